What follows belongs to an exercise in optimizing a design on an open flow for small area; a production flow would make more cautious choices. RTL that was checked went through simulation tests only; none was proved equivalent to the original. Runs are listed by start time; runs that overlapped did not see each other's results, and the first one shown may already differ from the original design. The series may have gaps, and a smaller design here may also do less where the tests do not look. The RTL of runs 2 to 8, 14, 15, 18, 20, 21, 23, 27, 30, 31 and 39 was laid out without a check of its function. The clock input has no modelled driver; a real chip could not lean on it and would need a root buffer or a full tree. Power and IR drop assume default switching activity.

`flow/run.sh`:
```
#!/bin/bash
# synth_recipe.tcl (not shown) runs the flow's synth.tcl, then flattens the netlist and writes it again
# the make line also repeats each setting of config.mk as NAME=value (left out here)
make -C /OpenROAD-flow-scripts/flow DESIGN_CONFIG=/design/flow/config.mk WORK_HOME=/design/flow/orfs CLKGATE_MAP_FILE= SYNTH_SCRIPT=/design/flow/synth_recipe.tcl finish
```
`flow/config.mk`:
```
export PLATFORM = sky130hd
export DESIGN_NAME = FIR
export DESIGN_NICKNAME = FIR
export VERILOG_FILES = /design/flow/design.v
export SDC_FILE = /design/flow/constraint.sdc
export NUM_CORES = 4
export LEC_CHECK = 0
export CAP_MARGIN = 20
export CORE_MARGIN = 2
export CORE_UTILIZATION = 40
export SLEW_MARGIN = 20
```
`flow/constraint.sdc`:
```
create_clock -name core_clock -period 6.0 [get_ports {clk}]
set_input_delay 1.2000 -clock core_clock [delete_from_list [all_inputs] [get_ports {clk}]]
set_output_delay 1.2000 -clock core_clock [all_outputs]
set_load 0.01 [all_outputs]
```
`flow/design.v`:
```
`timescale 1ns/1ns
module FIR(
		input				clk,			 
		input				rst_n,		 
		input				clk_en,		 
		input  [15:0]	filter_in,	 
		output [15:0]	filter_out	 
);
parameter  [7:0]	coeff0 = 8'd7;
parameter  [7:0]	coeff1 = 8'd5;
parameter  [7:0]	coeff2 = 8'd51;
parameter  [7:0]	coeff3 = 8'd135;
parameter  [7:0]	coeff4 = 8'd179;
parameter  [7:0]	coeff5 = 8'd135;
parameter  [7:0]	coeff6 = 8'd51;
parameter  [7:0]	coeff7 = 8'd5;
parameter  [7:0]	coeff8 = 8'd7;
reg [15:0]	delay_pipeline [0:8];	 
reg [23:0]	product 			[0:8];	 
reg [26:0]	sum;							 
always@(posedge clk or negedge rst_n) begin
	if(!rst_n) begin
		delay_pipeline[0] <= 0;
		delay_pipeline[1] <= 0;
		delay_pipeline[2] <= 0;
		delay_pipeline[3] <= 0;
		delay_pipeline[4] <= 0;
		delay_pipeline[5] <= 0;
		delay_pipeline[6] <= 0;
		delay_pipeline[7] <= 0;
		delay_pipeline[8] <= 0;
	end
	else if(clk_en) begin
		delay_pipeline[0] <= filter_in;
		delay_pipeline[1] <= delay_pipeline[0];
		delay_pipeline[2] <= delay_pipeline[1];
		delay_pipeline[3] <= delay_pipeline[2];
	   delay_pipeline[4] <= delay_pipeline[3];
		delay_pipeline[5] <= delay_pipeline[4];
		delay_pipeline[6] <= delay_pipeline[5];
		delay_pipeline[7] <= delay_pipeline[6];
	   delay_pipeline[8] <= delay_pipeline[7];
	end
end
always@(posedge clk or negedge rst_n) begin
	if(!rst_n) begin
		product[0] <= 0; 
		product[1] <= 0; 
		product[2] <= 0; 
		product[3] <= 0; 
	   product[4] <= 0; 
	   product[5] <= 0; 
	   product[6] <= 0; 
	   product[7] <= 0; 
	   product[8] <= 0; 
	end
	else if(clk_en) begin
		product[0] <= delay_pipeline[0]*coeff0;
		product[1] <= delay_pipeline[1]*coeff1;
		product[2] <= delay_pipeline[2]*coeff2;
		product[3] <= delay_pipeline[3]*coeff3;
		product[4] <= delay_pipeline[4]*coeff4;
		product[5] <= delay_pipeline[5]*coeff5;
		product[6] <= delay_pipeline[6]*coeff6;
		product[7] <= delay_pipeline[7]*coeff7;
		product[8] <= delay_pipeline[8]*coeff8;
	end
end
always@(posedge clk or negedge rst_n) begin
	if(!rst_n)
		sum <= 0;
	else if(clk_en)
		sum <= (product[8]+product[7]+product[6]+product[5]+product[4]+product[3]+product[2]+product[1]+product[0]);
end	
assign filter_out = sum[26:11];
endmodule
```
==> qor.csv, run 1 <==
stage,metric,value,unit
sta,fmax,198,MHz
synthesis,synth_edf_count,0,
place,hpwl,56900,microns
worst_setup_path,cp.depth,15,
clock_tree,clkLatencyLatePin,0.58,ns
clock_tree,htreeDepth,2,
synthesis,syn_nets,3549,
worst_setup_path,worstSetupPathType,flop to flop,
global_routing,met1_usage,26.4,%
synthesis,synth_area,30500,sq um
sta,worst_pin_slew,0.920,ns
drt,viasPerCell,5.27,
place,gp_congestion,0.905,
global_routing,use_met2,33.0,%
global_routing,antenna_found_initial,0,
sta,slew_viol_final,0,
synthesis,synth-main-ff-cell,dfrtp_1,
global_routing,grt_pass1_wl,119000,microns
drt,detailedRoute.firstPassIterationCount,5,
clock_tree,cts_setup_buffers,0,
clock_tree,hold_buffers,0,
clock_tree,path_clk_slew,0.06,ns
floorplan,dieArea,78600,sq um
finish,fillers,7168,
worst_setup_path,cp_common_cell,fa_1,
finish,drive_gt1_share,11.1,%
flow_run,cap_violations,0,
finish,nets,3575,
synthesis,synthArstFlopShare,100,%
drt,drtAntennaViolNets,0,
clock_tree,clk_path_buf_depth,3,
clock_tree,cts-root-buf,clkbuf_16,
finish,area_growth,9.53,%
global_routing,grt_max_degree,157,
worst_setup_path,required,6.41,ns
floorplan,die_x,280,microns
status,outcome,finished clean,
drt,drc_errors,0,
worst_setup_path,slowest_delay,0.53,ns
clock_tree,post_cts_resized,0,
sta,final.setup.tns,0,ns
worst_setup_path,slowest_stage,fa_1,
sta,min_period_over_period,84.1,%
sta,setup_viol,0,
global_routing,globalRouteOverflowTotal,0,
clock_tree,cts_buffers,41,
place,placedCellCount,3781,
clock_tree,clock_sinks,342,
worst_setup_path,cp.arrival,5.46,ns
sta,slew_headroom,38.7,%
floorplan,die_y,280,microns
synthesis,synth_warnings,3,
finish,layout_commonest_cell,inv_1,
sta,skew,0.0189,ns
worst_hold_path,min_path_cells,2,
sta,period_needed,5.05,ns
synthesis,yosysSeqAreaShare,28.0,%
worst_setup_path,crit_family,adder cells,
global_routing,gr-max-usage-layer,met2,
worst_setup_path,crit_path_end_kind,flop,
global_routing,grt_usage,19.3,%
finish,fin_cells,3852,
place,port_buffers,34,
synthesis,syn_area_per_cell,10.8,sq um
finish,final_cell_mix,"454 x inv_1, 400 x ha_1, 342 x dfrtp_1",
worst_setup_path,r2r_cells,15,
worst_setup_path,path_buf_inv,2,
global_routing,grt_use_met3,1.87,%
worst_hold_path,hold_class,flop to flop,
finish,num_antenna_cells,0,
synthesis,ys_types,74,
floorplan,rows,101,
drt,vias,20300,
drt,drt_iter0_drc,1117,
sta,rsz0062_at_grt,no,
synthesis,ys_seq_elements,342,
floorplan,start_util,40.3,%
worst_setup_path,critPathLaunchType,flop,
worst_setup_path,crit_path_max_fanout,6,
clock_tree,cts_tree,done,
floorplan,core,75800,sq um
sta,hold_viol,0,
worst_setup_path,crit_chain,inv_1 > fa_1 > inv_1 > fa_1 > fa_1 > fa_1 > ha_1 > a21o_1 > a221oi_1 > o211ai_1 > a31o_2 > a211oi_1 > o221ai_1 > a21oi_1 > a21oi_1,
global_routing,grt_pass1_vias,21500,
floorplan,io_pins,35,
synthesis,syn_inst,2820,
drt,wl_per_cell,18.8,microns
drt,wl,72500,microns
## flip-flops by register name, summed over array words and instances, names as in the netlist
register	count
sum	16
product	184
delay_pipeline	142
## layer usage
metal  share of wire [%]  routed length [microns]  vias up
met5                   0                        0        -
met4                 2.0                     1440        0
met3                 2.7                     1970       65
met2                  49                    35400      276
met1                  46                    33700    10300
li1                    -                        -     9667
## worst register-to-register path, stage by stage, from the launching register on
cell and delay, ns:
dfrtp_1 0.34, inv_1 0.06, fa_1 0.53, inv_1 0.06
fa_1 0.50, fa_1 0.51, fa_1 0.49, ha_1 0.33
a21o_1 0.19, a221oi_1 0.29, o211ai_1 0.23, a31o_2 0.40
a211oi_1 0.42, o221ai_1 0.23, a21oi_1 0.20, a21oi_1 0.08
## cell families after synthesis
family / Yosys count / share of synthesized area, %
DFF: 342 / 28.0
buffers and inverters: 514 / 6.32
AOI/OAI and AO/OA: 499 / 10.9
adders and majority gates: 710 / 36.7
and+or+nand+nor: 421 / 6.70
xor gates and xnor gates: 108 / 3.10
muxes: 226 / 8.26
## cells in the mapped netlist (10+ instances only)
cell type,n,share of area [%]
a211oi_1,18,0.44
a21boi_0,10,0.25
a21o_1,58,1.4
a21oi_1,122,2.0
a31oi_1,17,0.35
and3_1,12,0.25
clkbuf_1,56,0.69
dfrtp_1,342,28
fa_1,310,20
ha_1,400,16
inv_1,455,5.6
mux2_2,208,7.7
mux2i_1,18,0.59
nand2_1,114,1.4
nand2b_1,12,0.25
nand3_1,36,0.59
nand4_1,19,0.39
nor2_1,102,1.3
nor2b_1,18,0.37
nor3_1,40,0.66
nor4_1,11,0.23
o211ai_1,13,0.32
o21a_1,25,0.61
o21ai_0,115,1.9
o21bai_1,19,0.47
o31ai_1,20,0.49
or3_1,21,0.43
xnor2_1,74,2.1
xor2_1,34,0.97
## layout make-up
type | count | area, sq um | area share [%]
clock buffers | 60 | 1250 | 3.74
clock inverters | 11 | 209 | 0.625
inverters | 455 | 1710 | 5.11
multi-input cells | 1964 | 20100 | 60.0
flip-flops and latches | 342 | 8560 | 25.6
well taps | 978 | 1220 | 3.66
repair buffers | 42 | 448 | 1.34
## metrics by stage
step / utilization [%] / instance area [sq um] / worst slack (ns) / hold slack (ns)
2_1_floorplan: - / 30500 / 1.48 / 0.449
3_3_place_gp: 42.2 / 32000 / 1.05 / 0.483
3_5_place_dp: 42.2 / 32000 / 1.00 / 0.481
4_1_cts: 44.1 / 33500 / 0.968 / 0.496
5_1_grt: 44.1 / 33500 / 0.669 / 0.531
6_report: 44.1 / 33500 / 0.955 / 0.486
## worst paths after layout
| kind | from | endpoint | slack, ns |
|---|---|---|---|
| worst max-delay path | product[0][6] | sum[26] | 0.95 |
| worst min-delay path | sum[19] | sum[19] | 0.49 |
| min in group asynchronous | rst_n | delay_pipeline[0][15] | 0.64 |
| worst max register to register | product[0][6] | sum[26] | 0.95 |
| worst min register to register | sum[19] | sum[19] | 0.49 |
| max in group asynchronous | rst_n | delay_pipeline[6][14] | 4.02 |
Power of run 1 is not shown: default switching activity piles up to over one toggle a cycle in this logic, so the estimate is an artifact.
==> run 2: changes to the inputs <==
==> flow/design.v (replaced) <==
`timescale 1ns/1ns
module FIR(
	input				clk,
	input				rst_n,
	input				clk_en,
	input  [15:0]	filter_in,
	output [15:0]	filter_out
);
reg [15:0] d0, d1, d2, d3, d4, d5, d6, d7, d8;
reg [15:0] out;
reg [22:0] R;    
reg clr;    
always @(posedge clk or negedge rst_n) begin
	if (!rst_n) clr <= 1'b1;
	else        clr <= 1'b0;
end
always @(posedge clk or negedge rst_n) begin
	if (!rst_n) out <= 16'd0;
	else if (clk_en & ~clr) out <= S[26:11];
end
always @(posedge clk) begin
	if (clk_en) d0 <= filter_in;
	else if (clr) d0 <= 16'd0;
	if (clr) begin
		d1 <= 16'd0; d2 <= 16'd0; d3 <= 16'd0; d4 <= 16'd0; d5 <= 16'd0; d6 <= 16'd0; d7 <= 16'd0; d8 <= 16'd0; R <= {23{1'b0}};
	end else if (clk_en) begin
		d1 <= d0; d2 <= d1; d3 <= d2; d4 <= d3; d5 <= d4; d6 <= d5; d7 <= d6; d8 <= d7; R <= P;
	end
end
wire [16:0] A1 = d0 + d8;
wire [16:0] B1 = d1 + d7;
wire [16:0] C1 = d2 + d6;
wire Ps1 = ~(A1[1] ^ B1[4]);
wire Pc2 = A1[1] | B1[4];
wire Ps3 = A1[2] ^ B1[5] ^ B1[3];
wire Pc4 = (A1[2] & B1[5]) | (A1[2] & B1[3]) | (B1[5] & B1[3]);
wire Ps5 = A1[3] ^ B1[6] ^ B1[4];
wire Pc6 = (A1[3] & B1[6]) | (A1[3] & B1[4]) | (B1[6] & B1[4]);
wire Ps7 = C1[4] ^ C1[0];
wire Pc8 = C1[4] & C1[0];
wire Ps9 = A1[4] ^ B1[7] ^ B1[5];
wire Pc10 = (A1[4] & B1[7]) | (A1[4] & B1[5]) | (B1[7] & B1[5]);
wire Ps11 = C1[5] ^ C1[1] ^ ~A1[7];
wire Pc12 = (C1[5] & C1[1]) | (C1[5] & ~A1[7]) | (C1[1] & ~A1[7]);
wire Ps13 = A1[5] ^ B1[8] ^ B1[6];
wire Pc14 = (A1[5] & B1[8]) | (A1[5] & B1[6]) | (B1[8] & B1[6]);
wire Ps15 = C1[6] ^ C1[2] ^ ~A1[8];
wire Pc16 = (C1[6] & C1[2]) | (C1[6] & ~A1[8]) | (C1[2] & ~A1[8]);
wire Ps17 = A1[6] ^ B1[9] ^ B1[7];
wire Pc18 = (A1[6] & B1[9]) | (A1[6] & B1[7]) | (B1[9] & B1[7]);
wire Ps19 = C1[7] ^ C1[3] ^ ~A1[9];
wire Pc20 = (C1[7] & C1[3]) | (C1[7] & ~A1[9]) | (C1[3] & ~A1[9]);
wire Ps21 = A1[7] ^ B1[10] ^ B1[8];
wire Pc22 = (A1[7] & B1[10]) | (A1[7] & B1[8]) | (B1[10] & B1[8]);
wire Ps23 = C1[8] ^ C1[4] ^ ~A1[10];
wire Pc24 = (C1[8] & C1[4]) | (C1[8] & ~A1[10]) | (C1[4] & ~A1[10]);
wire Ps25 = A1[8] ^ B1[11] ^ B1[9];
wire Pc26 = (A1[8] & B1[11]) | (A1[8] & B1[9]) | (B1[11] & B1[9]);
wire Ps27 = C1[9] ^ C1[5] ^ ~A1[11];
wire Pc28 = (C1[9] & C1[5]) | (C1[9] & ~A1[11]) | (C1[5] & ~A1[11]);
wire Ps29 = A1[9] ^ B1[12] ^ B1[10];
wire Pc30 = (A1[9] & B1[12]) | (A1[9] & B1[10]) | (B1[12] & B1[10]);
wire Ps31 = C1[10] ^ C1[6] ^ ~A1[12];
wire Pc32 = (C1[10] & C1[6]) | (C1[10] & ~A1[12]) | (C1[6] & ~A1[12]);
wire Ps33 = A1[10] ^ B1[13] ^ B1[11];
wire Pc34 = (A1[10] & B1[13]) | (A1[10] & B1[11]) | (B1[13] & B1[11]);
wire Ps35 = C1[11] ^ C1[7] ^ ~A1[13];
wire Pc36 = (C1[11] & C1[7]) | (C1[11] & ~A1[13]) | (C1[7] & ~A1[13]);
wire Ps37 = A1[11] ^ B1[14] ^ B1[12];
wire Pc38 = (A1[11] & B1[14]) | (A1[11] & B1[12]) | (B1[14] & B1[12]);
wire Ps39 = C1[12] ^ C1[8] ^ ~A1[14];
wire Pc40 = (C1[12] & C1[8]) | (C1[12] & ~A1[14]) | (C1[8] & ~A1[14]);
wire Ps41 = A1[12] ^ B1[15] ^ B1[13];
wire Pc42 = (A1[12] & B1[15]) | (A1[12] & B1[13]) | (B1[15] & B1[13]);
wire Ps43 = C1[13] ^ C1[9] ^ ~A1[15];
wire Pc44 = (C1[13] & C1[9]) | (C1[13] & ~A1[15]) | (C1[9] & ~A1[15]);
wire Ps45 = A1[13] ^ B1[16] ^ B1[14];
wire Pc46 = (A1[13] & B1[16]) | (A1[13] & B1[14]) | (B1[16] & B1[14]);
wire Ps47 = C1[14] ^ C1[10] ^ ~A1[16];
wire Pc48 = (C1[14] & C1[10]) | (C1[14] & ~A1[16]) | (C1[10] & ~A1[16]);
wire Ps49 = A1[14] ^ B1[15];
wire Pc50 = A1[14] & B1[15];
wire Ps51 = ~A1[15];
wire Pc52 = A1[15];
wire Ps53 = B1[2] ^ B1[0];
wire Pc54 = B1[2] & B1[0];
wire Ps55 = A1[0] ^ B1[3] ^ B1[1];
wire Pc56 = (A1[0] & B1[3]) | (A1[0] & B1[1]) | (B1[3] & B1[1]);
wire Ps57 = C1[1] ^ ~A1[3];
wire Pc58 = C1[1] & ~A1[3];
wire Ps59 = B1[2] ^ C1[2] ^ ~A1[4];
wire Pc60 = (B1[2] & C1[2]) | (B1[2] & ~A1[4]) | (C1[2] & ~A1[4]);
wire Ps61 = ~C1[4] ^ ~C1[0] ^ Ps1;
wire Pc62 = (~C1[4] & ~C1[0]) | (~C1[4] & Ps1) | (~C1[0] & Ps1);
wire Ps63 = C1[3] ^ ~A1[5] ^ ~C1[5];
wire Pc64 = (C1[3] & ~A1[5]) | (C1[3] & ~C1[5]) | (~A1[5] & ~C1[5]);
wire Ps65 = ~C1[1] ^ Pc2 ^ Ps3;
wire Pc66 = (~C1[1] & Pc2) | (~C1[1] & Ps3) | (Pc2 & Ps3);
wire Ps67 = ~A1[6] ^ ~C1[6] ^ ~C1[2];
wire Pc68 = (~A1[6] & ~C1[6]) | (~A1[6] & ~C1[2]) | (~C1[6] & ~C1[2]);
wire Ps69 = Ps7 ^ Pc4 ^ Ps5;
wire Pc70 = (Ps7 & Pc4) | (Ps7 & Ps5) | (Pc4 & Ps5);
wire Ps71 = ~C1[7] ^ ~C1[3] ^ Pc8;
wire Pc72 = (~C1[7] & ~C1[3]) | (~C1[7] & Pc8) | (~C1[3] & Pc8);
wire Ps73 = Pc6 ^ Ps9 ^ Ps11;
wire Pc74 = (Pc6 & Ps9) | (Pc6 & Ps11) | (Ps9 & Ps11);
wire Ps75 = ~C1[8] ^ ~C1[4] ^ Pc10;
wire Pc76 = (~C1[8] & ~C1[4]) | (~C1[8] & Pc10) | (~C1[4] & Pc10);
wire Ps77 = Pc12 ^ Ps13 ^ Ps15;
wire Pc78 = (Pc12 & Ps13) | (Pc12 & Ps15) | (Ps13 & Ps15);
wire Ps79 = ~C1[9] ^ ~C1[5] ^ Pc14;
wire Pc80 = (~C1[9] & ~C1[5]) | (~C1[9] & Pc14) | (~C1[5] & Pc14);
wire Ps81 = Pc16 ^ Ps17 ^ Ps19;
wire Pc82 = (Pc16 & Ps17) | (Pc16 & Ps19) | (Ps17 & Ps19);
wire Ps83 = ~C1[10] ^ ~C1[6] ^ Pc18;
wire Pc84 = (~C1[10] & ~C1[6]) | (~C1[10] & Pc18) | (~C1[6] & Pc18);
wire Ps85 = Pc20 ^ Ps21 ^ Ps23;
wire Pc86 = (Pc20 & Ps21) | (Pc20 & Ps23) | (Ps21 & Ps23);
wire Ps87 = ~C1[11] ^ ~C1[7] ^ Pc22;
wire Pc88 = (~C1[11] & ~C1[7]) | (~C1[11] & Pc22) | (~C1[7] & Pc22);
wire Ps89 = Pc24 ^ Ps25 ^ Ps27;
wire Pc90 = (Pc24 & Ps25) | (Pc24 & Ps27) | (Ps25 & Ps27);
wire Ps91 = ~C1[12] ^ ~C1[8] ^ Pc26;
wire Pc92 = (~C1[12] & ~C1[8]) | (~C1[12] & Pc26) | (~C1[8] & Pc26);
wire Ps93 = Pc28 ^ Ps29 ^ Ps31;
wire Pc94 = (Pc28 & Ps29) | (Pc28 & Ps31) | (Ps29 & Ps31);
wire Ps95 = ~C1[13] ^ ~C1[9] ^ Pc30;
wire Pc96 = (~C1[13] & ~C1[9]) | (~C1[13] & Pc30) | (~C1[9] & Pc30);
wire Ps97 = Pc32 ^ Ps33 ^ Ps35;
wire Pc98 = (Pc32 & Ps33) | (Pc32 & Ps35) | (Ps33 & Ps35);
wire Ps99 = ~C1[14] ^ ~C1[10] ^ Pc34;
wire Pc100 = (~C1[14] & ~C1[10]) | (~C1[14] & Pc34) | (~C1[10] & Pc34);
wire Ps101 = Pc36 ^ Ps37 ^ Ps39;
wire Pc102 = (Pc36 & Ps37) | (Pc36 & Ps39) | (Ps37 & Ps39);
wire Ps103 = ~C1[15] ^ ~C1[11] ^ Pc38;
wire Pc104 = (~C1[15] & ~C1[11]) | (~C1[15] & Pc38) | (~C1[11] & Pc38);
wire Ps105 = Pc40 ^ Ps41 ^ Ps43;
wire Pc106 = (Pc40 & Ps41) | (Pc40 & Ps43) | (Ps41 & Ps43);
wire Ps107 = ~C1[16] ^ ~C1[12] ^ Pc42;
wire Pc108 = (~C1[16] & ~C1[12]) | (~C1[16] & Pc42) | (~C1[12] & Pc42);
wire Ps109 = Pc44 ^ Ps45 ^ Ps47;
wire Pc110 = (Pc44 & Ps45) | (Pc44 & Ps47) | (Ps45 & Ps47);
wire Ps111 = C1[15] ^ C1[11] ^ ~C1[13];
wire Pc112 = (C1[15] & C1[11]) | (C1[15] & ~C1[13]) | (C1[11] & ~C1[13]);
wire Ps113 = Ps49 ^ Pc46 ^ Pc48;
wire Pc114 = (Ps49 & Pc46) | (Ps49 & Pc48) | (Pc46 & Pc48);
wire Ps115 = B1[16] ^ C1[16] ^ C1[12];
wire Pc116 = (B1[16] & C1[16]) | (B1[16] & C1[12]) | (C1[16] & C1[12]);
wire Ps117 = ~C1[14] ^ Pc50 ^ Ps51;
wire Pc118 = (~C1[14] & Pc50) | (~C1[14] & Ps51) | (Pc50 & Ps51);
wire Ps119 = ~(A1[16] ^ C1[13]);
wire Pc120 = A1[16] | C1[13];
wire Ps121 = ~C1[15] ^ Pc52;
wire Pc122 = ~C1[15] & Pc52;
wire Ps123 = ~C1[14];
wire Pc124 = C1[14];
wire Ps125 = ~B1[1];
wire Pc126 = B1[1];
wire Ps127 = C1[0] ^ ~A1[2] ^ ~C1[2];
wire Pc128 = (C1[0] & ~A1[2]) | (C1[0] & ~C1[2]) | (~A1[2] & ~C1[2]);
wire Ps129 = ~C1[3] ^ Pc54 ^ Ps57;
wire Pc130 = (~C1[3] & Pc54) | (~C1[3] & Ps57) | (Pc54 & Ps57);
wire Ps131 = Pc58 ^ Pc56 ^ Ps59;
wire Pc132 = (Pc58 & Pc56) | (Pc58 & Ps59) | (Pc56 & Ps59);
wire Ps133 = Pc60 ^ Ps63 ^ Pc62;
wire Pc134 = (Pc60 & Ps63) | (Pc60 & Pc62) | (Ps63 & Pc62);
wire Ps135 = Pc64 ^ Ps67 ^ Pc66;
wire Pc136 = (Pc64 & Ps67) | (Pc64 & Pc66) | (Ps67 & Pc66);
wire Ps137 = Pc68 ^ Ps71 ^ Pc70;
wire Pc138 = (Pc68 & Ps71) | (Pc68 & Pc70) | (Ps71 & Pc70);
wire Ps139 = Pc72 ^ Ps75 ^ Pc74;
wire Pc140 = (Pc72 & Ps75) | (Pc72 & Pc74) | (Ps75 & Pc74);
wire Ps141 = Pc76 ^ Ps79 ^ Pc78;
wire Pc142 = (Pc76 & Ps79) | (Pc76 & Pc78) | (Ps79 & Pc78);
wire Ps143 = Pc80 ^ Ps83 ^ Pc82;
wire Pc144 = (Pc80 & Ps83) | (Pc80 & Pc82) | (Ps83 & Pc82);
wire Ps145 = Pc84 ^ Ps87 ^ Pc86;
wire Pc146 = (Pc84 & Ps87) | (Pc84 & Pc86) | (Ps87 & Pc86);
wire Ps147 = Pc88 ^ Ps91 ^ Pc90;
wire Pc148 = (Pc88 & Ps91) | (Pc88 & Pc90) | (Ps91 & Pc90);
wire Ps149 = Pc92 ^ Ps95 ^ Pc94;
wire Pc150 = (Pc92 & Ps95) | (Pc92 & Pc94) | (Ps95 & Pc94);
wire Ps151 = Pc96 ^ Ps99 ^ Pc98;
wire Pc152 = (Pc96 & Ps99) | (Pc96 & Pc98) | (Ps99 & Pc98);
wire Ps153 = Pc100 ^ Ps103 ^ Pc102;
wire Pc154 = (Pc100 & Ps103) | (Pc100 & Pc102) | (Ps103 & Pc102);
wire Ps155 = Pc104 ^ Ps107 ^ Pc106;
wire Pc156 = (Pc104 & Ps107) | (Pc104 & Pc106) | (Ps107 & Pc106);
wire Ps157 = Ps111 ^ Pc108 ^ Pc110;
wire Pc158 = (Ps111 & Pc108) | (Ps111 & Pc110) | (Pc108 & Pc110);
wire Ps159 = Pc112 ^ Ps115 ^ Ps117;
wire Pc160 = (Pc112 & Ps115) | (Pc112 & Ps117) | (Ps115 & Ps117);
wire Ps161 = Pc116 ^ Ps119 ^ Ps121;
wire Pc162 = (Pc116 & Ps119) | (Pc116 & Ps121) | (Ps119 & Ps121);
wire Ps163 = ~C1[16] ^ Ps123 ^ Pc120;
wire Pc164 = (~C1[16] & Ps123) | (~C1[16] & Pc120) | (Ps123 & Pc120);
wire Ps165 = B1[0] ^ ~A1[0];
wire Pc166 = B1[0] & ~A1[0];
wire Ps167 = ~A1[1] ^ ~C1[1] ^ Ps125;
wire Pc168 = (~A1[1] & ~C1[1]) | (~A1[1] & Ps125) | (~C1[1] & Ps125);
wire Ps169 = Pc126 ^ Ps53 ^ Ps127;
wire Pc170 = (Pc126 & Ps53) | (Pc126 & Ps127) | (Ps53 & Ps127);
wire Ps171 = Pc128 ^ Ps55 ^ Ps129;
wire Pc172 = (Pc128 & Ps55) | (Pc128 & Ps129) | (Ps55 & Ps129);
wire Ps173 = Pc130 ^ Ps61 ^ Ps131;
wire Pc174 = (Pc130 & Ps61) | (Pc130 & Ps131) | (Ps61 & Ps131);
wire Ps175 = Pc132 ^ Ps65 ^ Ps133;
wire Pc176 = (Pc132 & Ps65) | (Pc132 & Ps133) | (Ps65 & Ps133);
wire Ps177 = Ps69 ^ Pc134 ^ Ps135;
wire Pc178 = (Ps69 & Pc134) | (Ps69 & Ps135) | (Pc134 & Ps135);
wire Ps179 = Ps73 ^ Pc136 ^ Ps137;
wire Pc180 = (Ps73 & Pc136) | (Ps73 & Ps137) | (Pc136 & Ps137);
wire Ps181 = Ps77 ^ Pc138 ^ Ps139;
wire Pc182 = (Ps77 & Pc138) | (Ps77 & Ps139) | (Pc138 & Ps139);
wire Ps183 = Ps81 ^ Pc140 ^ Ps141;
wire Pc184 = (Ps81 & Pc140) | (Ps81 & Ps141) | (Pc140 & Ps141);
wire Ps185 = Ps85 ^ Pc142 ^ Ps143;
wire Pc186 = (Ps85 & Pc142) | (Ps85 & Ps143) | (Pc142 & Ps143);
wire Ps187 = Ps89 ^ Pc144 ^ Ps145;
wire Pc188 = (Ps89 & Pc144) | (Ps89 & Ps145) | (Pc144 & Ps145);
wire Ps189 = Ps93 ^ Pc146 ^ Ps147;
wire Pc190 = (Ps93 & Pc146) | (Ps93 & Ps147) | (Pc146 & Ps147);
wire Ps191 = Ps97 ^ Pc148 ^ Ps149;
wire Pc192 = (Ps97 & Pc148) | (Ps97 & Ps149) | (Pc148 & Ps149);
wire Ps193 = Ps101 ^ Pc150 ^ Ps151;
wire Pc194 = (Ps101 & Pc150) | (Ps101 & Ps151) | (Pc150 & Ps151);
wire Ps195 = Ps105 ^ Pc152 ^ Ps153;
wire Pc196 = (Ps105 & Pc152) | (Ps105 & Ps153) | (Pc152 & Ps153);
wire Ps197 = Ps109 ^ Pc154 ^ Ps155;
wire Pc198 = (Ps109 & Pc154) | (Ps109 & Ps155) | (Pc154 & Ps155);
wire Ps199 = Ps113 ^ Pc156 ^ Ps157;
wire Pc200 = (Ps113 & Pc156) | (Ps113 & Ps157) | (Pc156 & Ps157);
wire Ps201 = Pc114 ^ Ps159 ^ Pc158;
wire Pc202 = (Pc114 & Ps159) | (Pc114 & Pc158) | (Ps159 & Pc158);
wire Ps203 = Pc118 ^ Ps161 ^ Pc160;
wire Pc204 = (Pc118 & Ps161) | (Pc118 & Pc160) | (Ps161 & Pc160);
wire Ps205 = Pc122 ^ Ps163 ^ Pc162;
wire Pc206 = (Pc122 & Ps163) | (Pc122 & Pc162) | (Ps163 & Pc162);
wire Ps207 = C1[15] ^ Pc124 ^ Pc164;
wire Pc208 = (C1[15] & Pc124) | (C1[15] & Pc164) | (Pc124 & Pc164);
wire Ps209 = ~C1[16];
wire Pc210 = C1[16];
wire [22:0] P_r1 = {Pc208, Pc206, Pc204, Pc202, Pc200, Pc198, Pc196, Pc194, Pc192, Pc190, Pc188, Pc186, Pc184, Pc182, Pc180, Pc178, Pc176, Pc174, Pc172, Pc170, Pc168, Pc166, Ps165};
wire [22:0] P_r2 = {Ps209, Ps207, Ps205, Ps203, Ps201, Ps199, Ps197, Ps195, Ps193, Ps191, Ps189, Ps187, Ps185, Ps183, Ps181, Ps179, Ps177, Ps175, Ps173, Ps171, Ps169, Ps167, ~C1[0]};
wire [22:0] P = P_r1 + P_r2;
wire [16:0] D2 = d4 + d6;
wire Ss211 = ~d5[2];
wire Sc212 = d5[2];
wire Ss213 = d5[3] ^ R[5];
wire Sc214 = d5[3] & R[5];
wire Ss215 = ~(d5[4] ^ R[6]);
wire Sc216 = d5[4] | R[6];
wire Ss217 = ~d5[6] ^ ~d5[2];
wire Sc218 = ~d5[6] & ~d5[2];
wire Ss219 = d5[5] ^ R[7] ^ ~d5[7];
wire Sc220 = (d5[5] & R[7]) | (d5[5] & ~d5[7]) | (R[7] & ~d5[7]);
wire Ss221 = ~d5[3] ^ ~d5[1] ^ D2[4];
wire Sc222 = (~d5[3] & ~d5[1]) | (~d5[3] & D2[4]) | (~d5[1] & D2[4]);
wire Ss223 = d5[6] ^ d5[0] ^ R[8];
wire Sc224 = (d5[6] & d5[0]) | (d5[6] & R[8]) | (d5[0] & R[8]);
wire Ss225 = ~d5[8] ^ ~d5[4] ^ ~d5[2];
wire Sc226 = (~d5[8] & ~d5[4]) | (~d5[8] & ~d5[2]) | (~d5[4] & ~d5[2]);
wire Ss227 = D2[5] ^ D2[1];
wire Sc228 = D2[5] & D2[1];
wire Ss229 = d5[7] ^ d5[1] ^ R[9];
wire Sc230 = (d5[7] & d5[1]) | (d5[7] & R[9]) | (d5[1] & R[9]);
wire Ss231 = ~d5[9] ^ ~d5[5] ^ ~d5[3];
wire Sc232 = (~d5[9] & ~d5[5]) | (~d5[9] & ~d5[3]) | (~d5[5] & ~d5[3]);
wire Ss233 = D2[6] ^ D2[2] ^ ~D2[9];
wire Sc234 = (D2[6] & D2[2]) | (D2[6] & ~D2[9]) | (D2[2] & ~D2[9]);
wire Ss235 = d5[8] ^ d5[2] ^ R[10];
wire Sc236 = (d5[8] & d5[2]) | (d5[8] & R[10]) | (d5[2] & R[10]);
wire Ss237 = ~d5[10] ^ ~d5[6] ^ ~d5[4];
wire Sc238 = (~d5[10] & ~d5[6]) | (~d5[10] & ~d5[4]) | (~d5[6] & ~d5[4]);
wire Ss239 = D2[7] ^ D2[3] ^ ~D2[10];
wire Sc240 = (D2[7] & D2[3]) | (D2[7] & ~D2[10]) | (D2[3] & ~D2[10]);
wire Ss241 = d5[9] ^ d5[3] ^ R[11];
wire Sc242 = (d5[9] & d5[3]) | (d5[9] & R[11]) | (d5[3] & R[11]);
wire Ss243 = ~d5[11] ^ ~d5[7] ^ ~d5[5];
wire Sc244 = (~d5[11] & ~d5[7]) | (~d5[11] & ~d5[5]) | (~d5[7] & ~d5[5]);
wire Ss245 = D2[8] ^ D2[4] ^ ~D2[11];
wire Sc246 = (D2[8] & D2[4]) | (D2[8] & ~D2[11]) | (D2[4] & ~D2[11]);
wire Ss247 = d5[10] ^ d5[4] ^ R[12];
wire Sc248 = (d5[10] & d5[4]) | (d5[10] & R[12]) | (d5[4] & R[12]);
wire Ss249 = ~d5[12] ^ ~d5[8] ^ ~d5[6];
wire Sc250 = (~d5[12] & ~d5[8]) | (~d5[12] & ~d5[6]) | (~d5[8] & ~d5[6]);
wire Ss251 = D2[9] ^ D2[5] ^ ~D2[12];
wire Sc252 = (D2[9] & D2[5]) | (D2[9] & ~D2[12]) | (D2[5] & ~D2[12]);
wire Ss253 = d5[11] ^ d5[5] ^ R[13];
wire Sc254 = (d5[11] & d5[5]) | (d5[11] & R[13]) | (d5[5] & R[13]);
wire Ss255 = ~d5[13] ^ ~d5[9] ^ ~d5[7];
wire Sc256 = (~d5[13] & ~d5[9]) | (~d5[13] & ~d5[7]) | (~d5[9] & ~d5[7]);
wire Ss257 = D2[10] ^ D2[6] ^ ~D2[13];
wire Sc258 = (D2[10] & D2[6]) | (D2[10] & ~D2[13]) | (D2[6] & ~D2[13]);
wire Ss259 = d5[12] ^ d5[6] ^ R[14];
wire Sc260 = (d5[12] & d5[6]) | (d5[12] & R[14]) | (d5[6] & R[14]);
wire Ss261 = ~d5[14] ^ ~d5[10] ^ ~d5[8];
wire Sc262 = (~d5[14] & ~d5[10]) | (~d5[14] & ~d5[8]) | (~d5[10] & ~d5[8]);
wire Ss263 = D2[11] ^ D2[7] ^ ~D2[14];
wire Sc264 = (D2[11] & D2[7]) | (D2[11] & ~D2[14]) | (D2[7] & ~D2[14]);
wire Ss265 = d5[13] ^ d5[7] ^ R[15];
wire Sc266 = (d5[13] & d5[7]) | (d5[13] & R[15]) | (d5[7] & R[15]);
wire Ss267 = ~d5[15] ^ ~d5[11] ^ ~d5[9];
wire Sc268 = (~d5[15] & ~d5[11]) | (~d5[15] & ~d5[9]) | (~d5[11] & ~d5[9]);
wire Ss269 = D2[12] ^ D2[8] ^ ~D2[15];
wire Sc270 = (D2[12] & D2[8]) | (D2[12] & ~D2[15]) | (D2[8] & ~D2[15]);
wire Ss271 = ~(d5[14] ^ d5[8]);
wire Sc272 = d5[14] | d5[8];
wire Ss273 = R[16] ^ ~d5[12] ^ ~d5[10];
wire Sc274 = (R[16] & ~d5[12]) | (R[16] & ~d5[10]) | (~d5[12] & ~d5[10]);
wire Ss275 = D2[13] ^ D2[9] ^ ~D2[16];
wire Sc276 = (D2[13] & D2[9]) | (D2[13] & ~D2[16]) | (D2[9] & ~D2[16]);
wire Ss277 = d5[15] ^ d5[9] ^ R[17];
wire Sc278 = (d5[15] & d5[9]) | (d5[15] & R[17]) | (d5[9] & R[17]);
wire Ss279 = ~d5[13] ^ ~d5[11] ^ D2[14];
wire Sc280 = (~d5[13] & ~d5[11]) | (~d5[13] & D2[14]) | (~d5[11] & D2[14]);
wire Ss281 = ~(d5[10] ^ R[18]);
wire Sc282 = d5[10] | R[18];
wire Ss283 = ~d5[14] ^ ~d5[12];
wire Sc284 = ~d5[14] & ~d5[12];
wire Ss285 = ~(d5[11] ^ R[19]);
wire Sc286 = d5[11] | R[19];
wire Ss287 = ~d5[15] ^ ~d5[13];
wire Sc288 = ~d5[15] & ~d5[13];
wire Ss289 = d5[1] ^ R[3];
wire Sc290 = d5[1] & R[3];
wire Ss291 = R[4] ^ ~d5[4] ^ ~d5[0];
wire Sc292 = (R[4] & ~d5[4]) | (R[4] & ~d5[0]) | (~d5[4] & ~d5[0]);
wire Ss293 = Ss211 ^ D2[1];
wire Sc294 = Ss211 & D2[1];
wire Ss295 = ~d5[5] ^ ~d5[1] ^ Sc212;
wire Sc296 = (~d5[5] & ~d5[1]) | (~d5[5] & Sc212) | (~d5[1] & Sc212);
wire Ss297 = Ss213 ^ D2[2] ^ ~D2[5];
wire Sc298 = (Ss213 & D2[2]) | (Ss213 & ~D2[5]) | (D2[2] & ~D2[5]);
wire Ss299 = ~d5[0] ^ Sc214 ^ Ss217;
wire Sc300 = (~d5[0] & Sc214) | (~d5[0] & Ss217) | (Sc214 & Ss217);
wire Ss301 = Ss215 ^ D2[3] ^ ~D2[6];
wire Sc302 = (Ss215 & D2[3]) | (Ss215 & ~D2[6]) | (D2[3] & ~D2[6]);
wire Ss303 = Sc218 ^ Sc216 ^ Ss219;
wire Sc304 = (Sc218 & Sc216) | (Sc218 & Ss219) | (Sc216 & Ss219);
wire Ss305 = D2[0] ^ ~D2[7] ^ Ss221;
wire Sc306 = (D2[0] & ~D2[7]) | (D2[0] & Ss221) | (~D2[7] & Ss221);
wire Ss307 = Sc220 ^ Ss223 ^ Ss225;
wire Sc308 = (Sc220 & Ss223) | (Sc220 & Ss225) | (Ss223 & Ss225);
wire Ss309 = ~D2[8] ^ Ss227 ^ Sc222;
wire Sc310 = (~D2[8] & Ss227) | (~D2[8] & Sc222) | (Ss227 & Sc222);
wire Ss311 = Sc224 ^ Sc226 ^ Ss229;
wire Sc312 = (Sc224 & Sc226) | (Sc224 & Ss229) | (Sc226 & Ss229);
wire Ss313 = Ss231 ^ Sc228 ^ Ss233;
wire Sc314 = (Ss231 & Sc228) | (Ss231 & Ss233) | (Sc228 & Ss233);
wire Ss315 = Sc230 ^ Sc232 ^ Ss235;
wire Sc316 = (Sc230 & Sc232) | (Sc230 & Ss235) | (Sc232 & Ss235);
wire Ss317 = Ss237 ^ Sc234 ^ Ss239;
wire Sc318 = (Ss237 & Sc234) | (Ss237 & Ss239) | (Sc234 & Ss239);
wire Ss319 = Sc236 ^ Sc238 ^ Ss241;
wire Sc320 = (Sc236 & Sc238) | (Sc236 & Ss241) | (Sc238 & Ss241);
wire Ss321 = Ss243 ^ Sc240 ^ Ss245;
wire Sc322 = (Ss243 & Sc240) | (Ss243 & Ss245) | (Sc240 & Ss245);
wire Ss323 = Sc242 ^ Sc244 ^ Ss247;
wire Sc324 = (Sc242 & Sc244) | (Sc242 & Ss247) | (Sc244 & Ss247);
wire Ss325 = Ss249 ^ Sc246 ^ Ss251;
wire Sc326 = (Ss249 & Sc246) | (Ss249 & Ss251) | (Sc246 & Ss251);
wire Ss327 = Sc248 ^ Sc250 ^ Ss253;
wire Sc328 = (Sc248 & Sc250) | (Sc248 & Ss253) | (Sc250 & Ss253);
wire Ss329 = Ss255 ^ Sc252 ^ Ss257;
wire Sc330 = (Ss255 & Sc252) | (Ss255 & Ss257) | (Sc252 & Ss257);
wire Ss331 = Sc254 ^ Sc256 ^ Ss259;
wire Sc332 = (Sc254 & Sc256) | (Sc254 & Ss259) | (Sc256 & Ss259);
wire Ss333 = Ss261 ^ Sc258 ^ Ss263;
wire Sc334 = (Ss261 & Sc258) | (Ss261 & Ss263) | (Sc258 & Ss263);
wire Ss335 = Sc260 ^ Sc262 ^ Ss265;
wire Sc336 = (Sc260 & Sc262) | (Sc260 & Ss265) | (Sc262 & Ss265);
wire Ss337 = Ss267 ^ Sc264 ^ Ss269;
wire Sc338 = (Ss267 & Sc264) | (Ss267 & Ss269) | (Sc264 & Ss269);
wire Ss339 = Sc266 ^ Sc268 ^ Ss271;
wire Sc340 = (Sc266 & Sc268) | (Sc266 & Ss271) | (Sc268 & Ss271);
wire Ss341 = Ss273 ^ Sc270 ^ Ss275;
wire Sc342 = (Ss273 & Sc270) | (Ss273 & Ss275) | (Sc270 & Ss275);
wire Ss343 = Sc272 ^ Sc274 ^ Ss277;
wire Sc344 = (Sc272 & Sc274) | (Sc272 & Ss277) | (Sc274 & Ss277);
wire Ss345 = D2[10] ^ Sc276 ^ Ss279;
wire Sc346 = (D2[10] & Sc276) | (D2[10] & Ss279) | (Sc276 & Ss279);
wire Ss347 = Ss283 ^ Sc278 ^ Ss281;
wire Sc348 = (Ss283 & Sc278) | (Ss283 & Ss281) | (Sc278 & Ss281);
wire Ss349 = D2[15] ^ D2[11] ^ Sc280;
wire Sc350 = (D2[15] & D2[11]) | (D2[15] & Sc280) | (D2[11] & Sc280);
wire Ss351 = Sc284 ^ Ss287 ^ Sc282;
wire Sc352 = (Sc284 & Ss287) | (Sc284 & Sc282) | (Ss287 & Sc282);
wire Ss353 = Ss285 ^ D2[16] ^ D2[12];
wire Sc354 = (Ss285 & D2[16]) | (Ss285 & D2[12]) | (D2[16] & D2[12]);
wire Ss355 = d5[12] ^ R[20] ^ ~d5[14];
wire Sc356 = (d5[12] & R[20]) | (d5[12] & ~d5[14]) | (R[20] & ~d5[14]);
wire Ss357 = Sc288 ^ Sc286 ^ D2[13];
wire Sc358 = (Sc288 & Sc286) | (Sc288 & D2[13]) | (Sc286 & D2[13]);
wire Ss359 = ~(d5[13] ^ R[21]);
wire Sc360 = d5[13] | R[21];
wire Ss361 = ~d5[15] ^ D2[14];
wire Sc362 = ~d5[15] & D2[14];
wire Ss363 = d5[14] ^ R[22];
wire Sc364 = d5[14] & R[22];
wire Ss365 = ~R[1];
wire Sc366 = R[1];
wire Ss367 = d5[0] ^ R[2] ^ ~d5[2];
wire Sc368 = (d5[0] & R[2]) | (d5[0] & ~d5[2]) | (R[2] & ~d5[2]);
wire Ss369 = ~d5[3] ^ Ss289 ^ D2[0];
wire Sc370 = (~d5[3] & Ss289) | (~d5[3] & D2[0]) | (Ss289 & D2[0]);
wire Ss371 = Sc290 ^ Ss291 ^ ~D2[4];
wire Sc372 = (Sc290 & Ss291) | (Sc290 & ~D2[4]) | (Ss291 & ~D2[4]);
wire Ss373 = Sc292 ^ Ss295 ^ Sc294;
wire Sc374 = (Sc292 & Ss295) | (Sc292 & Sc294) | (Ss295 & Sc294);
wire Ss375 = Sc296 ^ Ss299 ^ Sc298;
wire Sc376 = (Sc296 & Ss299) | (Sc296 & Sc298) | (Ss299 & Sc298);
wire Ss377 = Sc300 ^ Ss303 ^ Sc302;
wire Sc378 = (Sc300 & Ss303) | (Sc300 & Sc302) | (Ss303 & Sc302);
wire Ss379 = Sc304 ^ Ss307 ^ Sc306;
wire Sc380 = (Sc304 & Ss307) | (Sc304 & Sc306) | (Ss307 & Sc306);
wire Ss381 = Sc308 ^ Ss311 ^ Sc310;
wire Sc382 = (Sc308 & Ss311) | (Sc308 & Sc310) | (Ss311 & Sc310);
wire Ss383 = Sc312 ^ Ss315 ^ Sc314;
wire Sc384 = (Sc312 & Ss315) | (Sc312 & Sc314) | (Ss315 & Sc314);
wire Ss385 = Sc316 ^ Ss319 ^ Sc318;
wire Sc386 = (Sc316 & Ss319) | (Sc316 & Sc318) | (Ss319 & Sc318);
wire Ss387 = Sc320 ^ Ss323 ^ Sc322;
wire Sc388 = (Sc320 & Ss323) | (Sc320 & Sc322) | (Ss323 & Sc322);
wire Ss389 = Sc324 ^ Ss327 ^ Sc326;
wire Sc390 = (Sc324 & Ss327) | (Sc324 & Sc326) | (Ss327 & Sc326);
wire Ss391 = Sc328 ^ Ss331 ^ Sc330;
wire Sc392 = (Sc328 & Ss331) | (Sc328 & Sc330) | (Ss331 & Sc330);
wire Ss393 = Sc332 ^ Ss335 ^ Sc334;
wire Sc394 = (Sc332 & Ss335) | (Sc332 & Sc334) | (Ss335 & Sc334);
wire Ss395 = Sc336 ^ Ss339 ^ Sc338;
wire Sc396 = (Sc336 & Ss339) | (Sc336 & Sc338) | (Ss339 & Sc338);
wire Ss397 = Sc340 ^ Ss343 ^ Sc342;
wire Sc398 = (Sc340 & Ss343) | (Sc340 & Sc342) | (Ss343 & Sc342);
wire Ss399 = Sc344 ^ Ss347 ^ Sc346;
wire Sc400 = (Sc344 & Ss347) | (Sc344 & Sc346) | (Ss347 & Sc346);
wire Ss401 = Sc348 ^ Ss351 ^ Ss353;
wire Sc402 = (Sc348 & Ss351) | (Sc348 & Ss353) | (Ss351 & Ss353);
wire Ss403 = Ss355 ^ Sc352 ^ Sc354;
wire Sc404 = (Ss355 & Sc352) | (Ss355 & Sc354) | (Sc352 & Sc354);
wire Ss405 = Sc356 ^ Ss359 ^ Ss361;
wire Sc406 = (Sc356 & Ss359) | (Sc356 & Ss361) | (Ss359 & Ss361);
wire Ss407 = Ss363 ^ Sc360 ^ D2[15];
wire Sc408 = (Ss363 & Sc360) | (Ss363 & D2[15]) | (Sc360 & D2[15]);
wire Ss409 = ~(d5[15] ^ Sc364);
wire Sc410 = d5[15] | Sc364;
wire Ss411 = R[0] ^ ~d5[0];
wire Sc412 = R[0] & ~d5[0];
wire Ss413 = ~d5[1] ^ Ss365 ^ ~D2[1];
wire Sc414 = (~d5[1] & Ss365) | (~d5[1] & ~D2[1]) | (Ss365 & ~D2[1]);
wire Ss415 = Sc366 ^ Ss367 ^ ~D2[2];
wire Sc416 = (Sc366 & Ss367) | (Sc366 & ~D2[2]) | (Ss367 & ~D2[2]);
wire Ss417 = Sc368 ^ ~D2[3] ^ Ss369;
wire Sc418 = (Sc368 & ~D2[3]) | (Sc368 & Ss369) | (~D2[3] & Ss369);
wire Ss419 = Ss293 ^ Sc370 ^ Ss371;
wire Sc420 = (Ss293 & Sc370) | (Ss293 & Ss371) | (Sc370 & Ss371);
wire Ss421 = Sc372 ^ Ss297 ^ Ss373;
wire Sc422 = (Sc372 & Ss297) | (Sc372 & Ss373) | (Ss297 & Ss373);
wire Ss423 = Ss301 ^ Sc374 ^ Ss375;
wire Sc424 = (Ss301 & Sc374) | (Ss301 & Ss375) | (Sc374 & Ss375);
wire Ss425 = Sc376 ^ Ss377 ^ Ss305;
wire Sc426 = (Sc376 & Ss377) | (Sc376 & Ss305) | (Ss377 & Ss305);
wire Ss427 = Sc378 ^ Ss309 ^ Ss379;
wire Sc428 = (Sc378 & Ss309) | (Sc378 & Ss379) | (Ss309 & Ss379);
wire Ss429 = Ss313 ^ Sc380 ^ Ss381;
wire Sc430 = (Ss313 & Sc380) | (Ss313 & Ss381) | (Sc380 & Ss381);
wire Ss431 = Ss317 ^ Sc382 ^ Ss383;
wire Sc432 = (Ss317 & Sc382) | (Ss317 & Ss383) | (Sc382 & Ss383);
wire Ss433 = Ss321 ^ Sc384 ^ Ss385;
wire Sc434 = (Ss321 & Sc384) | (Ss321 & Ss385) | (Sc384 & Ss385);
wire Ss435 = Ss325 ^ Sc386 ^ Ss387;
wire Sc436 = (Ss325 & Sc386) | (Ss325 & Ss387) | (Sc386 & Ss387);
wire Ss437 = Ss329 ^ Sc388 ^ Ss389;
wire Sc438 = (Ss329 & Sc388) | (Ss329 & Ss389) | (Sc388 & Ss389);
wire Ss439 = Ss333 ^ Sc390 ^ Ss391;
wire Sc440 = (Ss333 & Sc390) | (Ss333 & Ss391) | (Sc390 & Ss391);
wire Ss441 = Ss337 ^ Sc392 ^ Ss393;
wire Sc442 = (Ss337 & Sc392) | (Ss337 & Ss393) | (Sc392 & Ss393);
wire Ss443 = Ss341 ^ Sc394 ^ Ss395;
wire Sc444 = (Ss341 & Sc394) | (Ss341 & Ss395) | (Sc394 & Ss395);
wire Ss445 = Ss345 ^ Sc396 ^ Ss397;
wire Sc446 = (Ss345 & Sc396) | (Ss345 & Ss397) | (Sc396 & Ss397);
wire Ss447 = Ss349 ^ Sc398 ^ Ss399;
wire Sc448 = (Ss349 & Sc398) | (Ss349 & Ss399) | (Sc398 & Ss399);
wire Ss449 = Sc350 ^ Ss401 ^ Sc400;
wire Sc450 = (Sc350 & Ss401) | (Sc350 & Sc400) | (Ss401 & Sc400);
wire Ss451 = Ss357 ^ Sc402 ^ Ss403;
wire Sc452 = (Ss357 & Sc402) | (Ss357 & Ss403) | (Sc402 & Ss403);
wire Ss453 = Sc358 ^ Ss405 ^ Sc404;
wire Sc454 = (Sc358 & Ss405) | (Sc358 & Sc404) | (Ss405 & Sc404);
wire Ss455 = Sc362 ^ Ss407 ^ Sc406;
wire Sc456 = (Sc362 & Ss407) | (Sc362 & Sc406) | (Ss407 & Sc406);
wire Ss457 = Ss409 ^ D2[16] ^ Sc408;
wire Sc458 = (Ss409 & D2[16]) | (Ss409 & Sc408) | (D2[16] & Sc408);
wire Ss459 = ~Sc410;
wire Sc460 = Sc410;
wire [26:0] S_r1 = {1'b1, Sc460, Sc458, Sc456, Sc454, Sc452, Sc450, Sc448, Sc446, Sc444, Sc442, Sc440, Sc438, Sc436, Sc434, Sc432, Sc430, Sc428, Sc426, Sc424, Sc422, Sc420, Sc418, Sc416, Sc414, Sc412, Ss411};
wire [26:0] S_r2 = {1'b0, 1'b1, Ss459, Ss457, Ss455, Ss453, Ss451, Ss449, Ss447, Ss445, Ss443, Ss441, Ss439, Ss437, Ss435, Ss433, Ss431, Ss429, Ss427, Ss425, Ss423, Ss421, Ss419, Ss417, Ss415, Ss413, ~D2[0]};
wire [26:0] S = S_r1 + S_r2;
assign filter_out = out;
endmodule
==> qor.csv, run 2 <==
stage,metric,value,unit,change
finish,area_growth,21.5,%,
sta,hold_viol,0,,unchanged
clock_tree,htreeDepth,4,,+2
finish,regMostFlops,R,,
worst_setup_path,r2r_end,R[22],,
synthesis,synth.area.top_cells,"fa_1 22%, dfxtp_1 18%, ha_1 11%",,
place,port_buffers,34,,unchanged
synthesis,synth_area,16600,sq um,-46%
sta,setup_viol,0,,unchanged
power,powerDensity,351,nW/um^2,
power,p_switching,2.83,mW,
finish,final_cell_mix,"253 x inv_1, 199 x buf_4, 188 x nor2_1",,
clock_tree,hold_buffers,0,,unchanged
power,pwr-share-comb,62.7,%,
drt,wl_per_cell,16.6,microns,-12%
drt,vias,12400,,-39%
clock_tree,cts-root-buf,clkbuf_16,,
worst_hold_path,hold_class,flop to flop,,
synthesis,synth.most_common_cell,inv_1,,
sta,final.setup.tns,0,ns,unchanged
worst_setup_path,r2r-start,d6[0],,
worst_hold_path,hold_path_end,out[13],,
finish,layout_commonest_cell,inv_1,,
synthesis,ys_types,80,,+8.1%
clock_tree,cts_tree,done,,
place,hpwl,33600,microns,-41%
finish,fin_area,20100,sq um,-40%
floorplan,die_x,208,microns,-26%
worst_setup_path,critPathLaunchType,flop,,
finish,num_antenna_cells,0,,unchanged
worst_hold_path,min-delay-start,out[13],,
synthesis,yosysSeqAreaShare,23.7,%,-4.3 points
global_routing,grt_pass1_wl,66300,microns,-44%
sta,slew_headroom,39.7,%,+1.0 points
power,power,7.06,mW,
drt,drc_errors,0,,unchanged
sta,skew,0.0201,ns,+0.00116 ns
worst_setup_path,r2r_cells,26,,+11
synthesis,synth_edf_count,16,,+16
drt,drtAntennaViolNets,0,,unchanged
sta,slew_viol_final,0,,unchanged
floorplan,io_pins,35,,unchanged
power,peakVddDrop,0.279,mV,
clock_tree,clk_path_buf_depth,2,,-1
worst_setup_path,worstSetupPathType,flop to flop,,
drt,drt_iter0_drc,617,,-45%
global_routing,grt_max_degree,79,,-50%
finish,fillers,3757,,-48%
worst_setup_path,cp.arrival,6.27,ns,+0.81 ns
clock_tree,cts_buffers,17,,-59%
floorplan,dieArea,43100,sq um,-45%
synthesis,yosys-top-cells-count,"266 x inv_1, 190 x nor2_1, 180 x fa_1",,
synthesis,synth_warnings,1,,-2
global_routing,antenna_found_initial,0,,unchanged
synthesis,syn_area_per_cell,9.60,sq um,-11%
synthesis,synthArstFlopShare,9.24,%,-91 points
global_routing,globalRouteOverflowTotal,0,,unchanged
drt,detailedRoute.firstPassIterationCount,5,,unchanged
worst_setup_path,crit_path_max_fanout,3,,-3
flow_run,cap_violations,0,,unchanged
floorplan,core,40800,sq um,-46%
worst_setup_path,required,6.35,ns,-0.06 ns
sta,fmax,169,MHz,-15%
drt,wl,41300,microns,-43%
worst_setup_path,crit_path_end_kind,flop,,
power,leakage,9.44,nW,
synthesis,synth_top_area_share,21.7,%,-6.3 points
power,seqPwrFrac,20.4,%,
clock_tree,path_clk_slew,0.07,ns,about the same
place,postPlaceCellArea,18800,sq um,-41%
global_routing,grt_usage,19.3,%,+0.074 points
floorplan,start_util,40.6,%,+0.29 points
sta,worst_pin_slew,0.905,ns,-0.0153 ns
power,power.share.clock,16.9,%,
synthesis,ys_seq_elements,184,,-46%
sta,fin_hold_ws,0.483,ns,-0.00319 ns
status,outcome,finished clean,,
synthesis,syn_inst,1726,,-39%
floorplan,rows,74,,-27%
sta,rsz0062_at_grt,yes,,
worst_hold_path,min_path_cells,2,,unchanged
synthesis,synth-main-ff-cell,dfxtp_1,,
worst_setup_path,regToRegSetupSlack,0.08,ns,-0.87 ns
sta,setup_ws,0.0834,ns,-0.871 ns
place,post-place-ws,-0.336,ns,-1.34 ns
power,p_int,4.22,mW,
floorplan,die_y,208,microns,-26%
sta,period_needed,5.92,ns,+0.871 ns
synthesis,yosysTopAreaCell,fa_1,,
clock_tree,clock_sinks,184,,-46%
clock_tree,clkLatencyLatePin,0.46,ns,-0.12 ns
finish,drive_gt1_share,19.2,%,+8.1 points
global_routing,grt_pass1_vias,12900,,-40%
power,p_sw_share,40.1,%,
synthesis,syn_nets,2068,,-42%
place,gp_congestion,0.932,,+3.1%
sta,min_period_over_period,98.6,%,+15 points
drt,viasPerCell,5.01,,-5.0%
finish,largest_reg_flops,23,,-88%
finish,nets,2281,,-36%
-- run 2: critical path, cell delays in order, from the launching register on --
cell	delay (ns)
dfxtp_4	0.36
ha_2	0.18
inv_2	0.05
fa_2	0.20
nor2b_2	0.05
o31a_1	0.32
o211a_1	0.26
o21a_1	0.21
o21a_1	0.21
or3_4	0.33
and2_4	0.15
inv_1	0.10
ha_4	0.22
xor2_2	0.18
fa_2	0.38
inv_1	0.08
fa_1	0.43
fa_2	0.37
ha_2	0.19
a21o_1	0.18
a21o_1	0.18
a21oi_2	0.13
o21ai_2	0.07
o21a_1	0.21
o211a_1	0.22
or3_1	0.30
a32o_1	0.24
-- run 2: through the flow --
stage / cells / utilization (%)
after floorplan: 1726 / -
after global placement: 2428 / 46.0
after detailed placement: 2428 / 46.0
after CTS: 2467 / 47.9
after global routing: 2484 / 49.3
final: 2484 / 49.3
-- run 2: kinds of logic after synthesis --
kind of cell	count (synthesis)	synth area share, %
DFF	184	23.7
other	1	0.0226
muxes	136	8.22
adders and majority gates	337	33.4
buffers and inverters	308	6.99
xor gates and xnor gates	108	5.88
and+or+nand+nor	374	10.3
AOI/OAI and AO/OA	278	11.4
-- run 2: area by class of cell --
| class | instances | area (sq um) | share of cell area [%] |
|---|---|---|---|
| clock buffers | 22 | 454 | 2.26 |
| repair buffers | 235 | 1870 | 9.29 |
| well taps | 532 | 666 | 3.31 |
| clock inverters | 10 | 140 | 0.696 |
| inverters | 267 | 1000 | 4.99 |
| multi-input cells | 1234 | 12000 | 59.9 |
| flip-flops and latches | 184 | 3950 | 19.6 |
-- run 2: layer usage --
layer / GRT usage, % / share of wire, % / vias up
met5: 0 / 0 / -
met4: 5.86 / 2.1 / 0
met3: 2.19 / 2.5 / 43
met2: 33.1 / 48 / 166
met1: 25.7 / 47 / 6088
li1: - / - / 6137
-- run 2: timing repair --
item                       CTS  global route
buffers inserted             7            17
gates resized for setup     41            99
setup endpoints to repair   11            20
pin swaps                   26            78
-- run 2: how the worst max path moves through the flow --
stage / startpoint / end / depth (start not counted) / slack (ns)
finish: d6[0] / R[22] / 26 / 0.08
global route: d6[0] / out[11] / 27 / -0.22
CTS: d4[2] / out[11] / 24 / 0.004
detailed placement: d0[0] / R[22] / 25 / -0.34
global placement: d0[0] / R[22] / 25 / -0.30
floorplan: d1[0] / R[22] / 24 / 0.05
-- run 2: power groups by stage --
stage,logic [mW],registers [mW],clock network [mW]
6_report,4.42,1.44,1.19
5_1_grt,4.95,1.46,1.27
4_1_cts,4.09,1.44,1.21
3_5_place_dp,3.91,1.47,0
3_3_place_gp,3.85,1.47,0
2_1_floorplan,2.60,1.47,0
--- run 3: outline of the changes from run 2 ---
flow/design.v: 501 -> 511 lines; modules unchanged: 0
  FIR: edited, 500 -> 510 lines, not shown
==> qor.csv, run 3 <==
stage,metric,value,unit,change
clock_tree,cts-root-buf,clkbuf_16,,
power,peakVddDrop,0.278,mV,-0.45%
sta,final.setup.tns,-7.14,ns,-7.14 ns
sta,slew_headroom,41.8,%,+2.2 points
sta,setup_viol,16,,+16
place,gp_congestion,0.881,,-5.5%
clock_tree,htreeDepth,4,,unchanged
finish,num_antenna_cells,0,,unchanged
synthesis,synthArstFlopShare,9.60,%,+0.37 points
power,leakage,9.94,nW,+5.2%
clock_tree,clock_sinks,177,,-3.8%
worst_setup_path,cp.arrival,7.06,ns,+0.79 ns
synthesis,synth_top_area_share,28.0,%,+6.2 points
worst_setup_path,crit_path_end_kind,flop,,
synthesis,ys_types,67,,-16%
power,power.share.clock,19.8,%,+2.9 points
finish,drive_gt1_share,27.7,%,+8.5 points
finish,nets,2287,,+0.26%
sta,rsz0062_at_grt,yes,,
flow_run,cap_violations,0,,unchanged
global_routing,grt_usage,20.6,%,+1.2 points
power,powerDensity,288,nW/um^2,-18%
drt,vias,11800,,-5.1%
global_routing,grt_pass1_wl,65700,microns,-0.82%
sta,slew_viol_final,0,,unchanged
clock_tree,clk_path_buf_depth,2,,unchanged
worst_setup_path,crit_path_max_fanout,4,,+1
synthesis,yosysSeqAreaShare,24.0,%,+0.26 points
finish,final_cell_mix,"309 x buf_4, 271 x inv_1, 197 x fa_1",,
clock_tree,cts_buffers,17,,unchanged
drt,viasPerCell,4.78,,-4.4%
sta,fmax,150,MHz,-11%
place,placedCellCount,2409,,-0.78%
place,hpwl,33400,microns,-0.72%
sta,setup_ws,-0.681,ns,-0.764 ns
worst_setup_path,regToRegSetupSlack,-0.68,ns,-0.76 ns
worst_setup_path,required,6.38,ns,+0.03 ns
clock_tree,cts_tree,done,,
synthesis,syn_area_per_cell,9.85,sq um,+2.6%
synthesis,syn_nets,1956,,-5.4%
sta,hold_viol,0,,unchanged
worst_setup_path,worstSetupPathType,flop to flop,,
synthesis,yosysTopAreaCell,fa_1,,
drt,detailedRoute.firstPassIterationCount,5,,unchanged
synthesis,synth_edf_count,16,,unchanged
status,violatedChecks,setup timing,,
power,power,5.91,mW,-16%
floorplan,io_pins,35,,unchanged
power,seqPwrFrac,22.3,%,+1.9 points
power,p_switching,2.16,mW,-24%
synthesis,ys_seq_elements,177,,-3.8%
finish,fin_area,20500,sq um,+2.0%
synthesis,synth.area.top_cells,"fa_1 28%, dfxtp_1 18%, mux2i_1 9.2%",,
finish,area_growth,29.9,%,
floorplan,start_util,40.7,%,+0.13 points
global_routing,antenna_found_initial,0,,unchanged
synthesis,synth-main-ff-cell,dfxtp_1,,
drt,drtAntennaViolNets,0,,unchanged
drt,drc_errors,0,,unchanged
floorplan,rows,72,,-2.7%
synthesis,synth_warnings,1,,unchanged
floorplan,die_y,203,microns,-2.3%
status,outcome,failed layout checks,,
drt,wl,40500,microns,-1.9%
clock_tree,clkLatencyLatePin,0.46,ns,about the same
clock_tree,path_clk_slew,0.06,ns,about the same
power,p_sw_share,36.5,%,-3.6 points
synthesis,synth_area,15800,sq um,-4.6%
sta,period_needed,6.68,ns,+0.764 ns
drt,wl_per_cell,16.4,microns,-1.2%
floorplan,core,38800,sq um,-4.9%
drt,drt_iter0_drc,535,,-13%
worst_setup_path,critPathLaunchType,flop,,
finish,fin_cells,2467,,-0.68%
finish,layout_commonest_cell,buf_4,,
synthesis,synth.most_common_cell,inv_1,,
synthesis,syn_inst,1605,,-7.0%
sta,worst_pin_slew,0.873,ns,-0.0323 ns
sta,skew,0.0138,ns,-0.00623 ns
place,post-place-ws,-0.765,ns,-0.430 ns
floorplan,dieArea,41100,sq um,-4.5%
power,pwr-share-comb,57.9,%,-4.8 points
finish,utilization,52.9,%,+3.6 points
place,postPlaceCellArea,19100,sq um,+1.8%
sta,min_period_over_period,111,%,+13 points
global_routing,globalRouteOverflowTotal,0,,unchanged
global_routing,grt_pass1_vias,12600,,-2.2%
worst_hold_path,hold_class,flop to flop,,
sta,fin_hold_ws,0.480,ns,-0.00263 ns
synthesis,yosys-top-cells-count,"304 x inv_1, 221 x fa_1, 189 x nor2_1",,
power,p_int,3.75,mW,-11%
place,port_buffers,34,,unchanged
floorplan,die_x,203,microns,-2.3%
global_routing,grt_max_degree,108,,+37%
## run 3: cell count changes in the layout (fill, tap and decap cells not counted), moves of 18 or more
cell | previous run | this run
ha_1 | 127 | 92
inv_1 | 253 | 271
inv_2 | 13 | 31
buf_4 | 199 | 309
fa_1 | 166 | 197
xnor2_1 | 63 | 35
nand2_1 | 63 | 39
o21ai_0 | 44 | 18
## run 3: timing repair
item	4_1_cts	5_1_grt
hold buffers	0	0
gates resized for setup	84	82
pin swaps	78	112
buffers inserted	15	16
endpoints found under the setup margin	16	16
## run 3: worst max-delay path: stages (launching register included)
cell and delay [ns]:
dfxtp_2 0.33, ha_4 0.16, buf_6 0.11, a211o_1 0.33
a2111oi_4 0.28, buf_4 0.18, buf_4 0.11, buf_6 0.08
nor2_2 0.03, nor2_2 0.14, xnor2_2 0.17, fa_1 0.49
fa_1 0.47, fa_1 0.50, inv_1 0.05, fa_1 0.36
inv_1 0.08, fa_1 0.42, fa_1 0.49, ha_4 0.31
buf_4 0.12, nand4_1 0.19, nor3_2 0.25, a22oi_2 0.10
a21oi_2 0.20, nor2b_4 0.06, or4b_1 0.49, nand3_1 0.10
## run 3: final timing paths
check                           depth (start not counted)  startpoint      end
worst max-delay path                                   27       d9[0]  out[11]
worst min-delay path                                    2     out[13]  out[13]
worst max register to register                         27       d9[0]  out[11]
worst min register to register                          2     out[13]  out[13]
max in group asynchronous                               1       rst_n  out[15]
min in group asynchronous                               1       rst_n   out[0]
## run 3: area by class of cell
cell class | count | area [sq um]
clock buffers | 19 | 453
flip-flops and latches | 177 | 3800
clock inverters | 13 | 158
fillers | 3481 | 18300
well taps | 518 | 648
multi-input cells | 1080 | 11500
inverters | 304 | 1150
repair buffers | 356 | 2820
## run 3: kinds of logic (layout without fill, tap and decap cells)
logic type      Yosys count  in the layout  share of synthesized area [%]
compound gates          217            217                           9.19
xor+xnor                 68             68                           3.77
fa+ha+maj               332            332                           36.8
buf+inv                 348            692                           8.28
flops                   177            177                           24.0
mux                     146            146                           9.24
other cells               1              1                         0.0237
simple gates            316            316                           8.75
## run 3: per-layer routing
metal	up-vias	share of wire [%]	track usage [%]
li1	5797	-	-
met1	5765	49	28.8
met2	199	46	33.5
met3	41	3.1	2.71
met4	0	1.9	5.76
met5	-	0	0
## run 3: power by group through the flow
stage | clock network, mW | logic [mW] | registers [mW]
floorplan | 0 | 1.64 | 1.35
global placement | 0 | 2.59 | 1.34
detailed placement | 0 | 2.64 | 1.35
CTS | 1.20 | 3.05 | 1.32
global route | 1.25 | 3.75 | 1.33
finish | 1.17 | 3.42 | 1.32
==> run 4: changes to the inputs <==
==> flow/design.v: back to that of run 2 <==
--- a/flow/config.mk
+++ b/flow/config.mk
@@ -8,4 +8,5 @@
 export CAP_MARGIN = 20
 export CORE_MARGIN = 2
 export CORE_UTILIZATION = 40
+export GPL_TIMING_DRIVEN = 0
 export SLEW_MARGIN = 20
==> qor.csv, run 4 <==
stage,metric,value,unit,change
worst_hold_path,hold_class,flop to flop,,
sta,worst_pin_slew,1.02,ns,+0.147 ns
worst_setup_path,cp.arrival,6.37,ns,-0.69 ns
finish,seq_area,3970,sq um,+4.3%
sta,fin_hold_ws,0.480,ns,+0.000422 ns
power,power.share.clock,17.1,%,-2.7 points
worst_setup_path,crit_path_max_fanout,3,,-1
finish,fillers,3794,,+9.0%
finish,num_antenna_cells,0,,unchanged
clock_tree,cts_buffers,17,,unchanged
synthesis,synth_warnings,1,,unchanged
synthesis,syn_inst,1726,,+7.5%
drt,detailedRoute.firstPassIterationCount,5,,unchanged
worst_setup_path,worstSetupPathType,flop to flop,,
worst_setup_path,cp-startpoint,d6[0],,
drt,wl,43600,microns,+7.6%
finish,final_cell_mix,"254 x inv_1, 186 x nor2_1, 165 x fa_1",,
synthesis,synth_top_area_share,21.7,%,-6.2 points
synthesis,ys_types,80,,+19%
worst_setup_path,cp_common_cell,fa_2,,
finish,drive_gt1_share,16.2,%,-12 points
floorplan,rows,74,,+2.8%
drt,drtAntennaViolNets,0,,unchanged
global_routing,globalRouteOverflowTotal,0,,unchanged
global_routing,grt_max_degree,24,,-78%
clock_tree,htreeDepth,4,,unchanged
synthesis,syn_area_per_cell,9.60,sq um,-2.5%
floorplan,io_pins,35,,unchanged
synthesis,synth_edf_count,16,,unchanged
clock_tree,clkLatencyLatePin,0.46,ns,about the same
synthesis,yosysSeqAreaShare,23.7,%,-0.26 points
drt,wl_per_cell,18.3,microns,+11%
power,p_switching,2.80,mW,+30%
floorplan,start_util,40.6,%,-0.13 points
worst_setup_path,r2r-start,d6[0],,
status,outcome,failed layout checks,,
synthesis,synth.most_common_cell,inv_1,,
place,port_buffers,33,,-2.9%
finish,multi_input_area,12500,sq um,+8.6%
global_routing,grt_pass1_wl,68500,microns,+4.3%
finish,regMostFlops,R,,
clock_tree,clock_sinks,184,,+4.0%
sta,setup_viol,1,,-15
clock_tree,cts-root-buf,clkbuf_16,,
finish,largest_reg_flops,23,,
synthesis,synth.area.top_cells,"fa_1 22%, dfxtp_1 18%, ha_1 11%",,
status,violatedChecks,setup timing,,
drt,viasPerCell,5.14,,+7.5%
worst_setup_path,slowest_delay,0.43,ns,-0.07 ns
finish,layout_commonest_cell,inv_1,,
synthesis,yosys-top-cells-count,"266 x inv_1, 190 x nor2_1, 180 x fa_1",,
global_routing,grt_pass1_vias,12600,,-0.079%
floorplan,dieArea,43100,sq um,+4.7%
worst_setup_path,crit_path_end_kind,flop,,
synthesis,syn_nets,2068,,+5.7%
finish,area_growth,18.9,%,
global_routing,antenna_found_initial,0,,unchanged
place,postPlaceCellArea,17600,sq um,-8.0%
place,hpwl,35100,microns,+5.1%
sta,setup_ws,-0.0276,ns,+0.653 ns
power,p_int,3.83,mW,+2.0%
floorplan,core,40800,sq um,+5.2%
clock_tree,path_clk_slew,0.07,ns,about the same
clock_tree,clk_path_buf_depth,2,,unchanged
power,powerDensity,336,nW/um^2,+17%
sta,period_needed,6.03,ns,-0.653 ns
floorplan,die_x,208,microns,+2.3%
floorplan,die_y,208,microns,+2.3%
finish,fin_area,19700,sq um,-4.0%
synthesis,synthArstFlopShare,9.24,%,-0.37 points
sta,slew_headroom,32.1,%,-9.8 points
finish,nets,2185,,-4.5%
sta,hold_viol,0,,unchanged
drt,vias,12300,,+4.1%
power,p_sw_share,42.3,%,+5.8 points
worst_setup_path,critPathLaunchType,flop,,
sta,skew,0.0134,ns,-0.000442 ns
worst_hold_path,min-delay-start,out[12],,
power,pwr-share-comb,61.3,%,+3.4 points
sta,fmax,166,MHz,+11%
synthesis,ys_seq_elements,184,,+4.0%
drt,drt_iter0_drc,679,,+27%
power,peakVddDrop,0.228,mV,-18%
power,seqPwrFrac,21.6,%,-0.7 points
sta,rsz0062_at_grt,yes,,
synthesis,yosysTopAreaCell,fa_1,,
synthesis,synth_area,16600,sq um,+4.8%
synthesis,synth-main-ff-cell,dfxtp_1,,
sta,min_period_over_period,100,%,-11 points
worst_setup_path,slowest_stage,fa_2,,
power,leakage,8.90,nW,-10%
clock_tree,cts_tree,done,,
global_routing,grt_usage,20.2,%,-0.35 points
sta,slew_viol_final,0,,unchanged
worst_setup_path,required,6.35,ns,-0.03 ns
drt,drc_errors,0,,unchanged
flow_run,cap_violations,0,,unchanged
place,gp_congestion,0.867,,-1.5%
clock_tree,hold_buffers,0,,unchanged
## run 4: metal layers
metal  vias up  routed length, microns  GRT usage (%)
met3        52                    1470           2.41
li1       5926                       -              -
met1      6078                   20200           27.6
met2       230                   20800           33.6
met4         0                    1190           6.21
met5         -                       0              0
## run 4: power groups by stage
stage               sequential (mW)  combinational [mW]  clock (mW)
finish                         1.43                4.06        1.13
global route                   1.45                4.54        1.20
CTS                            1.43                3.79        1.16
detailed placement             1.46                3.43           0
global placement               1.46                3.37           0
floorplan                      1.47                2.60           0
## run 4: timing repair
action | CTS | global route
buffers inserted | 33 | 32
hold endpoints to repair | 0 | 0
gates cloned | 0 | 0
gates resized for setup | 120 | 98
setup endpoints to repair | 22 | 18
pin swaps | 56 | 91
## run 4: worst max-delay path, delay by kind of cell, from the launching register on
family	cells	cell delay (ns)
compound gates	11	2.20
xor+xnor	1	0.18
buf+inv	3	0.19
flops	1	0.37
simple gates	4	0.97
fa+ha+maj	7	1.99
## run 4: cell families (layout without fill, tap and decap cells)
kind of cell / Yosys count / in the layout / synth area share, %
compound gates: 278 / 278 / 11.4
xor+xnor: 108 / 108 / 5.88
fa+ha+maj: 337 / 337 / 33.4
buf+inv: 308 / 438 / 6.99
flops: 184 / 184 / 23.7
mux: 136 / 136 / 8.22
other cells: 1 / 1 / 0.0226
simple gates: 374 / 374 / 10.3
## run 4: worst paths after layout
kind                            slack, ns  cells past startpoint       to
max in group asynchronous            4.31                      1   out[9]
worst max-delay path                -0.03                     26    R[22]
worst min-delay path                 0.48                      2  out[12]
min in group asynchronous            1.19                      1   out[8]
worst min register to register       0.48                      2  out[12]
worst max register to register      -0.03                     26    R[22]
## run 4: stage by stage
stage          setup TNS, ns  instances  total power [mW]  setup WS (ns)  utilization [%]
3_5_place_dp           -9.71       2291              4.89         -0.835             43.0
5_1_grt               -0.949       2388              7.19         -0.184             48.3
4_1_cts              -0.0205       2356              6.38        -0.0205             46.5
6_report             -0.0276       2388              6.63        -0.0276             48.3
3_3_place_gp           -8.31       2291              4.83         -0.756             43.0
2_1_floorplan              0       1726              4.07         0.0450                -
## run 4: area by class of cell
cell class                      count  area share, %
Multi-Input combinational cell   1234           63.4
Sequential cell                   184           20.1
Inverter                          267           5.10
Timing Repair Buffer               99           4.28
Tap cell                          532           3.38
Clock buffer                       19           2.30
Buffer                             40          0.775
Clock inverter                     13          0.673
--- run 5: outline of the changes from run 4 ---
flow/design.v: 501 -> 1026 lines; modules unchanged: 0
  FIR: edited, 500 -> 1011 lines, shown in part
  fa: new, 4 lines, not shown
  mx: new, 3 lines
  mx1: new, 3 lines
  ha: new, 4 lines
==> module FIR, changes in run 5, first 17 of 1486 lines <==
@@ -6,495 +6,1006 @@
 	output [15:0]	filter_out
 );
 reg [15:0] d0, d1, d2, d3, d4, d5, d6, d7, d8;
+reg [24:0] R1;
+reg [24:0] R2;
 reg [15:0] out;
-reg [22:0] R;    
 reg clr;    
 always @(posedge clk or negedge rst_n) begin
 	if (!rst_n) clr <= 1'b1;
 	else        clr <= 1'b0;
 end
+wire ld   = clk_en & ~clr;
+wire hold = ~clk_en & ~clr;
+wire nld  = ~ld;
+wire s1, c2; ha us1 (.a(d0[0]), .b(d8[0]), .s(s1), .co(c2));
==> module mx as of run 5 <==
module mx(input s1, input a, input s0, input b, output y);
assign y = (s1 & a) | (s0 & b);
endmodule
==> module mx1 as of run 5 <==
module mx1(input s1, input a, input s0, input b, input c, output y);
assign y = (s1 & a) | (s0 & b) | c;
endmodule
==> module ha as of run 5 <==
module ha(input a, input b, output s, output co);
assign s = a ^ b;
assign co = a & b;
endmodule
--- a/flow/config.mk
+++ b/flow/config.mk
@@ -8,5 +8,5 @@
 export CAP_MARGIN = 20
 export CORE_MARGIN = 2
 export CORE_UTILIZATION = 40
-export GPL_TIMING_DRIVEN = 0
 export SLEW_MARGIN = 20
+export SYNTH_HIERARCHICAL = 1
==> qor.csv, run 5 <==
stage,metric,value,unit,change
worst_setup_path,crit_path_max_fanout,8,,+5
floorplan,rows,69,,-6.8%
sta,hold_viol,0,,unchanged
synthesis,synth-main-ff-cell,dfxtp_1,,
clock_tree,cts_setup_buffers,0,,-100%
sta,slew_headroom,44.7,%,+13 points
sta,setup_viol,0,,-1
global_routing,antenna_found_initial,0,,unchanged
worst_setup_path,r2r_end,R1[17],,
clock_tree,path_clk_slew,0.06,ns,about the same
clock_tree,post_cts_resized,0,,-100%
global_routing,grt_pass1_vias,10200,,-19%
finish,nets,1585,,-27%
synthesis,yosys-top-cells-count,"219 x fa_1, 192 x dfxtp_1, 191 x a22o_1",,
worst_setup_path,crit_path_end_kind,flop,,
place,port_buffers,34,,+3.0%
finish,area_growth,13.1,%,
power,power,4.44,mW,-33%
synthesis,ys_types,58,,-28%
finish,layout_commonest_cell,fa_1,,
synthesis,synth_edf_count,0,,-16
drt,wl_per_cell,19.1,microns,+4.7%
worst_setup_path,r2r-start,d5[1],,
finish,fin_area,16400,sq um,-17%
synthesis,synth.area.top_cells,"fa_1 30%, dfxtp_1 27%, a22o_1 12%",,
sta,worst_pin_slew,0.827,ns,-0.192 ns
clock_tree,htreeDepth,1,,-3
finish,num_antenna_cells,0,,unchanged
synthesis,syn_nets,1510,,-27%
global_routing,globalRouteOverflowTotal,0,,unchanged
drt,drt_iter0_drc,519,,-24%
finish,utilization,46.0,%,-2.3 points
floorplan,dieArea,37800,sq um,-12%
clock_tree,cts_buffers,24,,+7
sta,skew,0.0104,ns,-0.00300 ns
worst_setup_path,crit_end,R1[17],,
sta,min_period_over_period,89.0,%,-11 points
global_routing,grt_usage,18.4,%,-1.9 points
worst_setup_path,regToRegSetupSlack,0.66,ns,+0.69 ns
synthesis,synth_area,14500,sq um,-12%
clock_tree,clkLatencyLatePin,0.53,ns,+0.07 ns
synthesis,synth_warnings,7,,+6
synthesis,synthArstFlopShare,8.13,%,-1.1 points
clock_tree,cts-root-buf,clkbuf_16,,
drt,detailedRoute.firstPassIterationCount,5,,unchanged
finish,reg_top3,"R1 x24, R2 x24",,
sta,rsz0062_at_grt,no,,
synthesis,ys_seq_elements,209,,+14%
status,outcome,finished clean,,
power,seqPwrFrac,35.8,%,+14 points
power,power.share.clock,33.5,%,+16 points
sta,final.setup.tns,0,ns,+0.0276 ns
sta,fin_hold_ws,0.473,ns,-0.00780 ns
clock_tree,cts_tree,done,,
global_routing,grt_pass1_wl,55200,microns,-19%
synthesis,yosysSeqAreaShare,29.5,%,+5.7 points
floorplan,die_x,194,microns,-6.3%
synthesis,synth.most_common_cell,fa_1,,
global_routing,grt_max_degree,91,,+280%
drt,wl,32400,microns,-26%
drt,drtAntennaViolNets,0,,unchanged
floorplan,io_pins,35,,unchanged
power,p_int,3.05,mW,-20%
flow_run,cap_violations,0,,unchanged
power,p_sw_share,31.4,%,-11 points
finish,final_cell_mix,"219 x fa_1, 192 x dfxtp_1, 191 x a22o_1",,
power,peakVddDrop,0.224,mV,-1.7%
worst_hold_path,hold_class,flop to flop,,
floorplan,die_y,194,microns,-6.3%
sta,slew_viol_final,0,,unchanged
synthesis,yosysTopAreaCell,fa_1,,
clock_tree,clock_sinks,209,,+14%
worst_setup_path,critPathLaunchType,flop,,
worst_setup_path,required,6.41,ns,+0.06 ns
power,powerDensity,271,nW/um^2,-19%
clock_tree,clk_path_buf_depth,3,,+1
sta,period_needed,5.34,ns,-0.690 ns
finish,drive_gt1_share,6.33,%,-9.8 points
worst_setup_path,cp-startpoint,d5[1],,
place,hpwl,25100,microns,-28%
floorplan,core,35700,sq um,-13%
clock_tree,hold_buffers,0,,unchanged
drt,vias,9290,,-24%
power,leakage,7.60,nW,-15%
drt,viasPerCell,5.48,,+6.6%
floorplan,start_util,40.7,%,+0.084 points
power,p_switching,1.39,mW,-50%
worst_setup_path,cp.arrival,5.74,ns,-0.63 ns
place,postPlaceCellArea,15600,sq um,-11%
power,pwr-share-comb,30.7,%,-31 points
synthesis,synth_top_area_share,30.2,%,+8.5 points
synthesis,syn_inst,1141,,-34%
sta,fmax,187,MHz,+13%
worst_setup_path,worstSetupPathType,flop to flop,,
drt,drc_errors,0,,unchanged
worst_setup_path,r2r_cells,14,,-46%
synthesis,syn_area_per_cell,12.7,sq um,+32%
place,gp_congestion,0.848,,-2.2%
## run 5: per-stage QoR
stage / std cells / setup slack, ns
floorplan: 1141 / 0.703
global route: 1694 / 0.408
global placement: 1650 / 0.761
detailed placement: 1650 / 0.653
finish: 1694 / 0.662
CTS: 1693 / 0.644
## run 5: per-layer routing
metal | wire length [microns] | part of all wire (%) | vias to the layer above | global-route usage [%]
met2 | 15600 | 48 | 120 | 31.1
li1 | - | - | 4389 | -
met1 | 14900 | 46 | 4726 | 24.8
met3 | 996 | 3.1 | 55 | 2.71
met4 | 851 | 2.6 | 0 | 4.79
met5 | 0 | 0 | - | 0
## run 5: worst min-delay path by stage
stage,slack [ns],endpoint,depth (start not counted),from
final,0.47,R1[18],1,R1[18]
after global routing,0.49,R2[18],1,R2[18]
after CTS,0.47,R2[18],1,R2[18]
after detailed placement,0.46,d4[0],1,d4[0]
after global placement,0.45,d4[14],1,d4[14]
after floorplan,0.44,R1[18],1,R1[18]
## run 5: per-module statistics from Yosys, one instance, submodules excluded
module  cells  flip-flops and latches
FIR       605                     209
fa          1                       0
ha          1                       0
mx1         1                       0
mx          1                       0
## run 5: cell type report
| type | count | area [sq um] |
|---|---|---|
| well taps | 461 | 577 |
| fillers | 3245 | 19300 |
| inverters | 61 | 234 |
| repair buffers | 50 | 498 |
| clock inverters | 8 | 76.3 |
| multi-input cells | 870 | 10000 |
| clock buffers | 35 | 733 |
| flip-flops and latches | 209 | 4270 |
## run 5: cells by family after synthesis
logic type               count (synthesis)  synth area share [%]
multiplexers                             1                0.0690
flip-flops                             209                  29.5
adder cells (fa/ha/maj)                350                  41.5
XOR/XNOR                                60                  3.62
AO/OA/AOI/OAI                          332                  19.2
AND/OR/NAND/NOR                        125                  4.42
other                                    2                0.0518
buffers and inverters                   62                  1.61
## run 5: critical path, stage by stage (launching register included)
cell	delay, ns
dfxtp_1	0.63
ha_1	0.34
ha_1	0.19
o21a_1	0.18
o21a_1	0.20
or2_2	0.29
a21o_1	0.21
a311oi_2	0.36
xnor2_1	0.28
fa_1	0.49
fa_1	0.43
fa_1	0.45
fa_1	0.46
fa_1	0.37
a221o_1	0.32
## run 5: power by group through the flow
stage / Sequential (mW) / Combinational [mW] / Clock (mW)
finish: 1.59 / 1.36 / 1.49
global route: 1.61 / 1.56 / 1.59
CTS: 1.59 / 1.38 / 1.54
detailed placement: 1.62 / 1.38 / 0
global placement: 1.62 / 1.35 / 0
floorplan: 1.62 / 0.965 / 0
==> run 6: changes to the inputs <==
--- a/flow/config.mk
+++ b/flow/config.mk
@@ -7,6 +7,7 @@
 export LEC_CHECK = 0
 export CAP_MARGIN = 20
 export CORE_MARGIN = 2
-export CORE_UTILIZATION = 40
+export CORE_UTILIZATION = 65
+export GPL_TIMING_DRIVEN = 0
 export SLEW_MARGIN = 20
 export SYNTH_HIERARCHICAL = 1
==> qor.csv, run 6 <==
stage,metric,value,unit,change
power,peakVddDrop,0.277,mV,+24%
sta,setup_viol,0,,unchanged
drt,vias,9476,,+2.0%
synthesis,yosysSeqAreaShare,29.5,%,unchanged
clock_tree,htreeDepth,1,,unchanged
synthesis,synthArstFlopShare,8.13,%,unchanged
finish,nets,1578,,-0.44%
clock_tree,path_clk_slew,0.06,ns,about the same
sta,period_needed,5.44,ns,+0.0992 ns
synthesis,synth_edf_count,0,,unchanged
finish,layout_commonest_cell,fa_1,,
global_routing,grt_max_degree,137,,+51%
clock_tree,clkLatencyLatePin,0.52,ns,about the same
power,seqPwrFrac,34.7,%,-1.1 points
sta,fin_hold_ws,0.468,ns,-0.00438 ns
power,powerDensity,281,nW/um^2,+3.7%
clock_tree,hold_buffers,0,,unchanged
place,port_buffers,34,,unchanged
synthesis,yosys-top-cells-count,"219 x fa_1, 192 x dfxtp_1, 191 x a22o_1",,
worst_setup_path,worstSetupPathType,flop to flop,,
floorplan,io_pins,35,,unchanged
floorplan,die_y,153,microns,-21%
floorplan,dieArea,23500,sq um,-38%
synthesis,synth.most_common_cell,fa_1,,
worst_hold_path,hold_class,flop to flop,,
floorplan,rows,54,,-22%
synthesis,synth_area,14500,sq um,unchanged
worst_setup_path,cp.arrival,5.84,ns,+0.10 ns
clock_tree,cts_tree,done,,
floorplan,die_x,153,microns,-21%
global_routing,grt_pass1_vias,10500,,+2.2%
finish,num_antenna_cells,0,,unchanged
finish,area_growth,12.2,%,
finish,seq_area,4270,sq um,unchanged
worst_setup_path,required,6.40,ns,about the same
synthesis,synth_warnings,7,,unchanged
sta,fmax,184,MHz,-1.8%
floorplan,start_util,66.2,%,+26 points
power,p_sw_share,30.7,%,-0.67 points
global_routing,globalRouteOverflowTotal,0,,unchanged
power,power.share.clock,35.1,%,+1.6 points
worst_setup_path,critPathLaunchType,flop,,
sta,worst_pin_slew,0.935,ns,+0.108 ns
sta,slew_headroom,37.2,%,-7.5 points
power,p_int,3.17,mW,+4.0%
finish,fillers,1480,,-54%
global_routing,antenna_found_initial,0,,unchanged
flow_run,cap_violations,0,,unchanged
worst_setup_path,crit_path_end_kind,flop,,
synthesis,synth_mux_area_share,0.0690,%,unchanged
synthesis,synth-compound-area-share,19.2,%,unchanged
global_routing,grt_pass1_wl,53000,microns,-4.0%
drt,drtAntennaViolNets,0,,unchanged
synthesis,syn_area_per_cell,12.7,sq um,unchanged
synthesis,syn_inst,1141,,unchanged
finish,final_cell_mix,"219 x fa_1, 192 x dfxtp_1, 191 x a22o_1",,
clock_tree,clk_path_buf_depth,3,,unchanged
synthesis,synthAdderAreaFrac,41.5,%,unchanged
place,gp_congestion,0.882,,+3.9%
sta,min_period_over_period,90.6,%,+1.7 points
clock_tree,clock_sinks,209,,unchanged
status,outcome,finished clean,,
global_routing,grt_usage,28.2,%,+9.8 points
place,hpwl,23600,microns,-6.1%
synthesis,synth_top_area_share,30.2,%,unchanged
drt,drc_errors,0,,unchanged
drt,wl,31100,microns,-3.9%
floorplan,core,21900,sq um,-39%
clock_tree,cts_buffers,25,,+4.2%
power,pwr-share-comb,30.1,%,-0.6 points
power,leakage,7.62,nW,+0.26%
sta,slew_viol_final,0,,unchanged
synthesis,ys_seq_elements,209,,unchanged
power,power,4.57,mW,+3.0%
synthesis,synth_top_family_by_area,adder cells,,
synthesis,synth-main-ff-cell,dfxtp_1,,
drt,drt_iter0_drc,488,,-6.0%
finish,drive_gt1_share,5.95,%,-0.38 points
worst_setup_path,crit_path_max_fanout,8,,unchanged
synthesis,yosys.area_share.simple,4.42,%,unchanged
clock_tree,cts-root-buf,clkbuf_16,,
synthesis,yosys.area_share.xor_xnor,3.62,%,unchanged
worst_setup_path,regToRegSetupSlack,0.56,ns,-0.10 ns
clock_tree,cts_setup_buffers,0,,unchanged
power,p_switching,1.40,mW,+0.77%
synthesis,ys_types,58,,unchanged
drt,wl_per_cell,20.6,microns,+8.0%
sta,rsz0062_at_grt,no,,
sta,hold_viol,0,,unchanged
synthesis,yosysTopAreaCell,fa_1,,
drt,detailedRoute.firstPassIterationCount,5,,unchanged
finish,multi_input_area,10000,sq um,unchanged
sta,skew,0.0100,ns,-0.000368 ns
synthesis,syn_nets,1510,,unchanged
drt,viasPerCell,6.29,,+15%
synthesis,synth.area.top_cells,"fa_1 30%, dfxtp_1 27%, a22o_1 12%",,
clock_tree,post_cts_resized,0,,unchanged
finish,reg_top3,"R1 x24, R2 x24",,
-- run 6: changes by cell type in the layout (fill, tap and decap cells not counted), moves of 2 or more --
| cell | change |
|---|---|
| buf_16 | +5 |
| buf_4 | -13 |
| clkbuf_16 | +3 |
| clkinvlp_4 | +2 |
-- run 6: area by class of cell --
cell class,instances,area share (%)
plain buffers,1,0.0231
clock buffers,36,4.86
clock inverters,9,0.653
inverters,61,1.45
multi-input cells,870,61.5
flip-flops and latches,209,26.2
well taps,280,2.15
repair buffers,41,3.15
-- run 6: Yosys stat by module, one instance, submodules excluded --
module	cells	flip-flops and latches	area [sq um]
mx1	1	0	10.0
ha	1	0	12.5
FIR	605	209	6910
fa	1	0	20.0
mx	1	0	8.76
-- run 6: path summary, 6_finish.rpt --
kind | startpoint | endpoint | cells past startpoint
worst max register to register | d5[1] | R1[17] | 14
min in group asynchronous | rst_n | out[0] | 1
worst max-delay path | d5[1] | R1[17] | 14
worst min-delay path | R2[20] | R2[20] | 1
max in group asynchronous | rst_n | out[14] | 1
worst min register to register | R2[20] | R2[20] | 1
-- run 6: stage by stage --
stage	instance area, sq um	util (%)	TNS, ns	setup slack (ns)	instances
after floorplan	14500	-	0	0.703	1141
after global placement	15200	69.4	-521.93	-2.60	1455
after detailed placement	15400	70.3	0	0.524	1462
after CTS	16300	74.4	0	0.510	1507
after global routing	16300	74.3	0	0.255	1507
final	16300	74.3	0	0.563	1507
-- run 6: power by group through the flow --
| stage | Sequential [mW] | Clock (mW) | Combinational, mW |
|---|---|---|---|
| 2_1_floorplan | 1.62 | 0 | 0.965 |
| 3_5_place_dp | 1.62 | 0 | 1.37 |
| 6_report | 1.59 | 1.61 | 1.38 |
| 3_3_place_gp | 1.62 | 0 | 1.32 |
| 4_1_cts | 1.59 | 1.63 | 1.39 |
| 5_1_grt | 1.60 | 1.69 | 1.58 |
-- run 6: cells by family after synthesis --
group / after synthesis
AO/OA/AOI/OAI: 332
buffers and inverters: 62
AND/OR/NAND/NOR: 125
flip-flops: 209
adder cells (fa/ha/maj): 350
XOR/XNOR: 60
other: 2
multiplexers: 1
-- run 6: worst max-delay path, stage by stage (launching register included) --
cell	delay (ns)
dfxtp_1	0.61
ha_1	0.34
ha_1	0.23
o21a_1	0.19
o21a_1	0.18
or2_2	0.29
a21o_1	0.21
a311oi_2	0.38
xnor2_1	0.30
fa_1	0.51
fa_1	0.44
fa_1	0.47
fa_1	0.46
fa_1	0.38
a221o_1	0.33
-- run 6: metal layers --
layer / wire length, microns / share of wire (%) / GRT usage [%]
met1: 12900 / 41 / 36.1
met2: 15900 / 51 / 49.7
met3: 1140 / 3.7 / 3.60
met4: 1150 / 3.7 / 9.57
met5: 0 / 0 / 0
==> run 7: changes to the inputs <==
--- a/flow/config.mk
+++ b/flow/config.mk
@@ -7,7 +7,8 @@
 export LEC_CHECK = 0
 export CAP_MARGIN = 20
 export CORE_MARGIN = 2
-export CORE_UTILIZATION = 65
-export GPL_TIMING_DRIVEN = 0
+export CORE_UTILIZATION = 40
+export CTS_CLUSTER_DIAMETER = 100
+export CTS_CLUSTER_SIZE = 30
 export SLEW_MARGIN = 20
 export SYNTH_HIERARCHICAL = 1
==> qor.csv, run 7 <==
stage,metric,value,unit,change
synthesis,yosysSeqAreaShare,29.5,%,unchanged
clock_tree,clkLatencyLatePin,0.50,ns,-0.02 ns
clock_tree,cts_tree,done,,
sta,final.setup.tns,0,ns,unchanged
worst_setup_path,critPathLaunchType,flop,,
worst_setup_path,regToRegSetupSlack,0.65,ns,+0.08 ns
flow_run,cap_violations,0,,unchanged
sta,worst_pin_slew,0.795,ns,-0.140 ns
synthesis,yosys-top-cells-count,"219 x fa_1, 192 x dfxtp_1, 191 x a22o_1",,
synthesis,syn_inst,1141,,unchanged
clock_tree,htreeDepth,1,,unchanged
clock_tree,cts_setup_buffers,0,,unchanged
worst_setup_path,crit_path_max_fanout,8,,unchanged
worst_hold_path,min-delay-start,R1[23],,
worst_setup_path,worstSetupPathType,flop to flop,,
worst_setup_path,r2r_cells,14,,unchanged
global_routing,grt_pass1_vias,10100,,-3.6%
floorplan,die_x,194,microns,+27%
floorplan,core,35700,sq um,+63%
global_routing,grt_usage,18.0,%,-10 points
finish,layout_commonest_cell,fa_1,,
power,power,3.86,mW,-16%
drt,drt_iter0_drc,553,,+13%
sta,slew_viol_final,0,,unchanged
synthesis,syn_nets,1510,,unchanged
clock_tree,clk_path_buf_depth,3,,unchanged
power,pwr-share-comb,35.3,%,+5.2 points
clock_tree,hold_buffers,0,,unchanged
drt,vias,9175,,-3.2%
floorplan,start_util,40.7,%,-26 points
global_routing,grt_max_degree,91,,-34%
finish,utilization,44.8,%,-30 points
worst_setup_path,r2r_end,R1[13],,
power,peakVddDrop,0.142,mV,-49%
synthesis,synth.area.top_cells,"fa_1 30%, dfxtp_1 27%, a22o_1 12%",,
drt,detailedRoute.firstPassIterationCount,5,,unchanged
sta,fmax,187,MHz,+1.6%
synthesis,synth_edf_count,0,,unchanged
status,outcome,finished clean,,
place,hpwl,25100,microns,+6.5%
worst_setup_path,r2r-start,d5[1],,
sta,setup_viol,0,,unchanged
drt,wl,31800,microns,+2.2%
power,seqPwrFrac,41.1,%,+6.4 points
finish,area_growth,10.1,%,
worst_setup_path,crit_path_end_kind,flop,,
synthesis,synth_area,14500,sq um,unchanged
power,power.share.clock,23.6,%,-12 points
sta,hold_viol,0,,unchanged
synthesis,syn_area_per_cell,12.7,sq um,unchanged
clock_tree,post_cts_resized,0,,unchanged
synthesis,synth_top_area_share,30.2,%,unchanged
synthesis,synth-main-ff-cell,dfxtp_1,,
drt,drc_errors,0,,unchanged
sta,setup_ws,0.647,ns,+0.0840 ns
worst_hold_path,min_path_cells,1,,unchanged
worst_setup_path,cp.arrival,5.73,ns,-0.11 ns
clock_tree,path_clk_slew,0.10,ns,+0.04 ns
worst_hold_path,hold_class,flop to flop,,
drt,wl_per_cell,19.1,microns,-7.7%
drt,viasPerCell,5.50,,-13%
synthesis,ys_types,58,,unchanged
clock_tree,cts-root-buf,clkbuf_16,,
synthesis,synthArstFlopShare,8.13,%,unchanged
power,p_sw_share,33.3,%,+2.6 points
finish,reg_top3,"R1 x24, R2 x24",,
synthesis,ys_seq_elements,209,,unchanged
floorplan,io_pins,35,,unchanged
sta,skew,0.0274,ns,+0.0174 ns
finish,num_antenna_cells,0,,unchanged
clock_tree,clock_sinks,209,,unchanged
global_routing,grt_pass1_wl,54500,microns,+2.7%
floorplan,dieArea,37800,sq um,+61%
synthesis,synth_warnings,7,,unchanged
floorplan,die_y,194,microns,+27%
sta,period_needed,5.35,ns,-0.0840 ns
place,port_buffers,34,,unchanged
power,powerDensity,242,nW/um^2,-14%
synthesis,yosysTopAreaCell,fa_1,,
drt,drtAntennaViolNets,0,,unchanged
sta,slew_headroom,46.4,%,+9.2 points
sta,min_period_over_period,89.2,%,-1.4 points
global_routing,antenna_found_initial,0,,unchanged
finish,drive_gt1_share,4.55,%,-1.4 points
power,p_int,2.58,mW,-19%
power,p_switching,1.29,mW,-8.3%
clock_tree,cts_buffers,12,,-52%
power,leakage,7.38,nW,-3.1%
sta,rsz0062_at_grt,no,,
floorplan,rows,69,,+28%
worst_hold_path,hold_path_end,R1[23],,
finish,nets,1573,,-0.32%
place,gp_congestion,0.848,,-3.8%
synthesis,synth.most_common_cell,fa_1,,
finish,final_cell_mix,"219 x fa_1, 192 x dfxtp_1, 191 x a22o_1",,
place,post-place-ws,0.653,ns,+0.129 ns
global_routing,globalRouteOverflowTotal,0,,unchanged
worst_setup_path,required,6.38,ns,-0.02 ns
run 7: layout make-up:
cell class / count / area (sq um)
Fill cell: 3263 / 19700
Clock inverter: 3 / 36.3
Multi-Input combinational cell: 870 / 10000
Sequential cell: 209 / 4270
Tap cell: 461 / 577
Timing Repair Buffer: 50 / 498
Inverter: 61 / 234
Clock buffer: 15 / 343
run 7: layer usage:
layer  vias to the layer above  global-route usage (%)  part of all wire [%]
li1                       4353                       -                     -
met1                      4679                    24.6                    46
met2                       113                    31.0                    49
met3                        30                    2.03                   2.9
met4                         0                    3.82                   1.9
met5                         -                       0                     0
run 7: modules after synthesis (local to each module, per instance):
module  area [sq um]  cells  flip-flops and latches  times used
mx1             10.0      1                       0          17
FIR             6910    605                     209           1
fa              20.0      1                       0         219
ha              12.5      1                       0         109
mx              8.76      1                       0         191
run 7: worst max-delay path by stage:
stage	from	end	slack (ns)	cells after the start
floorplan	clk_en	R1[10]	0.70	2
global placement	d5[1]	R1[16]	0.76	14
detailed placement	d5[1]	R1[13]	0.65	14
CTS	d5[1]	R1[13]	0.62	14
global route	d5[1]	R1[13]	0.40	14
finish	d5[1]	R1[13]	0.65	14
run 7: logic make-up after synthesis:
logic type	share of synthesized area, %
adder cells (fa/ha/maj)	41.5
other	0.0518
AO/OA/AOI/OAI	19.2
multiplexers	0.0690
buffers and inverters	1.61
flip-flops	29.5
XOR/XNOR	3.62
AND/OR/NAND/NOR	4.42
run 7: power by group through the flow:
stage / combinational (mW) / sequential (mW) / clock [mW]
finish: 1.36 / 1.59 / 0.914
global route: 1.56 / 1.61 / 0.999
CTS: 1.38 / 1.59 / 0.948
detailed placement: 1.38 / 1.62 / 0
global placement: 1.35 / 1.62 / 0
floorplan: 0.965 / 1.62 / 0
run 7: stage by stage:
stage               hold slack, ns  cells  area, sq um
floorplan                    0.439   1141        14500
global placement             0.454   1650        15600
detailed placement           0.455   1650        15600
CTS                          0.481   1668        15900
global route                 0.495   1669        16000
finish                       0.479   1669        16000
run 7: critical path: stages (launching register included):
cell	delay, ns
dfxtp_1	0.64
ha_1	0.34
ha_1	0.19
o21a_1	0.18
o21a_1	0.20
or2_2	0.29
a21o_1	0.21
a311oi_2	0.36
xnor2_1	0.28
fa_1	0.53
fa_1	0.42
fa_1	0.46
fa_1	0.47
fa_1	0.37
a221o_1	0.31
==> run 8: too many edits to list; what changed since run 7 <==
flow/design.v: 1026 -> 944 lines; modules unchanged: 4
  FIR: edited, 1011 -> 929 lines, not shown
==> qor.csv, run 8 <==
stage,metric,value,unit,change
synthesis,synth.area.top_cells,"fa_1 29%, dfxtp_1 28%, a22o_1 12%",,
global_routing,globalRouteOverflowTotal,0,,unchanged
synthesis,yosysTopAreaCell,fa_1,,
sta,worst_pin_slew,0.906,ns,+0.111 ns
finish,largest_reg_flops,35,,
clock_tree,htreeDepth,4,,+3
global_routing,grt_pass1_wl,46500,microns,-15%
synthesis,synth_edf_count,0,,unchanged
floorplan,dieArea,33600,sq um,-11%
synthesis,ys_seq_elements,196,,-6.2%
synthesis,syn_area_per_cell,12.9,sq um,+1.5%
drt,wl,28000,microns,-12%
floorplan,start_util,40.6,%,about the same
drt,vias,8368,,-8.8%
power,leakage,7.10,nW,-3.8%
power,peakVddDrop,0.200,mV,+41%
clock_tree,clkLatencyLatePin,0.45,ns,-0.05 ns
sta,slew_viol_final,0,,unchanged
sta,slew_headroom,39.5,%,-7.0 points
synthesis,synth_area,12900,sq um,-11%
floorplan,core,31600,sq um,-11%
global_routing,grt_pass1_vias,8926,,-12%
synthesis,yosysSeqAreaShare,31.2,%,+1.7 points
synthesis,synth.most_common_cell,fa_1,,
sta,fmax,170,MHz,-9.1%
finish,final_cell_mix,"179 x fa_1, 178 x a22o_1, 176 x dfxtp_1",,
finish,regMostFlops,R,,
global_routing,antenna_found_initial,0,,unchanged
place,gp_congestion,0.846,,-0.28%
worst_setup_path,crit_path_max_fanout,3,,-5
clock_tree,clk_path_buf_depth,2,,-1
synthesis,synth_warnings,7,,unchanged
worst_setup_path,required,6.34,ns,-0.04 ns
synthesis,yosys-top-cells-count,"187 x fa_1, 179 x dfxtp_1, 178 x a22o_1",,
global_routing,met1_usage,23.2,%,-1.4 points
clock_tree,path_clk_slew,0.08,ns,-0.02 ns
drt,drc_errors,0,,unchanged
sta,min_period_over_period,98.2,%,+9.0 points
drt,wl_per_cell,18.2,microns,-4.3%
sta,skew,0.0149,ns,-0.0126 ns
global_routing,grt_max_degree,107,,+18%
floorplan,die_x,183,microns,-5.7%
worst_setup_path,cp.arrival,6.23,ns,+0.50 ns
drt,drt_iter0_drc,380,,-31%
worst_hold_path,hold_class,flop to flop,,
drt,drtAntennaViolNets,0,,unchanged
sta,rsz0062_at_grt,yes,,
status,outcome,finished clean,,
worst_setup_path,crit_path_end_kind,flop,,
global_routing,grt_usage,17.6,%,-0.41 points
finish,num_antenna_cells,0,,unchanged
floorplan,rows,65,,-5.8%
clock_tree,clock_sinks,196,,-6.2%
synthesis,synthArstFlopShare,8.67,%,+0.54 points
sta,final.setup.tns,0,ns,unchanged
clock_tree,cts-root-buf,clkbuf_16,,
clock_tree,hold_buffers,0,,unchanged
finish,fillers,2846,,-13%
floorplan,io_pins,35,,unchanged
drt,viasPerCell,5.46,,-0.77%
finish,area_growth,17.1,%,
finish,seq_area,4010,sq um,-6.0%
synthesis,synth-main-ff-cell,dfxtp_1,,
drt,detailedRoute.firstPassIterationCount,4,,-1
place,port_buffers,34,,unchanged
finish,utilization,47.6,%,+2.8 points
sta,period_needed,5.89,ns,+0.538 ns
finish,multi_input_area,8870,sq um,-11%
place,hpwl,21700,microns,-14%
synthesis,synth_top_area_share,29.1,%,-1.1 points
sta,hold_viol,0,,unchanged
flow_run,cap_violations,0,,unchanged
global_routing,use_met2,30.1,%,-0.98 points
synthesis,syn_inst,997,,-13%
synthesis,ys_types,45,,-22%
worst_setup_path,worstSetupPathType,flop to flop,,
worst_setup_path,critPathLaunchType,flop,,
sta,setup_viol,0,,unchanged
floorplan,die_y,183,microns,-5.7%
finish,drive_gt1_share,13.7,%,+9.1 points
clock_tree,cts_tree,done,,
clock_tree,cts_buffers,17,,+5
power,powerDensity,245,nW/um^2,+1.3%
finish,layout_commonest_cell,fa_1,,
global_routing,gr-max-usage-layer,met2,,
synthesis,syn_nets,1326,,-12%
global_routing,grt_use_met3,2.98,%,+0.95 points
finish,nets,1448,,-7.9%
==> run 8: changes by cell type after synthesis, moves of 7 or more <==
cell	delta
o21ai_0	-12
o31a_1	+7
nor2b_1	+7
inv_1	-11
a21boi_0	+7
fa_1	-32
a21oi_1	+7
nor3_1	-16
a22o_1	-13
nand3_1	-11
dfxtp_1	-13
ha_1	-8
xnor2_1	-16
==> run 8: layer usage <==
metal	vias to the layer above	routed length [microns]	part of all wire, %
met5	-	0	0
met4	0	482	1.7
met3	31	664	2.4
met2	96	14300	51
met1	4287	12500	45
li1	3954	-	-
==> run 8: Yosys stat by module (local to each module, per instance) <==
| module | times used | cell area, sq um | flops+latches |
|---|---|---|---|
| fa | 187 | 20.0 | 0 |
| ha | 99 | 12.5 | 0 |
| FIR | 1 | 6140 | 196 |
| mx1 | 17 | 10.0 | 0 |
| mx | 178 | 8.76 | 0 |
==> run 8: final timing paths <==
kind	startpoint	end	slack (ns)	cells past startpoint
setup / recovery	d2[1]	R[23]	0.11	18
hold / removal	R[27]	R[27]	0.48	1
setup reg to reg	d2[1]	R[23]	0.11	18
hold reg to reg	R[27]	R[27]	0.48	1
max in group asynchronous	rst_n	out[7]	4.30	1
min in group asynchronous	rst_n	out[13]	1.21	1
==> run 8: logic make-up after synthesis <==
logic type	Yosys count	synth area share (%)
adders and majority gates	311	41.2
AOI/OAI and AO/OA	309	19.9
DFF	196	31.2
and+or+nand+nor	86	3.28
buffers and inverters	50	1.46
xor gates and xnor gates	43	2.93
other	2	0.0584
==> run 8: worst max-delay path: stages, from the launching register on <==
cell,delay [ns]
dfxtp_1,0.34
fa_1,0.54
ha_1,0.23
ha_1,0.20
o21a_1,0.21
o21ai_4,0.21
a21oi_4,0.11
nor2_2,0.16
o2111ai_2,0.17
a21oi_2,0.22
o21bai_1,0.09
ha_1,0.31
fa_1,0.51
fa_1,0.43
fa_2,0.36
fa_1,0.51
fa_1,0.44
fa_1,0.46
a221o_1,0.31
==> run 8: power breakdown <==
group / total, mW / internal (mW) / switching (mW)
logic: 1.04 / 0.539 / 0.498
registers: 1.48 / 1.41 / 0.0739
clock network: 1.17 / 0.597 / 0.577
total: 3.69 / 2.54 / 1.15
==> run 8: area by class of cell <==
type	count	area share, %
repair buffers	103	5.79
clock inverters	14	1.10
flip-flops and latches	196	26.7
well taps	402	3.34
multi-input cells	751	59.0
clock buffers	18	2.85
inverters	50	1.28
==> run 8: stage by stage <==
stage / worst slack (ns) / total power [mW] / cell area [sq um] / hold slack, ns / std cells
floorplan: 0.170 / 2.23 / 12900 / 0.439 / 997
global placement: -0.158 / 2.55 / 14200 / 0.457 / 1500
detailed placement: -0.199 / 2.56 / 14200 / 0.460 / 1500
CTS: 0.000963 / 3.75 / 14900 / 0.481 / 1532
global route: -0.0946 / 3.94 / 15000 / 0.487 / 1534
finish: 0.109 / 3.69 / 15000 / 0.477 / 1534
==> run 8: timing repair <==
item / 4_1_cts / 5_1_grt
setup endpoints to repair: 6 / 6
setup buffers: 0 / 2
gates resized for setup: 9 / 43
gates cloned: 0 / 0
endpoints found under the hold margin: 0 / 0
pin swaps: 1 / 17
==> run 9: changes to the inputs <==
--- a/flow/design.v
+++ b/flow/design.v
@@ -7,7 +7,7 @@
 	output [15:0]	filter_out
 );
 reg [15:0] d0, d1, d2, d3, d4, d5, d6, d7, d8;
-reg [35:0] R;
+reg [41:0] R;
 reg [15:0] out;
 reg clr;    
 always @(posedge clk or negedge rst_n) begin
@@ -577,132 +577,128 @@
 wire s809, c810; fa us809 (.a(c760), .b(s761), .c(c808), .s(s809), .co(c810));
 wire s811, c812; fa us811 (.a(c762), .b(s763), .c(c810), .s(s811), .co(c812));
 wire s813, c814; fa us813 (.a(c764), .b(s765), .c(c812), .s(s813), .co(c814));
-wire s815, c816; fa us815 (.a(c766), .b(s767), .c(c814), .s(s815), .co(c816));
-wire s817, c818; fa us817 (.a(c768), .b(s769), .c(c816), .s(s817), .co(c818));
-wire s819, c820; ha us819 (.a(c772), .b(s773), .s(s819), .co(c820));
-wire s821, c822; fa us821 (.a(c774), .b(s775), .c(c820), .s(s821), .co(c822));
-wire s823, c824; fa us823 (.a(c776), .b(s777), .c(c822), .s(s823), .co(c824));
-wire s825, c826; ha us825 (.a(c780), .b(s781), .s(s825), .co(c826));
-wire s827, c828; fa us827 (.a(c782), .b(s783), .c(c826), .s(s827), .co(c828));
-wire s829, c830; ha us829 (.a(c786), .b(s787), .s(s829), .co(c830));
-wire s831, c832; fa us831 (.a(c788), .b(s789), .c(c830), .s(s831), .co(c832));
-wire s833, c834; ha us833 (.a(c792), .b(s793), .s(s833), .co(c834));
-wire s835, c836; fa us835 (.a(c794), .b(s795), .c(c834), .s(s835), .co(c836));
-wire s837, c838; ha us837 (.a(c798), .b(s799), .s(s837), .co(c838));
-wire s839, c840; fa us839 (.a(c800), .b(s801), .c(c838), .s(s839), .co(c840));
-wire s841, c842; ha us841 (.a(c802), .b(c840), .s(s841), .co(c842));
-wire s843 = ~R[24];
-wire c844 = R[24];
-wire s845 = ~R[29];
-wire c846 = R[29];
-wire s847, c848; ha us847 (.a(R[8]), .b(R[9]), .s(s847), .co(c848));
-wire s849, c850; ha us849 (.a(R[14]), .b(R[15]), .s(s849), .co(c850));
-wire s851, c852; ha us851 (.a(R[19]), .b(R[20]), .s(s851), .co(c852));
-wire s853, c854; ha us853 (.a(R[25]), .b(R[26]), .s(s853), .co(c854));
-wire s855 = ~(R[27] ^ c844);
-wire c856 = R[27] | c844;
-wire s857 = ~R[28];
-wire c858 = R[28];
-wire s859, c860; fa us859 (.a(R[30]), .b(R[31]), .c(s845), .s(s859), .co(c860));
-wire s861 = ~(R[32] ^ c846);
-wire c862 = R[32] | c846;
-wire s863 = ~R[33];
-wire c864 = R[33];
-wire s865 = ~R[34];
-wire c866 = R[34];
-wire s867 = ~R[35];
-wire c868 = R[35];
-wire k869 = 1'b1 & R[1];
-wire k870 = R[2] & k869;
-wire k871 = R[3] & k870;
-wire k872 = R[4] & k871;
-wire k873 = R[5] & k872;
-wire k874 = R[6] & k873;
-wire k875 = R[7] & k874;
-wire k876 = (s847 & R[10]) | (s847 & k875) | (R[10] & k875);
-wire k877 = (c848 & R[11]) | (c848 & k876) | (R[11] & k876);
-wire k878 = R[12] & k877;
-wire s879, c880; ha us879 (.a(s849), .b(R[16]), .s(s879), .co(c880));
-wire s881, c882; ha us881 (.a(c850), .b(R[17]), .s(s881), .co(c882));
-wire s883, c884; ha us883 (.a(s851), .b(R[21]), .s(s883), .co(c884));
-wire s885, c886; ha us885 (.a(c852), .b(R[22]), .s(s885), .co(c886));
-wire s887, c888; ha us887 (.a(s853), .b(s843), .s(s887), .co(c888));
-wire s889, c890; ha us889 (.a(c854), .b(s855), .s(s889), .co(c890));
-wire s891, c892; ha us891 (.a(c856), .b(s857), .s(s891), .co(c892));
-wire s893, c894; ha us893 (.a(c858), .b(s859), .s(s893), .co(c894));
-wire s895, c896; ha us895 (.a(c860), .b(s861), .s(s895), .co(c896));
-wire s897, c898; ha us897 (.a(c862), .b(s863), .s(s897), .co(c898));
-wire s899, c900; ha us899 (.a(c864), .b(s865), .s(s899), .co(c900));
-wire s901, c902; ha us901 (.a(c866), .b(s867), .s(s901), .co(c902));
-wire s903, c904; ha us903 (.a(c868), .b(1'b1), .s(s903), .co(c904));
-wire Sag905 = 1'b0 | (R[13] & k878);
-wire Sag906 = c880 | (s879 & Sag905);
-wire Sag907 = 1'b0 | (R[18] & c882);
-wire Sap908 = R[18] & s881;
-wire Sag909 = c886 | (s885 & c884);
-wire Sap910 = s885 & s883;
-wire Sag911 = c888 | (s887 & 1'b0);
-wire Sap912 = s887 & R[23];
-wire Sag913 = c892 | (s891 & c890);
-wire Sap914 = s891 & s889;
-wire Sag915 = c896 | (s895 & c894);
-wire Sap916 = s895 & s893;
-wire Sag917 = c900 | (s899 & c898);
-wire Sap918 = s899 & s897;
-wire Sag919 = c904 | (s903 & c902);
-wire Sap920 = s903 & s901;
-wire Sag921 = c882 | (s881 & Sag906);
-wire Sag922 = Sag907 | (Sap908 & Sag906);
-wire Sag923 = 1'b0 | (R[23] & Sag909);
-wire Sap924 = R[23] & Sap910;
-wire Sag925 = Sag911 | (Sap912 & Sag909);
-wire Sap926 = Sap912 & Sap910;
-wire Sag927 = c894 | (s893 & Sag913);
-wire Sap928 = s893 & Sap914;
-wire Sag929 = Sag915 | (Sap916 & Sag913);
-wire Sap930 = Sap916 & Sap914;
-wire Sag931 = c902 | (s901 & Sag917);
-wire Sap932 = s901 & Sap918;
-wire Sag933 = Sag919 | (Sap920 & Sag917);
-wire Sap934 = Sap920 & Sap918;
-wire Sag935 = c884 | (s883 & Sag922);
-wire Sag936 = Sag909 | (Sap910 & Sag922);
-wire Sag937 = Sag923 | (Sap924 & Sag922);
-wire Sag938 = Sag925 | (Sap926 & Sag922);
-wire Sag939 = c898 | (s897 & Sag929);
-wire Sap940 = s897 & Sap930;
-wire Sag941 = Sag917 | (Sap918 & Sag929);
-wire Sap942 = Sap918 & Sap930;
-wire Sag943 = Sag931 | (Sap932 & Sag929);
-wire Sap944 = Sap932 & Sap930;
-wire Sag945 = Sag933 | (Sap934 & Sag929);
-wire Sap946 = Sap934 & Sap930;
-wire Sag947 = c890 | (s889 & Sag938);
-wire Sag948 = Sag913 | (Sap914 & Sag938);
-wire Sag949 = Sag927 | (Sap928 & Sag938);
-wire Sag950 = Sag929 | (Sap930 & Sag938);
-wire Sag951 = Sag939 | (Sap940 & Sag938);
-wire Sag952 = Sag941 | (Sap942 & Sag938);
-wire Sag953 = Sag943 | (Sap944 & Sag938);
-wire Sag954 = Sag945 | (Sap946 & Sag938);
-wire Sax955 = R[13] ^ k878;
-wire Sax956 = s879 ^ Sag905;
-wire Sax957 = s881 ^ Sag906;
-wire Sax958 = R[18] ^ Sag921;
-wire Sax959 = s883 ^ Sag922;
-wire Sax960 = s885 ^ Sag935;
-wire Sax961 = R[23] ^ Sag936;
-wire Sax962 = s887 ^ Sag937;
-wire Sax963 = s889 ^ Sag938;
-wire Sax964 = s891 ^ Sag947;
-wire Sax965 = s893 ^ Sag948;
-wire Sax966 = s895 ^ Sag949;
-wire Sax967 = s897 ^ Sag950;
-wire Sax968 = s899 ^ Sag951;
-wire Sax969 = s901 ^ Sag952;
-wire Sax970 = s903 ^ Sag953;
-wire [15:0] S = {Sax970, Sax969, Sax968, Sax967, Sax966, Sax965, Sax964, Sax963, Sax962, Sax961, Sax960, Sax959, Sax958, Sax957, Sax956, Sax955};
-wire [35:0] R_in = {c842, s841, s839, s837, c836, s797, c796, s835, s833, c832, s791, c790, s831, s829, c828, s785, c784, s827, s825, c824, s779, c778, s823, s821, s819, c818, s771, c770, s817, s815, s813, s811, s809, s807, s805, s803};
+wire s815, c816; ha us815 (.a(c768), .b(s769), .s(s815), .co(c816));
+wire s817, c818; fa us817 (.a(c770), .b(s771), .c(c816), .s(s817), .co(c818));
+wire s819, c820; ha us819 (.a(c796), .b(s797), .s(s819), .co(c820));
+wire s821, c822; fa us821 (.a(c798), .b(s799), .c(c820), .s(s821), .co(c822));
+wire s823 = ~R[38];
+wire c824 = R[38];
+wire s825, c826; ha us825 (.a(R[6]), .b(R[7]), .s(s825), .co(c826));
+wire s827, c828; ha us827 (.a(R[11]), .b(R[12]), .s(s827), .co(c828));
+wire s829, c830; ha us829 (.a(R[14]), .b(R[15]), .s(s829), .co(c830));
+wire s831, c832; ha us831 (.a(R[16]), .b(R[17]), .s(s831), .co(c832));
+wire s833, c834; ha us833 (.a(R[18]), .b(R[19]), .s(s833), .co(c834));
+wire s835, c836; ha us835 (.a(R[20]), .b(R[21]), .s(s835), .co(c836));
+wire s837, c838; ha us837 (.a(R[22]), .b(R[23]), .s(s837), .co(c838));
+wire s839, c840; ha us839 (.a(R[24]), .b(R[25]), .s(s839), .co(c840));
+wire s841, c842; ha us841 (.a(R[26]), .b(R[27]), .s(s841), .co(c842));
+wire s843, c844; ha us843 (.a(R[28]), .b(R[29]), .s(s843), .co(c844));
+wire s845 = ~(R[30] ^ R[31]);
+wire c846 = R[30] | R[31];
+wire s847 = ~(R[32] ^ R[33]);
+wire c848 = R[32] | R[33];
+wire s849 = ~(R[34] ^ R[35]);
+wire c850 = R[34] | R[35];
+wire s851 = ~R[36];
+wire c852 = R[36];
+wire s853 = ~R[37];
+wire c854 = R[37];
+wire s855, c856; fa us855 (.a(R[39]), .b(R[40]), .c(s823), .s(s855), .co(c856));
+wire s857 = ~(R[41] ^ c824);
+wire c858 = R[41] | c824;
+wire k859 = 1'b1 & R[1];
+wire k860 = R[2] & k859;
+wire k861 = R[3] & k860;
+wire k862 = R[4] & k861;
+wire k863 = R[5] & k862;
+wire k864 = (s825 & R[8]) | (s825 & k863) | (R[8] & k863);
+wire k865 = (c826 & R[9]) | (c826 & k864) | (R[9] & k864);
+wire k866 = R[10] & k865;
+wire k867 = (s827 & R[13]) | (s827 & k866) | (R[13] & k866);
+wire k868 = (c828 & s829) | (c828 & k867) | (s829 & k867);
+wire s869, c870; ha us869 (.a(c830), .b(s831), .s(s869), .co(c870));
+wire s871, c872; ha us871 (.a(c832), .b(s833), .s(s871), .co(c872));
+wire s873, c874; ha us873 (.a(c834), .b(s835), .s(s873), .co(c874));
+wire s875, c876; ha us875 (.a(c836), .b(s837), .s(s875), .co(c876));
+wire s877, c878; ha us877 (.a(c838), .b(s839), .s(s877), .co(c878));
+wire s879, c880; ha us879 (.a(c840), .b(s841), .s(s879), .co(c880));
+wire s881, c882; ha us881 (.a(c842), .b(s843), .s(s881), .co(c882));
+wire s883, c884; ha us883 (.a(c844), .b(s845), .s(s883), .co(c884));
+wire s885, c886; ha us885 (.a(c846), .b(s847), .s(s885), .co(c886));
+wire s887, c888; ha us887 (.a(c848), .b(s849), .s(s887), .co(c888));
+wire s889, c890; ha us889 (.a(c850), .b(s851), .s(s889), .co(c890));
+wire s891, c892; ha us891 (.a(c852), .b(s853), .s(s891), .co(c892));
+wire s893, c894; ha us893 (.a(c854), .b(s855), .s(s893), .co(c894));
+wire s895, c896; ha us895 (.a(c856), .b(s857), .s(s895), .co(c896));
+wire s897, c898; ha us897 (.a(c858), .b(1'b1), .s(s897), .co(c898));
+wire Sag899 = c870 | (s869 & k868);
+wire Sag900 = c872 | (s871 & Sag899);
+wire Sag901 = c876 | (s875 & c874);
+wire Sap902 = s875 & s873;
+wire Sag903 = c880 | (s879 & c878);
+wire Sap904 = s879 & s877;
+wire Sag905 = c884 | (s883 & c882);
+wire Sap906 = s883 & s881;
+wire Sag907 = c888 | (s887 & c886);
+wire Sap908 = s887 & s885;
+wire Sag909 = c892 | (s891 & c890);
+wire Sap910 = s891 & s889;
+wire Sag911 = c896 | (s895 & c894);
+wire Sap912 = s895 & s893;
+wire Sag913 = 1'b0 | (1'b1 & c898);
+wire Sap914 = 1'b1 & s897;
+wire Sag915 = c874 | (s873 & Sag900);
+wire Sag916 = Sag901 | (Sap902 & Sag900);
+wire Sag917 = c882 | (s881 & Sag903);
+wire Sap918 = s881 & Sap904;
+wire Sag919 = Sag905 | (Sap906 & Sag903);
+wire Sap920 = Sap906 & Sap904;
+wire Sag921 = c890 | (s889 & Sag907);
+wire Sap922 = s889 & Sap908;
+wire Sag923 = Sag909 | (Sap910 & Sag907);
+wire Sap924 = Sap910 & Sap908;
+wire Sag925 = c898 | (s897 & Sag911);
+wire Sap926 = s897 & Sap912;
+wire Sag927 = Sag913 | (Sap914 & Sag911);
+wire Sap928 = Sap914 & Sap912;
+wire Sag929 = c878 | (s877 & Sag916);
+wire Sag930 = Sag903 | (Sap904 & Sag916);
+wire Sag931 = Sag917 | (Sap918 & Sag916);
+wire Sag932 = Sag919 | (Sap920 & Sag916);
+wire Sag933 = c894 | (s893 & Sag923);
+wire Sap934 = s893 & Sap924;
+wire Sag935 = Sag911 | (Sap912 & Sag923);
+wire Sap936 = Sap912 & Sap924;
+wire Sag937 = Sag925 | (Sap926 & Sag923);
+wire Sap938 = Sap926 & Sap924;
+wire Sag939 = Sag927 | (Sap928 & Sag923);
+wire Sap940 = Sap928 & Sap924;
+wire Sag941 = c886 | (s885 & Sag932);
+wire Sag942 = Sag907 | (Sap908 & Sag932);
+wire Sag943 = Sag921 | (Sap922 & Sag932);
+wire Sag944 = Sag923 | (Sap924 & Sag932);
+wire Sag945 = Sag933 | (Sap934 & Sag932);
+wire Sag946 = Sag935 | (Sap936 & Sag932);
+wire Sag947 = Sag937 | (Sap938 & Sag932);
+wire Sag948 = Sag939 | (Sap940 & Sag932);
+wire Sax949 = s869 ^ k868;
+wire Sax950 = s871 ^ Sag899;
+wire Sax951 = s873 ^ Sag900;
+wire Sax952 = s875 ^ Sag915;
+wire Sax953 = s877 ^ Sag916;
+wire Sax954 = s879 ^ Sag929;
+wire Sax955 = s881 ^ Sag930;
+wire Sax956 = s883 ^ Sag931;
+wire Sax957 = s885 ^ Sag932;
+wire Sax958 = s887 ^ Sag941;
+wire Sax959 = s889 ^ Sag942;
+wire Sax960 = s891 ^ Sag943;
+wire Sax961 = s893 ^ Sag944;
+wire Sax962 = s895 ^ Sag945;
+wire Sax963 = s897 ^ Sag946;
+wire Sax964 = 1'b1 ^ Sag947;
+wire [15:0] S = {Sax964, Sax963, Sax962, Sax961, Sax960, Sax959, Sax958, Sax957, Sax956, Sax955, Sax954, Sax953, Sax952, Sax951, Sax950, Sax949};
+wire [41:0] R_in = {c802, c822, s801, c800, s821, s819, s795, c794, s793, c792, s791, c790, s789, c788, s787, c786, s785, c784, s783, c782, s781, c780, s779, c778, s777, c776, s775, c774, c818, s773, c772, s817, s815, c814, s767, c766, s813, s811, s809, s807, s805, s803};
 wire [15:0] d1_n;
 mx md1_n0 (.s1(ld), .a(d0[0]), .s0(hold), .b(d1[0]), .y(d1_n[0]));
 mx md1_n1 (.s1(ld), .a(d0[1]), .s0(hold), .b(d1[1]), .y(d1_n[1]));
@@ -856,43 +852,49 @@
 mx md0_n13 (.s1(clk_en), .a(filter_in[13]), .s0(hold), .b(d0[13]), .y(d0_n[13]));
 mx md0_n14 (.s1(clk_en), .a(filter_in[14]), .s0(hold), .b(d0[14]), .y(d0_n[14]));
 mx md0_n15 (.s1(clk_en), .a(filter_in[15]), .s0(hold), .b(d0[15]), .y(d0_n[15]));
-wire [35:0] R_n;
+wire [41:0] R_n;
 mx mR_n0 (.s1(ld), .a(R_in[0]), .s0(hold), .b(R[0]), .y(R_n[0]));
 mx1 mR_n1 (.s1(ld), .a(R_in[1]), .s0(hold), .b(R[1]), .c(clr), .y(R_n[1]));
 mx1 mR_n2 (.s1(ld), .a(R_in[2]), .s0(hold), .b(R[2]), .c(clr), .y(R_n[2]));
 mx1 mR_n3 (.s1(ld), .a(R_in[3]), .s0(hold), .b(R[3]), .c(clr), .y(R_n[3]));
 mx1 mR_n4 (.s1(ld), .a(R_in[4]), .s0(hold), .b(R[4]), .c(clr), .y(R_n[4]));
 mx1 mR_n5 (.s1(ld), .a(R_in[5]), .s0(hold), .b(R[5]), .c(clr), .y(R_n[5]));
-mx1 mR_n6 (.s1(ld), .a(R_in[6]), .s0(hold), .b(R[6]), .c(clr), .y(R_n[6]));
+mx mR_n6 (.s1(ld), .a(R_in[6]), .s0(hold), .b(R[6]), .y(R_n[6]));
 mx1 mR_n7 (.s1(ld), .a(R_in[7]), .s0(hold), .b(R[7]), .c(clr), .y(R_n[7]));
 mx mR_n8 (.s1(ld), .a(R_in[8]), .s0(hold), .b(R[8]), .y(R_n[8]));
 mx1 mR_n9 (.s1(ld), .a(R_in[9]), .s0(hold), .b(R[9]), .c(clr), .y(R_n[9]));
-mx mR_n10 (.s1(ld), .a(R_in[10]), .s0(hold), .b(R[10]), .y(R_n[10]));
-mx1 mR_n11 (.s1(ld), .a(R_in[11]), .s0(hold), .b(R[11]), .c(clr), .y(R_n[11]));
+mx1 mR_n10 (.s1(ld), .a(R_in[10]), .s0(hold), .b(R[10]), .c(clr), .y(R_n[10]));
+mx mR_n11 (.s1(ld), .a(R_in[11]), .s0(hold), .b(R[11]), .y(R_n[11]));
 mx1 mR_n12 (.s1(ld), .a(R_in[12]), .s0(hold), .b(R[12]), .c(clr), .y(R_n[12]));
-mx1 mR_n13 (.s1(ld), .a(R_in[13]), .s0(hold), .b(R[13]), .c(clr), .y(R_n[13]));
+mx mR_n13 (.s1(ld), .a(R_in[13]), .s0(hold), .b(R[13]), .y(R_n[13]));
 mx mR_n14 (.s1(ld), .a(R_in[14]), .s0(hold), .b(R[14]), .y(R_n[14]));
 mx1 mR_n15 (.s1(ld), .a(R_in[15]), .s0(hold), .b(R[15]), .c(clr), .y(R_n[15]));
 mx mR_n16 (.s1(ld), .a(R_in[16]), .s0(hold), .b(R[16]), .y(R_n[16]));
 mx1 mR_n17 (.s1(ld), .a(R_in[17]), .s0(hold), .b(R[17]), .c(clr), .y(R_n[17]));
-mx1 mR_n18 (.s1(ld), .a(R_in[18]), .s0(hold), .b(R[18]), .c(clr), .y(R_n[18]));
-mx mR_n19 (.s1(ld), .a(R_in[19]), .s0(hold), .b(R[19]), .y(R_n[19]));
-mx1 mR_n20 (.s1(ld), .a(R_in[20]), .s0(hold), .b(R[20]), .c(clr), .y(R_n[20]));
-mx mR_n21 (.s1(ld), .a(R_in[21]), .s0(hold), .b(R[21]), .y(R_n[21]));
-mx1 mR_n22 (.s1(ld), .a(R_in[22]), .s0(hold), .b(R[22]), .c(clr), .y(R_n[22]));
+mx mR_n18 (.s1(ld), .a(R_in[18]), .s0(hold), .b(R[18]), .y(R_n[18]));
+mx1 mR_n19 (.s1(ld), .a(R_in[19]), .s0(hold), .b(R[19]), .c(clr), .y(R_n[19]));
+mx mR_n20 (.s1(ld), .a(R_in[20]), .s0(hold), .b(R[20]), .y(R_n[20]));
+mx1 mR_n21 (.s1(ld), .a(R_in[21]), .s0(hold), .b(R[21]), .c(clr), .y(R_n[21]));
+mx mR_n22 (.s1(ld), .a(R_in[22]), .s0(hold), .b(R[22]), .y(R_n[22]));
 mx1 mR_n23 (.s1(ld), .a(R_in[23]), .s0(hold), .b(R[23]), .c(clr), .y(R_n[23]));
 mx mR_n24 (.s1(ld), .a(R_in[24]), .s0(hold), .b(R[24]), .y(R_n[24]));
-mx mR_n25 (.s1(ld), .a(R_in[25]), .s0(hold), .b(R[25]), .y(R_n[25]));
+mx1 mR_n25 (.s1(ld), .a(R_in[25]), .s0(hold), .b(R[25]), .c(clr), .y(R_n[25]));
 mx mR_n26 (.s1(ld), .a(R_in[26]), .s0(hold), .b(R[26]), .y(R_n[26]));
-mx mR_n27 (.s1(ld), .a(R_in[27]), .s0(hold), .b(R[27]), .y(R_n[27]));
+mx1 mR_n27 (.s1(ld), .a(R_in[27]), .s0(hold), .b(R[27]), .c(clr), .y(R_n[27]));
 mx mR_n28 (.s1(ld), .a(R_in[28]), .s0(hold), .b(R[28]), .y(R_n[28]));
-mx mR_n29 (.s1(ld), .a(R_in[29]), .s0(hold), .b(R[29]), .y(R_n[29]));
+mx1 mR_n29 (.s1(ld), .a(R_in[29]), .s0(hold), .b(R[29]), .c(clr), .y(R_n[29]));
 mx mR_n30 (.s1(ld), .a(R_in[30]), .s0(hold), .b(R[30]), .y(R_n[30]));
 mx mR_n31 (.s1(ld), .a(R_in[31]), .s0(hold), .b(R[31]), .y(R_n[31]));
 mx mR_n32 (.s1(ld), .a(R_in[32]), .s0(hold), .b(R[32]), .y(R_n[32]));
 mx mR_n33 (.s1(ld), .a(R_in[33]), .s0(hold), .b(R[33]), .y(R_n[33]));
 mx mR_n34 (.s1(ld), .a(R_in[34]), .s0(hold), .b(R[34]), .y(R_n[34]));
 mx mR_n35 (.s1(ld), .a(R_in[35]), .s0(hold), .b(R[35]), .y(R_n[35]));
+mx mR_n36 (.s1(ld), .a(R_in[36]), .s0(hold), .b(R[36]), .y(R_n[36]));
+mx mR_n37 (.s1(ld), .a(R_in[37]), .s0(hold), .b(R[37]), .y(R_n[37]));
+mx mR_n38 (.s1(ld), .a(R_in[38]), .s0(hold), .b(R[38]), .y(R_n[38]));
+mx mR_n39 (.s1(ld), .a(R_in[39]), .s0(hold), .b(R[39]), .y(R_n[39]));
+mx mR_n40 (.s1(ld), .a(R_in[40]), .s0(hold), .b(R[40]), .y(R_n[40]));
+mx mR_n41 (.s1(ld), .a(R_in[41]), .s0(hold), .b(R[41]), .y(R_n[41]));
 wire [15:0] out_n;
 mx mout_n0 (.s1(ld), .a(S[0]), .s0(nld), .b(out[0]), .y(out_n[0]));
 mx mout_n1 (.s1(ld), .a(S[1]), .s0(nld), .b(out[1]), .y(out_n[1]));
==> qor.csv, run 9 <==
stage,metric,value,unit,change
status,outcome,finished clean,,
global_routing,grt_max_degree,130,,+21%
synthesis,syn_inst,1039,,+4.2%
synthesis,synth_warnings,7,,unchanged
place,port_buffers,34,,unchanged
sta,min_period_over_period,94.1,%,-4.0 points
finish,num_antenna_cells,0,,unchanged
synthesis,synth.area.top_cells,"dfxtp_1 28%, fa_1 28%, ha_1 12%",,
worst_hold_path,min-delay-start,R[38],,
floorplan,dieArea,34300,sq um,+2.2%
sta,skew,0.0201,ns,+0.00522 ns
sta,fmax,177,MHz,+4.3%
global_routing,grt_pass1_vias,8912,,-0.16%
worst_setup_path,critPathLaunchType,flop,,
synthesis,synth-main-ff-cell,dfxtp_1,,
drt,drtAntennaViolNets,0,,unchanged
worst_setup_path,crit_path_end_kind,flop,,
sta,slew_viol_final,0,,unchanged
clock_tree,clock_sinks,202,,+3.1%
clock_tree,cts-root-buf,clkbuf_16,,
drt,drc_errors,0,,unchanged
power,peakVddDrop,0.188,mV,-5.9%
sta,final.setup.tns,0,ns,unchanged
clock_tree,path_clk_slew,0.12,ns,+0.04 ns
worst_hold_path,hold_class,flop to flop,,
finish,largest_reg_flops,41,,+17%
finish,nets,1425,,-1.6%
worst_setup_path,crit_path_max_fanout,4,,+1
power,powerDensity,231,nW/um^2,-6.0%
floorplan,die_x,185,microns,+1.1%
floorplan,die_y,185,microns,+1.1%
drt,wl_per_cell,18.3,microns,+0.17%
drt,vias,8318,,-0.60%
place,gp_congestion,0.817,,-3.4%
place,hpwl,21900,microns,+0.91%
sta,setup_viol,0,,unchanged
worst_setup_path,r2r_cells,16,,-2
clock_tree,cts_setup_buffers,0,,unchanged
worst_setup_path,worstSetupPathType,flop to flop,,
synthesis,yosysSeqAreaShare,31.4,%,+0.22 points
drt,wl,28200,microns,+0.69%
synthesis,syn_area_per_cell,12.7,sq um,-1.9%
global_routing,globalRouteOverflowTotal,0,,unchanged
global_routing,grt_use_met3,2.01,%,-0.97 points
clock_tree,cts_tree,done,,
drt,viasPerCell,5.39,,-1.1%
finish,area_growth,10.2,%,
drt,detailedRoute.firstPassIterationCount,4,,unchanged
floorplan,start_util,40.5,%,-0.12 points
clock_tree,clk_path_buf_depth,3,,+1
synthesis,syn_nets,1368,,+3.2%
finish,regMostFlops,R,,
flow_run,cap_violations,0,,unchanged
global_routing,grt_usage,17.6,%,-0.038 points
sta,worst_pin_slew,1.03,ns,+0.123 ns
synthesis,synth_area,13100,sq um,+2.3%
global_routing,antenna_found_initial,0,,unchanged
synthesis,synthArstFlopShare,8.42,%,-0.26 points
drt,drt_iter0_drc,408,,+7.4%
worst_setup_path,regToRegSetupSlack,0.35,ns,+0.24 ns
worst_hold_path,hold_path_end,R[38],,
worst_setup_path,required,6.39,ns,+0.05 ns
sta,rsz0062_at_grt,no,,
synthesis,synth_top_area_share,28.2,%,-0.95 points
worst_setup_path,r2r-start,d2[1],,
worst_setup_path,r2r_end,R[29],,
worst_setup_path,cp.arrival,6.04,ns,-0.19 ns
synthesis,yosysTopAreaCell,dfxtp_1,,
global_routing,gr-max-usage-layer,met2,,
synthesis,synth.most_common_cell,dfxtp_1,,
finish,drive_gt1_share,5.00,%,-8.7 points
clock_tree,htreeDepth,1,,-3
synthesis,ys_types,58,,+29%
floorplan,io_pins,35,,unchanged
sta,period_needed,5.65,ns,-0.243 ns
synthesis,ys_seq_elements,202,,+3.1%
synthesis,synth_edf_count,0,,unchanged
power,leakage,6.73,nW,-5.3%
floorplan,core,32500,sq um,+2.6%
global_routing,met1_usage,23.1,%,-0.10 points
sta,slew_headroom,31.4,%,-8.0 points
finish,final_cell_mix,"184 x dfxtp_1, 184 x a22o_1, 181 x fa_1",,
global_routing,grt_pass1_wl,47600,microns,+2.4%
sta,hold_viol,0,,unchanged
floorplan,rows,66,,+1.5%
global_routing,use_met2,31.2,%,+1.2 points
clock_tree,clkLatencyLatePin,0.49,ns,+0.04 ns
power,power,3.34,mW,-9.5%
worst_hold_path,min_path_cells,1,,unchanged
clock_tree,cts_buffers,11,,-6
synthesis,yosys-top-cells-count,"185 x dfxtp_1, 184 x a22o_1, 181 x fa_1",,
==> run 9: cell count changes in the layout (fill, tap and decap cells not counted), sizes merged, moves of 7 or more <==
cell / change
o21ai: +15
a21o: -9
nor2b: -7
a21oi: +9
buf: -58
==> run 9: worst max-delay path by stage <==
stage	cells past startpoint	endpoint	start	slack [ns]
6_report	16	R[29]	d2[1]	0.35
5_1_grt	16	R[29]	d2[1]	0.05
4_1_cts	16	R[29]	d4[1]	0.09
3_5_place_dp	16	R[29]	d4[1]	0.14
3_3_place_gp	16	R[29]	d4[1]	0.19
2_1_floorplan	15	R[10]	d4[1]	0.52
==> run 9: kinds of logic after synthesis <==
family	count (synthesis)	share of synthesized area [%]
adders and majority gates	310	39.8
and+or+nand+nor	96	3.58
AOI/OAI and AO/OA	320	19.9
DFF	202	31.4
xor gates and xnor gates	54	3.65
buffers and inverters	55	1.58
other	2	0.0571
==> run 9: modules after synthesis (local to each module, per instance) <==
module  copies in the design  cell area (sq um)  flops+latches  cells
ha                       103               12.5              0      1
fa                       181               20.0              0      1
mx1                       17               10.0              0      1
mx                       184               8.76              0      1
FIR                        1               6450            202    554
==> run 9: metrics by stage <==
| step | area (sq um) | utilization (%) | hold slack (ns) | cells | worst slack (ns) |
|---|---|---|---|---|---|
| floorplan | 13200 | - | 0.439 | 1039 | 0.517 |
| global placement | 14100 | 43.6 | 0.456 | 1525 | 0.189 |
| detailed placement | 14100 | 43.6 | 0.456 | 1525 | 0.135 |
| CTS | 14500 | 44.6 | 0.485 | 1542 | 0.0912 |
| global route | 14500 | 44.6 | 0.498 | 1542 | 0.0543 |
| finish | 14500 | 44.6 | 0.482 | 1542 | 0.352 |
==> run 9: worst max-delay path: stages, from the launching register on <==
cell and delay [ns]:
dfxtp_1 0.36, fa_1 0.55, ha_1 0.23, ha_1 0.19
o21a_1 0.17, o21ai_1 0.24, a21oi_2 0.17, o21ai_2 0.20
a21oi_1 0.10, or3_1 0.37, ha_2 0.43, fa_1 0.46
fa_1 0.47, fa_1 0.39, fa_1 0.51, fa_1 0.41
a221o_1 0.32
==> run 9: cell type report <==
class                   count  area, sq um
clock inverters             3         38.8
inverters                  54          208
multi-input cells         782         8830
repair buffers             45          435
clock buffers              14          297
well taps                 442          553
fillers                  3014        18000
flip-flops and latches    202         4130
==> run 9: metal layers <==
layer,vias to the layer above,wire [microns]
li1,3950,-
met1,4282,12900
met2,62,14300
met3,24,516
met4,0,446
met5,-,0
==> run 9: what timing repair did <==
action,4_1_cts,5_1_grt
gates resized for setup,0,5
hold buffers,0,0
setup endpoints to repair,0,10
hold endpoints to repair,0,0
==> run 9: report_power, final <==
part,leakage (nW),internal [mW],switching [mW]
Combinational,4.85,0.494,0.479
Sequential,1.71,1.45,0.0713
Clock,0.164,0.368,0.484
Total,6.73,2.31,1.03
--- run 10: outline of the changes from run 9 ---
flow/design.v: 946 -> 888 lines; modules unchanged: 4
  FIR: edited, 931 -> 873 lines, not shown
==> qor.csv, run 10 <==
stage,metric,value,unit,change
status,outcome,finished clean,,
worst_setup_path,crit_chain,fa_1 > ha_1 > ha_1 > o211ai_1 > a21boi_1 > o31a_1 > o21ai_2 > nand2_1 > a211oi_1 > nor2_2 > fa_1 > fa_1 > fa_1 > fa_1 > ha_1 > fa_1 > a221o_1,,
worst_hold_path,hold_class,flop to flop,,
global_routing,grt_usage,19.9,%,+2.3 points
synthesis,synth.area.top_cells,"fa_1 32%, dfxtp_1 28%, a22o_1 12%",,
finish,fin_area,14600,sq um,+0.61%
global_routing,gr-max-usage-layer,met2,,
synthesis,syn_inst,985,,-5.2%
worst_setup_path,critPathLaunchType,flop,,
floorplan,rows,65,,-1.5%
flow_run,cap_violations,0,,unchanged
sta,fmax,175,MHz,-1.1%
sta,worst_pin_slew,1.06,ns,+0.0305 ns
floorplan,start_util,40.7,%,+0.20 points
sta,final.setup.tns,0,ns,unchanged
worst_setup_path,crit_path_max_fanout,6,,+2
drt,drtAntennaViolNets,0,,unchanged
floorplan,die_y,183,microns,-1.1%
worst_setup_path,required,6.34,ns,-0.05 ns
worst_setup_path,cp_common_cell,fa_1,,
worst_setup_path,slowest_delay,0.53,ns,-0.02 ns
clock_tree,cts_buffers,17,,+6
global_routing,grt_pass1_wl,50200,microns,+5.5%
floorplan,io_pins,35,,unchanged
finish,largest_reg_flops,35,,-15%
finish,area_growth,13.5,%,
synthesis,synthArstFlopShare,8.67,%,+0.26 points
clock_tree,cts_tree,done,,
worst_setup_path,cp.arrival,6.05,ns,about the same
drt,wl,31000,microns,+10%
place,hpwl,24600,microns,+12%
finish,regMostFlops,R,,
synthesis,synth.most_common_cell,fa_1,,
global_routing,grt_use_met3,3.34,%,+1.3 points
power,power,3.74,mW,+12%
clock_tree,cts_setup_buffers,0,,unchanged
synthesis,syn_area_per_cell,13.0,sq um,+3.1%
clock_tree,clk_path_buf_depth,2,,-1
synthesis,synth_top_area_share,32.1,%,+3.9 points
synthesis,yosysTopAreaCell,fa_1,,
synthesis,syn_nets,1319,,-3.6%
drt,detailedRoute.firstPassIterationCount,5,,+1
synthesis,synth-main-ff-cell,dfxtp_1,,
global_routing,use_met2,34.2,%,+3.0 points
place,placedCellCount,1453,,-4.7%
finish,nets,1404,,-1.5%
finish,seq_area,4010,sq um,-2.9%
clock_tree,clock_sinks,196,,-3.0%
clock_tree,cts-root-buf,clkbuf_16,,
worst_setup_path,worstSetupPathType,flop to flop,,
synthesis,synth_warnings,7,,unchanged
synthesis,synth_area,12800,sq um,-2.3%
sta,hold_viol,0,,unchanged
drt,drc_errors,0,,unchanged
global_routing,antenna_found_initial,0,,unchanged
drt,wl_per_cell,20.9,microns,+14%
global_routing,globalRouteOverflowTotal,0,,unchanged
sta,min_period_over_period,95.2,%,+1.0 points
finish,fillers,2857,,-5.2%
place,port_buffers,34,,unchanged
clock_tree,path_clk_slew,0.07,ns,-0.05 ns
worst_setup_path,path_buf_inv,0,,unchanged
power,peakVddDrop,0.221,mV,+17%
drt,vias,8226,,-1.1%
global_routing,grt_max_degree,117,,-10%
finish,fin_cells,1485,,-3.7%
synthesis,yosysSeqAreaShare,31.2,%,-0.20 points
sta,setup_viol,0,,unchanged
finish,final_cell_mix,"206 x fa_1, 179 x dfxtp_1, 178 x a22o_1",,
place,gp_congestion,0.890,,+8.9%
floorplan,dieArea,33600,sq um,-2.2%
sta,fin_hold_ws,0.473,ns,-0.00950 ns
power,powerDensity,257,nW/um^2,+11%
global_routing,grt_pass1_vias,9098,,+2.1%
power,leakage,6.76,nW,+0.45%
worst_setup_path,slowest_stage,fa_1,,
floorplan,core,31600,sq um,-2.8%
finish,layout_commonest_cell,fa_1,,
synthesis,ys_types,45,,-22%
sta,period_needed,5.71,ns,+0.0623 ns
drt,viasPerCell,5.54,,+2.7%
clock_tree,clkLatencyLatePin,0.46,ns,-0.03 ns
drt,drt_iter0_drc,428,,+4.9%
sta,rsz0062_at_grt,yes,,
sta,slew_headroom,29.2,%,-2.2 points
synthesis,yosys-top-cells-count,"206 x fa_1, 179 x dfxtp_1, 178 x a22o_1",,
finish,drive_gt1_share,6.93,%,+1.9 points
finish,multi_input_area,8700,sq um,-1.4%
sta,skew,0.0189,ns,-0.00116 ns
worst_setup_path,crit_family,adder cells,,
synthesis,synth_edf_count,0,,unchanged
floorplan,die_x,183,microns,-1.1%
clock_tree,htreeDepth,4,,+3
place,postPlaceCellArea,14000,sq um,-1.3%
global_routing,met1_usage,25.8,%,+2.7 points
sta,slew_viol_final,0,,unchanged
finish,num_antenna_cells,0,,unchanged
worst_setup_path,crit_path_end_kind,flop,,
synthesis,ys_seq_elements,196,,-3.0%
clock_tree,hold_buffers,0,,unchanged
## run 10: changes by cell type after synthesis, sizes merged, moves of 6 or more
cell,delta
and3,-6
a21oi,-25
nand4,-6
fa,+25
a22o,-6
nand2,-6
nor2,+17
a21o,-7
nand3,-6
xor2,-11
or2,-7
dfxtp,-6
nor3,+6
ha,-20
## run 10: power by group
| group | switching, mW | internal (mW) | leakage [nW] |
|---|---|---|---|
| sequential | 0.0783 | 1.40 | 1.66 |
| combinational | 0.558 | 0.542 | 4.82 |
| clock | 0.553 | 0.614 | 0.274 |
| total | 1.19 | 2.55 | 6.76 |
## run 10: logic make-up after synthesis
family,after synthesis,synth area share [%]
AOI/OAI and AO/OA,286,18.3
buffers and inverters,52,1.52
xor gates and xnor gates,42,2.86
and+or+nand+nor,92,3.36
other,2,0.0585
DFF,196,31.2
adders and majority gates,315,42.7
## run 10: path summary, 6_finish.rpt
kind / start / endpoint / slack [ns] / cells past startpoint
max in group asynchronous: rst_n / out[13] / 4.25 / 1
min in group asynchronous: rst_n / out[0] / 1.22 / 1
worst max register to register: d4[1] / R[22] / 0.29 / 17
worst min register to register: R[33] / R[33] / 0.47 / 1
worst min-delay path: R[33] / R[33] / 0.47 / 1
worst max-delay path: d4[1] / R[22] / 0.29 / 17
## run 10: repair_timing
action,CTS,global route
endpoints found under the hold margin,0,0
resized for setup,0,10
endpoints found under the setup margin,0,7
## run 10: worst reg2reg max path, cell delays in order (launching register included)
cell and delay, ns:
dfxtp_1 0.39, fa_1 0.45, ha_1 0.29, ha_1 0.20
o211ai_1 0.20, a21boi_1 0.12, o31a_1 0.35, o21ai_2 0.23
nand2_1 0.14, a211oi_1 0.30, nor2_2 0.13, fa_1 0.47
fa_1 0.43, fa_1 0.53, fa_1 0.42, ha_1 0.21
fa_1 0.42, a221o_1 0.31
## run 10: layout make-up
cell class | count | area share (%)
multi-input cells | 737 | 59.7
inverters | 52 | 1.37
clock inverters | 9 | 0.644
clock buffers | 23 | 3.29
well taps | 402 | 3.45
flip-flops and latches | 196 | 27.5
repair buffers | 66 | 4.07
## run 10: modules after synthesis (local to each module, per instance)
module  cell area [sq um]  cells  times used
FIR                  5880    495           1
fa                   20.0      1         206
ha                   12.5      1          89
mx                   8.76      1         178
mx1                  10.0      1          17
## run 10: stage by stage
stage / util (%) / setup slack [ns]
2_1_floorplan: - / 0.484
3_3_place_gp: 44.2 / 0.186
3_5_place_dp: 44.2 / 0.150
4_1_cts: 46.0 / 0.133
5_1_grt: 46.2 / -0.0189
6_report: 46.2 / 0.290
## run 10: per-layer routing
metal | up-vias | part of all wire, %
met4 | 0 | 2.1
met5 | - | 0
met1 | 4264 | 45
li1 | 3792 | -
met2 | 131 | 50
met3 | 39 | 3.1
==> run 11: changes to the inputs <==
--- a/flow/config.mk
+++ b/flow/config.mk
@@ -7,8 +7,9 @@
 export LEC_CHECK = 0
 export CAP_MARGIN = 20
 export CORE_MARGIN = 2
-export CORE_UTILIZATION = 40
-export CTS_CLUSTER_DIAMETER = 100
+export CORE_UTILIZATION = 55
+export CTS_CLUSTER_DIAMETER = 80
 export CTS_CLUSTER_SIZE = 30
+export GPL_TIMING_DRIVEN = 0
 export SLEW_MARGIN = 20
 export SYNTH_HIERARCHICAL = 1
==> qor.csv, run 11 <==
stage,metric,value,unit,change
floorplan,die_y,157,microns,-14%
synthesis,syn_nets,1319,,unchanged
synthesis,synthAdderAreaFrac,42.7,%,unchanged
finish,regMostFlops,R,,
clock_tree,clock_sinks,196,,unchanged
clock_tree,cts_buffers,17,,unchanged
worst_hold_path,hold_path_end,d7[10],,
place,hpwl,23000,microns,-6.5%
global_routing,grt_max_degree,128,,+9.4%
status,outcome,finished clean,,
synthesis,synth-main-ff-cell,dfxtp_1,,
sta,hold_viol,0,,unchanged
worst_setup_path,cp.arrival,6.24,ns,+0.19 ns
finish,drive_gt1_share,7.63,%,+0.71 points
drt,vias,8077,,-1.8%
worst_setup_path,critPathLaunchType,flop,,
synthesis,yosys-top-cells-count,"206 x fa_1, 179 x dfxtp_1, 178 x a22o_1",,
drt,detailedRoute.firstPassIterationCount,5,,unchanged
sta,period_needed,5.90,ns,+0.188 ns
global_routing,grt_usage,26.6,%,+6.7 points
place,port_buffers,34,,unchanged
finish,nets,1382,,-1.6%
synthesis,synth_mux_area_share,0,%,unchanged
synthesis,ys_seq_elements,196,,unchanged
drt,drt_iter0_drc,526,,+23%
clock_tree,path_clk_slew,0.08,ns,about the same
drt,wl_per_cell,21.4,microns,+2.4%
synthesis,synth.area.top_cells,"fa_1 32%, dfxtp_1 28%, a22o_1 12%",,
global_routing,globalRouteOverflowTotal,0,,unchanged
floorplan,rows,55,,-15%
sta,slew_headroom,41.7,%,+13 points
synthesis,syn_area_per_cell,13.0,sq um,unchanged
synthesis,ys_types,45,,unchanged
sta,setup_viol,0,,unchanged
floorplan,die_x,157,microns,-14%
power,peakVddDrop,0.197,mV,-11%
clock_tree,htreeDepth,4,,unchanged
sta,skew,0.0154,ns,-0.00357 ns
worst_setup_path,crit_path_max_fanout,6,,unchanged
worst_setup_path,worstSetupPathType,flop to flop,,
synthesis,synth_top_area_share,32.1,%,unchanged
global_routing,grt_pass1_vias,8940,,-1.7%
worst_hold_path,hold_class,flop to flop,,
sta,rsz0062_at_grt,yes,,
flow_run,cap_violations,0,,unchanged
floorplan,dieArea,24600,sq um,-27%
drt,viasPerCell,5.88,,+6.1%
worst_setup_path,r2r_cells,17,,unchanged
floorplan,start_util,56.4,%,+16 points
finish,area_growth,13.8,%,
sta,slew_viol_final,0,,unchanged
clock_tree,clkLatencyLatePin,0.44,ns,-0.02 ns
synthesis,yosys.area_share.xor_xnor,2.86,%,unchanged
drt,drtAntennaViolNets,0,,unchanged
power,power,3.80,mW,+1.5%
worst_setup_path,slowest_stage,fa_1,,
synthesis,synth-compound-area-share,18.3,%,unchanged
global_routing,antenna_found_initial,0,,unchanged
finish,largest_reg_flops,35,,unchanged
sta,min_period_over_period,98.3,%,+3.1 points
clock_tree,clk_path_buf_depth,2,,unchanged
worst_setup_path,required,6.34,ns,about the same
worst_hold_path,min-delay-start,d7[10],,
floorplan,io_pins,35,,unchanged
synthesis,synth_warnings,7,,unchanged
clock_tree,hold_buffers,0,,unchanged
finish,layout_commonest_cell,fa_1,,
clock_tree,cts_tree,done,,
drt,wl,29400,microns,-5.3%
clock_tree,cts-root-buf,clkbuf_16,,
worst_setup_path,r2r_end,R[22],,
finish,fillers,1787,,-37%
synthesis,yosysTopAreaCell,fa_1,,
sta,worst_pin_slew,0.874,ns,-0.185 ns
synthesis,synth.most_common_cell,fa_1,,
finish,final_cell_mix,"202 x fa_1, 178 x a22o_1, 176 x dfxtp_1",,
worst_setup_path,crit_path_end_kind,flop,,
worst_setup_path,slowest_delay,0.54,ns,about the same
worst_setup_path,crit_chain,fa_1 > ha_1 > ha_1 > o211ai_1 > a21boi_1 > o31a_2 > o211a_1 > o21a_1 > nor2_4 > xnor2_4 > fa_1 > fa_1 > fa_1 > fa_1 > ha_1 > fa_1 > a221o_1,,
worst_setup_path,regToRegSetupSlack,0.10,ns,-0.19 ns
synthesis,yosys.area_share.simple,3.36,%,unchanged
floorplan,core,22800,sq um,-28%
synthesis,synthArstFlopShare,8.67,%,unchanged
synthesis,synth_area,12800,sq um,unchanged
worst_hold_path,min_path_cells,1,,unchanged
worst_setup_path,r2r-start,d2[1],,
synthesis,synth_top_family_by_area,adder cells,,
finish,num_antenna_cells,0,,unchanged
sta,fmax,170,MHz,-3.2%
place,gp_congestion,0.871,,-2.1%
synthesis,synth_edf_count,0,,unchanged
global_routing,grt_pass1_wl,48800,microns,-2.8%
power,leakage,6.74,nW,-0.18%
sta,fin_hold_ws,0.473,ns,+0.000719 ns
worst_setup_path,cp_common_cell,fa_1,,
synthesis,syn_inst,985,,unchanged
synthesis,yosysSeqAreaShare,31.2,%,unchanged
power,powerDensity,260,nW/um^2,+1.2%
drt,drc_errors,0,,unchanged
-- run 11: cell counts after synthesis --
No cell type changed its count.
-- run 11: worst max-delay path by stage --
stage / from / end / slack, ns
3_3_place_gp: clk_en / R[17] / -2.44
3_5_place_dp: d2[1] / R[22] / -0.32
2_1_floorplan: d2[1] / R[12] / 0.48
5_1_grt: d2[1] / R[27] / -0.03
6_report: d2[1] / R[22] / 0.10
4_1_cts: d2[1] / R[22] / 0.0001
-- run 11: per-stage QoR --
stage | TNS [ns] | setup slack [ns] | cell area (sq um) | instances | util [%]
after floorplan | 0 | 0.484 | 12800 | 985 | -
after global placement | -457.66 | -2.44 | 13600 | 1332 | 59.6
after detailed placement | -1.60 | -0.318 | 13800 | 1339 | 60.5
after CTS | 0 | 0.000135 | 14500 | 1373 | 63.7
after global routing | -0.0624 | -0.0263 | 14600 | 1374 | 64.2
final | 0 | 0.101 | 14600 | 1374 | 64.2
-- run 11: kinds of logic (layout without fill, tap and decap cells) --
kind of cell / count (synthesis) / in the layout
adder cells (fa/ha/maj): 315 / 315
AO/OA/AOI/OAI: 286 / 286
flip-flops: 196 / 196
AND/OR/NAND/NOR: 92 / 92
buffers and inverters: 52 / 128
XOR/XNOR: 42 / 42
other: 2 / 2
-- run 11: timing repair --
action,CTS,global route
gates cloned,0,0
endpoints found under the setup margin,9,9
buffers inserted,2,1
resized for setup,15,29
pin swaps,4,8
hold endpoints to repair,0,0
-- run 11: report_power, final --
| group | leakage, nW | switching [mW] | internal [mW] |
|---|---|---|---|
| clock network | 0.307 | 0.590 | 0.627 |
| logic | 4.78 | 0.560 | 0.550 |
| registers | 1.66 | 0.0749 | 1.40 |
-- run 11: layout make-up --
| cell class | count | area (sq um) | share of cell area (%) |
|---|---|---|---|
| well taps | 313 | 392 | 2.68 |
| clock buffers | 18 | 450 | 3.08 |
| repair buffers | 44 | 548 | 3.75 |
| clock inverters | 14 | 179 | 1.22 |
| multi-input cells | 737 | 8830 | 60.4 |
| flip-flops and latches | 196 | 4020 | 27.5 |
| inverters | 52 | 203 | 1.39 |
-- run 11: critical path, delay by kind of cell, from the launching register on --
kind | cells | cell delay [ns]
xor gates and xnor gates | 1 | 0.13
and+or+nand+nor | 1 | 0.18
adders and majority gates | 9 | 3.49
DFF | 1 | 0.39
AOI/OAI and AO/OA | 6 | 1.60
-- run 11: metal layers --
| layer | GRT usage [%] | share of wire [%] | vias to the layer above |
|---|---|---|---|
| met3 | 4.65 | 3.4 | 49 |
| li1 | - | - | 3752 |
| met4 | 10.6 | 4.2 | 0 |
| met1 | 34.8 | 43 | 4119 |
| met5 | 0 | 0 | - |
| met2 | 44.0 | 49 | 157 |
-- run 11: modules after synthesis (local to each module, per instance) --
module | cells inside | area [sq um] | flip-flops and latches | copies in the design
FIR | 495 | 5880 | 196 | 1
fa | 1 | 20.0 | 0 | 206
ha | 1 | 12.5 | 0 | 89
mx | 1 | 8.76 | 0 | 178
mx1 | 1 | 10.0 | 0 | 17
==> run 12: changes to the inputs <==
--- a/flow/config.mk
+++ b/flow/config.mk
@@ -7,9 +7,7 @@
 export LEC_CHECK = 0
 export CAP_MARGIN = 20
 export CORE_MARGIN = 2
-export CORE_UTILIZATION = 55
-export CTS_CLUSTER_DIAMETER = 80
-export CTS_CLUSTER_SIZE = 30
-export GPL_TIMING_DRIVEN = 0
+export CORE_UTILIZATION = 40
+export CTS_BUF_LIST = sky130_fd_sc_hd__clkbuf_4 sky130_fd_sc_hd__clkbuf_8
 export SLEW_MARGIN = 20
 export SYNTH_HIERARCHICAL = 1
==> qor.csv, run 12 <==
stage,metric,value,unit,change
power,p_sw_share,32.8,%,+0.52 points
sta,slew_headroom,27.3,%,-14 points
finish,fillers,2877,,+61%
synthesis,synth-main-ff-cell,dfxtp_1,,
clock_tree,htreeDepth,4,,unchanged
synthesis,yosysSeqAreaShare,31.2,%,unchanged
finish,final_cell_mix,"206 x fa_1, 178 x dfxtp_1, 178 x a22o_1",,
floorplan,core,31600,sq um,+39%
power,powerDensity,242,nW/um^2,-7.0%
place,port_buffers,34,,unchanged
drt,drc_errors,0,,unchanged
floorplan,dieArea,33600,sq um,+36%
power,pwr-share-comb,31.5,%,+2.3 points
worst_setup_path,cp.arrival,6.10,ns,-0.14 ns
worst_setup_path,critPathLaunchType,flop,,
global_routing,grt_pass1_wl,49900,microns,+2.2%
sta,min_period_over_period,95.6,%,-2.7 points
global_routing,gr-max-usage-layer,met2,,
status,outcome,finished clean,,
sta,slew_viol_final,0,,unchanged
global_routing,antenna_found_initial,0,,unchanged
sta,skew,0.0227,ns,+0.00729 ns
sta,worst_pin_slew,1.09,ns,+0.214 ns
power,power.share.clock,26.1,%,-5.9 points
drt,wl,30800,microns,+4.8%
worst_setup_path,slowest_delay,0.53,ns,about the same
power,peakVddDrop,0.148,mV,-25%
synthesis,syn_nets,1319,,unchanged
global_routing,grt_usage,19.7,%,-6.9 points
global_routing,globalRouteOverflowTotal,0,,unchanged
synthesis,synth_edf_count,0,,unchanged
clock_tree,path_clk_slew,0.11,ns,+0.03 ns
drt,viasPerCell,5.51,,-6.2%
finish,nets,1406,,+1.7%
clock_tree,cts_buffers,17,,unchanged
worst_setup_path,worstSetupPathType,flop to flop,,
synthesis,synth_top_area_share,32.1,%,unchanged
sta,fin_hold_ws,0.480,ns,+0.00711 ns
worst_setup_path,path_buf_inv,0,,unchanged
clock_tree,cts_tree,done,,
place,gp_congestion,0.890,,+2.2%
floorplan,io_pins,35,,unchanged
worst_hold_path,hold_class,flop to flop,,
sta,setup_ws,0.263,ns,+0.161 ns
synthesis,yosys-top-cells-count,"206 x fa_1, 179 x dfxtp_1, 178 x a22o_1",,
worst_setup_path,crit_path_max_fanout,6,,unchanged
finish,largest_reg_flops,35,,unchanged
power,seqPwrFrac,42.3,%,+3.5 points
floorplan,start_util,40.7,%,-16 points
synthesis,synth_warnings,7,,unchanged
sta,fmax,174,MHz,+2.8%
finish,area_growth,12.3,%,
synthesis,synth.most_common_cell,fa_1,,
power,p_switching,1.14,mW,-6.7%
synthesis,syn_area_per_cell,13.0,sq um,unchanged
finish,fin_cells,1487,,+8.2%
finish,drive_gt1_share,7.65,%,+0.015 points
worst_setup_path,crit_path_end_kind,flop,,
clock_tree,cts-root-buf,clkbuf_8,,
global_routing,grt_use_met3,3.04,%,-1.6 points
clock_tree,clk_path_buf_depth,2,,unchanged
finish,seq_area,4010,sq um,-0.12%
worst_setup_path,slowest_stage,fa_1,,
drt,drt_iter0_drc,435,,-17%
sta,period_needed,5.74,ns,-0.161 ns
finish,layout_commonest_cell,fa_1,,
floorplan,die_x,183,microns,+17%
finish,num_antenna_cells,0,,unchanged
drt,detailedRoute.firstPassIterationCount,4,,-1
clock_tree,clock_sinks,196,,unchanged
worst_setup_path,required,6.37,ns,+0.03 ns
sta,rsz0062_at_grt,no,,
synthesis,synthArstFlopShare,8.67,%,unchanged
synthesis,yosysTopAreaCell,fa_1,,
finish,multi_input_area,8700,sq um,-1.5%
floorplan,rows,65,,+18%
power,leakage,6.70,nW,-0.67%
power,p_int,2.35,mW,-8.9%
place,post-place-ws,0.150,ns,+0.467 ns
drt,drtAntennaViolNets,0,,unchanged
sta,final.setup.tns,0,ns,unchanged
worst_setup_path,regToRegSetupSlack,0.26,ns,+0.16 ns
global_routing,grt_max_degree,117,,-8.6%
worst_setup_path,crit_family,adder cells,,
finish,regMostFlops,R,,
power,power,3.49,mW,-8.2%
global_routing,use_met2,33.9,%,-10 points
place,placedCellCount,1453,,+8.5%
drt,wl_per_cell,20.7,microns,-3.2%
flow_run,cap_violations,0,,unchanged
sta,setup_viol,0,,unchanged
drt,vias,8196,,+1.5%
synthesis,ys_types,45,,unchanged
floorplan,die_y,183,microns,+17%
global_routing,grt_pass1_vias,9017,,+0.86%
worst_setup_path,cp_common_cell,fa_1,,
worst_setup_path,crit_chain,fa_1 > ha_1 > ha_1 > o211ai_1 > a21boi_1 > o31a_1 > o211a_1 > o21a_1 > nor2_1 > xnor2_2 > fa_1 > fa_1 > fa_1 > fa_1 > ha_1 > fa_1 > a221o_1,,
place,hpwl,24600,microns,+7.0%
clock_tree,clkLatencyLatePin,0.49,ns,+0.05 ns
sta,hold_viol,0,,unchanged
synthesis,synth.area.top_cells,"fa_1 32%, dfxtp_1 28%, a22o_1 12%",,
global_routing,met1_usage,25.7,%,-9.1 points
synthesis,syn_inst,985,,unchanged
synthesis,synth_area,12800,sq um,unchanged
synthesis,ys_seq_elements,196,,unchanged
-- run 12: per-module statistics from Yosys, one instance, submodules excluded --
| module | flip-flops and latches | cells inside | cell area [sq um] | times used |
|---|---|---|---|---|
| mx1 | 0 | 1 | 10.0 | 17 |
| mx | 0 | 1 | 8.76 | 178 |
| fa | 0 | 1 | 20.0 | 206 |
| FIR | 196 | 495 | 5880 | 1 |
| ha | 0 | 1 | 12.5 | 89 |
-- run 12: per-layer routing --
metal	up-vias	wire length (microns)	share of wire, %
met2	118	15300	50
li1	3795	-	-
met3	38	777	2.5
met4	0	688	2.2
met1	4245	14000	46
met5	-	0	0
-- run 12: timing repair --
item / in CTS / in global routing
endpoints found under the setup margin: 0 / 7
gates resized for setup: 0 / 12
buffers inserted: 0 / 2
hold buffers: 0 / 0
-- run 12: cells by family after synthesis --
family                     Yosys count  share of synthesized area (%)
and+or+nand+nor                     92                           3.36
DFF                                196                           31.2
other                                2                         0.0585
AOI/OAI and AO/OA                  286                           18.3
adders and majority gates          315                           42.7
buffers and inverters               52                           1.52
xor gates and xnor gates            42                           2.86
-- run 12: final timing paths --
path,from,end,cells after the start
max in group asynchronous,rst_n,out[13],1
min in group asynchronous,rst_n,out[1],1
worst max register to register,d6[1],R[22],17
worst min register to register,R[33],R[33],1
worst max-delay path,d6[1],R[22],17
worst min-delay path,R[33],R[33],1
-- run 12: per-stage QoR --
| stage | area, sq um | utilization, % |
|---|---|---|
| 3_3_place_gp | 14000 | 44.2 |
| 4_1_cts | 14400 | 45.5 |
| 3_5_place_dp | 14000 | 44.2 |
| 5_1_grt | 14400 | 45.7 |
| 2_1_floorplan | 12800 | - |
| 6_report | 14400 | 45.7 |
-- run 12: area by class of cell --
cell class                      instances  area share (%)
Clock buffer                           22            1.93
Multi-Input combinational cell        737            60.3
Timing Repair Buffer                   68            4.21
Clock inverter                         10           0.858
Inverter                               52            1.39
Sequential cell                       196            27.8
Tap cell                              402            3.49
-- run 12: power groups by stage --
stage,clock (mW),sequential [mW],combinational [mW]
global placement,0,1.51,1.10
floorplan,0,1.51,0.729
CTS,0.935,1.48,1.12
detailed placement,0,1.51,1.11
global route,0.990,1.49,1.24
finish,0.912,1.48,1.10
==> run 13: changes to the inputs <==
--- a/flow/config.mk
+++ b/flow/config.mk
@@ -8,6 +8,6 @@
 export CAP_MARGIN = 20
 export CORE_MARGIN = 2
 export CORE_UTILIZATION = 40
-export CTS_BUF_LIST = sky130_fd_sc_hd__clkbuf_4 sky130_fd_sc_hd__clkbuf_8
+export CTS_BUF_LIST = sky130_fd_sc_hd__clkbuf_8
 export SLEW_MARGIN = 20
 export SYNTH_HIERARCHICAL = 1
==> qor.csv, run 13 <==
stage,metric,value,unit,change
sta,worst_pin_slew,1.08,ns,-0.00630 ns
worst_setup_path,crit_path_end_kind,flop,,
synthesis,synth_area,12800,sq um,unchanged
floorplan,core,31600,sq um,unchanged
synthesis,synth.most_common_cell,fa_1,,
finish,nets,1406,,unchanged
sta,rsz0062_at_grt,no,,
sta,final.setup.tns,0,ns,unchanged
sta,fmax,174,MHz,about the same
global_routing,grt_max_degree,117,,unchanged
place,post-place-ws,0.150,ns,unchanged
global_routing,grt_use_met3,3.04,%,unchanged
sta,slew_viol_final,0,,unchanged
drt,wl,30800,microns,about the same
sta,period_needed,5.73,ns,-0.00393 ns
place,gp_congestion,0.890,,unchanged
sta,setup_viol,0,,unchanged
place,hpwl,24600,microns,unchanged
synthesis,synth_edf_count,0,,unchanged
clock_tree,htreeDepth,4,,unchanged
finish,regMostFlops,R,,
global_routing,gr-max-usage-layer,met2,,
synthesis,synth_warnings,7,,unchanged
drt,drt_iter0_drc,451,,+3.7%
finish,utilization,45.7,%,-0.048 points
synthesis,yosysTopAreaCell,fa_1,,
synthesis,synth_top_area_share,32.1,%,unchanged
global_routing,grt_usage,19.7,%,+0.032 points
worst_hold_path,hold_class,flop to flop,,
global_routing,globalRouteOverflowTotal,0,,unchanged
drt,drc_errors,0,,unchanged
worst_setup_path,required,6.37,ns,about the same
floorplan,io_pins,35,,unchanged
global_routing,grt_pass1_vias,9035,,+0.20%
synthesis,ys_types,45,,unchanged
sta,setup_ws,0.267,ns,+0.00393 ns
floorplan,start_util,40.7,%,unchanged
finish,fillers,2878,,+0.035%
global_routing,antenna_found_initial,0,,unchanged
worst_setup_path,crit_path_max_fanout,6,,unchanged
synthesis,yosys-top-cells-count,"206 x fa_1, 179 x dfxtp_1, 178 x a22o_1",,
drt,vias,8187,,-0.11%
clock_tree,cts_buffers,17,,unchanged
drt,drtAntennaViolNets,0,,unchanged
floorplan,rows,65,,unchanged
global_routing,met1_usage,25.8,%,about the same
drt,viasPerCell,5.51,,-0.11%
drt,detailedRoute.firstPassIterationCount,5,,+1
worst_setup_path,cp.arrival,6.10,ns,about the same
synthesis,yosysSeqAreaShare,31.2,%,unchanged
flow_run,cap_violations,0,,unchanged
place,port_buffers,34,,unchanged
finish,largest_reg_flops,35,,unchanged
worst_setup_path,worstSetupPathType,flop to flop,,
synthesis,ys_seq_elements,196,,unchanged
synthesis,synth-main-ff-cell,dfxtp_1,,
synthesis,syn_nets,1319,,unchanged
synthesis,syn_inst,985,,unchanged
clock_tree,clk_path_buf_depth,2,,unchanged
power,peakVddDrop,0.148,mV,-0.19%
finish,num_antenna_cells,0,,unchanged
synthesis,synthArstFlopShare,8.67,%,unchanged
power,powerDensity,240,nW/um^2,-0.55%
drt,wl_per_cell,20.7,microns,about the same
clock_tree,cts-root-buf,clkbuf_8,,
finish,area_growth,12.2,%,
floorplan,dieArea,33600,sq um,unchanged
global_routing,use_met2,34.0,%,+0.091 points
sta,hold_viol,0,,unchanged
clock_tree,hold_buffers,0,,unchanged
clock_tree,path_clk_slew,0.11,ns,about the same
finish,drive_gt1_share,7.28,%,-0.37 points
status,outcome,finished clean,,
sta,skew,0.0233,ns,+0.000659 ns
floorplan,die_y,183,microns,unchanged
synthesis,synth.area.top_cells,"fa_1 32%, dfxtp_1 28%, a22o_1 12%",,
floorplan,die_x,183,microns,unchanged
sta,slew_headroom,27.7,%,+0.42 points
synthesis,syn_area_per_cell,13.0,sq um,unchanged
worst_setup_path,critPathLaunchType,flop,,
finish,layout_commonest_cell,fa_1,,
sta,min_period_over_period,95.6,%,about the same
finish,final_cell_mix,"206 x fa_1, 178 x dfxtp_1, 178 x a22o_1",,
clock_tree,clkLatencyLatePin,0.49,ns,about the same
clock_tree,cts_tree,done,,
global_routing,grt_pass1_wl,50000,microns,+0.15%
clock_tree,clock_sinks,196,,unchanged
power,leakage,6.70,nW,about the same
power,power,3.47,mW,-0.65%
==> run 13: cell counts after synthesis <==
No cell type changed its count.
==> run 13: worst max-delay path, stage by stage, from the launching register on <==
cell      delay [ns]
dfxtp_1         0.39
fa_1            0.44
ha_1            0.29
ha_1            0.21
o211ai_1        0.20
a21boi_1        0.12
o31a_1          0.39
o211a_1         0.27
o21a_1          0.18
nor2_1          0.16
xnor2_2         0.17
fa_1            0.45
fa_1            0.46
fa_1            0.53
fa_1            0.42
ha_1            0.21
fa_1            0.42
a221o_1         0.31
==> run 13: cell type report <==
type	count	area [sq um]	share of cell area [%]
multi-input cells	737	8700	60.4
flip-flops and latches	196	4010	27.8
repair buffers	68	608	4.22
well taps	402	503	3.49
clock buffers	18	248	1.72
inverters	52	200	1.39
clock inverters	14	139	0.964
==> run 13: cells by family after synthesis <==
family	share of synthesized area (%)
xor gates and xnor gates	2.86
AOI/OAI and AO/OA	18.3
buffers and inverters	1.52
and+or+nand+nor	3.36
DFF	31.2
other	0.0585
adders and majority gates	42.7
==> run 13: power by group <==
part           switching (mW)  internal, mW  leakage, nW  total [mW]
clock                   0.509         0.380        0.205       0.890
combinational           0.558         0.542         4.84        1.10
sequential             0.0783          1.40         1.66        1.48
==> run 13: final timing paths <==
path,cells past startpoint,endpoint,from,slack (ns)
max,17,R[22],d6[1],0.27
min,1,R[33],R[33],0.48
max reg2reg,17,R[22],d6[1],0.27
min reg2reg,1,R[33],R[33],0.48
max in group asynchronous,1,out[13],rst_n,4.28
min in group asynchronous,1,out[1],rst_n,1.19
==> run 13: modules after synthesis (local to each module, per instance) <==
module,flip-flops and latches,times used,cells inside
FIR,196,1,495
fa,0,206,1
ha,0,89,1
mx,0,178,1
mx1,0,17,1
==> run 13: layer usage <==
layer / up-vias / part of all wire [%] / routed length, microns
met5: - / 0 / 0
met4: 0 / 2.2 / 688
met3: 38 / 2.8 / 870
met2: 118 / 50 / 15300
met1: 4237 / 45 / 13900
li1: 3794 / - / -
==> run 13: what timing repair did <==
action	4_1_cts	5_1_grt
buffers inserted	0	2
gates resized for setup	0	12
setup endpoints to repair	0	7
hold endpoints to repair	0	0
==> run 13: stage by stage <==
step                      cells  cell area (sq um)  hold WS [ns]
after detailed placement   1453              14000         0.454
final                      1487              14400         0.481
after floorplan             985              12800         0.439
after global placement     1453              14000         0.452
after CTS                  1485              14300         0.480
after global routing       1487              14400         0.501
==> run 14: too many edits to list; what changed since run 13 <==
flow/design.v: 888 -> 958 lines; modules unchanged: 4
  FIR: edited, 873 -> 931 lines, shown in part
  aoi21: new, 3 lines
  oai21: new, 3 lines
  nand2: new, 3 lines
  nor2: new, 3 lines
==> module FIR as of run 14, first 22 of 931 lines <==
module FIR(
	input				clk,
	input				rst_n,
	input				clk_en,
	input  [15:0]	filter_in,
	output [15:0]	filter_out
);
reg [15:0] d0, d1, d2, d3, d4, d5, d6, d7, d8;
reg [34:0] R;
reg [15:0] out;
reg clr;    
always @(posedge clk or negedge rst_n) begin
	if (!rst_n) clr <= 1'b1;
	else        clr <= 1'b0;
end
wire ld   = clk_en & ~clr;
wire hold = ~clk_en & ~clr;
wire nld  = ~ld;
wire s1, c2; ha us1 (.a(d0[0]), .b(d8[0]), .s(s1), .co(c2));
wire s3, c4; ha us3 (.a(d0[1]), .b(d8[1]), .s(s3), .co(c4));
wire s5, c6; ha us5 (.a(d0[2]), .b(d8[2]), .s(s5), .co(c6));
wire s7, c8; ha us7 (.a(d0[3]), .b(d8[3]), .s(s7), .co(c8));
==> module aoi21 as of run 14 <==
module aoi21(input a, input b, input c, output y);
assign y = ~(a | (b & c));
endmodule
==> module oai21 as of run 14 <==
module oai21(input a, input b, input c, output y);
assign y = ~((a | b) & c);
endmodule
==> module nand2 as of run 14 <==
module nand2(input a, input b, output y);
assign y = ~(a & b);
endmodule
==> module nor2 as of run 14 <==
module nor2(input a, input b, output y);
assign y = ~(a | b);
endmodule
==> qor.csv, run 14 <==
stage,metric,value,unit,change
finish,final_cell_mix,"206 x fa_1, 179 x dfxtp_1, 178 x a22o_1",,
drt,wl,31400,microns,+2.2%
worst_setup_path,r2r_cells,18,,+1
finish,drive_gt1_share,8.65,%,+1.4 points
finish,largest_reg_flops,35,,unchanged
worst_setup_path,worstSetupPathType,flop to flop,,
synthesis,synth_warnings,7,,unchanged
clock_tree,cts_setup_buffers,0,,unchanged
synthesis,synth.most_common_cell,fa_1,,
sta,period_needed,5.77,ns,+0.0379 ns
sta,setup_viol,0,,unchanged
worst_setup_path,critPathLaunchType,flop,,
finish,nets,1430,,+1.7%
worst_setup_path,crit_path_end_kind,flop,,
worst_hold_path,min_path_cells,1,,unchanged
drt,drt_iter0_drc,487,,+8.0%
synthesis,synth_top_area_share,31.6,%,-0.55 points
synthesis,synthArstFlopShare,8.67,%,unchanged
clock_tree,cts-root-buf,clkbuf_8,,
global_routing,grt_max_degree,134,,+15%
drt,wl_per_cell,20.3,microns,-2.1%
drt,viasPerCell,5.44,,-1.2%
finish,area_growth,12.6,%,
floorplan,dieArea,34100,sq um,+1.7%
clock_tree,clk_path_buf_depth,2,,unchanged
power,pwr-share-comb,32.2,%,+0.5 points
floorplan,start_util,40.4,%,-0.34 points
synthesis,yosys-top-cells-count,"206 x fa_1, 179 x dfxtp_1, 178 x a22o_1",,
place,hpwl,25300,microns,+2.8%
synthesis,syn_nets,1340,,+1.6%
floorplan,core,32400,sq um,+2.6%
clock_tree,cts_tree,done,,
finish,num_antenna_cells,0,,unchanged
status,outcome,finished clean,,
flow_run,cap_violations,0,,unchanged
drt,vias,8441,,+3.1%
power,seqPwrFrac,41.7,%,-0.9 points
worst_setup_path,required,6.39,ns,+0.02 ns
power,peakVddDrop,0.169,mV,+14%
finish,layout_commonest_cell,fa_1,,
floorplan,die_y,185,microns,+0.85%
finish,regMostFlops,R,,
place,port_buffers,34,,unchanged
clock_tree,htreeDepth,4,,unchanged
power,powerDensity,241,nW/um^2,about the same
global_routing,antenna_found_initial,1,,+1
synthesis,yosysTopAreaCell,fa_1,,
synthesis,yosysSeqAreaShare,30.7,%,-0.53 points
power,power.share.clock,26.1,%,+0.4 points
floorplan,io_pins,35,,unchanged
drt,drc_errors,0,,unchanged
finish,multi_input_area,8910,sq um,+2.4%
floorplan,rows,66,,+1.5%
sta,fmax,173,MHz,-0.66%
power,p_sw_share,33.2,%,+0.17 points
synthesis,synth_edf_count,0,,unchanged
worst_setup_path,cp.arrival,6.16,ns,+0.06 ns
finish,fillers,3007,,+4.5%
power,p_int,2.37,mW,+2.0%
floorplan,die_x,185,microns,+0.85%
power,leakage,6.89,nW,+2.8%
sta,slew_headroom,28.7,%,+1.0 points
drt,drtAntennaViolNets,0,,unchanged
sta,skew,0.0164,ns,-0.00692 ns
place,gp_congestion,0.825,,-7.3%
synthesis,synth_area,13100,sq um,+1.7%
clock_tree,clock_sinks,196,,unchanged
worst_hold_path,hold_class,flop to flop,,
synthesis,synth.area.top_cells,"fa_1 32%, dfxtp_1 27%, a22o_1 12%",,
sta,hold_viol,0,,unchanged
synthesis,syn_inst,1007,,+2.2%
clock_tree,cts_buffers,17,,unchanged
sta,slew_viol_final,0,,unchanged
finish,seq_area,4010,sq um,about the same
drt,detailedRoute.firstPassIterationCount,6,,+1
sta,final.setup.tns,0,ns,unchanged
synthesis,ys_types,62,,+38%
clock_tree,path_clk_slew,0.11,ns,about the same
synthesis,syn_area_per_cell,13.0,sq um,-0.49%
clock_tree,clkLatencyLatePin,0.48,ns,about the same
global_routing,grt_pass1_wl,51100,microns,+2.3%
global_routing,grt_usage,20.0,%,+0.34 points
global_routing,grt_pass1_vias,8993,,-0.46%
power,p_switching,1.18,mW,+2.7%
sta,min_period_over_period,96.2,%,+0.63 points
global_routing,globalRouteOverflowTotal,0,,unchanged
synthesis,ys_seq_elements,196,,unchanged
synthesis,synth-main-ff-cell,dfxtp_1,,
sta,rsz0062_at_grt,no,,
power,power,3.54,mW,+2.2%
sta,worst_pin_slew,1.07,ns,-0.0126 ns
worst_setup_path,crit_path_max_fanout,4,,-2
[run 14: layer usage]
| metal | part of all wire, % | global-route usage (%) | vias to the layer above |
|---|---|---|---|
| li1 | - | - | 3927 |
| met1 | 44 | 25.7 | 4335 |
| met2 | 50 | 34.5 | 146 |
| met3 | 2.9 | 3.38 | 33 |
| met4 | 3.0 | 6.35 | 0 |
| met5 | 0 | 0 | - |
[run 14: cells by family after synthesis]
family	Yosys count	share of synthesized area [%]
flops	196	30.7
other cells	2	0.0575
simple gates	97	3.80
compound gates	310	19.6
xor+xnor	37	2.48
buf+inv	51	1.46
fa+ha+maj	314	41.9
[run 14: area by class of cell]
class / instances / area share (%)
multi-input combinational: 760 / 60.5
sequential: 196 / 27.2
timing repair buffer: 71 / 4.28
tap: 442 / 3.76
clock buffer: 20 / 1.87
inverter: 51 / 1.33
clock inverter: 12 / 0.969
[run 14: power groups by stage]
stage | clock [mW] | combinational, mW | sequential (mW)
finish | 0.925 | 1.14 | 1.48
global placement | 0 | 1.14 | 1.51
global route | 1.00 | 1.30 | 1.49
floorplan | 0 | 0.746 | 1.51
detailed placement | 0 | 1.16 | 1.51
CTS | 0.944 | 1.16 | 1.48
[run 14: worst max-delay path, cell delays in order (launching register included)]
cell      delay, ns
dfxtp_1        0.35
fa_1           0.47
ha_1           0.29
ha_1           0.15
o21ai_1        0.09
a221oi_2       0.41
o211ai_1       0.16
a41oi_2        0.29
nand4_1        0.16
and4b_1        0.25
o21bai_2       0.17
ha_4           0.25
fa_1           0.49
fa_1           0.39
fa_1           0.50
fa_1           0.42
ha_1           0.21
fa_1           0.43
a22o_1         0.21
[run 14: final timing paths]
kind,start,endpoint,slack [ns]
max,d2[1],R[27],0.23
min,R[33],R[33],0.48
max reg2reg,d2[1],R[27],0.23
min reg2reg,R[33],R[33],0.48
max in group asynchronous,rst_n,out[14],4.37
min in group asynchronous,rst_n,out[10],1.16
[run 14: stage by stage]
step           hold slack (ns)  utilization, %  std cells  instance area (sq um)  worst slack [ns]
6_report                 0.482            45.5       1552                  14700             0.229
5_1_grt                  0.494            45.5       1552                  14700           0.00130
4_1_cts                  0.484            45.4       1552                  14700            0.0630
3_5_place_dp             0.455            44.1       1520                  14300            0.0737
3_3_place_gp             0.454            44.1       1520                  14300             0.145
2_1_floorplan            0.439               -       1007                  13100             0.363
[run 14: modules after synthesis, one instance, submodules excluded]
module / flops+latches / cells
FIR: 196 / 517
fa: 0 / 1
ha: 0 / 1
mx1: 0 / 1
mx: 0 / 1
[run 14: repair_timing]
action	CTS	global route
resized for setup	0	7
setup endpoints to repair	0	7
hold buffers	0	0
--- run 15: outline of the changes from run 14 ---
flow/design.v: 958 -> 890 lines; modules unchanged: 8
  FIR: edited, 931 -> 857 lines, not shown
  ao21: new, 3 lines
  and2: new, 3 lines
==> module ao21 as of run 15 <==
module ao21(input a, input b, input c, output y);
assign y = a | (b & c);
endmodule
==> module and2 as of run 15 <==
module and2(input a, input b, output y);
assign y = a & b;
endmodule
==> qor.csv, run 15 <==
stage,metric,value,unit,change
power,peakVddDrop,0.193,mV,+14%
finish,num_antenna_cells,0,,unchanged
flow_run,cap_violations,0,,unchanged
global_routing,grt_pass1_vias,8730,,-2.9%
drt,drt_iter0_drc,501,,+2.9%
worst_setup_path,crit_path_end_kind,flop,,
drt,wl_per_cell,20.3,microns,about the same
global_routing,grt_usage,19.7,%,-0.28 points
drt,drtAntennaViolNets,0,,unchanged
clock_tree,cts_tree,done,,
synthesis,synthArstFlopShare,8.67,%,unchanged
synthesis,syn_area_per_cell,13.1,sq um,+0.69%
synthesis,synth_area,13200,sq um,+0.79%
worst_setup_path,cp.arrival,6.12,ns,-0.04 ns
clock_tree,path_clk_slew,0.12,ns,about the same
status,outcome,finished clean,,
finish,nets,1398,,-2.2%
finish,multi_input_area,8970,sq um,+0.69%
finish,regMostFlops,R,,
place,port_buffers,34,,unchanged
clock_tree,post_cts_resized,0,,unchanged
synthesis,synth_top_area_share,31.6,%,+0.055 points
finish,area_growth,11.4,%,
synthesis,yosysSeqAreaShare,30.4,%,-0.24 points
finish,fillers,2976,,-1.0%
sta,setup_viol,0,,unchanged
finish,fin_area,14700,sq um,-0.31%
floorplan,start_util,40.6,%,+0.22 points
finish,largest_reg_flops,35,,unchanged
finish,layout_commonest_cell,fa_1,,
power,powerDensity,237,nW/um^2,-1.6%
worst_setup_path,regToRegSetupSlack,0.30,ns,+0.07 ns
sta,slew_headroom,33.0,%,+4.3 points
synthesis,syn_inst,1008,,+0.099%
worst_setup_path,r2r_cells,14,,-4
synthesis,yosysTopAreaCell,fa_1,,
clock_tree,cts_buffers,17,,unchanged
clock_tree,clock_sinks,196,,unchanged
sta,skew,0.0192,ns,+0.00283 ns
global_routing,globalRouteOverflowTotal,0,,unchanged
clock_tree,clk_path_buf_depth,2,,unchanged
finish,final_cell_mix,"208 x fa_1, 179 x dfxtp_1, 178 x a22o_1",,
clock_tree,cts_setup_buffers,0,,unchanged
worst_setup_path,r2r_end,R[22],,
synthesis,synth_edf_count,0,,unchanged
sta,rsz0062_at_grt,no,,
worst_hold_path,min_path_cells,1,,unchanged
synthesis,synth_warnings,7,,unchanged
drt,detailedRoute.firstPassIterationCount,5,,-1
floorplan,core,32500,sq um,+0.26%
floorplan,die_x,185,microns,+0.39%
worst_setup_path,critPathLaunchType,flop,,
global_routing,antenna_found_initial,0,,-1
clock_tree,cts-root-buf,clkbuf_8,,
clock_tree,clkLatencyLatePin,0.51,ns,+0.03 ns
sta,min_period_over_period,95.0,%,-1.2 points
finish,seq_area,4010,sq um,unchanged
synthesis,ys_types,23,,-63%
drt,viasPerCell,5.26,,-3.4%
sta,fin_hold_ws,0.479,ns,-0.00308 ns
clock_tree,htreeDepth,4,,unchanged
floorplan,io_pins,35,,unchanged
sta,fmax,176,MHz,+1.3%
drt,drc_errors,0,,unchanged
synthesis,syn_nets,1323,,-1.3%
synthesis,synth.most_common_cell,fa_1,,
worst_hold_path,hold_path_end,R[32],,
global_routing,grt_pass1_wl,50400,microns,-1.3%
power,leakage,7.80,nW,+13%
finish,drive_gt1_share,5.29,%,-3.4 points
sta,period_needed,5.70,ns,-0.0742 ns
worst_setup_path,worstSetupPathType,flop to flop,,
sta,final.setup.tns,0,ns,unchanged
sta,hold_viol,0,,unchanged
place,hpwl,24000,microns,-5.0%
sta,setup_ws,0.303,ns,+0.0742 ns
place,postPlaceCellArea,14300,sq um,about the same
floorplan,rows,66,,unchanged
synthesis,yosys-top-cells-count,"208 x fa_1, 179 x dfxtp_1, 178 x a22o_1",,
synthesis,synth-main-ff-cell,dfxtp_1,,
floorplan,die_y,185,microns,+0.39%
sta,slew_viol_final,0,,unchanged
synthesis,ys_seq_elements,196,,unchanged
place,post-place-ws,0.260,ns,+0.187 ns
floorplan,dieArea,34400,sq um,+0.78%
worst_hold_path,hold_class,flop to flop,,
synthesis,synth.area.top_cells,"fa_1 32%, dfxtp_1 27%, a22o_1 12%",,
clock_tree,hold_buffers,0,,unchanged
worst_setup_path,r2r-start,d2[1],,
drt,wl,31200,microns,-0.86%
drt,vias,8084,,-4.2%
worst_hold_path,min-delay-start,R[32],,
global_routing,grt_max_degree,165,,+23%
sta,worst_pin_slew,1.00,ns,-0.0643 ns
place,gp_congestion,0.822,,-0.38%
finish,utilization,45.2,%,-0.25 points
worst_setup_path,required,6.42,ns,+0.03 ns
worst_setup_path,crit_path_max_fanout,9,,+5
==> run 15: cell count changes in the layout (fill, tap and decap cells not counted), moves of 6 or more <==
cell	previous run	this run
buf_4	36	20
a21oi_1	24	3
o21ai_0	12	2
xor2_1	15	59
nand2_1	19	0
and2_1	2	65
xnor2_1	21	0
nand2b_1	8	1
a21o_1	19	121
ha_1	107	88
nand3_1	11	1
nor2_1	26	3
o21a_1	6	0
==> run 15: per-module statistics from Yosys (local to each module, per instance) <==
module / cells inside / cell area (sq um) / flops+latches / copies in the design
and2: 1 / 6.26 / 0 / 64
ha: 1 / 12.5 / 0 / 85
ao21: 1 / 7.51 / 0 / 121
mx1: 1 / 10.0 / 0 / 17
fa: 1 / 20.0 / 0 / 208
FIR: 335 / 4910 / 196 / 1
mx: 1 / 8.76 / 0 / 178
==> run 15: routing by layer <==
metal / GRT usage (%) / routed length [microns] / share of wire, %
met1: 26.0 / 14000 / 45
met3: 3.54 / 915 / 2.9
met2: 33.6 / 15800 / 51
met4: 4.92 / 433 / 1.4
met5: 0 / 0 / 0
==> run 15: cell type report <==
class                   count  area share (%)
well taps                 442            3.77
multi-input cells         760            61.2
clock inverters            15            1.18
repair buffers             56            3.61
flip-flops and latches    196            27.3
clock buffers              17            1.59
inverters                  52            1.36
==> run 15: worst max-delay path by stage <==
stage | start | end | slack (ns) | depth (start not counted)
after floorplan | d2[1] | R[12] | 0.68 | 13
after global placement | d2[1] | R[22] | 0.40 | 14
final | d2[1] | R[22] | 0.30 | 14
after detailed placement | d2[3] | R[22] | 0.26 | 14
after global routing | d2[1] | R[22] | 0.07 | 14
after CTS | d2[1] | R[22] | 0.27 | 14
==> run 15: worst max-delay path, stage by stage (launching register included) <==
cell	delay [ns]
dfxtp_1	0.48
fa_1	0.44
ha_1	0.32
a21o_1	0.23
a21o_1	0.24
a21o_1	0.31
a21o_1	0.21
xor2_1	0.54
fa_1	0.52
fa_1	0.41
fa_1	0.53
fa_1	0.42
ha_1	0.21
fa_1	0.43
a221o_1	0.31
==> run 15: kinds of logic after synthesis <==
group | synth area share [%]
other | 0.0570
XOR/XNOR | 3.92
adder cells (fa/ha/maj) | 40.1
flip-flops | 30.4
buffers and inverters | 1.48
AND/OR/NAND/NOR | 3.29
AO/OA/AOI/OAI | 20.8
==> run 15: stage by stage <==
step / std cells / power (mW)
after floorplan: 1008 / 2.22
after global placement: 1506 / 2.59
after detailed placement: 1506 / 2.61
after CTS: 1538 / 3.53
after global routing: 1538 / 3.70
final: 1538 / 3.47
==> run 15: power by group <==
group | internal (mW) | total (mW) | switching, mW | leakage [nW]
Combinational | 0.538 | 1.08 | 0.538 | 5.94
Sequential | 1.40 | 1.48 | 0.0796 | 1.66
Clock | 0.381 | 0.918 | 0.537 | 0.197
==> run 16: changes to the inputs <==
==> flow/design.v: back to that of run 10 <==
==> flow/flow/run.sh (new file) <==
#!/bin/bash
# Layout: the standard ORFS flow (standard.sh), with two changes passed to ORFS
# through its own variables:
#  - the ports are buffered with the smallest buffer (buf_1) instead of the flow's default;
#  - clock tree synthesis uses clkbuf_8 buffers and inserts no dummy loads.
# The full output of the flow goes to flow.log in this folder; ORFS keeps each step's log
# under orfs/logs/.
set -euo pipefail
export BUFFER_PORTS_ARGS="-buffer_cell sky130_fd_sc_hd__buf_1"
export CTS_ARGS="-sink_clustering_enable -repair_clock_nets -buf_list sky130_fd_sc_hd__clkbuf_8 -dont_use_dummy_load"
bash standard.sh > flow.log 2>&1
==> flow/standard.sh (new file) <==
#!/bin/bash
# synth_recipe.tcl (not shown) runs the flow's synth.tcl, then flattens the netlist and writes it again
# the make line also repeats each setting of config.mk as NAME=value (left out here)
make -C /OpenROAD-flow-scripts/flow DESIGN_CONFIG=/design/flow/config.mk WORK_HOME=/design/flow/orfs CLKGATE_MAP_FILE= SYNTH_SCRIPT=/design/flow/synth_recipe.tcl "${@:-finish}"
--- a/flow/config.mk
+++ b/flow/config.mk
@@ -8,6 +8,5 @@
 export CAP_MARGIN = 20
 export CORE_MARGIN = 2
 export CORE_UTILIZATION = 40
-export CTS_BUF_LIST = sky130_fd_sc_hd__clkbuf_8
 export SLEW_MARGIN = 20
 export SYNTH_HIERARCHICAL = 1
removed: flow/run.sh
==> qor.csv, run 16 <==
stage,metric,value,unit,change
status,outcome,finished clean,,
drt,wl,30400,microns,-2.5%
worst_setup_path,crit_path_max_fanout,6,,-3
sta,hold_viol,0,,unchanged
synthesis,synth_edf_count,0,,unchanged
place,port_buffers,34,,unchanged
drt,viasPerCell,5.56,,+5.8%
synthesis,yosys.area_share.xor_xnor,2.86,%,-1.1 points
power,powerDensity,228,nW/um^2,-3.8%
sta,slew_headroom,27.7,%,-5.4 points
synthesis,yosysSeqAreaShare,31.2,%,+0.77 points
synthesis,yosys-top-cells-count,"206 x fa_1, 179 x dfxtp_1, 178 x a22o_1",,
global_routing,grt_max_degree,138,,-16%
floorplan,die_y,183,microns,-1.2%
worst_hold_path,hold_class,flop to flop,,
worst_setup_path,worstSetupPathType,flop to flop,,
finish,drive_gt1_share,7.31,%,+2.0 points
synthesis,syn_area_per_cell,13.0,sq um,-0.20%
clock_tree,cts_buffers,17,,unchanged
floorplan,start_util,40.7,%,+0.12 points
worst_setup_path,regToRegSetupSlack,0.27,ns,-0.03 ns
global_routing,grt_pass1_wl,49200,microns,-2.6%
sta,skew,0.0274,ns,+0.00813 ns
floorplan,io_pins,35,,unchanged
synthesis,synth.most_common_cell,fa_1,,
synthesis,synth_top_family_by_area,adder cells,,
sta,final.setup.tns,0,ns,unchanged
global_routing,grt_usage,19.3,%,-0.46 points
floorplan,die_x,183,microns,-1.2%
floorplan,rows,65,,-1.5%
synthesis,yosys.area_share.simple,3.36,%,+0.074 points
synthesis,synth_top_area_share,32.1,%,+0.49 points
drt,vias,8171,,+1.1%
power,leakage,6.51,nW,-17%
global_routing,grt_pass1_vias,8823,,+1.1%
power,power,3.21,mW,-7.6%
global_routing,antenna_found_initial,0,,unchanged
synthesis,synth_mux_area_share,0,%,unchanged
floorplan,dieArea,33600,sq um,-2.4%
sta,slew_viol_final,0,,unchanged
sta,min_period_over_period,95.5,%,+0.58 points
worst_hold_path,min_path_cells,1,,unchanged
worst_setup_path,r2r_cells,18,,+4
finish,nets,1403,,+0.36%
worst_setup_path,r2r-start,d4[1],,
sta,setup_viol,0,,unchanged
place,hpwl,23700,microns,-1.3%
synthesis,synthAdderAreaFrac,42.7,%,+2.7 points
worst_hold_path,hold_path_end,d2[12],,
drt,wl_per_cell,20.7,microns,+2.1%
synthesis,ys_seq_elements,196,,unchanged
clock_tree,htreeDepth,4,,unchanged
finish,final_cell_mix,"201 x fa_1, 178 x a22o_1, 176 x dfxtp_1",,
synthesis,yosysTopAreaCell,fa_1,,
clock_tree,hold_buffers,0,,unchanged
finish,area_growth,9.78,%,
worst_setup_path,critPathLaunchType,flop,,
power,peakVddDrop,0.164,mV,-15%
floorplan,core,31600,sq um,-2.8%
drt,drc_errors,0,,unchanged
clock_tree,clk_path_buf_depth,2,,unchanged
place,gp_congestion,0.877,,+6.6%
synthesis,synth.area.top_cells,"fa_1 32%, dfxtp_1 28%, a22o_1 12%",,
worst_setup_path,required,6.36,ns,-0.06 ns
synthesis,synth_warnings,7,,unchanged
finish,utilization,44.7,%,-0.53 points
clock_tree,cts-root-buf,clkbuf_8,,
clock_tree,path_clk_slew,0.09,ns,-0.03 ns
drt,drt_iter0_drc,453,,-9.6%
finish,num_antenna_cells,0,,unchanged
synthesis,syn_nets,1319,,-0.30%
synthesis,syn_inst,985,,-2.3%
sta,fmax,174,MHz,-0.61%
worst_hold_path,min-delay-start,d1[12],,
synthesis,synthArstFlopShare,8.67,%,unchanged
finish,layout_commonest_cell,fa_1,,
worst_setup_path,crit_path_end_kind,flop,,
synthesis,synth-compound-area-share,18.3,%,-2.5 points
worst_setup_path,cp.arrival,6.09,ns,-0.03 ns
flow_run,cap_violations,0,,unchanged
sta,period_needed,5.73,ns,+0.0349 ns
sta,rsz0062_at_grt,no,,
clock_tree,cts_tree,done,,
synthesis,synth_area,12800,sq um,-2.5%
drt,drtAntennaViolNets,0,,unchanged
clock_tree,clkLatencyLatePin,0.48,ns,-0.03 ns
synthesis,ys_types,45,,+96%
global_routing,globalRouteOverflowTotal,0,,unchanged
finish,largest_reg_flops,35,,unchanged
worst_setup_path,r2r_end,R[27],,
sta,worst_pin_slew,1.09,ns,+0.0806 ns
clock_tree,clock_sinks,196,,unchanged
drt,detailedRoute.firstPassIterationCount,6,,+1
finish,regMostFlops,R,,
synthesis,synth-main-ff-cell,dfxtp_1,,
## run 16: cell count changes after synthesis, moves of 21 or more
| cell | change |
|---|---|
| a21o_1 | -115 |
| xnor2_1 | +33 |
| nor2_1 | +40 |
| xor2_1 | -50 |
| and2_1 | -63 |
| ha_1 | +21 |
## run 16: what timing repair did
action | 4_1_cts | 5_1_grt
pin swaps | 0 | 13
setup endpoints to repair | 1 | 9
buffers inserted | 0 | 4
gates resized for setup | 1 | 29
hold endpoints to repair | 0 | 0
## run 16: critical path: stages (launching register included)
cell	delay [ns]
dfxtp_2	0.34
fa_1	0.55
ha_1	0.23
ha_2	0.19
o211ai_1	0.24
a21boi_2	0.10
o31a_1	0.41
o21ai_4	0.22
a31oi_4	0.13
o21ai_1	0.18
nand2b_1	0.12
ha_4	0.32
fa_1	0.44
fa_1	0.42
fa_1	0.40
fa_1	0.46
ha_1	0.23
fa_1	0.44
a22o_1	0.21
## run 16: cell type report
class	count	area, sq um
clock buffers	17	234
fillers	2954	17500
inverters	52	200
multi-input cells	737	8780
flip-flops and latches	196	4010
well taps	402	503
repair buffers	65	374
## run 16: modules after synthesis, one instance, submodules excluded
module	times used	cell area [sq um]	flip-flops and latches
FIR	1	5880	196
fa	206	20.0	0
ha	89	12.5	0
mx	178	8.76	0
mx1	17	10.0	0
## run 16: cells by family (layout without fill, tap and decap cells)
group / count (synthesis) / in the layout
AOI/OAI and AO/OA: 286 / 286
xor gates and xnor gates: 42 / 42
adders and majority gates: 315 / 315
buffers and inverters: 52 / 134
DFF: 196 / 196
other: 2 / 2
and+or+nand+nor: 92 / 92
## run 16: metrics by stage
stage	instance area (sq um)	hold WS (ns)	setup slack, ns	instances
4_1_cts	13900	0.477	0.0596	1465
3_5_place_dp	13700	0.453	0.0384	1448
3_3_place_gp	13700	0.453	0.181	1448
2_1_floorplan	12800	0.439	0.484	985
5_1_grt	14100	0.487	0.0157	1469
6_report	14100	0.474	0.268	1469
## run 16: routing by layer
layer	vias to the layer above	wire length, microns	GRT usage (%)
li1	3774	-	-
met1	4244	13700	25.5
met2	124	15300	33.1
met3	29	846	3.06
met4	0	639	5.15
met5	-	0	0
## run 16: power breakdown
group | total (mW) | switching [mW] | internal (mW) | leakage (nW)
Sequential | 1.47 | 0.0760 | 1.40 | 1.66
Clock | 0.694 | 0.442 | 0.252 | 0.122
Combinational | 1.04 | 0.560 | 0.481 | 4.73
Total | 3.21 | 1.08 | 2.13 | 6.51
## run 16: worst max path at each step
stage / from / slack [ns] / cells after the start / endpoint
2_1_floorplan: d2[1] / 0.48 / 16 / R[12]
3_3_place_gp: d2[1] / 0.18 / 18 / R[27]
3_5_place_dp: d4[1] / 0.04 / 18 / R[27]
4_1_cts: d2[1] / 0.06 / 18 / R[27]
5_1_grt: d8[1] / 0.02 / 17 / R[33]
6_report: d4[1] / 0.27 / 18 / R[27]
==> run 17: changes to the inputs <==
--- a/flow/flow/run.sh
+++ b/flow/flow/run.sh
@@ -8,4 +8,5 @@
 set -euo pipefail
 export BUFFER_PORTS_ARGS="-buffer_cell sky130_fd_sc_hd__buf_1"
 export CTS_ARGS="-sink_clustering_enable -repair_clock_nets -buf_list sky130_fd_sc_hd__clkbuf_8 -dont_use_dummy_load"
+export RECOVER_POWER=100
 bash standard.sh > flow.log 2>&1
==> qor.csv, run 17 <==
stage,metric,value,unit,change
finish,num_antenna_cells,0,,unchanged
synthesis,synth_area,12800,sq um,unchanged
finish,drive_gt1_share,6.75,%,-0.56 points
sta,rsz0062_at_grt,no,,
worst_hold_path,min-delay-start,d1[12],,
worst_hold_path,min_path_cells,1,,unchanged
power,peakVddDrop,0.164,mV,about the same
synthesis,syn_inst,985,,unchanged
global_routing,grt_usage,19.3,%,unchanged
synthesis,synth_top_area_share,32.1,%,unchanged
place,hpwl,23700,microns,unchanged
sta,worst_pin_slew,2.39,ns,+1.30 ns
finish,area_growth,9.32,%,
power,power.share.clock,21.7,%,about the same
power,powerDensity,228,nW/um^2,+0.30%
flow_run,cap_violations,1,,+1
sta,slew_viol_final,38,,+38
clock_tree,clkLatencyLatePin,0.47,ns,about the same
floorplan,die_x,183,microns,unchanged
synthesis,syn_area_per_cell,13.0,sq um,unchanged
sta,hold_viol,0,,unchanged
clock_tree,hold_buffers,0,,unchanged
drt,wl,30400,microns,+0.16%
synthesis,yosys-top-cells-count,"206 x fa_1, 179 x dfxtp_1, 178 x a22o_1",,
place,gp_congestion,0.877,,unchanged
floorplan,dieArea,33600,sq um,unchanged
sta,skew,0.0274,ns,+0.0000750 ns
power,p_switching,1.08,mW,about the same
synthesis,synthArstFlopShare,8.67,%,unchanged
sta,final.setup.tns,0,ns,unchanged
finish,seq_area,4010,sq um,about the same
worst_setup_path,r2r-start,d4[1],,
finish,fillers,2959,,+0.17%
clock_tree,cts_buffers,17,,unchanged
status,outcome,failed layout checks,,
synthesis,synth_warnings,7,,unchanged
synthesis,synth-main-ff-cell,dfxtp_1,,
sta,setup_viol,0,,unchanged
floorplan,rows,65,,unchanged
power,p_int,2.13,mW,-0.15%
drt,wl_per_cell,20.7,microns,+0.16%
drt,drtAntennaViolNets,0,,unchanged
worst_setup_path,worstSetupPathType,flop to flop,,
worst_setup_path,crit_path_end_kind,flop,,
place,port_buffers,34,,unchanged
worst_hold_path,hold_path_end,d2[12],,
finish,largest_reg_flops,35,,unchanged
synthesis,yosysSeqAreaShare,31.2,%,unchanged
power,seqPwrFrac,46.0,%,about the same
worst_setup_path,r2r_end,R[27],,
floorplan,core,31600,sq um,unchanged
worst_hold_path,hold_class,flop to flop,,
worst_setup_path,critPathLaunchType,flop,,
synthesis,synth.area.top_cells,"fa_1 32%, dfxtp_1 28%, a22o_1 12%",,
worst_setup_path,required,6.36,ns,about the same
floorplan,io_pins,35,,unchanged
power,pwr-share-comb,32.4,%,about the same
clock_tree,path_clk_slew,0.09,ns,about the same
finish,layout_commonest_cell,fa_1,,
floorplan,die_y,183,microns,unchanged
worst_setup_path,crit_path_max_fanout,6,,unchanged
drt,detailedRoute.firstPassIterationCount,5,,-1
clock_tree,cts_tree,done,,
finish,final_cell_mix,"201 x fa_1, 178 x a22o_1, 177 x dfxtp_1",,
power,leakage,6.49,nW,-0.24%
status,violatedChecks,"capacitance limit, slew limit",,
worst_setup_path,r2r_cells,18,,unchanged
finish,multi_input_area,8740,sq um,-0.38%
sta,period_needed,5.74,ns,+0.00434 ns
worst_setup_path,regToRegSetupSlack,0.26,ns,about the same
clock_tree,clk_path_buf_depth,2,,unchanged
clock_tree,clock_sinks,196,,unchanged
worst_setup_path,cp.arrival,6.10,ns,about the same
sta,slew_headroom,-59.7,%,-87 points
sta,min_period_over_period,95.6,%,about the same
global_routing,grt_pass1_wl,49200,microns,unchanged
synthesis,synth.most_common_cell,fa_1,,
global_routing,grt_pass1_vias,8823,,unchanged
sta,fmax,174,MHz,about the same
floorplan,start_util,40.7,%,unchanged
drt,drt_iter0_drc,464,,+2.4%
clock_tree,cts-root-buf,clkbuf_8,,
global_routing,globalRouteOverflowTotal,0,,unchanged
clock_tree,htreeDepth,4,,unchanged
finish,nets,1403,,unchanged
drt,vias,8163,,-0.098%
drt,drc_errors,0,,unchanged
synthesis,ys_seq_elements,196,,unchanged
synthesis,synth_edf_count,0,,unchanged
synthesis,yosysTopAreaCell,fa_1,,
sta,fin_hold_ws,0.474,ns,-0.0000480 ns
finish,regMostFlops,R,,
power,p_sw_share,33.6,%,about the same
synthesis,ys_types,45,,unchanged
drt,viasPerCell,5.56,,about the same
global_routing,antenna_found_initial,0,,unchanged
synthesis,syn_nets,1319,,unchanged
global_routing,grt_max_degree,138,,unchanged
## run 17: how the worst max path moves through the flow
stage | start | to | slack [ns] | depth (start not counted)
6_report | d4[1] | R[27] | 0.26 | 18
5_1_grt | d8[1] | R[33] | 0.01 | 17
4_1_cts | d2[1] | R[27] | 0.06 | 18
3_5_place_dp | d4[1] | R[27] | 0.04 | 18
3_3_place_gp | d2[1] | R[27] | 0.18 | 18
2_1_floorplan | d2[1] | R[12] | 0.48 | 16
## run 17: logic make-up (layout without fill, tap and decap cells)
kind of cell,after synthesis,count (layout),share of synthesized area (%)
AOI/OAI and AO/OA,286,286,18.3
other,2,2,0.0585
xor gates and xnor gates,42,42,2.86
DFF,196,196,31.2
buffers and inverters,52,134,1.52
adders and majority gates,315,315,42.7
and+or+nand+nor,92,92,3.36
## run 17: power groups by stage
stage	Combinational [mW]	Clock (mW)	Sequential, mW
finish	1.04	0.694	1.47
global route	1.18	0.763	1.49
CTS	1.06	0.713	1.48
detailed placement	1.05	0	1.50
global placement	1.04	0	1.50
floorplan	0.729	0	1.51
## run 17: layout make-up
type / count / share of cell area, %
clock buffers: 17 / 1.67
flip-flops and latches: 196 / 28.6
multi-input cells: 737 / 62.3
well taps: 402 / 3.58
inverters: 52 / 1.43
repair buffers: 65 / 2.49
## run 17: routing by layer
| metal | vias to the layer above | part of all wire (%) | global-route usage, % |
|---|---|---|---|
| met5 | - | 0 | 0 |
| met4 | 0 | 2.1 | 5.15 |
| met3 | 29 | 2.7 | 3.06 |
| met2 | 102 | 50 | 33.1 |
| met1 | 4261 | 45 | 25.5 |
| li1 | 3771 | - | - |
## run 17: worst max-delay path: stages, from the launching register on
cell and delay [ns]:
dfxtp_2 0.34, fa_1 0.55, ha_1 0.23, ha_2 0.19, o211ai_1 0.24, a21boi_2 0.10, o31a_1 0.42, o21ai_4 0.22
a31oi_4 0.13, o21ai_1 0.18, nand2b_1 0.12, ha_4 0.32, fa_1 0.44, fa_1 0.42, fa_1 0.40, fa_1 0.46
ha_1 0.23, fa_1 0.44, a22o_1 0.21
## run 17: modules after synthesis, one instance, submodules excluded
module	cells inside	flip-flops and latches
fa	1	0
mx	1	0
FIR	495	196
mx1	1	0
ha	1	0
## run 17: per-stage QoR
stage          power (mW)  std cells  utilization, %  setup slack (ns)  cell area, sq um
2_1_floorplan        2.24        985               -             0.484             12800
3_3_place_gp         2.54       1448            43.4             0.181             13700
3_5_place_dp         2.55       1448            43.4            0.0384             13700
4_1_cts              3.24       1465            44.2            0.0596             13900
5_1_grt              3.43       1469            44.5            0.0131             14000
6_report             3.21       1469            44.5             0.264             14000
## run 17: repair_timing
action / CTS / global route
setup buffers: 0 / 4
resized for setup: 1 / 29
setup endpoints to repair: 1 / 9
pin swaps: 0 / 13
==> run 18: too many edits to list; what changed since run 17 <==
flow/design.v: 888 -> 895 lines; modules unchanged: 4
  FIR: edited, 873 -> 880 lines, shown in part
==> module FIR, changes in run 18, first 17 of 464 lines <==
@@ -6,7 +6,7 @@
 	output [15:0]	filter_out
 );
 reg [15:0] d0, d1, d2, d3, d4, d5, d6, d7, d8;
-reg [34:0] R;
+reg [40:0] R;
 reg [15:0] out;
 reg clr;    
 always @(posedge clk or negedge rst_n) begin
@@ -441,124 +441,124 @@
 wire s606, c607; fa us606 (.a(c559), .b(s560), .c(c605), .s(s606), .co(c607));
 wire s608, c609; fa us608 (.a(c561), .b(s562), .c(c607), .s(s608), .co(c609));
 wire s610, c611; fa us610 (.a(c563), .b(s564), .c(c609), .s(s610), .co(c611));
-wire s612, c613; fa us612 (.a(c565), .b(s566), .c(c611), .s(s612), .co(c613));
-wire s614, c615; ha us614 (.a(c569), .b(s570), .s(s614), .co(c615));
-wire s616, c617; fa us616 (.a(c571), .b(s572), .c(c615), .s(s616), .co(c617));
-wire s618, c619; fa us618 (.a(c573), .b(s574), .c(c617), .s(s618), .co(c619));
--- a/flow/flow/run.sh
+++ b/flow/flow/run.sh
@@ -8,5 +8,4 @@
 set -euo pipefail
 export BUFFER_PORTS_ARGS="-buffer_cell sky130_fd_sc_hd__buf_1"
 export CTS_ARGS="-sink_clustering_enable -repair_clock_nets -buf_list sky130_fd_sc_hd__clkbuf_8 -dont_use_dummy_load"
-export RECOVER_POWER=100
 bash standard.sh > flow.log 2>&1
==> qor.csv, run 18 <==
stage,metric,value,unit,change
finish,area_growth,9.80,%,
floorplan,dieArea,34000,sq um,+1.4%
sta,min_period_over_period,89.9,%,-5.7 points
finish,largest_reg_flops,41,,+17%
worst_setup_path,slowest_stage,fa_1,,
sta,setup_ws,0.604,ns,+0.341 ns
clock_tree,clkLatencyLatePin,0.54,ns,+0.07 ns
place,hpwl,24100,microns,+1.7%
place,post-place-ws,0.569,ns,+0.530 ns
sta,worst_pin_slew,1.03,ns,-1.36 ns
global_routing,antenna_found_initial,0,,unchanged
drt,wl,31300,microns,+2.9%
place,port_buffers,34,,unchanged
sta,final.setup.tns,0,ns,unchanged
drt,wl_per_cell,20.6,microns,-0.60%
sta,hold_viol,0,,unchanged
worst_setup_path,crit_chain,fa_1 > ha_1 > ha_1 > o211ai_1 > a21boi_1 > o31a_1 > o21ai_1 > a31oi_1 > o21ai_0 > nand2b_1 > ha_1 > fa_1 > fa_1 > fa_1 > fa_1 > a221o_1,,
power,peakVddDrop,0.154,mV,-6.0%
sta,slew_viol_final,0,,-100%
synthesis,synth.most_common_cell,fa_1,,
synthesis,ys_seq_elements,202,,+3.1%
floorplan,start_util,40.4,%,-0.35 points
worst_setup_path,cp.arrival,5.81,ns,-0.29 ns
finish,drive_gt1_share,5.01,%,-1.7 points
drt,vias,8249,,+1.1%
global_routing,grt_pass1_vias,9066,,+2.8%
clock_tree,clock_sinks,202,,+3.1%
drt,detailedRoute.firstPassIterationCount,4,,-1
synthesis,yosysTopAreaCell,fa_1,,
clock_tree,cts_tree,done,,
flow_run,cap_violations,0,,-1
synthesis,synthArstFlopShare,8.42,%,-0.26 points
worst_hold_path,hold_class,flop to flop,,
floorplan,rows,66,,+1.5%
finish,num_antenna_cells,0,,unchanged
clock_tree,hold_buffers,0,,unchanged
floorplan,core,32300,sq um,+2.3%
power,powerDensity,246,nW/um^2,+7.6%
place,gp_congestion,0.888,,+1.3%
clock_tree,clk_path_buf_depth,3,,+1
floorplan,io_pins,35,,unchanged
global_routing,grt_usage,19.9,%,+0.58 points
global_routing,globalRouteOverflowTotal,0,,unchanged
global_routing,grt_pass1_wl,51200,microns,+4.2%
synthesis,synth_area,13000,sq um,+1.4%
floorplan,die_x,184,microns,+0.70%
synthesis,synth_warnings,7,,unchanged
synthesis,yosys-top-cells-count,"206 x fa_1, 185 x dfxtp_1, 184 x a22o_1",,
power,leakage,6.61,nW,+1.8%
synthesis,synth_top_area_share,31.6,%,-0.46 points
clock_tree,cts_setup_buffers,0,,unchanged
worst_setup_path,cp_common_cell,fa_1,,
synthesis,yosysSeqAreaShare,31.7,%,+0.48 points
synthesis,synth_edf_count,0,,unchanged
finish,nets,1415,,+0.86%
clock_tree,cts-root-buf,clkbuf_8,,
synthesis,syn_area_per_cell,13.1,sq um,+0.12%
clock_tree,cts_buffers,36,,+19
worst_setup_path,slowest_delay,0.51,ns,-0.04 ns
clock_tree,htreeDepth,2,,-2
sta,setup_viol,0,,unchanged
sta,fmax,185,MHz,+6.3%
sta,rsz0062_at_grt,no,,
synthesis,syn_inst,998,,+1.3%
drt,viasPerCell,5.43,,-2.3%
power,power,3.51,mW,+9.6%
worst_setup_path,required,6.41,ns,+0.05 ns
clock_tree,post_cts_resized,0,,-1
drt,drc_errors,0,,unchanged
worst_setup_path,critPathLaunchType,flop,,
drt,drt_iter0_drc,495,,+6.7%
finish,final_cell_mix,"206 x fa_1, 185 x dfxtp_1, 184 x a22o_1",,
global_routing,grt_max_degree,138,,unchanged
finish,regMostFlops,R,,
synthesis,synth-main-ff-cell,dfxtp_1,,
finish,layout_commonest_cell,fa_1,,
synthesis,syn_nets,1333,,+1.1%
worst_setup_path,crit_path_max_fanout,6,,unchanged
worst_setup_path,worstSetupPathType,flop to flop,,
status,outcome,finished clean,,
sta,slew_headroom,31.6,%,+91 points
synthesis,ys_types,45,,unchanged
sta,period_needed,5.40,ns,-0.341 ns
worst_setup_path,crit_path_end_kind,flop,,
synthesis,synth.area.top_cells,"fa_1 32%, dfxtp_1 28%, a22o_1 12%",,
floorplan,die_y,184,microns,+0.70%
drt,drtAntennaViolNets,0,,unchanged
sta,skew,0.0439,ns,+0.0165 ns
clock_tree,path_clk_slew,0.06,ns,-0.03 ns
[run 18: cell count changes in the layout (fill, tap and decap cells not counted), moves of 3 or more]
cell      change
buf_4        -18
clkbuf_1      -4
dfxtp_1       +8
a22o_1        +6
fa_2          -5
ha_1          +4
xnor2_2       -3
xnor2_1       +3
clkbuf_8     +19
fa_1          +5
[run 18: kinds of logic after synthesis]
logic type | Yosys count | share of synthesized area [%]
xor gates and xnor gates | 42 | 2.82
AOI/OAI and AO/OA | 292 | 18.4
adders and majority gates | 316 | 42.2
other | 2 | 0.0576
and+or+nand+nor | 92 | 3.31
buffers and inverters | 52 | 1.50
DFF | 202 | 31.7
[run 18: path summary, 6_finish.rpt]
kind	from	to	slack, ns	depth (start not counted)
max	d2[1]	R[29]	0.60	16
min	d7[13]	d8[13]	0.46	1
max reg2reg	d2[1]	R[29]	0.60	16
min reg2reg	d7[13]	d8[13]	0.46	1
max in group asynchronous	rst_n	out[12]	5.03	1
min in group asynchronous	rst_n	out[1]	0.60	1
[run 18: per-stage QoR]
stage	cell area (sq um)	utilization [%]	hold slack, ns	std cells
3_3_place_gp	13800	42.8	0.452	1484
2_1_floorplan	13000	-	0.439	998
6_report	14300	44.3	0.457	1520
3_5_place_dp	13800	42.8	0.454	1484
4_1_cts	14300	44.3	0.454	1520
5_1_grt	14300	44.3	0.478	1520
[run 18: worst max-delay path: cells and delay by family, from the launching register on]
family          cells  cell delay, ns
simple gates        1            0.10
flops               1            0.49
compound gates      7            1.56
fa+ha+maj           8            3.15
[run 18: routing by layer]
layer	part of all wire (%)	GRT usage (%)
met1	45	26.3
met2	49	34.1
met4	2.3	5.12
met5	0	0
met3	3.7	3.04
[run 18: area by class of cell]
cell class | instances | area (sq um)
fill | 3035 | 18000
timing repair buffer | 44 | 216
sequential | 202 | 4130
tap | 442 | 553
inverter | 52 | 200
clock buffer | 36 | 495
multi-input combinational | 744 | 8710
[run 18: power by group]
| part | internal, mW | switching, mW | leakage (nW) | total (mW) |
|---|---|---|---|---|
| combinational | 0.434 | 0.511 | 4.64 | 0.945 |
| clock | 0.530 | 0.526 | 0.259 | 1.06 |
| sequential | 1.44 | 0.0749 | 1.71 | 1.51 |
[run 18: modules after synthesis (local to each module, per instance)]
module  copies in the design  flip-flops and latches  cells inside
mx1                       17                       0             1
fa                       206                       0             1
ha                        90                       0             1
FIR                        1                     202           501
mx                       184                       0             1
==> run 19: changes to the inputs <==
==> flow/design.v: back to that of run 10 <==
--- a/flow/flow/run.sh
+++ b/flow/flow/run.sh
@@ -8,4 +8,5 @@
 set -euo pipefail
 export BUFFER_PORTS_ARGS="-buffer_cell sky130_fd_sc_hd__buf_1"
 export CTS_ARGS="-sink_clustering_enable -repair_clock_nets -buf_list sky130_fd_sc_hd__clkbuf_8 -dont_use_dummy_load"
+export SETUP_MOVE_SEQUENCE=unbuffer,sizeup,swap
 bash standard.sh > flow.log 2>&1
==> qor.csv, run 19 <==
stage,metric,value,unit,change
clock_tree,path_clk_slew,0.09,ns,+0.03 ns
global_routing,grt_pass1_vias,8823,,-2.7%
clock_tree,cts_tree,done,,
global_routing,globalRouteOverflowTotal,0,,unchanged
place,hpwl,23700,microns,-1.7%
synthesis,yosysTopAreaCell,fa_1,,
sta,worst_pin_slew,1.10,ns,+0.0754 ns
flow_run,cap_violations,0,,unchanged
status,outcome,finished clean,,
sta,min_period_over_period,95.1,%,+5.2 points
finish,drive_gt1_share,7.06,%,+2.0 points
synthesis,synth_warnings,7,,unchanged
sta,skew,0.0278,ns,-0.0161 ns
synthesis,synth_edf_count,0,,unchanged
clock_tree,htreeDepth,4,,+2
power,powerDensity,227,nW/um^2,-7.5%
finish,seq_area,4010,sq um,-2.8%
worst_hold_path,hold_class,flop to flop,,
global_routing,grt_use_met3,3.06,%,+0.015 points
drt,wl_per_cell,20.7,microns,+0.36%
floorplan,dieArea,33600,sq um,-1.4%
worst_hold_path,min-delay-start,d1[12],,
drt,drtAntennaViolNets,0,,unchanged
global_routing,grt_usage,19.3,%,-0.58 points
clock_tree,clkLatencyLatePin,0.47,ns,-0.07 ns
synthesis,yosysSeqAreaShare,31.2,%,-0.48 points
worst_hold_path,min_path_cells,1,,unchanged
power,leakage,6.49,nW,-1.8%
power,peakVddDrop,0.164,mV,+6.2%
synthesis,ys_types,45,,unchanged
sta,slew_viol_final,0,,unchanged
global_routing,antenna_found_initial,0,,unchanged
drt,vias,8157,,-1.1%
finish,multi_input_area,8800,sq um,+0.96%
drt,drt_iter0_drc,444,,-10%
worst_setup_path,cp.arrival,6.05,ns,+0.24 ns
worst_setup_path,slowest_stage,fa_1,,
finish,final_cell_mix,"201 x fa_1, 178 x a22o_1, 176 x dfxtp_1",,
worst_setup_path,required,6.34,ns,-0.07 ns
synthesis,ys_seq_elements,196,,-3.0%
sta,final.setup.tns,0,ns,unchanged
worst_setup_path,r2r_cells,18,,+2
clock_tree,clock_sinks,196,,-3.0%
finish,regMostFlops,R,,
drt,wl,30300,microns,-3.3%
synthesis,synth_top_area_share,32.1,%,+0.46 points
floorplan,io_pins,35,,unchanged
synthesis,synthArstFlopShare,8.67,%,+0.26 points
worst_setup_path,critPathLaunchType,flop,,
worst_setup_path,cp_common_cell,fa_1,,
worst_setup_path,slowest_delay,0.55,ns,+0.04 ns
place,port_buffers,34,,unchanged
sta,setup_viol,0,,unchanged
global_routing,grt_pass1_wl,49200,microns,-4.1%
clock_tree,cts_setup_buffers,0,,unchanged
finish,nets,1399,,-1.1%
finish,fin_cells,1465,,-3.6%
global_routing,gr-max-usage-layer,met2,,
finish,num_antenna_cells,0,,unchanged
synthesis,syn_area_per_cell,13.0,sq um,-0.12%
finish,layout_commonest_cell,fa_1,,
clock_tree,clk_path_buf_depth,2,,-1
floorplan,die_x,183,microns,-0.70%
clock_tree,hold_buffers,0,,unchanged
synthesis,syn_nets,1319,,-1.1%
global_routing,use_met2,33.1,%,-1.0 points
worst_setup_path,crit_path_end_kind,flop,,
place,gp_congestion,0.877,,-1.3%
synthesis,synth.most_common_cell,fa_1,,
drt,viasPerCell,5.57,,+2.6%
global_routing,met1_usage,25.5,%,-0.81 points
clock_tree,cts-root-buf,clkbuf_8,,
floorplan,start_util,40.7,%,+0.35 points
power,power,3.20,mW,-8.9%
floorplan,die_y,183,microns,-0.70%
synthesis,synth_area,12800,sq um,-1.4%
sta,fmax,175,MHz,-5.4%
sta,period_needed,5.71,ns,+0.310 ns
sta,hold_viol,0,,unchanged
worst_setup_path,r2r-start,d4[1],,
worst_setup_path,regToRegSetupSlack,0.29,ns,-0.31 ns
floorplan,rows,65,,-1.5%
place,placedCellCount,1448,,-2.4%
synthesis,yosys-top-cells-count,"206 x fa_1, 179 x dfxtp_1, 178 x a22o_1",,
floorplan,core,31600,sq um,-2.3%
finish,area_growth,9.70,%,about the same
synthesis,syn_inst,985,,-1.3%
finish,fillers,2949,,-2.8%
finish,largest_reg_flops,35,,-15%
worst_setup_path,crit_path_max_fanout,6,,unchanged
worst_setup_path,crit_chain,fa_1 > ha_1 > ha_2 > o211ai_1 > a21boi_2 > o31a_1 > o21ai_1 > nand2b_1 > ha_4 > nor2_4 > xnor2_4 > fa_1 > fa_2 > fa_1 > fa_1 > ha_1 > fa_1 > a221o_1,,
worst_setup_path,r2r_end,R[22],,
drt,detailedRoute.firstPassIterationCount,5,,+1
sta,rsz0062_at_grt,no,,
worst_setup_path,worstSetupPathType,flop to flop,,
drt,drc_errors,0,,unchanged
sta,slew_headroom,26.6,%,-5.0 points
clock_tree,cts_buffers,17,,-53%
synthesis,synth.area.top_cells,"fa_1 32%, dfxtp_1 28%, a22o_1 12%",,
worst_hold_path,hold_path_end,d2[12],,
global_routing,grt_max_degree,138,,unchanged
synthesis,synth-main-ff-cell,dfxtp_1,,
run 19: cell count changes after synthesis:
cell | previous run | this run
a22o_1 | 184 | 178
dfxtp_1 | 185 | 179
ha_1 | 110 | 109
run 19: area by class of cell:
type	count	area share (%)
Sequential cell	196	28.5
Timing Repair Buffer	61	2.44
Inverter	52	1.42
Clock buffer	17	1.66
Multi-Input combinational cell	737	62.4
Tap cell	402	3.57
run 19: layer usage:
metal	share of wire, %	wire, microns
met1	45	13700
met2	50	15100
met3	2.7	816
met4	2.1	626
met5	0	0
run 19: cells by family (layout without fill, tap and decap cells):
family | after synthesis | after routing | share of synthesized area (%)
AOI/OAI and AO/OA | 286 | 286 | 18.3
adders and majority gates | 315 | 315 | 42.7
buffers and inverters | 52 | 130 | 1.52
xor gates and xnor gates | 42 | 42 | 2.86
and+or+nand+nor | 92 | 92 | 3.36
DFF | 196 | 196 | 31.2
other | 2 | 2 | 0.0585
run 19: worst max-delay path by stage:
stage,startpoint,to,slack [ns],depth (start not counted)
floorplan,d2[1],R[12],0.48,16
global placement,d2[1],R[27],0.18,18
detailed placement,d4[1],R[27],0.04,18
CTS,d2[1],R[27],0.06,18
global route,d8[1],R[33],0.02,17
finish,d4[1],R[22],0.29,18
run 19: where the power goes:
group	switching [mW]	total, mW	internal, mW
clock	0.438	0.690	0.252
combinational	0.558	1.04	0.480
sequential	0.0760	1.47	1.40
total	1.07	3.20	2.13
run 19: per-module statistics from Yosys, one instance, submodules excluded:
module	copies in the design	area [sq um]
fa	206	20.0
mx	178	8.76
ha	89	12.5
mx1	17	10.0
FIR	1	5880
run 19: critical path, delay by kind of cell, from the launching register on:
family / cells / cell delay (ns)
adder cells (fa/ha/maj): 10 / 3.58
XOR/XNOR: 1 / 0.18
AND/OR/NAND/NOR: 2 / 0.26
flip-flops: 1 / 0.34
AO/OA/AOI/OAI: 5 / 1.24
run 19: timing repair:
item | CTS | global route
gates resized for setup | 1 | 32
hold endpoints to repair | 0 | 0
setup endpoints to repair | 1 | 9
pin swaps | 0 | 13
run 19: through the flow:
stage	hold slack [ns]	util, %	cell area, sq um	worst slack (ns)
after detailed placement	0.453	43.4	13700	0.0384
after CTS	0.477	44.2	13900	0.0596
after global placement	0.453	43.4	13700	0.181
after floorplan	0.439	-	12800	0.484
final	0.472	44.7	14100	0.294
after global routing	0.487	44.7	14100	0.0157
--- run 20: outline of the changes from run 19 ---
flow/design.v: 888 -> 910 lines; modules unchanged: 4
  FIR: edited, 873 -> 883 lines, shown in part
  aoi21: new, 3 lines
  nand2: new, 3 lines
  nor2: new, 3 lines
  oai21: new, 3 lines
==> module FIR as of run 20, first 15 of 883 lines <==
module FIR(
	input				clk,
	input				rst_n,
	input				clk_en,
	input  [15:0]	filter_in,
	output [15:0]	filter_out
);
reg [15:0] d0, d1, d2, d3, d4, d5, d6, d7, d8;
reg [32:0] R;
reg [15:0] out;
reg clr;    
always @(posedge clk or negedge rst_n) begin
	if (!rst_n) clr <= 1'b1;
	else        clr <= 1'b0;
end
==> module aoi21 as of run 20 <==
module aoi21(input a, input b, input c, output y);
assign y = ~(a | (b & c));
endmodule
==> module nand2 as of run 20 <==
module nand2(input a, input b, output y);
assign y = ~(a & b);
endmodule
==> module nor2 as of run 20 <==
module nor2(input a, input b, output y);
assign y = ~(a | b);
endmodule
==> module oai21 as of run 20 <==
module oai21(input a, input b, input c, output y);
assign y = ~((a | b) & c);
endmodule
--- a/flow/flow/run.sh
+++ b/flow/flow/run.sh
@@ -8,5 +8,4 @@
 set -euo pipefail
 export BUFFER_PORTS_ARGS="-buffer_cell sky130_fd_sc_hd__buf_1"
 export CTS_ARGS="-sink_clustering_enable -repair_clock_nets -buf_list sky130_fd_sc_hd__clkbuf_8 -dont_use_dummy_load"
-export SETUP_MOVE_SEQUENCE=unbuffer,sizeup,swap
 bash standard.sh > flow.log 2>&1
==> qor.csv, run 20 <==
stage,metric,value,unit,change
synthesis,syn_area_per_cell,12.8,sq um,-1.7%
status,outcome,finished clean,,
place,port_buffers,34,,unchanged
drt,detailedRoute.firstPassIterationCount,4,,-1
drt,wl,31000,microns,+2.3%
sta,skew,0.0338,ns,+0.00601 ns
clock_tree,htreeDepth,4,,unchanged
sta,setup_ws,0.232,ns,-0.0616 ns
global_routing,grt_usage,19.8,%,+0.51 points
floorplan,core,31700,sq um,+0.52%
floorplan,io_pins,35,,unchanged
power,power,3.20,mW,-0.21%
place,postPlaceCellArea,13900,sq um,+1.5%
worst_setup_path,cp.arrival,6.11,ns,+0.06 ns
worst_setup_path,crit_chain,ha_1 > ha_1 > o211ai_1 > buf_4 > a21boi_2 > o31a_1 > o21ai_1 > nand2b_1 > ha_1 > nor2_2 > xnor2_2 > fa_1 > fa_2 > fa_1 > fa_1 > ha_1 > fa_1 > fa_1 > a221o_1,,
worst_setup_path,r2r-start,d8[1],,
floorplan,die_x,184,microns,+0.28%
sta,rsz0062_at_grt,no,,
global_routing,globalRouteOverflowTotal,0,,unchanged
clock_tree,cts-root-buf,clkbuf_8,,
worst_setup_path,slowest_delay,0.56,ns,about the same
worst_setup_path,crit_family,adder cells,,
worst_hold_path,hold_class,flop to flop,,
synthesis,syn_nets,1337,,+1.4%
synthesis,synth_warnings,7,,unchanged
finish,largest_reg_flops,33,,-5.7%
synthesis,synth_top_area_share,31.9,%,-0.18 points
clock_tree,clkLatencyLatePin,0.48,ns,about the same
sta,fmax,173,MHz,-1.1%
finish,nets,1440,,+2.9%
power,leakage,6.65,nW,+2.4%
worst_setup_path,slowest_stage,fa_2,,
global_routing,grt_pass1_vias,8946,,+1.4%
worst_setup_path,critPathLaunchType,flop,,
synthesis,synth_area,12900,sq um,+0.57%
clock_tree,hold_buffers,0,,unchanged
synthesis,ys_seq_elements,194,,-1.0%
worst_hold_path,min-delay-start,d1[12],,
drt,viasPerCell,5.50,,-1.3%
clock_tree,cts_buffers,17,,unchanged
power,powerDensity,224,nW/um^2,-1.6%
drt,top_layer_used,met4,,
drt,vias,8304,,+1.8%
finish,multi_input_area,8830,sq um,+0.34%
finish,area_growth,10.6,%,
power,peakVddDrop,0.144,mV,-12%
floorplan,rows,65,,unchanged
finish,fin_area,14300,sq um,+1.4%
synthesis,yosysTopAreaCell,fa_1,,
flow_run,cap_violations,0,,unchanged
finish,fin_cells,1511,,+3.1%
synthesis,yosys-top-cells-count,"206 x fa_1, 177 x dfxtp_1, 176 x a22o_1",,
place,hpwl,24800,microns,+4.7%
sta,worst_pin_slew,0.795,ns,-0.306 ns
finish,fillers,2913,,-1.2%
sta,fin_hold_ws,0.472,ns,+0.000346 ns
drt,met3WireLength,776,microns,-4.9%
floorplan,start_util,40.7,%,about the same
floorplan,dieArea,33800,sq um,+0.56%
worst_setup_path,crit_path_max_fanout,6,,unchanged
place,post-place-ws,-0.0386,ns,-0.0770 ns
drt,wl_per_cell,20.5,microns,-0.85%
synthesis,synth-main-ff-cell,dfxtp_1,,
global_routing,grt_max_degree,98,,-29%
worst_setup_path,path_buf_inv,1,,+1
sta,hold_viol,0,,unchanged
synthesis,syn_inst,1008,,+2.3%
synthesis,synth_edf_count,0,,unchanged
drt,wl_met1,14200,microns,+3.5%
synthesis,synth.most_common_cell,fa_1,,
synthesis,synthArstFlopShare,8.76,%,+0.089 points
finish,utilization,45.1,%,+0.40 points
global_routing,grt_pass1_wl,50500,microns,+2.7%
synthesis,yosysSeqAreaShare,30.7,%,-0.49 points
finish,seq_area,3980,sq um,-0.97%
sta,period_needed,5.77,ns,+0.0616 ns
worst_setup_path,required,6.34,ns,about the same
finish,layout_commonest_cell,fa_1,,
drt,drtAntennaViolNets,0,,unchanged
finish,regMostFlops,R,,
worst_setup_path,cp_common_cell,fa_1,,
floorplan,die_y,184,microns,+0.28%
drt,wl_met2,15200,microns,+0.28%
global_routing,antenna_found_initial,0,,unchanged
drt,drc_errors,0,,unchanged
finish,num_antenna_cells,0,,unchanged
sta,slew_viol_final,0,,unchanged
place,gp_congestion,0.895,,+2.1%
sta,min_period_over_period,96.1,%,+1.0 points
worst_setup_path,cp-startpoint,d8[1],,
place,placedCellCount,1491,,+3.0%
clock_tree,path_clk_slew,0.10,ns,about the same
sta,final.setup.tns,0,ns,unchanged
worst_setup_path,crit_path_end_kind,flop,,
clock_tree,cts_tree,done,,
sta,slew_headroom,46.6,%,+20 points
worst_setup_path,worstSetupPathType,flop to flop,,
clock_tree,clk_path_buf_depth,2,,unchanged
clock_tree,clock_sinks,194,,-1.0%
sta,setup_viol,0,,unchanged
synthesis,synth.area.top_cells,"fa_1 32%, dfxtp_1 27%, a22o_1 12%",,
finish,drive_gt1_share,10.6,%,+3.5 points
drt,drt_iter0_drc,414,,-6.8%
synthesis,ys_types,45,,unchanged
finish,final_cell_mix,"203 x fa_1, 176 x a22o_1, 175 x dfxtp_1",,
## run 20: cell count changes in the layout (fill, tap and decap cells not counted), sizes merged, moves of 3 or more
cell / delta
buf: +23
inv: +13
nand2: +12
a21oi: +16
o21a: -3
xor2: +9
ha: -5
o21ai: +9
nor2: -7
## run 20: cell type report
class / instances / share of cell area [%]
tap: 402 / 3.52
clock buffer: 17 / 1.64
sequential: 194 / 27.8
timing repair buffer: 84 / 3.53
inverter: 65 / 1.74
multi-input combinational: 749 / 61.8
## run 20: logic make-up (layout without fill, tap and decap cells)
logic type,after synthesis,in the layout,share of synthesized area [%]
other,2,2,0.0581
XOR/XNOR,50,50,3.39
buffers and inverters,65,166,1.89
AND/OR/NAND/NOR,90,90,3.15
AO/OA/AOI/OAI,297,297,18.8
adder cells (fa/ha/maj),310,310,42.0
flip-flops,194,194,30.7
## run 20: worst register-to-register path, stage by stage (launching register included)
cell and delay [ns]:
dfxtp_4 0.38, ha_1 0.29, ha_1 0.20, o211ai_1 0.17, buf_4 0.16, a21boi_2 0.06, o31a_1 0.39, o21ai_1 0.16
nand2b_1 0.07, ha_1 0.19, nor2_2 0.15, xnor2_2 0.16, fa_1 0.50, fa_2 0.57, fa_1 0.44, fa_1 0.39
ha_1 0.23, fa_1 0.38, fa_1 0.44, a221o_1 0.32
## run 20: path summary, 6_finish.rpt
kind | end | slack, ns | depth (start not counted)
max | R[19] | 0.23 | 19
min | d2[12] | 0.47 | 1
max reg2reg | R[19] | 0.23 | 19
min reg2reg | d2[12] | 0.47 | 1
max in group asynchronous | clr | 4.98 | 1
min in group asynchronous | out[4] | 0.65 | 1
## run 20: timing repair
item | CTS | global route
resized for setup | 2 | 29
endpoints found under the setup margin | 3 | 8
pin swaps | 0 | 13
buffers inserted | 0 | 3
## run 20: metal layers
layer	vias to the layer above	GRT usage [%]
li1	3852	-
met2	134	32.8
met5	-	0
met3	37	2.71
met1	4281	26.9
met4	0	6.40
## run 20: report_power, final
part / internal, mW / switching (mW)
combinational: 0.493 / 0.572
clock: 0.251 / 0.417
sequential: 1.38 / 0.0784
## run 20: per-module statistics from Yosys, one instance, submodules excluded
module,cells,times used,flops+latches,cell area [sq um]
FIR,470,1,194,5680
aoi21,1,18,0,8.76
fa,1,206,0,20.0
ha,1,89,0,12.5
mx,1,176,0,8.76
mx1,1,17,0,10.0
nand2,1,15,0,3.75
nor2,1,3,0,3.75
oai21,1,14,0,5.00
--- run 21: outline of the changes from run 20 ---
flow/design.v: 910 -> 912 lines; modules unchanged: 8
  FIR: edited, 883 -> 885 lines, shown in part
==> module FIR, changes in run 21, first 21 of 252 lines <==
@@ -6,7 +6,7 @@
 	output [15:0]	filter_out
 );
 reg [15:0] d0, d1, d2, d3, d4, d5, d6, d7, d8;
-reg [32:0] R;
+reg [34:0] R;
 reg [15:0] out;
 reg clr;    
 always @(posedge clk or negedge rst_n) begin
@@ -454,60 +454,60 @@
 wire s620, c621; fa us620 (.a(c573), .b(s574), .c(c619), .s(s620), .co(c621));
 wire s622, c623; fa us622 (.a(c575), .b(s576), .c(c621), .s(s622), .co(c623));
 wire s624, c625; fa us624 (.a(c577), .b(s578), .c(c623), .s(s624), .co(c625));
-wire s626, c627; fa us626 (.a(c579), .b(s580), .c(c625), .s(s626), .co(c627));
-wire s628, c629; ha us628 (.a(c583), .b(s584), .s(s628), .co(c629));
+wire s626, c627; ha us626 (.a(c581), .b(s582), .s(s626), .co(c627));
+wire s628, c629; fa us628 (.a(c583), .b(s584), .c(c627), .s(s628), .co(c629));
 wire s630, c631; fa us630 (.a(c585), .b(s586), .c(c629), .s(s630), .co(c631));
-wire s632, c633; fa us632 (.a(c587), .b(s588), .c(c631), .s(s632), .co(c633));
-wire s634, c635; ha us634 (.a(c591), .b(s592), .s(s634), .co(c635));
-wire s636, c637; fa us636 (.a(c593), .b(s594), .c(c635), .s(s636), .co(c637));
==> qor.csv, run 21 <==
stage,metric,value,unit,change
finish,area_growth,8.59,%,
worst_setup_path,slowest_delay,0.50,ns,-0.06 ns
place,hpwl,24100,microns,-3.0%
floorplan,rows,65,,unchanged
worst_hold_path,min_path_cells,1,,unchanged
synthesis,synth-main-ff-cell,dfxtp_1,,
sta,slew_viol_final,0,,unchanged
sta,period_needed,5.72,ns,-0.0461 ns
finish,layout_commonest_cell,fa_1,,
drt,drc_errors,0,,unchanged
drt,drt_iter0_drc,480,,+16%
synthesis,synth.area.top_cells,"fa_1 32%, dfxtp_1 28%, a22o_1 12%",,
sta,hold_viol,0,,unchanged
sta,setup_viol,0,,unchanged
worst_setup_path,r2r_cells,17,,-2
sta,rsz0062_at_grt,no,,
synthesis,synth_top_area_share,31.8,%,-0.14 points
floorplan,die_y,184,microns,+0.22%
global_routing,grt_max_degree,102,,+4.1%
worst_setup_path,crit_family,adder cells,,
finish,largest_reg_flops,35,,+6.1%
sta,worst_pin_slew,1.02,ns,+0.222 ns
finish,final_cell_mix,"206 x fa_1, 179 x dfxtp_1, 178 x a22o_1",,
drt,detailedRoute.firstPassIterationCount,5,,+1
global_routing,antenna_found_initial,0,,unchanged
global_routing,grt_pass1_wl,49900,microns,-1.2%
power,peakVddDrop,0.143,mV,-0.23%
finish,regMostFlops,R,,
floorplan,start_util,40.9,%,+0.18 points
synthesis,syn_inst,1012,,+0.40%
drt,drtAntennaViolNets,0,,unchanged
synthesis,synth_edf_count,0,,unchanged
synthesis,synthArstFlopShare,8.67,%,-0.089 points
place,port_buffers,34,,unchanged
sta,fmax,175,MHz,+0.81%
sta,slew_headroom,32.2,%,-14 points
worst_setup_path,cp.arrival,6.09,ns,-0.02 ns
synthesis,yosys-top-cells-count,"206 x fa_1, 179 x dfxtp_1, 178 x a22o_1",,
clock_tree,cts_buffers,17,,unchanged
power,power,3.21,mW,+0.53%
worst_setup_path,crit_path_max_fanout,6,,unchanged
clock_tree,clkLatencyLatePin,0.49,ns,about the same
worst_setup_path,critPathLaunchType,flop,,
power,leakage,6.51,nW,-2.1%
global_routing,grt_usage,19.5,%,-0.25 points
floorplan,io_pins,35,,unchanged
drt,viasPerCell,5.53,,+0.54%
floorplan,die_x,184,microns,+0.22%
worst_setup_path,cp.depth,17,,-2
synthesis,ys_types,45,,unchanged
drt,wl,30500,microns,-1.6%
status,outcome,finished clean,,
floorplan,core,31700,sq um,unchanged
sta,final.setup.tns,0,ns,unchanged
finish,drive_gt1_share,6.72,%,-3.8 points
sta,fin_hold_ws,0.478,ns,+0.00565 ns
worst_setup_path,path_buf_inv,0,,-1
finish,nets,1418,,-1.5%
worst_setup_path,crit_chain,ha_1 > ha_1 > o211ai_1 > a21boi_1 > o31a_1 > o21ai_1 > a31oi_1 > nor2_1 > xnor2_1 > fa_1 > fa_1 > fa_1 > fa_1 > ha_1 > fa_1 > fa_1 > a22o_1,,
clock_tree,cts_tree,done,,
clock_tree,clk_path_buf_depth,2,,unchanged
place,gp_congestion,0.851,,-4.9%
worst_hold_path,hold_class,flop to flop,,
worst_setup_path,cp_common_cell,fa_1,,
synthesis,syn_nets,1341,,+0.30%
synthesis,yosysSeqAreaShare,30.9,%,+0.17 points
clock_tree,path_clk_slew,0.09,ns,about the same
drt,vias,8227,,-0.93%
worst_setup_path,required,6.37,ns,+0.03 ns
worst_setup_path,worstSetupPathType,flop to flop,,
power,powerDensity,228,nW/um^2,+2.0%
synthesis,synth_area,13000,sq um,+0.45%
clock_tree,htreeDepth,4,,unchanged
global_routing,grt_pass1_vias,8876,,-0.78%
synthesis,synth.most_common_cell,fa_1,,
worst_setup_path,slowest_stage,fa_1,,
floorplan,dieArea,33900,sq um,+0.44%
worst_setup_path,crit_path_end_kind,flop,,
clock_tree,clock_sinks,196,,+1.0%
finish,num_antenna_cells,0,,unchanged
synthesis,synth_warnings,7,,unchanged
sta,min_period_over_period,95.4,%,-0.77 points
drt,wl_per_cell,20.5,microns,about the same
worst_setup_path,regToRegSetupSlack,0.28,ns,+0.05 ns
flow_run,cap_violations,0,,unchanged
synthesis,syn_area_per_cell,12.8,sq um,about the same
sta,skew,0.0399,ns,+0.00616 ns
synthesis,yosysTopAreaCell,fa_1,,
synthesis,ys_seq_elements,196,,+1.0%
clock_tree,cts-root-buf,clkbuf_8,,
global_routing,globalRouteOverflowTotal,0,,unchanged
==> run 21: stage by stage <==
step           cell area (sq um)  util, %  worst slack [ns]  std cells
2_1_floorplan              13000        -             0.727       1012
3_3_place_gp               13800     43.5             0.303       1472
3_5_place_dp               13800     43.5             0.184       1472
4_1_cts                    14000     44.2             0.142       1489
5_1_grt                    14100     44.4            0.0259       1489
6_report                   14100     44.4             0.278       1489
==> run 21: final cells by class <==
cell class,count,area (sq um)
inverters,65,249
clock buffers,17,234
flip-flops and latches,196,4010
repair buffers,58,309
well taps,402,503
fillers,2930,17600
multi-input cells,751,8790
==> run 21: power by group <==
group	switching, mW	leakage, nW	internal [mW]
clock	0.432	0.122	0.252
sequential	0.0794	1.66	1.40
combinational	0.567	4.72	0.484
==> run 21: cells by family after synthesis <==
group | synth area share, %
flops | 30.9
fa+ha+maj | 41.8
simple gates | 3.13
compound gates | 18.8
xor+xnor | 3.37
other cells | 0.0579
buf+inv | 1.88
==> run 21: per-module statistics from Yosys, one instance, submodules excluded, a selection <==
| module | cell area, sq um | cells inside |
|---|---|---|
| mx1 | 10.0 | 1 |
| fa | 20.0 | 1 |
| aoi21 | 8.76 | 1 |
| nand2 | 3.75 | 1 |
| mx | 8.76 | 1 |
| nor2 | 3.75 | 1 |
| ha | 12.5 | 1 |
| oai21 | 5.00 | 1 |
==> run 21: what timing repair did <==
action / CTS / global route
setup endpoints to repair: 0 / 5
hold buffers: 0 / 0
resized for setup: 0 / 8
setup buffers: 0 / 0
==> run 21: worst paths after layout <==
kind	from	end
max	d8[1]	R[33]
min	d7[4]	d7[4]
max reg2reg	d8[1]	R[33]
min reg2reg	d7[4]	d7[4]
max in group asynchronous	rst_n	clr
min in group asynchronous	rst_n	out[2]
==> run 21: routing by layer <==
| layer | vias to the layer above | track usage (%) | part of all wire (%) |
|---|---|---|---|
| li1 | 3810 | - | - |
| met1 | 4280 | 26.2 | 46 |
| met2 | 106 | 32.7 | 49 |
| met3 | 31 | 2.94 | 2.8 |
| met4 | 0 | 6.24 | 2.5 |
| met5 | - | 0 | 0 |
==> run 21: worst reg2reg max path: stages, from the launching register on <==
cell and delay, ns:
dfxtp_1 0.44, ha_1 0.28, ha_1 0.20, o211ai_1 0.27, a21boi_1 0.13, o31a_1 0.38
o21ai_1 0.30, a31oi_1 0.13, nor2_1 0.35, xnor2_1 0.16, fa_1 0.46, fa_1 0.50
fa_1 0.39, fa_1 0.37, ha_1 0.22, fa_1 0.38, fa_1 0.44, a22o_1 0.21
==> run 22: changes to the inputs <==
==> flow/design.v: back to that of run 10 <==
--- a/flow/config.mk
+++ b/flow/config.mk
@@ -8,5 +8,6 @@
 export CAP_MARGIN = 20
 export CORE_MARGIN = 2
 export CORE_UTILIZATION = 40
+export GPL_TIMING_DRIVEN = 0
 export SLEW_MARGIN = 20
 export SYNTH_HIERARCHICAL = 1
==> qor.csv, run 22 <==
stage,metric,value,unit,change
sta,setup_viol,0,,unchanged
finish,seq_area,4020,sq um,+0.22%
worst_hold_path,min_path_cells,1,,unchanged
place,gp_congestion,0.829,,-2.5%
power,power,3.18,mW,-0.96%
synthesis,synth-compound-area-share,18.3,%,-0.59 points
worst_setup_path,worstSetupPathType,flop to flop,,
worst_setup_path,required,6.35,ns,-0.02 ns
finish,area_growth,10.5,%,
drt,drt_iter0_drc,326,,-32%
global_routing,grt_max_degree,92,,-9.8%
sta,fmax,172,MHz,-1.7%
synthesis,synth_area,12800,sq um,-1.0%
worst_setup_path,crit_path_end_kind,flop,,
synthesis,synth.most_common_cell,fa_1,,
synthesis,ys_seq_elements,196,,unchanged
place,hpwl,23200,microns,-3.4%
clock_tree,path_clk_slew,0.10,ns,about the same
worst_hold_path,min-delay-start,d7[0],,
worst_hold_path,hold_path_end,d8[0],,
synthesis,syn_inst,985,,-2.7%
worst_setup_path,cp.arrival,6.17,ns,+0.08 ns
clock_tree,clk_path_buf_depth,2,,unchanged
place,port_buffers,34,,unchanged
drt,detailedRoute.firstPassIterationCount,6,,+1
clock_tree,htreeDepth,4,,unchanged
worst_setup_path,crit_path_max_fanout,6,,unchanged
synthesis,synth_warnings,7,,unchanged
finish,drive_gt1_share,6.57,%,-0.14 points
synthesis,syn_nets,1319,,-1.6%
finish,layout_commonest_cell,fa_1,,
drt,drc_errors,0,,unchanged
place,post-place-ws,-0.290,ns,-0.474 ns
clock_tree,clock_sinks,196,,unchanged
sta,worst_pin_slew,0.950,ns,-0.0676 ns
floorplan,die_x,183,microns,-0.50%
finish,fillers,2921,,-0.31%
drt,wl,28800,microns,-5.4%
power,leakage,6.51,nW,about the same
global_routing,globalRouteOverflowTotal,0,,unchanged
drt,wl_per_cell,19.9,microns,-3.0%
clock_tree,cts-root-buf,clkbuf_8,,
sta,slew_headroom,36.7,%,+4.5 points
synthesis,synth_top_area_share,32.1,%,+0.32 points
worst_setup_path,r2r-start,d2[1],,
flow_run,cap_violations,0,,unchanged
synthesis,synthArstFlopShare,8.67,%,unchanged
synthesis,synth.area.top_cells,"fa_1 32%, dfxtp_1 28%, a22o_1 12%",,
global_routing,grt_pass1_vias,8624,,-2.8%
synthesis,synth-main-ff-cell,dfxtp_1,,
floorplan,rows,65,,unchanged
clock_tree,clkLatencyLatePin,0.47,ns,-0.02 ns
clock_tree,cts_buffers,17,,unchanged
sta,rsz0062_at_grt,yes,,
synthesis,synth_edf_count,0,,unchanged
drt,viasPerCell,5.53,,about the same
finish,final_cell_mix,"202 x fa_1, 178 x a22o_1, 174 x dfxtp_1",,
synthesis,synthAdderAreaFrac,42.7,%,+0.91 points
synthesis,yosys.area_share.simple,3.36,%,+0.23 points
drt,drtAntennaViolNets,0,,unchanged
synthesis,ys_types,45,,unchanged
sta,fin_hold_ws,0.462,ns,-0.0164 ns
clock_tree,cts_tree,done,,
floorplan,core,31600,sq um,-0.51%
worst_setup_path,r2r_end,R[22],,
sta,period_needed,5.82,ns,+0.101 ns
sta,hold_viol,0,,unchanged
global_routing,antenna_found_initial,0,,unchanged
finish,regMostFlops,R,,
worst_hold_path,hold_class,flop to flop,,
floorplan,io_pins,35,,unchanged
sta,skew,0.0311,ns,-0.00887 ns
drt,vias,8024,,-2.5%
finish,multi_input_area,8850,sq um,+0.68%
synthesis,yosys.area_share.xor_xnor,2.86,%,-0.51 points
worst_setup_path,regToRegSetupSlack,0.18,ns,-0.10 ns
synthesis,yosysTopAreaCell,fa_1,,
global_routing,grt_usage,18.6,%,-0.96 points
finish,nets,1386,,-2.3%
global_routing,grt_pass1_wl,47500,microns,-4.7%
synthesis,yosys-top-cells-count,"206 x fa_1, 179 x dfxtp_1, 178 x a22o_1",,
worst_setup_path,critPathLaunchType,flop,,
worst_setup_path,r2r_cells,17,,unchanged
floorplan,dieArea,33600,sq um,-0.99%
synthesis,syn_area_per_cell,13.0,sq um,+1.7%
power,peakVddDrop,0.151,mV,+5.1%
status,outcome,finished clean,,
finish,largest_reg_flops,35,,unchanged
synthesis,synth_top_family_by_area,adder cells,,
finish,utilization,45.0,%,+0.57 points
sta,slew_viol_final,0,,unchanged
synthesis,yosysSeqAreaShare,31.2,%,+0.32 points
finish,num_antenna_cells,0,,unchanged
sta,min_period_over_period,97.1,%,+1.7 points
sta,setup_ws,0.177,ns,-0.101 ns
power,powerDensity,224,nW/um^2,-1.7%
floorplan,die_y,183,microns,-0.50%
floorplan,start_util,40.7,%,-0.21 points
synthesis,synth_mux_area_share,0,%,unchanged
[run 22: cell types whose count changed in the layout (fill, tap and decap cells not counted), moves of 8 or more]
| cell | before | now |
|---|---|---|
| buf_4 | 24 | 6 |
| a21oi_2 | 17 | 0 |
| inv_1 | 64 | 51 |
| nand2_1 | 25 | 12 |
| o21ai_1 | 17 | 5 |
| buf_16 | 0 | 8 |
[run 22: cell families after synthesis]
family,after synthesis
AOI/OAI and AO/OA,286
xor gates and xnor gates,42
adders and majority gates,315
buffers and inverters,52
DFF,196
other,2
and+or+nand+nor,92
[run 22: worst max-delay path by stage]
stage,end,cells past startpoint,slack [ns],from
CTS,R[27],18,-0.03,d2[1]
detailed placement,R[22],16,-0.29,d2[1]
global route,R[27],18,-0.06,d2[1]
floorplan,R[12],16,0.48,d2[1]
global placement,R[24],3,-2.11,clk_en
finish,R[22],17,0.18,d2[1]
[run 22: routing by layer]
| metal | vias up | track usage [%] | wire length [microns] |
|---|---|---|---|
| met3 | 21 | 2.68 | 789 |
| li1 | 3735 | - | - |
| met1 | 4163 | 24.7 | 13000 |
| met4 | 0 | 4.54 | 419 |
| met5 | - | 0 | 0 |
| met2 | 105 | 32.1 | 14600 |
[run 22: final cells by class]
type / instances / share of cell area [%]
sequential: 196 / 28.3
multi-input combinational: 737 / 62.3
tap: 402 / 3.54
inverter: 52 / 1.43
timing repair buffer: 48 / 2.78
clock buffer: 17 / 1.65
[run 22: power by group]
group,switching [mW],internal (mW),leakage [nW],total (mW)
Combinational,0.542,0.485,4.72,1.03
Sequential,0.0797,1.40,1.66,1.48
Clock,0.425,0.252,0.122,0.677
[run 22: timing repair]
action                                  in CTS  in global routing
pin swaps                                    3                 12
hold buffers                                 0                  0
buffers inserted                             0                  6
resized for setup                           14                 30
endpoints found under the setup margin       8                 10
[run 22: per-stage QoR]
| step | instance area, sq um | TNS [ns] | instances |
|---|---|---|---|
| floorplan | 12800 | 0 | 985 |
| global placement | 13500 | -400.09 | 1421 |
| detailed placement | 13700 | -1.12 | 1429 |
| CTS | 14000 | -0.0481 | 1446 |
| global route | 14200 | -0.156 | 1452 |
| finish | 14200 | 0 | 1452 |
[run 22: critical path, stage by stage (launching register included)]
cell      delay, ns
dfxtp_4        0.38
fa_1           0.46
ha_1           0.29
ha_1           0.19
o211ai_1       0.26
a21boi_1       0.14
o31a_1         0.38
o21ai_4        0.29
nand2_4        0.11
a211oi_4       0.26
nor2_4         0.10
fa_1           0.49
fa_1           0.44
fa_1           0.53
fa_1           0.42
ha_1           0.21
fa_1           0.44
a221o_1        0.32
[run 22: modules after synthesis (local to each module, per instance)]
module	cells	flops+latches	area [sq um]
FIR	495	196	5880
ha	1	0	12.5
mx	1	0	8.76
fa	1	0	20.0
mx1	1	0	10.0
## Run 23: large edit since run 22, in outline
flow/design.v: 888 -> 907 lines; modules unchanged: 4
  FIR: edited, 873 -> 880 lines, shown in part
  aoi21: new, 3 lines
  nand2: new, 3 lines
  nor2: new, 3 lines
  oai21: new, 3 lines
==> module FIR as of run 23, first 18 of 880 lines <==
module FIR(
	input				clk,
	input				rst_n,
	input				clk_en,
	input  [15:0]	filter_in,
	output [15:0]	filter_out
);
reg [15:0] d0, d1, d2, d3, d4, d5, d6, d7, d8;
reg [34:0] R;
reg [15:0] out;
reg clr;    
always @(posedge clk or negedge rst_n) begin
	if (!rst_n) clr <= 1'b1;
	else        clr <= 1'b0;
end
wire ld   = clk_en & ~clr;
wire hold = ~clk_en & ~clr;
wire nld  = ~ld;
==> module aoi21 as of run 23 <==
module aoi21(input a, input b, input c, output y);
assign y = ~(a | (b & c));
endmodule
==> module nand2 as of run 23 <==
module nand2(input a, input b, output y);
assign y = ~(a & b);
endmodule
==> module nor2 as of run 23 <==
module nor2(input a, input b, output y);
assign y = ~(a | b);
endmodule
==> module oai21 as of run 23 <==
module oai21(input a, input b, input c, output y);
assign y = ~((a | b) & c);
endmodule
--- a/flow/config.mk
+++ b/flow/config.mk
@@ -8,6 +8,5 @@
 export CAP_MARGIN = 20
 export CORE_MARGIN = 2
 export CORE_UTILIZATION = 40
-export GPL_TIMING_DRIVEN = 0
 export SLEW_MARGIN = 20
 export SYNTH_HIERARCHICAL = 1
==> qor.csv, run 23 <==
stage,metric,value,unit,change
status,outcome,finished clean,,
synthesis,syn_inst,997,,+1.2%
synthesis,synth.area.top_cells,"fa_1 32%, dfxtp_1 28%, a22o_1 12%",,
worst_setup_path,cp.arrival,6.11,ns,-0.06 ns
sta,fin_hold_ws,0.461,ns,-0.000774 ns
sta,rsz0062_at_grt,no,,
floorplan,core,31700,sq um,+0.52%
place,gp_congestion,0.867,,+4.5%
finish,regMostFlops,R,,
synthesis,ys_seq_elements,196,,unchanged
synthesis,synthAdderAreaFrac,42.0,%,-0.76 points
place,postPlaceCellArea,13900,sq um,+1.1%
worst_setup_path,required,6.35,ns,about the same
sta,slew_headroom,39.7,%,+3.0 points
synthesis,synth.most_common_cell,fa_1,,
worst_setup_path,crit_path_max_fanout,7,,+1
global_routing,antenna_found_initial,0,,unchanged
flow_run,cap_violations,0,,unchanged
synthesis,yosysSeqAreaShare,31.0,%,-0.17 points
global_routing,use_met2,33.0,%,+0.97 points
synthesis,synth_edf_count,0,,unchanged
global_routing,grt_usage,19.3,%,+0.67 points
synthesis,synth-main-ff-cell,dfxtp_1,,
worst_setup_path,crit_path_end_kind,flop,,
finish,fillers,2950,,+0.99%
global_routing,grt_pass1_wl,48800,microns,+2.7%
place,hpwl,23900,microns,+2.8%
synthesis,synth-compound-area-share,18.7,%,+0.41 points
sta,setup_ws,0.241,ns,+0.0642 ns
clock_tree,clk_path_buf_depth,2,,unchanged
synthesis,synth_mux_area_share,0,%,unchanged
place,placedCellCount,1470,,+2.9%
floorplan,die_x,184,microns,+0.27%
clock_tree,cts_tree,done,,
finish,layout_commonest_cell,fa_1,,
sta,final.setup.tns,0,ns,unchanged
clock_tree,hold_buffers,0,,unchanged
finish,seq_area,4010,sq um,-0.22%
floorplan,rows,65,,unchanged
clock_tree,clkLatencyLatePin,0.49,ns,+0.02 ns
clock_tree,cts_setup_buffers,0,,unchanged
drt,wl_per_cell,20.3,microns,+2.2%
power,powerDensity,222,nW/um^2,-0.97%
sta,worst_pin_slew,0.905,ns,-0.0446 ns
floorplan,start_util,40.7,%,about the same
power,peakVddDrop,0.166,mV,+10%
clock_tree,htreeDepth,4,,unchanged
synthesis,yosysTopAreaCell,fa_1,,
global_routing,met1_usage,24.9,%,+0.23 points
worst_setup_path,worstSetupPathType,flop to flop,,
place,port_buffers,34,,unchanged
worst_setup_path,crit_chain,fa_1 > ha_1 > a21oi_2 > o21ai_1 > a21oi_2 > buf_4 > o21ai_1 > xor2_1 > fa_1 > fa_1 > fa_1 > fa_1 > ha_1 > fa_1 > a221o_1,,
drt,detailedRoute.firstPassIterationCount,5,,-1
global_routing,grt_pass1_vias,8676,,+0.60%
finish,area_growth,9.37,%,
worst_setup_path,cp_common_cell,fa_1,,
place,post-place-ws,0.186,ns,+0.477 ns
finish,num_antenna_cells,0,,unchanged
sta,setup_viol,0,,unchanged
synthesis,yosys.area_share.simple,2.80,%,-0.56 points
sta,hold_viol,0,,unchanged
clock_tree,clock_sinks,196,,unchanged
finish,largest_reg_flops,35,,unchanged
finish,fin_area,14100,sq um,-0.51%
synthesis,synth_area,12900,sq um,+0.56%
power,leakage,6.61,nW,+1.6%
power,power,3.13,mW,-1.5%
sta,min_period_over_period,96.0,%,-1.1 points
finish,multi_input_area,8710,sq um,-1.6%
sta,skew,0.0384,ns,+0.00737 ns
drt,viasPerCell,5.44,,-1.5%
global_routing,gr-max-usage-layer,met2,,
finish,final_cell_mix,"206 x fa_1, 179 x dfxtp_1, 178 x a22o_1",,
worst_setup_path,slowest_delay,0.54,ns,about the same
worst_setup_path,path_buf_inv,1,,+1
worst_setup_path,crit_family,adder cells,,
worst_hold_path,hold_class,flop to flop,,
clock_tree,cts-root-buf,clkbuf_8,,
clock_tree,cts_buffers,17,,unchanged
clock_tree,path_clk_slew,0.10,ns,about the same
synthesis,yosys-top-cells-count,"206 x fa_1, 179 x dfxtp_1, 178 x a22o_1",,
drt,wl,30200,microns,+4.7%
synthesis,syn_area_per_cell,13.0,sq um,-0.66%
worst_setup_path,slowest_stage,fa_1,,
drt,drt_iter0_drc,448,,+37%
finish,utilization,44.5,%,-0.46 points
global_routing,globalRouteOverflowTotal,0,,unchanged
synthesis,synthArstFlopShare,8.67,%,unchanged
synthesis,synth_top_family_by_area,adder cells,,
drt,drc_errors,0,,unchanged
floorplan,dieArea,33700,sq um,+0.55%
drt,vias,8093,,+0.86%
finish,fin_cells,1487,,+2.4%
drt,drtAntennaViolNets,0,,unchanged
sta,fmax,174,MHz,+1.1%
synthesis,ys_types,46,,+2.2%
floorplan,io_pins,35,,unchanged
synthesis,yosys.area_share.xor_xnor,3.66,%,+0.80 points
finish,nets,1414,,+2.0%
sta,slew_viol_final,0,,unchanged
synthesis,synth_top_area_share,31.9,%,-0.18 points
finish,drive_gt1_share,8.66,%,+2.1 points
synthesis,syn_nets,1324,,+0.38%
synthesis,synth_warnings,7,,unchanged
global_routing,grt_max_degree,180,,+96%
floorplan,die_y,184,microns,+0.27%
sta,period_needed,5.76,ns,-0.0642 ns
worst_setup_path,critPathLaunchType,flop,,
global_routing,grt_use_met3,3.27,%,+0.59 points
==> run 23: cell count changes in the layout (fill, tap and decap cells not counted), moves of 6 or more <==
cell	delta
o21ai_0	-10
o21a_1	-6
inv_1	+9
xor2_1	+10
o21ai_1	+12
xnor2_1	+6
a21oi_2	+21
nand2_1	+10
buf_4	+30
nor3_1	-9
a21o_1	+8
nor2_1	-11
buf_16	-8
==> run 23: final cells by class <==
| class | instances | share of cell area, % |
|---|---|---|
| multi-input cells | 739 | 61.6 |
| inverters | 61 | 1.66 |
| well taps | 402 | 3.56 |
| flip-flops and latches | 196 | 28.4 |
| repair buffers | 72 | 3.11 |
| clock buffers | 17 | 1.66 |
==> run 23: kinds of logic after synthesis <==
family                     count (synthesis)
adders and majority gates                310
AOI/OAI and AO/OA                        294
DFF                                      196
and+or+nand+nor                           79
buffers and inverters                     62
xor gates and xnor gates                  54
other                                      2
==> run 23: final timing paths <==
kind	start	endpoint	slack, ns	cells past startpoint
hold / removal	d1[11]	d2[11]	0.46	1
setup / recovery	d4[1]	R[23]	0.24	15
min in group asynchronous	rst_n	out[4]	0.65	1
hold reg to reg	d1[11]	d2[11]	0.46	1
setup reg to reg	d4[1]	R[23]	0.24	15
max in group asynchronous	rst_n	out[6]	5.00	1
==> run 23: what timing repair did <==
item                                    in CTS  in global routing
endpoints found under the setup margin       0                  2
hold endpoints to repair                     0                  0
resized for setup                            0                  4
==> run 23: modules after synthesis, one instance, submodules excluded <==
module	flip-flops and latches	area, sq um	cells inside	times used
FIR	196	5690	460	1
fa	0	20.0	1	206
ha	0	12.5	1	86
mx1	0	10.0	1	17
aoi21	0	8.76	1	18
mx	0	8.76	1	178
oai21	0	5.00	1	14
nand2	0	3.75	1	15
nor2	0	3.75	1	3
==> run 23: power breakdown <==
| part | internal, mW | switching (mW) |
|---|---|---|
| clock network | 0.252 | 0.430 |
| logic | 0.457 | 0.525 |
| registers | 1.40 | 0.0754 |
==> run 23: worst register-to-register path: stages, from the launching register on <==
cell	delay, ns
dfxtp_1	0.39
fa_1	0.44
ha_1	0.33
a21oi_2	0.21
o21ai_1	0.19
a21oi_2	0.45
buf_4	0.21
o21ai_1	0.07
xor2_1	0.53
fa_1	0.54
fa_1	0.43
fa_1	0.45
fa_1	0.47
ha_1	0.20
fa_1	0.42
a221o_1	0.31
==> run 23: metal layers <==
layer / up-vias / part of all wire (%)
met5: - / 0
met4: 0 / 2.5
met3: 28 / 2.5
met2: 102 / 51
met1: 4173 / 44
li1: 3790 / -
--- run 24: outline of the changes from run 23 ---
flow/design.v: 907 -> 908 lines; modules unchanged: 8
  FIR: edited, 880 -> 881 lines, shown in part
==> module FIR, changes in run 24, first 15 of 427 lines <==
@@ -454,124 +454,124 @@
 wire s620, c621; fa us620 (.a(c573), .b(s574), .c(c619), .s(s620), .co(c621));
 wire s622, c623; fa us622 (.a(c575), .b(s576), .c(c621), .s(s622), .co(c623));
 wire s624, c625; fa us624 (.a(c577), .b(s578), .c(c623), .s(s624), .co(c625));
-wire s626, c627; fa us626 (.a(c579), .b(s580), .c(c625), .s(s626), .co(c627));
-wire s628, c629; ha us628 (.a(c583), .b(s584), .s(s628), .co(c629));
+wire s626, c627; ha us626 (.a(c581), .b(s582), .s(s626), .co(c627));
+wire s628, c629; fa us628 (.a(c583), .b(s584), .c(c627), .s(s628), .co(c629));
 wire s630, c631; fa us630 (.a(c585), .b(s586), .c(c629), .s(s630), .co(c631));
-wire s632, c633; fa us632 (.a(c587), .b(s588), .c(c631), .s(s632), .co(c633));
-wire s634, c635; ha us634 (.a(c591), .b(s592), .s(s634), .co(c635));
-wire s636, c637; fa us636 (.a(c593), .b(s594), .c(c635), .s(s636), .co(c637));
-wire s638, c639; ha us638 (.a(c597), .b(s598), .s(s638), .co(c639));
-wire s640, c641; fa us640 (.a(c599), .b(s600), .c(c639), .s(s640), .co(c641));
-wire s642, c643; ha us642 (.a(c603), .b(s604), .s(s642), .co(c643));
==> qor.csv, run 24 <==
stage,metric,value,unit,change
clock_tree,clk_path_buf_depth,2,,unchanged
drt,wl,29900,microns,-0.94%
sta,slew_viol_final,0,,unchanged
floorplan,core,31700,sq um,unchanged
drt,wl_per_cell,20.3,microns,+0.14%
sta,period_needed,5.66,ns,-0.101 ns
synthesis,synth.area.top_cells,"fa_1 32%, dfxtp_1 28%, a22o_1 12%",,
sta,rsz0062_at_grt,no,,
worst_setup_path,crit_path_max_fanout,4,,-3
drt,vias,8096,,+0.037%
synthesis,syn_nets,1326,,+0.15%
worst_setup_path,regToRegSetupSlack,0.34,ns,+0.10 ns
clock_tree,cts_setup_buffers,0,,unchanged
sta,slew_headroom,33.5,%,-6.1 points
synthesis,ys_seq_elements,196,,unchanged
global_routing,grt_pass1_wl,48600,microns,-0.41%
synthesis,synth_area,12900,sq um,about the same
clock_tree,cts-root-buf,clkbuf_8,,
finish,largest_reg_flops,35,,unchanged
sta,skew,0.0287,ns,-0.00973 ns
synthesis,synth.most_common_cell,fa_1,,
worst_setup_path,crit_path_end_kind,flop,,
place,post-place-ws,0.276,ns,+0.0892 ns
synthesis,ys_types,46,,unchanged
global_routing,antenna_found_initial,0,,unchanged
sta,min_period_over_period,94.3,%,-1.7 points
finish,num_antenna_cells,0,,unchanged
sta,worst_pin_slew,0.997,ns,+0.0919 ns
floorplan,die_y,184,microns,about the same
clock_tree,clock_sinks,196,,unchanged
synthesis,syn_area_per_cell,13.0,sq um,about the same
flow_run,cap_violations,0,,unchanged
clock_tree,path_clk_slew,0.10,ns,about the same
floorplan,die_x,184,microns,about the same
clock_tree,clkLatencyLatePin,0.49,ns,about the same
finish,final_cell_mix,"206 x fa_1, 178 x dfxtp_1, 178 x a22o_1",,
place,hpwl,23500,microns,-1.8%
finish,drive_gt1_share,7.39,%,-1.3 points
power,peakVddDrop,0.159,mV,-4.1%
global_routing,globalRouteOverflowTotal,0,,unchanged
place,port_buffers,34,,unchanged
synthesis,synthArstFlopShare,8.67,%,unchanged
sta,setup_ws,0.342,ns,+0.101 ns
synthesis,synth_edf_count,0,,unchanged
status,outcome,finished clean,,
sta,setup_viol,0,,unchanged
global_routing,grt_usage,19.1,%,-0.17 points
drt,drc_errors,0,,unchanged
worst_setup_path,required,6.35,ns,about the same
floorplan,dieArea,33800,sq um,about the same
synthesis,syn_inst,998,,+0.10%
synthesis,synth_top_area_share,31.9,%,about the same
power,leakage,6.54,nW,-1.1%
synthesis,yosysTopAreaCell,fa_1,,
clock_tree,cts_buffers,17,,unchanged
finish,layout_commonest_cell,fa_1,,
sta,final.setup.tns,0,ns,unchanged
drt,drtAntennaViolNets,0,,unchanged
synthesis,synth_warnings,7,,unchanged
drt,detailedRoute.firstPassIterationCount,5,,unchanged
synthesis,synth-main-ff-cell,dfxtp_1,,
synthesis,yosys-top-cells-count,"206 x fa_1, 179 x dfxtp_1, 178 x a22o_1",,
finish,nets,1399,,-1.1%
global_routing,grt_max_degree,180,,unchanged
floorplan,start_util,40.8,%,about the same
clock_tree,htreeDepth,4,,unchanged
floorplan,io_pins,35,,unchanged
synthesis,yosysSeqAreaShare,31.0,%,about the same
drt,viasPerCell,5.50,,+1.1%
sta,fmax,177,MHz,+1.8%
finish,area_growth,8.50,%,
sta,hold_viol,0,,unchanged
worst_setup_path,worstSetupPathType,flop to flop,,
global_routing,grt_pass1_vias,8615,,-0.70%
finish,regMostFlops,R,,
place,gp_congestion,0.879,,+1.3%
worst_setup_path,critPathLaunchType,flop,,
clock_tree,cts_tree,done,,
power,powerDensity,225,nW/um^2,+1.5%
floorplan,rows,65,,unchanged
worst_setup_path,cp.arrival,6.01,ns,-0.10 ns
worst_hold_path,hold_class,flop to flop,,
drt,drt_iter0_drc,466,,+4.0%
[run 24: cell count changes after synthesis, sizes merged]
cell	previous run	this run
ha	102	103
[run 24: area by class of cell]
class	instances	area, sq um
Clock buffer	17	234
Tap cell	402	503
Sequential cell	196	4010
Inverter	61	234
Multi-Input combinational cell	740	8730
Timing Repair Buffer	55	312
Fill cell	2911	17700
[run 24: what timing repair did]
action	4_1_cts	5_1_grt
hold endpoints to repair	0	0
hold buffers	0	0
endpoints found under the setup margin	0	4
gates resized for setup	0	7
[run 24: where the power goes]
part | total (mW) | leakage [nW] | switching, mW | internal (mW)
clock | 0.686 | 0.122 | 0.434 | 0.252
combinational | 0.995 | 4.75 | 0.530 | 0.465
sequential | 1.48 | 1.66 | 0.0780 | 1.40
total | 3.16 | 6.54 | 1.04 | 2.12
[run 24: path summary, 6_finish.rpt]
path | from | to | depth (start not counted)
max in group asynchronous | rst_n | out[13] | 1
setup / recovery | d8[1] | R[12] | 17
min in group asynchronous | rst_n | out[4] | 1
hold / removal | R[32] | R[32] | 1
setup reg to reg | d8[1] | R[12] | 17
hold reg to reg | R[32] | R[32] | 1
[run 24: cells by family after synthesis]
kind of cell / count (synthesis) / share of synthesized area, %
other: 2 / 0.0581
XOR/XNOR: 54 / 3.66
AO/OA/AOI/OAI: 294 / 18.7
AND/OR/NAND/NOR: 79 / 2.80
adder cells (fa/ha/maj): 311 / 42.0
buffers and inverters: 62 / 1.80
flip-flops: 196 / 31.0
[run 24: stage by stage]
stage / power [mW] / hold WS [ns] / util, % / area [sq um] / cells
2_1_floorplan: 2.20 / 0.439 / - / 12900 / 998
3_3_place_gp: 2.50 / 0.453 / 43.4 / 13800 / 1454
3_5_place_dp: 2.52 / 0.453 / 43.4 / 13800 / 1454
4_1_cts: 3.20 / 0.478 / 44.1 / 14000 / 1471
5_1_grt: 3.38 / 0.490 / 44.2 / 14000 / 1471
6_report: 3.16 / 0.474 / 44.2 / 14000 / 1471
[run 24: layer usage]
layer  global-route usage (%)  routed length, microns  up-vias
li1                         -                       -     3753
met1                     25.3                   13400     4169
met2                     32.3                   15000      133
met3                     2.91                     755       41
met4                     5.89                     768        0
met5                        0                       0        -
[run 24: Yosys stat by module, one instance, submodules excluded]
module	cells	area [sq um]	flip-flops and latches	copies in the design
FIR	460	5690	196	1
fa	1	20.0	0	206
ha	1	12.5	0	87
mx1	1	10.0	0	17
aoi21	1	8.76	0	18
mx	1	8.76	0	178
oai21	1	5.00	0	14
nand2	1	3.75	0	15
nor2	1	3.75	0	3
[run 24: critical path, cell delays in order, from the launching register on]
cell	delay (ns)
dfxtp_1	0.45
ha_1	0.28
ha_1	0.20
o211ai_1	0.17
nand2_1	0.18
a21o_1	0.23
a21o_1	0.20
a21oi_1	0.18
xnor2_1	0.28
inv_1	0.14
fa_1	0.46
fa_1	0.47
fa_1	0.54
fa_1	0.42
ha_1	0.20
fa_1	0.38
fa_1	0.43
a221o_1	0.31
==> run 25: changes to the inputs <==
--- a/flow/config.mk
+++ b/flow/config.mk
@@ -7,6 +7,6 @@
 export LEC_CHECK = 0
 export CAP_MARGIN = 20
 export CORE_MARGIN = 2
-export CORE_UTILIZATION = 40
+export CORE_UTILIZATION = 50
 export SLEW_MARGIN = 20
 export SYNTH_HIERARCHICAL = 1
==> qor.csv, run 25 <==
stage,metric,value,unit,change
worst_hold_path,min_path_cells,1,,unchanged
clock_tree,hold_buffers,0,,unchanged
worst_setup_path,r2r_cells,19,,+2
finish,regMostFlops,R,,
synthesis,ys_seq_elements,196,,unchanged
place,port_buffers,34,,unchanged
worst_hold_path,hold_path_end,d1[0],,
place,post-place-ws,0.180,ns,-0.0955 ns
synthesis,ys_types,46,,unchanged
worst_setup_path,r2r-start,d5[1],,
global_routing,grt_pass1_wl,48200,microns,-0.91%
status,outcome,finished clean,,
drt,drt_iter0_drc,457,,-1.9%
sta,setup_viol,0,,unchanged
place,gp_congestion,0.891,,+1.4%
drt,wl,30000,microns,+0.14%
sta,min_period_over_period,94.4,%,about the same
clock_tree,clock_sinks,196,,unchanged
drt,viasPerCell,5.76,,+4.6%
floorplan,dieArea,27200,sq um,-20%
synthesis,yosysSeqAreaShare,31.0,%,unchanged
clock_tree,cts_tree,done,,
power,peakVddDrop,0.160,mV,+0.66%
power,power,3.15,mW,-0.39%
worst_setup_path,regToRegSetupSlack,0.34,ns,about the same
finish,fin_area,13900,sq um,-0.71%
synthesis,synth_top_area_share,31.9,%,unchanged
worst_setup_path,r2r_end,R[17],,
floorplan,rows,58,,-11%
synthesis,synth-main-ff-cell,dfxtp_1,,
finish,nets,1401,,+0.14%
drt,drtAntennaViolNets,0,,unchanged
synthesis,syn_area_per_cell,13.0,sq um,unchanged
clock_tree,clk_path_buf_depth,2,,unchanged
worst_hold_path,hold_class,flop to flop,,
clock_tree,cts_buffers,17,,unchanged
sta,skew,0.0514,ns,+0.0228 ns
floorplan,core,25300,sq um,-20%
finish,utilization,55.2,%,+11 points
sta,fmax,177,MHz,about the same
worst_setup_path,slowest_stage,fa_1,,
worst_setup_path,cp.arrival,6.00,ns,about the same
clock_tree,cts-root-buf,clkbuf_8,,
worst_setup_path,slowest_delay,0.56,ns,+0.02 ns
synthesis,synth.area.top_cells,"fa_1 32%, dfxtp_1 28%, a22o_1 12%",,
drt,drc_errors,0,,unchanged
finish,final_cell_mix,"206 x fa_1, 179 x dfxtp_1, 178 x a22o_1",,
global_routing,grt_pass1_vias,8599,,-0.19%
place,postPlaceCellArea,13700,sq um,-0.65%
drt,wl_per_cell,21.4,microns,+5.1%
global_routing,grt_max_degree,180,,unchanged
clock_tree,clkLatencyLatePin,0.49,ns,about the same
finish,num_antenna_cells,0,,unchanged
worst_hold_path,min-delay-start,d1[0],,
power,leakage,6.55,nW,+0.23%
sta,slew_viol_final,0,,unchanged
worst_setup_path,required,6.34,ns,about the same
worst_setup_path,critPathLaunchType,flop,,
global_routing,globalRouteOverflowTotal,0,,unchanged
synthesis,synth_area,12900,sq um,unchanged
finish,drive_gt1_share,7.19,%,-0.20 points
finish,largest_reg_flops,35,,unchanged
drt,vias,8065,,-0.38%
sta,slew_headroom,38.3,%,+4.7 points
floorplan,die_y,165,microns,-10%
worst_setup_path,cp_common_cell,fa_1,,
worst_setup_path,crit_chain,ha_1 > ha_1 > o21ai_1 > o2bb2ai_1 > nor2_1 > nor2_1 > nor2b_1 > nor2_1 > o21bai_1 > ha_1 > nor2_1 > xnor2_1 > fa_1 > fa_1 > fa_1 > fa_1 > ha_1 > fa_1 > a221o_1,,
floorplan,die_x,165,microns,-10%
sta,setup_ws,0.337,ns,-0.00412 ns
sta,rsz0062_at_grt,no,,
sta,worst_pin_slew,0.926,ns,-0.0711 ns
synthesis,synth.most_common_cell,fa_1,,
clock_tree,htreeDepth,4,,unchanged
power,powerDensity,226,nW/um^2,+0.32%
synthesis,yosysTopAreaCell,fa_1,,
worst_setup_path,crit_path_max_fanout,4,,unchanged
sta,final.setup.tns,0,ns,unchanged
synthesis,yosys-top-cells-count,"206 x fa_1, 179 x dfxtp_1, 178 x a22o_1",,
sta,hold_viol,0,,unchanged
finish,layout_commonest_cell,fa_1,,
floorplan,start_util,51.2,%,+10 points
flow_run,cap_violations,0,,unchanged
worst_setup_path,crit_path_end_kind,flop,,
global_routing,antenna_found_initial,0,,unchanged
finish,area_growth,7.72,%,
synthesis,syn_inst,998,,unchanged
floorplan,io_pins,35,,unchanged
synthesis,synthArstFlopShare,8.67,%,unchanged
clock_tree,path_clk_slew,0.08,ns,-0.02 ns
synthesis,syn_nets,1326,,unchanged
place,hpwl,23400,microns,-0.24%
worst_setup_path,worstSetupPathType,flop to flop,,
global_routing,grt_usage,23.9,%,+4.8 points
sta,period_needed,5.66,ns,+0.00412 ns
drt,detailedRoute.firstPassIterationCount,4,,-1
synthesis,synth_edf_count,0,,unchanged
synthesis,synth_warnings,7,,unchanged
## run 25: per-module statistics from Yosys, one instance, submodules excluded
module	cells	area, sq um	flip-flops and latches	copies in the design
ha	1	12.5	0	87
oai21	1	5.00	0	14
nor2	1	3.75	0	3
nand2	1	3.75	0	15
mx	1	8.76	0	178
aoi21	1	8.76	0	18
mx1	1	10.0	0	17
fa	1	20.0	0	206
FIR	460	5690	196	1
## run 25: how the worst max path moves through the flow
stage | from | endpoint | slack [ns] | cells past startpoint
2_1_floorplan | d2[1] | R[12] | 0.73 | 13
5_1_grt | d8[1] | R[12] | 0.01 | 17
3_5_place_dp | d2[1] | R[22] | 0.18 | 15
4_1_cts | d2[1] | R[22] | 0.16 | 15
3_3_place_gp | d2[1] | R[22] | 0.24 | 15
6_report | d5[1] | R[17] | 0.34 | 19
## run 25: worst max-delay path: cells and delay by family (launching register included)
family	cells	cell delay (ns)
compound gates	4	0.81
flops	1	0.46
xor+xnor	1	0.28
fa+ha+maj	9	3.38
simple gates	5	0.64
## run 25: repair_timing
item	CTS	global route
gates resized for setup	0	5
setup buffers	0	0
endpoints found under the hold margin	0	0
setup endpoints to repair	0	3
## run 25: cell type report
type / instances / area, sq um
inverters: 61 / 234
well taps: 330 / 413
flip-flops and latches: 196 / 4010
fillers: 2145 / 11300
multi-input cells: 740 / 8720
repair buffers: 57 / 313
clock buffers: 17 / 234
## run 25: where the power goes
part	switching [mW]	internal (mW)	leakage [nW]
Sequential	0.0784	1.40	1.66
Clock	0.430	0.252	0.122
Combinational	0.523	0.462	4.77
## run 25: cells by family (layout without fill, tap and decap cells)
| kind of cell | after synthesis | in the layout | synth area share [%] |
|---|---|---|---|
| xor gates and xnor gates | 54 | 54 | 3.66 |
| and+or+nand+nor | 79 | 79 | 2.80 |
| buffers and inverters | 62 | 135 | 1.80 |
| AOI/OAI and AO/OA | 294 | 294 | 18.7 |
| DFF | 196 | 196 | 31.0 |
| adders and majority gates | 311 | 311 | 42.0 |
| other | 2 | 2 | 0.0581 |
## run 25: metrics by stage
| step | hold WS [ns] | instances |
|---|---|---|
| 5_1_grt | 0.496 | 1401 |
| 2_1_floorplan | 0.439 | 998 |
| 3_3_place_gp | 0.452 | 1384 |
| 3_5_place_dp | 0.457 | 1384 |
| 6_report | 0.474 | 1401 |
| 4_1_cts | 0.480 | 1401 |
## run 25: layer usage
layer	share of wire [%]	wire (microns)	up-vias	track usage, %
met1	44	13300	4153	31.7
met3	2.7	821	29	3.42
met5	0	0	-	0
li1	-	-	3757	-
met4	2.3	703	0	7.00
met2	51	15200	126	41.1
==> run 26: changes to the inputs <==
--- a/flow/flow/run.sh
+++ b/flow/flow/run.sh
@@ -7,5 +7,5 @@
 # under orfs/logs/.
 set -euo pipefail
 export BUFFER_PORTS_ARGS="-buffer_cell sky130_fd_sc_hd__buf_1"
-export CTS_ARGS="-sink_clustering_enable -repair_clock_nets -buf_list sky130_fd_sc_hd__clkbuf_8 -dont_use_dummy_load"
+export CTS_ARGS="-sink_clustering_enable -repair_clock_nets -buf_list sky130_fd_sc_hd__clkbuf_8 -dont_use_dummy_load -sink_clustering_size 24 -sink_clustering_max_diameter 120"
 bash standard.sh > flow.log 2>&1
--- a/flow/config.mk
+++ b/flow/config.mk
@@ -7,6 +7,6 @@
 export LEC_CHECK = 0
 export CAP_MARGIN = 20
 export CORE_MARGIN = 2
-export CORE_UTILIZATION = 50
+export CORE_UTILIZATION = 40
 export SLEW_MARGIN = 20
 export SYNTH_HIERARCHICAL = 1
==> qor.csv, run 26 <==
stage,metric,value,unit,change
drt,drt_iter0_drc,466,,+2.0%
place,placedCellCount,1454,,+5.1%
clock_tree,path_clk_slew,0.10,ns,+0.02 ns
place,hpwl,23500,microns,+0.24%
worst_setup_path,critPathLaunchType,flop,,
finish,largest_reg_flops,35,,unchanged
synthesis,synth_warnings,7,,unchanged
worst_setup_path,regToRegSetupSlack,0.34,ns,about the same
worst_setup_path,crit_path_max_fanout,4,,unchanged
finish,fin_cells,1471,,+5.0%
synthesis,synth_area,12900,sq um,unchanged
drt,drc_errors,0,,unchanged
worst_setup_path,cp-startpoint,d8[1],,
drt,drtAntennaViolNets,0,,unchanged
sta,fmax,177,MHz,about the same
clock_tree,cts_buffers,17,,unchanged
power,p_switching,1.04,mW,+1.1%
synthesis,synth.most_common_cell,fa_1,,
floorplan,rows,65,,+12%
power,peakVddDrop,0.159,mV,-0.65%
drt,wl,29900,microns,-0.14%
global_routing,grt_usage,19.1,%,-4.8 points
synthesis,syn_inst,998,,unchanged
synthesis,synth_mux_area_share,0,%,unchanged
synthesis,synthAdderAreaFrac,42.0,%,unchanged
sta,skew,0.0287,ns,-0.0228 ns
sta,fin_hold_ws,0.474,ns,+0.000934 ns
clock_tree,clkLatencyLatePin,0.49,ns,about the same
floorplan,die_x,184,microns,+12%
global_routing,grt_pass1_vias,8615,,+0.19%
place,port_buffers,34,,unchanged
flow_run,cap_violations,0,,unchanged
power,pwr-share-comb,31.5,%,+0.2 points
clock_tree,hold_buffers,0,,unchanged
global_routing,grt_pass1_wl,48600,microns,+0.92%
synthesis,synth_top_area_share,31.9,%,unchanged
worst_setup_path,crit_end,R[12],,
sta,hold_viol,0,,unchanged
power,power.share.clock,21.7,%,about the same
finish,final_cell_mix,"206 x fa_1, 178 x dfxtp_1, 178 x a22o_1",,
finish,regMostFlops,R,,
place,gp_congestion,0.879,,-1.4%
finish,layout_commonest_cell,fa_1,,
worst_setup_path,r2r-start,d8[1],,
drt,wl_per_cell,20.3,microns,-4.9%
drt,detailedRoute.firstPassIterationCount,5,,+1
global_routing,globalRouteOverflowTotal,0,,unchanged
global_routing,antenna_found_initial,0,,unchanged
synthesis,synth.area.top_cells,"fa_1 32%, dfxtp_1 28%, a22o_1 12%",,
floorplan,die_y,184,microns,+12%
sta,rsz0062_at_grt,no,,
synthesis,synth_top_family_by_area,adder cells,,
sta,setup_viol,0,,unchanged
global_routing,grt_max_degree,180,,unchanged
sta,worst_pin_slew,0.997,ns,+0.0711 ns
clock_tree,cts_tree,done,,
floorplan,core,31700,sq um,+26%
sta,period_needed,5.66,ns,-0.00412 ns
worst_setup_path,worstSetupPathType,flop to flop,,
sta,final.setup.tns,0,ns,unchanged
worst_hold_path,hold_class,flop to flop,,
clock_tree,htreeDepth,4,,unchanged
finish,nets,1399,,-0.14%
clock_tree,cts-root-buf,clkbuf_8,,
synthesis,yosys-top-cells-count,"206 x fa_1, 179 x dfxtp_1, 178 x a22o_1",,
worst_setup_path,required,6.35,ns,about the same
finish,area_growth,8.50,%,
floorplan,start_util,40.8,%,-10 points
sta,slew_viol_final,0,,unchanged
worst_setup_path,r2r_cells,17,,-2
place,post-place-ws,0.276,ns,+0.0955 ns
synthesis,yosys.area_share.xor_xnor,3.66,%,unchanged
worst_setup_path,r2r_end,R[12],,
synthesis,yosysSeqAreaShare,31.0,%,unchanged
synthesis,synth-main-ff-cell,dfxtp_1,,
clock_tree,clock_sinks,196,,unchanged
finish,drive_gt1_share,7.39,%,+0.20 points
power,p_int,2.12,mW,about the same
worst_hold_path,min-delay-start,R[32],,
finish,num_antenna_cells,0,,unchanged
sta,setup_ws,0.342,ns,+0.00412 ns
synthesis,synth-compound-area-share,18.7,%,unchanged
sta,slew_headroom,33.5,%,-4.7 points
power,leakage,6.54,nW,-0.23%
synthesis,ys_seq_elements,196,,unchanged
drt,vias,8096,,+0.38%
synthesis,yosysTopAreaCell,fa_1,,
worst_setup_path,cp.arrival,6.01,ns,about the same
synthesis,synthArstFlopShare,8.67,%,unchanged
synthesis,syn_nets,1326,,unchanged
clock_tree,clk_path_buf_depth,2,,unchanged
floorplan,dieArea,33800,sq um,+24%
synthesis,yosys.area_share.simple,2.80,%,unchanged
power,p_sw_share,33.0,%,+0.22 points
drt,viasPerCell,5.50,,-4.4%
power,seqPwrFrac,46.8,%,-0.2 points
synthesis,syn_area_per_cell,13.0,sq um,unchanged
floorplan,io_pins,35,,unchanged
sta,min_period_over_period,94.3,%,about the same
status,outcome,finished clean,,
worst_setup_path,crit_path_end_kind,flop,,
power,power,3.16,mW,+0.40%
synthesis,ys_types,46,,unchanged
synthesis,synth_edf_count,0,,unchanged
power,powerDensity,225,nW/um^2,-0.32%
-- run 26: worst min-delay path by stage --
stage | to | depth (start not counted)
after global placement | d1[0] | 1
after CTS | d1[13] | 1
final | R[32] | 1
after global routing | d7[9] | 1
after detailed placement | d7[11] | 1
after floorplan | R[27] | 1
-- run 26: critical path, cell delays in order, from the launching register on --
cell and delay (ns):
dfxtp_1 0.45, ha_1 0.28, ha_1 0.20, o211ai_1 0.17, nand2_1 0.18, a21o_1 0.23, a21o_1 0.20, a21oi_1 0.18
xnor2_1 0.28, inv_1 0.14, fa_1 0.46, fa_1 0.47, fa_1 0.54, fa_1 0.42, ha_1 0.20, fa_1 0.38
fa_1 0.43, a221o_1 0.31
-- run 26: routing by layer --
metal	up-vias	track usage, %	wire [microns]
li1	3753	-	-
met1	4169	25.3	13400
met2	133	32.3	15000
met3	41	2.91	755
met4	0	5.89	768
met5	-	0	0
-- run 26: logic make-up (layout without fill, tap and decap cells) --
group           Yosys count  after routing
compound gates          294            294
simple gates             79             79
xor+xnor                 54             54
buf+inv                  62            133
other cells               2              2
fa+ha+maj               311            311
flops                   196            196
-- run 26: metrics by stage --
step,instance area [sq um],utilization (%)
2_1_floorplan,12900,-
3_3_place_gp,13800,43.4
3_5_place_dp,13800,43.4
4_1_cts,14000,44.1
5_1_grt,14000,44.2
6_report,14000,44.2
-- run 26: final cells by class --
type,instances,area [sq um]
fillers,2911,17700
multi-input cells,740,8730
flip-flops and latches,196,4010
clock buffers,17,234
repair buffers,55,312
well taps,402,503
inverters,61,234
-- run 26: power groups by stage --
stage	combinational (mW)	sequential (mW)	clock, mW
6_report	0.995	1.48	0.686
5_1_grt	1.14	1.49	0.753
4_1_cts	1.01	1.48	0.706
3_5_place_dp	1.01	1.51	0
3_3_place_gp	0.991	1.51	0
2_1_floorplan	0.687	1.51	0
-- run 26: repair_timing --
action / CTS / global route
endpoints found under the setup margin: 0 / 4
setup buffers: 0 / 0
gates resized for setup: 0 / 7
-- run 26: Yosys stat by module, one instance, submodules excluded --
module	flops+latches	area, sq um	copies in the design	cells inside
fa	0	20.0	206	1
FIR	196	5690	1	460
ha	0	12.5	87	1
aoi21	0	8.76	18	1
mx1	0	10.0	17	1
nor2	0	3.75	3	1
oai21	0	5.00	14	1
mx	0	8.76	178	1
nand2	0	3.75	15	1
--- run 27: outline of the changes from run 26 ---
flow/design.v: 908 -> 919 lines; modules unchanged: 8
  FIR: edited, 881 -> 892 lines, not shown
new, not shown: flow/flow/skew_cts.tcl
==> flow/flow/run.sh (replaced) <==
#!/bin/bash
# Layout: the standard ORFS flow (standard.sh), with these changes passed to ORFS
# through its own variables and step hooks:
#  - the ports are buffered with the smallest buffer (buf_1) instead of the flow's default;
#  - clock tree synthesis uses clkbuf_8 buffers and inserts no dummy loads;
#  - useful skew: the output registers out[*] are clocked from the root of the clock tree
#    through a chain of delay cells (flow/skew_cts.tcl, after clock tree synthesis), which
#    gives the paths from the delay line into them more time; before clock tree synthesis
#    the same skew is given to the timing-driven steps as ideal clock latency
#    (flow/skew_pre.tcl).  The paths from out[*] to the ports have ample slack.
# The full output of the flow goes to flow.log in this folder; ORFS keeps each step's log
# under orfs/logs/.
set -euo pipefail
HERE=$(pwd)
export BUFFER_PORTS_ARGS="-buffer_cell sky130_fd_sc_hd__buf_1"
export CTS_ARGS="-sink_clustering_enable -repair_clock_nets -buf_list sky130_fd_sc_hd__clkbuf_8 -dont_use_dummy_load"
export SKEW_NDLY=4
export SKEW_IDEAL_NS=2.35
export PRE_FLOORPLAN_TCL=$HERE/flow/skew_pre.tcl
export POST_CTS_TCL=$HERE/flow/skew_cts.tcl
export SKIP_CTS_REPAIR_TIMING=1
bash standard.sh > flow.log 2>&1
==> flow/flow/skew_pre.tcl (new file) <==
# Hook before floorplanning: the output registers will be clocked late (see skew_cts.tcl);
# tell the timing-driven steps before clock tree synthesis about it as ideal clock latency.
set skew_pins {}
foreach inst [get_cells *] {
  set ref [get_property $inst ref_name]
  if { [string match "out*" [get_property $inst name]] && [string match "sky130_fd_sc_hd__df*" $ref] } {
    lappend skew_pins [get_pins -of_objects $inst -filter "name == CLK"]
  }
}
puts "skew: [llength $skew_pins] output registers get ideal clock latency $::env(SKEW_IDEAL_NS) ns"
set_clock_latency $::env(SKEW_IDEAL_NS) $skew_pins
==> qor.csv, run 27 <==
stage,metric,value,unit,change
synthesis,synth-main-ff-cell,dfxtp_1,,
worst_setup_path,cp.arrival,8.39,ns,+2.38 ns
synthesis,syn_nets,1292,,-2.6%
clock_tree,cts_tree,done,,
place,port_buffers,34,,unchanged
finish,multi_input_area,8530,sq um,-2.3%
finish,num_antenna_cells,0,,unchanged
drt,met3WireLength,641,microns,-15%
worst_setup_path,r2r_end,out[9],,
synthesis,synth_top_area_share,29.1,%,-2.7 points
clock_tree,clkLatencyLatePin,2.70,ns,+2.21 ns
status,outcome,finished clean,,
sta,skew,2.26,ns,+2.23 ns
worst_hold_path,min-delay-start,d9[14],,
drt,top_layer_used,met4,,
sta,setup_ws,0.208,ns,-0.133 ns
global_routing,grt_pass1_vias,8610,,-0.058%
drt,wl,27400,microns,-8.4%
worst_setup_path,required,8.60,ns,+2.25 ns
global_routing,grt_max_degree,177,,-1.7%
drt,wl_met2,14300,microns,-4.4%
worst_setup_path,slowest_delay,0.55,ns,about the same
synthesis,synth_edf_count,0,,unchanged
sta,slew_viol_final,0,,unchanged
drt,wl_per_cell,17.7,microns,-13%
power,powerDensity,192,nW/um^2,-15%
sta,rsz0062_at_grt,yes,,
worst_setup_path,r2r_cells,28,,+11
clock_tree,clock_sinks,177,,-9.7%
finish,final_cell_mix,"176 x a22o_1, 172 x fa_1, 171 x dfxtp_1",,
place,hpwl,20600,microns,-12%
drt,detailedRoute.firstPassIterationCount,4,,-1
place,post-place-ws,0.486,ns,+0.210 ns
sta,fmax,173,MHz,-2.3%
worst_setup_path,crit_path_end_kind,flop,,
worst_setup_path,r2r-start,d4[1],,
floorplan,io_pins,35,,unchanged
floorplan,core,29700,sq um,-6.3%
finish,fin_cells,1552,,+5.5%
finish,seq_area,3560,sq um,-11%
flow_run,cap_violations,0,,unchanged
worst_setup_path,slowest_stage,dlygate4sd3_1,,
sta,hold_viol,0,,unchanged
sta,worst_pin_slew,0.998,ns,+0.00137 ns
finish,nets,1467,,+4.9%
finish,fillers,2653,,-8.9%
sta,fin_hold_ws,0.0813,ns,-0.393 ns
drt,drtAntennaViolNets,0,,unchanged
worst_setup_path,critPathLaunchType,flop,,
synthesis,synth.area.top_cells,"dfxtp_1 29%, fa_1 29%, a22o_1 13%",,
power,power,2.76,mW,-13%
floorplan,start_util,40.7,%,-0.089 points
worst_hold_path,hold_path_end,out[10],,
drt,drt_iter0_drc,380,,-18%
finish,area_growth,18.8,%,
sta,slew_headroom,33.4,%,-0.091 points
global_routing,grt_usage,18.4,%,-0.69 points
synthesis,yosysTopAreaCell,dfxtp_1,,
drt,wl_met1,12000,microns,-11%
global_routing,globalRouteOverflowTotal,0,,unchanged
worst_setup_path,worstSetupPathType,flop to flop,,
finish,utilization,48.3,%,+4.1 points
power,peakVddDrop,0.119,mV,-25%
synthesis,synth_warnings,7,,unchanged
global_routing,antenna_found_initial,0,,unchanged
synthesis,yosysSeqAreaShare,29.4,%,-1.6 points
synthesis,syn_area_per_cell,12.2,sq um,-5.7%
clock_tree,path_clk_slew,0.10,ns,about the same
power,leakage,6.76,nW,+3.4%
synthesis,syn_inst,989,,-0.90%
place,gp_congestion,0.863,,-1.7%
drt,vias,8296,,+2.5%
synthesis,ys_types,47,,+2.2%
sta,min_period_over_period,96.5,%,+2.2 points
global_routing,grt_pass1_wl,45000,microns,-7.4%
sta,period_needed,5.79,ns,+0.133 ns
drt,drc_errors,0,,unchanged
drt,viasPerCell,5.35,,-2.9%
worst_hold_path,hold_class,flop to flop,,
synthesis,synthArstFlopShare,0.565,%,-8.1 points
floorplan,die_y,178,microns,-3.2%
floorplan,die_x,178,microns,-3.2%
floorplan,rows,63,,-3.1%
worst_setup_path,regToRegSetupSlack,0.21,ns,-0.13 ns
sta,setup_viol,0,,unchanged
synthesis,synth_area,12100,sq um,-6.5%
synthesis,ys_seq_elements,177,,-9.7%
worst_hold_path,min_path_cells,11,,+10
synthesis,yosys-top-cells-count,"176 x a22o_1, 176 x dfxtp_1, 173 x fa_1",,
worst_setup_path,crit_path_max_fanout,3,,-1
finish,layout_commonest_cell,a22o_1,,
finish,drive_gt1_share,9.21,%,+1.8 points
floorplan,dieArea,31600,sq um,-6.4%
worst_setup_path,cp_common_cell,ha_1,,
place,placedCellCount,1425,,-2.0%
-- run 27: cell count changes after synthesis, moves of 7 or more --
cell	change
a21oi_1	+8
a221o_1	-16
dfrtp_1	-16
fa_1	-33
ha_1	+8
nand2_1	+10
nor2b_1	+15
o21ai_0	+7
xor2_1	+8
-- run 27: cell type report, without the clock buffers --
class	instances	area share [%]
inverters	63	1.65
well taps	390	3.40
multi-input cells	748	59.4
flip-flops and latches	177	24.8
plain buffers	5	0.375
repair buffers	152	8.78
-- run 27: metal layers --
| metal | vias up | global-route usage [%] |
|---|---|---|
| li1 | 3918 | - |
| met1 | 4241 | 23.7 |
| met2 | 104 | 31.6 |
| met3 | 33 | 3.02 |
| met4 | 0 | 5.74 |
| met5 | - | 0 |
-- run 27: per-stage QoR --
stage                     TNS, ns  instance area [sq um]
after floorplan                 0                  12100
after global placement          0                  12800
after detailed placement        0                  12800
after global routing      -0.0501                  14400
final                           0                  14400
-- run 27: cells by family after synthesis --
logic type / after synthesis / synth area share [%]
AO/OA/AOI/OAI: 299 / 19.8
XOR/XNOR: 64 / 4.64
adder cells (fa/ha/maj): 287 / 40.4
buffers and inverters: 64 / 1.99
flip-flops: 177 / 29.4
other: 2 / 0.0621
AND/OR/NAND/NOR: 96 / 3.74
-- run 27: report_power, final --
group          total (mW)  internal [mW]  switching [mW]
sequential           1.26           1.23          0.0338
combinational       0.795          0.426           0.369
clock               0.698          0.298           0.399
-- run 27: how the worst max path moves through the flow --
stage / from / end / slack, ns / cells past startpoint
after global placement: d5[1] / out[13] / 0.63 / 27
after detailed placement: d5[1] / out[13] / 0.49 / 27
after floorplan: d5[1] / out[11] / 0.89 / 27
final: d4[1] / out[9] / 0.21 / 28
after global routing: d4[1] / out[9] / -0.05 / 28
-- run 27: critical path, delay by kind of cell (launching register included) --
family | cells | cell delay [ns]
AND/OR/NAND/NOR | 6 | 1.17
XOR/XNOR | 2 | 0.25
flip-flops | 1 | 0.34
buffers and inverters | 2 | 0.62
AO/OA/AOI/OAI | 4 | 1.10
adder cells (fa/ha/maj) | 14 | 4.46
-- run 27: modules after synthesis (local to each module, per instance), a selection --
module / flip-flops and latches / cell area (sq um)
FIR: 177 / 5690
aoi21: 0 / 8.76
fa: 0 / 20.0
ha: 0 / 12.5
mx: 0 / 8.76
nor2: 0 / 3.75
oai21: 0 / 5.00
==> run 28: changes to the inputs <==
--- a/flow/design.v
+++ b/flow/design.v
@@ -622,73 +622,87 @@
 wire s862, c863; ha us862 (.a(c822), .b(s823), .s(s862), .co(c863));
 wire s864, c865; ha us864 (.a(c824), .b(s825), .s(s864), .co(c865));
 wire s866, c867; ha us866 (.a(c826), .b(1'b1), .s(s866), .co(c867));
-wire Sag868 = c839 | (s838 & k837);
-wire Sag869 = c841 | (s840 & Sag868);
-wire Sag870 = c845 | (s844 & c843);
-wire Sap871 = s844 & s842;
-wire Sag872 = c849 | (s848 & c847);
-wire Sap873 = s848 & s846;
-wire Sag874 = c853 | (s852 & c851);
-wire Sap875 = s852 & s850;
-wire Sag876 = c857 | (s856 & c855);
-wire Sap877 = s856 & s854;
-wire Sag878 = c861 | (s860 & c859);
-wire Sap879 = s860 & s858;
-wire Sag880 = c865 | (s864 & c863);
-wire Sap881 = s864 & s862;
-wire Sag882 = 1'b0 | (1'b1 & c867);
-wire Sap883 = 1'b1 & s866;
-wire Sag884 = c843 | (s842 & Sag869);
-wire Sag885 = Sag870 | (Sap871 & Sag869);
-wire Sag886 = c851 | (s850 & Sag872);
-wire Sap887 = s850 & Sap873;
-wire Sag888 = Sag874 | (Sap875 & Sag872);
-wire Sap889 = Sap875 & Sap873;
-wire Sag890 = c859 | (s858 & Sag876);
-wire Sap891 = s858 & Sap877;
-wire Sag892 = Sag878 | (Sap879 & Sag876);
-wire Sap893 = Sap879 & Sap877;
-wire Sag894 = c867 | (s866 & Sag880);
-wire Sap895 = s866 & Sap881;
-wire Sag896 = Sag882 | (Sap883 & Sag880);
-wire Sap897 = Sap883 & Sap881;
-wire Sag898 = c847 | (s846 & Sag885);
-wire Sag899 = Sag872 | (Sap873 & Sag885);
-wire Sag900 = Sag886 | (Sap887 & Sag885);
-wire Sag901 = Sag888 | (Sap889 & Sag885);
-wire Sag902 = c863 | (s862 & Sag892);
-wire Sap903 = s862 & Sap893;
-wire Sag904 = Sag880 | (Sap881 & Sag892);
-wire Sap905 = Sap881 & Sap893;
-wire Sag906 = Sag894 | (Sap895 & Sag892);
-wire Sap907 = Sap895 & Sap893;
-wire Sag908 = Sag896 | (Sap897 & Sag892);
-wire Sap909 = Sap897 & Sap893;
-wire Sag910 = c855 | (s854 & Sag901);
-wire Sag911 = Sag876 | (Sap877 & Sag901);
-wire Sag912 = Sag890 | (Sap891 & Sag901);
-wire Sag913 = Sag892 | (Sap893 & Sag901);
-wire Sag914 = Sag902 | (Sap903 & Sag901);
-wire Sag915 = Sag904 | (Sap905 & Sag901);
-wire Sag916 = Sag906 | (Sap907 & Sag901);
-wire Sag917 = Sag908 | (Sap909 & Sag901);
-wire Sax918 = s838 ^ k837;
-wire Sax919 = s840 ^ Sag868;
-wire Sax920 = s842 ^ Sag869;
-wire Sax921 = s844 ^ Sag884;
-wire Sax922 = s846 ^ Sag885;
-wire Sax923 = s848 ^ Sag898;
-wire Sax924 = s850 ^ Sag899;
-wire Sax925 = s852 ^ Sag900;
-wire Sax926 = s854 ^ Sag901;
-wire Sax927 = s856 ^ Sag910;
-wire Sax928 = s858 ^ Sag911;
-wire Sax929 = s860 ^ Sag912;
-wire Sax930 = s862 ^ Sag913;
-wire Sax931 = s864 ^ Sag914;
-wire Sax932 = s866 ^ Sag915;
-wire Sax933 = 1'b1 ^ Sag916;
-wire [15:0] S = {Sax933, Sax932, Sax931, Sax930, Sax929, Sax928, Sax927, Sax926, Sax925, Sax924, Sax923, Sax922, Sax921, Sax920, Sax919, Sax918};
+wire g868; aoi21 ug868 (.a(c839), .b(s838), .c(k837), .y(g868));
+wire g869; aoi21 ug869 (.a(c843), .b(s842), .c(c841), .y(g869));
+wire g870; nand2 ug870 (.a(s842), .b(s840), .y(g870));
+wire g871; aoi21 ug871 (.a(c847), .b(s846), .c(c845), .y(g871));
+wire g872; nand2 ug872 (.a(s846), .b(s844), .y(g872));
+wire g873; aoi21 ug873 (.a(c851), .b(s850), .c(c849), .y(g873));
+wire g874; nand2 ug874 (.a(s850), .b(s848), .y(g874));
+wire g875; aoi21 ug875 (.a(c855), .b(s854), .c(c853), .y(g875));
+wire g876; nand2 ug876 (.a(s854), .b(s852), .y(g876));
+wire g877; aoi21 ug877 (.a(c859), .b(s858), .c(c857), .y(g877));
+wire g878; nand2 ug878 (.a(s858), .b(s856), .y(g878));
+wire g879; aoi21 ug879 (.a(c863), .b(s862), .c(c861), .y(g879));
+wire g880; nand2 ug880 (.a(s862), .b(s860), .y(g880));
+wire g881; aoi21 ug881 (.a(c867), .b(s866), .c(c865), .y(g881));
+wire g882; nand2 ug882 (.a(s866), .b(s864), .y(g882));
+wire i883 = ~g868;
+wire g884; aoi21 ug884 (.a(c841), .b(s840), .c(i883), .y(g884));
+wire g885; oai21 ug885 (.a(g870), .b(g868), .c(g869), .y(g885));
+wire i886 = ~g871;
+wire g887; aoi21 ug887 (.a(c849), .b(s848), .c(i886), .y(g887));
+wire i888 = ~g872;
+wire g889; nand2 ug889 (.a(s848), .b(i888), .y(g889));
+wire g890; oai21 ug890 (.a(g874), .b(g871), .c(g873), .y(g890));
+wire g891; nor2 ug891 (.a(g874), .b(g872), .y(g891));
+wire i892 = ~g875;
+wire g893; aoi21 ug893 (.a(c857), .b(s856), .c(i892), .y(g893));
+wire i894 = ~g876;
+wire g895; nand2 ug895 (.a(s856), .b(i894), .y(g895));
+wire g896; oai21 ug896 (.a(g878), .b(g875), .c(g877), .y(g896));
+wire g897; nor2 ug897 (.a(g878), .b(g876), .y(g897));
+wire i898 = ~g879;
+wire g899; aoi21 ug899 (.a(c865), .b(s864), .c(i898), .y(g899));
+wire i900 = ~g880;
+wire g901; nand2 ug901 (.a(s864), .b(i900), .y(g901));
+wire g902; oai21 ug902 (.a(g882), .b(g879), .c(g881), .y(g902));
+wire g903; nor2 ug903 (.a(g882), .b(g880), .y(g903));
+wire g904; aoi21 ug904 (.a(c845), .b(s844), .c(g885), .y(g904));
+wire i905 = ~g885;
+wire g906; oai21 ug906 (.a(g872), .b(i905), .c(g871), .y(g906));
+wire g907; oai21 ug907 (.a(g889), .b(i905), .c(g887), .y(g907));
+wire g908; aoi21 ug908 (.a(g890), .b(g891), .c(g885), .y(g908));
+wire g909; aoi21 ug909 (.a(c861), .b(s860), .c(g896), .y(g909));
+wire g910; nand2 ug910 (.a(s860), .b(g897), .y(g910));
+wire i911 = ~g896;
+wire g912; oai21 ug912 (.a(g880), .b(i911), .c(g879), .y(g912));
+wire g913; nand2 ug913 (.a(i900), .b(g897), .y(g913));
+wire g914; oai21 ug914 (.a(g901), .b(i911), .c(g899), .y(g914));
+wire i915 = ~g901;
+wire g916; nand2 ug916 (.a(i915), .b(g897), .y(g916));
+wire g917; aoi21 ug917 (.a(g902), .b(g903), .c(g896), .y(g917));
+wire g918; nand2 ug918 (.a(g903), .b(g897), .y(g918));
+wire i919 = ~g908;
+wire g920; aoi21 ug920 (.a(c853), .b(s852), .c(i919), .y(g920));
+wire g921; oai21 ug921 (.a(g876), .b(g908), .c(g875), .y(g921));
+wire g922; oai21 ug922 (.a(g895), .b(g908), .c(g893), .y(g922));
+wire g923; aoi21 ug923 (.a(g896), .b(g897), .c(i919), .y(g923));
+wire g924; oai21 ug924 (.a(g910), .b(g908), .c(g909), .y(g924));
+wire i925 = ~g912;
+wire g926; oai21 ug926 (.a(g913), .b(g908), .c(i925), .y(g926));
+wire i927 = ~g914;
+wire g928; oai21 ug928 (.a(g916), .b(g908), .c(i927), .y(g928));
+wire g929; oai21 ug929 (.a(g918), .b(g908), .c(g917), .y(g929));
+wire g930; nand2 ug930 (.a(1'b1), .b(g929), .y(g930));
+wire Sax931 = s838 ^ k837;
+wire Sax932 = ~(s840 ^ g868);
+wire Sax933 = ~(s842 ^ g884);
+wire Sax934 = s844 ^ g885;
+wire Sax935 = ~(s846 ^ g904);
+wire Sax936 = s848 ^ g906;
+wire Sax937 = s850 ^ g907;
+wire Sax938 = ~(s852 ^ g908);
+wire Sax939 = ~(s854 ^ g920);
+wire Sax940 = s856 ^ g921;
+wire Sax941 = s858 ^ g922;
+wire Sax942 = ~(s860 ^ g923);
+wire Sax943 = s862 ^ g924;
+wire Sax944 = s864 ^ g926;
+wire Sax945 = s866 ^ g928;
+wire Sax946 = 1'b1 ^ g929;
+wire i947 = ~g930;
+wire [15:0] S = {Sax946, Sax945, Sax944, Sax943, Sax942, Sax941, Sax940, Sax939, Sax938, Sax937, Sax936, Sax935, Sax934, Sax933, Sax932, Sax931};
 wire [15:0] d1_n;
 mx md1_n0 (.s1(ld), .a(d0[0]), .s0(hold), .b(d1[0]), .y(d1_n[0]));
 mx md1_n1 (.s1(ld), .a(d0[1]), .s0(hold), .b(d1[1]), .y(d1_n[1]));
@@ -859,23 +873,24 @@
 mx md0_n13 (.s1(clk_en), .a(filter_in[13]), .s0(hold), .b(d0[13]), .y(d0_n[13]));
 mx md0_n14 (.s1(clk_en), .a(filter_in[14]), .s0(hold), .b(d0[14]), .y(d0_n[14]));
 mx md0_n15 (.s1(clk_en), .a(filter_in[15]), .s0(hold), .b(d0[15]), .y(d0_n[15]));
+wire ld_o, hold_o; ctl u_ctl_o (.en(clk_en), .clr(clr), .ld(ld_o), .hold(hold_o));
 wire [15:0] out_n;
-mx mout_n0 (.s1(ld), .a(S[0]), .s0(hold), .b(out[0]), .y(out_n[0]));
-mx mout_n1 (.s1(ld), .a(S[1]), .s0(hold), .b(out[1]), .y(out_n[1]));
-mx mout_n2 (.s1(ld), .a(S[2]), .s0(hold), .b(out[2]), .y(out_n[2]));
-mx mout_n3 (.s1(ld), .a(S[3]), .s0(hold), .b(out[3]), .y(out_n[3]));
-mx mout_n4 (.s1(ld), .a(S[4]), .s0(hold), .b(out[4]), .y(out_n[4]));
-mx mout_n5 (.s1(ld), .a(S[5]), .s0(hold), .b(out[5]), .y(out_n[5]));
-mx mout_n6 (.s1(ld), .a(S[6]), .s0(hold), .b(out[6]), .y(out_n[6]));
-mx mout_n7 (.s1(ld), .a(S[7]), .s0(hold), .b(out[7]), .y(out_n[7]));
-mx mout_n8 (.s1(ld), .a(S[8]), .s0(hold), .b(out[8]), .y(out_n[8]));
-mx mout_n9 (.s1(ld), .a(S[9]), .s0(hold), .b(out[9]), .y(out_n[9]));
-mx mout_n10 (.s1(ld), .a(S[10]), .s0(hold), .b(out[10]), .y(out_n[10]));
-mx mout_n11 (.s1(ld), .a(S[11]), .s0(hold), .b(out[11]), .y(out_n[11]));
-mx mout_n12 (.s1(ld), .a(S[12]), .s0(hold), .b(out[12]), .y(out_n[12]));
-mx mout_n13 (.s1(ld), .a(S[13]), .s0(hold), .b(out[13]), .y(out_n[13]));
-mx mout_n14 (.s1(ld), .a(S[14]), .s0(hold), .b(out[14]), .y(out_n[14]));
-mx mout_n15 (.s1(ld), .a(S[15]), .s0(hold), .b(out[15]), .y(out_n[15]));
+mx mout_n0 (.s1(ld_o), .a(S[0]), .s0(hold_o), .b(out[0]), .y(out_n[0]));
+mx mout_n1 (.s1(ld_o), .a(S[1]), .s0(hold_o), .b(out[1]), .y(out_n[1]));
+mx mout_n2 (.s1(ld_o), .a(S[2]), .s0(hold_o), .b(out[2]), .y(out_n[2]));
+mx mout_n3 (.s1(ld_o), .a(S[3]), .s0(hold_o), .b(out[3]), .y(out_n[3]));
+mx mout_n4 (.s1(ld_o), .a(S[4]), .s0(hold_o), .b(out[4]), .y(out_n[4]));
+mx mout_n5 (.s1(ld_o), .a(S[5]), .s0(hold_o), .b(out[5]), .y(out_n[5]));
+mx mout_n6 (.s1(ld_o), .a(S[6]), .s0(hold_o), .b(out[6]), .y(out_n[6]));
+mx mout_n7 (.s1(ld_o), .a(S[7]), .s0(hold_o), .b(out[7]), .y(out_n[7]));
+mx mout_n8 (.s1(ld_o), .a(S[8]), .s0(hold_o), .b(out[8]), .y(out_n[8]));
+mx mout_n9 (.s1(ld_o), .a(S[9]), .s0(hold_o), .b(out[9]), .y(out_n[9]));
+mx mout_n10 (.s1(ld_o), .a(S[10]), .s0(hold_o), .b(out[10]), .y(out_n[10]));
+mx mout_n11 (.s1(ld_o), .a(S[11]), .s0(hold_o), .b(out[11]), .y(out_n[11]));
+mx mout_n12 (.s1(ld_o), .a(S[12]), .s0(hold_o), .b(out[12]), .y(out_n[12]));
+mx mout_n13 (.s1(ld_o), .a(S[13]), .s0(hold_o), .b(out[13]), .y(out_n[13]));
+mx mout_n14 (.s1(ld_o), .a(S[14]), .s0(hold_o), .b(out[14]), .y(out_n[14]));
+mx mout_n15 (.s1(ld_o), .a(S[15]), .s0(hold_o), .b(out[15]), .y(out_n[15]));
 always @(posedge clk) out <= out_n;
 always @(posedge clk) begin
 	d0 <= d0_n;
@@ -901,6 +916,10 @@
 module mx1(input s1, input a, input s0, input b, input c, output y);
 assign y = (s1 & a) | (s0 & b) | c;
 endmodule
+module ctl(input en, input clr, output ld, output hold);
+assign ld = en & ~clr;
+assign hold = ~en & ~clr;
+endmodule
 module ha(input a, input b, output s, output co);
 assign s = a ^ b;
 assign co = a & b;
--- a/flow/flow/run.sh
+++ b/flow/flow/run.sh
@@ -14,8 +14,8 @@
 HERE=$(pwd)
 export BUFFER_PORTS_ARGS="-buffer_cell sky130_fd_sc_hd__buf_1"
 export CTS_ARGS="-sink_clustering_enable -repair_clock_nets -buf_list sky130_fd_sc_hd__clkbuf_8 -dont_use_dummy_load"
-export SKEW_NDLY=4
-export SKEW_IDEAL_NS=2.35
+export SKEW_NDLY=2
+export SKEW_IDEAL_NS=1.15
 export PRE_FLOORPLAN_TCL=$HERE/flow/skew_pre.tcl
 export POST_CTS_TCL=$HERE/flow/skew_cts.tcl
 export SKIP_CTS_REPAIR_TIMING=1
==> qor.csv, run 28 <==
stage,metric,value,unit,change
power,powerDensity,202,nW/um^2,+5.0%
global_routing,grt_usage,17.2,%,-1.2 points
drt,wl_per_cell,17.0,microns,-3.6%
drt,vias,7878,,-5.0%
worst_setup_path,regToRegSetupSlack,0.31,ns,+0.10 ns
sta,setup_viol,0,,unchanged
worst_setup_path,r2r-start,d2[1],,
synthesis,synth.area.top_cells,"dfxtp_1 29%, fa_1 28%, a22o_1 13%",,
global_routing,globalRouteOverflowTotal,0,,unchanged
worst_setup_path,cp.arrival,7.18,ns,-1.21 ns
synthesis,syn_nets,1329,,+2.9%
worst_setup_path,worstSetupPathType,flop to flop,,
sta,min_period_over_period,94.8,%,-1.7 points
flow_run,cap_violations,0,,unchanged
clock_tree,cts_tree,done,,
worst_setup_path,cp-startpoint,d2[1],,
synthesis,syn_area_per_cell,11.9,sq um,-2.8%
floorplan,die_x,179,microns,+0.67%
worst_setup_path,cp_common_cell,fa_1,,
drt,drtAntennaViolNets,0,,unchanged
synthesis,yosysTopAreaCell,dfxtp_1,,
synthesis,synth-main-ff-cell,dfxtp_1,,
worst_setup_path,crit_path_max_fanout,8,,+5
place,port_buffers,34,,unchanged
synthesis,synth_warnings,7,,unchanged
global_routing,grt_pass1_vias,8148,,-5.4%
synthesis,ys_seq_elements,177,,unchanged
synthesis,yosys-top-cells-count,"176 x a22o_1, 176 x dfxtp_1, 173 x fa_1",,
sta,setup_ws,0.312,ns,+0.104 ns
floorplan,start_util,40.4,%,-0.30 points
floorplan,io_pins,35,,unchanged
sta,skew,1.14,ns,-1.13 ns
power,leakage,6.26,nW,-7.5%
finish,fillers,2819,,+6.3%
worst_setup_path,r2r_end,out[11],,
worst_setup_path,r2r_cells,25,,-11%
place,gp_congestion,0.796,,-7.8%
finish,utilization,44.1,%,-4.2 points
floorplan,dieArea,32100,sq um,+1.3%
worst_setup_path,critPathLaunchType,flop,,
floorplan,die_y,179,microns,+0.67%
finish,area_growth,9.32,%,
power,peakVddDrop,0.124,mV,+4.2%
sta,slew_viol_final,0,,unchanged
synthesis,synth_top_area_share,28.8,%,-0.40 points
floorplan,core,30300,sq um,+2.1%
worst_setup_path,crit_path_end_kind,flop,,
synthesis,synth_edf_count,0,,unchanged
finish,final_cell_mix,"176 x a22o_1, 176 x dfxtp_1, 173 x fa_1",,
synthesis,synth_area,12300,sq um,+1.4%
worst_setup_path,required,7.49,ns,-1.11 ns
sta,period_needed,5.69,ns,-0.104 ns
sta,hold_viol,0,,unchanged
status,outcome,finished clean,,
sta,worst_pin_slew,1.07,ns,+0.0691 ns
place,post-place-ws,0.177,ns,-0.309 ns
clock_tree,clock_sinks,177,,unchanged
worst_setup_path,slowest_stage,fa_1,,
sta,slew_headroom,28.8,%,-4.6 points
drt,drc_errors,0,,unchanged
floorplan,rows,64,,+1.6%
drt,detailedRoute.firstPassIterationCount,4,,unchanged
finish,drive_gt1_share,9.27,%,+0.063 points
drt,wl,25700,microns,-6.4%
drt,drt_iter0_drc,384,,+1.1%
global_routing,grt_pass1_wl,42300,microns,-6.0%
place,hpwl,20400,microns,-0.79%
sta,fmax,176,MHz,+1.8%
clock_tree,path_clk_slew,0.09,ns,about the same
worst_setup_path,crit_end,out[11],,
global_routing,grt_max_degree,101,,-43%
synthesis,ys_types,43,,-8.5%
global_routing,antenna_found_initial,0,,unchanged
synthesis,syn_inst,1031,,+4.2%
clock_tree,clkLatencyLatePin,1.59,ns,-1.11 ns
synthesis,synthArstFlopShare,0.565,%,unchanged
finish,num_antenna_cells,0,,unchanged
drt,viasPerCell,5.23,,-2.2%
worst_setup_path,slowest_delay,0.54,ns,about the same
sta,fin_hold_ws,0.204,ns,+0.123 ns
finish,nets,1411,,-3.8%
worst_hold_path,hold_class,flop to flop,,
synthesis,yosysSeqAreaShare,29.0,%,-0.40 points
==> run 28: cell types whose count changed after synthesis, moves of 4 or more <==
cell	previous run	this run
a21oi_2	18	36
inv_1	63	78
o21ai_1	14	29
nor2_1	24	38
a21oi_1	23	13
a21o_1	12	4
nand2_1	32	40
o211ai_1	6	0
ha_1	111	106
o21a_1	3	7
o21ai_0	12	16
xor2_1	28	32
==> run 28: worst min-delay path by stage <==
stage	start	endpoint	slack [ns]	cells past startpoint
2_1_floorplan	clr	out[0]	-0.28	2
3_3_place_gp	clr	out[0]	-0.06	2
3_5_place_dp	clr	out[3]	-0.07	2
5_1_grt	d6[15]	out[14]	0.28	5
6_report	d6[15]	out[14]	0.20	5
==> run 28: per-layer routing <==
layer	global-route usage [%]	up-vias	share of wire, %
met4	5.45	0	1.4
li1	-	3840	-
met3	3.16	21	2.6
met2	29.1	72	51
met1	22.3	3945	45
met5	0	-	0
==> run 28: cell families (layout without fill, tap and decap cells) <==
logic type | count (synthesis) | after routing | synth area share [%]
other | 2 | 2 | 0.0613
buffers and inverters | 79 | 159 | 2.42
xor gates and xnor gates | 66 | 66 | 4.72
adders and majority gates | 279 | 279 | 39.1
DFF | 177 | 177 | 29.0
AOI/OAI and AO/OA | 306 | 306 | 20.1
and+or+nand+nor | 122 | 122 | 4.64
==> run 28: layout make-up, without the clock buffers <==
type                            count  area, sq um  area share (%)
Multi-Input combinational cell    775         8460            63.1
Sequential cell                   177         3550            26.5
Tap cell                          396          495            3.70
Timing Repair Buffer               61          333            2.48
Inverter                           78          293            2.19
Buffer                              3         33.8           0.252
==> run 28: critical path, delay by kind of cell, from the launching register on <==
family	cells	cell delay [ns]
XOR/XNOR	2	0.22
AO/OA/AOI/OAI	12	2.41
adder cells (fa/ha/maj)	8	3.17
flip-flops	1	0.41
buffers and inverters	3	0.47
==> run 28: per-module statistics from Yosys (local to each module, per instance), a selection <==
| module | cells | cell area (sq um) | flip-flops and latches |
|---|---|---|---|
| FIR | 493 | 5540 | 177 |
| aoi21 | 1 | 8.76 | 0 |
| ctl | 2 | 17.5 | 0 |
| fa | 1 | 20.0 | 0 |
| ha | 1 | 12.5 | 0 |
| nand2 | 1 | 3.75 | 0 |
| nor2 | 1 | 3.75 | 0 |
| oai21 | 1 | 5.00 | 0 |
==> run 28: per-stage QoR <==
stage	cell area (sq um)	setup TNS, ns	cells	power (mW)
after global routing	13400	-0.00588	1507	2.88
after global placement	13100	0	1485	2.04
after floorplan	12300	0	1031	1.88
after detailed placement	13100	0	1485	2.05
final	13400	0	1507	2.70
==> run 28: report_power, final <==
| part | switching (mW) | internal [mW] |
|---|---|---|
| logic | 0.418 | 0.350 |
| registers | 0.0371 | 1.23 |
| clock network | 0.384 | 0.281 |
| total | 0.839 | 1.86 |
==> run 29: changes to the inputs <==
--- a/flow/flow/run.sh
+++ b/flow/flow/run.sh
@@ -14,8 +14,8 @@
 HERE=$(pwd)
 export BUFFER_PORTS_ARGS="-buffer_cell sky130_fd_sc_hd__buf_1"
 export CTS_ARGS="-sink_clustering_enable -repair_clock_nets -buf_list sky130_fd_sc_hd__clkbuf_8 -dont_use_dummy_load"
-export SKEW_NDLY=2
-export SKEW_IDEAL_NS=1.15
+export SKEW_NDLY=3
+export SKEW_IDEAL_NS=1.75
 export PRE_FLOORPLAN_TCL=$HERE/flow/skew_pre.tcl
 export POST_CTS_TCL=$HERE/flow/skew_cts.tcl
 export SKIP_CTS_REPAIR_TIMING=1
==> qor.csv, run 29 <==
stage,metric,value,unit,change
floorplan,rows,64,,unchanged
sta,final.setup.tns,0,ns,unchanged
floorplan,start_util,40.4,%,unchanged
clock_tree,clkLatencyLatePin,2.17,ns,+0.58 ns
worst_setup_path,cp.arrival,7.76,ns,+0.58 ns
finish,drive_gt1_share,7.48,%,-1.8 points
worst_setup_path,crit_path_end_kind,flop,,
drt,drc_errors,0,,unchanged
synthesis,syn_nets,1329,,unchanged
floorplan,core,30300,sq um,unchanged
global_routing,antenna_found_initial,0,,unchanged
finish,num_antenna_cells,0,,unchanged
finish,nets,1409,,-0.14%
worst_setup_path,regToRegSetupSlack,0.30,ns,about the same
worst_hold_path,hold_class,flop to flop,,
clock_tree,path_clk_slew,0.10,ns,about the same
global_routing,grt_max_degree,111,,+9.9%
finish,area_growth,9.57,%,
synthesis,synth_top_area_share,28.8,%,unchanged
power,peakVddDrop,0.126,mV,+1.7%
worst_setup_path,r2r_cells,29,,+16%
synthesis,synth_warnings,7,,unchanged
global_routing,grt_usage,17.2,%,about the same
drt,drt_iter0_drc,411,,+7.0%
worst_hold_path,min-delay-start,d5[6],,
power,leakage,6.26,nW,about the same
drt,wl_per_cell,17.1,microns,+0.21%
worst_setup_path,r2r_end,out[11],,
synthesis,yosys-top-cells-count,"176 x a22o_1, 176 x dfxtp_1, 173 x fa_1",,
sta,skew,1.73,ns,+0.589 ns
floorplan,die_x,179,microns,unchanged
place,hpwl,20300,microns,-0.33%
global_routing,grt_pass1_vias,8205,,+0.70%
worst_setup_path,slowest_delay,0.54,ns,about the same
drt,drtAntennaViolNets,0,,unchanged
synthesis,syn_area_per_cell,11.9,sq um,unchanged
drt,vias,7923,,+0.57%
sta,worst_pin_slew,1.02,ns,-0.0469 ns
worst_setup_path,crit_path_max_fanout,5,,-3
synthesis,synth_area,12300,sq um,unchanged
sta,rsz0062_at_grt,no,,
worst_setup_path,slowest_stage,dlygate4sd3_1,,
synthesis,yosysSeqAreaShare,29.0,%,unchanged
worst_setup_path,r2r-start,d4[1],,
drt,wl,25700,microns,about the same
global_routing,grt_pass1_wl,42200,microns,-0.26%
flow_run,cap_violations,0,,unchanged
worst_setup_path,critPathLaunchType,flop,,
synthesis,yosysTopAreaCell,dfxtp_1,,
synthesis,synth_edf_count,0,,unchanged
sta,setup_viol,0,,unchanged
floorplan,io_pins,35,,unchanged
worst_setup_path,worstSetupPathType,flop to flop,,
drt,viasPerCell,5.26,,+0.70%
drt,detailedRoute.firstPassIterationCount,5,,+1
synthesis,synth-main-ff-cell,dfxtp_1,,
finish,fin_cells,1505,,-0.13%
power,powerDensity,201,nW/um^2,-0.11%
worst_hold_path,min_path_cells,7,,+2
place,post-place-ws,0.711,ns,+0.535 ns
sta,setup_ws,0.304,ns,-0.00821 ns
synthesis,ys_seq_elements,177,,unchanged
finish,fillers,2855,,+1.3%
floorplan,die_y,179,microns,unchanged
sta,period_needed,5.70,ns,+0.00821 ns
place,port_buffers,34,,unchanged
sta,hold_viol,0,,unchanged
sta,fmax,176,MHz,-0.14%
clock_tree,clock_sinks,177,,unchanged
sta,min_period_over_period,94.9,%,+0.14 points
synthesis,syn_inst,1031,,unchanged
place,placedCellCount,1467,,-1.2%
synthesis,ys_types,43,,unchanged
worst_setup_path,cp_common_cell,fa_1,,
worst_hold_path,hold_path_end,out[2],,
sta,slew_viol_final,0,,unchanged
floorplan,dieArea,32100,sq um,unchanged
status,outcome,finished clean,,
worst_setup_path,required,8.07,ns,+0.58 ns
sta,slew_headroom,32.0,%,+3.1 points
place,gp_congestion,0.782,,-1.8%
finish,final_cell_mix,"176 x a22o_1, 176 x dfxtp_1, 173 x fa_1",,
synthesis,synthArstFlopShare,0.565,%,unchanged
synthesis,synth.area.top_cells,"dfxtp_1 29%, fa_1 28%, a22o_1 13%",,
global_routing,globalRouteOverflowTotal,0,,unchanged
clock_tree,cts_tree,done,,
## run 29: cells by family after synthesis
group	share of synthesized area (%)
AOI/OAI and AO/OA	20.1
adders and majority gates	39.1
DFF	29.0
and+or+nand+nor	4.64
buffers and inverters	2.42
xor gates and xnor gates	4.72
other	0.0613
## run 29: where the power goes
group / leakage (nW) / total, mW / internal, mW / switching [mW]
clock network: 0.142 / 0.676 / 0.289 / 0.387
logic: 4.68 / 0.759 / 0.348 / 0.411
registers: 1.44 / 1.27 / 1.23 / 0.0379
## run 29: layer usage
metal  up-vias  track usage (%)  part of all wire (%)
met5         -                0                     0
met4         0             5.76                   2.1
met3        38             3.39                   2.6
met2        98             29.1                    51
met1      3963             22.1                    45
li1       3824                -                     -
## run 29: Yosys stat by module (local to each module, per instance)
module  cells inside  flip-flops and latches
FIR              493                     177
aoi21              1                       0
ctl                2                       0
fa                 1                       0
ha                 1                       0
mx                 1                       0
nand2              1                       0
nor2               1                       0
oai21              1                       0
## run 29: worst max-delay path: cells and delay by family, from the launching register on
family | cells | cell delay [ns]
compound gates | 12 | 2.32
xor+xnor | 2 | 0.28
fa+ha+maj | 8 | 2.96
buf+inv | 3 | 0.76
flops | 1 | 0.33
simple gates | 4 | 0.64
## run 29: final cells by class, without the clock buffers
| cell class | count | area (sq um) | area share, % |
|---|---|---|---|
| inverter | 78 | 293 | 2.18 |
| sequential | 177 | 3550 | 26.4 |
| multi-input combinational | 775 | 8440 | 62.9 |
| timing repair buffer | 58 | 370 | 2.76 |
| tap | 396 | 495 | 3.69 |
| buffer | 4 | 43.8 | 0.326 |
## run 29: worst max path at each step
stage,from,to,slack (ns),cells past startpoint
floorplan,d1[1],out[11],1.38,28
global placement,d1[1],out[8],0.73,28
detailed placement,d1[1],out[8],0.71,28
global route,d6[1],out[11],0.0009,29
finish,d4[1],out[11],0.30,29
## run 29: metrics by stage
step                      area (sq um)  power (mW)  util (%)  hold WS (ns)
after global routing             13400        2.89      44.2         0.114
after floorplan                  12300        1.88         -        -0.877
after detailed placement         13000        2.05      42.7        -0.640
final                            13400        2.70      44.2        0.0642
after global placement           13000        2.04      42.7        -0.615
==> run 30: changes to the inputs <==
--- a/flow/design.v
+++ b/flow/design.v
@@ -605,104 +605,112 @@
 wire k833 = (c788 & s789) | (c788 & k832) | (s789 & k832);
 wire k834 = (c790 & s791) | (c790 & k833) | (s791 & k833);
 wire k835 = (c792 & s793) | (c792 & k834) | (s793 & k834);
-wire k836 = (c794 & s795) | (c794 & k835) | (s795 & k835);
-wire k837 = (c796 & s797) | (c796 & k836) | (s797 & k836);
-wire s838, c839; ha us838 (.a(c798), .b(s799), .s(s838), .co(c839));
-wire s840, c841; ha us840 (.a(c800), .b(s801), .s(s840), .co(c841));
-wire s842, c843; ha us842 (.a(c802), .b(s803), .s(s842), .co(c843));
-wire s844, c845; ha us844 (.a(c804), .b(s805), .s(s844), .co(c845));
-wire s846, c847; ha us846 (.a(c806), .b(s807), .s(s846), .co(c847));
-wire s848, c849; ha us848 (.a(c808), .b(s809), .s(s848), .co(c849));
-wire s850, c851; ha us850 (.a(c810), .b(s811), .s(s850), .co(c851));
-wire s852, c853; ha us852 (.a(c812), .b(s813), .s(s852), .co(c853));
-wire s854, c855; ha us854 (.a(c814), .b(s815), .s(s854), .co(c855));
-wire s856, c857; ha us856 (.a(c816), .b(s817), .s(s856), .co(c857));
-wire s858, c859; ha us858 (.a(c818), .b(s819), .s(s858), .co(c859));
-wire s860, c861; ha us860 (.a(c820), .b(s821), .s(s860), .co(c861));
-wire s862, c863; ha us862 (.a(c822), .b(s823), .s(s862), .co(c863));
-wire s864, c865; ha us864 (.a(c824), .b(s825), .s(s864), .co(c865));
-wire s866, c867; ha us866 (.a(c826), .b(1'b1), .s(s866), .co(c867));
-wire g868; aoi21 ug868 (.a(c839), .b(s838), .c(k837), .y(g868));
-wire g869; aoi21 ug869 (.a(c843), .b(s842), .c(c841), .y(g869));
-wire g870; nand2 ug870 (.a(s842), .b(s840), .y(g870));
-wire g871; aoi21 ug871 (.a(c847), .b(s846), .c(c845), .y(g871));
-wire g872; nand2 ug872 (.a(s846), .b(s844), .y(g872));
-wire g873; aoi21 ug873 (.a(c851), .b(s850), .c(c849), .y(g873));
-wire g874; nand2 ug874 (.a(s850), .b(s848), .y(g874));
-wire g875; aoi21 ug875 (.a(c855), .b(s854), .c(c853), .y(g875));
-wire g876; nand2 ug876 (.a(s854), .b(s852), .y(g876));
-wire g877; aoi21 ug877 (.a(c859), .b(s858), .c(c857), .y(g877));
-wire g878; nand2 ug878 (.a(s858), .b(s856), .y(g878));
-wire g879; aoi21 ug879 (.a(c863), .b(s862), .c(c861), .y(g879));
-wire g880; nand2 ug880 (.a(s862), .b(s860), .y(g880));
-wire g881; aoi21 ug881 (.a(c867), .b(s866), .c(c865), .y(g881));
-wire g882; nand2 ug882 (.a(s866), .b(s864), .y(g882));
-wire i883 = ~g868;
-wire g884; aoi21 ug884 (.a(c841), .b(s840), .c(i883), .y(g884));
-wire g885; oai21 ug885 (.a(g870), .b(g868), .c(g869), .y(g885));
-wire i886 = ~g871;
-wire g887; aoi21 ug887 (.a(c849), .b(s848), .c(i886), .y(g887));
-wire i888 = ~g872;
-wire g889; nand2 ug889 (.a(s848), .b(i888), .y(g889));
-wire g890; oai21 ug890 (.a(g874), .b(g871), .c(g873), .y(g890));
-wire g891; nor2 ug891 (.a(g874), .b(g872), .y(g891));
-wire i892 = ~g875;
-wire g893; aoi21 ug893 (.a(c857), .b(s856), .c(i892), .y(g893));
-wire i894 = ~g876;
-wire g895; nand2 ug895 (.a(s856), .b(i894), .y(g895));
-wire g896; oai21 ug896 (.a(g878), .b(g875), .c(g877), .y(g896));
-wire g897; nor2 ug897 (.a(g878), .b(g876), .y(g897));
-wire i898 = ~g879;
-wire g899; aoi21 ug899 (.a(c865), .b(s864), .c(i898), .y(g899));
-wire i900 = ~g880;
-wire g901; nand2 ug901 (.a(s864), .b(i900), .y(g901));
-wire g902; oai21 ug902 (.a(g882), .b(g879), .c(g881), .y(g902));
-wire g903; nor2 ug903 (.a(g882), .b(g880), .y(g903));
-wire g904; aoi21 ug904 (.a(c845), .b(s844), .c(g885), .y(g904));
-wire i905 = ~g885;
-wire g906; oai21 ug906 (.a(g872), .b(i905), .c(g871), .y(g906));
-wire g907; oai21 ug907 (.a(g889), .b(i905), .c(g887), .y(g907));
-wire g908; aoi21 ug908 (.a(g890), .b(g891), .c(g885), .y(g908));
-wire g909; aoi21 ug909 (.a(c861), .b(s860), .c(g896), .y(g909));
-wire g910; nand2 ug910 (.a(s860), .b(g897), .y(g910));
-wire i911 = ~g896;
-wire g912; oai21 ug912 (.a(g880), .b(i911), .c(g879), .y(g912));
-wire g913; nand2 ug913 (.a(i900), .b(g897), .y(g913));
-wire g914; oai21 ug914 (.a(g901), .b(i911), .c(g899), .y(g914));
-wire i915 = ~g901;
-wire g916; nand2 ug916 (.a(i915), .b(g897), .y(g916));
-wire g917; aoi21 ug917 (.a(g902), .b(g903), .c(g896), .y(g917));
-wire g918; nand2 ug918 (.a(g903), .b(g897), .y(g918));
-wire i919 = ~g908;
-wire g920; aoi21 ug920 (.a(c853), .b(s852), .c(i919), .y(g920));
-wire g921; oai21 ug921 (.a(g876), .b(g908), .c(g875), .y(g921));
-wire g922; oai21 ug922 (.a(g895), .b(g908), .c(g893), .y(g922));
-wire g923; aoi21 ug923 (.a(g896), .b(g897), .c(i919), .y(g923));
-wire g924; oai21 ug924 (.a(g910), .b(g908), .c(g909), .y(g924));
-wire i925 = ~g912;
-wire g926; oai21 ug926 (.a(g913), .b(g908), .c(i925), .y(g926));
-wire i927 = ~g914;
-wire g928; oai21 ug928 (.a(g916), .b(g908), .c(i927), .y(g928));
-wire g929; oai21 ug929 (.a(g918), .b(g908), .c(g917), .y(g929));
-wire g930; nand2 ug930 (.a(1'b1), .b(g929), .y(g930));
-wire Sax931 = s838 ^ k837;
-wire Sax932 = ~(s840 ^ g868);
-wire Sax933 = ~(s842 ^ g884);
-wire Sax934 = s844 ^ g885;
-wire Sax935 = ~(s846 ^ g904);
-wire Sax936 = s848 ^ g906;
-wire Sax937 = s850 ^ g907;
-wire Sax938 = ~(s852 ^ g908);
-wire Sax939 = ~(s854 ^ g920);
-wire Sax940 = s856 ^ g921;
-wire Sax941 = s858 ^ g922;
-wire Sax942 = ~(s860 ^ g923);
-wire Sax943 = s862 ^ g924;
-wire Sax944 = s864 ^ g926;
-wire Sax945 = s866 ^ g928;
-wire Sax946 = 1'b1 ^ g929;
-wire i947 = ~g930;
-wire [15:0] S = {Sax946, Sax945, Sax944, Sax943, Sax942, Sax941, Sax940, Sax939, Sax938, Sax937, Sax936, Sax935, Sax934, Sax933, Sax932, Sax931};
+wire s836, c837; ha us836 (.a(c794), .b(s795), .s(s836), .co(c837));
+wire s838, c839; ha us838 (.a(c796), .b(s797), .s(s838), .co(c839));
+wire s840, c841; ha us840 (.a(c798), .b(s799), .s(s840), .co(c841));
+wire s842, c843; ha us842 (.a(c800), .b(s801), .s(s842), .co(c843));
+wire s844, c845; ha us844 (.a(c802), .b(s803), .s(s844), .co(c845));
+wire s846, c847; ha us846 (.a(c804), .b(s805), .s(s846), .co(c847));
+wire s848, c849; ha us848 (.a(c806), .b(s807), .s(s848), .co(c849));
+wire s850, c851; ha us850 (.a(c808), .b(s809), .s(s850), .co(c851));
+wire s852, c853; ha us852 (.a(c810), .b(s811), .s(s852), .co(c853));
+wire s854, c855; ha us854 (.a(c812), .b(s813), .s(s854), .co(c855));
+wire s856, c857; ha us856 (.a(c814), .b(s815), .s(s856), .co(c857));
+wire s858, c859; ha us858 (.a(c816), .b(s817), .s(s858), .co(c859));
+wire s860, c861; ha us860 (.a(c818), .b(s819), .s(s860), .co(c861));
+wire s862, c863; ha us862 (.a(c820), .b(s821), .s(s862), .co(c863));
+wire s864, c865; ha us864 (.a(c822), .b(s823), .s(s864), .co(c865));
+wire s866, c867; ha us866 (.a(c824), .b(s825), .s(s866), .co(c867));
+wire s868, c869; ha us868 (.a(c826), .b(1'b1), .s(s868), .co(c869));
+wire g870; aoi21 ug870 (.a(c837), .b(s836), .c(k835), .y(g870));
+wire g871; aoi21 ug871 (.a(c841), .b(s840), .c(c839), .y(g871));
+wire g872; nand2 ug872 (.a(s840), .b(s838), .y(g872));
+wire g873; aoi21 ug873 (.a(c845), .b(s844), .c(c843), .y(g873));
+wire g874; nand2 ug874 (.a(s844), .b(s842), .y(g874));
+wire g875; aoi21 ug875 (.a(c849), .b(s848), .c(c847), .y(g875));
+wire g876; nand2 ug876 (.a(s848), .b(s846), .y(g876));
+wire g877; aoi21 ug877 (.a(c853), .b(s852), .c(c851), .y(g877));
+wire g878; nand2 ug878 (.a(s852), .b(s850), .y(g878));
+wire g879; aoi21 ug879 (.a(c857), .b(s856), .c(c855), .y(g879));
+wire g880; nand2 ug880 (.a(s856), .b(s854), .y(g880));
+wire g881; aoi21 ug881 (.a(c861), .b(s860), .c(c859), .y(g881));
+wire g882; nand2 ug882 (.a(s860), .b(s858), .y(g882));
+wire g883; aoi21 ug883 (.a(c865), .b(s864), .c(c863), .y(g883));
+wire g884; nand2 ug884 (.a(s864), .b(s862), .y(g884));
+wire g885; aoi21 ug885 (.a(c869), .b(s868), .c(c867), .y(g885));
+wire g886; nand2 ug886 (.a(s868), .b(s866), .y(g886));
+wire i887 = ~g870;
+wire g888; aoi21 ug888 (.a(c839), .b(s838), .c(i887), .y(g888));
+wire g889; oai21 ug889 (.a(g872), .b(g870), .c(g871), .y(g889));
+wire i890 = ~g873;
+wire g891; aoi21 ug891 (.a(c847), .b(s846), .c(i890), .y(g891));
+wire i892 = ~g874;
+wire g893; nand2 ug893 (.a(s846), .b(i892), .y(g893));
+wire g894; oai21 ug894 (.a(g876), .b(g873), .c(g875), .y(g894));
+wire g895; nor2 ug895 (.a(g876), .b(g874), .y(g895));
+wire i896 = ~g877;
+wire g897; aoi21 ug897 (.a(c855), .b(s854), .c(i896), .y(g897));
+wire i898 = ~g878;
+wire g899; nand2 ug899 (.a(s854), .b(i898), .y(g899));
+wire g900; oai21 ug900 (.a(g880), .b(g877), .c(g879), .y(g900));
+wire g901; nor2 ug901 (.a(g880), .b(g878), .y(g901));
+wire i902 = ~g881;
+wire g903; aoi21 ug903 (.a(c863), .b(s862), .c(i902), .y(g903));
+wire i904 = ~g882;
+wire g905; nand2 ug905 (.a(s862), .b(i904), .y(g905));
+wire g906; oai21 ug906 (.a(g884), .b(g881), .c(g883), .y(g906));
+wire g907; nor2 ug907 (.a(g884), .b(g882), .y(g907));
+wire i908 = ~g885;
+wire g909; nand2 ug909 (.a(1'b1), .b(i908), .y(g909));
+wire i910 = ~g886;
+wire g911; nand2 ug911 (.a(1'b1), .b(i910), .y(g911));
+wire g912; aoi21 ug912 (.a(c843), .b(s842), .c(g889), .y(g912));
+wire i913 = ~g889;
+wire g914; oai21 ug914 (.a(g874), .b(i913), .c(g873), .y(g914));
+wire g915; oai21 ug915 (.a(g893), .b(i913), .c(g891), .y(g915));
+wire g916; aoi21 ug916 (.a(g894), .b(g895), .c(g889), .y(g916));
+wire g917; aoi21 ug917 (.a(c859), .b(s858), .c(g900), .y(g917));
+wire g918; nand2 ug918 (.a(s858), .b(g901), .y(g918));
+wire i919 = ~g900;
+wire g920; oai21 ug920 (.a(g882), .b(i919), .c(g881), .y(g920));
+wire g921; nand2 ug921 (.a(i904), .b(g901), .y(g921));
+wire g922; oai21 ug922 (.a(g905), .b(i919), .c(g903), .y(g922));
+wire i923 = ~g905;
+wire g924; nand2 ug924 (.a(i923), .b(g901), .y(g924));
+wire g925; aoi21 ug925 (.a(g906), .b(g907), .c(g900), .y(g925));
+wire g926; nand2 ug926 (.a(g907), .b(g901), .y(g926));
+wire i927 = ~g916;
+wire g928; aoi21 ug928 (.a(c851), .b(s850), .c(i927), .y(g928));
+wire g929; oai21 ug929 (.a(g878), .b(g916), .c(g877), .y(g929));
+wire g930; oai21 ug930 (.a(g899), .b(g916), .c(g897), .y(g930));
+wire g931; aoi21 ug931 (.a(g900), .b(g901), .c(i927), .y(g931));
+wire g932; oai21 ug932 (.a(g918), .b(g916), .c(g917), .y(g932));
+wire i933 = ~g920;
+wire g934; oai21 ug934 (.a(g921), .b(g916), .c(i933), .y(g934));
+wire i935 = ~g922;
+wire g936; oai21 ug936 (.a(g924), .b(g916), .c(i935), .y(g936));
+wire g937; oai21 ug937 (.a(g926), .b(g916), .c(g925), .y(g937));
+wire g938; aoi21 ug938 (.a(c867), .b(s866), .c(g937), .y(g938));
+wire i939 = ~g937;
+wire g940; oai21 ug940 (.a(g886), .b(i939), .c(g885), .y(g940));
+wire g941; oai21 ug941 (.a(g911), .b(i939), .c(g909), .y(g941));
+wire Sax942 = ~(s840 ^ g888);
+wire Sax943 = s842 ^ g889;
+wire Sax944 = ~(s844 ^ g912);
+wire Sax945 = s846 ^ g914;
+wire Sax946 = s848 ^ g915;
+wire Sax947 = ~(s850 ^ g916);
+wire Sax948 = ~(s852 ^ g928);
+wire Sax949 = s854 ^ g929;
+wire Sax950 = s856 ^ g930;
+wire Sax951 = ~(s858 ^ g931);
+wire Sax952 = s860 ^ g932;
+wire Sax953 = s862 ^ g934;
+wire Sax954 = s864 ^ g936;
+wire Sax955 = s866 ^ g937;
+wire Sax956 = ~(s868 ^ g938);
+wire Sax957 = 1'b1 ^ g940;
+wire [15:0] S = {Sax957, Sax956, Sax955, Sax954, Sax953, Sax952, Sax951, Sax950, Sax949, Sax948, Sax947, Sax946, Sax945, Sax944, Sax943, Sax942};
 wire [15:0] d1_n;
 mx md1_n0 (.s1(ld), .a(d0[0]), .s0(hold), .b(d1[0]), .y(d1_n[0]));
 mx md1_n1 (.s1(ld), .a(d0[1]), .s0(hold), .b(d1[1]), .y(d1_n[1]));
--- a/flow/flow/run.sh
+++ b/flow/flow/run.sh
@@ -14,8 +14,8 @@
 HERE=$(pwd)
 export BUFFER_PORTS_ARGS="-buffer_cell sky130_fd_sc_hd__buf_1"
 export CTS_ARGS="-sink_clustering_enable -repair_clock_nets -buf_list sky130_fd_sc_hd__clkbuf_8 -dont_use_dummy_load"
-export SKEW_NDLY=3
-export SKEW_IDEAL_NS=1.75
+export SKEW_CHAIN="dlygate4sd3_1 dlygate4sd3_1 clkbuf_8"
+export SKEW_IDEAL_NS=1.15
 export PRE_FLOORPLAN_TCL=$HERE/flow/skew_pre.tcl
 export POST_CTS_TCL=$HERE/flow/skew_cts.tcl
 export SKIP_CTS_REPAIR_TIMING=1
--- a/flow/flow/skew_cts.tcl
+++ b/flow/flow/skew_cts.tcl
@@ -26,8 +26,7 @@
 set cx [expr {int($cx / [llength $flops])}]
 set cy [expr {int($cy / [llength $flops])}]
 set chain {}
-for {set i 0} {$i < $::env(SKEW_NDLY)} {incr i} { lappend chain sky130_fd_sc_hd__dlygate4sd3_1 }
-lappend chain sky130_fd_sc_hd__clkbuf_8
+foreach c $::env(SKEW_CHAIN) { lappend chain sky130_fd_sc_hd__$c }
 set i 0
 foreach mname $chain {
   set inst [odb::dbInst_create $block [$db findMaster $mname] "skew_cell$i"]
==> qor.csv, run 30 <==
stage,metric,value,unit,change
finish,final_cell_mix,"177 x a22o_1, 176 x dfxtp_1, 173 x fa_1",,
sta,min_period_over_period,94.1,%,-0.82 points
global_routing,antenna_found_initial,0,,unchanged
worst_setup_path,slowest_delay,0.51,ns,-0.03 ns
finish,fin_area,13400,sq um,+0.12%
finish,multi_input_area,8550,sq um,+1.3%
floorplan,rows,64,,unchanged
floorplan,core,30500,sq um,+0.53%
synthesis,synth.most_common_cell,a22o_1,,
place,hpwl,20800,microns,+2.4%
status,outcome,finished clean,,
synthesis,syn_area_per_cell,11.9,sq um,-0.22%
place,post-place-ws,0.249,ns,-0.463 ns
synthesis,synth_area,12300,sq um,+0.65%
worst_hold_path,hold_class,flop to flop,,
worst_setup_path,r2r_cells,23,,-21%
synthesis,synth_warnings,7,,unchanged
clock_tree,path_clk_slew,0.10,ns,about the same
flow_run,cap_violations,0,,unchanged
synthesis,syn_nets,1340,,+0.83%
clock_tree,cts_tree,done,,
sta,fmax,177,MHz,+0.87%
clock_tree,clock_sinks,177,,unchanged
finish,fillers,2894,,+1.4%
finish,nets,1412,,+0.21%
synthesis,synth.area.top_cells,"dfxtp_1 29%, fa_1 28%, a22o_1 13%",,
sta,setup_ws,0.353,ns,+0.0492 ns
power,leakage,6.32,nW,+1.0%
sta,period_needed,5.65,ns,-0.0492 ns
drt,wl,26500,microns,+3.1%
sta,slew_headroom,34.0,%,+2.0 points
sta,setup_viol,0,,unchanged
synthesis,yosysTopAreaCell,dfxtp_1,,
global_routing,grt_max_degree,161,,+45%
worst_setup_path,critPathLaunchType,flop,,
finish,area_growth,8.99,%,
global_routing,grt_pass1_vias,8297,,+1.1%
clock_tree,clkLatencyLatePin,1.60,ns,-0.57 ns
floorplan,io_pins,35,,unchanged
worst_hold_path,min_path_cells,7,,unchanged
synthesis,ys_types,45,,+4.7%
sta,skew,1.15,ns,-0.578 ns
global_routing,globalRouteOverflowTotal,0,,unchanged
floorplan,dieArea,32300,sq um,+0.64%
power,power,2.69,mW,-0.57%
drt,wl_per_cell,17.6,microns,+3.0%
worst_setup_path,cp_common_cell,fa_1,,
finish,seq_area,3550,sq um,unchanged
power,powerDensity,200,nW/um^2,-0.69%
drt,viasPerCell,5.35,,+1.7%
place,postPlaceCellArea,13100,sq um,+1.2%
worst_setup_path,cp.arrival,7.15,ns,-0.61 ns
worst_setup_path,slowest_stage,fa_1,,
synthesis,synth_edf_count,0,,unchanged
floorplan,die_x,180,microns,+0.32%
synthesis,yosysSeqAreaShare,28.8,%,-0.19 points
synthesis,yosys-top-cells-count,"177 x a22o_1, 176 x dfxtp_1, 173 x fa_1",,
synthesis,syn_inst,1040,,+0.87%
global_routing,grt_pass1_wl,43800,microns,+3.9%
floorplan,die_y,180,microns,+0.32%
power,peakVddDrop,0.125,mV,-0.43%
sta,worst_pin_slew,0.987,ns,-0.0338 ns
finish,utilization,44.1,%,-0.18 points
drt,drtAntennaViolNets,0,,unchanged
synthesis,synthArstFlopShare,0.565,%,unchanged
synthesis,synth-main-ff-cell,dfxtp_1,,
place,gp_congestion,0.813,,+4.0%
place,port_buffers,34,,unchanged
drt,vias,8064,,+1.8%
worst_setup_path,worstSetupPathType,flop to flop,,
drt,drc_errors,0,,unchanged
sta,slew_viol_final,0,,unchanged
drt,detailedRoute.firstPassIterationCount,5,,unchanged
worst_setup_path,required,7.50,ns,-0.57 ns
finish,num_antenna_cells,0,,unchanged
synthesis,synth_top_area_share,28.6,%,-0.19 points
synthesis,ys_seq_elements,177,,unchanged
worst_setup_path,crit_path_end_kind,flop,,
drt,drt_iter0_drc,426,,+3.6%
sta,final.setup.tns,0,ns,unchanged
floorplan,start_util,40.4,%,+0.051 points
finish,layout_commonest_cell,a22o_1,,
worst_setup_path,crit_path_max_fanout,4,,-1
finish,drive_gt1_share,8.65,%,+1.2 points
sta,hold_viol,0,,unchanged
global_routing,grt_usage,17.1,%,-0.10 points
worst_setup_path,crit_chain,ha_1 > ha_1 > o211ai_1 > a21oi_1 > o41ai_2 > a21oi_1 > a21o_1 > a221o_1 > xnor2_1 > fa_1 > fa_1 > fa_1 > fa_1 > fa_1 > ha_1 > a21oi_2 > o21ai_1 > a21oi_2 > o21ai_1 > inv_1 > o21ai_1 > inv_1 > a22o_1,,
## run 30: cell count changes in the layout (fill, tap and decap cells not counted), sizes merged, moves of 5 or more
cell         change
nor2             -8
xor2             -6
o21ai            -6
nand2b           -6
nor3             +8
buf              +7
o21bai           -5
dlygate4sd3     -15
a21oi            +8
## run 30: per-stage QoR
step	hold slack, ns	cells
6_report	0.121	1506
5_1_grt	0.210	1506
3_5_place_dp	-0.0400	1485
3_3_place_gp	-0.0403	1485
2_1_floorplan	-0.277	1040
## run 30: layout make-up, without the clock buffers
type,count,area share [%]
timing repair buffer,51,2.10
inverter,80,2.23
tap,396,3.69
sequential,177,26.4
buffer,3,0.251
multi-input combinational,782,63.6
## run 30: worst paths after layout
kind | start | end | slack [ns]
max reg2reg | d4[1] | out[15] | 0.35
max in group asynchronous | rst_n | clr | 5.31
min in group asynchronous | rst_n | clr | 0.67
max | d4[1] | out[15] | 0.35
min | d4[15] | out[15] | 0.12
min reg2reg | d4[15] | out[15] | 0.12
## run 30: power by group
part	switching, mW	leakage [nW]	internal (mW)
Combinational	0.417	4.75	0.339
Sequential	0.0357	1.44	1.23
Clock	0.386	0.138	0.280
Total	0.839	6.32	1.85
## run 30: per-module statistics from Yosys (local to each module, per instance)
| module | area, sq um | flops+latches | cells inside |
|---|---|---|---|
| FIR | 5570 | 177 | 496 |
| aoi21 | 8.76 | 0 | 1 |
| mx | 8.76 | 0 | 1 |
| nand2 | 3.75 | 0 | 1 |
| nor2 | 3.75 | 0 | 1 |
| fa | 20.0 | 0 | 1 |
| ha | 12.5 | 0 | 1 |
| oai21 | 5.00 | 0 | 1 |
| ctl | 17.5 | 0 | 2 |
## run 30: worst max-delay path: cells and delay by family (launching register included)
family / cells / cell delay (ns)
DFF: 1 / 0.34
buffers and inverters: 2 / 0.12
adders and majority gates: 8 / 3.12
AOI/OAI and AO/OA: 12 / 2.64
xor gates and xnor gates: 1 / 0.41
## run 30: cell families (layout without fill, tap and decap cells)
family	Yosys count	count (layout)	share of synthesized area (%)
compound gates	324	324	21.0
xor+xnor	59	59	4.19
fa+ha+maj	281	281	39.0
buf+inv	81	151	2.46
flops	177	177	28.8
other cells	2	2	0.0609
simple gates	116	116	4.49
## run 30: per-layer routing
layer	global-route usage [%]	vias up	wire length, microns	share of wire (%)
met3	2.76	25	594	2.2
met4	4.81	0	362	1.4
met2	29.1	87	13600	51
met1	22.6	4081	11900	45
li1	-	3871	-	-
met5	0	-	0	0
==> run 31: changes to the inputs <==
--- a/flow/design.v
+++ b/flow/design.v
@@ -605,112 +605,90 @@
 wire k833 = (c788 & s789) | (c788 & k832) | (s789 & k832);
 wire k834 = (c790 & s791) | (c790 & k833) | (s791 & k833);
 wire k835 = (c792 & s793) | (c792 & k834) | (s793 & k834);
-wire s836, c837; ha us836 (.a(c794), .b(s795), .s(s836), .co(c837));
-wire s838, c839; ha us838 (.a(c796), .b(s797), .s(s838), .co(c839));
-wire s840, c841; ha us840 (.a(c798), .b(s799), .s(s840), .co(c841));
-wire s842, c843; ha us842 (.a(c800), .b(s801), .s(s842), .co(c843));
-wire s844, c845; ha us844 (.a(c802), .b(s803), .s(s844), .co(c845));
-wire s846, c847; ha us846 (.a(c804), .b(s805), .s(s846), .co(c847));
-wire s848, c849; ha us848 (.a(c806), .b(s807), .s(s848), .co(c849));
-wire s850, c851; ha us850 (.a(c808), .b(s809), .s(s850), .co(c851));
-wire s852, c853; ha us852 (.a(c810), .b(s811), .s(s852), .co(c853));
-wire s854, c855; ha us854 (.a(c812), .b(s813), .s(s854), .co(c855));
-wire s856, c857; ha us856 (.a(c814), .b(s815), .s(s856), .co(c857));
-wire s858, c859; ha us858 (.a(c816), .b(s817), .s(s858), .co(c859));
-wire s860, c861; ha us860 (.a(c818), .b(s819), .s(s860), .co(c861));
-wire s862, c863; ha us862 (.a(c820), .b(s821), .s(s862), .co(c863));
-wire s864, c865; ha us864 (.a(c822), .b(s823), .s(s864), .co(c865));
-wire s866, c867; ha us866 (.a(c824), .b(s825), .s(s866), .co(c867));
-wire s868, c869; ha us868 (.a(c826), .b(1'b1), .s(s868), .co(c869));
-wire g870; aoi21 ug870 (.a(c837), .b(s836), .c(k835), .y(g870));
-wire g871; aoi21 ug871 (.a(c841), .b(s840), .c(c839), .y(g871));
-wire g872; nand2 ug872 (.a(s840), .b(s838), .y(g872));
-wire g873; aoi21 ug873 (.a(c845), .b(s844), .c(c843), .y(g873));
-wire g874; nand2 ug874 (.a(s844), .b(s842), .y(g874));
-wire g875; aoi21 ug875 (.a(c849), .b(s848), .c(c847), .y(g875));
-wire g876; nand2 ug876 (.a(s848), .b(s846), .y(g876));
-wire g877; aoi21 ug877 (.a(c853), .b(s852), .c(c851), .y(g877));
-wire g878; nand2 ug878 (.a(s852), .b(s850), .y(g878));
-wire g879; aoi21 ug879 (.a(c857), .b(s856), .c(c855), .y(g879));
-wire g880; nand2 ug880 (.a(s856), .b(s854), .y(g880));
-wire g881; aoi21 ug881 (.a(c861), .b(s860), .c(c859), .y(g881));
-wire g882; nand2 ug882 (.a(s860), .b(s858), .y(g882));
-wire g883; aoi21 ug883 (.a(c865), .b(s864), .c(c863), .y(g883));
-wire g884; nand2 ug884 (.a(s864), .b(s862), .y(g884));
-wire g885; aoi21 ug885 (.a(c869), .b(s868), .c(c867), .y(g885));
-wire g886; nand2 ug886 (.a(s868), .b(s866), .y(g886));
-wire i887 = ~g870;
-wire g888; aoi21 ug888 (.a(c839), .b(s838), .c(i887), .y(g888));
-wire g889; oai21 ug889 (.a(g872), .b(g870), .c(g871), .y(g889));
-wire i890 = ~g873;
-wire g891; aoi21 ug891 (.a(c847), .b(s846), .c(i890), .y(g891));
-wire i892 = ~g874;
-wire g893; nand2 ug893 (.a(s846), .b(i892), .y(g893));
-wire g894; oai21 ug894 (.a(g876), .b(g873), .c(g875), .y(g894));
-wire g895; nor2 ug895 (.a(g876), .b(g874), .y(g895));
-wire i896 = ~g877;
-wire g897; aoi21 ug897 (.a(c855), .b(s854), .c(i896), .y(g897));
-wire i898 = ~g878;
-wire g899; nand2 ug899 (.a(s854), .b(i898), .y(g899));
-wire g900; oai21 ug900 (.a(g880), .b(g877), .c(g879), .y(g900));
-wire g901; nor2 ug901 (.a(g880), .b(g878), .y(g901));
-wire i902 = ~g881;
-wire g903; aoi21 ug903 (.a(c863), .b(s862), .c(i902), .y(g903));
-wire i904 = ~g882;
-wire g905; nand2 ug905 (.a(s862), .b(i904), .y(g905));
-wire g906; oai21 ug906 (.a(g884), .b(g881), .c(g883), .y(g906));
-wire g907; nor2 ug907 (.a(g884), .b(g882), .y(g907));
-wire i908 = ~g885;
-wire g909; nand2 ug909 (.a(1'b1), .b(i908), .y(g909));
-wire i910 = ~g886;
-wire g911; nand2 ug911 (.a(1'b1), .b(i910), .y(g911));
-wire g912; aoi21 ug912 (.a(c843), .b(s842), .c(g889), .y(g912));
-wire i913 = ~g889;
-wire g914; oai21 ug914 (.a(g874), .b(i913), .c(g873), .y(g914));
-wire g915; oai21 ug915 (.a(g893), .b(i913), .c(g891), .y(g915));
-wire g916; aoi21 ug916 (.a(g894), .b(g895), .c(g889), .y(g916));
-wire g917; aoi21 ug917 (.a(c859), .b(s858), .c(g900), .y(g917));
-wire g918; nand2 ug918 (.a(s858), .b(g901), .y(g918));
-wire i919 = ~g900;
-wire g920; oai21 ug920 (.a(g882), .b(i919), .c(g881), .y(g920));
-wire g921; nand2 ug921 (.a(i904), .b(g901), .y(g921));
-wire g922; oai21 ug922 (.a(g905), .b(i919), .c(g903), .y(g922));
-wire i923 = ~g905;
-wire g924; nand2 ug924 (.a(i923), .b(g901), .y(g924));
-wire g925; aoi21 ug925 (.a(g906), .b(g907), .c(g900), .y(g925));
-wire g926; nand2 ug926 (.a(g907), .b(g901), .y(g926));
-wire i927 = ~g916;
-wire g928; aoi21 ug928 (.a(c851), .b(s850), .c(i927), .y(g928));
-wire g929; oai21 ug929 (.a(g878), .b(g916), .c(g877), .y(g929));
-wire g930; oai21 ug930 (.a(g899), .b(g916), .c(g897), .y(g930));
-wire g931; aoi21 ug931 (.a(g900), .b(g901), .c(i927), .y(g931));
-wire g932; oai21 ug932 (.a(g918), .b(g916), .c(g917), .y(g932));
-wire i933 = ~g920;
-wire g934; oai21 ug934 (.a(g921), .b(g916), .c(i933), .y(g934));
-wire i935 = ~g922;
-wire g936; oai21 ug936 (.a(g924), .b(g916), .c(i935), .y(g936));
-wire g937; oai21 ug937 (.a(g926), .b(g916), .c(g925), .y(g937));
-wire g938; aoi21 ug938 (.a(c867), .b(s866), .c(g937), .y(g938));
-wire i939 = ~g937;
-wire g940; oai21 ug940 (.a(g886), .b(i939), .c(g885), .y(g940));
-wire g941; oai21 ug941 (.a(g911), .b(i939), .c(g909), .y(g941));
-wire Sax942 = ~(s840 ^ g888);
-wire Sax943 = s842 ^ g889;
-wire Sax944 = ~(s844 ^ g912);
-wire Sax945 = s846 ^ g914;
-wire Sax946 = s848 ^ g915;
-wire Sax947 = ~(s850 ^ g916);
-wire Sax948 = ~(s852 ^ g928);
-wire Sax949 = s854 ^ g929;
-wire Sax950 = s856 ^ g930;
-wire Sax951 = ~(s858 ^ g931);
-wire Sax952 = s860 ^ g932;
-wire Sax953 = s862 ^ g934;
-wire Sax954 = s864 ^ g936;
-wire Sax955 = s866 ^ g937;
-wire Sax956 = ~(s868 ^ g938);
-wire Sax957 = 1'b1 ^ g940;
-wire [15:0] S = {Sax957, Sax956, Sax955, Sax954, Sax953, Sax952, Sax951, Sax950, Sax949, Sax948, Sax947, Sax946, Sax945, Sax944, Sax943, Sax942};
+wire k836 = (c794 & s795) | (c794 & k835) | (s795 & k835);
+wire k837 = (c796 & s797) | (c796 & k836) | (s797 & k836);
+wire s838, c839; ha us838 (.a(c798), .b(s799), .s(s838), .co(c839));
+wire s840, c841; ha us840 (.a(c800), .b(s801), .s(s840), .co(c841));
+wire s842, c843; ha us842 (.a(c802), .b(s803), .s(s842), .co(c843));
+wire s844, c845; ha us844 (.a(c804), .b(s805), .s(s844), .co(c845));
+wire s846, c847; ha us846 (.a(c806), .b(s807), .s(s846), .co(c847));
+wire s848, c849; ha us848 (.a(c808), .b(s809), .s(s848), .co(c849));
+wire s850, c851; ha us850 (.a(c810), .b(s811), .s(s850), .co(c851));
+wire s852, c853; ha us852 (.a(c812), .b(s813), .s(s852), .co(c853));
+wire s854, c855; ha us854 (.a(c814), .b(s815), .s(s854), .co(c855));
+wire s856, c857; ha us856 (.a(c816), .b(s817), .s(s856), .co(c857));
+wire s858, c859; ha us858 (.a(c818), .b(s819), .s(s858), .co(c859));
+wire s860, c861; ha us860 (.a(c820), .b(s821), .s(s860), .co(c861));
+wire s862, c863; ha us862 (.a(c822), .b(s823), .s(s862), .co(c863));
+wire s864, c865; ha us864 (.a(c824), .b(s825), .s(s864), .co(c865));
+wire s866, c867; ha us866 (.a(c826), .b(1'b1), .s(s866), .co(c867));
+wire Sag868 = c839 | (s838 & k837);
+wire Sag869 = c841 | (s840 & Sag868);
+wire Sag870 = c845 | (s844 & c843);
+wire Sap871 = s844 & s842;
+wire Sag872 = c849 | (s848 & c847);
+wire Sap873 = s848 & s846;
+wire Sag874 = c853 | (s852 & c851);
+wire Sap875 = s852 & s850;
+wire Sag876 = c857 | (s856 & c855);
+wire Sap877 = s856 & s854;
+wire Sag878 = c861 | (s860 & c859);
+wire Sap879 = s860 & s858;
+wire Sag880 = c865 | (s864 & c863);
+wire Sap881 = s864 & s862;
+wire Sag882 = 1'b0 | (1'b1 & c867);
+wire Sap883 = 1'b1 & s866;
+wire Sag884 = c843 | (s842 & Sag869);
+wire Sag885 = Sag870 | (Sap871 & Sag869);
+wire Sag886 = c851 | (s850 & Sag872);
+wire Sap887 = s850 & Sap873;
+wire Sag888 = Sag874 | (Sap875 & Sag872);
+wire Sap889 = Sap875 & Sap873;
+wire Sag890 = c859 | (s858 & Sag876);
+wire Sap891 = s858 & Sap877;
+wire Sag892 = Sag878 | (Sap879 & Sag876);
+wire Sap893 = Sap879 & Sap877;
+wire Sag894 = c867 | (s866 & Sag880);
+wire Sap895 = s866 & Sap881;
+wire Sag896 = Sag882 | (Sap883 & Sag880);
+wire Sap897 = Sap883 & Sap881;
+wire Sag898 = c847 | (s846 & Sag885);
+wire Sag899 = Sag872 | (Sap873 & Sag885);
+wire Sag900 = Sag886 | (Sap887 & Sag885);
+wire Sag901 = Sag888 | (Sap889 & Sag885);
+wire Sag902 = c863 | (s862 & Sag892);
+wire Sap903 = s862 & Sap893;
+wire Sag904 = Sag880 | (Sap881 & Sag892);
+wire Sap905 = Sap881 & Sap893;
+wire Sag906 = Sag894 | (Sap895 & Sag892);
+wire Sap907 = Sap895 & Sap893;
+wire Sag908 = Sag896 | (Sap897 & Sag892);
+wire Sap909 = Sap897 & Sap893;
+wire Sag910 = c855 | (s854 & Sag901);
+wire Sag911 = Sag876 | (Sap877 & Sag901);
+wire Sag912 = Sag890 | (Sap891 & Sag901);
+wire Sag913 = Sag892 | (Sap893 & Sag901);
+wire Sag914 = Sag902 | (Sap903 & Sag901);
+wire Sag915 = Sag904 | (Sap905 & Sag901);
+wire Sag916 = Sag906 | (Sap907 & Sag901);
+wire Sag917 = Sag908 | (Sap909 & Sag901);
+wire Sax918 = s838 ^ k837;
+wire Sax919 = s840 ^ Sag868;
+wire Sax920 = s842 ^ Sag869;
+wire Sax921 = s844 ^ Sag884;
+wire Sax922 = s846 ^ Sag885;
+wire Sax923 = s848 ^ Sag898;
+wire Sax924 = s850 ^ Sag899;
+wire Sax925 = s852 ^ Sag900;
+wire Sax926 = s854 ^ Sag901;
+wire Sax927 = s856 ^ Sag910;
+wire Sax928 = s858 ^ Sag911;
+wire Sax929 = s860 ^ Sag912;
+wire Sax930 = s862 ^ Sag913;
+wire Sax931 = s864 ^ Sag914;
+wire Sax932 = s866 ^ Sag915;
+wire Sax933 = 1'b1 ^ Sag916;
+wire [15:0] S = {Sax933, Sax932, Sax931, Sax930, Sax929, Sax928, Sax927, Sax926, Sax925, Sax924, Sax923, Sax922, Sax921, Sax920, Sax919, Sax918};
 wire [15:0] d1_n;
 mx md1_n0 (.s1(ld), .a(d0[0]), .s0(hold), .b(d1[0]), .y(d1_n[0]));
 mx md1_n1 (.s1(ld), .a(d0[1]), .s0(hold), .b(d1[1]), .y(d1_n[1]));
--- a/flow/flow/run.sh
+++ b/flow/flow/run.sh
@@ -14,8 +14,9 @@
 HERE=$(pwd)
 export BUFFER_PORTS_ARGS="-buffer_cell sky130_fd_sc_hd__buf_1"
 export CTS_ARGS="-sink_clustering_enable -repair_clock_nets -buf_list sky130_fd_sc_hd__clkbuf_8 -dont_use_dummy_load"
-export SKEW_CHAIN="dlygate4sd3_1 dlygate4sd3_1 clkbuf_8"
-export SKEW_IDEAL_NS=1.15
+export SKEW_CHAIN="dlygate4sd3_1 dlygate4sd3_1 dlygate4sd3_1 dlygate4sd1_1 clkbuf_8"
+export SKEW_SEL_NDLY=2
+export SKEW_IDEAL_NS=2.0
 export PRE_FLOORPLAN_TCL=$HERE/flow/skew_pre.tcl
 export POST_CTS_TCL=$HERE/flow/skew_cts.tcl
 export SKIP_CTS_REPAIR_TIMING=1
--- a/flow/flow/skew_cts.tcl
+++ b/flow/flow/skew_cts.tcl
@@ -39,10 +39,55 @@
   set prev $net
   incr i
 }
+set oldnets {}
 foreach f $flops {
   set it [$f findITerm CLK]
+  lappend oldnets [$it getNet]
   $it disconnect
   $it connect $prev
+}
+# clock buffers left without loads are removed
+foreach n [lsort -unique $oldnets] {
+  set nloads 0
+  foreach it [$n getITerms] {
+    if { [$it isInputSignal] } { incr nloads }
+  }
+  if { $nloads == 0 } {
+    set drv [$n getFirstOutput]
+    if { $drv != "NULL" } {
+      set bi [$drv getInst]
+      puts "skew: removing clock buffer [$bi getName] left without loads"
+      odb::dbInst_destroy $bi
+    }
+    odb::dbNet_destroy $n
+  }
+}
+# The select signals of the output registers' multiplexers (ld_o, hold_o) come from the
+# clk_en input and the clr register, which are timed on the normal clock: delay each of
+# them once, at its driver, instead of leaving the hold repair to pad every load.
+foreach nname {ld_o hold_o} {
+  set net [$block findNet $nname]
+  if { $net == "NULL" } { continue }
+  set loads {}
+  foreach it [$net getITerms] {
+    if { [$it isInputSignal] } { lappend loads $it }
+  }
+  set prev $net
+  for {set k 0} {$k < $::env(SKEW_SEL_NDLY)} {incr k} {
+    set inst [odb::dbInst_create $block [$db findMaster sky130_fd_sc_hd__dlygate4sd3_1] "skewsel_${nname}_c$k"]
+    set n2 [odb::dbNet_create $block "skewsel_${nname}_n$k"]
+    [$inst findITerm A] connect $prev
+    [$inst findITerm X] connect $n2
+    set drv [$net getFirstOutput]
+    set loc [[$drv getInst] getLocation]
+    $inst setLocation [lindex $loc 0] [lindex $loc 1]
+    $inst setPlacementStatus PLACED
+    set prev $n2
+  }
+  foreach it $loads {
+    $it disconnect
+    $it connect $prev
+  }
 }
 global_connect
 set_placement_padding -global \
==> qor.csv, run 31 <==
stage,metric,value,unit,change
drt,drtAntennaViolNets,0,,unchanged
floorplan,rows,63,,-1.6%
synthesis,syn_area_per_cell,12.2,sq um,+3.0%
worst_setup_path,path_buf_inv,2,,unchanged
power,leakage,6.49,nW,+2.6%
worst_setup_path,crit_path_max_fanout,3,,-1
sta,hold_viol,2,,+2
drt,vias,7957,,-1.3%
finish,nets,1414,,+0.14%
worst_hold_path,hold_class,flop to flop,,
synthesis,synthAdderAreaFrac,40.4,%,+1.3 points
power,peakVddDrop,0.147,mV,+17%
global_routing,grt_pass1_wl,44000,microns,+0.36%
floorplan,core,29700,sq um,-2.6%
synthesis,yosys.area_share.xor_xnor,4.63,%,+0.44 points
drt,drc_errors,0,,unchanged
drt,wl,26500,microns,+0.24%
sta,slew_viol_final,0,,unchanged
drt,drt_iter0_drc,439,,+3.1%
worst_setup_path,cp_common_cell,ha_1,,
global_routing,globalRouteOverflowTotal,0,,unchanged
status,violatedChecks,hold timing,,
sta,setup_viol,0,,unchanged
worst_setup_path,required,8.24,ns,+0.74 ns
power,p_int,1.88,mW,+1.4%
worst_setup_path,crit_path_end_kind,flop,,
sta,worst_pin_slew,0.841,ns,-0.146 ns
flow_run,cap_violations,0,,unchanged
finish,fillers,2747,,-5.1%
power,p_sw_share,29.6,%,-1.7 points
finish,area_growth,13.1,%,
floorplan,io_pins,35,,unchanged
worst_setup_path,critPathLaunchType,flop,,
drt,wl_per_cell,17.7,microns,+0.71%
worst_setup_path,worstSetupPathType,flop to flop,,
global_routing,antenna_found_initial,0,,unchanged
global_routing,grt_usage,18.1,%,+0.94 points
worst_setup_path,slowest_delay,0.56,ns,+0.05 ns
sta,min_period_over_period,94.6,%,+0.46 points
synthesis,synth_top_area_share,29.1,%,+0.54 points
global_routing,grt_pass1_vias,8351,,+0.65%
worst_setup_path,slowest_stage,dlygate4sd3_1,,
place,placedCellCount,1431,,-3.6%
clock_tree,clock_sinks,177,,unchanged
finish,fin_cells,1499,,-0.46%
floorplan,die_x,178,microns,-0.91%
power,power.share.clock,25.1,%,+0.3 points
sta,period_needed,5.67,ns,+0.0275 ns
synthesis,yosys.area_share.simple,3.88,%,-0.62 points
floorplan,dieArea,31700,sq um,-1.8%
synthesis,synth-main-ff-cell,dfxtp_1,,
power,powerDensity,194,nW/um^2,-2.8%
synthesis,yosysTopAreaCell,dfxtp_1,,
finish,num_antenna_cells,0,,unchanged
synthesis,syn_inst,991,,-4.7%
place,hpwl,20500,microns,-1.8%
place,port_buffers,34,,unchanged
synthesis,ys_seq_elements,177,,unchanged
drt,detailedRoute.firstPassIterationCount,4,,-1
synthesis,syn_nets,1294,,-3.4%
sta,fin_hold_ws,-0.101,ns,-0.222 ns
power,p_switching,0.787,mW,-6.2%
finish,drive_gt1_share,7.84,%,-0.80 points
synthesis,synth-compound-area-share,19.8,%,-1.2 points
synthesis,yosysSeqAreaShare,29.3,%,+0.54 points
synthesis,ys_types,48,,+6.7%
power,power,2.66,mW,-0.98%
worst_setup_path,cp.arrival,7.92,ns,+0.77 ns
floorplan,start_util,40.7,%,+0.31 points
synthesis,synth_mux_area_share,0,%,unchanged
place,gp_congestion,0.831,,+2.1%
sta,slew_headroom,44.0,%,+10 points
status,outcome,failed layout checks,,
power,pwr-share-comb,27.3,%,-0.8 points
power,seqPwrFrac,47.6,%,+0.5 points
finish,final_cell_mix,"176 x a22o_1, 173 x dfxtp_1, 172 x fa_1",,
sta,fmax,176,MHz,-0.49%
global_routing,grt_max_degree,161,,unchanged
finish,layout_commonest_cell,a22o_1,,
drt,viasPerCell,5.31,,-0.87%
synthesis,synth_warnings,7,,unchanged
sta,skew,1.92,ns,+0.770 ns
synthesis,synth_edf_count,0,,unchanged
synthesis,synthArstFlopShare,0.565,%,unchanged
synthesis,synth_top_family_by_area,adder cells,,
clock_tree,path_clk_slew,0.10,ns,about the same
synthesis,synth_area,12100,sq um,-1.9%
floorplan,die_y,178,microns,-0.91%
clock_tree,clkLatencyLatePin,2.34,ns,+0.74 ns
worst_setup_path,crit_family,adder cells,,
synthesis,synth.area.top_cells,"dfxtp_1 29%, fa_1 29%, a22o_1 13%",,
synthesis,yosys-top-cells-count,"176 x a22o_1, 176 x dfxtp_1, 173 x fa_1",,
run 31: worst paths after layout:
kind / from / cells after the start / slack, ns / endpoint
hold / removal: d5[3] / 8 / -0.10 / out[0]
setup / recovery: d4[1] / 25 / 0.33 / out[4]
hold reg to reg: d5[3] / 8 / -0.10 / out[0]
min in group asynchronous: rst_n / 1 / 0.68 / clr
setup reg to reg: d4[1] / 25 / 0.33 / out[4]
max in group asynchronous: rst_n / 1 / 5.30 / clr
run 31: logic make-up (layout without fill, tap and decap cells):
family,count (synthesis),in the layout
compound gates,299,299
fa+ha+maj,287,287
flops,177,177
simple gates,98,98
xor+xnor,64,64
buf+inv,64,182
other cells,2,2
run 31: layout make-up, without the clock buffers:
class,count,area [sq um],share of cell area (%)
Inverter,63,236,1.73
Tap cell,390,488,3.56
Timing Repair Buffer,94,703,5.14
Buffer,9,92.6,0.676
Sequential cell,177,3550,26.0
Multi-Input combinational cell,750,8400,61.3
run 31: routing by layer:
layer	wire (microns)	up-vias	part of all wire, %	GRT usage [%]
li1	-	3817	-	-
met5	0	-	0	0
met2	13700	73	52	31.0
met3	643	16	2.4	3.68
met4	326	0	1.2	4.00
met1	11800	4051	45	23.4
run 31: power groups by stage:
stage               sequential [mW]  combinational (mW)  clock (mW)
floorplan                      1.28               0.512           0
global placement               1.29               0.670           0
detailed placement             1.29               0.678           0
global route                   1.27               0.825       0.739
finish                         1.27               0.727       0.669
run 31: per-module statistics from Yosys, one instance, submodules excluded:
| module | cell area, sq um | cells inside | flip-flops and latches |
|---|---|---|---|
| fa | 20.0 | 1 | 0 |
| FIR | 5690 | 502 | 177 |
| aoi21 | 8.76 | 1 | 0 |
| ha | 12.5 | 1 | 0 |
| ctl | 17.5 | 2 | 0 |
| nand2 | 3.75 | 1 | 0 |
| oai21 | 5.00 | 1 | 0 |
| mx | 8.76 | 1 | 0 |
| nor2 | 3.75 | 1 | 0 |
run 31: through the flow:
step           TNS (ns)  cell area [sq um]  hold slack [ns]  util [%]  setup WS (ns)
3_3_place_gp          0              12900           -0.925      43.4          0.330
6_report              0              13700           -0.101      46.1          0.326
3_5_place_dp          0              12900           -0.914      43.4          0.328
5_1_grt         -0.0299              13700          0.00676      46.1        -0.0137
2_1_floorplan         0              12100            -1.13         -          0.548
run 31: worst min-delay path, delay by kind of cell (launching register included):
| kind | cells | cell delay [ns] |
|---|---|---|
| flops | 1 | 0.39 |
| compound gates | 1 | 0.13 |
| fa+ha+maj | 7 | 1.25 |
==> run 32: changes to the inputs <==
==> flow/design.v: back to that of run 28 <==
--- a/flow/flow/run.sh
+++ b/flow/flow/run.sh
@@ -14,9 +14,8 @@
 HERE=$(pwd)
 export BUFFER_PORTS_ARGS="-buffer_cell sky130_fd_sc_hd__buf_1"
 export CTS_ARGS="-sink_clustering_enable -repair_clock_nets -buf_list sky130_fd_sc_hd__clkbuf_8 -dont_use_dummy_load"
-export SKEW_CHAIN="dlygate4sd3_1 dlygate4sd3_1 dlygate4sd3_1 dlygate4sd1_1 clkbuf_8"
-export SKEW_SEL_NDLY=2
-export SKEW_IDEAL_NS=2.0
+export SKEW_CHAIN="dlygate4sd3_1 dlygate4sd3_1 dlygate4sd1_1 clkbuf_8"
+export SKEW_IDEAL_NS=1.4
 export PRE_FLOORPLAN_TCL=$HERE/flow/skew_pre.tcl
 export POST_CTS_TCL=$HERE/flow/skew_cts.tcl
 export SKIP_CTS_REPAIR_TIMING=1
--- a/flow/flow/skew_cts.tcl
+++ b/flow/flow/skew_cts.tcl
@@ -62,33 +62,6 @@
     odb::dbNet_destroy $n
   }
 }
-# The select signals of the output registers' multiplexers (ld_o, hold_o) come from the
-# clk_en input and the clr register, which are timed on the normal clock: delay each of
-# them once, at its driver, instead of leaving the hold repair to pad every load.
-foreach nname {ld_o hold_o} {
-  set net [$block findNet $nname]
-  if { $net == "NULL" } { continue }
-  set loads {}
-  foreach it [$net getITerms] {
-    if { [$it isInputSignal] } { lappend loads $it }
-  }
-  set prev $net
-  for {set k 0} {$k < $::env(SKEW_SEL_NDLY)} {incr k} {
-    set inst [odb::dbInst_create $block [$db findMaster sky130_fd_sc_hd__dlygate4sd3_1] "skewsel_${nname}_c$k"]
-    set n2 [odb::dbNet_create $block "skewsel_${nname}_n$k"]
-    [$inst findITerm A] connect $prev
-    [$inst findITerm X] connect $n2
-    set drv [$net getFirstOutput]
-    set loc [[$drv getInst] getLocation]
-    $inst setLocation [lindex $loc 0] [lindex $loc 1]
-    $inst setPlacementStatus PLACED
-    set prev $n2
-  }
-  foreach it $loads {
-    $it disconnect
-    $it connect $prev
-  }
-}
 global_connect
 set_placement_padding -global \
   -left $::env(CELL_PAD_IN_SITES_DETAIL_PLACEMENT) \
--- a/flow/config.mk
+++ b/flow/config.mk
@@ -8,5 +8,6 @@
 export CAP_MARGIN = 20
 export CORE_MARGIN = 2
 export CORE_UTILIZATION = 40
+export HOLD_SLACK_MARGIN = 0.1
 export SLEW_MARGIN = 20
 export SYNTH_HIERARCHICAL = 1
==> qor.csv, run 32 <==
stage,metric,value,unit,change
floorplan,rows,64,,+1.6%
synthesis,synth_top_area_share,28.8,%,-0.35 points
synthesis,synth-main-ff-cell,dfxtp_1,,
sta,setup_viol,0,,unchanged
clock_tree,cts_tree,done,,
worst_hold_path,hold_class,flop to flop,,
flow_run,cap_violations,0,,unchanged
synthesis,synth_edf_count,0,,unchanged
global_routing,globalRouteOverflowTotal,0,,unchanged
floorplan,start_util,40.4,%,-0.36 points
sta,skew,1.37,ns,-0.547 ns
worst_setup_path,slowest_stage,fa_1,,
sta,hold_viol,0,,-2
finish,fin_cells,1504,,+0.33%
place,post-place-ws,0.335,ns,+0.00663 ns
drt,wl_per_cell,17.1,microns,-3.6%
synthesis,yosysSeqAreaShare,29.0,%,-0.36 points
synthesis,syn_inst,1031,,+4.0%
clock_tree,clock_sinks,177,,unchanged
worst_setup_path,r2r_end,out[11],,
finish,drive_gt1_share,8.12,%,+0.28 points
synthesis,syn_nets,1329,,+2.7%
clock_tree,path_clk_slew,0.10,ns,about the same
worst_setup_path,crit_path_max_fanout,7,,+4
synthesis,synth_warnings,7,,unchanged
floorplan,io_pins,35,,unchanged
worst_setup_path,critPathLaunchType,flop,,
finish,final_cell_mix,"176 x a22o_1, 176 x dfxtp_1, 173 x fa_1",,
floorplan,die_y,179,microns,+0.60%
floorplan,dieArea,32100,sq um,+1.2%
synthesis,synth_area,12300,sq um,+1.2%
drt,drtAntennaViolNets,0,,unchanged
worst_hold_path,hold_path_end,out[14],,
sta,final.setup.tns,0,ns,unchanged
sta,slew_viol_final,0,,unchanged
place,port_buffers,34,,unchanged
worst_hold_path,min-delay-start,d4[15],,
worst_setup_path,worstSetupPathType,flop to flop,,
sta,worst_pin_slew,1.07,ns,+0.226 ns
finish,multi_input_area,8430,sq um,+0.37%
worst_setup_path,r2r-start,d1[1],,
sta,rsz0062_at_grt,no,,
global_routing,grt_pass1_wl,42500,microns,-3.4%
synthesis,yosysTopAreaCell,dfxtp_1,,
sta,min_period_over_period,93.3,%,-1.3 points
drt,wl,25700,microns,-3.3%
global_routing,grt_pass1_vias,8229,,-1.5%
drt,viasPerCell,5.25,,-1.1%
finish,nets,1408,,-0.42%
sta,setup_ws,0.403,ns,+0.0773 ns
worst_setup_path,path_buf_inv,2,,unchanged
synthesis,yosys-top-cells-count,"176 x a22o_1, 176 x dfxtp_1, 173 x fa_1",,
worst_setup_path,r2r_cells,28,,+12%
drt,drt_iter0_drc,355,,-19%
worst_setup_path,cp.arrival,7.32,ns,-0.60 ns
worst_setup_path,crit_path_end_kind,flop,,
drt,detailedRoute.firstPassIterationCount,4,,unchanged
floorplan,die_x,179,microns,+0.60%
sta,period_needed,5.60,ns,-0.0773 ns
worst_setup_path,crit_family,adder cells,,
synthesis,syn_area_per_cell,11.9,sq um,-2.7%
synthesis,ys_types,43,,-10%
worst_setup_path,cp_common_cell,fa_1,,
global_routing,antenna_found_initial,0,,unchanged
worst_hold_path,min_path_cells,5,,-3
worst_setup_path,regToRegSetupSlack,0.40,ns,+0.08 ns
global_routing,grt_max_degree,96,,-40%
worst_setup_path,required,7.72,ns,-0.52 ns
clock_tree,clkLatencyLatePin,1.82,ns,-0.52 ns
drt,drc_errors,0,,unchanged
power,leakage,6.24,nW,-3.7%
place,placedCellCount,1477,,+3.2%
finish,area_growth,9.01,%,
sta,fmax,179,MHz,+1.4%
worst_setup_path,slowest_delay,0.56,ns,about the same
finish,seq_area,3550,sq um,-0.11%
synthesis,synth.area.top_cells,"dfxtp_1 29%, fa_1 28%, a22o_1 13%",,
finish,num_antenna_cells,0,,unchanged
finish,fillers,2871,,+4.5%
floorplan,core,30300,sq um,+2.1%
global_routing,grt_usage,17.2,%,-0.83 points
place,gp_congestion,0.793,,-4.5%
status,outcome,finished clean,,
place,hpwl,20600,microns,+0.80%
power,powerDensity,203,nW/um^2,+4.2%
synthesis,synthArstFlopShare,0.565,%,unchanged
drt,vias,7895,,-0.78%
power,peakVddDrop,0.133,mV,-9.7%
synthesis,ys_seq_elements,177,,unchanged
sta,slew_headroom,28.9,%,-15 points
-- run 32: changes by cell type in the layout (fill, tap and decap cells not counted), sizes merged, moves of 4 or more --
cell         change
dlygate4sd3     -40
o21ai           +20
inv             +15
nor2            +13
a21o             -8
a21oi            +8
nand2            +8
o211ai           -6
ha               -5
o21a             +4
xor2             +4
-- run 32: worst max-delay path by stage --
stage	slack [ns]	start	endpoint	cells after the start
floorplan	1.03	d1[1]	out[11]	28
global placement	0.37	d1[1]	out[11]	28
detailed placement	0.33	d1[1]	out[8]	28
global route	0.02	d1[1]	out[8]	28
finish	0.40	d1[1]	out[11]	28
-- run 32: layout make-up, without the clock buffers --
cell class                 instances  share of cell area (%)
multi-input combinational        775                    63.1
sequential                       177                    26.6
tap                              396                    3.71
timing repair buffer              57                    2.34
inverter                          78                    2.19
buffer                             4                   0.318
-- run 32: per-module statistics from Yosys (local to each module, per instance) --
module / cells inside / copies in the design / flip-flops and latches / area (sq um)
oai21: 1 / 28 / 0 / 5.00
nor2: 1 / 6 / 0 / 3.75
nand2: 1 / 29 / 0 / 3.75
mx: 1 / 176 / 0 / 8.76
ctl: 2 / 1 / 0 / 17.5
FIR: 493 / 1 / 177 / 5540
ha: 1 / 88 / 0 / 12.5
aoi21: 1 / 36 / 0 / 8.76
fa: 1 / 173 / 0 / 20.0
-- run 32: layer usage --
layer  vias up  wire length, microns  global-route usage (%)
li1       3829                     -                       -
met1      3969                 11600                    22.6
met2        74                 13100                    29.1
met3        23                   603                    2.91
met4         0                   382                    5.18
met5         -                     0                       0
-- run 32: power by group --
part           leakage (nW)  switching [mW]  internal (mW)
Clock                 0.144           0.398          0.287
Combinational          4.66           0.408          0.344
Sequential             1.44          0.0373           1.23
Total                  6.24           0.844           1.86
-- run 32: tightest hold or removal path: stages (launching register included) --
cell     delay, ns
dfxtp_1       0.38
ha_1          0.24
a21o_1        0.21
ha_1          0.30
xor2_1        0.14
a22o_1        0.13
-- run 32: through the flow --
stage | area (sq um) | util, % | hold WS (ns) | total power, mW
3_3_place_gp | 13000 | 42.9 | -0.300 | 2.04
3_5_place_dp | 13000 | 42.9 | -0.299 | 2.05
6_report | 13400 | 44.0 | 0.0999 | 2.71
2_1_floorplan | 12300 | - | -0.527 | 1.88
5_1_grt | 13400 | 44.0 | 0.109 | 2.89
-- run 32: logic make-up (layout without fill, tap and decap cells) --
logic type | count (synthesis) | after routing | share of synthesized area (%)
buf+inv | 79 | 156 | 2.42
compound gates | 306 | 306 | 20.1
fa+ha+maj | 279 | 279 | 39.1
flops | 177 | 177 | 29.0
xor+xnor | 66 | 66 | 4.72
simple gates | 122 | 122 | 4.64
other cells | 2 | 2 | 0.0613
==> run 33: changes to the inputs <==
--- a/flow/flow/run.sh
+++ b/flow/flow/run.sh
@@ -14,8 +14,9 @@
 HERE=$(pwd)
 export BUFFER_PORTS_ARGS="-buffer_cell sky130_fd_sc_hd__buf_1"
 export CTS_ARGS="-sink_clustering_enable -repair_clock_nets -buf_list sky130_fd_sc_hd__clkbuf_8 -dont_use_dummy_load"
-export SKEW_CHAIN="dlygate4sd3_1 dlygate4sd3_1 dlygate4sd1_1 clkbuf_8"
-export SKEW_IDEAL_NS=1.4
+export SKEW_CHAIN="dlygate4sd3_1 dlygate4sd3_1 dlygate4sd3_1 clkbuf_8"
+export SKEW_SEL_NDLY=1
+export SKEW_IDEAL_NS=1.75
 export PRE_FLOORPLAN_TCL=$HERE/flow/skew_pre.tcl
 export POST_CTS_TCL=$HERE/flow/skew_cts.tcl
 export SKIP_CTS_REPAIR_TIMING=1
--- a/flow/flow/skew_cts.tcl
+++ b/flow/flow/skew_cts.tcl
@@ -62,6 +62,33 @@
     odb::dbNet_destroy $n
   }
 }
+# The select signals of the output registers' multiplexers (ld_o, hold_o) come from the
+# clk_en input and the clr register, which are timed on the normal clock: delay each of
+# them once, at its driver, instead of leaving the hold repair to pad every load.
+foreach nname {ld_o hold_o} {
+  set net [$block findNet $nname]
+  if { $net == "NULL" } { continue }
+  set loads {}
+  foreach it [$net getITerms] {
+    if { [$it isInputSignal] } { lappend loads $it }
+  }
+  set prev $net
+  for {set k 0} {$k < $::env(SKEW_SEL_NDLY)} {incr k} {
+    set inst [odb::dbInst_create $block [$db findMaster sky130_fd_sc_hd__dlygate4sd3_1] "skewsel_${nname}_c$k"]
+    set n2 [odb::dbNet_create $block "skewsel_${nname}_n$k"]
+    [$inst findITerm A] connect $prev
+    [$inst findITerm X] connect $n2
+    set drv [$net getFirstOutput]
+    set loc [[$drv getInst] getLocation]
+    $inst setLocation [lindex $loc 0] [lindex $loc 1]
+    $inst setPlacementStatus PLACED
+    set prev $n2
+  }
+  foreach it $loads {
+    $it disconnect
+    $it connect $prev
+  }
+}
 global_connect
 set_placement_padding -global \
   -left $::env(CELL_PAD_IN_SITES_DETAIL_PLACEMENT) \
==> qor.csv, run 33 <==
stage,metric,value,unit,change
power,power,2.70,mW,about the same
sta,worst_pin_slew,1.03,ns,-0.0354 ns
sta,rsz0062_at_grt,no,,
synthesis,synth.area.top_cells,"dfxtp_1 29%, fa_1 28%, a22o_1 13%",,
finish,utilization,44.5,%,+0.44 points
worst_setup_path,worstSetupPathType,flop to flop,,
floorplan,io_pins,35,,unchanged
sta,min_period_over_period,93.4,%,about the same
sta,slew_viol_final,0,,unchanged
finish,area_growth,10.1,%,
drt,wl,25600,microns,-0.15%
worst_setup_path,critPathLaunchType,flop,,
finish,fillers,2850,,-0.73%
floorplan,rows,64,,unchanged
global_routing,use_met2,28.9,%,-0.19 points
synthesis,syn_nets,1329,,unchanged
worst_setup_path,required,8.06,ns,+0.34 ns
drt,wl_per_cell,17.0,microns,-0.61%
synthesis,synth-main-ff-cell,dfxtp_1,,
finish,fin_cells,1511,,+0.47%
drt,viasPerCell,5.21,,-0.66%
worst_setup_path,slowest_stage,dlygate4sd3_1,,
finish,seq_area,3550,sq um,unchanged
place,hpwl,20300,microns,-1.3%
drt,detailedRoute.firstPassIterationCount,7,,+3
synthesis,ys_seq_elements,177,,unchanged
clock_tree,clock_sinks,177,,unchanged
clock_tree,clkLatencyLatePin,2.15,ns,+0.33 ns
drt,drc_errors,0,,unchanged
worst_setup_path,slowest_delay,0.56,ns,about the same
global_routing,met1_usage,22.3,%,-0.35 points
global_routing,grt_usage,17.2,%,-0.022 points
synthesis,yosys-top-cells-count,"176 x a22o_1, 176 x dfxtp_1, 173 x fa_1",,
global_routing,grt_max_degree,111,,+16%
floorplan,die_y,179,microns,unchanged
finish,num_antenna_cells,0,,unchanged
drt,vias,7879,,-0.20%
place,port_buffers,34,,unchanged
finish,nets,1415,,+0.50%
power,powerDensity,200,nW/um^2,-1.1%
floorplan,start_util,40.4,%,unchanged
sta,fmax,179,MHz,about the same
synthesis,syn_area_per_cell,11.9,sq um,unchanged
global_routing,grt_pass1_vias,8221,,-0.097%
synthesis,synthArstFlopShare,0.565,%,unchanged
synthesis,synth_warnings,7,,unchanged
finish,drive_gt1_share,7.62,%,-0.50 points
sta,hold_viol,0,,unchanged
worst_setup_path,cp.arrival,7.66,ns,+0.34 ns
power,peakVddDrop,0.122,mV,-7.9%
global_routing,gr-max-usage-layer,met2,,
worst_setup_path,crit_path_end_kind,flop,,
worst_setup_path,cp_common_cell,fa_1,,
floorplan,core,30300,sq um,unchanged
synthesis,ys_types,43,,unchanged
status,outcome,finished clean,,
flow_run,cap_violations,0,,unchanged
sta,setup_viol,0,,unchanged
worst_setup_path,crit_path_max_fanout,7,,unchanged
synthesis,synth_top_area_share,28.8,%,unchanged
finish,final_cell_mix,"176 x a22o_1, 176 x dfxtp_1, 173 x fa_1",,
synthesis,synth_area,12300,sq um,unchanged
place,gp_congestion,0.782,,-1.4%
floorplan,die_x,179,microns,unchanged
global_routing,grt_pass1_wl,42200,microns,-0.67%
global_routing,grt_use_met3,3.35,%,+0.45 points
global_routing,globalRouteOverflowTotal,0,,unchanged
place,placedCellCount,1467,,-0.68%
sta,final.setup.tns,0,ns,unchanged
clock_tree,path_clk_slew,0.10,ns,about the same
power,leakage,6.30,nW,+0.88%
global_routing,antenna_found_initial,0,,unchanged
worst_hold_path,hold_class,flop to flop,,
drt,drt_iter0_drc,403,,+14%
worst_setup_path,regToRegSetupSlack,0.40,ns,about the same
drt,drtAntennaViolNets,0,,unchanged
synthesis,synth_edf_count,0,,unchanged
sta,period_needed,5.60,ns,+0.00461 ns
synthesis,yosysSeqAreaShare,29.0,%,unchanged
floorplan,dieArea,32100,sq um,unchanged
synthesis,syn_inst,1031,,unchanged
sta,skew,1.72,ns,+0.346 ns
finish,multi_input_area,8450,sq um,+0.25%
synthesis,yosysTopAreaCell,dfxtp_1,,
sta,slew_headroom,31.3,%,+2.4 points
run 33: cell type report, without the clock buffers:
cell class | instances | share of cell area [%]
Multi-Input combinational cell | 775 | 62.6
Inverter | 78 | 2.17
Buffer | 6 | 0.473
Tap cell | 396 | 3.67
Timing Repair Buffer | 63 | 3.10
Sequential cell | 177 | 26.3
run 33: logic make-up after synthesis:
group | share of synthesized area (%)
AO/OA/AOI/OAI | 20.1
XOR/XNOR | 4.72
adder cells (fa/ha/maj) | 39.1
buffers and inverters | 2.42
flip-flops | 29.0
other | 0.0613
AND/OR/NAND/NOR | 4.64
run 33: power breakdown:
part	internal [mW]	switching, mW
Sequential	1.23	0.0376
Clock	0.276	0.385
Combinational	0.360	0.414
Total	1.87	0.836
run 33: worst max-delay path: cells and delay by family, from the launching register on:
kind / cells / cell delay, ns
adder cells (fa/ha/maj): 8 / 2.96
AO/OA/AOI/OAI: 12 / 2.23
buffers and inverters: 2 / 0.67
AND/OR/NAND/NOR: 4 / 0.64
XOR/XNOR: 2 / 0.36
flip-flops: 1 / 0.33
run 33: modules after synthesis, one instance, submodules excluded, excerpt:
module,copies in the design,flip-flops and latches
fa,173,0
nand2,29,0
FIR,1,177
ctl,1,0
oai21,28,0
aoi21,36,0
run 33: through the flow:
step                cell area (sq um)  hold slack [ns]  setup slack (ns)
global placement                13000           -0.615             0.732
detailed placement              13000           -0.640             0.711
floorplan                       12300           -0.877              1.38
finish                          13500           0.0474             0.398
global route                    13500            0.148            0.0424
run 33: final timing paths:
kind                            startpoint       to  cells after the start
worst max-delay path                 d4[1]  out[14]                     28
worst min-delay path                d4[14]  out[15]                     10
worst max register to register       d4[1]  out[14]                     28
worst min register to register      d4[14]  out[15]                     10
max in group asynchronous            rst_n      clr                      1
min in group asynchronous            rst_n      clr                      1
run 33: per-layer routing:
| layer | vias up | routed length (microns) | part of all wire (%) |
|---|---|---|---|
| met3 | 33 | 611 | 2.4 |
| li1 | 3837 | - | - |
| met2 | 85 | 12900 | 50 |
| met5 | - | 0 | 0 |
| met1 | 3924 | 11600 | 45 |
| met4 | 0 | 503 | 2.0 |
==> run 34: changes to the inputs <==
--- a/flow/flow/run.sh
+++ b/flow/flow/run.sh
@@ -14,9 +14,8 @@
 HERE=$(pwd)
 export BUFFER_PORTS_ARGS="-buffer_cell sky130_fd_sc_hd__buf_1"
 export CTS_ARGS="-sink_clustering_enable -repair_clock_nets -buf_list sky130_fd_sc_hd__clkbuf_8 -dont_use_dummy_load"
-export SKEW_CHAIN="dlygate4sd3_1 dlygate4sd3_1 dlygate4sd3_1 clkbuf_8"
-export SKEW_SEL_NDLY=1
-export SKEW_IDEAL_NS=1.75
+export SKEW_CHAIN="dlygate4sd3_1 dlygate4sd3_1 dlygate4sd1_1 dlygate4sd1_1 clkbuf_8"
+export SKEW_IDEAL_NS=1.65
 export PRE_FLOORPLAN_TCL=$HERE/flow/skew_pre.tcl
 export POST_CTS_TCL=$HERE/flow/skew_cts.tcl
 export SKIP_CTS_REPAIR_TIMING=1
--- a/flow/flow/skew_cts.tcl
+++ b/flow/flow/skew_cts.tcl
@@ -62,33 +62,6 @@
     odb::dbNet_destroy $n
   }
 }
-# The select signals of the output registers' multiplexers (ld_o, hold_o) come from the
-# clk_en input and the clr register, which are timed on the normal clock: delay each of
-# them once, at its driver, instead of leaving the hold repair to pad every load.
-foreach nname {ld_o hold_o} {
-  set net [$block findNet $nname]
-  if { $net == "NULL" } { continue }
-  set loads {}
-  foreach it [$net getITerms] {
-    if { [$it isInputSignal] } { lappend loads $it }
-  }
-  set prev $net
-  for {set k 0} {$k < $::env(SKEW_SEL_NDLY)} {incr k} {
-    set inst [odb::dbInst_create $block [$db findMaster sky130_fd_sc_hd__dlygate4sd3_1] "skewsel_${nname}_c$k"]
-    set n2 [odb::dbNet_create $block "skewsel_${nname}_n$k"]
-    [$inst findITerm A] connect $prev
-    [$inst findITerm X] connect $n2
-    set drv [$net getFirstOutput]
-    set loc [[$drv getInst] getLocation]
-    $inst setLocation [lindex $loc 0] [lindex $loc 1]
-    $inst setPlacementStatus PLACED
-    set prev $n2
-  }
-  foreach it $loads {
-    $it disconnect
-    $it connect $prev
-  }
-}
 global_connect
 set_placement_padding -global \
   -left $::env(CELL_PAD_IN_SITES_DETAIL_PLACEMENT) \
==> qor.csv, run 34 <==
stage,metric,value,unit,change
finish,fillers,2830,,-0.70%
synthesis,yosysSeqAreaShare,29.0,%,unchanged
global_routing,grt_use_met3,3.27,%,-0.085 points
power,leakage,6.23,nW,-1.1%
floorplan,rows,64,,unchanged
floorplan,core,30300,sq um,unchanged
power,p_sw_share,30.9,%,about the same
finish,area_growth,9.08,%,
place,port_buffers,34,,unchanged
finish,nets,1405,,-0.71%
finish,drive_gt1_share,7.33,%,-0.29 points
flow_run,cap_violations,0,,unchanged
power,p_int,1.86,mW,-0.25%
synthesis,synthArstFlopShare,0.565,%,unchanged
sta,hold_viol,0,,unchanged
global_routing,met1_usage,21.8,%,-0.43 points
worst_hold_path,min_path_cells,8,,-2
sta,skew,1.57,ns,-0.144 ns
synthesis,ys_types,43,,unchanged
worst_hold_path,hold_path_end,out[11],,
clock_tree,clkLatencyLatePin,2.00,ns,-0.15 ns
clock_tree,clock_sinks,177,,unchanged
synthesis,syn_area_per_cell,11.9,sq um,unchanged
global_routing,use_met2,29.7,%,+0.72 points
global_routing,globalRouteOverflowTotal,0,,unchanged
clock_tree,path_clk_slew,0.09,ns,about the same
floorplan,start_util,40.4,%,unchanged
global_routing,grt_usage,17.1,%,-0.084 points
sta,final.setup.tns,0,ns,unchanged
finish,utilization,44.0,%,-0.41 points
global_routing,grt_pass1_wl,42100,microns,-0.36%
drt,detailedRoute.firstPassIterationCount,5,,-2
worst_setup_path,slowest_delay,0.54,ns,-0.02 ns
worst_setup_path,regToRegSetupSlack,0.49,ns,+0.09 ns
worst_hold_path,min-delay-start,d5[13],,
drt,drtAntennaViolNets,0,,unchanged
worst_setup_path,r2r_cells,28,,unchanged
synthesis,syn_inst,1031,,unchanged
synthesis,synth_edf_count,0,,unchanged
sta,rsz0062_at_grt,no,,
power,seqPwrFrac,47.1,%,+0.2 points
power,p_switching,0.834,mW,-0.32%
clock_tree,cts_tree,done,,
worst_setup_path,slowest_stage,fa_1,,
sta,min_period_over_period,91.8,%,-1.5 points
drt,wl,25800,microns,+0.52%
worst_setup_path,crit_family,adder cells,,
synthesis,syn_nets,1329,,unchanged
worst_setup_path,worstSetupPathType,flop to flop,,
floorplan,io_pins,35,,unchanged
place,gp_congestion,0.782,,about the same
place,hpwl,20300,microns,about the same
sta,fmax,182,MHz,+1.7%
global_routing,antenna_found_initial,0,,unchanged
worst_setup_path,r2r_end,out[8],,
worst_setup_path,cp_common_cell,fa_1,,
synthesis,yosysTopAreaCell,dfxtp_1,,
sta,setup_viol,0,,unchanged
worst_setup_path,crit_path_max_fanout,8,,+1
power,peakVddDrop,0.130,mV,+6.3%
synthesis,ys_seq_elements,177,,unchanged
global_routing,grt_pass1_vias,8181,,-0.49%
synthesis,synth_area,12300,sq um,unchanged
floorplan,die_y,179,microns,unchanged
global_routing,gr-max-usage-layer,met2,,
finish,final_cell_mix,"176 x a22o_1, 176 x dfxtp_1, 173 x fa_1",,
worst_setup_path,crit_path_end_kind,flop,,
worst_setup_path,cp.arrival,7.41,ns,-0.25 ns
worst_setup_path,critPathLaunchType,flop,,
sta,worst_pin_slew,1.03,ns,-0.0000244 ns
floorplan,die_x,179,microns,unchanged
drt,wl_per_cell,17.2,microns,+1.2%
floorplan,dieArea,32100,sq um,unchanged
drt,drt_iter0_drc,476,,+18%
sta,slew_viol_final,0,,unchanged
drt,vias,7877,,-0.025%
synthesis,synth-main-ff-cell,dfxtp_1,,
finish,fin_cells,1501,,-0.66%
place,placedCellCount,1468,,+0.068%
worst_setup_path,required,7.90,ns,-0.16 ns
power,power.share.clock,25.5,%,+1.1 points
synthesis,synth.area.top_cells,"dfxtp_1 29%, fa_1 28%, a22o_1 13%",,
worst_hold_path,hold_class,flop to flop,,
drt,viasPerCell,5.25,,+0.64%
status,outcome,finished clean,,
worst_setup_path,path_buf_inv,2,,unchanged
drt,drc_errors,0,,unchanged
sta,period_needed,5.51,ns,-0.0927 ns
synthesis,synth_top_area_share,28.8,%,unchanged
power,powerDensity,202,nW/um^2,+0.66%
synthesis,yosys-top-cells-count,"176 x a22o_1, 176 x dfxtp_1, 173 x fa_1",,
sta,slew_headroom,31.3,%,about the same
worst_setup_path,r2r-start,d4[1],,
synthesis,synth_warnings,7,,unchanged
power,pwr-share-comb,27.5,%,-1.1 points
finish,num_antenna_cells,0,,unchanged
global_routing,grt_max_degree,111,,unchanged
-- run 34: cell families after synthesis --
family	Yosys count	share of synthesized area [%]
AOI/OAI and AO/OA	306	20.1
and+or+nand+nor	122	4.64
buffers and inverters	79	2.42
other	2	0.0613
xor gates and xnor gates	66	4.72
DFF	177	29.0
adders and majority gates	279	39.1
-- run 34: area by class of cell, without the clock buffers --
class                   instances  area (sq um)  share of cell area (%)
plain buffers                   5          51.3                   0.384
multi-input cells             775          8420                    63.0
well taps                     396           495                    3.71
repair buffers                 53           320                    2.40
inverters                      78           293                    2.19
flip-flops and latches        177          3550                    26.6
-- run 34: worst max-delay path by stage --
| stage | depth (start not counted) | slack, ns | end | start |
|---|---|---|---|---|
| 2_1_floorplan | 28 | 1.28 | out[11] | d1[1] |
| 3_3_place_gp | 28 | 0.63 | out[11] | d1[1] |
| 3_5_place_dp | 28 | 0.59 | out[8] | d1[1] |
| 5_1_grt | 28 | 0.09 | out[11] | d1[1] |
| 6_report | 28 | 0.49 | out[8] | d4[1] |
-- run 34: modules after synthesis (local to each module, per instance) --
module,area (sq um),flops+latches
FIR,5540,177
nand2,3.75,0
ha,12.5,0
oai21,5.00,0
fa,20.0,0
mx,8.76,0
ctl,17.5,0
nor2,3.75,0
aoi21,8.76,0
-- run 34: worst min-delay path: cells and delay by family (launching register included) --
family,cells,cell delay [ns]
adder cells (fa/ha/maj),4,0.85
flip-flops,1,0.37
buffers and inverters,2,0.17
XOR/XNOR,1,0.14
AO/OA/AOI/OAI,1,0.12
-- run 34: power by group through the flow --
stage | combinational [mW] | sequential (mW) | clock, mW
after floorplan | 0.599 | 1.28 | 0
after global routing | 0.845 | 1.28 | 0.763
after global placement | 0.747 | 1.30 | 0
final | 0.741 | 1.27 | 0.686
after detailed placement | 0.754 | 1.30 | 0
-- run 34: metal layers --
layer | vias up | wire length, microns
met3 | 18 | 599
li1 | 3820 | -
met2 | 73 | 13200
met1 | 3966 | 11600
met4 | 0 | 329
met5 | - | 0
-- run 34: per-stage QoR --
step	hold slack (ns)	instance area [sq um]	setup slack, ns	total power [mW]
2_1_floorplan	-0.777	12300	1.28	1.88
3_3_place_gp	-0.515	13000	0.631	2.04
3_5_place_dp	-0.534	13000	0.593	2.05
5_1_grt	0.107	13400	0.0875	2.88
6_report	0.142	13400	0.491	2.70
==> run 35: changes to the inputs <==
--- a/flow/flow/run.sh
+++ b/flow/flow/run.sh
@@ -14,8 +14,8 @@
 HERE=$(pwd)
 export BUFFER_PORTS_ARGS="-buffer_cell sky130_fd_sc_hd__buf_1"
 export CTS_ARGS="-sink_clustering_enable -repair_clock_nets -buf_list sky130_fd_sc_hd__clkbuf_8 -dont_use_dummy_load"
-export SKEW_CHAIN="dlygate4sd3_1 dlygate4sd3_1 dlygate4sd1_1 dlygate4sd1_1 clkbuf_8"
-export SKEW_IDEAL_NS=1.65
+export SKEW_CHAIN="dlygate4sd3_1 dlygate4sd3_1 dlygate4sd1_1 clkbuf_8"
+export SKEW_IDEAL_NS=1.4
 export PRE_FLOORPLAN_TCL=$HERE/flow/skew_pre.tcl
 export POST_CTS_TCL=$HERE/flow/skew_cts.tcl
 export SKIP_CTS_REPAIR_TIMING=1
--- a/flow/config.mk
+++ b/flow/config.mk
@@ -7,7 +7,7 @@
 export LEC_CHECK = 0
 export CAP_MARGIN = 20
 export CORE_MARGIN = 2
-export CORE_UTILIZATION = 40
+export CORE_UTILIZATION = 50
 export HOLD_SLACK_MARGIN = 0.1
 export SLEW_MARGIN = 20
 export SYNTH_HIERARCHICAL = 1
==> qor.csv, run 35 <==
stage,metric,value,unit,change
status,outcome,finished clean,,
sta,slew_viol_final,0,,unchanged
floorplan,dieArea,25800,sq um,-20%
global_routing,grt_max_degree,103,,-7.2%
drt,detailedRoute.firstPassIterationCount,4,,-1
synthesis,syn_nets,1329,,unchanged
drt,viasPerCell,5.52,,+5.2%
synthesis,synth-main-ff-cell,dfxtp_1,,
worst_hold_path,min-delay-start,d4[15],,
worst_setup_path,cp.arrival,7.27,ns,-0.14 ns
sta,final.setup.tns,0,ns,unchanged
place,gp_congestion,0.825,,+5.5%
clock_tree,clock_sinks,177,,unchanged
finish,utilization,54.8,%,+11 points
clock_tree,clkLatencyLatePin,1.79,ns,-0.21 ns
synthesis,synthArstFlopShare,0.565,%,unchanged
sta,hold_viol,0,,unchanged
synthesis,syn_inst,1031,,unchanged
sta,rsz0062_at_grt,no,,
place,port_buffers,34,,unchanged
synthesis,yosys-top-cells-count,"176 x a22o_1, 176 x dfxtp_1, 173 x fa_1",,
worst_setup_path,crit_path_end_kind,flop,,
worst_setup_path,worstSetupPathType,flop to flop,,
global_routing,antenna_found_initial,0,,unchanged
floorplan,die_x,161,microns,-10%
worst_setup_path,r2r_cells,27,,-3.6%
drt,vias,7887,,+0.13%
flow_run,cap_violations,0,,unchanged
synthesis,ys_types,43,,unchanged
place,post-place-ws,0.401,ns,-0.192 ns
worst_setup_path,r2r_end,out[8],,
worst_hold_path,hold_path_end,out[14],,
global_routing,grt_pass1_vias,8325,,+1.8%
worst_hold_path,hold_class,flop to flop,,
finish,final_cell_mix,"176 x a22o_1, 176 x dfxtp_1, 173 x fa_1",,
sta,setup_ws,0.422,ns,-0.0695 ns
worst_setup_path,r2r-start,d2[1],,
worst_setup_path,crit_family,adder cells,,
worst_setup_path,crit_path_max_fanout,8,,unchanged
global_routing,globalRouteOverflowTotal,0,,unchanged
finish,drive_gt1_share,7.78,%,+0.45 points
floorplan,die_y,161,microns,-10%
place,hpwl,20700,microns,+2.0%
drt,wl_per_cell,18.3,microns,+6.6%
worst_setup_path,cp-startpoint,d2[1],,
synthesis,synth_edf_count,0,,unchanged
global_routing,grt_pass1_wl,43200,microns,+2.7%
synthesis,synth_area,12300,sq um,unchanged
worst_setup_path,cp_common_cell,fa_1,,
place,placedCellCount,1403,,-4.4%
worst_setup_path,regToRegSetupSlack,0.42,ns,-0.07 ns
drt,drtAntennaViolNets,0,,unchanged
floorplan,rows,57,,-11%
sta,worst_pin_slew,1.11,ns,+0.0789 ns
synthesis,ys_seq_elements,177,,unchanged
sta,fmax,179,MHz,-1.2%
synthesis,synth_top_area_share,28.8,%,unchanged
power,peakVddDrop,0.0998,mV,-23%
drt,drc_errors,0,,unchanged
sta,min_period_over_period,93.0,%,+1.2 points
finish,num_antenna_cells,0,,unchanged
floorplan,io_pins,35,,unchanged
worst_setup_path,slowest_delay,0.53,ns,about the same
sta,period_needed,5.58,ns,+0.0695 ns
power,leakage,6.23,nW,about the same
finish,area_growth,8.16,%,
drt,wl,26100,microns,+1.5%
sta,setup_viol,0,,unchanged
finish,fin_cells,1429,,-4.8%
worst_hold_path,min_path_cells,5,,-3
synthesis,yosysTopAreaCell,dfxtp_1,,
floorplan,core,24200,sq um,-20%
worst_setup_path,path_buf_inv,1,,-1
synthesis,synth.area.top_cells,"dfxtp_1 29%, fa_1 28%, a22o_1 13%",,
global_routing,grt_usage,21.5,%,+4.3 points
synthesis,yosysSeqAreaShare,29.0,%,unchanged
drt,drt_iter0_drc,318,,-33%
worst_setup_path,slowest_stage,fa_1,,
finish,nets,1405,,unchanged
power,power,2.70,mW,+0.27%
synthesis,syn_area_per_cell,11.9,sq um,unchanged
power,powerDensity,204,nW/um^2,+1.1%
worst_setup_path,required,7.69,ns,-0.21 ns
floorplan,start_util,50.7,%,+10 points
sta,skew,1.36,ns,-0.213 ns
clock_tree,path_clk_slew,0.10,ns,about the same
synthesis,synth_warnings,7,,unchanged
sta,slew_headroom,25.9,%,-5.4 points
worst_setup_path,critPathLaunchType,flop,,
[run 35: cell count changes in the layout (fill, tap and decap cells not counted)]
| cell | delta |
|---|---|
| dlygate4sd1_1 | -1 |
| buf_12 | -1 |
| a21oi_2 | -1 |
| buf_4 | +7 |
| a21oi_4 | +1 |
| clkbuf_8 | -1 |
| dlygate4sd3_1 | -4 |
[run 35: worst min-delay path, delay by kind of cell (launching register included)]
| family | cells | cell delay [ns] |
|---|---|---|
| fa+ha+maj | 2 | 0.57 |
| flops | 1 | 0.38 |
| compound gates | 2 | 0.36 |
| xor+xnor | 1 | 0.15 |
[run 35: layout make-up, without the clock buffers]
class	count	area (sq um)
buffer	4	42.5
sequential	177	3550
tap	324	405
fill	2159	10900
timing repair buffer	55	313
multi-input combinational	775	8430
inverter	78	293
[run 35: logic make-up after synthesis]
logic type | Yosys count | share of synthesized area, %
xor gates and xnor gates | 66 | 4.72
other | 2 | 0.0613
DFF | 177 | 29.0
and+or+nand+nor | 122 | 4.64
AOI/OAI and AO/OA | 306 | 20.1
adders and majority gates | 279 | 39.1
buffers and inverters | 79 | 2.42
[run 35: worst max path at each step]
stage               endpoint  slack [ns]  depth (start not counted)
floorplan            out[11]        1.03                         28
global placement      out[8]        0.46                         28
detailed placement   out[11]        0.40                         27
global route         out[11]        0.06                         28
finish                out[8]        0.42                         27
[run 35: per-layer routing]
layer | global-route usage, % | vias to the layer above | wire length (microns)
met5 | 0 | - | 0
met4 | 6.72 | 0 | 544
met3 | 3.62 | 30 | 577
met2 | 37.2 | 75 | 13400
met1 | 27.6 | 3959 | 11600
li1 | - | 3823 | -
[run 35: where the power goes]
part | internal (mW) | switching (mW) | leakage (nW) | total [mW]
combinational | 0.344 | 0.413 | 4.66 | 0.757
sequential | 1.23 | 0.0389 | 1.44 | 1.27
clock | 0.274 | 0.402 | 0.136 | 0.676
[run 35: modules after synthesis (local to each module, per instance)]
| module | flip-flops and latches | times used | cells |
|---|---|---|---|
| ha | 0 | 88 | 1 |
| nor2 | 0 | 6 | 1 |
| fa | 0 | 173 | 1 |
| oai21 | 0 | 28 | 1 |
| ctl | 0 | 1 | 2 |
| aoi21 | 0 | 36 | 1 |
| mx | 0 | 176 | 1 |
| nand2 | 0 | 29 | 1 |
| FIR | 177 | 1 | 493 |
[run 35: stage by stage]
stage | hold WS (ns) | cell area [sq um]
floorplan | -0.527 | 12300
global placement | -0.285 | 12900
detailed placement | -0.290 | 12900
global route | 0.181 | 13300
finish | 0.144 | 13300
==> run 36: too many edits to list; what changed since run 35 <==
flow/design.v: 938 -> 926 lines; modules unchanged: 9
  FIR: edited, 907 -> 895 lines, shown in part
==> module FIR as of run 36, first 18 of 895 lines <==
module FIR(
	input				clk,
	input				rst_n,
	input				clk_en,
	input  [15:0]	filter_in,
	output [15:0]	filter_out
);
reg [15:0] d0, d1, d2, d3, d4, d5, d6, d7, d8, d9;
reg [15:0] out;
reg clr;    
always @(posedge clk or negedge rst_n) begin
	if (!rst_n) clr <= 1'b1;
	else        clr <= 1'b0;
end
wire ld   = clk_en & ~clr;
wire hold = ~clk_en & ~clr;
wire nld  = ~ld;
wire s1, c2; ha us1 (.a(d1[0]), .b(d9[0]), .s(s1), .co(c2));
changed, not shown: flow/flow/skew_cts.tcl
--- a/flow/flow/run.sh
+++ b/flow/flow/run.sh
@@ -14,8 +14,9 @@
 HERE=$(pwd)
 export BUFFER_PORTS_ARGS="-buffer_cell sky130_fd_sc_hd__buf_1"
 export CTS_ARGS="-sink_clustering_enable -repair_clock_nets -buf_list sky130_fd_sc_hd__clkbuf_8 -dont_use_dummy_load"
-export SKEW_CHAIN="dlygate4sd3_1 dlygate4sd3_1 dlygate4sd1_1 clkbuf_8"
-export SKEW_IDEAL_NS=1.4
+export SKEW_CHAIN="dlygate4sd3_1 dlygate4sd3_1 dlygate4sd3_1 dlygate4sd1_1 clkbuf_8"
+export SKEW_SEL_NDLY=1
+export SKEW_IDEAL_NS=2.0
 export PRE_FLOORPLAN_TCL=$HERE/flow/skew_pre.tcl
 export POST_CTS_TCL=$HERE/flow/skew_cts.tcl
 export SKIP_CTS_REPAIR_TIMING=1
==> qor.csv, run 36 <==
stage,metric,value,unit,change
status,outcome,finished clean,,
drt,detailedRoute.firstPassIterationCount,4,,unchanged
sta,final.setup.tns,0,ns,unchanged
worst_setup_path,crit_path_max_fanout,4,,-4
synthesis,syn_area_per_cell,12.1,sq um,+1.7%
drt,drc_errors,0,,unchanged
synthesis,yosys-top-cells-count,"176 x a22o_1, 176 x dfxtp_1, 173 x fa_1",,
flow_run,cap_violations,0,,unchanged
global_routing,met1_usage,27.9,%,+0.31 points
floorplan,die_y,160,microns,-0.50%
synthesis,ys_seq_elements,177,,unchanged
worst_hold_path,hold_class,flop to flop,,
floorplan,core,23600,sq um,-2.3%
clock_tree,path_clk_slew,0.10,ns,about the same
finish,multi_input_area,8410,sq um,-0.27%
global_routing,globalRouteOverflowTotal,0,,unchanged
place,port_buffers,34,,unchanged
worst_setup_path,cp.arrival,7.83,ns,+0.56 ns
synthesis,synth_edf_count,0,,unchanged
sta,setup_ws,0.384,ns,-0.0373 ns
floorplan,rows,56,,-1.8%
sta,worst_pin_slew,0.951,ns,-0.159 ns
drt,viasPerCell,5.53,,+0.25%
place,gp_congestion,0.843,,+2.3%
synthesis,synth_warnings,7,,unchanged
global_routing,grt_use_met3,3.25,%,-0.37 points
sta,skew,1.90,ns,+0.535 ns
place,hpwl,20100,microns,-3.2%
sta,hold_viol,0,,unchanged
finish,fillers,2065,,-4.4%
worst_setup_path,required,8.22,ns,+0.53 ns
drt,vias,7918,,+0.39%
synthesis,synth_top_area_share,29.1,%,+0.30 points
finish,area_growth,11.8,%,
drt,wl_per_cell,18.1,microns,-1.2%
sta,fin_hold_ws,0.117,ns,-0.0270 ns
place,post-place-ws,0.542,ns,+0.141 ns
power,leakage,6.35,nW,+2.0%
floorplan,start_util,51.4,%,+0.68 points
global_routing,grt_pass1_vias,8322,,-0.036%
global_routing,gr-max-usage-layer,met2,,
sta,slew_viol_final,0,,unchanged
drt,wl,25900,microns,-1.0%
power,powerDensity,206,nW/um^2,+1.0%
power,peakVddDrop,0.135,mV,+35%
global_routing,grt_usage,21.4,%,-0.067 points
finish,num_antenna_cells,0,,unchanged
sta,slew_headroom,36.6,%,+11 points
global_routing,antenna_found_initial,0,,unchanged
floorplan,dieArea,25500,sq um,-1.0%
synthesis,synth-main-ff-cell,dfxtp_1,,
synthesis,yosysSeqAreaShare,29.3,%,+0.30 points
global_routing,grt_max_degree,85,,-17%
drt,drtAntennaViolNets,0,,unchanged
synthesis,syn_nets,1306,,-1.7%
sta,fmax,178,MHz,-0.66%
floorplan,die_x,160,microns,-0.50%
clock_tree,clkLatencyLatePin,2.32,ns,+0.53 ns
sta,rsz0062_at_grt,no,,
clock_tree,clock_sinks,177,,unchanged
sta,setup_viol,0,,unchanged
finish,seq_area,3550,sq um,unchanged
global_routing,use_met2,37.3,%,+0.12 points
synthesis,yosysTopAreaCell,dfxtp_1,,
synthesis,syn_inst,1003,,-2.7%
finish,drive_gt1_share,6.12,%,-1.7 points
worst_setup_path,critPathLaunchType,flop,,
finish,final_cell_mix,"176 x a22o_1, 176 x dfxtp_1, 173 x fa_1",,
synthesis,ys_types,43,,unchanged
finish,nets,1417,,+0.85%
drt,drt_iter0_drc,364,,+14%
global_routing,grt_pass1_wl,43200,microns,about the same
worst_setup_path,crit_path_end_kind,flop,,
worst_setup_path,worstSetupPathType,flop to flop,,
floorplan,io_pins,35,,unchanged
sta,min_period_over_period,93.6,%,+0.62 points
synthesis,synth_area,12100,sq um,-1.0%
synthesis,synth.area.top_cells,"dfxtp_1 29%, fa_1 29%, a22o_1 13%",,
sta,period_needed,5.62,ns,+0.0373 ns
synthesis,synthArstFlopShare,0.565,%,unchanged
==> run 36: changes by cell type after synthesis, sizes merged, moves of 2 or more <==
cell,delta
inv,-11
o21bai,+2
a21oi,-14
xor2,-7
a21o,+2
o21a,+3
ha,+5
nand2,-14
nand2b,+2
or2,+2
o21ai,-11
nor2,+6
nand3,+2
==> run 36: where the power goes <==
part | switching (mW) | total (mW) | internal (mW)
registers | 0.0366 | 1.27 | 1.23
clock network | 0.403 | 0.686 | 0.283
logic | 0.427 | 0.841 | 0.414
==> run 36: critical path, stage by stage (launching register included) <==
cell,delay [ns]
dfxtp_1,0.35
ha_1,0.30
ha_1,0.21
o21a_1,0.19
o21a_1,0.18
o21ai_0,0.25
a21oi_1,0.21
o21ai_0,0.19
nand2b_1,0.08
ha_1,0.18
nor2_1,0.12
xnor2_1,0.27
inv_1,0.12
fa_1,0.49
fa_1,0.52
fa_1,0.41
dlygate4sd3_1,0.60
fa_1,0.46
dlygate4sd3_1,0.57
a31o_2,0.22
dlygate4sd3_1,0.57
xor2_1,0.14
dlygate4sd3_1,0.56
a22o_1,0.21
==> run 36: layer usage <==
layer,routed length [microns],vias to the layer above
met4,417,0
met3,488,24
met1,11400,4002
met5,0,-
li1,-,3814
met2,13600,78
==> run 36: layout make-up, without the clock buffers <==
| cell class | instances | share of cell area [%] |
|---|---|---|
| Multi-Input combinational cell | 758 | 62.0 |
| Tap cell | 319 | 2.94 |
| Sequential cell | 177 | 26.2 |
| Buffer | 7 | 0.535 |
| Inverter | 67 | 1.85 |
| Timing Repair Buffer | 87 | 4.85 |
==> run 36: worst paths after layout <==
check                       start       to  slack, ns  depth (start not counted)
max in group asynchronous   rst_n      clr       5.30                          1
hold reg to reg            d6[14]  out[10]       0.12                          9
hold / removal             d6[14]  out[10]       0.12                          9
setup / recovery            d4[1]   out[0]       0.38                         23
min in group asynchronous   rst_n      clr       0.68                          1
setup reg to reg            d4[1]   out[0]       0.38                         23
==> run 36: cell families (layout without fill, tap and decap cells) <==
| logic type | Yosys count | after routing | share of synthesized area (%) |
|---|---|---|---|
| AO/OA/AOI/OAI | 291 | 291 | 19.5 |
| XOR/XNOR | 60 | 60 | 4.33 |
| adder cells (fa/ha/maj) | 284 | 284 | 40.0 |
| buffers and inverters | 68 | 177 | 2.10 |
| flip-flops | 177 | 177 | 29.3 |
| other | 2 | 2 | 0.0619 |
| AND/OR/NAND/NOR | 121 | 121 | 4.77 |
==> run 36: stage by stage <==
step | cell area, sq um | instances | power (mW) | util [%]
after floorplan | 12100 | 1003 | 1.88 | -
after global placement | 12700 | 1360 | 2.04 | 53.9
after detailed placement | 12700 | 1360 | 2.05 | 53.9
after global routing | 13600 | 1431 | 2.97 | 57.4
final | 13600 | 1431 | 2.79 | 57.4
==> run 36: Yosys stat by module (local to each module, per instance) <==
module	cells	flip-flops and latches
FIR	515	177
aoi21	1	0
ctl	2	0
fa	1	0
ha	1	0
mx	1	0
nand2	1	0
nor2	1	0
oai21	1	0
==> run 37: changes to the inputs <==
--- a/flow/flow/run.sh
+++ b/flow/flow/run.sh
@@ -14,9 +14,9 @@
 HERE=$(pwd)
 export BUFFER_PORTS_ARGS="-buffer_cell sky130_fd_sc_hd__buf_1"
 export CTS_ARGS="-sink_clustering_enable -repair_clock_nets -buf_list sky130_fd_sc_hd__clkbuf_8 -dont_use_dummy_load"
-export SKEW_CHAIN="dlygate4sd3_1 dlygate4sd3_1 dlygate4sd3_1 dlygate4sd1_1 clkbuf_8"
+export SKEW_CHAIN="dlygate4sd3_1 dlygate4sd3_1 dlygate4sd3_1 clkbuf_8"
 export SKEW_SEL_NDLY=1
-export SKEW_IDEAL_NS=2.0
+export SKEW_IDEAL_NS=1.75
 export PRE_FLOORPLAN_TCL=$HERE/flow/skew_pre.tcl
 export POST_CTS_TCL=$HERE/flow/skew_cts.tcl
 export SKIP_CTS_REPAIR_TIMING=1
==> qor.csv, run 37 <==
stage,metric,value,unit,change
synthesis,synth_top_area_share,29.1,%,unchanged
worst_setup_path,crit_family,adder cells,,
sta,fmax,180,MHz,+1.1%
sta,min_period_over_period,92.6,%,-1.0 points
global_routing,met1_usage,27.7,%,-0.16 points
sta,setup_viol,0,,unchanged
worst_hold_path,min-delay-start,d5[8],,
status,outcome,finished clean,,
clock_tree,path_clk_slew,0.10,ns,about the same
synthesis,syn_inst,1003,,unchanged
power,leakage,6.21,nW,-2.3%
sta,skew,1.71,ns,-0.185 ns
place,hpwl,20200,microns,+0.73%
drt,wl,25800,microns,-0.34%
clock_tree,clkLatencyLatePin,2.13,ns,-0.19 ns
floorplan,start_util,51.4,%,unchanged
finish,utilization,55.9,%,-1.5 points
synthesis,yosysSeqAreaShare,29.3,%,unchanged
synthesis,yosysTopAreaCell,dfxtp_1,,
global_routing,grt_use_met3,3.14,%,-0.10 points
worst_setup_path,slowest_stage,fa_1,,
global_routing,use_met2,37.7,%,+0.31 points
synthesis,synth.area.top_cells,"dfxtp_1 29%, fa_1 29%, a22o_1 13%",,
floorplan,die_y,160,microns,unchanged
place,port_buffers,34,,unchanged
clock_tree,clock_sinks,177,,unchanged
worst_setup_path,worstSetupPathType,flop to flop,,
synthesis,yosys-top-cells-count,"176 x a22o_1, 176 x dfxtp_1, 173 x fa_1",,
sta,slew_headroom,35.9,%,-0.69 points
power,power,2.70,mW,-3.5%
worst_setup_path,slowest_delay,0.50,ns,-0.10 ns
global_routing,grt_pass1_wl,43100,microns,-0.19%
worst_setup_path,crit_path_max_fanout,8,,+4
floorplan,dieArea,25500,sq um,unchanged
floorplan,die_x,160,microns,unchanged
worst_setup_path,crit_path_end_kind,flop,,
drt,viasPerCell,5.59,,+1.1%
floorplan,core,23600,sq um,unchanged
synthesis,ys_seq_elements,177,,unchanged
sta,worst_pin_slew,0.961,ns,+0.0104 ns
sta,hold_viol,0,,unchanged
sta,slew_viol_final,0,,unchanged
drt,vias,7837,,-1.0%
worst_setup_path,cp.arrival,7.59,ns,-0.24 ns
finish,final_cell_mix,"176 x a22o_1, 176 x dfxtp_1, 173 x fa_1",,
finish,area_growth,8.86,%,
worst_hold_path,hold_class,flop to flop,,
place,gp_congestion,0.865,,+2.5%
floorplan,rows,56,,unchanged
global_routing,antenna_found_initial,0,,unchanged
drt,drtAntennaViolNets,0,,unchanged
finish,nets,1387,,-2.1%
synthesis,syn_area_per_cell,12.1,sq um,unchanged
worst_setup_path,path_buf_inv,1,,-4
synthesis,synth_area,12100,sq um,unchanged
worst_setup_path,r2r_cells,25,,+8.7%
global_routing,globalRouteOverflowTotal,0,,unchanged
worst_setup_path,regToRegSetupSlack,0.44,ns,+0.06 ns
global_routing,grt_pass1_vias,8304,,-0.22%
synthesis,ys_types,43,,unchanged
drt,wl_per_cell,18.4,microns,+1.8%
synthesis,synth_edf_count,0,,unchanged
power,peakVddDrop,0.109,mV,-19%
power,powerDensity,204,nW/um^2,-0.91%
synthesis,syn_nets,1306,,unchanged
synthesis,synth_warnings,7,,unchanged
drt,detailedRoute.firstPassIterationCount,5,,+1
worst_hold_path,min_path_cells,7,,-2
worst_setup_path,required,8.03,ns,-0.19 ns
worst_setup_path,r2r_end,out[8],,
synthesis,synth-main-ff-cell,dfxtp_1,,
global_routing,grt_max_degree,85,,unchanged
sta,final.setup.tns,0,ns,unchanged
floorplan,io_pins,35,,unchanged
worst_hold_path,hold_path_end,out[4],,
worst_setup_path,cp_common_cell,fa_1,,
global_routing,gr-max-usage-layer,met2,,
drt,drc_errors,0,,unchanged
sta,rsz0062_at_grt,no,,
finish,num_antenna_cells,0,,unchanged
worst_setup_path,critPathLaunchType,flop,,
synthesis,synthArstFlopShare,0.565,%,unchanged
drt,drt_iter0_drc,342,,-6.0%
finish,drive_gt1_share,6.10,%,-0.015 points
sta,period_needed,5.56,ns,-0.0603 ns
worst_setup_path,r2r-start,d5[1],,
global_routing,grt_usage,21.4,%,+0.050 points
finish,multi_input_area,8360,sq um,-0.57%
finish,fillers,2108,,+2.1%
finish,seq_area,3550,sq um,unchanged
flow_run,cap_violations,0,,unchanged
## run 37: cell counts after synthesis
No cell type changed its count.
## run 37: layout make-up, without the clock buffers
| class | instances | area share (%) |
|---|---|---|
| plain buffers | 6 | 0.483 |
| inverters | 67 | 1.90 |
| repair buffers | 58 | 2.71 |
| multi-input cells | 758 | 63.3 |
| flip-flops and latches | 177 | 26.9 |
| well taps | 319 | 3.02 |
## run 37: stage by stage
step	cells	hold slack, ns	setup slack (ns)	area, sq um
6_report	1401	0.111	0.445	13200
5_1_grt	1401	0.206	0.0540	13200
3_5_place_dp	1364	-0.656	0.271	12700
3_3_place_gp	1364	-0.655	0.401	12700
2_1_floorplan	1003	-0.877	0.915	12100
## run 37: per-layer routing
metal | part of all wire (%) | vias to the layer above
met3 | 1.8 | 27
met2 | 52 | 59
li1 | - | 3747
met1 | 45 | 4004
met5 | 0 | -
met4 | 1.5 | 0
## run 37: cell families (layout without fill, tap and decap cells)
logic type,count (synthesis),after routing,synth area share [%]
adder cells (fa/ha/maj),284,284,40.0
buffers and inverters,68,147,2.10
other,2,2,0.0619
XOR/XNOR,60,60,4.33
flip-flops,177,177,29.3
AO/OA/AOI/OAI,291,291,19.5
AND/OR/NAND/NOR,121,121,4.77
## run 37: report_power, final
| part | switching, mW | total (mW) | internal, mW |
|---|---|---|---|
| clock | 0.401 | 0.677 | 0.276 |
| sequential | 0.0375 | 1.27 | 1.23 |
| combinational | 0.409 | 0.751 | 0.342 |
| total | 0.847 | 2.70 | 1.85 |
## run 37: how the worst max path moves through the flow
stage	start	end	cells after the start
global route	d5[1]	out[8]	25
finish	d5[1]	out[8]	25
detailed placement	d5[1]	out[11]	25
floorplan	d5[1]	out[11]	25
global placement	d5[1]	out[11]	25
## run 37: worst reg2reg max path, cell delays in order (launching register included)
cell and delay (ns):
dfxtp_1 0.45, fa_1 0.47, ha_1 0.29, ha_1 0.19, o21a_1 0.16, o21a_1 0.18
o21ai_1 0.17, a21oi_1 0.17, o41ai_4 0.39, o2111a_1 0.33, a21oi_1 0.12, a21o_1 0.19
ha_1 0.42, fa_1 0.48, fa_1 0.46, fa_1 0.39, fa_1 0.50, fa_1 0.41
ha_1 0.34, a21oi_2 0.14, o21ai_1 0.10, a21oi_4 0.24, inv_1 0.13, a21oi_2 0.14
xnor2_1 0.08, a22o_1 0.20
## run 37: modules after synthesis, one instance, submodules excluded
module | cells inside | cell area [sq um] | flip-flops and latches | times used
FIR | 515 | 5710 | 177 | 1
aoi21 | 1 | 8.76 | 0 | 18
ctl | 2 | 17.5 | 0 | 1
fa | 1 | 20.0 | 0 | 173
ha | 1 | 12.5 | 0 | 88
mx | 1 | 8.76 | 0 | 176
nand2 | 1 | 3.75 | 0 | 14
nor2 | 1 | 3.75 | 0 | 3
oai21 | 1 | 5.00 | 0 | 14
==> run 38: changes to the inputs <==
--- a/flow/flow/run.sh
+++ b/flow/flow/run.sh
@@ -14,9 +14,9 @@
 HERE=$(pwd)
 export BUFFER_PORTS_ARGS="-buffer_cell sky130_fd_sc_hd__buf_1"
 export CTS_ARGS="-sink_clustering_enable -repair_clock_nets -buf_list sky130_fd_sc_hd__clkbuf_8 -dont_use_dummy_load"
-export SKEW_CHAIN="dlygate4sd3_1 dlygate4sd3_1 dlygate4sd3_1 clkbuf_8"
+export SKEW_CHAIN="dlygate4sd3_1 dlygate4sd3_1 dlygate4sd1_1 dlygate4sd1_1 clkbuf_8"
 export SKEW_SEL_NDLY=1
-export SKEW_IDEAL_NS=1.75
+export SKEW_IDEAL_NS=1.65
 export PRE_FLOORPLAN_TCL=$HERE/flow/skew_pre.tcl
 export POST_CTS_TCL=$HERE/flow/skew_cts.tcl
 export SKIP_CTS_REPAIR_TIMING=1
==> qor.csv, run 38 <==
stage,metric,value,unit,change
status,outcome,finished clean,,
synthesis,synthAdderAreaFrac,40.0,%,unchanged
sta,period_needed,5.57,ns,+0.0164 ns
worst_setup_path,critPathLaunchType,flop,,
floorplan,core,23600,sq um,unchanged
worst_setup_path,cp_common_cell,fa_1,,
finish,fin_cells,1397,,-0.29%
global_routing,grt_pass1_vias,8095,,-2.5%
worst_setup_path,worstSetupPathType,flop to flop,,
synthesis,synth-main-ff-cell,dfxtp_1,,
drt,viasPerCell,5.53,,-1.2%
finish,final_cell_mix,"176 x a22o_1, 175 x dfxtp_1, 173 x fa_1",,
drt,drtAntennaViolNets,0,,unchanged
worst_hold_path,hold_class,flop to flop,,
worst_setup_path,slowest_stage,fa_1,,
finish,layout_commonest_cell,a22o_1,,
place,gp_congestion,0.827,,-4.3%
global_routing,antenna_found_initial,0,,unchanged
sta,slew_viol_final,0,,unchanged
sta,fin_hold_ws,0.184,ns,+0.0732 ns
place,postPlaceCellArea,12800,sq um,about the same
synthesis,ys_seq_elements,177,,unchanged
power,leakage,6.17,nW,-0.64%
sta,worst_pin_slew,0.951,ns,-0.0103 ns
place,port_buffers,34,,unchanged
synthesis,yosysSeqAreaShare,29.3,%,unchanged
finish,utilization,55.7,%,-0.19 points
synthesis,synth_top_area_share,29.1,%,unchanged
place,hpwl,20000,microns,-1.3%
finish,fin_area,13200,sq um,-0.34%
drt,wl_per_cell,18.0,microns,-2.0%
sta,setup_viol,0,,unchanged
floorplan,start_util,51.4,%,unchanged
global_routing,grt_max_degree,85,,unchanged
sta,hold_viol,0,,unchanged
synthesis,yosys.area_share.xor_xnor,4.33,%,unchanged
sta,fmax,179,MHz,-0.29%
worst_setup_path,crit_path_max_fanout,8,,unchanged
worst_setup_path,cp.arrival,7.45,ns,-0.14 ns
synthesis,syn_area_per_cell,12.1,sq um,unchanged
global_routing,grt_pass1_wl,41900,microns,-2.8%
global_routing,grt_usage,20.9,%,-0.60 points
floorplan,die_y,160,microns,unchanged
sta,setup_ws,0.428,ns,-0.0164 ns
floorplan,die_x,160,microns,unchanged
power,powerDensity,205,nW/um^2,+0.58%
clock_tree,clkLatencyLatePin,1.97,ns,-0.16 ns
clock_tree,clock_sinks,177,,unchanged
drt,detailedRoute.firstPassIterationCount,5,,unchanged
synthesis,synth_warnings,7,,unchanged
worst_setup_path,slowest_delay,0.55,ns,+0.05 ns
synthesis,yosysTopAreaCell,dfxtp_1,,
finish,num_antenna_cells,0,,unchanged
sta,slew_headroom,36.6,%,+0.69 points
sta,rsz0062_at_grt,no,,
sta,final.setup.tns,0,ns,unchanged
synthesis,syn_nets,1306,,unchanged
floorplan,io_pins,35,,unchanged
finish,area_growth,8.49,%,
synthesis,yosys-top-cells-count,"176 x a22o_1, 176 x dfxtp_1, 173 x fa_1",,
clock_tree,path_clk_slew,0.10,ns,about the same
synthesis,synthArstFlopShare,0.565,%,unchanged
synthesis,synth_edf_count,0,,unchanged
worst_setup_path,crit_path_end_kind,flop,,
finish,nets,1383,,-0.29%
worst_setup_path,regToRegSetupSlack,0.43,ns,-0.02 ns
synthesis,yosys.area_share.simple,4.77,%,unchanged
floorplan,rows,56,,unchanged
drt,drc_errors,0,,unchanged
place,placedCellCount,1365,,+0.073%
synthesis,synth_area,12100,sq um,unchanged
synthesis,synth.area.top_cells,"dfxtp_1 29%, fa_1 29%, a22o_1 13%",,
sta,skew,1.55,ns,-0.159 ns
drt,drt_iter0_drc,362,,+5.8%
place,post-place-ws,0.295,ns,+0.0239 ns
power,peakVddDrop,0.122,mV,+12%
floorplan,dieArea,25500,sq um,unchanged
drt,wl,25200,microns,-2.2%
finish,drive_gt1_share,6.49,%,+0.39 points
flow_run,cap_violations,0,,unchanged
power,power,2.70,mW,+0.24%
synthesis,synth_top_family_by_area,adder cells,,
drt,vias,7719,,-1.5%
global_routing,globalRouteOverflowTotal,0,,unchanged
synthesis,syn_inst,1003,,unchanged
worst_setup_path,required,7.87,ns,-0.16 ns
synthesis,synth_mux_area_share,0,%,unchanged
synthesis,synth-compound-area-share,19.5,%,unchanged
synthesis,ys_types,43,,unchanged
sta,min_period_over_period,92.9,%,+0.27 points
-- run 38: layer usage --
metal | global-route usage (%) | part of all wire, %
met5 | 0 | 0
met1 | 27.5 | 45
met2 | 36.1 | 51
met4 | 5.54 | 1.5
met3 | 3.14 | 2.1
-- run 38: worst paths after layout --
check,from,to,cells past startpoint
min in group asynchronous,rst_n,clr,1
max reg2reg,d3[1],out[8],26
max in group asynchronous,rst_n,clr,1
min,d5[13],out[11],8
min reg2reg,d5[13],out[11],8
max,d3[1],out[8],26
-- run 38: worst max-delay path, delay by kind of cell (launching register included) --
family | cells | cell delay (ns)
fa+ha+maj | 10 | 3.84
compound gates | 13 | 2.39
flops | 1 | 0.35
buf+inv | 2 | 0.31
xor+xnor | 1 | 0.08
-- run 38: layout make-up, without the clock buffers --
| cell class | count | area (sq um) |
|---|---|---|
| repair buffers | 53 | 303 |
| plain buffers | 7 | 71.3 |
| well taps | 319 | 399 |
| flip-flops and latches | 177 | 3550 |
| multi-input cells | 758 | 8360 |
| fillers | 2040 | 10500 |
| inverters | 67 | 251 |
-- run 38: power by group --
part	internal, mW	switching, mW	total [mW]	leakage, nW
Sequential	1.23	0.0372	1.27	1.44
Clock	0.280	0.398	0.678	0.142
Combinational	0.346	0.410	0.756	4.59
-- run 38: logic make-up (layout without fill, tap and decap cells) --
kind of cell / Yosys count / after routing
xor gates and xnor gates: 60 / 60
DFF: 177 / 177
adders and majority gates: 284 / 284
AOI/OAI and AO/OA: 291 / 291
and+or+nand+nor: 121 / 121
buffers and inverters: 68 / 143
other: 2 / 2
-- run 38: per-module statistics from Yosys (local to each module, per instance), a selection --
module  copies in the design  area (sq um)  cells inside
ctl                        1          17.5             2
FIR                        1          5710           515
ha                        88          12.5             1
fa                       173          20.0             1
aoi21                     18          8.76             1
mx                       176          8.76             1
==> run 39: changes to the inputs <==
==> flow/design.v: back to that of run 31 <==
==> qor.csv, run 39 <==
stage,metric,value,unit,change
worst_hold_path,min_path_cells,7,,-1
synthesis,syn_inst,991,,-1.2%
drt,viasPerCell,5.58,,+0.94%
worst_setup_path,required,7.86,ns,about the same
finish,fin_cells,1417,,+1.4%
drt,drc_errors,0,,unchanged
drt,drt_iter0_drc,392,,+8.3%
synthesis,synth_area,12100,sq um,-0.19%
drt,wl,26700,microns,+5.8%
sta,period_needed,5.75,ns,+0.176 ns
floorplan,core,23600,sq um,unchanged
worst_setup_path,regToRegSetupSlack,0.25,ns,-0.18 ns
synthesis,ys_types,48,,+12%
drt,detailedRoute.firstPassIterationCount,4,,-1
synthesis,synthArstFlopShare,0.565,%,unchanged
sta,slew_headroom,29.0,%,-7.6 points
clock_tree,path_clk_slew,0.10,ns,about the same
synthesis,syn_nets,1294,,-0.92%
synthesis,yosysSeqAreaShare,29.3,%,+0.054 points
status,outcome,finished clean,,
synthesis,synth_edf_count,0,,unchanged
clock_tree,clkLatencyLatePin,1.96,ns,about the same
floorplan,die_x,160,microns,about the same
synthesis,synth-main-ff-cell,dfxtp_1,,
synthesis,yosys-top-cells-count,"176 x a22o_1, 176 x dfxtp_1, 173 x fa_1",,
floorplan,io_pins,35,,unchanged
floorplan,dieArea,25500,sq um,-0.18%
worst_setup_path,worstSetupPathType,flop to flop,,
global_routing,grt_pass1_vias,8419,,+4.0%
finish,num_antenna_cells,0,,unchanged
flow_run,cap_violations,0,,unchanged
finish,final_cell_mix,"176 x a22o_1, 171 x fa_1, 169 x dfxtp_1",,
sta,setup_viol,0,,unchanged
worst_setup_path,r2r_end,out[13],,
global_routing,grt_usage,22.1,%,+1.2 points
synthesis,syn_area_per_cell,12.2,sq um,+1.0%
worst_setup_path,r2r_cells,27,,+3.8%
place,placedCellCount,1374,,+0.66%
synthesis,synth-compound-area-share,19.8,%,+0.30 points
drt,drtAntennaViolNets,0,,unchanged
synthesis,synth_top_area_share,29.1,%,+0.054 points
synthesis,synth_top_family_by_area,adder cells,,
clock_tree,clock_sinks,177,,unchanged
power,seqPwrFrac,47.6,%,+0.7 points
global_routing,grt_pass1_wl,44000,microns,+5.0%
floorplan,start_util,51.3,%,-0.095 points
finish,utilization,57.5,%,+1.8 points
synthesis,synth.area.top_cells,"dfxtp_1 29%, fa_1 29%, a22o_1 13%",,
worst_hold_path,hold_class,flop to flop,,
synthesis,yosys.area_share.xor_xnor,4.63,%,+0.30 points
power,power.share.clock,25.5,%,+0.4 points
floorplan,die_y,160,microns,about the same
sta,hold_viol,0,,unchanged
finish,fillers,2040,,unchanged
worst_setup_path,critPathLaunchType,flop,,
synthesis,synthAdderAreaFrac,40.4,%,+0.35 points
power,p_int,1.86,mW,about the same
worst_setup_path,cp.arrival,7.61,ns,+0.16 ns
worst_setup_path,crit_path_max_fanout,3,,-5
worst_hold_path,hold_path_end,out[0],,
power,powerDensity,196,nW/um^2,-4.4%
worst_setup_path,r2r-start,d1[1],,
power,p_switching,0.807,mW,-4.5%
place,port_buffers,34,,unchanged
worst_hold_path,min-delay-start,d5[2],,
synthesis,yosysTopAreaCell,dfxtp_1,,
synthesis,synth_mux_area_share,0,%,unchanged
sta,fmax,174,MHz,-3.1%
sta,worst_pin_slew,1.06,ns,+0.114 ns
power,p_sw_share,30.3,%,-0.97 points
place,gp_congestion,0.831,,+0.53%
drt,wl_per_cell,18.8,microns,+4.3%
sta,fin_hold_ws,0.192,ns,+0.00797 ns
synthesis,yosys.area_share.simple,3.88,%,-0.89 points
synthesis,ys_seq_elements,177,,unchanged
power,leakage,6.42,nW,+4.0%
floorplan,rows,56,,unchanged
global_routing,grt_max_degree,101,,+19%
sta,final.setup.tns,0,ns,unchanged
finish,nets,1403,,+1.4%
finish,area_growth,12.1,%,
drt,vias,7903,,+2.4%
global_routing,globalRouteOverflowTotal,0,,unchanged
worst_setup_path,crit_path_end_kind,flop,,
finish,fin_area,13600,sq um,+3.1%
place,postPlaceCellArea,12900,sq um,+0.96%
sta,slew_viol_final,0,,unchanged
finish,layout_commonest_cell,a22o_1,,
finish,drive_gt1_share,11.3,%,+4.8 points
place,hpwl,20800,microns,+4.0%
power,peakVddDrop,0.105,mV,-14%
synthesis,synth_warnings,7,,unchanged
global_routing,antenna_found_initial,0,,unchanged
sta,skew,1.52,ns,-0.0357 ns
power,pwr-share-comb,27.0,%,-1.0 points
sta,min_period_over_period,95.8,%,+2.9 points
==> run 39: changes by cell type after synthesis, moves of 4 or more <==
cell	before	now
nor2_1	44	25
o21a_1	10	3
nand2b_1	10	5
or2_2	9	5
o21ai_0	17	12
o211ai_1	0	6
inv_1	67	63
a21oi_1	17	23
a21o_1	6	12
nand2_1	26	32
==> run 39: routing by layer <==
metal,up-vias,routed length (microns),part of all wire (%),track usage [%]
met5,-,0,0,0
met4,0,554,2.1,6.65
met3,37,682,2.6,3.44
met2,100,13600,51,37.5
met1,3979,11800,44,29.2
li1,3787,-,-,-
==> run 39: worst max-delay path, cell delays in order (launching register included) <==
cell and delay, ns:
dfxtp_2 0.34, ha_4 0.23, ha_2 0.19, or2_4 0.26, ha_4 0.16, nor2_4 0.15, xnor2_4 0.14, fa_1 0.48
fa_1 0.52, fa_2 0.35, fa_1 0.51, fa_1 0.45, a222oi_1 0.32, inv_1 0.08, o31a_1 0.25, maj3_2 0.31
maj3_2 0.31, maj3_2 0.31, ha_1 0.18, or2_4 0.23, ha_4 0.15, o211ai_1 0.20, nand3_1 0.17, a21oi_2 0.23
o21ai_2 0.09, a211oi_2 0.24, nor2_1 0.07, a22o_1 0.21
==> run 39: worst max-delay path by stage <==
stage / startpoint / endpoint / slack (ns) / cells after the start
after floorplan: d5[1] / out[11] / 0.20 / 27
after detailed placement: d1[1] / out[13] / 0.04 / 27
final: d1[1] / out[13] / 0.25 / 27
after global placement: d1[1] / out[13] / 0.07 / 27
after global routing: d3[1] / out[13] / -0.006 / 27
==> run 39: Yosys stat by module (local to each module, per instance), a selection <==
module / flops+latches / times used / area (sq um)
nor2: 0 / 3 / 3.75
FIR: 177 / 1 / 5690
oai21: 0 / 14 / 5.00
aoi21: 0 / 18 / 8.76
ctl: 0 / 1 / 17.5
ha: 0 / 88 / 12.5
fa: 0 / 173 / 20.0
==> run 39: layout make-up, without the clock buffers <==
type | count | area [sq um] | area share [%]
multi-input combinational | 750 | 8550 | 63.0
sequential | 177 | 3560 | 26.2
timing repair buffer | 85 | 538 | 3.96
tap | 319 | 399 | 2.94
inverter | 63 | 236 | 1.74
buffer | 7 | 71.3 | 0.525
==> run 39: through the flow <==
| stage | worst slack [ns] | power [mW] |
|---|---|---|
| floorplan | 0.198 | 1.79 |
| global placement | 0.0743 | 1.97 |
| detailed placement | 0.0356 | 1.98 |
| global route | -0.00550 | 2.84 |
| finish | 0.252 | 2.66 |
==> run 39: kinds of logic after synthesis <==
logic type,after synthesis
adder cells (fa/ha/maj),287
XOR/XNOR,64
flip-flops,177
buffers and inverters,64
AO/OA/AOI/OAI,299
other,2
AND/OR/NAND/NOR,98
==> run 39: power groups by stage <==
stage                     sequential (mW)  clock [mW]  combinational [mW]
final                                1.27       0.679               0.718
after global placement               1.30           0               0.676
after detailed placement             1.30           0               0.681
after global routing                 1.28       0.755               0.811
after floorplan                      1.28           0               0.512
==> run 40: changes to the inputs <==
==> flow/design.v: back to that of run 36 <==
--- a/flow/flow/run.sh
+++ b/flow/flow/run.sh
@@ -14,9 +14,9 @@
 HERE=$(pwd)
 export BUFFER_PORTS_ARGS="-buffer_cell sky130_fd_sc_hd__buf_1"
 export CTS_ARGS="-sink_clustering_enable -repair_clock_nets -buf_list sky130_fd_sc_hd__clkbuf_8 -dont_use_dummy_load"
-export SKEW_CHAIN="dlygate4sd3_1 dlygate4sd3_1 dlygate4sd1_1 dlygate4sd1_1 clkbuf_8"
+export SKEW_CHAIN="dlygate4sd3_1 dlygate4sd3_1 dlygate4sd1_1 clkbuf_8"
 export SKEW_SEL_NDLY=1
-export SKEW_IDEAL_NS=1.65
+export SKEW_IDEAL_NS=1.4
 export PRE_FLOORPLAN_TCL=$HERE/flow/skew_pre.tcl
 export POST_CTS_TCL=$HERE/flow/skew_cts.tcl
 export SKIP_CTS_REPAIR_TIMING=1
==> qor.csv, run 40 <==
stage,metric,value,unit,change
place,post-place-ws,0.178,ns,+0.142 ns
drt,drt_iter0_drc,404,,+3.1%
synthesis,synth-main-ff-cell,dfxtp_1,,
finish,nets,1378,,-1.8%
finish,fin_cells,1392,,-1.8%
sta,min_period_over_period,95.1,%,-0.75 points
finish,area_growth,7.95,%,
global_routing,grt_max_degree,84,,-17%
worst_setup_path,r2r_end,out[8],,
place,port_buffers,34,,unchanged
floorplan,die_x,160,microns,about the same
clock_tree,path_clk_slew,0.10,ns,about the same
drt,vias,7702,,-2.5%
place,placedCellCount,1368,,-0.44%
synthesis,synth_warnings,7,,unchanged
finish,fillers,2046,,+0.29%
global_routing,grt_use_met3,2.99,%,-0.45 points
synthesis,yosysTopAreaCell,dfxtp_1,,
worst_setup_path,cp_common_cell,fa_1,,
drt,drc_errors,0,,unchanged
worst_hold_path,min_path_cells,7,,unchanged
global_routing,grt_usage,21.3,%,-0.81 points
flow_run,cap_violations,0,,unchanged
clock_tree,clock_sinks,177,,unchanged
synthesis,synth_area,12100,sq um,+0.19%
place,hpwl,20300,microns,-2.0%
synthesis,ys_seq_elements,177,,unchanged
floorplan,start_util,51.4,%,+0.095 points
global_routing,globalRouteOverflowTotal,0,,unchanged
power,powerDensity,205,nW/um^2,+4.4%
finish,drive_gt1_share,6.80,%,-4.5 points
global_routing,grt_pass1_wl,42600,microns,-3.3%
sta,setup_viol,0,,unchanged
worst_setup_path,r2r-start,d3[1],,
finish,final_cell_mix,"176 x a22o_1, 175 x dfxtp_1, 173 x fa_1",,
finish,utilization,55.4,%,-2.0 points
place,postPlaceCellArea,12800,sq um,-0.78%
floorplan,dieArea,25500,sq um,+0.18%
drt,detailedRoute.firstPassIterationCount,4,,unchanged
floorplan,rows,56,,unchanged
worst_setup_path,regToRegSetupSlack,0.30,ns,+0.04 ns
global_routing,use_met2,35.3,%,-2.2 points
finish,num_antenna_cells,0,,unchanged
synthesis,synth_top_area_share,29.1,%,-0.054 points
power,leakage,6.15,nW,-4.3%
power,peakVddDrop,0.109,mV,+3.9%
worst_setup_path,slowest_stage,fa_1,,
sta,slew_headroom,39.8,%,+11 points
global_routing,met1_usage,29.0,%,-0.23 points
worst_setup_path,crit_path_max_fanout,8,,+5
status,outcome,finished clean,,
drt,wl_per_cell,18.4,microns,-2.4%
worst_hold_path,min-delay-start,d5[15],,
sta,fin_hold_ws,0.119,ns,-0.0732 ns
synthesis,synthArstFlopShare,0.565,%,unchanged
sta,period_needed,5.70,ns,-0.0449 ns
power,power,2.68,mW,+0.71%
place,gp_congestion,0.835,,+0.41%
sta,rsz0062_at_grt,no,,
floorplan,io_pins,35,,unchanged
floorplan,core,23600,sq um,unchanged
sta,worst_pin_slew,0.903,ns,-0.162 ns
synthesis,syn_nets,1306,,+0.93%
clock_tree,clkLatencyLatePin,1.77,ns,-0.19 ns
worst_setup_path,cp.arrival,7.38,ns,-0.23 ns
synthesis,syn_area_per_cell,12.1,sq um,-1.0%
global_routing,gr-max-usage-layer,met2,,
worst_hold_path,hold_path_end,out[12],,
finish,layout_commonest_cell,a22o_1,,
synthesis,synth.area.top_cells,"dfxtp_1 29%, fa_1 29%, a22o_1 13%",,
worst_setup_path,path_buf_inv,2,,+1
worst_setup_path,slowest_delay,0.51,ns,about the same
finish,fin_area,13100,sq um,-3.5%
worst_setup_path,r2r_cells,26,,-3.7%
global_routing,grt_pass1_vias,8120,,-3.6%
sta,fmax,175,MHz,+0.79%
synthesis,syn_inst,1003,,+1.2%
sta,final.setup.tns,0,ns,unchanged
sta,slew_viol_final,0,,unchanged
worst_setup_path,required,7.67,ns,-0.19 ns
synthesis,synth_edf_count,0,,unchanged
drt,drtAntennaViolNets,0,,unchanged
worst_setup_path,worstSetupPathType,flop to flop,,
worst_hold_path,hold_class,flop to flop,,
synthesis,yosysSeqAreaShare,29.3,%,-0.054 points
sta,setup_ws,0.297,ns,+0.0449 ns
worst_setup_path,crit_path_end_kind,flop,,
drt,wl,25600,microns,-4.1%
worst_setup_path,crit_family,adder cells,,
worst_setup_path,critPathLaunchType,flop,,
sta,hold_viol,0,,unchanged
sta,skew,1.34,ns,-0.173 ns
synthesis,ys_types,43,,-10%
floorplan,die_y,160,microns,about the same
synthesis,yosys-top-cells-count,"176 x a22o_1, 176 x dfxtp_1, 173 x fa_1",,
drt,viasPerCell,5.53,,-0.79%
global_routing,antenna_found_initial,0,,unchanged
-- run 40: metal layers --
layer | vias up | share of wire, %
met3 | 29 | 2.0
met2 | 82 | 50
met4 | 0 | 2.1
li1 | 3738 | -
met5 | - | 0
met1 | 3853 | 46
-- run 40: cells by family after synthesis --
group	count (synthesis)	synth area share, %
other cells	2	0.0619
flops	177	29.3
buf+inv	68	2.10
simple gates	121	4.77
fa+ha+maj	284	40.0
xor+xnor	60	4.33
compound gates	291	19.5
-- run 40: worst max path at each step --
stage,from,endpoint,cells past startpoint
floorplan,d5[1],out[11],25
global placement,d5[1],out[11],26
detailed placement,d5[1],out[8],26
global route,d3[1],out[8],26
finish,d3[1],out[8],26
-- run 40: layout make-up, without the clock buffers --
class / count / area, sq um / area share (%)
multi-input cells: 758 / 8360 / 63.8
flip-flops and latches: 177 / 3550 / 27.1
well taps: 319 / 399 / 3.05
repair buffers: 50 / 265 / 2.03
inverters: 67 / 251 / 1.92
plain buffers: 6 / 62.6 / 0.478
-- run 40: per-module statistics from Yosys (local to each module, per instance) --
module / cells inside / cell area, sq um / times used
ha: 1 / 12.5 / 88
nand2: 1 / 3.75 / 14
oai21: 1 / 5.00 / 14
mx: 1 / 8.76 / 176
aoi21: 1 / 8.76 / 18
fa: 1 / 20.0 / 173
FIR: 515 / 5710 / 1
nor2: 1 / 3.75 / 3
ctl: 2 / 17.5 / 1
-- run 40: worst reg2reg max path, cell delays in order, from the launching register on --
cell,delay (ns)
dfxtp_1,0.35
fa_1,0.48
ha_1,0.30
ha_1,0.19
o21a_1,0.17
o21a_1,0.18
o21ai_2,0.16
a21oi_2,0.11
o41ai_2,0.30
buf_4,0.19
o2111a_1,0.26
a21oi_1,0.12
a21o_1,0.20
ha_1,0.30
fa_1,0.51
fa_1,0.43
fa_1,0.40
fa_1,0.51
fa_1,0.41
ha_1,0.33
a21oi_2,0.14
o21ai_1,0.10
a21oi_4,0.24
inv_1,0.12
a21oi_2,0.15
xnor2_1,0.08
a22o_1,0.20
-- run 40: report_power, final --
part / switching, mW / internal (mW)
combinational: 0.413 / 0.347
sequential: 0.0381 / 1.23
clock: 0.393 / 0.260
==> run 41: changes to the inputs <==
--- a/flow/flow/run.sh
+++ b/flow/flow/run.sh
@@ -14,9 +14,9 @@
 HERE=$(pwd)
 export BUFFER_PORTS_ARGS="-buffer_cell sky130_fd_sc_hd__buf_1"
 export CTS_ARGS="-sink_clustering_enable -repair_clock_nets -buf_list sky130_fd_sc_hd__clkbuf_8 -dont_use_dummy_load"
-export SKEW_CHAIN="dlygate4sd3_1 dlygate4sd3_1 dlygate4sd1_1 clkbuf_8"
+export SKEW_CHAIN="dlygate4sd3_1 dlygate4sd3_1 clkbuf_8"
 export SKEW_SEL_NDLY=1
-export SKEW_IDEAL_NS=1.4
+export SKEW_IDEAL_NS=1.15
 export PRE_FLOORPLAN_TCL=$HERE/flow/skew_pre.tcl
 export POST_CTS_TCL=$HERE/flow/skew_cts.tcl
 export SKIP_CTS_REPAIR_TIMING=1
==> qor.csv, run 41 <==
stage,metric,value,unit,change
finish,fillers,2113,,+3.3%
worst_setup_path,worstSetupPathType,flop to flop,,
global_routing,grt_pass1_vias,7958,,-2.0%
synthesis,synth-main-ff-cell,dfxtp_1,,
sta,period_needed,5.74,ns,+0.0370 ns
finish,seq_area,3550,sq um,unchanged
sta,fin_hold_ws,0.210,ns,+0.0914 ns
finish,area_growth,8.74,%,
global_routing,globalRouteOverflowTotal,0,,unchanged
synthesis,synthArstFlopShare,0.565,%,unchanged
synthesis,syn_area_per_cell,12.1,sq um,unchanged
worst_setup_path,cp_common_cell,fa_1,,
sta,min_period_over_period,95.7,%,+0.62 points
synthesis,yosys-top-cells-count,"176 x a22o_1, 176 x dfxtp_1, 173 x fa_1",,
synthesis,synth_area,12100,sq um,unchanged
worst_setup_path,regToRegSetupSlack,0.26,ns,-0.04 ns
drt,wl_per_cell,18.1,microns,-1.3%
worst_setup_path,critPathLaunchType,flop,,
worst_setup_path,r2r_cells,26,,unchanged
worst_hold_path,min_path_cells,6,,-1
worst_setup_path,r2r-start,d3[1],,
finish,nets,1384,,+0.44%
drt,drt_iter0_drc,451,,+12%
clock_tree,clock_sinks,177,,unchanged
synthesis,synth_top_area_share,29.1,%,unchanged
global_routing,grt_max_degree,85,,+1.2%
worst_hold_path,hold_class,flop to flop,,
power,leakage,6.19,nW,+0.68%
place,hpwl,20100,microns,-1.3%
clock_tree,clkLatencyLatePin,1.57,ns,-0.20 ns
worst_setup_path,path_buf_inv,3,,+1
synthesis,yosysSeqAreaShare,29.3,%,unchanged
global_routing,grt_usage,20.8,%,-0.44 points
floorplan,io_pins,35,,unchanged
sta,hold_viol,0,,unchanged
sta,slew_headroom,37.4,%,-2.4 points
floorplan,core,23600,sq um,unchanged
floorplan,start_util,51.4,%,unchanged
global_routing,grt_use_met3,2.73,%,-0.26 points
worst_setup_path,crit_path_end_kind,flop,,
finish,drive_gt1_share,8.16,%,+1.4 points
synthesis,synth.area.top_cells,"dfxtp_1 29%, fa_1 29%, a22o_1 13%",,
synthesis,ys_types,43,,unchanged
worst_setup_path,slowest_delay,0.55,ns,+0.04 ns
global_routing,grt_pass1_wl,41800,microns,-1.7%
status,outcome,finished clean,,
place,gp_congestion,0.851,,+1.9%
worst_setup_path,required,7.47,ns,-0.20 ns
sta,skew,1.16,ns,-0.183 ns
power,peakVddDrop,0.125,mV,+14%
worst_setup_path,slowest_stage,fa_1,,
global_routing,gr-max-usage-layer,met2,,
global_routing,use_met2,36.0,%,+0.69 points
worst_setup_path,crit_family,adder cells,,
drt,drc_errors,0,,unchanged
global_routing,antenna_found_initial,0,,unchanged
drt,drtAntennaViolNets,0,,unchanged
floorplan,rows,56,,unchanged
place,port_buffers,34,,unchanged
drt,vias,7751,,+0.64%
drt,wl,25300,microns,-0.89%
finish,layout_commonest_cell,a22o_1,,
worst_hold_path,hold_path_end,out[13],,
worst_setup_path,crit_path_max_fanout,7,,-1
drt,detailedRoute.firstPassIterationCount,5,,+1
clock_tree,path_clk_slew,0.10,ns,about the same
sta,final.setup.tns,0,ns,unchanged
sta,fmax,174,MHz,-0.64%
synthesis,syn_nets,1306,,unchanged
finish,final_cell_mix,"176 x a22o_1, 175 x dfxtp_1, 173 x fa_1",,
global_routing,met1_usage,27.8,%,-1.2 points
worst_setup_path,cp.arrival,7.21,ns,-0.17 ns
sta,setup_viol,0,,unchanged
floorplan,dieArea,25500,sq um,unchanged
synthesis,yosysTopAreaCell,dfxtp_1,,
finish,multi_input_area,8420,sq um,+0.75%
worst_setup_path,r2r_end,out[11],,
synthesis,syn_inst,1003,,unchanged
synthesis,synth_edf_count,0,,unchanged
drt,viasPerCell,5.54,,+0.20%
floorplan,die_x,160,microns,unchanged
sta,slew_viol_final,0,,unchanged
sta,worst_pin_slew,0.939,ns,+0.0360 ns
flow_run,cap_violations,0,,unchanged
synthesis,ys_seq_elements,177,,unchanged
finish,num_antenna_cells,0,,unchanged
power,powerDensity,205,nW/um^2,+0.22%
worst_hold_path,min-delay-start,d6[15],,
floorplan,die_y,160,microns,unchanged
synthesis,synth_warnings,7,,unchanged
run 41: cell counts after synthesis:
Identical to the previous run, type by type.
run 41: final cells by class, without the clock buffers:
class	count	area share (%)
Buffer	5	0.408
Timing Repair Buffer	56	2.22
Sequential cell	177	26.9
Tap cell	319	3.03
Inverter	67	1.91
Multi-Input combinational cell	758	63.8
run 41: worst max path at each step:
| stage | start | end | slack [ns] | cells after the start |
|---|---|---|---|---|
| global placement | d5[1] | out[11] | 0.09 | 25 |
| detailed placement | d5[1] | out[11] | -0.004 | 25 |
| global route | d3[1] | out[8] | -0.05 | 26 |
| finish | d3[1] | out[11] | 0.26 | 26 |
| floorplan | d5[1] | out[11] | 0.32 | 25 |
run 41: worst reg2reg max path, delay by kind of cell, from the launching register on:
family | cells | cell delay, ns
XOR/XNOR | 2 | 0.33
flip-flops | 1 | 0.35
adder cells (fa/ha/maj) | 9 | 3.56
AO/OA/AOI/OAI | 12 | 2.12
buffers and inverters | 3 | 0.42
run 41: cell families (layout without fill, tap and decap cells):
kind of cell             count (synthesis)  in the layout  synth area share (%)
flip-flops                             177            177                  29.3
buffers and inverters                   68            144                  2.10
XOR/XNOR                                60             60                  4.33
AO/OA/AOI/OAI                          291            291                  19.5
adder cells (fa/ha/maj)                284            284                  40.0
AND/OR/NAND/NOR                        121            121                  4.77
other                                    2              2                0.0619
run 41: stage by stage:
| step | utilization (%) | cell area, sq um | worst slack (ns) | std cells | power [mW] |
|---|---|---|---|---|---|
| after floorplan | - | 12100 | 0.315 | 1003 | 1.88 |
| final | 55.8 | 13200 | 0.260 | 1398 | 2.71 |
| after detailed placement | 54.3 | 12800 | -0.00403 | 1375 | 2.06 |
| after global routing | 55.8 | 13200 | -0.0531 | 1398 | 2.87 |
| after global placement | 54.3 | 12800 | 0.0883 | 1375 | 2.05 |
run 41: layer usage:
metal	part of all wire, %	wire, microns
met1	45	11500
met2	51	13000
met3	1.9	477
met4	1.3	320
met5	0	0
run 41: report_power, final:
group / total, mW / switching [mW] / internal, mW
logic: 0.776 / 0.418 / 0.358
registers: 1.27 / 0.0384 / 1.23
clock network: 0.662 / 0.394 / 0.268
run 41: Yosys stat by module, one instance, submodules excluded:
| module | cells inside | area [sq um] |
|---|---|---|
| nand2 | 1 | 3.75 |
| oai21 | 1 | 5.00 |
| mx | 1 | 8.76 |
| nor2 | 1 | 3.75 |
| aoi21 | 1 | 8.76 |
| FIR | 515 | 5710 |
| ctl | 2 | 17.5 |
| fa | 1 | 20.0 |
| ha | 1 | 12.5 |

separate check: timing with driven ports:
In the flow no input, the clock included, has a driving cell. The finished layouts below were timed again as built, in two steps.
Step 1 assumes that a clkbuf_16 drives the clock port and a buf_2 every other input.
Step 2, shift: input delay + t, output delay - t, t = (earliest + latest rising clock arrival at the registers) / 2. This alone moves slack from input paths to output paths.
a / b / c = ideal / step 1 / step 2; a / b = the first two.
| run | shift t [ns] | setup slack, ns | hold WS [ns] | worst setup path after step 2 | clock arrival spread, ns |
|---|---|---|---|---|---|
| run 1 | 0.628 | 0.955 / 0.955 / 0.955 | 0.486 / 0.486 / 0.486 | register to register | 0.020 / 0.020 |
| run 2 | 0.497 | 0.083 / 0.083 / 0.083 | 0.483 / 0.483 / 0.483 | register to register | 0.021 / 0.021 |
| run 3 | 0.504 | -0.681 / -0.681 / -0.681 | 0.480 / 0.480 / 0.480 | register to register | 0.015 / 0.015 |
| run 4 | 0.504 | -0.028 / -0.028 / -0.028 | 0.480 / 0.480 / 0.480 | register to register | 0.014 / 0.014 |
| run 5 | 0.577 | 0.662 / 0.662 / 0.662 | 0.473 / 0.473 / 0.473 | register to register | 0.012 / 0.011 |
| run 6 | 0.561 | 0.563 / 0.563 / 0.563 | 0.468 / 0.468 / 0.468 | register to register | 0.013 / 0.013 |
| run 7 | 0.536 | 0.647 / 0.647 / 0.647 | 0.479 / 0.479 / 0.479 | register to register | 0.028 / 0.028 |
| run 8 | 0.489 | 0.109 / 0.109 / 0.109 | 0.477 / 0.477 / 0.477 | register to register | 0.016 / 0.015 |
| run 9 | 0.530 | 0.352 / 0.352 / 0.352 | 0.482 / 0.482 / 0.482 | register to register | 0.021 / 0.021 |
| run 10 | 0.502 | 0.290 / 0.290 / 0.290 | 0.473 / 0.473 / 0.473 | register to register | 0.019 / 0.019 |
| run 11 | 0.485 | 0.101 / 0.101 / 0.101 | 0.473 / 0.473 / 0.473 | register to register | 0.016 / 0.016 |
| run 12 | 0.524 | 0.263 / 0.263 / 0.263 | 0.480 / 0.480 / 0.480 | register to register | 0.025 / 0.025 |
| run 13 | 0.526 | 0.267 / 0.267 / 0.267 | 0.481 / 0.481 / 0.481 | register to register | 0.026 / 0.026 |
| run 14 | 0.516 | 0.229 / 0.229 / 0.229 | 0.482 / 0.482 / 0.482 | register to register | 0.017 / 0.017 |
| run 15 | 0.548 | 0.303 / 0.303 / 0.303 | 0.479 / 0.479 / 0.479 | register to register | 0.020 / 0.020 |
| run 16 | 0.508 | 0.268 / 0.268 / 0.268 | 0.474 / 0.474 / 0.474 | register to register | 0.027 / 0.027 |
| run 17 | 0.506 | 0.264 / 0.264 / 0.264 | 0.474 / 0.474 / 0.474 | register to register | 0.028 / 0.027 |
| run 18 | 0.569 | 0.604 / 0.604 / 0.604 | 0.457 / 0.457 / 0.457 | register to register | 0.044 / 0.044 |
| run 19 | 0.505 | 0.294 / 0.294 / 0.294 | 0.472 / 0.472 / 0.472 | register to register | 0.028 / 0.028 |
| run 20 | 0.508 | 0.232 / 0.232 / 0.232 | 0.472 / 0.472 / 0.472 | register to register | 0.035 / 0.035 |
| run 21 | 0.514 | 0.278 / 0.278 / 0.278 | 0.478 / 0.478 / 0.478 | register to register | 0.039 / 0.040 |
| run 22 | 0.504 | 0.177 / 0.177 / 0.177 | 0.462 / 0.462 / 0.462 | register to register | 0.031 / 0.031 |
| run 23 | 0.514 | 0.241 / 0.241 / 0.241 | 0.461 / 0.461 / 0.461 | register to register | 0.039 / 0.039 |
| run 24 | 0.520 | 0.342 / 0.342 / 0.342 | 0.474 / 0.474 / 0.474 | register to register | 0.029 / 0.029 |
| run 25 | 0.506 | 0.337 / 0.337 / 0.337 | 0.474 / 0.474 / 0.474 | register to register | 0.052 / 0.051 |
| run 26 | 0.520 | 0.342 / 0.342 / 0.342 | 0.474 / 0.474 / 0.474 | register to register | 0.029 / 0.029 |
| run 27 | 1.614 | 0.208 / 0.208 / 0.208 | 0.081 / 0.081 / 0.081 | register to register | 2.262 / 2.262 |
| run 28 | 1.063 | 0.312 / 0.312 / 0.312 | 0.204 / 0.204 / 0.204 | register to register | 1.137 / 1.136 |
| run 29 | 1.347 | 0.304 / 0.304 / 0.304 | 0.064 / 0.064 / 0.064 | register to register | 1.726 / 1.725 |
| run 30 | 1.074 | 0.353 / 0.353 / 0.353 | 0.121 / 0.121 / 0.121 | register to register | 1.148 / 1.148 |
| run 31 | 1.426 | 0.326 / 0.326 / 0.326 | -0.101 / -0.101 / -0.101 | register to register | 1.918 / 1.918 |
| run 32 | 1.177 | 0.403 / 0.403 / 0.403 | 0.100 / 0.100 / 0.100 | register to register | 1.371 / 1.372 |
| run 33 | 1.337 | 0.398 / 0.398 / 0.398 | 0.047 / 0.047 / 0.047 | register to register | 1.718 / 1.718 |
| run 34 | 1.256 | 0.491 / 0.491 / 0.491 | 0.142 / 0.142 / 0.142 | register to register | 1.574 / 1.574 |
| run 35 | 1.151 | 0.422 / 0.422 / 0.422 | 0.144 / 0.144 / 0.144 | register to register | 1.362 / 1.361 |
| run 36 | 1.409 | 0.384 / 0.384 / 0.384 | 0.117 / 0.117 / 0.117 | register to register | 1.896 / 1.897 |
| run 37 | 1.319 | 0.445 / 0.445 / 0.445 | 0.111 / 0.111 / 0.111 | register to register | 1.711 / 1.711 |
| run 38 | 1.235 | 0.428 / 0.428 / 0.428 | 0.184 / 0.184 / 0.184 | register to register | 1.552 / 1.552 |
| run 39 | 1.244 | 0.252 / 0.252 / 0.252 | 0.192 / 0.192 / 0.192 | register to register | 1.516 / 1.516 |
| run 40 | 1.139 | 0.297 / 0.297 / 0.297 | 0.119 / 0.119 / 0.119 | register to register | 1.343 / 1.343 |
| run 41 | 1.034 | 0.260 / 0.260 / 0.260 | 0.210 / 0.210 / 0.210 | register to register | 1.160 / 1.160 |
In 15 of these runs the clock reaches the registers at very different times; t lies between them, and the last value is a rough guide only.
